This is an optimization exercise on Yosys and OpenROAD, whose aim is small area and a short achievable clock period, not a production implementation. RTL that was checked went through simulation tests only; none was proved equivalent to the original. Order is by start time. A run may have started before the one above it ended, and the first run may already hold edits. Some runs may be left out. An edit can pass the tests and still lose a function that they never use. The RTL of runs 18, 24 to 27, 29, 31, 32 and 38 was laid out without a check of its function.

==> flow/constraint.sdc <==
create_clock -name core_clock -period 20.0 [get_ports {clk}]
set_input_delay 4.0000 -clock core_clock [delete_from_list [all_inputs] [get_ports {clk}]]
set_output_delay 4.0000 -clock core_clock [all_outputs]
set_load 0.01 [all_outputs]
==> flow/design.v <==
`timescale 1ns / 1ns
module reduce_instr#(
	parameter rank_z = 3'b0,
	parameter rank_y = 3'b0,
	parameter rank_x = 3'b0,
	parameter lg_numprocs = 3,
	parameter PayloadWidth = 32
)
(
	input [FlitWidth-1:0] packetIn,
	input [NewCommWidth-1:0] new_comm,
	input clk,
	input rst,
	output rd_en,
	output [FlitChildWidth-1:0] packetOut
);
localparam num_procs = 1 << lg_numprocs;
localparam opPos = PayloadWidth;
localparam opWidth = 4;
localparam AlgTypePos = opPos+opWidth;
localparam AlgTypeWidth = 2;
localparam TagPos=AlgTypePos+AlgTypeWidth;
localparam TagWidth = 8;
localparam ContextIdPos = TagPos+TagWidth;
localparam ContextIdWidth = 8;
localparam RankPos = ContextIdPos + ContextIdWidth;
localparam RankWidth = 9;
localparam Src_XPos = RankPos+RankWidth;
localparam Src_XWidth = 3;
localparam Src_YPos = Src_XPos+Src_XWidth;
localparam Src_YWidth = 3;
localparam Src_ZPos = Src_YPos+Src_YWidth;
localparam Src_ZWidth = 3;
localparam Dst_XPos = Src_ZPos+Src_ZWidth;
localparam Dst_XWidth = 3;
localparam Dst_YPos = Dst_XPos+Dst_XWidth;
localparam Dst_YWidth = 3;
localparam Dst_ZPos = Dst_YPos+Dst_YWidth;
localparam Dst_ZWidth = 3;
localparam SrcPos = Src_XPos;
localparam SrcWidth = Src_XWidth+Src_YWidth+Src_ZWidth;
localparam DstPos = Dst_XPos;
localparam DstWidth = Dst_XWidth+Dst_YWidth+Dst_ZWidth;
localparam ValidBitPos = Dst_ZPos+Dst_ZWidth;
localparam FlitWidth = ValidBitPos + 1;
localparam ChildrenPos=ValidBitPos+1;
localparam ChildrenWidth=lg_numprocs;
localparam FlitChildWidth = FlitWidth+ChildrenWidth;
localparam CommTableSize = 4;
localparam lgCommSizePos = lg_numprocs*DstWidth;
localparam CommChildrenPos = lgCommSizePos+lg_numprocs+1;
localparam LocalRankPos = CommChildrenPos + lg_numprocs;
localparam RootPos = LocalRankPos+DstWidth;
localparam CommTableWidth = RootPos + DstWidth + 1;
localparam NewCommWidth = CommTableWidth+ContextIdWidth;
localparam Scan = 4'b0011;
localparam AlltoAll = 4'b0100;
localparam LargeBcast = 4'b0101;
localparam MediumBcast = 4'b0110;
localparam ShortBcast = 4'b0111;
localparam Scatter = 4'b1000;
localparam LargeAllGather = 4'b1001;
localparam ShortAllGather = 4'b1010;
localparam Gather = 4'b1011;
localparam ShortReduce = 4'b1100;
localparam LargeReduce = 4'b1101;
localparam ShortAllReduce = 4'b1110;
localparam LargeAllReduce = 4'b1111;
assign rd_en = ((t_op==ShortAllReduce)||(t_op==ShortAllGather))?rd_en_doubling: (t_op == LargeAllGather)? rd_en_ring : (t_op == ShortBcast) ? rd_en_bcast : 1'b1;
function [SrcWidth-1:0] rank_lookup;
	input [DstWidth:0] idx;
	begin
		rank_lookup = 0;
		if (idx < num_procs*num_procs) begin
			case (idx[5:0])
			6'd0: rank_lookup = {3'b0, 3'b0, 3'b0};
			6'd1: rank_lookup = {3'b0, 3'b0, 3'b01};
			6'd2: rank_lookup = {3'b0, 3'b01, 3'b0};
			6'd3: rank_lookup = {3'b0, 3'b1, 3'b1};	 
			6'd4: rank_lookup = {3'b1, 3'b0, 3'b0};
			6'd5: rank_lookup = {3'b01, 3'b0, 3'b01};
			6'd6: rank_lookup = {3'b01, 3'b01, 3'b0};
			6'd7: rank_lookup = {3'b01, 3'b01, 3'b01};	 
			6'd8: rank_lookup = {3'b0, 3'b0, 3'b011};
			6'd9: rank_lookup = {3'b0, 3'b0, 3'b010};
			6'd10: rank_lookup = {3'b0, 3'b01, 3'b011};
			6'd11: rank_lookup = {3'b0, 3'b1, 3'b010};	 
			6'd12: rank_lookup = {3'b1, 3'b0, 3'b011};
			6'd13: rank_lookup = {3'b01, 3'b0, 3'b010};
			6'd14: rank_lookup = {3'b01, 3'b01, 3'b011};
			6'd15: rank_lookup = {3'b01, 3'b01, 3'b010};
			6'd16: rank_lookup = {3'b0, 3'b011, 3'b0};
			6'd17: rank_lookup = {3'b0, 3'b011, 3'b01};
			6'd18: rank_lookup = {3'b0, 3'b010, 3'b0};
			6'd19: rank_lookup = {3'b0, 3'b10, 3'b1};	 
			6'd20: rank_lookup = {3'b1, 3'b011, 3'b0};
			6'd21: rank_lookup = {3'b01, 3'b011, 3'b01};
			6'd22: rank_lookup = {3'b01, 3'b010, 3'b0};
			6'd23: rank_lookup = {3'b01, 3'b010, 3'b01};	 
			6'd24: rank_lookup = {3'b0, 3'b011, 3'b011};
			6'd25: rank_lookup = {3'b0, 3'b011, 3'b010};
			6'd26: rank_lookup = {3'b0, 3'b010, 3'b011};
			6'd27: rank_lookup = {3'b0, 3'b10, 3'b010};	 
			6'd28: rank_lookup = {3'b1, 3'b011, 3'b011};
			6'd29: rank_lookup = {3'b01, 3'b011, 3'b010};
			6'd30: rank_lookup = {3'b01, 3'b010, 3'b011};
			6'd31: rank_lookup = {3'b01, 3'b010, 3'b010};
			6'd32: rank_lookup = {3'b011, 3'b0, 3'b0};
			6'd33: rank_lookup = {3'b011, 3'b0, 3'b01};
			6'd34: rank_lookup = {3'b011, 3'b01, 3'b0};
			6'd35: rank_lookup = {3'b011, 3'b1, 3'b1};	 
			6'd36: rank_lookup = {3'b010, 3'b0, 3'b0};
			6'd37: rank_lookup = {3'b010, 3'b0, 3'b01};
			6'd38: rank_lookup = {3'b010, 3'b01, 3'b0};
			6'd39: rank_lookup = {3'b010, 3'b01, 3'b01};	 
			6'd40: rank_lookup = {3'b011, 3'b0, 3'b011};
			6'd41: rank_lookup = {3'b011, 3'b0, 3'b010};
			6'd42: rank_lookup = {3'b011, 3'b01, 3'b011};
			6'd43: rank_lookup = {3'b011, 3'b1, 3'b010};	 
			6'd44: rank_lookup = {3'b010, 3'b0, 3'b011};
			6'd45: rank_lookup = {3'b010, 3'b0, 3'b010};
			6'd46: rank_lookup = {3'b010, 3'b01, 3'b011};
			6'd47: rank_lookup = {3'b010, 3'b01, 3'b010};
			6'd48: rank_lookup = {3'b011, 3'b011, 3'b0};
			6'd49: rank_lookup = {3'b011, 3'b011, 3'b01};
			6'd50: rank_lookup = {3'b011, 3'b010, 3'b0};
			6'd51: rank_lookup = {3'b011, 3'b10, 3'b1};	 
			6'd52: rank_lookup = {3'b010, 3'b011, 3'b0};
			6'd53: rank_lookup = {3'b010, 3'b011, 3'b01};
			6'd54: rank_lookup = {3'b010, 3'b010, 3'b0};
			6'd55: rank_lookup = {3'b010, 3'b010, 3'b01};	 
			6'd56: rank_lookup = {3'b011, 3'b011, 3'b011};
			6'd57: rank_lookup = {3'b011, 3'b011, 3'b010};
			6'd58: rank_lookup = {3'b011, 3'b010, 3'b011};
			6'd59: rank_lookup = {3'b011, 3'b10, 3'b010};	 
			6'd60: rank_lookup = {3'b010, 3'b011, 3'b011};
			6'd61: rank_lookup = {3'b010, 3'b011, 3'b010};
			6'd62: rank_lookup = {3'b010, 3'b010, 3'b011};
			6'd63: rank_lookup = {3'b010, 3'b010, 3'b010};
			endcase
		end
	end
endfunction
function [DstWidth-1:0] row_field;
	input [CommTableWidth-1:0] row;
	input [DstWidth:0] off;
	reg [CommTableWidth+2*DstWidth+1:0] ext;
	begin
		ext = {{(2*DstWidth+2){1'b0}}, row};
		row_field = (off < CommTableWidth) ? ext[off[5:0] +: DstWidth] : {DstWidth{1'b0}};
	end
endfunction
reg[CommTableWidth-1:0] comm_table[CommTableSize-1:0];
reg [CommTableSize-1:0]i;
wire [ContextIdWidth-1:0]new_comm_context = new_comm[NewCommWidth-2:NewCommWidth-1-ContextIdWidth];
always @(posedge clk) begin
 if (rst) begin  
  for(i=0;i<CommTableSize;i=i+1)begin
	comm_table[i]<=0;
  end
 end
 else if((new_comm[NewCommWidth-1]==1'b1)&&(new_comm_context < CommTableSize))begin
		comm_table[new_comm_context[1:0]][CommTableWidth-2:0] <= new_comm[CommTableWidth-2:0];
		comm_table[new_comm_context[1:0]][CommTableWidth-1] <= 1'b1;
 end
end
wire [ContextIdWidth-1:0]pkt_context = packetIn[ContextIdPos+ContextIdWidth-1:ContextIdPos];
wire [CommTableWidth-1:0]comm_row = (pkt_context < CommTableSize) ? comm_table[pkt_context[1:0]] : {CommTableWidth{1'b0}};
wire [lg_numprocs-1:0]lg_commsize = comm_row[lgCommSizePos+lg_numprocs-1:lgCommSizePos];
wire [num_procs-1:0]commsize = 1 << lg_commsize;
wire [lg_numprocs-1:0]communicator_children = comm_row[CommChildrenPos+ChildrenWidth-1:CommChildrenPos];
wire [DstWidth-1:0]local_rank = comm_row[LocalRankPos+DstWidth-1:LocalRankPos];
wire [DstWidth-1:0]t_root = comm_row[RootPos+DstWidth-1:RootPos];
wire [TagWidth-1:0]t_tag = (packetIn[TagPos+TagWidth-1:TagPos])%commsize;
wire [DstWidth-1:0]t_rank = packetIn[RankPos+RankWidth-1:RankPos];
wire [opWidth-1:0]t_op = packetIn[opPos+opWidth-1:opPos];
wire [DstWidth-1:0]my_rank = {rank_z[Dst_ZWidth-1:0], rank_y[Dst_YWidth-1:0], rank_x[Dst_XWidth-1:0]};
wire from_guest = (my_rank!=packetIn[SrcPos+SrcWidth-1:SrcPos]);
reg [Dst_XWidth-1:0] dst_x_ring, dst_y_ring, dst_z_ring;
reg home_ring;
wire rd_en_ring = ((home_ring) || (!from_guest));
always @(posedge clk) begin
	if(rst) begin
		home_ring <= 0;
		{dst_z_ring, dst_y_ring, dst_x_ring} <= 0;
	end
	else if (packetIn[ValidBitPos])begin
		{dst_z_ring, dst_y_ring, dst_x_ring} <= (home_ring)? my_rank : (local_rank == (num_procs-1))? t_root : rank_lookup(local_rank+1);
		home_ring <= ((from_guest) && (!home_ring) && (t_op==LargeAllGather));
	end
	else begin
		{dst_z_ring, dst_y_ring, dst_x_ring} <= 0;
	end
end
wire [Dst_XWidth-1:0] dst_x_uptree, dst_y_uptree, dst_z_uptree;
wire [DstWidth:0]uptree_offset = (lg_commsize-communicator_children-1)*DstWidth;
assign {dst_z_uptree, dst_y_uptree, dst_x_uptree} = (local_rank == 0)? my_rank : rank_lookup(row_field(comm_row, uptree_offset));  
reg [Dst_XWidth-1:0] dst_x_bcast, dst_y_bcast, dst_z_bcast;
reg [lg_numprocs:0] send_again_bcast;
reg home_bcast, send_home_bcast, one_child;
wire valid_bcast = (t_op == ShortBcast);
wire [DstWidth:0]bcast_offset = ((lg_commsize - communicator_children)+send_again_bcast)*DstWidth;
wire [DstWidth:0]bcast_threshold = (lg_commsize-2)*DstWidth;
wire rd_en_bcast = (local_rank==0)? (bcast_offset == bcast_threshold) : (communicator_children == 1)? one_child : ((home_bcast)||(local_rank[0]));
always @(posedge clk) begin
	if(rst) begin
		{dst_x_bcast, dst_y_bcast, dst_z_bcast} <= 0;
		send_again_bcast <= 0;
		home_bcast <= 0;
		one_child <= 0;
	end
	else if (packetIn[ValidBitPos])begin
		if(send_again_bcast == communicator_children-1) begin
			send_again_bcast<=0;
			home_bcast <= (local_rank!=0);
		end
		else begin
			send_again_bcast <= ((!home_bcast)&&(valid_bcast))? send_again_bcast+1 : send_again_bcast;
			home_bcast <= 0;
		end
		case(communicator_children)
			3'b000: {dst_z_bcast, dst_y_bcast, dst_x_bcast} <= my_rank;
			3'b001: {dst_z_bcast, dst_y_bcast, dst_x_bcast} <= (one_child)? my_rank : rank_lookup(row_field(comm_row, DstWidth*(lg_numprocs-1)));
			default: {dst_z_bcast, dst_y_bcast, dst_x_bcast} <= (send_home_bcast)? my_rank : rank_lookup(row_field(comm_row, bcast_offset));
		endcase
		one_child <= ((communicator_children==1) && (!one_child) && (t_op==ShortBcast));
	end
end
always @(posedge clk)begin
	send_home_bcast <= (rst)? 0 : home_bcast;
end
reg [Dst_XWidth-1:0] dst_x_halving, dst_y_halving, dst_z_halving;
reg [lg_numprocs-1:0]bitmask;
reg higher_differs;
reg [DstWidth:0]halving_offset;
reg [lg_numprocs:0]p, f;
always @(*)begin
	higher_differs = 0;
	for(f=0; f<lg_numprocs; f=f+1)begin
		bitmask[f] = ((t_tag[lg_numprocs-1-f] != local_rank[lg_numprocs-1-f])&&(!higher_differs));
		higher_differs = higher_differs || (t_tag[lg_numprocs-1-f] != local_rank[lg_numprocs-1-f]);
	end
	halving_offset=0;
	for(p=0; p<lg_numprocs; p=p+1) begin
		if ((1<<p) <= bitmask)
			halving_offset = p*DstWidth;
	end
end
always @(posedge clk)begin	 
	if (rst) begin
		{dst_z_halving, dst_y_halving, dst_x_halving} <= 0;
	end
	else if (packetIn[ValidBitPos])begin
		{dst_z_halving, dst_y_halving, dst_x_halving} <= (t_tag == local_rank[TagWidth-1:0])? my_rank : rank_lookup(row_field(comm_row, halving_offset));
	end
end
reg [Dst_XWidth-1:0]dst_x_doubling, dst_y_doubling, dst_z_doubling;
reg [lg_numprocs:0]send_again_doubling;
reg [lg_numprocs:0]base2;
reg home_doubling, send_home_doubling;
integer a;
wire valid_doubling = ((t_op == ShortAllGather) || (t_op == ShortAllReduce));
wire [DstWidth - 1 : 0] diff  = (t_rank > local_rank)? t_rank - local_rank : local_rank - t_rank;
wire [DstWidth : 0] doubling_offset = (((lg_commsize - 1) - (send_again_doubling+base2)) * DstWidth);
wire rd_en_doubling = (from_guest)? ((home_doubling)||(diff==(commsize/2))) : (doubling_offset == DstWidth);
always @(*)begin
	base2 = 0;
	for(a=0; a<DstWidth; a=a+1) begin
		if (diff[a])
			base2 = a+1;
	end
end
always @(posedge clk)begin
	if(rst) begin
		{dst_z_doubling, dst_y_doubling, dst_x_doubling} <= 0;
		send_again_doubling <= 0;
		home_doubling <= 0;
	end
	else if(packetIn[ValidBitPos])begin
		if((send_again_doubling == (lg_commsize-base2-1))&&(!home_doubling))begin
			send_again_doubling <= 0;
			home_doubling <= from_guest;
		end
		else begin
			if(valid_doubling) begin
				send_again_doubling <= ((!home_doubling)&&(valid_doubling))? send_again_doubling+1 : send_again_doubling;
			end
			home_doubling <= 0;
		end
		{dst_z_doubling, dst_y_doubling, dst_x_doubling} <= ((send_home_doubling)||(diff==(commsize/2)))? my_rank : rank_lookup(row_field(comm_row, doubling_offset));
	end
end
always @(posedge clk) begin
	send_home_doubling <= (rst)? 0 : home_doubling;
end
wire meant_for_me = ((packetIn[DstPos+DstWidth-1:DstPos]==my_rank)&&(comm_row[CommTableWidth-1]));
reg [Dst_XWidth-1:0] dst1, dst2, dst3;
reg [ChildrenWidth-1:0]children;
reg [TagWidth-1:0]tag;
always @(posedge clk) begin
	if(rst) begin
		{dst1, dst2, dst3} <= 0;
		children <= 0;
		tag <= 0;
	end
	else if((meant_for_me)&&(t_op>4'b0)) begin
		tag <= packetIn[TagPos+TagWidth-1:TagPos];
		case(t_op)
			LargeBcast: 	begin
									children <= 0;
									{dst1, dst2, dst3} <= {dst_x_halving, dst_y_halving, dst_z_halving};
								end
			MediumBcast: 	begin
									children <= 0;
									{dst1, dst2, dst3} <= {dst_x_halving, dst_y_halving, dst_z_halving};
								end
			ShortBcast: 	begin
									children <= 0;
									{dst1, dst2, dst3} <= {dst_x_bcast, dst_y_bcast, dst_z_bcast};
								end
			Scatter: 		begin
									children <= 0;
									{dst1, dst2, dst3} <= {dst_x_halving, dst_y_halving, dst_z_halving};
								end
			LargeAllGather:begin
									children <= 0;
									{dst1, dst2, dst3} <= {dst_x_ring, dst_y_ring, dst_z_ring};
								end
			ShortAllGather:begin
									children <= 0;
									{dst1, dst2, dst3} <= {dst_x_doubling, dst_y_doubling, dst_z_doubling};
								end
			Gather: 			begin
									children <= 0;
									{dst1, dst2, dst3} <= {dst_x_uptree, dst_y_uptree, dst_z_uptree};
								end
			ShortReduce: 	begin
									children <= communicator_children;
									{dst1, dst2, dst3} <= {dst_x_uptree, dst_y_uptree, dst_z_uptree};
								end
			LargeReduce: 	begin
									children <= (t_tag == local_rank)? lg_commsize : (halving_offset/DstWidth);
									{dst1, dst2, dst3} <= {dst_x_halving, dst_y_halving, dst_z_halving};
								end
			ShortAllReduce:begin
									children <= ((send_home_doubling)||(diff==(commsize/2)))? lg_commsize : ((lg_commsize-1)-(doubling_offset/DstWidth));
									{dst1, dst2, dst3} <= {dst_x_doubling, dst_y_doubling, dst_z_doubling};
								end
			LargeAllReduce:begin
									children <= (t_tag == local_rank)? lg_commsize : (halving_offset/DstWidth);
									{dst1, dst2, dst3} <= {dst_x_halving, dst_y_halving, dst_z_halving};
								end
			default: 		begin
									children <= 0;
									{dst3, dst2, dst1} <= packetIn[DstPos+DstWidth-1:DstPos];
								end
		endcase
	end
	else begin
			tag <= packetIn[TagPos+TagWidth-1:TagPos];
			children <= 0;
		   {dst3, dst2, dst1} <= packetIn[DstPos+DstWidth-1:DstPos];
	end
end
reg [PayloadWidth-1:0]payload;
reg [ContextIdWidth-1:0]contextId;
reg [opWidth-1:0]op;
reg [AlgTypeWidth-1:0]algtype;
reg [RankWidth-1:0]rank;
reg [Src_XWidth-1:0] src_x, src_y, src_z;
reg valid;
reg ok_meant_for_me;
reg [RankWidth-1:0]loc_rank;
always @(posedge clk) begin
 if ((rst) || (!packetIn[ValidBitPos])) begin  
  payload<=0;
  contextId<=0;
  op <= 0;
  algtype <= 0;
  rank<=0;
  {src_z, src_y, src_x}<=0;
  valid<=0;
  ok_meant_for_me <= 0;
  loc_rank <= 0;
 end
 else begin
  payload<=packetIn[PayloadWidth-1:0];
  contextId <= pkt_context;
  op <= t_op;
  algtype <= packetIn[AlgTypePos+AlgTypeWidth-1:AlgTypePos];
  rank<= t_rank;
  {src_z, src_y, src_x}<= packetIn[SrcPos+SrcWidth-1:SrcPos];
  valid<=packetIn[ValidBitPos];
  ok_meant_for_me <= meant_for_me;
  loc_rank <= local_rank;
 end  
end  
assign packetOut[PayloadWidth-1:0] = payload;
assign packetOut[opPos+opWidth-1:opPos] = op;
assign packetOut[AlgTypePos+AlgTypeWidth-1:AlgTypePos] = algtype;
assign packetOut[TagPos+TagWidth-1:TagPos] = tag;
assign packetOut[ContextIdPos+ContextIdWidth-1:ContextIdPos] = contextId;
assign packetOut[DstPos+DstWidth-1:DstPos] = {dst3, dst2, dst1};
assign packetOut[RankPos+RankWidth-1:RankPos] = ((ok_meant_for_me)&&({dst3, dst2, dst1}!=my_rank))? loc_rank : rank;
assign packetOut[SrcPos+SrcWidth-1:SrcPos] = ((ok_meant_for_me)&&({dst3, dst2, dst1}!=my_rank))? my_rank : {src_z, src_y, src_x};
assign packetOut[ValidBitPos] = valid;
assign packetOut[ChildrenPos+ChildrenWidth-1:ChildrenPos] = children;
endmodule
==> flow/run.sh <==
#!/bin/bash
# synth_recipe.tcl (not shown) runs the flow's synth.tcl, then flattens the netlist and writes it again
# the make line also repeats each setting of config.mk as NAME=value (left out here)
make -C /OpenROAD-flow-scripts/flow DESIGN_CONFIG=/design/flow/config.mk WORK_HOME=/design/flow/orfs CLKGATE_MAP_FILE= SYNTH_SCRIPT=/design/flow/synth_recipe.tcl finish
==> flow/config.mk <==
export PLATFORM = sky130hd
export DESIGN_NAME = reduce_instr
export DESIGN_NICKNAME = reduce_instr
export VERILOG_FILES = /design/flow/design.v
export SDC_FILE = /design/flow/constraint.sdc
export NUM_CORES = 4
export LEC_CHECK = 0
export CAP_MARGIN = 20
export CORE_MARGIN = 2
export CORE_UTILIZATION = 40
export SLEW_MARGIN = 20
==> results of run 1 <==
what timing repair did:
item                       4_1_cts  5_1_grt
pin swaps                        0        1
buffers inserted                 0        2
setup endpoints to repair        3       10
gates resized for setup          1       16
registers in the layout, indices dropped and copies added, names as in the netlist, 3 cells and up:
register             flops
dst_z_ring               3
comm_table             212
loc_rank                 9
op                       4
payload                 32
tag                      8
send_again_doubling      4
dst3                     3
children                 3
src_y                    3
rank                     9
send_again_bcast         4
dst1                     3
dst2                     3
dst_y_ring               3
src_z                    3
contextId                8
src_x                    3
dst_x_ring               3
worst max-delay path, delay by kind of cell:
family          cells  cell delay [ns]
simple gates       11             3.26
compound gates     10             3.12
buf+inv             7             2.11
fa+ha+maj           5             1.50
mux                 2             0.67
xor+xnor            2             0.45
cell families after synthesis:
family	Yosys count	synth area share
multiplexers	332	0.164
buffers and inverters	307	0.0444
AND/OR/NAND/NOR	1049	0.197
flip-flops	348	0.342
XOR/XNOR	90	0.0302
adder cells (fa/ha/maj)	146	0.0727
AO/OA/AOI/OAI	607	0.149
through the flow:
| stage | instances | cell area (um2) |
|---|---|---|
| floorplan | 2879 | 26500 |
| global placement | 3834 | 29600 |
| detailed placement | 3834 | 29600 |
| CTS | 3909 | 31100 |
| global route | 3912 | 31100 |
| finish | 3912 | 31100 |
cells in the mapped netlist (all sizes together) (6+ instances only):
library cell	n	share of area
o21bai	9	0.0025
mux2	60	0.025
xor2	32	0.011
buf	44	0.0072
o22ai	13	0.0031
dfxtp	136	0.10
o31ai	7	0.0020
and2	274	0.065
clkbuf	153	0.022
a2111oi	6	0.0020
nand4	10	0.0024
fa	14	0.011
a21oi	143	0.027
nor2	285	0.040
o21ai	157	0.030
nor4	16	0.0038
a311oi	11	0.0036
a221oi	8	0.0026
a211oi	37	0.011
inv	105	0.015
and3	29	0.0068
xnor2	57	0.019
nor4b	7	0.0023
nand3b	9	0.0025
nand2	225	0.032
nor3	63	0.012
o211a	11	0.0041
ha	131	0.062
edfxtp	212	0.24
nand3	31	0.0060
mux2i	195	0.074
nor3b	7	0.0020
a21o	31	0.0088
a31oi	35	0.0083
a21boi	9	0.0025
or2	12	0.0028
a22oi	17	0.0048
mux4	77	0.065
nor2b	35	0.0083
o211ai	24	0.0068
nand2b	27	0.0064
o21a	36	0.010
or3	10	0.0024
how the worst max path moves through the flow:
stage | start | to | slack [ns] | cells past startpoint
CTS | packetIn[53] | children[1]$_SDFF_PP0_ | 0.06 | 68
global placement | packetIn[53] | children[1]$_SDFF_PP0_ | 0.16 | 68
global route | packetIn[53] | dst_x_halving[0]$_SDFFE_PP0P_ | -0.13 | 68
floorplan | packetIn[46] | dst_z_halving[1]$_SDFFE_PP0P_ | 0.95 | 72
detailed placement | packetIn[53] | children[1]$_SDFF_PP0_ | -0.71 | 68
finish | packetIn[53] | rd_en | 0.87 | 37
layer usage:
metal | global-route usage | wire (um)
met1 | 0.345 | 39100
met2 | 0.431 | 41900
met3 | 0.0407 | 5700
met4 | 0.104 | 3910
met5 | 0 | 0
cell type report:
class	instances	area [um2]
Clock buffer	47	1080
Clock inverter	28	342
Fill cell	6131	34600
Inverter	110	413
Multi-Input combinational cell	2224	16400
Sequential cell	348	9090
Tap cell	864	1080
Timing Repair Buffer	291	2750
==> metrics.md, run 1 <==
| Metric | Value |
|---|---|
| Hold EP | `dst1[2]$_SDFF_PP0_` |
| Crit path top cell by count | `ha_1` |
| Layout area overhead | `17.4%` |
| GRT overflow | `0` |
| Max Clock Skew | `roughly 0.016 ns` |
| Min-delay worst type | `flop to flop` |
| Initial antenna violation count | `1` |
| Ys async rst share | `0` |
| CP Capture Type | `output pin` |
| Max clock buf depth | `3` |
| Total core area | `roughly 66000 um2` |
| Startpoint Class | `input port` |
| Fin worst setup slack | `0.871 ns` |
| Endpoints failing setup | `0` |
| All-Layer GR Usage | `0.262` |
| Total Routed Length | `around 90000 um` |
| Share of cells above drive strength 1 | `0.104` |
| Port Buf Inserts | `230` |
| Post-Syn Area | `around 27000 um2` |
| Distinct cells, synth | `87` |
| DRT iter0 DRCs | `approximately 2000` |
| Relative max-transition margin | `0.305` |
| Vias | `between 20000 and 25000` |
| Actual slew at the worst max-slew pin | `1.03 ns` |
| CP required | `about 16 ns` |
| Tcrit/Tclk final | `0.956` |
| Max H-tree Level | `2` |
| Global-route wire length before repair | `137000 um` |
| Worst path slowest cell | `clkdlybuf4s50_1` |
| Root buffer cell | `clkbuf_16` |
| Pre-CTS setup slack | `-0.707 ns` |
| Fin. Hold Viols | `0` |
| Die H | `between 200 and 300 um` |
| DP HPWL | `between 60000 and 70000 um` |
| Ys Warns | `1` |
| Hold-fix buffers at CTS | `0` |
| Fmax | `roughly 0.052 GHz` |
| Clock tree from TritonCTS | `built` |
| Final setup TNS | `0 ns` |
| Worst-path fanout max | `18` |
| Reg-to-reg endpoint | `children[1]$_SDFF_PP0_` |
| Clock Sinks | `between 300 and 400` |
| Final ANT Viol Nets | `0` |
| Commonest non-fill, non-tap cells in the layout | `nor2_1 (282), and2_1 (273), clkdlybuf4s50_1 (227)` |
| Avg Cell Area, Syn | `around 9.2 um2` |
| Syn_nets | `~3200` |
| Inserted Diodes | `0` |
| Die Span X | `about 260 um` |
| Reg clk slew, reported paths | `0.06 ns` |
| Max cap viols | `0` |
| FP Rows | `94` |
| Yosys reg bits | `approximately 350` |
| Critical path arrival | `about 15 ns` |
| Starting density of the core | `0.404` |
| Final core utilization | `0.474` |
| Largest net degree at the start of global routing | `63` |
| Avg WL per Cell | `approximately 23 um` |
| Top_reg_cell synth | `edfxtp_1` |
| CTS Buf Count | `a little over 40` |
| Status | `finished clean` |
| Leading cell type in the layout, fill and taps excluded | `nor2_1` |
| Vias in the first global route | `approximately 22000` |
| Via-to-Cell Ratio | `roughly 5.8` |
| Max stage delay on crit path | `approximately 0.66 ns` |
| Insertion delay to the later sink of the worst-skew pair | `0.59 ns` |
| Slew Limit Fails | `0` |
| Crit Reg-Reg Startpoint | `comm_table[0][28]$_SDFFCE_PN0P_` |
| GPL Wtd Cong | `0.972` |
| Hold wc startpoint | `dst_x_ring[2]$_SDFF_PP0_` |
| Hold WS | `about 0.46 ns` |
| Worst R2R Path Depth | `67` |
| Ports | `approximately 230` |
| Final #Nets | `between 3000 and 4000` |
| R2R Setup Slk | `4.37 ns` |
| EDFF count, synth | `between 200 and 250` |
| Critical path type | `input port to output pin` |
| TritonRoute pass-1 iters | `8` |
| Min cycle time layout | `around 19 ns` |
| Die area | `around 68000 um2` |
| Register area share after synthesis | `0.342` |
| Post-synthesis instance total | `2879` |
| DRC Markers | `0` |
| WHS Path Cells | `2` |
Power of run 1 is not shown: the default activity estimate is doubtful for this run.
==> inputs of run 2 (changes only) <==
==> flow/design.v (replaced) <==
`timescale 1ns / 1ns
module reduce_instr (
	input  [81:0] packetIn,
	input  [60:0] new_comm,
	input         clk,
	input         rst,
	output        rd_en,
	output [84:0] packetOut
);
function [5:0] addr6;
	input [5:0] i;
	addr6 = {i[5], i[5]^i[2], i[4], i[4]^i[1], i[3], i[3]^i[0]};
endfunction
function [8:0] expand;
	input [5:0] a;
	expand = {1'b0, a[5:4], 1'b0, a[3:2], 1'b0, a[1:0]};
endfunction
function [5:0] rank_addr;
	input [8:0] r;
	rank_addr = (r[8:6] == 3'd0) ? addr6(r[5:0]) : 6'd0;
endfunction
reg        t_v    [0:3];
reg [8:0]  t_root [0:3];
reg [8:0]  t_lr   [0:3];
reg [2:0]  t_ch   [0:3];
reg [3:0]  t_lg   [0:3];
reg [5:0]  t_p1   [0:3];
reg [5:0]  t_p2   [0:3];
reg [5:0]  t_p3   [0:3];
wire wr = new_comm[60] && (new_comm[59:54] == 6'd0);
wire [1:0] wsel = new_comm[53:52];
integer n;
always @(posedge clk) begin
	for (n = 0; n < 4; n = n + 1) begin
		if (rst)
			t_v[n] <= 1'b0;
		else if (wr && wsel == n)
			t_v[n] <= 1'b1;
		if (wr && wsel == n) begin
			t_root[n] <= new_comm[51:43];
			t_lr[n]   <= new_comm[42:34];
			t_ch[n]   <= new_comm[33:31];
			t_lg[n]   <= new_comm[30:27];
			t_p3[n]   <= rank_addr(new_comm[26:18]);
			t_p2[n]   <= rank_addr(new_comm[17:9]);
			t_p1[n]   <= rank_addr(new_comm[8:0]);
		end
	end
end
wire [7:0] pkt_context = packetIn[53:46];
reg  [3:0] rs;
reg  [8:0] root, lr;
reg  [2:0] ch;
reg  [3:0] lg4;
reg  [5:0] p1, p2, p3;
always @(*) begin
	root = 0; lr = 0; ch = 0; lg4 = 0; p1 = 0; p2 = 0; p3 = 0;
	for (n = 0; n < 4; n = n + 1) begin
		rs[n] = (pkt_context == n) && t_v[n];
		root = root | ({9{rs[n]}} & t_root[n]);
		lr   = lr   | ({9{rs[n]}} & t_lr[n]);
		ch   = ch   | ({3{rs[n]}} & t_ch[n]);
		lg4  = lg4  | ({4{rs[n]}} & t_lg[n]);
		p1   = p1   | ({6{rs[n]}} & t_p1[n]);
		p2   = p2   | ({6{rs[n]}} & t_p2[n]);
		p3   = p3   | ({6{rs[n]}} & t_p3[n]);
	end
end
wire row_valid = |rs;
wire [2:0] lg = lg4[2:0];
wire [5:0] fa3 = (lr[1:0] == 2'd0 && ch[2] == 1'b0) ? addr6({ch[1:0], lg4}) : 6'd0;
wire [5:0] fa4 = (root[1:0] == 2'd0 && lr[8] == 1'b0) ? addr6(lr[7:2]) : 6'd0;
function [5:0] fsel;
	input [2:0] k;
	input en;
	input [5:0] a0, a1, a2, a3, a4;
	begin
		fsel = 6'd0;
		if (en) case (k)
			3'd0: fsel = a0;
			3'd1: fsel = a1;
			3'd2: fsel = a2;
			3'd3: fsel = a3;
			3'd4: fsel = a4;
			default: fsel = 6'd0;
		endcase
	end
endfunction
wire [7:0] tag_raw   = packetIn[45:38];
wire [7:0] lgmask    = ~(8'hFF << lg);
wire [7:0] t_tag     = tag_raw & lgmask;
wire [8:0] t_rank    = packetIn[62:54];
wire [3:0] t_op      = packetIn[35:32];
wire       from_guest = (packetIn[71:63] != 9'd0);
wire       vin       = packetIn[81];
wire op_bc   = (t_op == 4'b0111);
wire op_ring = (t_op == 4'b1001);
wire op_dbl  = (t_op == 4'b1110) || (t_op == 4'b1010);
reg [8:0] dst_ring;
reg       home_ring;
wire rd_en_ring = home_ring || !from_guest;
always @(posedge clk) begin
	if (rst) begin
		home_ring <= 1'b0;
		dst_ring  <= 9'd0;
	end else if (vin) begin
		dst_ring  <= home_ring ? 9'd0 : (lr == 9'd7) ? root : (lr < 9'd63) ? expand(addr6(lr[5:0] + 6'd1)) : 9'd0;
		home_ring <= from_guest && !home_ring && op_ring;
	end else
		dst_ring  <= 9'd0;
end
wire [4:0] ku = {2'b0, lg} - {2'b0, ch} - 5'd1;
wire [5:0] dst_uptree = (lr == 9'd0) ? 6'd0 : fsel(ku[2:0], !ku[4] && !ku[3], p1, p2, p3, fa3, fa4);
reg [5:0] dst_bcast;
reg [3:0] sa_b;
reg       home_b, send_home_b, one_child;
wire [5:0] kb = {3'b0, lg} - {3'b0, ch} + {2'b0, sa_b};
wire rd_en_bcast = (lr == 9'd0) ? ({2'b0, ch} == {1'b0, sa_b} + 5'd2) :
                   (ch == 3'd1) ? one_child : (home_b || lr[0]);
always @(posedge clk) begin
	if (rst) begin
		dst_bcast <= 6'd0;
		sa_b      <= 4'd0;
		home_b    <= 1'b0;
		one_child <= 1'b0;
	end else if (vin) begin
		if (ch != 3'd0 && sa_b == {1'b0, ch} - 4'd1) begin
			sa_b   <= 4'd0;
			home_b <= (lr != 9'd0);
		end else begin
			if (!home_b && op_bc) sa_b <= sa_b + 4'd1;
			home_b <= 1'b0;
		end
		case (ch)
			3'd0: dst_bcast <= 6'd0;
			3'd1: dst_bcast <= one_child ? 6'd0 : p3;
			default: dst_bcast <= send_home_b ? 6'd0 : fsel(kb[2:0], kb[5:3] == 3'd0, p1, p2, p3, fa3, fa4);
		endcase
		one_child <= (ch == 3'd1) && !one_child && op_bc;
	end
end
always @(posedge clk)
	send_home_b <= rst ? 1'b0 : home_b;
wire [2:0] tx = t_tag[2:0] ^ lr[2:0];
wire [1:0] hidx = tx[2] ? 2'd0 : tx[1] ? 2'd1 : tx[0] ? 2'd2 : 2'd0;
wire       tag_eq8 = (t_tag == lr[7:0]);
reg  [5:0] dst_halving;
always @(posedge clk) begin
	if (rst)
		dst_halving <= 6'd0;
	else if (vin)
		dst_halving <= tag_eq8 ? 6'd0 : (hidx == 2'd2) ? p3 : (hidx == 2'd1) ? p2 : p1;
end
reg [5:0] dst_doubling;
reg [3:0] sa_d;
reg       home_d, send_home_d;
wire [9:0] sub  = {1'b0, t_rank} - {1'b0, lr};
wire [8:0] diff = sub[9] ? (lr - t_rank) : sub[8:0];
reg  [3:0] base2;
integer a;
always @(*) begin
	base2 = 4'd0;
	for (a = 0; a < 9; a = a + 1)
		if (diff[a]) base2 = a + 1;
end
wire [7:0] half     = (lg == 3'd0) ? 8'd0 : (8'd1 << (lg - 3'd1));
wire       diff_half = (diff == {1'b0, half});
wire [4:0] sb       = {1'b0, sa_d} + {1'b0, base2};           
wire [5:0] xd       = {3'b0, lg} - 6'd1 - {1'b0, sb};         
wire rd_en_doubling = from_guest ? (home_d || diff_half) : ({2'b0, lg} == sb + 5'd2);
always @(posedge clk) begin
	if (rst) begin
		dst_doubling <= 6'd0;
		sa_d         <= 4'd0;
		home_d       <= 1'b0;
	end else if (vin) begin
		if (({2'b0, lg} == sb + 5'd1) && !home_d) begin
			sa_d   <= 4'd0;
			home_d <= from_guest;
		end else begin
			if (op_dbl && !home_d) sa_d <= sa_d + 4'd1;
			home_d <= 1'b0;
		end
		dst_doubling <= (send_home_d || diff_half) ? 6'd0 : fsel(xd[2:0], xd[5:3] == 3'd0, p1, p2, p3, fa3, fa4);
	end
end
always @(posedge clk)
	send_home_d <= rst ? 1'b0 : home_d;
assign rd_en = op_dbl ? rd_en_doubling : op_ring ? rd_en_ring : op_bc ? rd_en_bcast : 1'b1;
wire [8:0] pkt_dst = packetIn[80:72];
wire mfm = (pkt_dst == 9'd0) && row_valid;
reg [8:0] dsel;
reg [2:0] csel;
always @(*) begin
	dsel = 9'd0;
	csel = 3'd0;
	case (t_op)
		4'b0101, 4'b0110, 4'b1000: dsel = expand(dst_halving);
		4'b0111: dsel = expand(dst_bcast);
		4'b1001: dsel = dst_ring;
		4'b1010: dsel = expand(dst_doubling);
		4'b1011: dsel = expand(dst_uptree);
		4'b1100: begin dsel = expand(dst_uptree); csel = ch; end
		4'b1101, 4'b1111: begin
			dsel = expand(dst_halving);
			csel = (tag_eq8 && !lr[8]) ? lg : {1'b0, hidx};
		end
		4'b1110: begin
			dsel = expand(dst_doubling);
			csel = (send_home_d || diff_half) ? lg : (sb[2:0] - {2'b0, (sb >= {2'b0, lg})});
		end
		default: ;
	endcase
end
wire fwd = mfm && (dsel != 9'd0);
reg [8:0]  dst_o;
reg [2:0]  children;
reg [7:0]  tag;
reg [31:0] payload;
reg [7:0]  contextId;
reg [3:0]  op;
reg [1:0]  algtype;
reg [8:0]  rank_o, src_o;
reg        valid;
always @(posedge clk) begin
	if (rst) begin
		dst_o    <= 9'd0;
		children <= 3'd0;
		tag      <= 8'd0;
	end else begin
		dst_o    <= pkt_dst | (mfm ? dsel : 9'd0);
		children <= mfm ? csel : 3'd0;
		tag      <= tag_raw;
	end
	if (rst || !vin) begin
		payload   <= 32'd0;
		contextId <= 8'd0;
		op        <= 4'd0;
		algtype   <= 2'd0;
		rank_o    <= 9'd0;
		src_o     <= 9'd0;
		valid     <= 1'b0;
	end else begin
		payload   <= packetIn[31:0];
		contextId <= pkt_context;
		op        <= t_op;
		algtype   <= packetIn[37:36];
		rank_o    <= fwd ? lr : t_rank;
		src_o     <= fwd ? 9'd0 : packetIn[71:63];
		valid     <= 1'b1;
	end
end
assign packetOut = {children, valid, dst_o, src_o, rank_o, contextId, tag, algtype, op, payload};
endmodule
==> run 2 against run 1 <==
First-iteration DRC count is 53% lower. Synthesized cell count is 50% lower. Final cell count is 44% lower. Routed wire length is 50% lower.
==> metrics.md, run 2 <==
| Metric | Value |
|---|---|
| Final #Nets | `between 1500 and 2000` |
| Max clock buf depth | `3` |
| Worst R2R Path Depth | `24` |
| Reg clk slew, reported paths | `0.06 ns` |
| GRT overflow | `0` |
| CTS Buf Count | `34` |
| Avg Cell Area, Syn | `10.6 um2` |
| Share of cells above drive strength 1 | `0.0630` |
| Leading cell type in the layout, fill and taps excluded | `clkdlybuf4s50_1` |
| Inserted Diodes | `0` |
| Post-Syn Area | `between 15000 and 20000 um2` |
| Endpoints failing setup | `0` |
| WHS Path Cells | `2` |
| Commonest non-fill, non-tap cells in the layout | `clkdlybuf4s50_1 (228), edfxtp_1 (172), dfxtp_1 (130)` |
| Buf/Inv on CP | `3` |
| Yosys reg bits | `slightly above 300` |
| Actual slew at the worst max-slew pin | `1.11 ns` |
| Tcrit/Tclk final | `0.790` |
| Port Buf Inserts | `230` |
| Ports | `231` |
| Min cycle time layout | `between 15 and 20 ns` |
| Max cap viols | `0` |
| Status | `finished clean` |
| Pre-CTS setup slack | `4.19 ns` |
| Setup Buffers After CTS | `0` |
| GPL Wtd Cong | `~0.98` |
| Post-synthesis instance total | `1439` |
| Total core area | `37600 um2` |
| Worst-path fanout max | `43` |
| Total Routed Length | `roughly 46000 um` |
| Die area | `slightly below 40000 um2` |
| Top_reg_cell synth | `edfxtp_1` |
| TritonRoute pass-1 iters | `5` |
| Final ANT Viol Nets | `0` |
| Starting density of the core | `0.405` |
| CP required | `between 15 and 20 ns` |
| Register area share after synthesis | `0.510` |
| Synth area leader | `edfxtp_1` |
| All-Layer GR Usage | `0.227` |
| Worst path slowest cell | `nor3b_2` |
| Max stage delay on crit path | `roughly 0.84 ns` |
| Layout area overhead | `24.9%` |
| DRC Markers | `0` |
| Slew Limit Fails | `0` |
| Root buffer cell | `clkbuf_16` |
| Critical path arrival | `roughly 12 ns` |
| Most common library cells after synthesis | `edfxtp_1 (172), dfxtp_1 (130), nand2_1 (109), nor2_1 (109), and2_1 (71)` |
| WP depth | `25` |
| Top-count cell post-synth | `edfxtp_1` |
| Max H-tree Level | `2` |
| Largest registers | `t_lr (36), t_root (36), payload (32)` |
| Fin worst setup slack | `about 4.2 ns` |
| Avg WL per Cell | `roughly 21 um` |
| Delay-heaviest family, CP | `simple AND/OR/NAND/NOR gates` |
| Largest net degree at the start of global routing | `approximately 60` |
| Insertion delay to the later sink of the worst-skew pair | `approximately 0.55 ns` |
| Crit path top cell by count | `ha_1` |
| Synth area leaders | `edfxtp_1 (34%), dfxtp_1 (17%), ha_1 (4.5%)` |
| Max Clock Skew | `0.0298 ns` |
| Critical path type | `input port to output pin` |
| Syn_nets | `1645` |
| CP Capture Type | `output pin` |
| EDFF count, synth | `172` |
| RSZ-0062 raised after global routing | `no` |
| Clock tree from TritonCTS | `built` |
| Via-to-Cell Ratio | `roughly 5.6` |
| Fmax | `approximately 0.063 GHz` |
| Ys Warns | `9` |
| FP Rows | `71` |
| Hold-fix buffers at CTS | `0` |
| Vias | `around 12000` |
| Vias in the first global route | `about 12000` |
| Die H | `199 um` |
| Final setup TNS | `0 ns` |
| Relative max-transition margin | `0.254` |
| DP HPWL | `around 34000 um` |
| Resized cells post-CTS | `0` |
| Final core utilization | `0.506` |
| Initial antenna violation count | `0` |
| Startpoint Class | `input port` |
| Die Span X | `199 um` |
| Ys async rst share | `0` |
| Min-delay worst type | `flop to flop` |
| Post-synth top area share | `0.339` |
| DRT iter0 DRCs | `946` |
| Distinct cells, synth | `91` |
| Clock Sinks | `302` |
| Fin. Hold Viols | `0` |
| Global-route wire length before repair | `about 68000 um` |
| Filler Cells Inserted | `about 3500` |
-- run 2: changes by cell type after synthesis, sizes merged, moves of 55 or more --
cell | before | now
mux4 | 77 | 6
nor2 | 285 | 110
o21ai | 157 | 70
mux2i | 195 | 30
nand2 | 225 | 111
ha | 131 | 55
a21oi | 143 | 61
mux2 | 60 | 5
and2 | 274 | 71
clkbuf | 153 | 55
-- run 2: final cells by class --
cell class / count / area [um2] / share of cell area
clock buffer: 48 / 977 / 0.0514
clock inverter: 14 / 75.1 / 0.00395
inverter: 60 / 225 / 0.0118
timing repair buffer: 247 / 2420 / 0.127
sequential: 302 / 7770 / 0.408
tap: 511 / 639 / 0.0336
multi-input combinational: 996 / 6920 / 0.364
-- run 2: metal layers --
metal  routed length [um]  vias up  GRT usage
li1                     -     5736          -
met1                19700     5822      0.305
met2                21400      477      0.370
met3                 2860       78     0.0351
met4                 1560        0     0.0862
met5                    0        -          0
-- run 2: logic make-up after synthesis --
logic type	Yosys count	synth area share
xor+xnor	61	0.0360
mux	41	0.0323
buf+inv	141	0.0371
flops	302	0.510
simple gates	471	0.160
compound gates	362	0.172
fa+ha+maj	61	0.0531
-- run 2: path summary, 6_finish.rpt --
path	from	end	slack (ns)
setup / recovery	packetIn[46]	rd_en	4.19
setup reg to reg	t_v[0]$_SDFFE_PP0P_	dst_doubling[3]$_SDFFE_PP0P_	10.89
hold reg to reg	home_b$_SDFFE_PP0P_	home_b$_SDFFE_PP0P_	0.47
hold / removal	home_b$_SDFFE_PP0P_	home_b$_SDFFE_PP0P_	0.47
-- run 2: through the flow --
stage / hold WS, ns / area [um2] / instances
2_1_floorplan: 0.441 / 15200 / 1439
3_3_place_gp: 0.449 / 18000 / 2116
3_5_place_dp: 0.462 / 18000 / 2116
4_1_cts: 0.472 / 19000 / 2178
5_1_grt: 0.480 / 19000 / 2178
6_report: 0.472 / 19000 / 2178
-- run 2: worst reg2reg max path, cell delays in order (launching register included) --
cell	delay (ns)
dfxtp_1	0.65
nor3b_2	0.91
a2111oi_4	0.21
nor2_1	0.67
ha_1	0.45
and2_1	0.21
o21a_1	0.20
a221oi_4	0.35
a31oi_2	0.18
nor2_1	0.42
mux2i_1	0.38
xnor2_1	0.13
o21ai_0	0.17
nand2_1	0.07
a21bo_2	0.23
a21bo_2	0.22
ha_1	0.21
fa_1	0.41
xor2_1	0.51
inv_1	0.19
ha_1	0.38
xnor2_1	0.68
or4bb_1	0.65
o221ai_1	0.38
a22o_1	0.18
Power of run 2 is not shown: the default activity estimate is doubtful for this run.
==> inputs of run 3 (changes only) <==
--- a/flow/config.mk
+++ b/flow/config.mk
@@ -10,2 +10,3 @@
 export CORE_UTILIZATION = 40
+export SETUP_SLACK_MARGIN = 5
 export SLEW_MARGIN = 20
==> run 3 against run 2 <==
Core utilization rose by 0.42 points. Clock skew fell by 0.0018 ns. Critical path type unchanged. Die area did not move. Setup slack improved by 1.1 ns. Still clean on timing, DRC and antenna. Maximum frequency rose by 7.8%.
==> metrics.md, run 3 <==
| Metric | Value |
|---|---|
| Status | `finished clean` |
| Commonest non-fill, non-tap cells in the layout | `clkdlybuf4s50_1 (228), edfxtp_1 (172), dfxtp_1 (130)` |
| Post-Place Cells | `between 2000 and 2500` |
| R2R Setup Slk | `around 12 ns` |
| Reg clk slew, reported paths | `about 0.060 ns` |
| Fmax | `about 0.068 GHz` |
| Post-synth top area share | `0.339` |
| Max cap viols | `0` |
| Via-to-Cell Ratio | `around 5.5` |
| Critical path type | `input port to output pin` |
| Final ANT Viol Nets | `0` |
| Max H-tree Level | `2` |
| Ys async rst share | `0` |
| DP HPWL | `about 34000 um` |
| Die area | `between 30000 and 40000 um2` |
| Fin. Hold Viols | `0` |
| Final #Nets | `around 1900` |
| Mux cell area share after synthesis | `0.0323` |
| Share of cells above drive strength 1 | `0.0764` |
| Die H | `around 200 um` |
| Top_reg_cell synth | `edfxtp_1` |
| Worst-path fanout max | `26` |
| Relative max-transition margin | `0.242` |
| Synth Area in XOR/XNOR | `0.0360` |
| Clock Sinks | `approximately 300` |
| Largest net degree at the start of global routing | `just over 60` |
| GPL Wtd Cong | `slightly below 1` |
| Endpoints failing setup | `0` |
| Critical path arrival | `about 11 ns` |
| Ports | `around 230` |
| Starting density of the core | `0.405` |
| Min-delay worst type | `flop to flop` |
| Yosys reg bits | `slightly above 300` |
| Global-route wire length before repair | `68400 um` |
| Hold EP | `home_b$_SDFFE_PP0P_` |
| CP required | `16.00 ns` |
| DRT iter0 DRCs | `a little under 900` |
| WHS Path Cells | `2` |
| Vias | `approximately 12000` |
| Vias in the first global route | `11666` |
| Tcrit/Tclk final | `0.733` |
| Hold wc startpoint | `home_b$_SDFFE_PP0P_` |
| Finished Layout Cells | `roughly 2200` |
| DRC Markers | `0` |
| All-Layer GR Usage | `0.228` |
| Synth Area in Compound Gates | `0.172` |
| Die Span X | `199 um` |
| Crit Reg-Reg Startpoint | `t_v[0]$_SDFFE_PP0P_` |
| Ys Warns | `9` |
| Max clock buf depth | `3` |
| Synth Area in Adders | `0.0531` |
| Min cycle time layout | `about 15 ns` |
| RSZ-0062 raised after global routing | `no` |
| Slew Limit Fails | `0` |
| Post-Syn Area | `15200 um2` |
| Synth area leader | `edfxtp_1` |
| Total placed instance area | `~18000 um2` |
| Total Routed Length | `around 46000 um` |
| TritonRoute pass-1 iters | `5` |
| Startpoint Class | `input port` |
| EDFF count, synth | `172` |
| Avg WL per Cell | `about 21 um` |
| Root buffer cell | `clkbuf_16` |
| Synth Area in Simple Gates | `0.160` |
| Distinct cells, synth | `91` |
| Leading cell type in the layout, fill and taps excluded | `clkdlybuf4s50_1` |
| Layout area overhead | `26.0%` |
| Most common library cells after synthesis | `edfxtp_1 (172), dfxtp_1 (130), nand2_1 (109), nor2_1 (109), and2_1 (71)` |
| Max Clock Skew | `approximately 0.028 ns` |
| Register area share after synthesis | `0.510` |
| Largest registers | `t_lr (36), t_root (36), payload (32)` |
| Clock tree from TritonCTS | `built` |
| Port Buf Inserts | `230` |
| Reg-to-reg endpoint | `dst_doubling[3]$_SDFFE_PP0P_` |
| Worst R2R Path Depth | `25` |
| Top-count cell post-synth | `edfxtp_1` |
| FP Rows | `71` |
| Total core area | `around 38000 um2` |
| Hold WS | `0.473 ns` |
| Avg Cell Area, Syn | `about 11 um2` |
| Largest family of logic cells by synthesized area | `compound AO/OA/AOI/OAI gates` |
| Actual slew at the worst max-slew pin | `about 1.1 ns` |
| Final instance area | `~19000 um2` |
| GRT overflow | `0` |
| Inserted Diodes | `0` |
| Syn_nets | `about 1600` |
| Initial antenna violation count | `0` |
| CTS Buf Count | `34` |
| Final setup TNS | `0 ns` |
| Post-synthesis instance total | `~1400` |
| Insertion delay to the later sink of the worst-skew pair | `between 0.5 and 0.6 ns` |
| Synth area leaders | `edfxtp_1 (34%), dfxtp_1 (17%), ha_1 (4.5%)` |
| CP Capture Type | `output pin` |
[run 3: worst max-delay path, cell delays in order]
cell and delay (ns):
clkdlybuf4s50_1 0.46, nor4_4 0.27, buf_4 0.20, nand2_4 0.24, nor2_4 0.37, ha_1 0.38, and2_1 0.21, o21a_1 0.20
a221oi_4 0.36, a31oi_2 0.22, a2111o_1 0.45, a21o_1 0.23, and2_1 0.18, o21ai_0 0.07, nand2_1 0.07, a21bo_2 0.23
a21bo_2 0.22, ha_1 0.21, fa_1 0.48, a21o_1 0.21, a21oi_2 0.27, xnor2_1 0.15, nand3_1 0.08, o21ai_0 0.09
a31oi_1 0.11, o21ai_1 0.11, clkdlybuf4s50_1 0.56
[run 3: repair_timing]
item                                    4_1_cts  5_1_grt
gates resized for setup                      11       14
hold buffers                                  0        0
buffers inserted                              1        7
pin swaps                                     1        4
endpoints found under the setup margin        1        1
[run 3: layout make-up]
class	instances	area [um2]
clock buffers	48	977
fillers	3446	18400
repair buffers	255	2490
flip-flops and latches	302	7770
multi-input cells	996	7000
inverters	60	226
well taps	511	639
clock inverters	14	75.1
[run 3: worst max path at each step]
stage	slack, ns	startpoint	cells past startpoint	to
3_3_place_gp	4.40	packetIn[46]	25	rd_en
5_1_grt	5.01	packetIn[46]	28	rd_en
2_1_floorplan	6.39	packetIn[47]	27	rd_en
3_5_place_dp	4.19	packetIn[46]	25	rd_en
6_report	5.33	packetIn[49]	27	rd_en
4_1_cts	5.01	packetIn[49]	24	rd_en
[run 3: kinds of logic after synthesis]
group                    after synthesis
AO/OA/AOI/OAI                        362
XOR/XNOR                              61
adder cells (fa/ha/maj)               61
buffers and inverters                141
flip-flops                           302
multiplexers                          41
AND/OR/NAND/NOR                      471
[run 3: metrics by stage]
| stage | utilization | setup WS (ns) |
|---|---|---|
| 2_1_floorplan | - | 6.39 |
| 5_1_grt | 0.511 | 5.01 |
| 6_report | 0.511 | 5.33 |
| 3_5_place_dp | 0.478 | 4.19 |
| 3_3_place_gp | 0.478 | 4.40 |
| 4_1_cts | 0.508 | 5.01 |
[run 3: metal layers]
layer,global-route usage,up-vias,share of wire
met5,0,-,0
met4,0.0871,0,0.034
met3,0.0351,75,0.057
met2,0.370,466,0.47
met1,0.307,5828,0.44
li1,-,5749,-
Power of run 3 is not shown: the default activity estimate is doubtful for this run.
==> inputs of run 4 (changes only) <==
--- a/flow/design.v
+++ b/flow/design.v
@@ -156,6 +156,20 @@
 reg       home_d, send_home_d;
-wire [9:0] sub  = {1'b0, t_rank} - {1'b0, lr};
-wire [8:0] diff = sub[9] ? (lr - t_rank) : sub[8:0];
-reg  [3:0] base2;
+wire [9:0] s = {1'b0, t_rank} - {1'b0, lr};
+reg  [10:0] zh, oh;    
+reg  [10:0] zl;        
+reg  [9:0]  zm;        
 integer a;
+always @(*) begin
+	zh[10] = 1'b1; oh[10] = 1'b1;
+	for (a = 9; a >= 0; a = a - 1) begin
+		zh[a] = zh[a+1] & ~s[a];
+		oh[a] = oh[a+1] & s[a];
+	end
+	zl[0] = 1'b1;
+	for (a = 0; a < 10; a = a + 1)
+		zl[a+1] = zl[a] & ~s[a];
+	for (a = 0; a < 10; a = a + 1)
+		zm[a] = zh[a] | (oh[a] & ~zl[a]);
+end
+reg [3:0] base2;
 always @(*) begin
@@ -163,9 +177,21 @@
 	for (a = 0; a < 9; a = a + 1)
-		if (diff[a]) base2 = a + 1;
-end
-wire [7:0] half     = (lg == 3'd0) ? 8'd0 : (8'd1 << (lg - 3'd1));
-wire       diff_half = (diff == {1'b0, half});
+		if (!zm[a]) base2 = a + 1;
+end
+reg diff_half;
+always @(*) begin
+	diff_half = zh[0];
+	for (a = 0; a < 7; a = a + 1)
+		if (lg == a + 1) diff_half = zl[a] & s[a] & (zh[a+1] | oh[a+1]);
+end
+wire [4:0] tq = {2'b0, lg} - 5'd2 - {1'b0, sa_d};
+reg eq_t;
+always @(*) begin
+	eq_t = 1'b0;
+	if (tq == 5'd0) eq_t = zh[0];
+	for (a = 1; a < 6; a = a + 1)
+		if (tq == a) eq_t = zm[a] & ~zm[a-1];
+end
 wire [4:0] sb       = {1'b0, sa_d} + {1'b0, base2};           
 wire [5:0] xd       = {3'b0, lg} - 6'd1 - {1'b0, sb};         
-wire rd_en_doubling = from_guest ? (home_d || diff_half) : ({2'b0, lg} == sb + 5'd2);
+wire rd_en_doubling = from_guest ? (home_d || diff_half) : eq_t;
 always @(posedge clk) begin
--- a/flow/config.mk
+++ b/flow/config.mk
@@ -7,2 +7,3 @@
 export LEC_CHECK = 0
+export ABC_AREA = 1
 export CAP_MARGIN = 20
==> run 4 against run 3 <==
Sequential share of layout area is 0.59 points higher. Clock skew down 0.0012 ns. Hold slack got worse by 0.0074 ns. Register-to-register slack worse by 1.2 ns. Maximum frequency up 7.7%.
==> metrics.md, run 4 <==
| Metric | Value |
|---|---|
| CP Capture Type | `output pin` |
| Port Buf Inserts | `between 200 and 250` |
| Top_reg_cell synth | `edfxtp_1` |
| Setup Buffers After CTS | `0` |
| Max Clock Skew | `approximately 0.027 ns` |
| DP HPWL | `32900 um` |
| Resized cells post-CTS | `0` |
| Min-delay worst type | `flop to flop` |
| Syn_nets | `around 1800` |
| Die H | `about 200 um` |
| Hold-fix buffers at CTS | `0` |
| Total Routed Length | `roughly 45000 um` |
| Commonest non-fill, non-tap cells in the layout | `inv_1 (241), clkdlybuf4s50_1 (229), nor2_1 (201), nand2_1 (201), edfxtp_1 (172)` |
| Leading cell type in the layout, fill and taps excluded | `inv_1` |
| Total core area | `36700 um2` |
| Endpoints failing setup | `0` |
| Vias | `12318` |
| Avg WL per Cell | `about 19 um` |
| Fin. Hold Viols | `0` |
| Pre-CTS setup slack | `around 6.4 ns` |
| Synth area leader | `edfxtp_1` |
| Tcrit/Tclk final | `0.681` |
| GPL Wtd Cong | `slightly above 1` |
| Max clock buf depth | `3` |
| Largest net degree at the start of global routing | `47` |
| Avg Cell Area, Syn | `roughly 9.3 um2` |
| DRT iter0 DRCs | `about 990` |
| Max stage delay on crit path | `a little under 0.6 ns` |
| Insertion delay to the later sink of the worst-skew pair | `0.55 ns` |
| Post-synthesis instance total | `1608` |
| Synth area leaders | `edfxtp_1 (35%), dfxtp_1 (17%), inv_1 (6.1%)` |
| Global-route wire length before repair | `between 60000 and 70000 um` |
| GRT overflow | `0` |
| Yosys reg bits | `~300` |
| Relative max-transition margin | `0.237` |
| Min cycle time layout | `between 10 and 15 ns` |
| Fin worst setup slack | `roughly 6.4 ns` |
| CP required | `16.00 ns` |
| Post-Syn Area | `14900 um2` |
| RSZ-0062 raised after global routing | `no` |
| Max cap viols | `0` |
| Die Span X | `~200 um` |
| Crit path top cell by count | `nand2_1` |
| Root buffer cell | `clkbuf_16` |
| EDFF count, synth | `about 170` |
| Worst path slowest cell | `clkdlybuf4s50_1` |
| Share of cells above drive strength 1 | `0.0915` |
| Crit Reg-Reg Startpoint | `t_v[1]$_SDFFE_PP0P_` |
| Delay-heaviest family, CP | `simple AND/OR/NAND/NOR gates` |
| DRC Markers | `0` |
| Final setup TNS | `0 ns` |
| Hold EP | `one_child$_SDFFE_PP0P_` |
| All-Layer GR Usage | `0.231` |
| Clock Sinks | `around 300` |
| Startpoint Class | `input port` |
| FP Rows | `70` |
| Reg clk slew, reported paths | `~0.060 ns` |
| Top-count cell post-synth | `inv_1` |
| Critical path arrival | `roughly 9.6 ns` |
| Layout area overhead | `26.7%` |
| Register area share after synthesis | `0.521` |
| Via-to-Cell Ratio | `between 5 and 6` |
| CTS Buf Count | `35` |
| Slew Limit Fails | `0` |
| Inserted Diodes | `0` |
| Worst-path fanout max | `37` |
| Most common library cells after synthesis | `inv_1 (241), nor2_1 (202), nand2_1 (201), edfxtp_1 (172), dfxtp_1 (130)` |
| Final #Nets | `approximately 2000` |
| Die area | `roughly 39000 um2` |
| Post-synth top area share | `0.346` |
| Status | `finished clean` |
| Final ANT Viol Nets | `0` |
| Critical path type | `input port to output pin` |
| Worst R2R Path Depth | `roughly 40` |
| Distinct cells, synth | `65` |
| Initial antenna violation count | `0` |
| Actual slew at the worst max-slew pin | `about 1.1 ns` |
| Buf/Inv on CP | `6` |
| Ports | `about 230` |
| R2R Setup Slk | `10.94 ns` |
| Hold wc startpoint | `one_child$_SDFFE_PP0P_` |
| Ys Warns | `9` |
| Clock tree from TritonCTS | `built` |
| Ys async rst share | `0` |
| Largest registers | `t_lr (36), t_root (36), payload (32)` |
| Fmax | `~0.073 GHz` |
| Max H-tree Level | `2` |
| Reg-to-reg endpoint | `dst_doubling[3]$_SDFFE_PP0P_` |
| TritonRoute pass-1 iters | `5` |
| WHS Path Cells | `2` |
| Vias in the first global route | `~12000` |
| Starting density of the core | `0.407` |
[run 4: cell types whose count changed in the layout (fill, tap and decap cells not counted), moves of 17 or more]
cell     delta
inv_1     +184
nor2b_1    -17
mux2i_1    -30
and2_1     -67
a22oi_1    -25
a22o_1     +20
a21oi_1    +35
xnor2_1    -25
nand2_1    +92
nand2_2    +28
nor2_1     +98
[run 4: metrics by stage]
step	cells	area [um2]	hold WS, ns	utilization
6_report	2348	18900	0.465	0.515
5_1_grt	2348	18900	0.481	0.515
4_1_cts	2348	18900	0.464	0.515
3_5_place_dp	2287	17800	0.456	0.485
3_3_place_gp	2287	17800	0.451	0.485
2_1_floorplan	1608	14900	0.440	-
[run 4: area by class of cell]
| cell class | count | area, um2 |
|---|---|---|
| multi-input combinational | 1008 | 6040 |
| inverter | 262 | 991 |
| sequential | 302 | 7770 |
| clock buffer | 43 | 906 |
| fill | 3409 | 17800 |
| tap | 468 | 586 |
| clock inverter | 18 | 191 |
| timing repair buffer | 247 | 2420 |
[run 4: worst max path at each step]
stage                      start    end  slack, ns  depth (start not counted)
floorplan           packetIn[53]  rd_en       8.24                         37
global placement    packetIn[47]  rd_en       6.46                         35
detailed placement  packetIn[47]  rd_en       6.37                         35
CTS                 packetIn[47]  rd_en       6.37                         35
global route        packetIn[47]  rd_en       5.85                         35
finish              packetIn[47]  rd_en       6.38                         35
[run 4: tightest hold or removal path, stage by stage (launching register included)]
cell     delay, ns
dfxtp_1       0.31
nand2_1       0.06
a21oi_1       0.05
[run 4: cell families (layout without fill, tap and decap cells)]
logic type	Yosys count	after routing	synth area share
DFF	302	302	0.521
and+or+nand+nor	615	615	0.195
buffers and inverters	298	570	0.0769
AOI/OAI and AO/OA	296	296	0.131
xor gates and xnor gates	41	41	0.0263
adders and majority gates	56	56	0.0500
[run 4: layer usage]
layer | GRT usage | wire length (um) | part of all wire
met4 | 0.0852 | 1370 | 0.031
met2 | 0.378 | 20900 | 0.47
met5 | 0 | 0 | 0
met3 | 0.0350 | 2390 | 0.053
met1 | 0.309 | 20100 | 0.45
Power of run 4 is not shown: the default activity estimate is doubtful for this run.
==> inputs of run 5 (changes only) <==
==> flow/flow/run.sh (new file) <==
#!/bin/bash
# Standard layout, with plain buf_1 cells as the port buffers.
set -euo pipefail
export BUFFER_PORTS_ARGS="-buffer_cell sky130_fd_sc_hd__buf_1"
bash standard.sh finish > standard.log 2>&1
==> flow/standard.sh (new file) <==
#!/bin/bash
# synth_recipe.tcl (not shown) runs the flow's synth.tcl, then flattens the netlist and writes it again
# the make line also repeats each setting of config.mk as NAME=value (left out here)
make -C /OpenROAD-flow-scripts/flow DESIGN_CONFIG=/design/flow/config.mk WORK_HOME=/design/flow/orfs CLKGATE_MAP_FILE= SYNTH_SCRIPT=/design/flow/synth_recipe.tcl "${@:-finish}"
removed: flow/run.sh
==> run 5 against run 4 <==
Largest cell class unchanged. Via count is 0.39% lower. Global-route usage is 1.5 points lower. Area after synthesis stayed put. Still clean on timing, DRC and antenna. Flip-flop and latch count stayed put. Setup slack better by 0.75 ns. Clock-buffer cell count stayed put. Die area stayed put. Critical path type unchanged. Register-to-register slack better by 0.13 ns. Final cell count is 0.17% higher. Critical path depth stayed put. Maximum frequency is 5.8% higher.
==> metrics.md, run 5 <==
| Metric | Value |
|---|---|
| Distinct cells, synth | `65` |
| Top_reg_cell synth | `edfxtp_1` |
| Max Clock Skew | `approximately 0.027 ns` |
| Filler Cells Inserted | `approximately 3500` |
| Worst path slowest cell | `nor2_1` |
| Leading cell type in the layout, fill and taps excluded | `inv_1` |
| Critical path type | `input port to output pin` |
| Largest net degree at the start of global routing | `47` |
| RSZ-0062 raised after global routing | `no` |
| Final #Nets | `roughly 2000` |
| Syn_nets | `approximately 1800` |
| All-Layer GR Usage | `0.216` |
| FP Rows | `70` |
| Status | `finished clean` |
| Fmax | `approximately 0.078 GHz` |
| Starting density of the core | `0.407` |
| Die H | `197 um` |
| Hold WS | `approximately 0.47 ns` |
| Avg WL per Cell | `around 18 um` |
| Final ANT Viol Nets | `0` |
| Min-delay worst type | `flop to flop` |
| Min cycle time layout | `about 13 ns` |
| DRC Markers | `0` |
| Final instance area | `between 15000 and 20000 um2` |
| Die Span X | `approximately 200 um` |
| Commonest non-fill, non-tap cells in the layout | `inv_1 (241), buf_1 (229), nor2_1 (202)` |
| DP HPWL | `around 31000 um` |
| CP required | `16.00 ns` |
| Max H-tree Level | `2` |
| Vias | `roughly 12000` |
| Yosys reg bits | `approximately 300` |
| Ys async rst share | `0` |
| EDFF count, synth | `172` |
| Relative max-transition margin | `0.209` |
| Actual slew at the worst max-slew pin | `1.18 ns` |
| Initial antenna violation count | `0` |
| Max cap viols | `0` |
| Avg Cell Area, Syn | `just over 9 um2` |
| Max clock buf depth | `3` |
| Insertion delay to the later sink of the worst-skew pair | `approximately 0.54 ns` |
| Synth area leader | `edfxtp_1` |
| Share of cells above drive strength 1 | `0.0913` |
| Die area | `~40000 um2` |
| Fin. Hold Viols | `0` |
| Resized cells post-CTS | `0` |
| Setup Buffers After CTS | `0` |
| Slew Limit Fails | `0` |
| Port Buf Inserts | `between 200 and 250` |
| Largest registers | `t_lr (36), t_root (36), payload (32)` |
| Max stage delay on crit path | `~0.48 ns` |
| Crit path top cell by count | `nand2_1` |
| Total core area | `between 30000 and 40000 um2` |
| Clock Sinks | `roughly 300` |
| Final setup TNS | `0 ns` |
| Total Routed Length | `approximately 42000 um` |
| Post-synthesis instance total | `1608` |
| Vias in the first global route | `approximately 12000` |
| Synth area leaders | `edfxtp_1 (35%), dfxtp_1 (17%), inv_1 (6.1%)` |
| CP Capture Type | `output pin` |
| GRT overflow | `0` |
| Hold-fix buffers at CTS | `0` |
| Post-Syn Area | `about 15000 um2` |
| Inserted Diodes | `0` |
| Total placed instance area | `approximately 16000 um2` |
| Endpoints failing setup | `0` |
| CTS Buf Count | `35` |
| Ports | `around 230` |
| GPL Wtd Cong | `between 0.9 and 1` |
| Top-count cell post-synth | `inv_1` |
| TritonRoute pass-1 iters | `5` |
| Startpoint Class | `input port` |
| Global-route wire length before repair | `64300 um` |
| Worst-path fanout max | `37` |
| Reg clk slew, reported paths | `0.06 ns` |
| Clock tree from TritonCTS | `built` |
| Post-synth top area share | `0.346` |
| Layout area overhead | `17.3%` |
| Most common library cells after synthesis | `inv_1 (241), nor2_1 (202), nand2_1 (201), edfxtp_1 (172), dfxtp_1 (130)` |
| Multi-input gate area | `slightly above 6000 um2` |
| Ys Warns | `9` |
| Root buffer cell | `clkbuf_16` |
| Critical path arrival | `8.88 ns` |
| DRT iter0 DRCs | `roughly 1000` |
| Final core utilization | `0.477` |
| Register area share after synthesis | `0.521` |
| Tcrit/Tclk final | `0.644` |
| Reg area | `slightly below 8000 um2` |
| Via-to-Cell Ratio | `5.22` |
run 5: changes by cell type in the layout (fill, tap and decap cells not counted), sizes merged:
cell,change
inv,+2
buf,+231
clkinvlp,-1
clkdlybuf4s50,-229
clkbuf,+1
run 5: per-layer routing:
| layer | vias to the layer above | track usage | wire (um) |
|---|---|---|---|
| met5 | - | 0.0102 | 53 |
| met4 | 2 | 0.0877 | 1560 |
| met3 | 89 | 0.0338 | 2510 |
| met2 | 421 | 0.358 | 19600 |
| met1 | 5781 | 0.281 | 18700 |
| li1 | 5977 | - | - |
run 5: path summary, 6_finish.rpt:
| check | cells past startpoint | slack, ns | endpoint | from |
|---|---|---|---|---|
| setup / recovery | 35 | 7.12 | rd_en | packetIn[47] |
| hold reg to reg | 2 | 0.47 | dst_halving[4]$_SDFFE_PP0P_ | dst_halving[4]$_SDFFE_PP0P_ |
| hold / removal | 2 | 0.47 | dst_halving[4]$_SDFFE_PP0P_ | dst_halving[4]$_SDFFE_PP0P_ |
| setup reg to reg | 41 | 11.07 | dst_doubling[3]$_SDFFE_PP0P_ | t_v[1]$_SDFFE_PP0P_ |
run 5: kinds of logic (layout without fill, tap and decap cells):
logic type,after synthesis,after routing,synth area share
xor gates and xnor gates,41,41,0.0263
AOI/OAI and AO/OA,296,296,0.131
DFF,302,302,0.521
and+or+nand+nor,615,615,0.195
adders and majority gates,56,56,0.0500
buffers and inverters,298,574,0.0769
run 5: area by class of cell:
type,count,area share
clock inverters,19,0.0109
clock buffers,43,0.0529
inverters,262,0.0566
well taps,468,0.0334
repair buffers,250,0.0580
flip-flops and latches,302,0.444
multi-input cells,1008,0.345
run 5: worst max-delay path: cells and delay by family:
kind	cells	cell delay, ns
AND/OR/NAND/NOR	24	2.54
adder cells (fa/ha/maj)	2	0.63
buffers and inverters	6	1.10
AO/OA/AOI/OAI	3	0.59
run 5: through the flow:
| step | setup slack [ns] | cells |
|---|---|---|
| 2_1_floorplan | 8.24 | 1608 |
| 3_3_place_gp | 7.28 | 2290 |
| 3_5_place_dp | 7.09 | 2290 |
| 4_1_cts | 7.09 | 2352 |
| 5_1_grt | 6.58 | 2352 |
| 6_report | 7.12 | 2352 |
Power of run 5 is not shown: the default activity estimate is doubtful for this run.
==> inputs of run 6 (changes only) <==
==> flow/flow/run.sh (replaced) <==
#!/bin/bash
# Standard layout, with plain buf_1 cells as the port buffers and a larger
# setup target for the timing repair steps.
set -euo pipefail
export BUFFER_PORTS_ARGS="-buffer_cell sky130_fd_sc_hd__buf_1"
export SETUP_SLACK_MARGIN=8
bash standard.sh finish > standard.log 2>&1
--- a/flow/config.mk
+++ b/flow/config.mk
@@ -11,3 +11,2 @@
 export CORE_UTILIZATION = 40
-export SETUP_SLACK_MARGIN = 5
 export SLEW_MARGIN = 20
==> run 6 against run 5 <==
Area after synthesis is the same. Die area unchanged. Clock skew rose by 0.0023 ns. Critical path depth up 1. Final cell count grew 2.1%. Maximum frequency is 8.9% higher. Hold slack better by 0.00079 ns. Via count grew 3.5%.
==> metrics.md, run 6 <==
| Metric | Value |
|---|---|
| Status | `finished clean` |
| Busiest grt layer | `met2` |
| Worst-path fanout max | `6` |
| Die area | `slightly below 40000 um2` |
| Initial antenna violation count | `0` |
| WHS Path Cells | `2` |
| DP HPWL | `between 30000 and 40000 um` |
| Final ANT Viol Nets | `0` |
| Fmax | `approximately 0.085 GHz` |
| Vias in the first global route | `roughly 12000` |
| Worst R2R Path Depth | `40` |
| Reg clk slew, reported paths | `0.06 ns` |
| Total core area | `36700 um2` |
| DRC Markers | `0` |
| Tcrit/Tclk final | `0.591` |
| Avg WL per Cell | `roughly 19 um` |
| Total placed instance area | `~16000 um2` |
| Final setup TNS | `0 ns` |
| Post-synthesis instance total | `roughly 1600` |
| Ys Warns | `9` |
| Post-Syn Area | `between 10000 and 15000 um2` |
| Die H | `between 150 and 200 um` |
| GPL Wtd Cong | `just under 1` |
| Met1 Usage GRT | `0.294` |
| Max Clock Skew | `between 0.02 and 0.03 ns` |
| Worst path slowest cell | `fa_2` |
| Die Span X | `approximately 200 um` |
| Root buffer cell | `clkbuf_16` |
| Vias | `approximately 13000` |
| Layout area overhead | `23.5%` |
| Inserted Diodes | `0` |
| Max clock buf depth | `3` |
| Synth area leader | `edfxtp_1` |
| Min cycle time layout | `11.83 ns` |
| Fin. Hold Viols | `0` |
| All-Layer GR Usage | `0.226` |
| Clock tree from TritonCTS | `built` |
| Met3 usage | `0.0324` |
| Endpoints failing setup | `0` |
| Leading cell type in the layout, fill and taps excluded | `inv_1` |
| Slew Limit Fails | `0` |
| Hold-fix buffers at CTS | `0` |
| Critical path type | `input port to output pin` |
| Clock Sinks | `about 300` |
| Final instance area | `18400 um2` |
| Startpoint Class | `input port` |
| Largest registers | `t_lr (36), t_root (36), payload (32)` |
| Largest net degree at the start of global routing | `47` |
| Via-to-Cell Ratio | `~5.3` |
| CP Capture Type | `output pin` |
| Final #Nets | `2109` |
| Ys async rst share | `0` |
| Ports | `~230` |
| Register area share after synthesis | `0.521` |
| CP required | `~16 ns` |
| Hold WS | `approximately 0.47 ns` |
| Distinct cells, synth | `between 60 and 70` |
| Top_reg_cell synth | `edfxtp_1` |
| Avg Cell Area, Syn | `a little over 9 um2` |
| Syn_nets | `1809` |
| Top-count cell post-synth | `inv_1` |
| Total Routed Length | `45000 um` |
| Port Buf Inserts | `230` |
| Synth area leaders | `edfxtp_1 (35%), dfxtp_1 (17%), inv_1 (6.1%)` |
| CTS Buf Count | `35` |
| Relative max-transition margin | `0.217` |
| Share of cells above drive strength 1 | `0.138` |
| Actual slew at the worst max-slew pin | `1.17 ns` |
| Commonest non-fill, non-tap cells in the layout | `inv_1 (234), buf_1 (220), nor2_1 (197)` |
| Insertion delay to the later sink of the worst-skew pair | `between 0.5 and 0.6 ns` |
| Max H-tree Level | `2` |
| GRT overflow | `0` |
| Most common library cells after synthesis | `inv_1 (241), nor2_1 (202), nand2_1 (201), edfxtp_1 (172), dfxtp_1 (130)` |
| DRT iter0 DRCs | `between 900 and 1000` |
| Max stage delay on crit path | `between 0.3 and 0.4 ns` |
| Post-synth top area share | `0.346` |
| FP Rows | `70` |
| Crit path top cell by count | `nand2_1` |
| Max cap viols | `0` |
| Global-route wire length before repair | `around 67000 um` |
| EDFF count, synth | `~170` |
| Critical path arrival | `approximately 7.8 ns` |
| RSZ-0062 raised after global routing | `yes` |
| Min-delay worst type | `flop to flop` |
| Starting density of the core | `0.407` |
| TritonRoute pass-1 iters | `5` |
| Met2 Use GR | `0.381` |
| Yosys reg bits | `~300` |
run 6: path summary, 6_finish.rpt:
kind / startpoint / endpoint / slack, ns
hold reg to reg: dst_halving[4]$_SDFFE_PP0P_ / dst_halving[4]$_SDFFE_PP0P_ / 0.47
setup / recovery: packetIn[52] / rd_en / 8.17
hold / removal: dst_halving[4]$_SDFFE_PP0P_ / dst_halving[4]$_SDFFE_PP0P_ / 0.47
setup reg to reg: t_v[1]$_SDFFE_PP0P_ / dst_doubling[3]$_SDFFE_PP0P_ / 12.11
run 6: kinds of logic after synthesis:
group,after synthesis,synth area share
xor gates and xnor gates,41,0.0263
buffers and inverters,298,0.0769
DFF,302,0.521
adders and majority gates,56,0.0500
and+or+nand+nor,615,0.195
AOI/OAI and AO/OA,296,0.131
run 6: repair_timing:
item                       in CTS  in global routing
resized for setup              51                 59
buffers inserted               14                 28
setup endpoints to repair       7                  1
cloned                          6                  1
pin swaps                      13                 38
run 6: area by class of cell:
cell class	count	area, um2
clock inverters	19	191
well taps	468	586
repair buffers	297	1550
repair inverters	2	17.5
fillers	3419	18300
clock buffers	43	926
multi-input cells	1008	6330
inverters	262	1050
flip-flops and latches	302	7770
run 6: critical path: cells and delay by family:
kind	cells	cell delay, ns
compound gates	2	0.44
fa+ha+maj	2	0.49
buf+inv	6	0.57
simple gates	26	2.28
run 6: per-stage QoR:
stage               setup slack, ns  instances   util
floorplan                      8.24       1608      -
CTS                            8.00       2372  0.489
global route                   7.84       2401  0.502
finish                         8.17       2401  0.502
global placement               7.28       2290  0.447
detailed placement             7.09       2290  0.447
run 6: per-layer routing:
layer | up-vias | part of all wire
li1 | 6077 | -
met1 | 6106 | 0.43
met2 | 431 | 0.48
met3 | 84 | 0.057
met4 | 0 | 0.033
met5 | - | 0
Power of run 6 is not shown: the default activity estimate is doubtful for this run.
==> inputs of run 7 (changes only) <==
--- a/flow/flow/run.sh
+++ b/flow/flow/run.sh
@@ -5,3 +5,3 @@
 export BUFFER_PORTS_ARGS="-buffer_cell sky130_fd_sc_hd__buf_1"
-export SETUP_SLACK_MARGIN=8
+export SETUP_SLACK_MARGIN=10
 bash standard.sh finish > standard.log 2>&1
==> run 7 against run 6 <==
Flip-flop and latch count is the same. Clock-buffer cell count grew 3. Still clean on timing, DRC and antenna. Routed wire length grew 0.45%. Die area is the same. Hold slack is essentially flat. Clock skew shrank 0.00064 ns. Highest routed layer unchanged. Critical path type unchanged. Sequential share of layout area shrank 0.18 points. Maximum frequency grew 0.69%. Setup slack gained 0.081 ns. Final cell count grew 0.46%. First-iteration DRC count shrank 11%.
==> metrics.md, run 7 <==
| Metric | Value |
|---|---|
| Status | `finished clean` |
| Total placed instance area | `roughly 16000 um2` |
| Vias | `12608` |
| Layout area overhead | `24.0%` |
| All-Layer GR Usage | `0.231` |
| Fin. Hold Viols | `0` |
| Ys Warns | `9` |
| Min-delay worst type | `flop to flop` |
| CP Capture Type | `output pin` |
| Actual slew at the worst max-slew pin | `between 1 and 1.5 ns` |
| EDFF count, synth | `between 150 and 200` |
| Tcrit/Tclk final | `0.587` |
| Ys async rst share | `0` |
| Max H-tree Level | `2` |
| GRT overflow | `0` |
| Top-count cell post-synth | `inv_1` |
| Multi-input gate area | `about 6400 um2` |
| Max clock buf depth | `3` |
| Reg area | `~8000 um2` |
| Via-to-Cell Ratio | `approximately 5.2` |
| Top_reg_cell synth | `edfxtp_1` |
| Largest registers | `t_lr (36), t_root (36), payload (32)` |
| Hold-fix buffers at CTS | `0` |
| Max Clock Skew | `about 0.028 ns` |
| Share of cells above drive strength 1 | `0.147` |
| Filler Cells Inserted | `~3400` |
| DRC Markers | `0` |
| Worst-path fanout max | `11` |
| Critical path arrival | `7.75 ns` |
| Root buffer cell | `clkbuf_16` |
| GPL Wtd Cong | `between 0.9 and 1` |
| Avg Cell Area, Syn | `between 9 and 10 um2` |
| Final ANT Viol Nets | `0` |
| Startpoint Class | `input port` |
| Largest net degree at the start of global routing | `48` |
| Commonest non-fill, non-tap cells in the layout | `inv_1 (235), buf_1 (220), nor2_1 (194)` |
| Reg clk slew, reported paths | `roughly 0.060 ns` |
| Synth area leaders | `edfxtp_1 (35%), dfxtp_1 (17%), inv_1 (6.1%)` |
| RSZ-0062 raised after global routing | `yes` |
| Register area share after synthesis | `0.521` |
| Syn_nets | `about 1800` |
| TritonRoute pass-1 iters | `5` |
| Hold WS | `roughly 0.47 ns` |
| Vias in the first global route | `between 10000 and 15000` |
| Die H | `a little under 200 um` |
| Leading cell type in the layout, fill and taps excluded | `inv_1` |
| Max stage delay on crit path | `roughly 0.27 ns` |
| Crit path top cell by count | `nand2_1` |
| Ports | `approximately 230` |
| Global-route wire length before repair | `a little under 70000 um` |
| Slew Limit Fails | `0` |
| DP HPWL | `around 32000 um` |
| Port Buf Inserts | `230` |
| Endpoints failing setup | `0` |
| Post-synth top area share | `0.346` |
| Insertion delay to the later sink of the worst-skew pair | `around 0.55 ns` |
| Final #Nets | `approximately 2100` |
| Starting density of the core | `0.407` |
| Synth area leader | `edfxtp_1` |
| Clock tree from TritonCTS | `built` |
| Distinct cells, synth | `between 60 and 70` |
| Die area | `just under 40000 um2` |
| Fmax | `around 0.085 GHz` |
| Relative max-transition margin | `0.273` |
| Worst path slowest cell | `ha_1` |
| Post-synthesis instance total | `~1600` |
| Critical path type | `input port to output pin` |
| Die Span X | `~200 um` |
| Avg WL per Cell | `18.7 um` |
| CP required | `~16 ns` |
| Max cap viols | `0` |
| Most common library cells after synthesis | `inv_1 (241), nor2_1 (202), nand2_1 (201), edfxtp_1 (172), dfxtp_1 (130)` |
| Min cycle time layout | `11.75 ns` |
| CTS Buf Count | `35` |
| Yosys reg bits | `just over 300` |
| Total Routed Length | `~45000 um` |
| Total core area | `between 30000 and 40000 um2` |
| Final instance area | `18500 um2` |
| Initial antenna violation count | `1` |
| Fin worst setup slack | `just over 8 ns` |
| DRT iter0 DRCs | `between 800 and 900` |
| Final setup TNS | `0 ns` |
| Pre-CTS setup slack | `about 7.2 ns` |
| FP Rows | `70` |
| Post-Syn Area | `14900 um2` |
| Clock Sinks | `around 300` |
[run 7: cell count changes in the layout (fill, tap and decap cells not counted), sizes merged]
cell,before,now
bufbuf,4,2
inv,261,264
bufinv,3,2
diode,0,1
buf,290,300
clkbuf,46,48
clkinvlp,3,5
clkinv,16,12
[run 7: layout make-up]
cell class / instances / share of cell area
timing repair inverter: 4 / 0.00189
timing repair buffer: 304 / 0.0855
clock inverter: 17 / 0.00926
antenna: 1 / 0.000135
tap: 468 / 0.0316
inverter: 262 / 0.0565
clock buffer: 46 / 0.0507
sequential: 302 / 0.420
multi-input combinational: 1008 / 0.345
[run 7: per-layer routing]
metal,GRT usage,up-vias,part of all wire
met5,0,-,0
met4,0.0919,0,0.035
met3,0.0328,95,0.060
met2,0.380,430,0.46
met1,0.308,5979,0.44
li1,-,6104,-
[run 7: final timing paths]
path | startpoint | endpoint | slack [ns] | cells after the start
min reg2reg | t_v[0]$_SDFFE_PP0P_ | t_v[0]$_SDFFE_PP0P_ | 0.47 | 2
max | packetIn[52] | rd_en | 8.25 | 36
min | t_v[0]$_SDFFE_PP0P_ | t_v[0]$_SDFFE_PP0P_ | 0.47 | 2
max reg2reg | t_v[2]$_SDFFE_PP0P_ | dst_doubling[5]$_SDFFE_PP0P_ | 13.25 | 42
[run 7: metrics by stage]
| stage | utilization | std cells |
|---|---|---|
| 3_5_place_dp | 0.448 | 2287 |
| 4_1_cts | 0.497 | 2397 |
| 2_1_floorplan | - | 1608 |
| 3_3_place_gp | 0.448 | 2287 |
| 6_report | 0.504 | 2412 |
| 5_1_grt | 0.504 | 2412 |
[run 7: what timing repair did]
action	4_1_cts	5_1_grt
setup buffers	41	14
cloned	6	0
pin swaps	32	35
endpoints found under the setup margin	15	10
gates resized for setup	71	34
[run 7: critical path: cells and delay by family]
family,cells,cell delay [ns]
xor+xnor,1,0.18
compound gates,3,0.40
simple gates,24,2.09
buf+inv,7,0.77
fa+ha+maj,1,0.27
[run 7: kinds of logic after synthesis]
family	after synthesis	share of synthesized area
fa+ha+maj	56	0.0500
compound gates	296	0.131
xor+xnor	41	0.0263
buf+inv	298	0.0769
flops	302	0.521
simple gates	615	0.195
Power of run 7 is not shown: the default activity estimate is doubtful for this run.
==> inputs of run 8 (changes only) <==
==> flow/flow/run.sh (replaced) <==
#!/bin/bash
# Standard layout, with plain buf_1 cells as the port buffers, a larger setup
# target for the timing repair steps and a lighter clock tree.
set -euo pipefail
export BUFFER_PORTS_ARGS="-buffer_cell sky130_fd_sc_hd__buf_1"
export SETUP_SLACK_MARGIN=10
export CTS_ARGS="-sink_clustering_enable -repair_clock_nets -buf_list sky130_fd_sc_hd__clkbuf_8 -dont_use_dummy_load"
bash standard.sh finish > standard.log 2>&1
==> run 8 against run 7 <==
Still clean. Area after synthesis unchanged. Routed wire length increased by 0.13%. Non-clock buffer count decreased by 1. Critical path type unchanged. Maximum frequency increased by 0.14%. Register-to-register slack got worse by 0.11 ns.
==> metrics.md, run 8 <==
| Metric | Value |
|---|---|
| Status | `finished clean` |
| Critical path type | `input port to output pin` |
| CP required | `16.00 ns` |
| Worst-path fanout max | `6` |
| Synth Area in Compound Gates | `0.131` |
| Clock Sinks | `just over 300` |
| Insertion delay to the later sink of the worst-skew pair | `a little over 0.6 ns` |
| Actual slew at the worst max-slew pin | `1.07 ns` |
| Distinct cells, synth | `65` |
| Layout area overhead | `21.2%` |
| TritonRoute pass-1 iters | `5` |
| Synth area leader | `edfxtp_1` |
| Die Span X | `a little under 200 um` |
| Min cycle time layout | `11.73 ns` |
| Ys async rst share | `0` |
| Max Clock Skew | `slightly below 0.08 ns` |
| DP HPWL | `31800 um` |
| DR top layer | `met4` |
| Vias | `between 10000 and 15000` |
| Slew Limit Fails | `0` |
| Worst R2R Path Depth | `42` |
| Syn_nets | `roughly 1800` |
| Largest net degree at the start of global routing | `48` |
| WHS Path Cells | `2` |
| Relative max-transition margin | `0.284` |
| Total core area | `between 30000 and 40000 um2` |
| Tcrit/Tclk final | `0.587` |
| Worst Setup SP | `packetIn[50]` |
| CP Capture Type | `output pin` |
| Final ANT Viol Nets | `0` |
| All-Layer GR Usage | `0.230` |
| DRC Markers | `0` |
| Endpoints failing setup | `0` |
| Commonest non-fill, non-tap cells in the layout | `inv_1 (235), buf_1 (220), nor2_1 (195)` |
| Met2 routed WL | `21100 um` |
| Reg-to-reg endpoint | `dst_doubling[1]$_SDFFE_PP0P_` |
| Register area share after synthesis | `0.521` |
| Clock tree from TritonCTS | `built` |
| Largest family of logic cells by synthesized area | `simple AND/OR/NAND/NOR gates` |
| Critical path arrival | `between 7 and 8 ns` |
| Die area | `~39000 um2` |
| DRT iter0 DRCs | `around 890` |
| Mux cell area share after synthesis | `0` |
| Ports | `approximately 230` |
| Post-synthesis instance total | `approximately 1600` |
| Min-delay worst type | `flop to flop` |
| Pre-CTS setup slack | `between 7 and 8 ns` |
| Top_reg_cell synth | `edfxtp_1` |
| Crit Reg-Reg Startpoint | `t_v[1]$_SDFFE_PP0P_` |
| Most common library cells after synthesis | `inv_1 (241), nor2_1 (202), nand2_1 (201), edfxtp_1 (172), dfxtp_1 (130)` |
| Leading cell type in the layout, fill and taps excluded | `inv_1` |
| Top-count cell post-synth | `inv_1` |
| Met3 Wirelength | `between 2000 and 3000 um` |
| Initial antenna violation count | `1` |
| Total Routed Length | `45200 um` |
| Max H-tree Level | `2` |
| Die H | `slightly below 200 um` |
| Root buffer cell | `clkbuf_8` |
| Fmax | `between 0.08 and 0.09 GHz` |
| Synth Area in XOR/XNOR | `0.0263` |
| Max cap viols | `0` |
| Yosys reg bits | `302` |
| Hold wc startpoint | `home_d$_SDFFE_PP0P_` |
| RSZ-0062 raised after global routing | `yes` |
| EDFF count, synth | `about 170` |
| Post-Route M1 WL | `between 15000 and 20000 um` |
| Avg WL per Cell | `approximately 19 um` |
| Hold EP | `send_home_d$_SDFF_PP0_` |
| FP Rows | `70` |
| Avg Cell Area, Syn | `~9.3 um2` |
| Post-synth top area share | `0.346` |
| Crit path top cell by count | `nand2_1` |
| Largest registers | `t_lr (36), t_root (36), payload (32)` |
| Final #Nets | `roughly 2100` |
| Port Buf Inserts | `between 200 and 250` |
| GPL Wtd Cong | `about 0.98` |
| Starting density of the core | `0.407` |
| Via-to-Cell Ratio | `~5.2` |
| Synth Area in Adders | `0.0500` |
| CTS Buf Count | `49` |
| Startpoint Class | `input port` |
| Filler Cells Inserted | `3490` |
| Synth area leaders | `edfxtp_1 (35%), dfxtp_1 (17%), inv_1 (6.1%)` |
| Reg clk slew, reported paths | `about 0.06 ns` |
| Max clock buf depth | `3` |
| Vias in the first global route | `approximately 12000` |
| Final setup TNS | `0 ns` |
| Post-Syn Area | `~15000 um2` |
| Worst path slowest cell | `ha_1` |
| GRT overflow | `0` |
| Fin. Hold Viols | `0` |
| Ys Warns | `9` |
| Share of cells above drive strength 1 | `0.148` |
| Global-route wire length before repair | `slightly below 70000 um` |
| Max stage delay on crit path | `approximately 0.38 ns` |
| R2R Setup Slk | `13.14 ns` |
| Synth Area in Simple Gates | `0.195` |
| Fin worst setup slack | `roughly 8.3 ns` |
## run 8: cell count changes in the layout (fill, tap and decap cells not counted), moves of 2 or more
cell and change:
bufinv_16 -2, clkbuf_1 -8, clkbuf_16 -35, clkbuf_8 +47, clkinv_1 -4, clkinv_2 -2
clkinv_8 -2, clkinvlp_4 -4
## run 8: worst max path at each step
stage / end / slack (ns) / cells after the start
after global routing: rd_en / 7.95 / 37
after CTS: rd_en / 8.28 / 38
after global placement: rd_en / 7.39 / 22
after detailed placement: rd_en / 7.22 / 21
after floorplan: rd_en / 8.53 / 37
final: rd_en / 8.27 / 34
## run 8: layout make-up
class                           instances  area [um2]  area share
Timing Repair Buffer                  303        1570      0.0866
Clock buffer                           49         674      0.0373
Inverter                              262        1040      0.0578
Timing Repair inverter                  5        43.8     0.00242
Sequential cell                       302        7770       0.429
Tap cell                              468         586      0.0324
Antenna cell                            1        2.50    0.000138
Multi-Input combinational cell       1008        6400       0.354
## run 8: kinds of logic after synthesis
logic type,Yosys count
AO/OA/AOI/OAI,296
XOR/XNOR,41
adder cells (fa/ha/maj),56
buffers and inverters,298
flip-flops,302
AND/OR/NAND/NOR,615
## run 8: layer usage
metal	up-vias	global-route usage
met3	85	0.0340
li1	6089	-
met1	5932	0.304
met5	-	0
met2	459	0.379
met4	0	0.0936
## run 8: worst max-delay path: cells and delay by family
family | cells | cell delay, ns
AO/OA/AOI/OAI | 3 | 0.30
buffers and inverters | 6 | 0.76
AND/OR/NAND/NOR | 24 | 2.26
adder cells (fa/ha/maj) | 1 | 0.38
## run 8: per-stage QoR
| step | util | std cells | hold slack, ns | cell area (um2) |
|---|---|---|---|---|
| global route | 0.493 | 2398 | 0.467 | 18100 |
| finish | 0.493 | 2398 | 0.451 | 18100 |
| global placement | 0.448 | 2287 | 0.452 | 16400 |
| CTS | 0.485 | 2382 | 0.452 | 17800 |
| detailed placement | 0.448 | 2287 | 0.456 | 16400 |
| floorplan | - | 1608 | 0.440 | 15000 |
## run 8: repair_timing
item | in CTS | in global routing
pin swaps | 32 | 41
buffers inserted | 40 | 14
endpoints found under the setup margin | 15 | 9
hold buffers | 0 | 0
cloned | 6 | 1
gates resized for setup | 71 | 37
Power of run 8 is not shown: the default activity estimate is doubtful for this run.
==> inputs of run 9 (changes only) <==
--- a/flow/flow/run.sh
+++ b/flow/flow/run.sh
@@ -6,3 +6,3 @@
 export SETUP_SLACK_MARGIN=10
-export CTS_ARGS="-sink_clustering_enable -repair_clock_nets -buf_list sky130_fd_sc_hd__clkbuf_8 -dont_use_dummy_load"
+export CTS_ARGS="-sink_clustering_enable -repair_clock_nets -buf_list sky130_fd_sc_hd__clkbuf_4 -dont_use_dummy_load"
 bash standard.sh finish > standard.log 2>&1
==> run 9 against run 8 <==
Still clean on timing, DRC and antenna. Core utilization down 0.061 points. Clock-buffer cell count up 31. Routed wire length about the same. Maximum frequency down 0.17%. Clock skew up 0.0055 ns. Highest routed layer unchanged.
==> metrics.md, run 9 <==
| Metric | Value |
|---|---|
| Status | `finished clean` |
| Min cycle time layout | `around 12 ns` |
| Yosys reg bits | `302` |
| CP Capture Type | `output pin` |
| RSZ-0062 raised after global routing | `yes` |
| Most common library cells after synthesis | `inv_1 (241), nor2_1 (202), nand2_1 (201), edfxtp_1 (172), dfxtp_1 (130)` |
| Total core area | `around 37000 um2` |
| Max clock buf depth | `3` |
| Filler Cells Inserted | `around 3500` |
| Vias | `around 13000` |
| Slew Limit Fails | `0` |
| DRT iter0 DRCs | `744` |
| Avg WL per Cell | `approximately 19 um` |
| CTS Buf Count | `80` |
| Endpoints failing setup | `0` |
| Final setup TNS | `0 ns` |
| Critical path arrival | `between 7 and 8 ns` |
| Finished Layout Cells | `between 2000 and 2500` |
| Post-Place Cells | `approximately 2300` |
| Largest registers | `t_lr (36), t_root (36), payload (32)` |
| Post-synth top area share | `0.346` |
| Synth area leaders | `edfxtp_1 (35%), dfxtp_1 (17%), inv_1 (6.1%)` |
| DP HPWL | `31800 um` |
| Buf/Inv on CP | `6` |
| Top_reg_cell synth | `edfxtp_1` |
| Avg Cell Area, Syn | `9.28 um2` |
| Delay-heaviest family, CP | `simple AND/OR/NAND/NOR gates` |
| Total Routed Length | `around 45000 um` |
| Largest net degree at the start of global routing | `between 40 and 50` |
| Hold WS | `around 0.47 ns` |
| Worst path slowest cell | `ha_4` |
| Startpoint Class | `input port` |
| FP Rows | `70` |
| Reg clk slew, reported paths | `0.05 ns` |
| DRC Markers | `0` |
| Commonest non-fill, non-tap cells in the layout | `inv_1 (235), buf_1 (220), nor2_1 (195)` |
| Final #Nets | `~2200` |
| GRT overflow | `0` |
| Max cap viols | `0` |
| Ys async rst share | `0` |
| Synth area leader | `edfxtp_1` |
| Min-delay worst type | `flop to flop` |
| Max stage delay on crit path | `0.25 ns` |
| Crit path top cell by count | `nor2_4` |
| Port Buf Inserts | `230` |
| Register area share after synthesis | `0.521` |
| Reg area | `about 7800 um2` |
| Syn_nets | `around 1800` |
| Multi-input gate area | `6410 um2` |
| Critical path type | `input port to output pin` |
| CP required | `~16 ns` |
| Global-route wire length before repair | `~68000 um` |
| Via-to-Cell Ratio | `about 5.2` |
| Top-count cell post-synth | `inv_1` |
| Die H | `~200 um` |
| Distinct cells, synth | `65` |
| Max Clock Skew | `0.0837 ns` |
| Starting density of the core | `0.407` |
| Initial antenna violation count | `3` |
| Relative max-transition margin | `0.247` |
| EDFF count, synth | `~170` |
| Clock tree from TritonCTS | `built` |
| Fmax | `0.0851 GHz` |
| Ports | `between 200 and 250` |
| Ys Warns | `9` |
| Hold-fix buffers at CTS | `0` |
| TritonRoute pass-1 iters | `5` |
| Vias in the first global route | `around 12000` |
| Root buffer cell | `clkbuf_4` |
| Tcrit/Tclk final | `0.588` |
| Leading cell type in the layout, fill and taps excluded | `inv_1` |
| Share of cells above drive strength 1 | `0.163` |
| Actual slew at the worst max-slew pin | `between 1 and 1.5 ns` |
| Final ANT Viol Nets | `0` |
| Insertion delay to the later sink of the worst-skew pair | `roughly 0.74 ns` |
| GPL Wtd Cong | `approximately 0.98` |
| Fin. Hold Viols | `0` |
| Max H-tree Level | `3` |
| Layout area overhead | `21.1%` |
| Post-Syn Area | `about 15000 um2` |
| Clock Sinks | `302` |
| Die area | `~40000 um2` |
| Die Span X | `approximately 200 um` |
| All-Layer GR Usage | `0.230` |
| Worst-path fanout max | `5` |
| Post-synthesis instance total | `between 1500 and 2000` |
==> run 9: cell count changes in the layout (fill, tap and decap cells not counted), sizes merged <==
| cell | change |
|---|---|
| inv | -1 |
| clkbuf | +31 |
| buf | +5 |
| clkinv | +1 |
| diode | +5 |
==> run 9: area by class of cell <==
type / instances / area share
Timing Repair inverter: 5 / 0.00242
Timing Repair Buffer: 308 / 0.0886
Clock buffer: 80 / 0.0332
Inverter: 262 / 0.0578
Multi-Input combinational cell: 1008 / 0.355
Sequential cell: 302 / 0.430
Tap cell: 468 / 0.0324
Antenna cell: 6 / 0.000831
==> run 9: kinds of logic (layout without fill, tap and decap cells) <==
group | after synthesis | count (layout) | share of synthesized area
other | 0 | 6 | 0
AND/OR/NAND/NOR | 615 | 615 | 0.195
AO/OA/AOI/OAI | 296 | 296 | 0.131
flip-flops | 302 | 302 | 0.521
XOR/XNOR | 41 | 41 | 0.0263
adder cells (fa/ha/maj) | 56 | 56 | 0.0500
buffers and inverters | 298 | 655 | 0.0769
==> run 9: timing repair <==
| action | in CTS | in global routing |
|---|---|---|
| buffers inserted | 41 | 18 |
| gates resized for setup | 71 | 36 |
| gates cloned | 6 | 1 |
| endpoints found under the setup margin | 14 | 7 |
| pin swaps | 32 | 40 |
==> run 9: metal layers <==
layer	vias to the layer above	wire, um	global-route usage	share of wire
met5	-	0	0	0
met4	0	1260	0.0883	0.028
met3	81	2670	0.0400	0.059
met2	457	21300	0.380	0.47
met1	5976	20000	0.303	0.44
li1	6200	-	-	-
==> run 9: stage by stage <==
step	util	setup WS, ns	area (um2)
final	0.492	8.25	18100
after global routing	0.492	7.94	18100
after CTS	0.483	8.28	17700
after detailed placement	0.448	7.22	16400
after global placement	0.448	7.39	16400
after floorplan	-	8.53	15000
==> run 9: worst paths after layout <==
| kind | from | endpoint | slack (ns) | depth (start not counted) |
|---|---|---|---|---|
| setup / recovery | packetIn[52] | rd_en | 8.25 | 31 |
| setup reg to reg | t_v[1]$_SDFFE_PP0P_ | dst_doubling[5]$_SDFFE_PP0P_ | 13.18 | 42 |
| hold reg to reg | dst_doubling[3]$_SDFFE_PP0P_ | dst_doubling[3]$_SDFFE_PP0P_ | 0.47 | 2 |
| hold / removal | dst_doubling[3]$_SDFFE_PP0P_ | dst_doubling[3]$_SDFFE_PP0P_ | 0.47 | 2 |
==> run 9: tightest hold or removal path, stage by stage, from the launching register on <==
cell and delay, ns:
dfxtp_1 0.31, nand2_1 0.06, a21oi_1 0.05
Power of run 9 is not shown: the default activity estimate is doubtful for this run.
==> inputs of run 10 (changes only) <==
==> flow/flow/run.sh (replaced) <==
#!/bin/bash
# Standard synthesis; its combinational cells re-mapped by ABC for area
# (flip-flops untouched); then the standard layout steps, with buf_1 port
# buffers, a larger setup target for timing repair and a lighter clock tree.
set -euo pipefail
export BUFFER_PORTS_ARGS="-buffer_cell sky130_fd_sc_hd__buf_1"
export SETUP_SLACK_MARGIN=10
export CTS_ARGS="-sink_clustering_enable -repair_clock_nets -buf_list sky130_fd_sc_hd__clkbuf_16 -sink_clustering_size 30 -sink_clustering_max_diameter 120 -dont_use_dummy_load"
bash standard.sh synth > synth.log 2>&1
R=orfs/results/$FLOW_PLATFORM/reduce_instr/base
cp $R/1_2_yosys.v std_synth.v
export REMAP_LIB=$FLOW_HOME/platforms/$FLOW_PLATFORM/lib/sky130_fd_sc_hd__tt_025C_1v80.lib
export REMAP_IN=std_synth.v REMAP_OUT=remapped.v REMAP_TOP=$FLOW_TOP
export REMAP_DONT_USE="$(cat flow/dont_use.txt)"
$FLOW_HOME/../tools/install/yosys/bin/yosys -c flow/remap.tcl > remap.log 2>&1
cp remapped.v $R/1_2_yosys.v
rm -f $R/1_synth.odb $R/1_synth.sdc
bash standard.sh finish > finish.log 2>&1
==> flow/flow/dont_use.txt (new file) <==
sky130_fd_sc_hd__probe_p_8
sky130_fd_sc_hd__probec_p_8
sky130_fd_sc_hd__lpflow_bleeder_1
sky130_fd_sc_hd__lpflow_clkbufkapwr_1
sky130_fd_sc_hd__lpflow_clkbufkapwr_16
sky130_fd_sc_hd__lpflow_clkbufkapwr_2
sky130_fd_sc_hd__lpflow_clkbufkapwr_4
sky130_fd_sc_hd__lpflow_clkbufkapwr_8
sky130_fd_sc_hd__lpflow_clkinvkapwr_1
sky130_fd_sc_hd__lpflow_clkinvkapwr_16
sky130_fd_sc_hd__lpflow_clkinvkapwr_2
sky130_fd_sc_hd__lpflow_clkinvkapwr_4
sky130_fd_sc_hd__lpflow_clkinvkapwr_8
sky130_fd_sc_hd__lpflow_decapkapwr_12
sky130_fd_sc_hd__lpflow_decapkapwr_3
sky130_fd_sc_hd__lpflow_decapkapwr_4
sky130_fd_sc_hd__lpflow_decapkapwr_6
sky130_fd_sc_hd__lpflow_decapkapwr_8
sky130_fd_sc_hd__lpflow_inputiso0n_1
sky130_fd_sc_hd__lpflow_inputiso0p_1
sky130_fd_sc_hd__lpflow_inputiso1n_1
sky130_fd_sc_hd__lpflow_inputiso1p_1
sky130_fd_sc_hd__lpflow_inputisolatch_1
sky130_fd_sc_hd__lpflow_isobufsrc_1
sky130_fd_sc_hd__lpflow_isobufsrc_16
sky130_fd_sc_hd__lpflow_isobufsrc_2
sky130_fd_sc_hd__lpflow_isobufsrc_4
sky130_fd_sc_hd__lpflow_isobufsrc_8
sky130_fd_sc_hd__lpflow_isobufsrckapwr_16
sky130_fd_sc_hd__lpflow_lsbuf_lh_hl_isowell_tap_1
sky130_fd_sc_hd__lpflow_lsbuf_lh_hl_isowell_tap_2
sky130_fd_sc_hd__lpflow_lsbuf_lh_hl_isowell_tap_4
sky130_fd_sc_hd__lpflow_lsbuf_lh_isowell_4
sky130_fd_sc_hd__lpflow_lsbuf_lh_isowell_tap_1
sky130_fd_sc_hd__lpflow_lsbuf_lh_isowell_tap_2
sky130_fd_sc_hd__lpflow_lsbuf_lh_isowell_tap_4
==> flow/flow/remap.tcl (new file) <==
# Re-map the combinational cells of the standard synthesis netlist with ABC's
# default area-oriented script. The flip-flop instances (names, cell types)
# are kept as they are: they are black boxes here.
set lib $::env(REMAP_LIB)
yosys read_liberty -ignore_miss_func -overwrite -setattr liberty_cell $lib
yosys read_verilog $::env(REMAP_IN)
yosys hierarchy -top $::env(REMAP_TOP)
set seq {}
foreach c [split [string trim [exec grep -oE {sky130_fd_sc_hd__[a-z0-9_]+} $::env(REMAP_IN) | sort -u]] "\n"] {
  if { [regexp {__(e?dfxtp|dfrtp|dfstp|dfbbp|sdf|dl)} $c] } { lappend seq $c }
}
yosys blackbox {*}$seq
yosys flatten
yosys opt -purge
set du {}
foreach c $::env(REMAP_DONT_USE) { lappend du -dont_use $c }
yosys abc -liberty $lib {*}$du
yosys opt_clean -purge
yosys stat -liberty $lib
yosys write_verilog -noattr -nohex -nodec $::env(REMAP_OUT)
==> run 10 against run 9 <==
Still clean. Sequential share of layout area grew 5.3 points. Synthesized cell count shrank 23%. Die area shrank 11%. Hold slack lost 0.0091 ns. Final cell count shrank 18%. Highest routed layer unchanged. Cell area shrank 11%. Clock skew shrank 0.018 ns.
==> metrics.md, run 10 <==
| Metric | Value |
|---|---|
| Max clock buf depth | `3` |
| Finished Layout Cells | `approximately 2000` |
| Die Span X | `~190 um` |
| FP Rows | `66` |
| Vias in the first global route | `about 11000` |
| Min-delay worst type | `flop to flop` |
| Share of cells above drive strength 1 | `0.101` |
| CTS Buf Count | `14` |
| Max Clock Skew | `between 0.06 and 0.07 ns` |
| Final ANT Viol Nets | `0` |
| Vias | `between 10000 and 15000` |
| Relative max-transition margin | `0.344` |
| Clock tree from TritonCTS | `built` |
| Via-to-Cell Ratio | `around 5.8` |
| Max H-tree Level | `1` |
| Filler Cells Inserted | `just over 3000` |
| DR top layer | `met4` |
| Clock Sinks | `302` |
| Tcrit/Tclk final | `0.613` |
| Total Routed Length | `approximately 42000 um` |
| Critical path type | `input port to output pin` |
| DRC Markers | `0` |
| CP Capture Type | `output pin` |
| Pre-CTS setup slack | `6.78 ns` |
| Insertion delay to the later sink of the worst-skew pair | `around 0.52 ns` |
| Commonest non-fill, non-tap cells in the layout | `buf_1 (220), edfxtp_1 (172), nand2_1 (167)` |
| Reg clk slew, reported paths | `0.08 ns` |
| Fin. Hold Viols | `0` |
| Status | `finished clean` |
| Avg Cell Area, Syn | `about 11 um2` |
| Fin worst setup slack | `between 7 and 8 ns` |
| Die H | `between 150 and 200 um` |
| Critical path arrival | `around 8.3 ns` |
| Startpoint Class | `input port` |
| GRT overflow | `0` |
| Final setup TNS | `0 ns` |
| Die area | `approximately 35000 um2` |
| Total core area | `32600 um2` |
| Ports | `231` |
| Fmax | `slightly above 0.08 GHz` |
| Worst R2R Path Depth | `24` |
| Avg WL per Cell | `roughly 21 um` |
| DRT iter0 DRCs | `~1400` |
| Final #Nets | `approximately 1700` |
| Hold-fix buffers at CTS | `0` |
| Hold wc startpoint | `dst_doubling[2]$_SDFFE_PP0P_` |
| Global-route wire length before repair | `approximately 64000 um` |
| Worst-path fanout max | `8` |
| CP required | `16.00 ns` |
| Ys Warns | `9` |
| Slew Limit Fails | `0` |
| All-Layer GR Usage | `0.244` |
| Min cycle time layout | `~12 ns` |
| Endpoints failing setup | `0` |
| Leading cell type in the layout, fill and taps excluded | `buf_1` |
| Hold WS | `between 0.4 and 0.5 ns` |
| Syn_nets | `1382` |
| Largest registers | `t_lr (36), t_root (36), payload (32)` |
| WHS Path Cells | `2` |
| Worst Setup SP | `packetIn[52]` |
| Port Buf Inserts | `230` |
| Post-Syn Area | `approximately 13000 um2` |
| Largest net degree at the start of global routing | `50` |
| Actual slew at the worst max-slew pin | `roughly 0.97 ns` |
| Post-synthesis instance total | `about 1200` |
| DP HPWL | `about 28000 um` |
| Max cap viols | `0` |
| GPL Wtd Cong | `0.914` |
| TritonRoute pass-1 iters | `8` |
| Initial antenna violation count | `1` |
| Met2 routed WL | `between 15000 and 20000 um` |
| Post-Route M1 WL | `18200 um` |
| Starting density of the core | `0.407` |
| Crit Reg-Reg Startpoint | `t_v[3]$_SDFFE_PP0P_` |
| Post-Place Cells | `~1900` |
| Met3 Wirelength | `between 3000 and 4000 um` |
| Root buffer cell | `clkbuf_16` |
| Layout area overhead | `21.3%` |
| RSZ-0062 raised after global routing | `yes` |
run 10: path summary, 6_finish.rpt:
kind,end,slack (ns)
setup / recovery,rd_en,7.73
hold / removal,dst_doubling[2]$_SDFFE_PP0P_,0.46
setup reg to reg,dst_doubling[3]$_SDFFE_PP0P_,13.58
hold reg to reg,dst_doubling[2]$_SDFFE_PP0P_,0.46
run 10: cell type report:
cell class	instances	area, um2	share of cell area
Sequential cell	302	7770	0.483
Multi-Input combinational cell	912	5870	0.365
Timing Repair Buffer	298	1420	0.0883
Tap cell	442	553	0.0344
Clock buffer	14	350	0.0218
Inverter	32	121	0.00754
Antenna cell	1	2.50	0.000156
run 10: critical path: stages:
cell,delay (ns)
buf_4,0.13
nor4_4,0.05
buf_6,0.13
buf_4,0.14
nand4_1,0.08
nand4_1,0.23
or2_4,0.35
a221oi_4,0.35
o31ai_2,0.14
or3_1,0.33
o32a_1,0.41
nor4_4,0.31
nand4_1,0.25
nand2b_1,0.27
o21ai_0,0.13
a21oi_1,0.09
a21oi_1,0.14
o22ai_1,0.11
a31oi_2,0.20
nor4_2,0.07
o32ai_2,0.16
buf_2,0.19
run 10: what timing repair did:
item / 4_1_cts / 5_1_grt
setup endpoints to repair: 14 / 8
buffers inserted: 45 / 7
resized for setup: 49 / 21
cloned: 9 / 0
pin swaps: 29 / 10
run 10: per-layer routing:
metal,vias to the layer above,track usage
li1,5351,-
met1,5505,0.343
met2,555,0.390
met3,95,0.0276
met4,0,0.0913
met5,-,0
run 10: through the flow:
step | instance area, um2 | util
after CTS | 15900 | 0.488
final | 16100 | 0.493
after global placement | 15000 | 0.459
after floorplan | 13400 | -
after detailed placement | 15000 | 0.459
after global routing | 16100 | 0.493
Power of run 10 is not shown: the default activity estimate is doubtful for this run.
==> inputs of run 11 (changes only) <==
--- a/flow/flow/run.sh
+++ b/flow/flow/run.sh
@@ -7,3 +7,3 @@
 export SETUP_SLACK_MARGIN=10
-export CTS_ARGS="-sink_clustering_enable -repair_clock_nets -buf_list sky130_fd_sc_hd__clkbuf_16 -sink_clustering_size 30 -sink_clustering_max_diameter 120 -dont_use_dummy_load"
+export CTS_ARGS="-sink_clustering_enable -repair_clock_nets -buf_list sky130_fd_sc_hd__clkbuf_8 -sink_clustering_size 14 -sink_clustering_max_diameter 80 -dont_use_dummy_load"
 bash standard.sh synth > synth.log 2>&1
==> run 11 against run 10 <==
Still clean. Flip-flop and latch count unchanged. Setup slack improved by 0.0075 ns. Cell area is 0.19% lower. Maximum frequency about the same. Clock-buffer cell count increased by 13. Largest cell class unchanged. Highest routed layer unchanged.
==> metrics.md, run 11 <==
| Metric | Value |
|---|---|
| Status | `finished clean` |
| Worst path cell trace | `buf_4 -> nor4_4 -> buf_6 -> buf_4 -> nand4_1 -> a41oi_2 -> maj3_2 -> a221oi_4 -> o311ai_4 -> a21oi_2 -> o31ai_2 -> xor2_1 -> nand4_1 -> or4_4 -> o21a_1 -> nand4_1 -> o311ai_0 -> a21oi_1 -> o21ai_1 -> nand2_1 -> o32ai_2 -> buf_2` |
| CP Capture Type | `output pin` |
| Total Routed Length | `42500 um` |
| R2R Setup Slk | `about 14 ns` |
| Clock tree from TritonCTS | `built` |
| Min-delay worst type | `flop to flop` |
| Ys Warns | `9` |
| Critical path arrival | `between 8 and 9 ns` |
| Total core area | `32600 um2` |
| Root buffer cell | `clkbuf_8` |
| Largest registers | `t_lr (36), t_root (36), payload (32)` |
| Syn_nets | `~1400` |
| Final ANT Viol Nets | `0` |
| Avg Cell Area, Syn | `10.7 um2` |
| GRT overflow | `0` |
| Critical path type | `input port to output pin` |
| Delay-heaviest family, CP | `compound AO/OA/AOI/OAI gates` |
| Tcrit/Tclk final | `0.613` |
| Vias | `11550` |
| Worst path slowest cell | `or4_4` |
| Port Buf Inserts | `230` |
| Clock Sinks | `302` |
| Starting density of the core | `0.407` |
| Min cycle time layout | `12.26 ns` |
| Buf/Inv on CP | `4` |
| DP HPWL | `27800 um` |
| FP Rows | `66` |
| DRC Markers | `0` |
| Post-synthesis instance total | `1237` |
| Layout area overhead | `21.0%` |
| RSZ-0062 raised after global routing | `yes` |
| Die H | `around 190 um` |
| Final setup TNS | `0 ns` |
| All-Layer GR Usage | `0.246` |
| Reg clk slew, reported paths | `around 0.080 ns` |
| Via-to-Cell Ratio | `approximately 5.7` |
| Endpoints failing setup | `0` |
| Die Span X | `186 um` |
| Post-Syn Area | `13300 um2` |
| DRT iter0 DRCs | `1414` |
| Insertion delay to the later sink of the worst-skew pair | `about 0.60 ns` |
| Vias in the first global route | `11019` |
| Leading cell type in the layout, fill and taps excluded | `buf_1` |
| GPL Wtd Cong | `0.914` |
| Relative max-transition margin | `0.351` |
| Actual slew at the worst max-slew pin | `slightly below 1 ns` |
| Max stage delay on crit path | `about 0.6 ns` |
| Max cap viols | `0` |
| Ports | `about 230` |
| Worst-path fanout max | `8` |
| Fin. Hold Viols | `0` |
| Share of cells above drive strength 1 | `0.106` |
| Die area | `~35000 um2` |
| Max clock buf depth | `3` |
| Final #Nets | `between 1500 and 2000` |
| Crit path top cell by count | `nand4_1` |
| Fmax | `around 0.08 GHz` |
| Global-route wire length before repair | `64900 um` |
| Startpoint Class | `input port` |
| Slew Limit Fails | `0` |
| TritonRoute pass-1 iters | `7` |
| Largest net degree at the start of global routing | `50` |
| CP required | `around 16 ns` |
| Max H-tree Level | `1` |
| Initial antenna violation count | `1` |
| CTS Buf Count | `27` |
| Avg WL per Cell | `21.2 um` |
| Max Clock Skew | `between 0.05 and 0.06 ns` |
| Commonest non-fill, non-tap cells in the layout | `buf_1 (220), edfxtp_1 (172), nand2_1 (167)` |
## run 11: path summary, 6_finish.rpt
kind,cells past startpoint,endpoint,start
worst max-delay path,22,rd_en,packetIn[51]
worst min-delay path,2,dst_doubling[4]$_SDFFE_PP0P_,dst_doubling[4]$_SDFFE_PP0P_
worst max register to register,23,dst_doubling[4]$_SDFFE_PP0P_,t_v[1]$_SDFFE_PP0P_
worst min register to register,2,dst_doubling[4]$_SDFFE_PP0P_,dst_doubling[4]$_SDFFE_PP0P_
## run 11: area by class of cell
class                           count  area [um2]
Fill cell                        3061       16600
Inverter                           32         121
Sequential cell                   302        7770
Multi-Input combinational cell    912        5850
Antenna cell                        1        2.50
Tap cell                          442         553
Timing Repair Buffer              294        1390
Clock buffer                       27         372
## run 11: tightest hold or removal path: stages, from the launching register on
cell and delay [ns]:
dfxtp_1 0.33, nand2_1 0.05, o31ai_1 0.05
## run 11: per-stage QoR
step | hold WS [ns] | utilization | setup slack [ns] | cell area (um2) | instances
floorplan | 0.425 | - | 7.89 | 13400 | 1237
global placement | 0.438 | 0.459 | 6.86 | 15000 | 1925
detailed placement | 0.442 | 0.459 | 6.78 | 15000 | 1925
CTS | 0.462 | 0.489 | 7.85 | 16000 | 2006
global route | 0.481 | 0.492 | 7.45 | 16100 | 2010
finish | 0.460 | 0.492 | 7.74 | 16100 | 2010
## run 11: repair_timing
| action | CTS | global route |
|---|---|---|
| hold endpoints to repair | 0 | 0 |
| resized for setup | 49 | 18 |
| setup endpoints to repair | 14 | 7 |
| gates cloned | 9 | 0 |
| pin swaps | 29 | 6 |
| buffers inserted | 45 | 3 |
| hold buffers | 0 | 0 |
## run 11: per-layer routing
metal / vias up / routed length, um / global-route usage
met2: 555 / 19300 / 0.391
met5: - / 0 / 0
met3: 101 / 3120 / 0.0309
li1: 5371 / - / -
met4: 0 / 1670 / 0.0951
met1: 5523 / 18400 / 0.343
Power of run 11 is not shown: the default activity estimate is doubtful for this run.
==> inputs of run 12 (changes only) <==
--- a/flow/design.v
+++ b/flow/design.v
@@ -50,9 +50,13 @@
 wire [7:0] pkt_context = packetIn[53:46];
+wire [1:0] cs = pkt_context[1:0];
+wire       row_valid = (pkt_context[7:2] == 6'd0) && t_v[cs];
+wire [8:0] lr_u = t_lr[cs];
+wire [3:0] lg4_u = t_lg[cs];
+wire [2:0] ch_u = t_ch[cs];
+wire [2:0] lg_u = lg4_u[2:0];
 reg  [3:0] rs;
-reg  [8:0] root, lr;
-reg  [2:0] ch;
-reg  [3:0] lg4;
+reg  [8:0] root;
 reg  [5:0] p1, p2, p3;
 always @(*) begin
-	root = 0; lr = 0; ch = 0; lg4 = 0; p1 = 0; p2 = 0; p3 = 0;
+	root = 0; p1 = 0; p2 = 0; p3 = 0;
 	for (n = 0; n < 4; n = n + 1) begin
@@ -60,5 +64,2 @@
 		root = root | ({9{rs[n]}} & t_root[n]);
-		lr   = lr   | ({9{rs[n]}} & t_lr[n]);
-		ch   = ch   | ({3{rs[n]}} & t_ch[n]);
-		lg4  = lg4  | ({4{rs[n]}} & t_lg[n]);
 		p1   = p1   | ({6{rs[n]}} & t_p1[n]);
@@ -68,4 +69,6 @@
 end
-wire row_valid = |rs;
-wire [2:0] lg = lg4[2:0];
+wire [8:0] lr  = {9{row_valid}} & lr_u;
+wire [3:0] lg4 = {4{row_valid}} & lg4_u;
+wire [2:0] ch  = {3{row_valid}} & ch_u;
+wire [2:0] lg  = lg4[2:0];
 wire [5:0] fa3 = (lr[1:0] == 2'd0 && ch[2] == 1'b0) ? addr6({ch[1:0], lg4}) : 6'd0;
@@ -117,4 +120,5 @@
 wire [5:0] kb = {3'b0, lg} - {3'b0, ch} + {2'b0, sa_b};
-wire rd_en_bcast = (lr == 9'd0) ? ({2'b0, ch} == {1'b0, sa_b} + 5'd2) :
-                   (ch == 3'd1) ? one_child : (home_b || lr[0]);
+wire rd_en_bcast_u = (lr_u == 9'd0) ? ({2'b0, ch_u} == {1'b0, sa_b} + 5'd2) :
+                     (ch_u == 3'd1) ? one_child : (home_b || lr_u[0]);
+wire rd_en_bcast = row_valid && rd_en_bcast_u;
 always @(posedge clk) begin
@@ -156,6 +160,7 @@
 reg       home_d, send_home_d;
-wire [9:0] s = {1'b0, t_rank} - {1'b0, lr};
+wire [9:0] s = {1'b0, t_rank} - {1'b0, lr_u};
 reg  [10:0] zh, oh;    
 reg  [10:0] zl;        
-reg  [9:0]  zm;        
+reg  [9:0]  zm_u;      
+reg  [9:0]  zt;        
 integer a;
@@ -171,4 +176,25 @@
 	for (a = 0; a < 10; a = a + 1)
-		zm[a] = zh[a] | (oh[a] & ~zl[a]);
-end
+		zm_u[a] = zh[a] | (oh[a] & ~zl[a]);
+	zt[9] = 1'b1;
+	for (a = 8; a >= 0; a = a - 1)
+		zt[a] = zt[a+1] & ~t_rank[a];
+end
+reg dh_u;
+always @(*) begin
+	dh_u = zh[0];
+	for (a = 0; a < 7; a = a + 1)
+		if (lg_u == a + 1) dh_u = zl[a] & s[a] & (zh[a+1] | oh[a+1]);
+end
+wire [4:0] tq = {2'b0, lg_u} - 5'd2 - {1'b0, sa_d};
+reg eq_t;
+always @(*) begin
+	eq_t = 1'b0;
+	if (tq == 5'd0) eq_t = zh[0];
+	for (a = 1; a < 6; a = a + 1)
+		if (tq == a) eq_t = zm_u[a] & ~zm_u[a-1];
+end
+wire rd_en_doubling = row_valid ? (from_guest ? (home_d || dh_u) : eq_t)
+                                : (from_guest && (home_d || zt[0]));
+wire [9:0] zm = row_valid ? zm_u : zt;
+wire diff_half = row_valid ? dh_u : zt[0];
 reg [3:0] base2;
@@ -179,19 +205,4 @@
 end
-reg diff_half;
-always @(*) begin
-	diff_half = zh[0];
-	for (a = 0; a < 7; a = a + 1)
-		if (lg == a + 1) diff_half = zl[a] & s[a] & (zh[a+1] | oh[a+1]);
-end
-wire [4:0] tq = {2'b0, lg} - 5'd2 - {1'b0, sa_d};
-reg eq_t;
-always @(*) begin
-	eq_t = 1'b0;
-	if (tq == 5'd0) eq_t = zh[0];
-	for (a = 1; a < 6; a = a + 1)
-		if (tq == a) eq_t = zm[a] & ~zm[a-1];
-end
 wire [4:0] sb       = {1'b0, sa_d} + {1'b0, base2};           
 wire [5:0] xd       = {3'b0, lg} - 6'd1 - {1'b0, sb};         
-wire rd_en_doubling = from_guest ? (home_d || diff_half) : eq_t;
 always @(posedge clk) begin
@@ -202,3 +213,3 @@
 	end else if (vin) begin
-		if (({2'b0, lg} == sb + 5'd1) && !home_d) begin
+		if ((xd == 6'd0) && !home_d) begin
 			sa_d   <= 4'd0;
@@ -235,3 +246,3 @@
 			dsel = expand(dst_doubling);
-			csel = (send_home_d || diff_half) ? lg : (sb[2:0] - {2'b0, (sb >= {2'b0, lg})});
+			csel = (send_home_d || diff_half) ? lg : (sb[2:0] - {2'b0, xd[5]});
 		end
==> run 12 against run 11 <==
Synthesized cell count up 8.6%. First-iteration DRC count down 28%. Setup slack lost 0.21 ns. Sequential share of layout area is 1.7 points lower. Non-clock buffer count decreased by 2. Routed wire length rose by 8.0%. Flip-flop and latch count did not move. Final cell count grew 5.3%. Global-route usage is 0.081 points higher. Cell area rose by 3.6%. Highest routed layer unchanged.
==> metrics.md, run 12 <==
| Metric | Value |
|---|---|
| Status | `finished clean` |
| Post-Syn Area | `between 10000 and 15000 um2` |
| Reg-to-reg endpoint | `dst_doubling[5]$_SDFFE_PP0P_` |
| R2R Setup Slk | `about 14 ns` |
| Worst Setup SP | `packetIn[46]` |
| RSZ-0062 raised after global routing | `yes` |
| Leading cell type in the layout, fill and taps excluded | `buf_1` |
| Global-route wire length before repair | `around 69000 um` |
| Worst R2R Path Depth | `24` |
| DRC Markers | `0` |
| Critical path type | `input port to output pin` |
| Layout area overhead | `19.0%` |
| Crit Reg-Reg Startpoint | `t_lr[0][0]$_DFFE_PP_` |
| Fin. Hold Viols | `0` |
| Crit path top cell by count | `a2111o_1` |
| DRT iter0 DRCs | `just over 1000` |
| Reg clk slew, reported paths | `about 0.060 ns` |
| DP HPWL | `32600 um` |
| Busiest grt layer | `met2` |
| Worst path cell trace | `buf_6 -> buf_12 -> mux4_2 -> nand2b_4 -> o31ai_2 -> a21oi_2 -> o31ai_4 -> a2111o_1 -> a211oi_4 -> o21ai_2 -> a2111o_1 -> nor4_4 -> nand3_1 -> nor2b_4 -> o41ai_2 -> o21ai_1 -> a21oi_1 -> o22ai_2 -> a311oi_1 -> nor2_1 -> a211oi_2 -> buf_2` |
| Vias in the first global route | `between 10000 and 15000` |
| Commonest non-fill, non-tap cells in the layout | `buf_1 (226), edfxtp_1 (172), nand2_1 (152)` |
| Worst-path fanout max | `5` |
| Slew Limit Fails | `0` |
| Worst path slowest cell | `mux4_2` |
| Pre-CTS setup slack | `between 6 and 7 ns` |
| All-Layer GR Usage | `0.247` |
| Starting density of the core | `0.406` |
| Critical path arrival | `between 8 and 9 ns` |
| Avg WL per Cell | `21.7 um` |
| Vias | `about 12000` |
| Total core area | `approximately 34000 um2` |
| TritonRoute pass-1 iters | `5` |
| Clock tree from TritonCTS | `built` |
| Max H-tree Level | `1` |
| Avg Cell Area, Syn | `approximately 10 um2` |
| CP Capture Type | `output pin` |
| GRT overflow | `0` |
| Tcrit/Tclk final | `0.623` |
| Min cycle time layout | `between 10 and 15 ns` |
| Max Clock Skew | `just under 0.05 ns` |
| Relative max-transition margin | `0.307` |
| Die area | `about 36000 um2` |
| Total Routed Length | `roughly 46000 um` |
| Max cap viols | `0` |
| Initial antenna violation count | `0` |
| Final core utilization | `0.483` |
| Root buffer cell | `clkbuf_8` |
| Fmax | `about 0.080 GHz` |
| Met2 Use GR | `0.406` |
| Min-delay worst type | `flop to flop` |
| Largest net degree at the start of global routing | `62` |
| Met3 usage | `0.0299` |
| Share of cells above drive strength 1 | `0.0879` |
| CTS Buf Count | `26` |
| Max stage delay on crit path | `approximately 0.55 ns` |
| FP Rows | `68` |
| Via-to-Cell Ratio | `roughly 5.8` |
| Actual slew at the worst max-slew pin | `approximately 1.0 ns` |
| Die H | `about 190 um` |
| CP required | `~16 ns` |
| Ports | `231` |
| Syn_nets | `1488` |
| Clock Sinks | `between 300 and 400` |
| Post-synthesis instance total | `1343` |
| Final #Nets | `~1800` |
| Hold-fix buffers at CTS | `0` |
| Final ANT Viol Nets | `0` |
| Insertion delay to the later sink of the worst-skew pair | `~0.6 ns` |
| Ys Warns | `9` |
| Die Span X | `191 um` |
| GPL Wtd Cong | `approximately 1` |
| Met1 Usage GRT | `0.343` |
| Max clock buf depth | `3` |
| Endpoints failing setup | `0` |
| Crit path to | `rd_en` |
| Filler Cells Inserted | `between 3000 and 4000` |
| Largest registers | `t_lr (36), t_root (36), payload (32)` |
| Final setup TNS | `0 ns` |
| Fin worst setup slack | `7.53 ns` |
| Startpoint Class | `input port` |
| Port Buf Inserts | `between 200 and 250` |
## run 12: worst min path at each step
stage | startpoint | to | slack (ns) | cells past startpoint
2_1_floorplan | dst_doubling[2]$_SDFFE_PP0P_ | dst_doubling[2]$_SDFFE_PP0P_ | 0.42 | 2
5_1_grt | dst_doubling[2]$_SDFFE_PP0P_ | dst_doubling[2]$_SDFFE_PP0P_ | 0.50 | 2
3_3_place_gp | dst_doubling[0]$_SDFFE_PP0P_ | dst_doubling[0]$_SDFFE_PP0P_ | 0.44 | 2
4_1_cts | dst_doubling[0]$_SDFFE_PP0P_ | dst_doubling[0]$_SDFFE_PP0P_ | 0.46 | 2
3_5_place_dp | dst_doubling[0]$_SDFFE_PP0P_ | dst_doubling[0]$_SDFFE_PP0P_ | 0.44 | 2
6_report | dst_doubling[0]$_SDFFE_PP0P_ | dst_doubling[0]$_SDFFE_PP0P_ | 0.46 | 2
## run 12: routing by layer
metal	vias to the layer above	part of all wire
met5	-	0
met4	0	0.026
met3	73	0.070
met2	515	0.46
met1	5965	0.44
li1	5800	-
## run 12: layout make-up
| type | instances | area [um2] | area share |
|---|---|---|---|
| inverter | 27 | 108 | 0.00647 |
| timing repair buffer | 292 | 1460 | 0.0875 |
| antenna | 1 | 2.50 | 0.000150 |
| clock buffer | 26 | 358 | 0.0215 |
| multi-input combinational | 1014 | 6380 | 0.383 |
| sequential | 302 | 7770 | 0.467 |
| tap | 455 | 569 | 0.0342 |
## run 12: through the flow
step,area (um2),instances,hold slack (ns)
global placement,15700,2058,0.441
CTS,16400,2101,0.457
floorplan,14000,1343,0.424
detailed placement,15700,2058,0.443
finish,16600,2117,0.459
global route,16600,2116,0.496
## run 12: what timing repair did
action | 4_1_cts | 5_1_grt
setup endpoints to repair | 13 | 30
buffers inserted | 14 | 15
cloned | 3 | 0
gates resized for setup | 41 | 27
pin swaps | 21 | 17
## run 12: worst max-delay path: cells and delay by family
family / cells / cell delay (ns)
compound gates: 13 / 2.73
simple gates: 5 / 0.78
mux: 1 / 0.55
buf+inv: 3 / 0.39
Power of run 12 is not shown: the default activity estimate is doubtful for this run.
==> inputs of run 13 (changes only) <==
==> flow/design.v: back to that of run 4 <==
--- a/flow/flow/run.sh
+++ b/flow/flow/run.sh
@@ -14,2 +14,3 @@
 export REMAP_DONT_USE="$(cat flow/dont_use.txt)"
+export REMAP_FAST=flow/fast.abc
 $FLOW_HOME/../tools/install/yosys/bin/yosys -c flow/remap.tcl > remap.log 2>&1
==> flow/flow/fast.abc (new file) <==
strash
dc2
dch
map -B 0.9
--- a/flow/flow/remap.tcl
+++ b/flow/flow/remap.tcl
@@ -16,3 +16,3 @@
 foreach c $::env(REMAP_DONT_USE) { lappend du -dont_use $c }
-yosys abc -liberty $lib {*}$du
+yosys abc -script $::env(REMAP_FAST) -liberty $lib {*}$du
 yosys opt_clean -purge
==> run 13 against run 12 <==
Register-to-register slack improved by 0.64 ns. Sequential share of layout area fell by 1.1 points. Critical path type unchanged. Maximum frequency rose by 7.7%. Non-clock buffer count fell by 6. Critical path depth rose by 7. Core utilization rose by 1.5 points. Die area fell by 1.2%. Via count rose by 0.24%. Area after synthesis fell by 1.3%. Still clean on timing, DRC and antenna. Cell area rose by 2.5%. Routed wire length fell by 5.0%.
==> metrics.md, run 13 <==
| Metric | Value |
|---|---|
| Root buffer cell | `clkbuf_8` |
| Clock Sinks | `302` |
| Worst-path fanout max | `8` |
| CP Capture Type | `output pin` |
| Reg clk slew, reported paths | `around 0.09 ns` |
| Ys Warns | `9` |
| Largest registers | `t_lr (36), t_root (36), payload (32)` |
| Die Span X | `approximately 190 um` |
| Worst path slowest cell | `or2_4` |
| Post-synthesis instance total | `1588` |
| FP Rows | `68` |
| Die H | `between 150 and 200 um` |
| Die area | `36000 um2` |
| Post-Syn Area | `between 10000 and 15000 um2` |
| Starting density of the core | `0.403` |
| Insertion delay to the later sink of the worst-skew pair | `0.61 ns` |
| DRC Markers | `0` |
| Final #Nets | `about 2100` |
| Vias in the first global route | `around 11000` |
| Fmax | `0.0864 GHz` |
| Inserted Diodes | `0` |
| Avg Cell Area, Syn | `between 8 and 9 um2` |
| Min cycle time layout | `11.58 ns` |
| Final ANT Viol Nets | `0` |
| Critical path arrival | `7.58 ns` |
| Pre-CTS setup slack | `~7.7 ns` |
| Vias | `between 10000 and 15000` |
| Max H-tree Level | `1` |
| DP HPWL | `between 20000 and 30000 um` |
| Tcrit/Tclk final | `0.579` |
| Final setup TNS | `0 ns` |
| Share of cells above drive strength 1 | `0.148` |
| Hold wc startpoint | `dst_doubling[2]$_SDFFE_PP0P_` |
| TritonRoute pass-1 iters | `5` |
| Hold WS | `~0.47 ns` |
| CTS Buf Count | `26` |
| Total core area | `between 30000 and 40000 um2` |
| Startpoint Class | `input port` |
| GRT overflow | `0` |
| Max cap viols | `0` |
| Clock tree from TritonCTS | `built` |
| Port Buf Inserts | `230` |
| All-Layer GR Usage | `0.234` |
| Max stage delay on crit path | `approximately 0.29 ns` |
| CP required | `16.00 ns` |
| Fin. Hold Viols | `0` |
| Min-delay worst type | `flop to flop` |
| DRT iter0 DRCs | `1125` |
| Critical path type | `input port to output pin` |
| Layout area overhead | `23.5%` |
| Via-to-Cell Ratio | `between 5 and 6` |
| Endpoints failing setup | `0` |
| Fin worst setup slack | `~8.4 ns` |
| Slew Limit Fails | `0` |
| Commonest non-fill, non-tap cells in the layout | `nand2_1 (340), buf_1 (222), clkinv_1 (214)` |
| Avg WL per Cell | `18.4 um` |
| Worst Setup SP | `packetIn[50]` |
| Leading cell type in the layout, fill and taps excluded | `nand2_1` |
| Syn_nets | `1733` |
| GPL Wtd Cong | `roughly 1` |
| Relative max-transition margin | `0.341` |
| Status | `finished clean` |
| Hold-fix buffers at CTS | `0` |
| Actual slew at the worst max-slew pin | `roughly 0.98 ns` |
| RSZ-0062 raised after global routing | `yes` |
| Max clock buf depth | `3` |
| Crit Reg-Reg Startpoint | `t_v[0]$_SDFFE_PP0P_` |
| Max Clock Skew | `between 0.07 and 0.08 ns` |
| Global-route wire length before repair | `around 64000 um` |
| Largest net degree at the start of global routing | `45` |
| Initial antenna violation count | `0` |
| Total Routed Length | `roughly 44000 um` |
| Ports | `231` |
## run 13: changes by cell type in the layout (fill, tap and decap cells not counted), moves of 24 or more
cell,before,now
a21oi_1,73,46
a22o_2,0,39
and2_0,32,0
and3_1,59,0
clkinv_1,24,214
nand2_1,152,340
nand3_1,42,84
nand4_1,16,61
nor2_1,127,188
nor2_4,2,26
xnor2_1,39,12
## run 13: cell type report
cell class / count / area (um2)
clock buffer: 26 / 358
fill: 3277 / 17200
inverter: 241 / 1020
multi-input combinational: 1045 / 5820
sequential: 302 / 7770
tap: 455 / 569
timing repair buffer: 286 / 1380
timing repair inverter: 10 / 143
## run 13: timing repair
item	4_1_cts	5_1_grt
gates resized for setup	73	96
pin swaps	36	45
buffers inserted	35	10
gates cloned	9	1
setup endpoints to repair	1	1
## run 13: metrics by stage
step / std cells / util / area [um2]
after global placement: 2284 / 0.453 / 15500
after CTS: 2354 / 0.484 / 16600
after floorplan: 1588 / - / 14000
after global routing: 2365 / 0.497 / 17100
final: 2365 / 0.497 / 17100
after detailed placement: 2284 / 0.453 / 15500
## run 13: path summary, 6_finish.rpt
kind | endpoint | slack (ns) | cells after the start
max | rd_en | 8.42 | 29
min | dst_doubling[2]$_SDFFE_PP0P_ | 0.47 | 2
max reg2reg | dst_doubling[0]$_SDFFE_PP0P_ | 14.16 | 33
min reg2reg | dst_doubling[2]$_SDFFE_PP0P_ | 0.47 | 2
## run 13: metal layers
| metal | routed length, um | vias up | global-route usage |
|---|---|---|---|
| met5 | 0 | - | 0 |
| met4 | 1930 | 0 | 0.0993 |
| met3 | 2810 | 113 | 0.0470 |
| met2 | 20000 | 444 | 0.381 |
| met1 | 18900 | 5809 | 0.303 |
| li1 | - | 6017 | - |
## run 13: critical path, delay by kind of cell
family,cells,cell delay (ns)
buf+inv,8,0.97
simple gates,15,1.65
compound gates,6,0.97
Power of run 13 is not shown: the default activity estimate is doubtful for this run.
==> inputs of run 14 (changes only) <==
==> flow/design.v: back to that of run 12 <==
--- a/flow/flow/remap.tcl
+++ b/flow/flow/remap.tcl
@@ -16,3 +16,5 @@
 foreach c $::env(REMAP_DONT_USE) { lappend du -dont_use $c }
-yosys abc -script $::env(REMAP_FAST) -liberty $lib {*}$du
+yosys select -set cone w:rd_en %cie*
+yosys abc -script $::env(REMAP_FAST) -liberty $lib {*}$du @cone
+yosys abc -liberty $lib {*}$du
 yosys opt_clean -purge
==> run 14 against run 13 <==
Synthesized cell count decreased by 11%. Still clean on timing, DRC and antenna. Critical path depth fell by 1. First-iteration DRC count is 18% lower. Final cell count decreased by 8.1%. Die area is 0.80% lower. Register-to-register slack got worse by 0.68 ns. Sequential share of layout area rose by 2.0 points. Cell area decreased by 4.2%. Non-clock buffer count shrank 6. Critical path type unchanged.
==> metrics.md, run 14 <==
| Metric | Value |
|---|---|
| Status | `finished clean` |
| Max Clock Skew | `0.119 ns` |
| GPL Wtd Cong | `between 0.9 and 1` |
| Inserted Diodes | `0` |
| Filler Cells Inserted | `3224` |
| Slew Limit Fails | `0` |
| Commonest non-fill, non-tap cells in the layout | `buf_1 (226), nand2_1 (214), edfxtp_1 (172)` |
| Total core area | `around 34000 um2` |
| Critical path arrival | `slightly above 7 ns` |
| Min-delay worst type | `flop to flop` |
| Ys Warns | `9` |
| Post-Syn Area | `~14000 um2` |
| All-Layer GR Usage | `0.222` |
| CP Capture Type | `output pin` |
| Die area | `around 36000 um2` |
| Final ANT Viol Nets | `0` |
| Total placed instance area | `approximately 15000 um2` |
| Final instance area | `roughly 16000 um2` |
| FP Rows | `67` |
| Endpoints failing setup | `0` |
| Finished Layout Cells | `2174` |
| Global-route wire length before repair | `just over 60000 um` |
| Worst-path fanout max | `9` |
| Critical path type | `input port to output pin` |
| TritonRoute pass-1 iters | `7` |
| Initial antenna violation count | `1` |
| Avg WL per Cell | `about 19 um` |
| Final setup TNS | `0 ns` |
| Via-to-Cell Ratio | `roughly 5.5` |
| Startpoint Class | `input port` |
| Total Routed Length | `between 40000 and 50000 um` |
| DRC Markers | `0` |
| Layout area overhead | `19.3%` |
| Vias in the first global route | `about 11000` |
| Clock Sinks | `approximately 300` |
| CP required | `roughly 16 ns` |
| Max clock buf depth | `3` |
| Insertion delay to the later sink of the worst-skew pair | `0.63 ns` |
| DRT iter0 DRCs | `approximately 900` |
| Die H | `between 150 and 200 um` |
| Fmax | `~0.089 GHz` |
| CTS Buf Count | `28` |
| Vias | `11966` |
| Hold WS | `approximately 0.47 ns` |
| Avg Cell Area, Syn | `roughly 9.7 um2` |
| Max cap viols | `0` |
| Port Buf Inserts | `230` |
| Fin. Hold Viols | `0` |
| Hold wc startpoint | `dst_doubling[5]$_SDFFE_PP0P_` |
| RSZ-0062 raised after global routing | `yes` |
| Actual slew at the worst max-slew pin | `0.942 ns` |
| Post-Place Cells | `roughly 2100` |
| Reg clk slew, reported paths | `about 0.080 ns` |
| Worst Setup SP | `packetIn[46]` |
| Post-synthesis instance total | `between 1000 and 1500` |
| DP HPWL | `about 30000 um` |
| GRT overflow | `0` |
| Leading cell type in the layout, fill and taps excluded | `buf_1` |
| Min cycle time layout | `11.18 ns` |
| Largest net degree at the start of global routing | `between 50 and 60` |
| Clock tree from TritonCTS | `built` |
| Starting density of the core | `0.407` |
| Relative max-transition margin | `0.367` |
| Final #Nets | `about 1900` |
| Share of cells above drive strength 1 | `0.0991` |
| Ports | `231` |
| Crit Reg-Reg Startpoint | `t_lr[2][1]$_DFFE_PP_` |
| Largest registers | `t_lr (36), t_root (36), payload (32)` |
| Root buffer cell | `clkbuf_8` |
| Max H-tree Level | `1` |
| Syn_nets | `around 1600` |
| Die Span X | `~190 um` |
| Tcrit/Tclk final | `0.559` |
-- run 14: per-layer routing --
metal	track usage	wire (um)	vias up	share of wire
li1	-	-	5728	-
met1	0.304	18100	5709	0.44
met2	0.362	19000	460	0.46
met3	0.0302	2650	67	0.065
met4	0.0760	1200	2	0.029
met5	0	11	-	0.00027
-- run 14: layout make-up --
type                       count  area (um2)  area share
sequential                   302        7770       0.475
multi-input combinational   1005        5890       0.360
timing repair buffer         280        1280      0.0784
tap                          448         561      0.0343
inverter                     108         439      0.0269
clock buffer                  28         385      0.0236
timing repair inverter         3        18.8     0.00115
-- run 14: metrics by stage --
step                       util  setup WS (ns)
after detailed placement  0.458           8.00
after floorplan               -           9.38
after global placement    0.458           8.08
after CTS                 0.478           8.81
after global routing      0.486           8.54
final                     0.486           8.82
-- run 14: what timing repair did --
action / in CTS / in global routing
setup buffers: 16 / 14
resized for setup: 39 / 44
cloned: 2 / 1
hold buffers: 0 / 0
pin swaps: 24 / 21
endpoints found under the setup margin: 13 / 27
-- run 14: worst paths after layout --
check | end | slack (ns) | depth (start not counted)
setup / recovery | rd_en | 8.82 | 28
hold / removal | dst_doubling[5]$_SDFFE_PP0P_ | 0.47 | 2
setup reg to reg | dst_doubling[2]$_SDFFE_PP0P_ | 13.48 | 33
hold reg to reg | dst_doubling[5]$_SDFFE_PP0P_ | 0.47 | 2
-- run 14: worst max-delay path, cell delays in order --
cell,delay (ns)
buf_8,0.13
nor2_4,0.20
clkinv_8,0.10
or2_4,0.26
nand3_4,0.11
nand2_4,0.07
nand3_4,0.09
nand3_4,0.08
nand3_4,0.08
nand3b_1,0.12
nand2_2,0.10
nand2_1,0.05
nand2_1,0.07
nand2_2,0.09
inv_2,0.07
nand4_1,0.17
nor3_4,0.33
nand2_2,0.12
o21ai_4,0.22
nand3_2,0.08
nand2_1,0.06
nand2_1,0.05
nand3_1,0.08
nand2_1,0.06
clkinv_2,0.06
nand2_2,0.05
a21oi_2,0.11
buf_2,0.14
Power of run 14 is not shown: the default activity estimate is doubtful for this run.
==> inputs of run 15 (changes only) <==
--- a/flow/flow/run.sh
+++ b/flow/flow/run.sh
@@ -6,3 +6,3 @@
 export BUFFER_PORTS_ARGS="-buffer_cell sky130_fd_sc_hd__buf_1"
-export SETUP_SLACK_MARGIN=10
+export SETUP_SLACK_MARGIN=12
 export CTS_ARGS="-sink_clustering_enable -repair_clock_nets -buf_list sky130_fd_sc_hd__clkbuf_8 -sink_clustering_size 14 -sink_clustering_max_diameter 80 -dont_use_dummy_load"
==> run 15 against run 14 <==
Die area stayed put. First-iteration DRC count is 11% higher. Synthesized cell count stayed put. Largest cell class unchanged. Core utilization is 2.1 points higher. Global-route usage is 0.36 points higher. Cell area is 4.3% higher. Critical endpoint unchanged. Clock-buffer cell count stayed put. Non-clock buffer count is 29 higher. Area after synthesis stayed put. Clock skew is 0.034 ns lower.
==> metrics.md, run 15 <==
| Metric | Value |
|---|---|
| Insertion delay to the later sink of the worst-skew pair | `0.61 ns` |
| Initial antenna violation count | `0` |
| Ports | `roughly 230` |
| CTS Buf Count | `28` |
| Relative max-transition margin | `0.381` |
| FP Rows | `67` |
| Die Span X | `around 190 um` |
| Reg clk slew, reported paths | `~0.090 ns` |
| Fin worst setup slack | `between 8 and 9 ns` |
| Total Routed Length | `~42000 um` |
| Syn_nets | `between 1500 and 2000` |
| GPL Wtd Cong | `between 0.9 and 1` |
| Commonest non-fill, non-tap cells in the layout | `buf_1 (226), nand2_1 (210), edfxtp_1 (172)` |
| Fmax | `approximately 0.09 GHz` |
| Root buffer cell | `clkbuf_8` |
| Final core utilization | `0.507` |
| Global-route wire length before repair | `between 60000 and 70000 um` |
| Endpoints failing setup | `0` |
| CP Capture Type | `output pin` |
| TritonRoute pass-1 iters | `6` |
| Hold EP | `dst_doubling[4]$_SDFFE_PP0P_` |
| R2R Setup Slk | `between 10 and 15 ns` |
| All-Layer GR Usage | `0.226` |
| WHS Path Cells | `2` |
| Vias | `around 12000` |
| Max cap viols | `0` |
| Critical path type | `input port to output pin` |
| DRC Markers | `0` |
| Filler Cells Inserted | `3126` |
| Post-synthesis instance total | `~1400` |
| Avg WL per Cell | `between 15 and 20 um` |
| Vias in the first global route | `around 11000` |
| Post-Syn Area | `13700 um2` |
| Inserted Diodes | `0` |
| GRT overflow | `0` |
| RSZ-0062 raised after global routing | `yes` |
| Ys Warns | `9` |
| Largest registers | `t_lr (36), t_root (36), payload (32)` |
| Clock Sinks | `approximately 300` |
| Layout area overhead | `24.5%` |
| Min cycle time layout | `approximately 11 ns` |
| Die area | `approximately 36000 um2` |
| Hold-fix buffers at CTS | `0` |
| Starting density of the core | `0.407` |
| Die H | `approximately 190 um` |
| Tcrit/Tclk final | `0.559` |
| Slew Limit Fails | `0` |
| DP HPWL | `roughly 29000 um` |
| Final setup TNS | `0 ns` |
| Worst R2R Path Depth | `30` |
| DRT iter0 DRCs | `1019` |
| Via-to-Cell Ratio | `between 5 and 6` |
| Reg-to-reg endpoint | `dst_doubling[0]$_SDFFE_PP0P_` |
| Hold wc startpoint | `dst_doubling[4]$_SDFFE_PP0P_` |
| CP required | `~16 ns` |
| Clock tree from TritonCTS | `built` |
| Max Clock Skew | `approximately 0.085 ns` |
| Critical path arrival | `roughly 7 ns` |
| Share of cells above drive strength 1 | `0.150` |
| Largest net degree at the start of global routing | `57` |
| Status | `finished clean` |
| Actual slew at the worst max-slew pin | `0.921 ns` |
| Worst-path fanout max | `8` |
| Max H-tree Level | `1` |
| Pre-CTS setup slack | `~8.0 ns` |
| Max clock buf depth | `3` |
| Port Buf Inserts | `230` |
| Crit Reg-Reg Startpoint | `t_lr[2][3]$_DFFE_PP_` |
| Startpoint Class | `input port` |
| Final #Nets | `about 1900` |
| Hold WS | `between 0.4 and 0.5 ns` |
| Avg Cell Area, Syn | `between 9 and 10 um2` |
| Leading cell type in the layout, fill and taps excluded | `buf_1` |
| Final ANT Viol Nets | `0` |
| Min-delay worst type | `flop to flop` |
| Fin. Hold Viols | `0` |
| Total core area | `between 30000 and 40000 um2` |
-- run 15: worst max-delay path: stages --
cell and delay (ns):
buf_12 0.12, nor2_4 0.20, clkinv_8 0.11, buf_6 0.13, o21ai_4 0.21, or2_4 0.17
nand3_2 0.09, nand3_2 0.09, nand3_2 0.09, nand2_2 0.09, nand2_2 0.06, nand2_2 0.08
nand3_2 0.07, nand2_2 0.07, nand4_1 0.20, nor3_4 0.34, buf_4 0.16, nand4_1 0.08
nand2_2 0.13, nand3_2 0.06, nand2_1 0.07, nand2_1 0.04, nand2_1 0.08, nand2_1 0.07
nand3_2 0.06, nand2_2 0.06, a21oi_2 0.10, buf_2 0.14
-- run 15: layer usage --
layer	GRT usage	routed length, um	share of wire
met5	0	0	0
met4	0.0679	1220	0.029
met3	0.0258	2420	0.058
met2	0.375	19800	0.47
met1	0.310	18400	0.44
-- run 15: stage by stage --
| stage | instance area (um2) | instances |
|---|---|---|
| finish | 17000 | 2203 |
| detailed placement | 15400 | 2110 |
| floorplan | 13800 | 1415 |
| CTS | 16400 | 2173 |
| global placement | 15400 | 2110 |
| global route | 17000 | 2203 |
-- run 15: cell type report --
type	count	area, um2	share of cell area
Timing Repair Buffer	309	1550	0.0911
Multi-Input combinational cell	1005	6300	0.370
Inverter	108	457	0.0268
Timing Repair inverter	3	22.5	0.00132
Sequential cell	302	7770	0.456
Tap cell	448	561	0.0329
Clock buffer	28	385	0.0226
-- run 15: worst max path at each step --
stage,start,to,slack (ns),cells after the start
2_1_floorplan,packetIn[46],rd_en,9.39,26
3_5_place_dp,packetIn[46],rd_en,8.02,24
3_3_place_gp,packetIn[47],rd_en,8.03,26
4_1_cts,packetIn[47],rd_en,8.90,25
6_report,packetIn[46],rd_en,8.83,28
5_1_grt,packetIn[46],rd_en,8.62,28
-- run 15: what timing repair did --
action / 4_1_cts / 5_1_grt
endpoints found under the hold margin: 0 / 0
buffers inserted: 33 / 28
pin swaps: 30 / 63
gates cloned: 2 / 2
endpoints found under the setup margin: 49 / 39
gates resized for setup: 71 / 105
Power of run 15 is not shown: the default activity estimate is doubtful for this run.
==> inputs of run 16 (changes only) <==
--- a/flow/flow/run.sh
+++ b/flow/flow/run.sh
@@ -6,3 +6,3 @@
 export BUFFER_PORTS_ARGS="-buffer_cell sky130_fd_sc_hd__buf_1"
-export SETUP_SLACK_MARGIN=12
+export SETUP_SLACK_MARGIN=10
 export CTS_ARGS="-sink_clustering_enable -repair_clock_nets -buf_list sky130_fd_sc_hd__clkbuf_8 -sink_clustering_size 14 -sink_clustering_max_diameter 80 -dont_use_dummy_load"
--- a/flow/config.mk
+++ b/flow/config.mk
@@ -10,3 +10,3 @@
 export CORE_MARGIN = 2
-export CORE_UTILIZATION = 40
+export CORE_UTILIZATION = 55
 export SLEW_MARGIN = 20
==> run 16 against run 15 <==
Still clean on timing, DRC and antenna. Cell area decreased by 5.9%. Register-to-register slack worse by 0.46 ns. Hold slack gained 0.011 ns. Routed wire length shrank 8.7%.
==> metrics.md, run 16 <==
| Metric | Value |
|---|---|
| Fin. Hold Viols | `0` |
| Post-synthesis instance total | `between 1000 and 1500` |
| FP Rows | `57` |
| Post-Route M1 WL | `16000 um` |
| Largest registers | `t_lr (36), t_root (36), payload (32)` |
| DRT iter0 DRCs | `~1100` |
| Share of cells above drive strength 1 | `0.0903` |
| Worst Setup SP | `packetIn[46]` |
| Delay-heaviest family, CP | `simple AND/OR/NAND/NOR gates` |
| Clock Sinks | `302` |
| Die Span X | `162 um` |
| Endpoints failing setup | `0` |
| Die area | `between 20000 and 30000 um2` |
| Avg Cell Area, Syn | `between 9 and 10 um2` |
| Total core area | `about 24000 um2` |
| Syn_nets | `around 1600` |
| Vias in the first global route | `10973` |
| Max H-tree Level | `1` |
| DRC Markers | `0` |
| Reg-to-reg endpoint | `dst_doubling[1]$_SDFFE_PP0P_` |
| DR top layer | `met4` |
| CP required | `16.00 ns` |
| Total Routed Length | `between 30000 and 40000 um` |
| Final setup TNS | `0 ns` |
| Filler Cells Inserted | `~2100` |
| Post-Syn Area | `13700 um2` |
| Max clock buf depth | `3` |
| Layout area overhead | `17.2%` |
| DP HPWL | `27400 um` |
| Insertion delay to the later sink of the worst-skew pair | `0.57 ns` |
| RSZ-0062 raised after global routing | `yes` |
| R2R Setup Slk | `13.93 ns` |
| Starting density of the core | `0.561` |
| Relative max-transition margin | `0.368` |
| Global-route wire length before repair | `about 59000 um` |
| Clock tree from TritonCTS | `built` |
| Tcrit/Tclk final | `0.561` |
| Crit Reg-Reg Startpoint | `t_lr[2][5]$_DFFE_PP_` |
| Max cap viols | `0` |
| Inserted Diodes | `0` |
| Avg WL per Cell | `between 15 and 20 um` |
| Worst-path fanout max | `9` |
| Final #Nets | `1863` |
| Die H | `around 160 um` |
| Initial antenna violation count | `0` |
| Via-to-Cell Ratio | `slightly below 6` |
| Port Buf Inserts | `230` |
| Crit path to | `rd_en` |
| Worst R2R Path Depth | `31` |
| CP Capture Type | `output pin` |
| Reg clk slew, reported paths | `around 0.090 ns` |
| GPL Wtd Cong | `~0.96` |
| Worst path slowest cell | `or2_4` |
| Startpoint Class | `input port` |
| TritonRoute pass-1 iters | `7` |
| Min cycle time layout | `roughly 11 ns` |
| CTS Buf Count | `25` |
| Max Clock Skew | `between 0.02 and 0.025 ns` |
| GRT overflow | `0` |
| Met2 routed WL | `around 17000 um` |
| Vias | `around 12000` |
| Critical path type | `input port to output pin` |
| Ports | `~230` |
| Min-delay worst type | `flop to flop` |
| Actual slew at the worst max-slew pin | `0.940 ns` |
| Slew Limit Fails | `0` |
| Ys Warns | `9` |
| Root buffer cell | `clkbuf_8` |
| Final ANT Viol Nets | `0` |
| Max stage delay on crit path | `0.27 ns` |
| Buf/Inv on CP | `4` |
| Met3 Wirelength | `between 3000 and 4000 um` |
| Fmax | `between 0.08 and 0.09 GHz` |
| Status | `finished clean` |
| Commonest non-fill, non-tap cells in the layout | `buf_1 (226), nand2_1 (222), edfxtp_1 (172)` |
| Largest net degree at the start of global routing | `between 50 and 60` |
| WP depth | `27` |
| Leading cell type in the layout, fill and taps excluded | `buf_1` |
| All-Layer GR Usage | `0.285` |
| Critical path arrival | `7.22 ns` |
==> run 16: cell count changes in the layout (fill, tap and decap cells not counted), moves of 6 or more <==
| cell | before | now |
|---|---|---|
| o21ai_0 | 61 | 69 |
| nand3_2 | 14 | 8 |
| nand2_2 | 23 | 12 |
| buf_4 | 71 | 43 |
| nand2_1 | 210 | 222 |
| xnor2_1 | 21 | 28 |
==> run 16: how the worst min path moves through the flow <==
stage / from / to / cells after the start
after floorplan: dst_doubling[2]$_SDFFE_PP0P_ / dst_doubling[2]$_SDFFE_PP0P_ / 2
after global placement: dst_halving[2]$_SDFFE_PP0P_ / dst_halving[2]$_SDFFE_PP0P_ / 1
after detailed placement: dst_doubling[2]$_SDFFE_PP0P_ / dst_doubling[2]$_SDFFE_PP0P_ / 2
after CTS: dst_doubling[2]$_SDFFE_PP0P_ / dst_doubling[2]$_SDFFE_PP0P_ / 2
after global routing: dst_halving[2]$_SDFFE_PP0P_ / dst_halving[2]$_SDFFE_PP0P_ / 1
final: dst_doubling[2]$_SDFFE_PP0P_ / dst_doubling[2]$_SDFFE_PP0P_ / 2
==> run 16: worst register-to-register path, delay by kind of cell, from the launching register on <==
kind / cells / cell delay, ns
DFF: 1 / 0.40
and+or+nand+nor: 15 / 2.59
AOI/OAI and AO/OA: 9 / 1.69
buffers and inverters: 5 / 0.48
muxes: 1 / 0.41
adders and majority gates: 1 / 0.45
==> run 16: metrics by stage <==
stage	hold WS (ns)	instances	worst slack, ns	utilization	area [um2]
floorplan	0.425	1415	9.38	-	13800
global placement	0.440	1988	8.18	0.625	15200
detailed placement	0.443	1988	8.06	0.625	15200
CTS	0.467	2032	8.87	0.650	15800
global route	0.495	2040	8.52	0.658	16000
finish	0.465	2040	8.78	0.658	16000
==> run 16: final cells by class <==
cell class              count  area (um2)  area share
clock buffers              25         344      0.0215
repair buffers            274        1220      0.0763
repair inverters            2        13.8    0.000858
well taps                 324         405      0.0253
flip-flops and latches    302        7770       0.484
inverters                 108         444      0.0277
multi-input cells        1005        5840       0.364
==> run 16: routing by layer <==
metal  global-route usage  vias up
li1                     -     5708
met1                0.392     5548
met2                0.453      534
met3               0.0544       87
met4                0.106        0
met5                    0        -
==> run 16: timing repair <==
action,in CTS,in global routing
pin swaps,22,20
hold buffers,0,0
gates cloned,2,0
setup buffers,17,8
setup endpoints to repair,11,28
gates resized for setup,37,34
endpoints found under the hold margin,0,0
Power of run 16 is not shown: the default activity estimate is doubtful for this run.
==> inputs of run 17 (changes only) <==
--- a/flow/flow/run.sh
+++ b/flow/flow/run.sh
@@ -6,3 +6,3 @@
 export BUFFER_PORTS_ARGS="-buffer_cell sky130_fd_sc_hd__buf_1"
-export SETUP_SLACK_MARGIN=10
+export SETUP_SLACK_MARGIN=8
 export CTS_ARGS="-sink_clustering_enable -repair_clock_nets -buf_list sky130_fd_sc_hd__clkbuf_8 -sink_clustering_size 14 -sink_clustering_max_diameter 80 -dont_use_dummy_load"
==> run 17 against run 16 <==
Still clean on timing, DRC and antenna. Routed wire length fell by 1.2%. Clock-buffer cell count is the same. Non-clock buffer count is 15 lower. Final cell count shrank 0.83%. Via count down 0.72%. Hold slack barely moved. Register-to-register slack got worse by 0.43 ns. Area after synthesis unchanged. Critical path type unchanged. Highest routed layer unchanged.
==> metrics.md, run 17 <==
| Metric | Value |
|---|---|
| Status | `finished clean` |
| Vias | `11791` |
| DP HPWL | `between 20000 and 30000 um` |
| Inserted Diodes | `0` |
| R2R Setup Slk | `roughly 14 ns` |
| Vias in the first global route | `around 11000` |
| Root buffer cell | `clkbuf_8` |
| Layout area overhead | `14.1%` |
| Max Clock Skew | `roughly 0.028 ns` |
| Post-synthesis instance total | `~1400` |
| RSZ-0062 raised after global routing | `no` |
| Final ANT Viol Nets | `0` |
| Ys Warns | `9` |
| Largest net degree at the start of global routing | `57` |
| All-Layer GR Usage | `0.282` |
| Relative max-transition margin | `0.271` |
| Total core area | `between 20000 and 25000 um2` |
| CTS Buf Count | `25` |
| TritonRoute pass-1 iters | `6` |
| Tcrit/Tclk final | `0.578` |
| Initial antenna violation count | `0` |
| Starting density of the core | `0.561` |
| Syn_nets | `1560` |
| Fin. Hold Viols | `0` |
| Clock Sinks | `between 300 and 400` |
| Slew Limit Fails | `0` |
| Avg WL per Cell | `about 19 um` |
| Largest registers | `t_lr (36), t_root (36), payload (32)` |
| Total Routed Length | `approximately 38000 um` |
| FP Rows | `57` |
| Reg clk slew, reported paths | `0.09 ns` |
| Max clock buf depth | `3` |
| Global-route wire length before repair | `58100 um` |
| Ports | `around 230` |
| Die Span X | `approximately 160 um` |
| Critical path type | `input port to output pin` |
| Share of cells above drive strength 1 | `0.0524` |
| DRT iter0 DRCs | `1112` |
| Worst-path fanout max | `9` |
| Fmax | `roughly 0.086 GHz` |
| Critical path arrival | `between 7 and 8 ns` |
| GPL Wtd Cong | `0.976` |
| CP required | `16.00 ns` |
| Port Buf Inserts | `230` |
| Startpoint Class | `input port` |
| Max H-tree Level | `1` |
| GRT overflow | `0` |
| Final setup TNS | `0 ns` |
| Final #Nets | `1846` |
| Leading cell type in the layout, fill and taps excluded | `nand2_1` |
| Commonest non-fill, non-tap cells in the layout | `nand2_1 (234), buf_1 (227), edfxtp_1 (172)` |
| Insertion delay to the later sink of the worst-skew pair | `0.59 ns` |
| Endpoints failing setup | `0` |
| Max cap viols | `0` |
| Avg Cell Area, Syn | `roughly 9.7 um2` |
| Actual slew at the worst max-slew pin | `1.08 ns` |
| Die H | `162 um` |
| Post-Syn Area | `13700 um2` |
| Die area | `around 26000 um2` |
| Min-delay worst type | `flop to flop` |
| CP Capture Type | `output pin` |
| Min cycle time layout | `approximately 12 ns` |
| DRC Markers | `0` |
| Via-to-Cell Ratio | `around 5.8` |
| Clock tree from TritonCTS | `built` |
[run 17: layout make-up]
type,instances,area [um2]
Tap cell,324,405
Multi-Input combinational cell,1005,5600
Timing Repair Buffer,259,1080
Fill cell,2103,8770
Sequential cell,302,7770
Inverter,108,420
Clock buffer,25,344
[run 17: per-layer routing]
| layer | global-route usage | routed length (um) |
|---|---|---|
| met5 | 0 | 0 |
| met4 | 0.0897 | 1210 |
| met1 | 0.405 | 16600 |
| met3 | 0.0414 | 2790 |
| met2 | 0.444 | 17100 |
[run 17: metrics by stage]
step / std cells / util / area (um2) / setup WS (ns) / hold WS [ns]
finish: 2023 / 0.641 / 15600 / 8.43 / 0.465
global route: 2023 / 0.641 / 15600 / 8.01 / 0.486
CTS: 2014 / 0.635 / 15500 / 8.07 / 0.464
detailed placement: 1989 / 0.621 / 15100 / 7.35 / 0.442
global placement: 1989 / 0.621 / 15100 / 7.59 / 0.436
floorplan: 1415 / - / 13700 / 8.78 / 0.425
[run 17: worst max-delay path: stages]
cell	delay [ns]
clkbuf_2	0.17
nor2_4	0.18
clkinv_4	0.10
buf_4	0.16
buf_4	0.14
o21ai_0	0.60
nor2_1	0.14
clkinv_1	0.09
nand2_1	0.09
clkinv_1	0.07
nand2_1	0.05
nand2_1	0.11
nand4_1	0.21
nor3_4	0.31
nand3_1	0.13
nand2_1	0.15
nand3_1	0.08
nor2_1	0.10
nor2_1	0.05
nand3_1	0.09
nand2_1	0.06
clkinv_1	0.05
nand2_1	0.06
a21oi_1	0.16
buf_1	0.17
[run 17: what timing repair did]
item / 4_1_cts / 5_1_grt
hold buffers: 0 / 0
gates cloned: 0 / 0
endpoints found under the hold margin: 0 / 0
pin swaps: 0 / 3
setup buffers: 0 / 9
gates resized for setup: 11 / 23
endpoints found under the setup margin: 1 / 1
[run 17: path summary, 6_finish.rpt]
kind              cells after the start                      endpoint                    startpoint
setup / recovery                     25                         rd_en                  packetIn[47]
hold / removal                        2  dst_doubling[0]$_SDFFE_PP0P_  dst_doubling[0]$_SDFFE_PP0P_
setup reg to reg                     30  dst_doubling[2]$_SDFFE_PP0P_          t_lr[0][0]$_DFFE_PP_
hold reg to reg                       2  dst_doubling[0]$_SDFFE_PP0P_  dst_doubling[0]$_SDFFE_PP0P_
Power of run 17 is not shown: the default activity estimate is doubtful for this run.
==> inputs of run 18 (changes only) <==
--- a/flow/design.v
+++ b/flow/design.v
@@ -183,5 +183,5 @@
 always @(*) begin
-	dh_u = zh[0];
+	dh_u = (lg_u == 3'd0) & zh[0];
 	for (a = 0; a < 7; a = a + 1)
-		if (lg_u == a + 1) dh_u = zl[a] & s[a] & (zh[a+1] | oh[a+1]);
+		dh_u = dh_u | ((lg_u == a + 1) & zl[a] & s[a] & (zh[a+1] | oh[a+1]));
 end
@@ -190,6 +190,5 @@
 always @(*) begin
-	eq_t = 1'b0;
-	if (tq == 5'd0) eq_t = zh[0];
+	eq_t = (tq == 5'd0) & zh[0];
 	for (a = 1; a < 6; a = a + 1)
-		if (tq == a) eq_t = zm_u[a] & ~zm_u[a-1];
+		eq_t = eq_t | ((tq == a) & zm_u[a] & ~zm_u[a-1]);
 end
@@ -202,4 +201,4 @@
 	base2 = 4'd0;
-	for (a = 0; a < 9; a = a + 1)
-		if (!zm[a]) base2 = a + 1;
+	for (a = 1; a < 10; a = a + 1)
+		base2 = base2 | ({4{zm[a] & ~zm[a-1]}} & a);
 end
--- a/flow/flow/run.sh
+++ b/flow/flow/run.sh
@@ -6,3 +6,3 @@
 export BUFFER_PORTS_ARGS="-buffer_cell sky130_fd_sc_hd__buf_1"
-export SETUP_SLACK_MARGIN=8
+export SETUP_SLACK_MARGIN=10
 export CTS_ARGS="-sink_clustering_enable -repair_clock_nets -buf_list sky130_fd_sc_hd__clkbuf_8 -sink_clustering_size 14 -sink_clustering_max_diameter 80 -dont_use_dummy_load"
@@ -14,3 +14,3 @@
 export REMAP_DONT_USE="$(cat flow/dont_use.txt)"
-export REMAP_FAST=flow/fast.abc
+export REMAP_FAST=flow/fast.abc REMAP_AREA=flow/area.abc
 $FLOW_HOME/../tools/install/yosys/bin/yosys -c flow/remap.tcl > remap.log 2>&1
==> flow/flow/area.abc (new file) <==
strash
dc2
dch -f
amap
--- a/flow/flow/remap.tcl
+++ b/flow/flow/remap.tcl
@@ -18,3 +18,3 @@
 yosys abc -script $::env(REMAP_FAST) -liberty $lib {*}$du @cone
-yosys abc -liberty $lib {*}$du
+yosys abc -script $::env(REMAP_AREA) -liberty $lib {*}$du
 yosys opt_clean -purge
==> run 18 against run 17 <==
Die area about the same. Hold slack got worse by 0.023 ns. Still clean on timing, DRC and antenna. Via count grew 4.2%. Highest routed layer unchanged. Global-route usage is 0.84 points higher. Area after synthesis is essentially flat. Setup slack improved by 0.27 ns. Cell area rose by 3.6%. Non-clock buffer count rose by 20.
==> metrics.md, run 18 <==
| Metric | Value |
|---|---|
| Status | `finished clean` |
| Post-Syn Area | `~14000 um2` |
| Post-synthesis instance total | `around 1500` |
| Worst Setup SP | `packetIn[47]` |
| Leading cell type in the layout, fill and taps excluded | `buf_1` |
| WP depth | `27` |
| Final ANT Viol Nets | `0` |
| Total core area | `roughly 24000 um2` |
| Port Buf Inserts | `230` |
| Multi-input gate area | `5640 um2` |
| Avg WL per Cell | `about 19 um` |
| RSZ-0062 raised after global routing | `yes` |
| Delay-heaviest family, CP | `simple AND/OR/NAND/NOR gates` |
| Root buffer cell | `clkbuf_8` |
| Fmax | `0.0885 GHz` |
| Tcrit/Tclk final | `0.565` |
| Clock Sinks | `302` |
| Fin. Hold Viols | `0` |
| CP required | `roughly 16 ns` |
| Filler Cells Inserted | `between 2000 and 2500` |
| Buf/Inv on CP | `5` |
| Max cap viols | `0` |
| Worst R2R Path Depth | `38` |
| Max H-tree Level | `1` |
| Inserted Diodes | `0` |
| Initial antenna violation count | `0` |
| Critical path arrival | `7.30 ns` |
| Total Routed Length | `~40000 um` |
| Die area | `about 26000 um2` |
| Hold-fix buffers at CTS | `0` |
| Crit path to | `rd_en` |
| Endpoints failing setup | `0` |
| Min cycle time layout | `11.30 ns` |
| Crit Reg-Reg Startpoint | `t_lr[2][0]$_DFFE_PP_` |
| TritonRoute pass-1 iters | `6` |
| Final setup TNS | `0 ns` |
| DP HPWL | `~28000 um` |
| Insertion delay to the later sink of the worst-skew pair | `around 0.59 ns` |
| Max clock buf depth | `3` |
| Worst path slowest cell | `buf_4` |
| Min-delay worst type | `flop to flop` |
| Layout area overhead | `18.1%` |
| Actual slew at the worst max-slew pin | `about 0.97 ns` |
| Largest registers | `t_lr (36), t_root (36), payload (32)` |
| Critical path type | `input port to output pin` |
| Die H | `about 160 um` |
| Vias in the first global route | `11113` |
| Relative max-transition margin | `0.350` |
| Die Span X | `162 um` |
| Largest net degree at the start of global routing | `45` |
| Startpoint Class | `input port` |
| CP Capture Type | `output pin` |
| Via-to-Cell Ratio | `roughly 5.9` |
| Ports | `~230` |
| CTS Buf Count | `25` |
| Reg area | `just under 8000 um2` |
| DRT iter0 DRCs | `1222` |
| Max stage delay on crit path | `0.21 ns` |
| DRC Markers | `0` |
| Max Clock Skew | `0.0503 ns` |
| GPL Wtd Cong | `between 1 and 1.5` |
| Global-route wire length before repair | `roughly 60000 um` |
| Commonest non-fill, non-tap cells in the layout | `buf_1 (226), nor2_1 (182), clkinv_1 (175)` |
| All-Layer GR Usage | `0.290` |
| Slew Limit Fails | `0` |
| GRT overflow | `0` |
| Starting density of the core | `0.562` |
| Vias | `12289` |
| Reg clk slew, reported paths | `0.09 ns` |
| Avg Cell Area, Syn | `9.42 um2` |
| Ys Warns | `9` |
| Crit path top cell by count | `nand2_2` |
| Worst-path fanout max | `6` |
| R2R Setup Slk | `approximately 14 ns` |
| Reg-to-reg endpoint | `dst_doubling[1]$_SDFFE_PP0P_` |
| Syn_nets | `1600` |
| Final #Nets | `~1900` |
| Clock tree from TritonCTS | `built` |
| FP Rows | `57` |
| Share of cells above drive strength 1 | `0.0961` |
-- run 18: how the worst min path moves through the flow --
stage | start | end | slack (ns) | cells past startpoint
floorplan | t_v[1]$_SDFFE_PP0P_ | t_v[1]$_SDFFE_PP0P_ | 0.41 | 2
global placement | t_v[1]$_SDFFE_PP0P_ | t_v[1]$_SDFFE_PP0P_ | 0.43 | 2
detailed placement | home_d$_SDFFE_PP0P_ | send_home_d$_SDFF_PP0_ | 0.43 | 2
CTS | home_d$_SDFFE_PP0P_ | send_home_d$_SDFF_PP0_ | 0.44 | 2
global route | t_v[3]$_SDFFE_PP0P_ | t_v[3]$_SDFFE_PP0P_ | 0.47 | 2
finish | home_d$_SDFFE_PP0P_ | send_home_d$_SDFF_PP0_ | 0.44 | 2
-- run 18: final cells by class --
| class | count | area share |
|---|---|---|
| repair buffers | 279 | 0.0799 |
| inverters | 186 | 0.0455 |
| well taps | 324 | 0.0250 |
| multi-input cells | 967 | 0.348 |
| clock buffers | 25 | 0.0213 |
| flip-flops and latches | 302 | 0.480 |
-- run 18: worst register-to-register path, delay by kind of cell (launching register included) --
kind / cells / cell delay (ns)
and+or+nand+nor: 25 / 3.41
AOI/OAI and AO/OA: 7 / 1.69
buffers and inverters: 6 / 0.81
DFF: 1 / 0.38
-- run 18: timing repair --
item                       CTS  global route
pin swaps                   23            25
setup endpoints to repair   33            39
setup buffers               12            16
gates cloned                 0             1
gates resized for setup     55            50
-- run 18: per-stage QoR --
| step | instance area [um2] | instances | util | hold WS (ns) | setup WS [ns] |
|---|---|---|---|---|---|
| after floorplan | 13800 | 1455 | - | 0.415 | 9.40 |
| after global placement | 15200 | 2029 | 0.624 | 0.430 | 8.15 |
| after detailed placement | 15200 | 2029 | 0.624 | 0.425 | 7.95 |
| after CTS | 15800 | 2066 | 0.649 | 0.440 | 8.92 |
| after global routing | 16200 | 2083 | 0.664 | 0.474 | 8.48 |
| final | 16200 | 2083 | 0.664 | 0.442 | 8.70 |
-- run 18: per-layer routing --
metal | global-route usage | vias up | share of wire
met1 | 0.405 | 5704 | 0.42
met2 | 0.456 | 623 | 0.45
li1 | - | 5845 | -
met4 | 0.103 | 0 | 0.037
met3 | 0.0554 | 117 | 0.088
met5 | 0 | - | 0
Power of run 18 is not shown: the default activity estimate is doubtful for this run.
==> inputs of run 19 (changes only) <==
--- a/flow/design.v
+++ b/flow/design.v
@@ -160,19 +160,70 @@
 reg       home_d, send_home_d;
-wire [9:0] s = {1'b0, t_rank} - {1'b0, lr_u};
-reg  [10:0] zh, oh;    
-reg  [10:0] zl;        
+wire [9:0] tt = {1'b0, t_rank};
+wire [9:0] ll = {1'b0, lr_u};
+wire [9:0] e = ~(tt ^ ll);
+wire [9:0] u = tt & ~ll;
+wire [9:0] d = ~tt & ll;
+function [10:0] pfx_down;
+	input [9:0] g, p;
+	reg [9:0] G, P, G2, P2;
+	integer i, st;
+	begin
+		G = g; P = p;
+		for (st = 1; st < 10; st = st * 2) begin
+			for (i = 0; i < 10; i = i + 1) begin
+				if (i + st < 10) begin
+					G2[i] = G[i] | (P[i] & G[i+st]);
+					P2[i] = P[i] & P[i+st];
+				end else begin
+					G2[i] = G[i];
+					P2[i] = P[i];
+				end
+			end
+			G = G2; P = P2;
+		end
+		pfx_down = {1'b0, G};
+	end
+endfunction
+function [10:0] pfx_up;
+	input [9:0] g, p;
+	reg [9:0] G, P, G2, P2;
+	integer i, st;
+	begin
+		G = g; P = p;
+		for (st = 1; st < 10; st = st * 2) begin
+			for (i = 0; i < 10; i = i + 1) begin
+				if (i >= st) begin
+					G2[i] = G[i] | (P[i] & G[i-st]);
+					P2[i] = P[i] & P[i-st];
+				end else begin
+					G2[i] = G[i];
+					P2[i] = P[i];
+				end
+			end
+			G = G2; P = P2;
+		end
+		pfx_up = {G, 1'b0};
+	end
+endfunction
+reg  [10:0] eqh, eql;   
+integer a;
+always @(*) begin
+	eqh[10] = 1'b1;
+	for (a = 9; a >= 0; a = a - 1) eqh[a] = eqh[a+1] & e[a];
+	eql[0] = 1'b1;
+	for (a = 0; a < 10; a = a + 1) eql[a+1] = eql[a] & e[a];
+end
+wire [10:0] b  = pfx_up(d, e);
+wire [10:0] pp1 = pfx_down(u & {eqh[10:1]}, d) ;
+wire [10:0] mm1 = pfx_down(d & {eqh[10:1]}, u) ;
 reg  [9:0]  zm_u;      
 reg  [9:0]  zt;        
-integer a;
+reg  [10:0] zh, oh;    
 always @(*) begin
-	zh[10] = 1'b1; oh[10] = 1'b1;
-	for (a = 9; a >= 0; a = a - 1) begin
-		zh[a] = zh[a+1] & ~s[a];
-		oh[a] = oh[a+1] & s[a];
+	for (a = 0; a < 10; a = a + 1) begin
+		zh[a] = b[a] ? pp1[a] : eqh[a];
+		oh[a] = b[a] ? eqh[a] : mm1[a];
+		zm_u[a] = zh[a] | (oh[a] & ~eql[a]);
 	end
-	zl[0] = 1'b1;
-	for (a = 0; a < 10; a = a + 1)
-		zl[a+1] = zl[a] & ~s[a];
-	for (a = 0; a < 10; a = a + 1)
-		zm_u[a] = zh[a] | (oh[a] & ~zl[a]);
+	zh[10] = 1'b1; oh[10] = 1'b1;
 	zt[9] = 1'b1;
@@ -183,5 +234,5 @@
 always @(*) begin
-	dh_u = (lg_u == 3'd0) & zh[0];
+	dh_u = (lg_u == 3'd0) & eqh[0];
 	for (a = 0; a < 7; a = a + 1)
-		dh_u = dh_u | ((lg_u == a + 1) & zl[a] & s[a] & (zh[a+1] | oh[a+1]));
+		dh_u = dh_u | ((lg_u == a + 1) & eql[a] & (pp1[a] | mm1[a]));
 end
@@ -190,3 +241,3 @@
 always @(*) begin
-	eq_t = (tq == 5'd0) & zh[0];
+	eq_t = (tq == 5'd0) & eqh[0];
 	for (a = 1; a < 6; a = a + 1)
==> run 19 against run 18 <==
Global-route usage rose by 2.4 points. Final cell count rose by 5.7%. Sequential share of layout area fell by 2.6 points. Flip-flop and latch count did not move.
==> metrics.md, run 19 <==
| Metric | Value |
|---|---|
| Status | `finished clean` |
| Endpoints failing setup | `0` |
| CP Capture Type | `output pin` |
| Post-Syn Area | `approximately 14000 um2` |
| Tcrit/Tclk final | `0.527` |
| Post-synthesis instance total | `1556` |
| WHS Path Cells | `2` |
| R2R Setup Slk | `13.60 ns` |
| Relative max-transition margin | `0.286` |
| Hold-fix buffers at CTS | `0` |
| DP HPWL | `approximately 32000 um` |
| Layout area overhead | `20.8%` |
| Leading cell type in the layout, fill and taps excluded | `buf_1` |
| Ports | `around 230` |
| RSZ-0062 raised after global routing | `yes` |
| Vias | `roughly 13000` |
| Fin. Hold Viols | `0` |
| Via-to-Cell Ratio | `~6` |
| Actual slew at the worst max-slew pin | `1.05 ns` |
| Avg Cell Area, Syn | `9.10 um2` |
| Root buffer cell | `clkbuf_8` |
| Pre-CTS setup slack | `slightly above 8 ns` |
| DRT iter0 DRCs | `approximately 1400` |
| Final setup TNS | `0 ns` |
| Die area | `27100 um2` |
| Total Routed Length | `43800 um` |
| Final #Nets | `just over 2000` |
| CTS Buf Count | `26` |
| Insertion delay to the later sink of the worst-skew pair | `a little over 0.6 ns` |
| Max clock buf depth | `3` |
| Hold WS | `between 0.4 and 0.5 ns` |
| TritonRoute pass-1 iters | `6` |
| Initial antenna violation count | `0` |
| Avg WL per Cell | `between 15 and 20 um` |
| Slew Limit Fails | `0` |
| Final core utilization | `0.677` |
| Hold wc startpoint | `t_v[2]$_SDFFE_PP0P_` |
| Min cycle time layout | `10.54 ns` |
| Total core area | `between 20000 and 30000 um2` |
| Share of cells above drive strength 1 | `0.123` |
| Inserted Diodes | `0` |
| Die H | `roughly 160 um` |
| Max H-tree Level | `1` |
| Worst R2R Path Depth | `20` |
| Final ANT Viol Nets | `0` |
| Global-route wire length before repair | `approximately 66000 um` |
| Startpoint Class | `input port` |
| Clock Sinks | `roughly 300` |
| Max cap viols | `0` |
| Fin worst setup slack | `~9.5 ns` |
| Worst-path fanout max | `8` |
| Ys Warns | `9` |
| Reg-to-reg endpoint | `rank_o[0]$_SDFF_PN0_` |
| Min-delay worst type | `flop to flop` |
| Critical path type | `input port to output pin` |
| Reg clk slew, reported paths | `0.09 ns` |
| DRC Markers | `0` |
| Max Clock Skew | `0.0777 ns` |
| FP Rows | `58` |
| All-Layer GR Usage | `0.314` |
| Critical path arrival | `~6.5 ns` |
| Crit Reg-Reg Startpoint | `t_v[0]$_SDFFE_PP0P_` |
| Largest registers | `t_lr (36), t_root (36), payload (32)` |
| GRT overflow | `0` |
| GPL Wtd Cong | `1.03` |
| Hold EP | `t_v[2]$_SDFFE_PP0P_` |
| Commonest non-fill, non-tap cells in the layout | `buf_1 (227), nor2_1 (181), clkinv_1 (177)` |
| Filler Cells Inserted | `about 2100` |
| Largest net degree at the start of global routing | `between 40 and 50` |
| Starting density of the core | `0.561` |
| Die Span X | `164 um` |
| Fmax | `around 0.095 GHz` |
| Clock tree from TritonCTS | `built` |
| Vias in the first global route | `~12000` |
| CP required | `around 16 ns` |
| Syn_nets | `~1700` |
| Port Buf Inserts | `230` |
-- run 19: layout make-up --
class | count | area [um2] | share of cell area
clock buffers | 26 | 358 | 0.0209
inverters | 205 | 886 | 0.0518
multi-input cells | 1050 | 6250 | 0.365
flip-flops and latches | 302 | 7770 | 0.454
well taps | 330 | 413 | 0.0241
repair buffers | 285 | 1380 | 0.0805
repair inverters | 4 | 55.1 | 0.00322
-- run 19: routing by layer --
metal,share of wire,GRT usage,up-vias
met5,0,0,-
met4,0.041,0.123,0
met3,0.077,0.0357,118
met2,0.47,0.514,663
met1,0.41,0.432,6223
li1,-,-,6211
-- run 19: worst max-delay path by stage --
stage / to / start / slack, ns
after floorplan: rd_en / packetIn[47] / 9.94
after global placement: rd_en / packetIn[46] / 8.44
after detailed placement: rd_en / packetIn[46] / 8.25
after CTS: rd_en / packetIn[47] / 9.50
after global routing: rd_en / packetIn[46] / 9.27
final: rd_en / packetIn[47] / 9.46
-- run 19: critical path: stages --
cell	delay (ns)
buf_16	0.14
clkinv_16	0.07
nand2_8	0.07
or2_4	0.30
nand3_4	0.11
nand2_4	0.08
clkinv_4	0.05
nand2_4	0.05
nor2_4	0.15
nand2_4	0.11
nor2_4	0.16
inv_4	0.05
nor2_4	0.15
nand2_1	0.09
a21boi_2	0.17
nand2_1	0.06
a21boi_1	0.07
nand2_2	0.09
nand2_1	0.06
nand2_1	0.05
nand2_1	0.05
nand2_1	0.05
nand2_1	0.05
nand2_1	0.07
nand2_2	0.06
nand2_2	0.06
buf_6	0.09
-- run 19: metrics by stage --
stage          instance area (um2)  cells
2_1_floorplan                14400   1556
3_3_place_gp                 15800   2131
3_5_place_dp                 15800   2131
4_1_cts                      16800   2187
5_1_grt                      17100   2202
6_report                     17100   2202
-- run 19: what timing repair did --
action / in CTS / in global routing
gates cloned: 4 / 3
pin swaps: 28 / 28
setup buffers: 26 / 12
endpoints found under the setup margin: 16 / 21
resized for setup: 96 / 55
Power of run 19 is not shown: the default activity estimate is doubtful for this run.
==> inputs of run 20 (changes only) <==
--- a/flow/flow/run.sh
+++ b/flow/flow/run.sh
@@ -6,3 +6,3 @@
 export BUFFER_PORTS_ARGS="-buffer_cell sky130_fd_sc_hd__buf_1"
-export SETUP_SLACK_MARGIN=10
+export SETUP_SLACK_MARGIN=8
 export CTS_ARGS="-sink_clustering_enable -repair_clock_nets -buf_list sky130_fd_sc_hd__clkbuf_8 -sink_clustering_size 14 -sink_clustering_max_diameter 80 -dont_use_dummy_load"
==> run 20 against run 19 <==
Via count down 3.2%. Critical path depth increased by 1. Synthesized cell count stayed put. Core utilization down 4.4 points. Critical path type unchanged. Highest routed layer unchanged.
==> metrics.md, run 20 <==
| Metric | Value |
|---|---|
| Crit Reg-Reg Startpoint | `t_lr[2][2]$_DFFE_PP_` |
| Starting density of the core | `0.561` |
| Status | `finished clean` |
| Root buffer cell | `clkbuf_8` |
| Avg WL per Cell | `19.3 um` |
| Commonest non-fill, non-tap cells in the layout | `buf_1 (228), nand2_1 (215), clkinv_1 (201)` |
| Worst Setup SP | `packetIn[47]` |
| Fmax | `approximately 0.086 GHz` |
| Max cap viols | `0` |
| Max stage delay on crit path | `approximately 0.3 ns` |
| Min-delay worst type | `flop to flop` |
| Largest net degree at the start of global routing | `59` |
| GPL Wtd Cong | `about 1` |
| Global-route wire length before repair | `63900 um` |
| Critical path arrival | `approximately 7.6 ns` |
| RSZ-0062 raised after global routing | `no` |
| Vias | `approximately 13000` |
| Ys Warns | `9` |
| Min cycle time layout | `11.59 ns` |
| Fin. Hold Viols | `0` |
| Post-Syn Area | `approximately 14000 um2` |
| Crit path top cell by count | `nand2_1` |
| Post-synthesis instance total | `roughly 1600` |
| Max clock buf depth | `3` |
| Final setup TNS | `0 ns` |
| TritonRoute pass-1 iters | `8` |
| Final #Nets | `just under 2000` |
| Total Routed Length | `41700 um` |
| DP HPWL | `about 31000 um` |
| Inserted Diodes | `0` |
| Ports | `about 230` |
| Largest registers | `t_lr (36), t_root (36), payload (32)` |
| Max H-tree Level | `1` |
| Total core area | `around 25000 um2` |
| Initial antenna violation count | `0` |
| Worst path slowest cell | `or2_2` |
| Startpoint Class | `input port` |
| Clock tree from TritonCTS | `built` |
| DRT iter0 DRCs | `around 1500` |
| Leading cell type in the layout, fill and taps excluded | `buf_1` |
| Die Span X | `between 150 and 200 um` |
| Reg clk slew, reported paths | `0.10 ns` |
| Syn_nets | `roughly 1700` |
| Critical path type | `input port to output pin` |
| Layout area overhead | `13.0%` |
| Clock Sinks | `about 300` |
| All-Layer GR Usage | `0.305` |
| GRT overflow | `0` |
| CP Capture Type | `output pin` |
| Hold wc startpoint | `t_v[1]$_SDFFE_PP0P_` |
| Insertion delay to the later sink of the worst-skew pair | `0.61 ns` |
| Worst-path fanout max | `22` |
| Via-to-Cell Ratio | `about 5.9` |
| Endpoints failing setup | `0` |
| CTS Buf Count | `26` |
| FP Rows | `between 50 and 60` |
| Actual slew at the worst max-slew pin | `about 1.1 ns` |
| Slew Limit Fails | `0` |
| Max Clock Skew | `around 0.10 ns` |
| Die H | `between 150 and 200 um` |
| Share of cells above drive strength 1 | `0.0366` |
| Tcrit/Tclk final | `0.580` |
| Final ANT Viol Nets | `0` |
| Port Buf Inserts | `230` |
| CP required | `16.00 ns` |
| Die area | `roughly 27000 um2` |
| Relative max-transition margin | `0.292` |
| Avg Cell Area, Syn | `~9.1 um2` |
| Vias in the first global route | `about 12000` |
| DRC Markers | `0` |
| R2R Setup Slk | `~13 ns` |
| Setup Buffers After CTS | `0` |
-- run 20: worst paths after layout --
| kind | endpoint | cells past startpoint |
|---|---|---|
| min | t_v[1]$_SDFFE_PP0P_ | 2 |
| max | rd_en | 28 |
| max reg2reg | sa_d[3]$_SDFFE_PP0P_ | 33 |
| min reg2reg | t_v[1]$_SDFFE_PP0P_ | 2 |
-- run 20: layer usage --
metal | GRT usage | share of wire | up-vias
li1 | - | - | 6114
met1 | 0.417 | 0.42 | 5971
met2 | 0.500 | 0.47 | 593
met3 | 0.0389 | 0.076 | 109
met4 | 0.111 | 0.042 | 0
met5 | 0 | 0 | -
-- run 20: critical path, delay by kind of cell --
family                 cells  cell delay [ns]
AOI/OAI and AO/OA          1             0.17
buffers and inverters      6             1.01
and+or+nand+nor           21             2.41
-- run 20: through the flow --
step,setup WS (ns),area (um2),instances,hold WS [ns],utilization
2_1_floorplan,8.51,14200,1556,0.415,-
3_3_place_gp,7.55,15600,2133,0.429,0.618
3_5_place_dp,7.28,15600,2133,0.441,0.618
4_1_cts,8.02,16000,2159,0.455,0.633
5_1_grt,8.04,16000,2159,0.465,0.634
6_report,8.41,16000,2159,0.454,0.634
-- run 20: cell type report --
cell class | count | area, um2
clock buffers | 26 | 358
multi-input cells | 1049 | 5700
fillers | 2222 | 9240
flip-flops and latches | 302 | 7770
inverters | 205 | 778
repair buffers | 247 | 993
well taps | 330 | 413
-- run 20: what timing repair did --
| item | in CTS | in global routing |
|---|---|---|
| cloned | 0 | 0 |
| endpoints found under the setup margin | 1 | 10 |
| gates resized for setup | 6 | 13 |
| hold buffers | 0 | 0 |
| pin swaps | 0 | 0 |
Power of run 20 is not shown: the default activity estimate is doubtful for this run.
==> inputs of run 21 (changes only) <==
--- a/flow/flow/run.sh
+++ b/flow/flow/run.sh
@@ -6,3 +6,3 @@
 export BUFFER_PORTS_ARGS="-buffer_cell sky130_fd_sc_hd__buf_1"
-export SETUP_SLACK_MARGIN=8
+export SETUP_SLACK_MARGIN=9
 export CTS_ARGS="-sink_clustering_enable -repair_clock_nets -buf_list sky130_fd_sc_hd__clkbuf_8 -sink_clustering_size 14 -sink_clustering_max_diameter 80 -dont_use_dummy_load"
==> run 21 against run 20 <==
Critical endpoint unchanged. Die area unchanged. Area after synthesis unchanged. Setup slack better by 0.81 ns. Cell area up 3.2%. Still clean on timing, DRC and antenna. Sequential share of layout area down 1.5 points. Hold slack worse by 0.0031 ns. Critical path depth down 14. Clock skew down 0.0086 ns. Critical path type unchanged. Largest cell class unchanged. Core utilization up 2.1 points. First-iteration DRC count down 22%.
==> metrics.md, run 21 <==
| Metric | Value |
|---|---|
| CP Capture Type | `output pin` |
| Clock tree from TritonCTS | `built` |
| Largest registers | `t_lr (36), t_root (36), payload (32)` |
| Relative max-transition margin | `0.285` |
| Endpoints failing setup | `0` |
| Ports | `231` |
| FP Rows | `58` |
| Layout area overhead | `16.7%` |
| Worst-path fanout max | `37` |
| Insertion delay to the later sink of the worst-skew pair | `~0.6 ns` |
| Inserted Diodes | `0` |
| Tcrit/Tclk final | `0.539` |
| Initial antenna violation count | `1` |
| Die H | `about 160 um` |
| All-Layer GR Usage | `0.307` |
| TritonRoute pass-1 iters | `7` |
| Worst Setup SP | `packetIn[50]` |
| Filler Cells Inserted | `around 2100` |
| Startpoint Class | `input port` |
| Max cap viols | `0` |
| Leading cell type in the layout, fill and taps excluded | `buf_1` |
| DP HPWL | `31300 um` |
| Ys Warns | `9` |
| CTS Buf Count | `26` |
| Avg WL per Cell | `between 15 and 20 um` |
| Clock Sinks | `roughly 300` |
| Fmax | `around 0.093 GHz` |
| Vias in the first global route | `about 12000` |
| Max clock buf depth | `3` |
| Critical path arrival | `approximately 6.8 ns` |
| DRT iter0 DRCs | `1213` |
| CP required | `roughly 16 ns` |
| Reg clk slew, reported paths | `0.09 ns` |
| Largest net degree at the start of global routing | `59` |
| Port Buf Inserts | `230` |
| Min-delay worst type | `flop to flop` |
| Final setup TNS | `0 ns` |
| Root buffer cell | `clkbuf_8` |
| Status | `finished clean` |
| Total Routed Length | `between 40000 and 50000 um` |
| GRT overflow | `0` |
| Avg Cell Area, Syn | `~9.1 um2` |
| Final ANT Viol Nets | `0` |
| Min cycle time layout | `10.78 ns` |
| Commonest non-fill, non-tap cells in the layout | `buf_1 (227), nand2_1 (191), clkinv_1 (188)` |
| Critical path type | `input port to output pin` |
| Fin. Hold Viols | `0` |
| Total core area | `between 20000 and 30000 um2` |
| GPL Wtd Cong | `around 0.97` |
| Crit Reg-Reg Startpoint | `t_lr[2][2]$_DFFE_PP_` |
| DRC Markers | `0` |
| Reg-to-reg endpoint | `sa_d[3]$_SDFFE_PP0P_` |
| Global-route wire length before repair | `63900 um` |
| Starting density of the core | `0.561` |
| Syn_nets | `~1700` |
| Final #Nets | `~2000` |
| Max Clock Skew | `0.0955 ns` |
| Die area | `about 27000 um2` |
| Slew Limit Fails | `0` |
| RSZ-0062 raised after global routing | `no` |
| Post-Syn Area | `approximately 14000 um2` |
| Via-to-Cell Ratio | `5.87` |
| Crit path to | `rd_en` |
| Share of cells above drive strength 1 | `0.0872` |
| Post-synthesis instance total | `1556` |
| Max H-tree Level | `1` |
| Die Span X | `~160 um` |
| Vias | `12838` |
| Actual slew at the worst max-slew pin | `around 1.1 ns` |
| R2R Setup Slk | `13.24 ns` |
| Worst R2R Path Depth | `34` |
[run 21: how the worst min path moves through the flow]
stage	startpoint	endpoint	slack, ns	cells after the start
2_1_floorplan	t_v[1]$_SDFFE_PP0P_	t_v[1]$_SDFFE_PP0P_	0.41	2
3_5_place_dp	t_v[1]$_SDFFE_PP0P_	t_v[1]$_SDFFE_PP0P_	0.44	2
4_1_cts	t_v[1]$_SDFFE_PP0P_	t_v[1]$_SDFFE_PP0P_	0.46	2
6_report	t_v[1]$_SDFFE_PP0P_	t_v[1]$_SDFFE_PP0P_	0.45	2
3_3_place_gp	t_v[3]$_SDFFE_PP0P_	t_v[3]$_SDFFE_PP0P_	0.43	2
5_1_grt	t_v[2]$_SDFFE_PP0P_	t_v[2]$_SDFFE_PP0P_	0.48	2
[run 21: metrics by stage]
stage          hold slack (ns)  utilization  cells  setup WS [ns]  area [um2]
6_report                 0.450        0.654   2187           9.22       16500
2_1_floorplan            0.415            -   1556           9.06       14200
3_3_place_gp             0.427        0.619   2135           7.74       15600
5_1_grt                  0.478        0.654   2187           8.99       16500
3_5_place_dp             0.442        0.619   2135           7.48       15600
4_1_cts                  0.455        0.639   2164           9.01       16100
[run 21: repair_timing]
| item | 4_1_cts | 5_1_grt |
|---|---|---|
| setup buffers | 3 | 21 |
| endpoints found under the setup margin | 15 | 1 |
| gates cloned | 0 | 1 |
| resized for setup | 52 | 67 |
| pin swaps | 0 | 10 |
| hold buffers | 0 | 0 |
[run 21: cell type report]
type,count,area (um2),share of cell area
clock buffers,26,358,0.0217
inverters,205,821,0.0497
multi-input cells,1049,5950,0.360
flip-flops and latches,302,7770,0.470
well taps,330,413,0.0250
repair buffers,274,1210,0.0732
repair inverters,1,8.76,0.000530
[run 21: worst max-delay path: stages]
cell	delay [ns]
buf_1	0.08
or4_2	0.68
nor3_1	0.22
buf_4	0.23
clkinv_1	0.21
nor2_4	0.19
a31oi_2	0.05
buf_4	0.27
clkinvlp_4	0.23
o211ai_1	0.14
a21oi_1	0.14
nand2_1	0.11
nand2_1	0.09
buf_2	0.13
[run 21: per-layer routing]
metal | vias up | wire length (um) | track usage
li1 | 6190 | - | -
met1 | 5950 | 17300 | 0.422
met2 | 597 | 19900 | 0.499
met3 | 101 | 3430 | 0.0397
met4 | 0 | 1700 | 0.115
met5 | - | 0 | 0
Power of run 21 is not shown: the default activity estimate is doubtful for this run.
==> inputs of run 22 (changes only) <==
--- a/flow/config.mk
+++ b/flow/config.mk
@@ -10,3 +10,3 @@
 export CORE_MARGIN = 2
-export CORE_UTILIZATION = 55
+export CORE_UTILIZATION = 65
 export SLEW_MARGIN = 20
==> run 22 against run 21 <==
Non-clock buffer count fell by 5. Area after synthesis unchanged. Routed wire length fell by 1.5%. Clock-buffer cell count unchanged. Global-route usage grew 4.1 points. Largest cell class unchanged. Highest routed layer unchanged.
==> metrics.md, run 22 <==
| Metric | Value |
|---|---|
| Fmax | `a little over 0.09 GHz` |
| Endpoints failing setup | `0` |
| DP HPWL | `about 30000 um` |
| Syn_nets | `~1700` |
| CP required | `about 16 ns` |
| DRT iter0 DRCs | `~1500` |
| Status | `finished clean` |
| Largest net degree at the start of global routing | `59` |
| Share of cells above drive strength 1 | `0.0794` |
| Actual slew at the worst max-slew pin | `between 1 and 1.5 ns` |
| Slew Limit Fails | `0` |
| Relative max-transition margin | `0.295` |
| Reg clk slew, reported paths | `about 0.09 ns` |
| Starting density of the core | `0.655` |
| Startpoint Class | `input port` |
| GPL Wtd Cong | `about 1.0` |
| Post-Place Cells | `roughly 2100` |
| Die Span X | `approximately 150 um` |
| Tcrit/Tclk final | `0.544` |
| Root buffer cell | `clkbuf_8` |
| Max Clock Skew | `0.0732 ns` |
| Max cap viols | `0` |
| Max clock buf depth | `3` |
| CP Capture Type | `output pin` |
| Ports | `231` |
| Filler Cells Inserted | `~1500` |
| Die area | `23000 um2` |
| Die H | `about 150 um` |
| Total Routed Length | `around 42000 um` |
| Total core area | `around 22000 um2` |
| Min cycle time layout | `between 10 and 15 ns` |
| Port Buf Inserts | `between 200 and 250` |
| Layout area overhead | `15.8%` |
| Leading cell type in the layout, fill and taps excluded | `buf_1` |
| Initial antenna violation count | `0` |
| Final setup TNS | `0 ns` |
| All-Layer GR Usage | `0.348` |
| TritonRoute pass-1 iters | `6` |
| FP Rows | `54` |
| Min-delay worst type | `flop to flop` |
| Avg WL per Cell | `between 15 and 20 um` |
| R2R Setup Slk | `roughly 13 ns` |
| Max H-tree Level | `1` |
| Insertion delay to the later sink of the worst-skew pair | `0.59 ns` |
| Fin. Hold Viols | `0` |
| Commonest non-fill, non-tap cells in the layout | `buf_1 (227), nand2_1 (199), clkinv_1 (190)` |
| RSZ-0062 raised after global routing | `no` |
| Post-Syn Area | `about 14000 um2` |
| Finished Layout Cells | `2133` |
| Via-to-Cell Ratio | `~6.2` |
| Post-synthesis instance total | `around 1600` |
| Vias in the first global route | `roughly 12000` |
| CTS Buf Count | `26` |
| Final ANT Viol Nets | `0` |
| Clock Sinks | `between 300 and 400` |
| Largest registers | `t_lr (36), t_root (36), payload (32)` |
| Critical path type | `input port to output pin` |
| DRC Markers | `0` |
| Global-route wire length before repair | `61900 um` |
| Avg Cell Area, Syn | `9.10 um2` |
| Clock tree from TritonCTS | `built` |
| Vias | `13243` |
| Final #Nets | `roughly 2000` |
| GRT overflow | `0` |
| Ys Warns | `9` |
| Critical path arrival | `6.87 ns` |
| Worst-path fanout max | `12` |
==> run 22: final timing paths <==
kind / startpoint / end / cells past startpoint
worst min-delay path: t_v[2]$_SDFFE_PP0P_ / t_v[2]$_SDFFE_PP0P_ / 2
worst max register to register: t_lr[1][3]$_DFFE_PP_ / sa_d[3]$_SDFFE_PP0P_ / 35
worst max-delay path: packetIn[46] / rd_en / 23
worst min register to register: t_v[2]$_SDFFE_PP0P_ / t_v[2]$_SDFFE_PP0P_ / 2
==> run 22: critical path, stage by stage <==
cell,delay [ns]
buf_8,0.13
inv_8,0.10
buf_4,0.12
nand2_1,0.12
o221ai_1,0.21
o21ai_0,0.23
buf_4,0.25
nor2_2,0.14
clkinv_1,0.14
nand2_1,0.08
nand2_1,0.10
nand3_1,0.11
nand2_1,0.09
nand2_1,0.09
nand4_1,0.13
nor3_1,0.22
a21oi_1,0.09
a21oi_1,0.14
nand2_1,0.08
nand2_1,0.06
nand2_1,0.06
nand2_1,0.05
clkbuf_2,0.13
==> run 22: layout make-up <==
type                            instances  area (um2)  area share
Tap cell                              280         350      0.0214
Inverter                              205         810      0.0494
Antenna cell                            1        2.50    0.000153
Multi-Input combinational cell       1050        5940       0.362
Clock buffer                           26         358      0.0218
Sequential cell                       302        7770       0.474
Timing Repair Buffer                  269        1180      0.0717
==> run 22: what timing repair did <==
item | 4_1_cts | 5_1_grt
setup endpoints to repair | 15 | 4
hold buffers | 0 | 0
pin swaps | 0 | 11
resized for setup | 42 | 67
buffers inserted | 6 | 18
cloned | 0 | 1
==> run 22: layer usage <==
metal / global-route usage / wire [um] / share of wire
met1: 0.465 / 16000 / 0.38
met2: 0.562 / 19600 / 0.47
met3: 0.0527 / 4050 / 0.097
met4: 0.169 / 2150 / 0.051
met5: 0 / 0 / 0
==> run 22: per-stage QoR <==
| stage | instance area, um2 | hold slack, ns | util | worst slack, ns |
|---|---|---|---|---|
| after floorplan | 14200 | 0.415 | - | 9.06 |
| after CTS | 16000 | 0.447 | 0.742 | 9.02 |
| after detailed placement | 15500 | 0.433 | 0.718 | 7.62 |
| after global routing | 16400 | 0.471 | 0.759 | 8.86 |
| after global placement | 15500 | 0.427 | 0.718 | 7.75 |
| final | 16400 | 0.450 | 0.759 | 9.13 |
Power of run 22 is not shown: the default activity estimate is doubtful for this run.
==> inputs of run 23 (changes only) <==
--- a/flow/flow/run.sh
+++ b/flow/flow/run.sh
@@ -7,3 +7,3 @@
 export SETUP_SLACK_MARGIN=9
-export CTS_ARGS="-sink_clustering_enable -repair_clock_nets -buf_list sky130_fd_sc_hd__clkbuf_8 -sink_clustering_size 14 -sink_clustering_max_diameter 80 -dont_use_dummy_load"
+export CTS_ARGS="-sink_clustering_enable -repair_clock_nets -buf_list sky130_fd_sc_hd__clkbuf_8 -sink_clustering_size 20 -sink_clustering_max_diameter 60 -dont_use_dummy_load"
 bash standard.sh synth > synth.log 2>&1
--- a/flow/config.mk
+++ b/flow/config.mk
@@ -10,3 +10,3 @@
 export CORE_MARGIN = 2
-export CORE_UTILIZATION = 65
+export CORE_UTILIZATION = 55
 export SLEW_MARGIN = 20
==> run 23 against run 22 <==
Core utilization shrank 11 points. Via count shrank 3.0%. Area after synthesis is the same. Hold slack gained 0.0018 ns. Highest routed layer unchanged. Clock skew grew 0.025 ns. Non-clock buffer count grew 5. Critical endpoint unchanged. Still clean.
==> metrics.md, run 23 <==
| Metric | Value |
|---|---|
| Met3 Wirelength | `approximately 3500 um` |
| Min cycle time layout | `~11 ns` |
| Ports | `231` |
| DR top layer | `met4` |
| Vias in the first global route | `11798` |
| Endpoints failing setup | `0` |
| Final ANT Viol Nets | `0` |
| R2R Setup Slk | `approximately 13 ns` |
| Layout area overhead | `16.5%` |
| Met2 routed WL | `roughly 20000 um` |
| Fin. Hold Viols | `0` |
| Relative max-transition margin | `0.287` |
| TritonRoute pass-1 iters | `7` |
| DRT iter0 DRCs | `1315` |
| Clock tree from TritonCTS | `built` |
| Total core area | `about 25000 um2` |
| Global-route wire length before repair | `63700 um` |
| Total Routed Length | `between 40000 and 50000 um` |
| Root buffer cell | `clkbuf_8` |
| Final setup TNS | `0 ns` |
| Critical path type | `input port to output pin` |
| CP Capture Type | `output pin` |
| RSZ-0062 raised after global routing | `no` |
| CP required | `16.00 ns` |
| Ys Warns | `9` |
| Die Span X | `~160 um` |
| Startpoint Class | `input port` |
| Initial antenna violation count | `1` |
| Max H-tree Level | `1` |
| Worst-path fanout max | `37` |
| Post-Place Cells | `around 2100` |
| Min-delay worst type | `flop to flop` |
| Reg clk slew, reported paths | `around 0.10 ns` |
| Die H | `approximately 160 um` |
| Vias | `12849` |
| Leading cell type in the layout, fill and taps excluded | `buf_1` |
| Avg WL per Cell | `slightly below 20 um` |
| Tcrit/Tclk final | `0.539` |
| Filler Cells Inserted | `around 2100` |
| DP HPWL | `approximately 31000 um` |
| Max cap viols | `0` |
| Final core utilization | `0.653` |
| Final #Nets | `2002` |
| Post-synthesis instance total | `about 1600` |
| Syn_nets | `roughly 1700` |
| Max clock buf depth | `3` |
| CTS Buf Count | `24` |
| Fmax | `~0.093 GHz` |
| All-Layer GR Usage | `0.305` |
| Die area | `around 27000 um2` |
| Slew Limit Fails | `0` |
| DRC Markers | `0` |
| Insertion delay to the later sink of the worst-skew pair | `about 0.59 ns` |
| Max Clock Skew | `just under 0.1 ns` |
| Max stage delay on crit path | `0.68 ns` |
| Clock Sinks | `302` |
| Post-Syn Area | `roughly 14000 um2` |
| Worst path slowest cell | `or4_2` |
| Actual slew at the worst max-slew pin | `around 1.1 ns` |
| Starting density of the core | `0.561` |
| GRT overflow | `0` |
| Largest net degree at the start of global routing | `59` |
| Via-to-Cell Ratio | `5.88` |
| Status | `finished clean` |
| FP Rows | `58` |
| Commonest non-fill, non-tap cells in the layout | `buf_1 (227), nand2_1 (192), clkinv_1 (188)` |
| Share of cells above drive strength 1 | `0.0857` |
| Worst path cell trace | `buf_1 -> or4_2 -> nor3_1 -> buf_4 -> clkinv_1 -> nor2_4 -> a31oi_2 -> buf_4 -> clkinvlp_4 -> o211ai_1 -> a21oi_1 -> nand2_1 -> nand2_1 -> buf_2` |
| Avg Cell Area, Syn | `slightly above 9 um2` |
| Critical path arrival | `6.78 ns` |
| Inserted Diodes | `0` |
| GPL Wtd Cong | `roughly 0.97` |
| Port Buf Inserts | `between 200 and 250` |
| Post-Route M1 WL | `around 17000 um` |
| Largest registers | `t_lr (36), t_root (36), payload (32)` |
| Finished Layout Cells | `around 2200` |
[run 23: area by class of cell]
cell class	instances	area [um2]	share of cell area
tap	330	413	0.0250
timing repair buffer	274	1210	0.0733
sequential	302	7770	0.471
timing repair inverter	1	8.76	0.000531
clock buffer	24	330	0.0200
multi-input combinational	1049	5950	0.361
inverter	205	821	0.0497
[run 23: routing by layer]
metal | vias up | GRT usage
li1 | 6177 | -
met1 | 5942 | 0.424
met2 | 635 | 0.500
met3 | 95 | 0.0347
met4 | 0 | 0.105
met5 | - | 0
[run 23: through the flow]
stage / hold slack (ns) / instance area, um2 / setup WS [ns]
floorplan: 0.415 / 14200 / 9.06
global placement: 0.427 / 15600 / 7.74
detailed placement: 0.442 / 15600 / 7.48
CTS: 0.457 / 16100 / 9.01
global route: 0.480 / 16500 / 8.99
finish: 0.452 / 16500 / 9.22
[run 23: final timing paths]
kind | from | to | cells after the start
setup / recovery | packetIn[50] | rd_en | 14
hold / removal | t_v[1]$_SDFFE_PP0P_ | t_v[1]$_SDFFE_PP0P_ | 2
setup reg to reg | t_lr[2][2]$_DFFE_PP_ | sa_d[3]$_SDFFE_PP0P_ | 34
hold reg to reg | t_v[1]$_SDFFE_PP0P_ | t_v[1]$_SDFFE_PP0P_ | 2
[run 23: repair_timing]
item,CTS,global route
hold buffers,0,0
setup endpoints to repair,15,2
gates resized for setup,52,66
cloned,0,1
buffers inserted,3,21
pin swaps,0,10
[run 23: critical path: cells and delay by family]
family                 cells  cell delay [ns]
buffers and inverters      6             1.15
AOI/OAI and AO/OA          3             0.33
and+or+nand+nor            5             1.27
Power of run 23 is not shown: the default activity estimate is doubtful for this run.
==> inputs of run 24 (changes only) <==
--- a/flow/design.v
+++ b/flow/design.v
@@ -162,68 +162,39 @@
 wire [9:0] ll = {1'b0, lr_u};
-wire [9:0] e = ~(tt ^ ll);
-wire [9:0] u = tt & ~ll;
-wire [9:0] d = ~tt & ll;
-function [10:0] pfx_down;
-	input [9:0] g, p;
-	reg [9:0] G, P, G2, P2;
-	integer i, st;
-	begin
-		G = g; P = p;
-		for (st = 1; st < 10; st = st * 2) begin
-			for (i = 0; i < 10; i = i + 1) begin
-				if (i + st < 10) begin
-					G2[i] = G[i] | (P[i] & G[i+st]);
-					P2[i] = P[i] & P[i+st];
-				end else begin
-					G2[i] = G[i];
-					P2[i] = P[i];
-				end
-			end
-			G = G2; P = P2;
-		end
-		pfx_down = {1'b0, G};
-	end
-endfunction
-function [10:0] pfx_up;
-	input [9:0] g, p;
-	reg [9:0] G, P, G2, P2;
-	integer i, st;
-	begin
-		G = g; P = p;
-		for (st = 1; st < 10; st = st * 2) begin
-			for (i = 0; i < 10; i = i + 1) begin
-				if (i >= st) begin
-					G2[i] = G[i] | (P[i] & G[i-st]);
-					P2[i] = P[i] & P[i-st];
-				end else begin
-					G2[i] = G[i];
-					P2[i] = P[i];
-				end
+reg  [9:0] bw;    
+reg  [9:0] G, P, G2, P2;
+integer st, q;
+always @(*) begin
+	G = ~tt & ll;           
+	P = ~(tt ^ ll);         
+	for (st = 1; st < 10; st = st * 2) begin
+		for (q = 0; q < 10; q = q + 1) begin
+			if (q >= st) begin
+				G2[q] = G[q] | (P[q] & G[q-st]);
+				P2[q] = P[q] & P[q-st];
+			end else begin
+				G2[q] = G[q];
+				P2[q] = P[q];
 			end
-			G = G2; P = P2;
 		end
-		pfx_up = {G, 1'b0};
+		G = G2; P = P2;
 	end
-endfunction
-reg  [10:0] eqh, eql;   
-integer a;
-always @(*) begin
-	eqh[10] = 1'b1;
-	for (a = 9; a >= 0; a = a - 1) eqh[a] = eqh[a+1] & e[a];
-	eql[0] = 1'b1;
-	for (a = 0; a < 10; a = a + 1) eql[a+1] = eql[a] & e[a];
+	bw = {G[8:0], 1'b0};
 end
-wire [10:0] b  = pfx_up(d, e);
-wire [10:0] pp1 = pfx_down(u & {eqh[10:1]}, d) ;
-wire [10:0] mm1 = pfx_down(d & {eqh[10:1]}, u) ;
+wire [9:0] s = tt ^ ll ^ bw;
+reg  [10:0] zh, oh;    
+reg  [10:0] zl;        
 reg  [9:0]  zm_u;      
 reg  [9:0]  zt;        
-reg  [10:0] zh, oh;    
+integer a;
 always @(*) begin
-	for (a = 0; a < 10; a = a + 1) begin
-		zh[a] = b[a] ? pp1[a] : eqh[a];
-		oh[a] = b[a] ? eqh[a] : mm1[a];
-		zm_u[a] = zh[a] | (oh[a] & ~eql[a]);
-	end
 	zh[10] = 1'b1; oh[10] = 1'b1;
+	for (a = 9; a >= 0; a = a - 1) begin
+		zh[a] = zh[a+1] & ~s[a];
+		oh[a] = oh[a+1] & s[a];
+	end
+	zl[0] = 1'b1;
+	for (a = 0; a < 10; a = a + 1)
+		zl[a+1] = zl[a] & ~s[a];
+	for (a = 0; a < 10; a = a + 1)
+		zm_u[a] = zh[a] | (oh[a] & ~zl[a]);
 	zt[9] = 1'b1;
@@ -234,5 +205,5 @@
 always @(*) begin
-	dh_u = (lg_u == 3'd0) & eqh[0];
+	dh_u = (lg_u == 3'd0) & zh[0];
 	for (a = 0; a < 7; a = a + 1)
-		dh_u = dh_u | ((lg_u == a + 1) & eql[a] & (pp1[a] | mm1[a]));
+		dh_u = dh_u | ((lg_u == a + 1) & zl[a] & s[a] & (zh[a+1] | oh[a+1]));
 end
@@ -241,3 +212,3 @@
 always @(*) begin
-	eq_t = (tq == 5'd0) & eqh[0];
+	eq_t = (tq == 5'd0) & zh[0];
 	for (a = 1; a < 6; a = a + 1)
--- a/flow/flow/run.sh
+++ b/flow/flow/run.sh
@@ -7,3 +7,3 @@
 export SETUP_SLACK_MARGIN=9
-export CTS_ARGS="-sink_clustering_enable -repair_clock_nets -buf_list sky130_fd_sc_hd__clkbuf_8 -sink_clustering_size 20 -sink_clustering_max_diameter 60 -dont_use_dummy_load"
+export CTS_ARGS="-sink_clustering_enable -repair_clock_nets -buf_list sky130_fd_sc_hd__clkbuf_8 -sink_clustering_size 14 -sink_clustering_max_diameter 80 -dont_use_dummy_load"
 bash standard.sh synth > synth.log 2>&1
==> run 24 against run 23 <==
Flip-flop and latch count unchanged. Global-route usage down 1.6 points. Still clean on timing, DRC and antenna. Area after synthesis down 3.2%. Via count down 5.1%.
==> metrics.md, run 24 <==
| Metric | Value |
|---|---|
| Clock Sinks | `a little over 300` |
| Final ANT Viol Nets | `0` |
| Starting density of the core | `0.562` |
| Die Span X | `approximately 160 um` |
| CP Capture Type | `output pin` |
| Fin worst setup slack | `slightly below 9 ns` |
| Final #Nets | `around 1900` |
| Vias | `roughly 12000` |
| TritonRoute pass-1 iters | `6` |
| DP HPWL | `27600 um` |
| RSZ-0062 raised after global routing | `yes` |
| Min-delay worst type | `flop to flop` |
| Actual slew at the worst max-slew pin | `around 1.1 ns` |
| Fmax | `around 0.09 GHz` |
| Final core utilization | `0.664` |
| Leading cell type in the layout, fill and taps excluded | `buf_1` |
| Avg Cell Area, Syn | `9.45 um2` |
| Largest registers | `t_lr (36), t_root (36), payload (32)` |
| Clock tree from TritonCTS | `built` |
| Max cap viols | `0` |
| DRT iter0 DRCs | `~1200` |
| GPL Wtd Cong | `a little over 1` |
| Root buffer cell | `clkbuf_8` |
| Final setup TNS | `0 ns` |
| Post-Syn Area | `~14000 um2` |
| Fin. Hold Viols | `0` |
| Slew Limit Fails | `0` |
| Share of cells above drive strength 1 | `0.0942` |
| Tcrit/Tclk final | `0.556` |
| Ys Warns | `9` |
| Commonest non-fill, non-tap cells in the layout | `buf_1 (227), nor2_1 (198), edfxtp_1 (172)` |
| Total Routed Length | `slightly below 40000 um` |
| All-Layer GR Usage | `0.289` |
| Via-to-Cell Ratio | `5.88` |
| Finished Layout Cells | `approximately 2100` |
| Reg clk slew, reported paths | `0.10 ns` |
| Syn_nets | `about 1600` |
| Vias in the first global route | `11308` |
| Initial antenna violation count | `0` |
| Insertion delay to the later sink of the worst-skew pair | `a little under 0.6 ns` |
| GRT overflow | `0` |
| Pre-CTS setup slack | `7.82 ns` |
| Relative max-transition margin | `0.271` |
| Total core area | `24400 um2` |
| Min cycle time layout | `approximately 11 ns` |
| Die area | `approximately 26000 um2` |
| Endpoints failing setup | `0` |
| Die H | `~160 um` |
| Max Clock Skew | `0.0240 ns` |
| Global-route wire length before repair | `about 60000 um` |
| Inserted Diodes | `0` |
| Max clock buf depth | `3` |
| Layout area overhead | `18.0%` |
| Post-Place Cells | `2027` |
| Post-synthesis instance total | `around 1500` |
| Largest net degree at the start of global routing | `53` |
| CTS Buf Count | `25` |
| Avg WL per Cell | `around 19 um` |
| Critical path type | `input port to output pin` |
| Critical path arrival | `7.13 ns` |
| Ports | `about 230` |
| Status | `finished clean` |
| Worst-path fanout max | `10` |
| Port Buf Inserts | `between 200 and 250` |
| DRC Markers | `0` |
| Max H-tree Level | `1` |
| CP required | `around 16 ns` |
| FP Rows | `between 50 and 60` |
| Startpoint Class | `input port` |
## run 24: changes by cell type in the layout (fill, tap and decap cells not counted), sizes merged, moves of 7 or more
cell and delta:
nand2 -31, a21oi -13, a22o +11, nor4 +11, a21boi -7, a221oi +10
clkinv -35, o21ai -15, a222oi -11
## run 24: layout make-up
cell class                      instances  area (um2)
Fill cell                            2004        8200
Sequential cell                       302        7770
Multi-Input combinational cell        981        5750
Timing Repair Buffer                  274        1240
Inverter                              169         674
Tap cell                              324         405
Clock buffer                           25         344
Timing Repair inverter                  1        5.00
## run 24: layer usage
layer / vias to the layer above / part of all wire / global-route usage
met2: 593 / 0.46 / 0.468
met1: 5648 / 0.42 / 0.400
met4: 0 / 0.033 / 0.0949
met5: - / 0 / 0
met3: 94 / 0.086 / 0.0480
li1: 5863 / - / -
## run 24: timing repair
item,in CTS,in global routing
pin swaps,12,26
endpoints found under the hold margin,0,0
buffers inserted,12,11
setup endpoints to repair,12,2
gates resized for setup,65,59
hold buffers,0,0
gates cloned,1,0
## run 24: per-stage QoR
stage / hold WS [ns] / cell area, um2
after detailed placement: 0.446 / 15200
after floorplan: 0.416 / 13700
after global placement: 0.443 / 15200
after CTS: 0.459 / 15800
after global routing: 0.466 / 16200
final: 0.458 / 16200
## run 24: path summary, 6_finish.rpt
path                                           start                     end  slack (ns)  depth (start not counted)
worst max-delay path                    packetIn[46]                   rd_en        8.87                         28
worst max register to register  t_lr[2][1]$_DFFE_PP_    sa_d[3]$_SDFFE_PP0P_       13.08                         34
worst min-delay path             home_b$_SDFFE_PP0P_  send_home_b$_SDFF_PP0_        0.46                          2
worst min register to register   home_b$_SDFFE_PP0P_  send_home_b$_SDFF_PP0_        0.46                          2
## run 24: critical path, cell delays in order
cell and delay (ns):
buf_8 0.13, nor2_4 0.14, clkinv_4 0.11, or2_4 0.28, nand3_4 0.11, nand2_4 0.07, nand3_4 0.07, nand3_4 0.08
nand3_4 0.09, nand3_2 0.07, nand2_2 0.10, nand2_4 0.07, nand3_4 0.12, nand3_2 0.13, nand2_4 0.10, nand4_1 0.23
nor2_2 0.20, nand4_1 0.19, nand2_1 0.14, nand3_1 0.07, nor2_1 0.11, nor2_1 0.05, nand3_1 0.08, nand2_1 0.06
nand2_1 0.07, nand2_1 0.05, nand2_1 0.08, buf_2 0.13
Power of run 24 is not shown: the default activity estimate is doubtful for this run.
==> inputs of run 25 (changes only) <==
--- a/flow/design.v
+++ b/flow/design.v
@@ -162,39 +162,65 @@
 wire [9:0] ll = {1'b0, lr_u};
-reg  [9:0] bw;    
-reg  [9:0] G, P, G2, P2;
-integer st, q;
-always @(*) begin
-	G = ~tt & ll;           
-	P = ~(tt ^ ll);         
-	for (st = 1; st < 10; st = st * 2) begin
-		for (q = 0; q < 10; q = q + 1) begin
-			if (q >= st) begin
-				G2[q] = G[q] | (P[q] & G[q-st]);
-				P2[q] = P[q] & P[q-st];
-			end else begin
-				G2[q] = G[q];
-				P2[q] = P[q];
+wire [9:0] e = ~(tt ^ ll);
+wire [9:0] u = tt & ~ll;
+wire [9:0] d = ~tt & ll;
+function [10:0] pfx_down;
+	input [9:0] g, p;
+	reg [9:0] G, P, G2, P2;
+	integer i, st;
+	begin
+		G = g; P = p;
+		for (st = 1; st < 10; st = st * 2) begin
+			for (i = 0; i < 10; i = i + 1) begin
+				if (i + st < 10) begin
+					G2[i] = G[i] | (P[i] & G[i+st]);
+					P2[i] = P[i] & P[i+st];
+				end else begin
+					G2[i] = G[i];
+					P2[i] = P[i];
+				end
 			end
+			G = G2; P = P2;
 		end
-		G = G2; P = P2;
+		pfx_down = {1'b0, G};
 	end
-	bw = {G[8:0], 1'b0};
-end
-wire [9:0] s = tt ^ ll ^ bw;
-reg  [10:0] zh, oh;    
-reg  [10:0] zl;        
+endfunction
+function [10:0] pfx_up;
+	input [9:0] g, p;
+	reg [9:0] G, P, G2, P2;
+	integer i, st;
+	begin
+		G = g; P = p;
+		for (st = 1; st < 10; st = st * 2) begin
+			for (i = 0; i < 10; i = i + 1) begin
+				if (i >= st) begin
+					G2[i] = G[i] | (P[i] & G[i-st]);
+					P2[i] = P[i] & P[i-st];
+				end else begin
+					G2[i] = G[i];
+					P2[i] = P[i];
+				end
+			end
+			G = G2; P = P2;
+		end
+		pfx_up = {G, 1'b0};
+	end
+endfunction
+wire [10:0] eqh_x = pfx_down({e[9], 9'd0}, {1'b0, e[8:0]});
+wire [10:0] eql_x = pfx_up({9'd0, e[0]}, {e[9:1], 1'b0});
+wire [10:0] eqh = {1'b1, eqh_x[9:0]};
+wire [10:0] eql = {eql_x[10:1], 1'b1};
+integer a;
+wire [10:0] b  = pfx_up(d, e);
+wire [10:0] pp1 = pfx_down(u & {eqh[10:1]}, d) ;
+wire [10:0] mm1 = pfx_down(d & {eqh[10:1]}, u) ;
 reg  [9:0]  zm_u;      
 reg  [9:0]  zt;        
-integer a;
+reg  [10:0] zh, oh;    
 always @(*) begin
-	zh[10] = 1'b1; oh[10] = 1'b1;
-	for (a = 9; a >= 0; a = a - 1) begin
-		zh[a] = zh[a+1] & ~s[a];
-		oh[a] = oh[a+1] & s[a];
+	for (a = 0; a < 10; a = a + 1) begin
+		zh[a] = b[a] ? pp1[a] : eqh[a];
+		oh[a] = b[a] ? eqh[a] : mm1[a];
+		zm_u[a] = zh[a] | (oh[a] & ~eql[a]);
 	end
-	zl[0] = 1'b1;
-	for (a = 0; a < 10; a = a + 1)
-		zl[a+1] = zl[a] & ~s[a];
-	for (a = 0; a < 10; a = a + 1)
-		zm_u[a] = zh[a] | (oh[a] & ~zl[a]);
+	zh[10] = 1'b1; oh[10] = 1'b1;
 	zt[9] = 1'b1;
@@ -205,5 +231,5 @@
 always @(*) begin
-	dh_u = (lg_u == 3'd0) & zh[0];
+	dh_u = (lg_u == 3'd0) & eqh[0];
 	for (a = 0; a < 7; a = a + 1)
-		dh_u = dh_u | ((lg_u == a + 1) & zl[a] & s[a] & (zh[a+1] | oh[a+1]));
+		dh_u = dh_u | ((lg_u == a + 1) & eql[a] & (pp1[a] | mm1[a]));
 end
@@ -212,3 +238,3 @@
 always @(*) begin
-	eq_t = (tq == 5'd0) & zh[0];
+	eq_t = (tq == 5'd0) & eqh[0];
 	for (a = 1; a < 6; a = a + 1)
--- a/flow/flow/run.sh
+++ b/flow/flow/run.sh
@@ -1,5 +1,8 @@
 #!/bin/bash
-# Standard synthesis; its combinational cells re-mapped by ABC for area
-# (flip-flops untouched); then the standard layout steps, with buf_1 port
-# buffers, a larger setup target for timing repair and a lighter clock tree.
+# Standard synthesis (ORFS synth.tcl through synth_recipe.tcl), with only its ABC
+# script changed to one that keeps the design's logic structure; then the
+# combinational cells re-mapped by ABC (flip-flops untouched): the input cone
+# of rd_en for delay, the rest for area. Then the standard layout steps, with
+# buf_1 port buffers, a larger setup target for timing repair and a lighter
+# clock tree.
 set -euo pipefail
@@ -8,3 +11,6 @@
 export CTS_ARGS="-sink_clustering_enable -repair_clock_nets -buf_list sky130_fd_sc_hd__clkbuf_8 -sink_clustering_size 14 -sink_clustering_max_diameter 80 -dont_use_dummy_load"
-bash standard.sh synth > synth.log 2>&1
+rm -rf scripts_local
+cp -r $FLOW_HOME/scripts scripts_local
+cp flow/synth.abc scripts_local/abc_area.script
+SCRIPTS_DIR=$PWD/scripts_local bash standard.sh synth > synth.log 2>&1
 R=orfs/results/$FLOW_PLATFORM/reduce_instr/base
==> flow/flow/synth.abc (new file) <==
strash
map
==> run 25 against run 24 <==
Still clean. Synthesized cell count increased by 7.4%. Setup slack improved by 0.27 ns. Cell area increased by 1.6%. Final cell count increased by 5.8%. Sequential share of layout area decreased by 0.77 points. Area after synthesis increased by 2.1%. Clock skew increased by 0.052 ns. Critical path type unchanged. Largest cell class unchanged. Highest routed layer is now met5.
==> metrics.md, run 25 <==
| Metric | Value |
|---|---|
| CP required | `16.00 ns` |
| Insertion delay to the later sink of the worst-skew pair | `~0.61 ns` |
| Via-to-Cell Ratio | `5.87` |
| Status | `finished clean` |
| Min cycle time layout | `10.86 ns` |
| Syn_nets | `1705` |
| Crit Reg-Reg Startpoint | `t_lr[0][1]$_DFFE_PP_` |
| CP Capture Type | `output pin` |
| Buf/Inv on CP | `6` |
| Startpoint Class | `input port` |
| GRT overflow | `0` |
| Port Buf Inserts | `between 200 and 250` |
| Total Routed Length | `around 42000 um` |
| Relative max-transition margin | `0.316` |
| Avg Cell Area, Syn | `around 9 um2` |
| Final ANT Viol Nets | `0` |
| Delay-heaviest family, CP | `simple AND/OR/NAND/NOR gates` |
| Largest net degree at the start of global routing | `47` |
| RSZ-0062 raised after global routing | `no` |
| Reg clk slew, reported paths | `around 0.1 ns` |
| DRT iter0 DRCs | `~1300` |
| Final setup TNS | `0 ns` |
| Global-route wire length before repair | `between 60000 and 70000 um` |
| Max clock buf depth | `3` |
| Die area | `roughly 27000 um2` |
| Fin worst setup slack | `between 9 and 10 ns` |
| FP Rows | `58` |
| Total core area | `about 25000 um2` |
| Max Clock Skew | `0.0759 ns` |
| Clock tree from TritonCTS | `built` |
| Worst-path fanout max | `9` |
| Min-delay worst type | `flop to flop` |
| DP HPWL | `between 30000 and 40000 um` |
| Share of cells above drive strength 1 | `0.100` |
| Clock Sinks | `302` |
| Final core utilization | `0.655` |
| Critical path arrival | `between 6 and 7 ns` |
| Max cap viols | `0` |
| Tcrit/Tclk final | `0.543` |
| Hold-fix buffers at CTS | `0` |
| Root buffer cell | `clkbuf_8` |
| Ports | `around 230` |
| Post-synthesis instance total | `1560` |
| Hold wc startpoint | `home_d$_SDFFE_PP0P_` |
| Commonest non-fill, non-tap cells in the layout | `nor2_1 (227), buf_1 (226), nand2_1 (196)` |
| Final #Nets | `around 2000` |
| Largest registers | `t_lr (36), t_root (36), payload (32)` |
| Vias | `around 13000` |
| Endpoints failing setup | `0` |
| All-Layer GR Usage | `0.305` |
| Inserted Diodes | `0` |
| Crit path top cell by count | `nand2_2` |
| Die Span X | `roughly 160 um` |
| GPL Wtd Cong | `between 1 and 1.5` |
| TritonRoute pass-1 iters | `8` |
| Pre-CTS setup slack | `7.73 ns` |
| Layout area overhead | `17.5%` |
| Ys Warns | `9` |
| Initial antenna violation count | `2` |
| Starting density of the core | `0.558` |
| Actual slew at the worst max-slew pin | `around 1 ns` |
| Max stage delay on crit path | `~0.21 ns` |
| DRC Markers | `0` |
| Worst path slowest cell | `nor2_4` |
| Slew Limit Fails | `0` |
| Vias in the first global route | `11752` |
| Post-Syn Area | `~14000 um2` |
| CTS Buf Count | `26` |
| Avg WL per Cell | `19.0 um` |
| Fin. Hold Viols | `0` |
| Critical path type | `input port to output pin` |
| Die H | `roughly 160 um` |
| Worst Setup SP | `packetIn[47]` |
| Fmax | `roughly 0.092 GHz` |
| Leading cell type in the layout, fill and taps excluded | `nor2_1` |
| Max H-tree Level | `1` |
==> run 25: cell type report <==
cell class	instances	area, um2
Sequential cell	302	7770
Tap cell	330	413
Clock buffer	26	358
Inverter	200	788
Multi-Input combinational cell	1058	5850
Timing Repair Buffer	280	1280
Fill cell	2127	8660
==> run 25: worst register-to-register path: cells and delay by family, from the launching register on <==
family	cells	cell delay, ns
flip-flops	1	0.43
AO/OA/AOI/OAI	15	3.61
buffers and inverters	4	0.57
AND/OR/NAND/NOR	13	2.02
==> run 25: worst paths after layout <==
path | endpoint | slack (ns) | depth (start not counted)
max | rd_en | 9.14 | 29
min | send_home_d$_SDFF_PP0_ | 0.45 | 2
max reg2reg | sa_d[3]$_SDFFE_PP0P_ | 13.25 | 32
min reg2reg | send_home_d$_SDFF_PP0_ | 0.45 | 2
==> run 25: per-stage QoR <==
stage | cells | area, um2 | hold slack, ns
after global routing | 2196 | 16500 | 0.481
final | 2196 | 16500 | 0.452
after global placement | 2131 | 15400 | 0.445
after detailed placement | 2131 | 15400 | 0.442
after floorplan | 1560 | 14000 | 0.425
after CTS | 2165 | 16000 | 0.454
==> run 25: timing repair <==
item,in CTS,in global routing
resized for setup,47,92
buffers inserted,8,31
endpoints found under the setup margin,5,3
hold endpoints to repair,0,0
pin swaps,2,34
==> run 25: routing by layer <==
| layer | part of all wire | wire length, um | track usage | vias up |
|---|---|---|---|---|
| met2 | 0.44 | 18300 | 0.465 | 672 |
| met1 | 0.41 | 17200 | 0.419 | 5933 |
| met4 | 0.050 | 2090 | 0.138 | 2 |
| met5 | 0.00038 | 16 | 0 | - |
| li1 | - | - | - | 6148 |
| met3 | 0.10 | 4190 | 0.0653 | 133 |
Power of run 25 is not shown: the default activity estimate is doubtful for this run.
==> inputs of run 26 (changes only) <==
==> flow/flow/fast.abc (replaced) <==
strash
map
==> run 26 against run 25 <==
Still clean on timing, DRC and antenna. Non-clock buffer count rose by 7. Global-route usage increased by 3.1 points. Via count increased by 17%. Flip-flop and latch count unchanged. Cell area increased by 9.4%. Synthesized cell count increased by 9.9%. Area after synthesis up 8.4%. Critical path type unchanged.
==> metrics.md, run 26 <==
| Metric | Value |
|---|---|
| Die Span X | `roughly 170 um` |
| Syn_nets | `about 1900` |
| Worst path slowest cell | `a41oi_4` |
| Max clock buf depth | `3` |
| Post-Syn Area | `around 15000 um2` |
| Reg clk slew, reported paths | `around 0.10 ns` |
| Die H | `approximately 170 um` |
| Inserted Diodes | `0` |
| Fmax | `approximately 0.09 GHz` |
| Fin. Hold Viols | `0` |
| Multi-input gate area | `between 7000 and 8000 um2` |
| CTS Buf Count | `26` |
| GPL Wtd Cong | `~1.0` |
| GRT overflow | `0` |
| Min-delay worst type | `flop to flop` |
| Share of cells above drive strength 1 | `0.0981` |
| Die area | `a little under 30000 um2` |
| Worst-path fanout max | `19` |
| Worst path cell trace | `buf_2 -> bufbuf_16 -> nand3b_1 -> a41oi_4 -> nand2_2 -> nand2_4 -> nand4_1 -> buf_4 -> nor2_1 -> a311oi_2 -> o21ai_0 -> o2bb2ai_2 -> nand4_1 -> o21ai_0 -> o211ai_1 -> nand3_1 -> nand2_1 -> nand2_1 -> buf_2` |
| Final instance area | `around 18000 um2` |
| Filler Cells Inserted | `2300` |
| Vias | `roughly 15000` |
| Pre-CTS setup slack | `a little over 7 ns` |
| All-Layer GR Usage | `0.336` |
| Ys Warns | `9` |
| TritonRoute pass-1 iters | `6` |
| Clock Sinks | `302` |
| Final ANT Viol Nets | `0` |
| Via-to-Cell Ratio | `~6.4` |
| Min cycle time layout | `around 11 ns` |
| Starting density of the core | `0.562` |
| Max H-tree Level | `1` |
| FP Rows | `60` |
| Max cap viols | `0` |
| Status | `finished clean` |
| Root buffer cell | `clkbuf_8` |
| CP Capture Type | `output pin` |
| Startpoint Class | `input port` |
| Actual slew at the worst max-slew pin | `around 1.2 ns` |
| Avg WL per Cell | `between 20 and 25 um` |
| Ports | `231` |
| Critical path arrival | `between 7 and 8 ns` |
| Final setup TNS | `0 ns` |
| Largest registers | `t_lr (36), t_root (36), payload (32)` |
| CP required | `16.00 ns` |
| Relative max-transition margin | `0.179` |
| DRC Markers | `0` |
| Delay-heaviest family, CP | `simple AND/OR/NAND/NOR gates` |
| Fin worst setup slack | `8.92 ns` |
| Max stage delay on crit path | `about 0.35 ns` |
| Global-route wire length before repair | `75300 um` |
| Tcrit/Tclk final | `0.554` |
| Total core area | `27000 um2` |
| Max Clock Skew | `0.0948 ns` |
| Slew Limit Fails | `0` |
| Endpoints failing setup | `0` |
| Final #Nets | `around 2200` |
| RSZ-0062 raised after global routing | `yes` |
| Total Routed Length | `around 50000 um` |
| Reg area | `between 7000 and 8000 um2` |
| Critical path type | `input port to output pin` |
| Hold WS | `between 0.4 and 0.5 ns` |
| Post-synthesis instance total | `roughly 1700` |
| Initial antenna violation count | `1` |
| Buf/Inv on CP | `4` |
| Total placed instance area | `16700 um2` |
| Vias in the first global route | `about 14000` |
| Layout area overhead | `18.5%` |
| Commonest non-fill, non-tap cells in the layout | `nor2_1 (226), buf_1 (226), clkinv_1 (211)` |
| DRT iter0 DRCs | `1953` |
| Insertion delay to the later sink of the worst-skew pair | `~0.62 ns` |
| Largest net degree at the start of global routing | `57` |
| Port Buf Inserts | `230` |
| DP HPWL | `roughly 36000 um` |
| Avg Cell Area, Syn | `8.86 um2` |
| Hold-fix buffers at CTS | `0` |
| Clock tree from TritonCTS | `built` |
run 26: cell types whose count changed in the layout (fill, tap and decap cells not counted), moves of 7 or more:
cell      change
nand4_1      +42
nor3_1        +9
nand3b_1     +13
nand2_1      -30
clkinv_1     +29
inv_2         -7
nand3_1      +43
nor2_4       -13
nand2_2      -15
nor2_2        -8
run 26: final cells by class:
cell class,count,share of cell area
multi-input combinational,1196,0.399
timing repair buffer,287,0.0785
tap,341,0.0237
inverter,218,0.0471
clock buffer,26,0.0199
sequential,302,0.431
run 26: path summary, 6_finish.rpt:
| kind | endpoint | startpoint | slack (ns) | depth (start not counted) |
|---|---|---|---|---|
| setup / recovery | rd_en | packetIn[47] | 8.92 | 19 |
| hold / removal | dst_bcast[5]$_SDFFE_PP0P_ | dst_bcast[5]$_SDFFE_PP0P_ | 0.47 | 2 |
| setup reg to reg | sa_d[3]$_SDFFE_PP0P_ | t_lr[0][5]$_DFFE_PP_ | 13.11 | 33 |
| hold reg to reg | dst_bcast[5]$_SDFFE_PP0P_ | dst_bcast[5]$_SDFFE_PP0P_ | 0.47 | 2 |
run 26: per-layer routing:
metal  share of wire  track usage
met5               0            0
met4           0.047        0.133
met3            0.11       0.0802
met2            0.43        0.505
met1            0.42        0.470
run 26: worst min-delay path: stages, from the launching register on:
cell,delay (ns)
dfxtp_1,0.31
clkinv_1,0.05
o22ai_1,0.07
run 26: what timing repair did:
action | CTS | global route
setup endpoints to repair | 14 | 7
gates cloned | 4 | 0
pin swaps | 16 | 19
buffers inserted | 14 | 18
gates resized for setup | 99 | 44
run 26: metrics by stage:
stage | util | cells
2_1_floorplan | - | 1715
3_3_place_gp | 0.618 | 2308
3_5_place_dp | 0.618 | 2308
4_1_cts | 0.654 | 2352
5_1_grt | 0.666 | 2370
6_report | 0.666 | 2370
Power of run 26 is not shown: the default activity estimate is doubtful for this run.
==> inputs of run 27 (changes only) <==
==> flow/design.v: back to that of run 24 <==
==> flow/flow/run.sh (replaced) <==
#!/bin/bash
# Standard synthesis; its combinational cells re-mapped by ABC for area
# (flip-flops untouched); then the standard layout steps, with buf_1 port
# buffers, a larger setup target for timing repair and a lighter clock tree.
set -euo pipefail
export BUFFER_PORTS_ARGS="-buffer_cell sky130_fd_sc_hd__buf_1"
export SETUP_SLACK_MARGIN=9.5
export CTS_ARGS="-sink_clustering_enable -repair_clock_nets -buf_list sky130_fd_sc_hd__clkbuf_8 -sink_clustering_size 14 -sink_clustering_max_diameter 80 -dont_use_dummy_load"
bash standard.sh synth > synth.log 2>&1
R=orfs/results/$FLOW_PLATFORM/reduce_instr/base
cp $R/1_2_yosys.v std_synth.v
export REMAP_LIB=$FLOW_HOME/platforms/$FLOW_PLATFORM/lib/sky130_fd_sc_hd__tt_025C_1v80.lib
export REMAP_IN=std_synth.v REMAP_OUT=remapped.v REMAP_TOP=$FLOW_TOP
export REMAP_DONT_USE="$(cat flow/dont_use.txt)"
export REMAP_FAST=flow/fast.abc REMAP_AREA=flow/area.abc
$FLOW_HOME/../tools/install/yosys/bin/yosys -c flow/remap.tcl > remap.log 2>&1
cp remapped.v $R/1_2_yosys.v
rm -f $R/1_synth.odb $R/1_synth.sdc
bash standard.sh finish > finish.log 2>&1
==> flow/flow/fast.abc (replaced) <==
strash
dc2
dch
map -B 0.9
removed: flow/flow/synth.abc
==> run 27 against run 26 <==
Maximum frequency down 0.30%. Largest cell class unchanged. Global-route usage shrank 4.4 points. Routed wire length is 21% lower. Final cell count down 12%. Cell area down 9.6%. Die area decreased by 9.5%. First-iteration DRC count fell by 39%. Setup slack got worse by 0.033 ns. Clock-buffer cell count down 1. Clock skew shrank 0.047 ns. Highest routed layer unchanged. Area after synthesis is 9.7% lower. Critical path depth up 10.
==> metrics.md, run 27 <==
| Metric | Value |
|---|---|
| Status | `finished clean` |
| DRC Markers | `0` |
| Leading cell type in the layout, fill and taps excluded | `buf_1` |
| Clock Sinks | `between 300 and 400` |
| Pre-CTS setup slack | `a little over 8 ns` |
| Root buffer cell | `clkbuf_8` |
| Avg WL per Cell | `19.0 um` |
| Max H-tree Level | `1` |
| CP required | `between 15 and 20 ns` |
| DRT iter0 DRCs | `~1200` |
| GPL Wtd Cong | `0.992` |
| Syn_nets | `between 1500 and 2000` |
| Post-synthesis instance total | `1452` |
| Vias in the first global route | `between 10000 and 15000` |
| Critical path arrival | `approximately 7.1 ns` |
| Fmax | `approximately 0.09 GHz` |
| Die H | `around 160 um` |
| Clock tree from TritonCTS | `built` |
| Insertion delay to the later sink of the worst-skew pair | `approximately 0.59 ns` |
| Layout area overhead | `18.7%` |
| Initial antenna violation count | `0` |
| Busiest grt layer | `met2` |
| Share of cells above drive strength 1 | `0.0964` |
| Vias | `12346` |
| Post-Syn Area | `approximately 14000 um2` |
| Max clock buf depth | `3` |
| Worst R2R Path Depth | `36` |
| GRT overflow | `0` |
| Worst path slowest cell | `or2_4` |
| Max cap viols | `0` |
| Crit Reg-Reg Startpoint | `t_lr[2][1]$_DFFE_PP_` |
| Final ANT Viol Nets | `0` |
| Slew Limit Fails | `0` |
| Max Clock Skew | `~0.048 ns` |
| Buf/Inv on CP | `3` |
| Die area | `26200 um2` |
| Crit path top cell by count | `nand2_2` |
| Largest registers | `t_lr (36), t_root (36), payload (32)` |
| Tcrit/Tclk final | `0.556` |
| Startpoint Class | `input port` |
| Starting density of the core | `0.562` |
| Met1 Usage GRT | `0.413` |
| Final setup TNS | `0 ns` |
| Die Span X | `between 150 and 200 um` |
| Reg-to-reg endpoint | `sa_d[3]$_SDFFE_PP0P_` |
| CP Capture Type | `output pin` |
| CTS Buf Count | `25` |
| Critical path type | `input port to output pin` |
| TritonRoute pass-1 iters | `5` |
| DP HPWL | `about 28000 um` |
| Port Buf Inserts | `230` |
| Min-delay worst type | `flop to flop` |
| Worst Setup SP | `packetIn[46]` |
| Crit path to | `rd_en` |
| Ports | `between 200 and 250` |
| Met2 Use GR | `0.471` |
| Inserted Diodes | `0` |
| WP depth | `29` |
| Min cycle time layout | `roughly 11 ns` |
| All-Layer GR Usage | `0.292` |
| Worst-path fanout max | `5` |
| Ys Warns | `9` |
| Fin. Hold Viols | `0` |
| Delay-heaviest family, CP | `simple AND/OR/NAND/NOR gates` |
| RSZ-0062 raised after global routing | `yes` |
| Reg clk slew, reported paths | `~0.1 ns` |
| Relative max-transition margin | `0.287` |
| Via-to-Cell Ratio | `5.91` |
| Hold-fix buffers at CTS | `0` |
| Total core area | `around 24000 um2` |
| Commonest non-fill, non-tap cells in the layout | `buf_1 (227), nor2_1 (199), edfxtp_1 (172)` |
| Actual slew at the worst max-slew pin | `around 1.1 ns` |
| R2R Setup Slk | `approximately 13 ns` |
| Total Routed Length | `~40000 um` |
| Fin worst setup slack | `~8.9 ns` |
| Endpoints failing setup | `0` |
| Met3 usage | `0.0432` |
| Largest net degree at the start of global routing | `46` |
| Global-route wire length before repair | `60400 um` |
| Max stage delay on crit path | `0.30 ns` |
| Final #Nets | `~1900` |
| FP Rows | `57` |
| Avg Cell Area, Syn | `~9.4 um2` |
## run 27: area by class of cell
type,count,area (um2)
repair inverters,2,15.0
fillers,2005,8110
clock buffers,25,344
flip-flops and latches,302,7770
inverters,169,683
repair buffers,285,1340
multi-input cells,981,5730
well taps,324,405
## run 27: worst min-delay path by stage
stage | from | end | cells past startpoint
after floorplan | home_b$_SDFFE_PP0P_ | send_home_b$_SDFF_PP0_ | 2
after global routing | home_b$_SDFFE_PP0P_ | send_home_b$_SDFF_PP0_ | 2
after CTS | home_b$_SDFFE_PP0P_ | send_home_b$_SDFF_PP0_ | 2
final | home_b$_SDFFE_PP0P_ | send_home_b$_SDFF_PP0_ | 2
after detailed placement | home_b$_SDFFE_PP0P_ | send_home_b$_SDFF_PP0_ | 2
after global placement | home_b$_SDFFE_PP0P_ | send_home_b$_SDFF_PP0_ | 2
## run 27: timing repair
item / in CTS / in global routing
gates resized for setup: 43 / 47
cloned: 1 / 2
setup buffers: 17 / 13
pin swaps: 14 / 19
setup endpoints to repair: 6 / 13
## run 27: worst reg2reg max path, delay by kind of cell, from the launching register on
kind            cells  cell delay, ns
compound gates      7            1.84
simple gates       21            3.42
buf+inv             7            0.76
xor+xnor            1            0.23
flops               1            0.37
## run 27: through the flow
stage                     area [um2]  utilization  instances  hold slack, ns
after floorplan                13800            -       1452           0.416
after global placement         15300        0.629       2030           0.427
after detailed placement       15300        0.629       2030           0.433
after CTS                      16000        0.655       2073           0.448
after global routing           16300        0.668       2088           0.461
final                          16300        0.668       2088           0.459
## run 27: metal layers
| layer | vias to the layer above | routed length [um] |
|---|---|---|
| li1 | 5889 | - |
| met1 | 5779 | 16900 |
| met2 | 588 | 18400 |
| met3 | 90 | 3400 |
| met4 | 0 | 1070 |
| met5 | - | 0 |
Power of run 27 is not shown: the default activity estimate is doubtful for this run.
==> inputs of run 28 (changes only) <==
--- a/flow/design.v
+++ b/flow/design.v
@@ -22,4 +22,5 @@
 reg        t_v    [0:3];
-reg [8:0]  t_root [0:3];
-reg [8:0]  t_lr   [0:3];
+reg [8:0]  t_x    [0:3];
+reg        t_is7  [0:3];
+reg        t_rz   [0:3];
 reg [2:0]  t_ch   [0:3];
@@ -31,2 +32,4 @@
 wire [1:0] wsel = new_comm[53:52];
+wire       w_is7 = (new_comm[42:34] == 9'd7);
+wire [8:0] w_x = w_is7 ? new_comm[51:43] : new_comm[42:34];
 integer n;
@@ -39,4 +42,5 @@
 		if (wr && wsel == n) begin
-			t_root[n] <= new_comm[51:43];
-			t_lr[n]   <= new_comm[42:34];
+			t_x[n]    <= w_x;
+			t_is7[n]  <= w_is7;
+			t_rz[n]   <= (new_comm[44:43] == 2'd0);
 			t_ch[n]   <= new_comm[33:31];
@@ -52,3 +56,5 @@
 wire       row_valid = (pkt_context[7:2] == 6'd0) && t_v[cs];
-wire [8:0] lr_u = t_lr[cs];
+wire [8:0] x_u = t_x[cs];
+wire       is7_u = t_is7[cs];
+wire [8:0] lr_u = is7_u ? 9'd7 : x_u;
 wire [3:0] lg4_u = t_lg[cs];
@@ -57,9 +63,9 @@
 reg  [3:0] rs;
-reg  [8:0] root;
+reg        rz;
 reg  [5:0] p1, p2, p3;
 always @(*) begin
-	root = 0; p1 = 0; p2 = 0; p3 = 0;
+	rz = 0; p1 = 0; p2 = 0; p3 = 0;
 	for (n = 0; n < 4; n = n + 1) begin
 		rs[n] = (pkt_context == n) && t_v[n];
-		root = root | ({9{rs[n]}} & t_root[n]);
+		rz   = rz   | (rs[n] & t_rz[n]);
 		p1   = p1   | ({6{rs[n]}} & t_p1[n]);
@@ -70,2 +76,4 @@
 wire [8:0] lr  = {9{row_valid}} & lr_u;
+wire       is7 = row_valid & is7_u;
+wire [8:0] root_if7 = {9{row_valid}} & x_u;    
 wire [3:0] lg4 = {4{row_valid}} & lg4_u;
@@ -74,3 +82,3 @@
 wire [5:0] fa3 = (lr[1:0] == 2'd0 && ch[2] == 1'b0) ? addr6({ch[1:0], lg4}) : 6'd0;
-wire [5:0] fa4 = (root[1:0] == 2'd0 && lr[8] == 1'b0) ? addr6(lr[7:2]) : 6'd0;
+wire [5:0] fa4 = (rz && lr[8] == 1'b0) ? addr6(lr[7:2]) : 6'd0;
 function [5:0] fsel;
@@ -109,3 +117,3 @@
 	end else if (vin) begin
-		dst_ring  <= home_ring ? 9'd0 : (lr == 9'd7) ? root : (lr < 9'd63) ? expand(addr6(lr[5:0] + 6'd1)) : 9'd0;
+		dst_ring  <= home_ring ? 9'd0 : is7 ? root_if7 : (lr < 9'd63) ? expand(addr6(lr[5:0] + 6'd1)) : 9'd0;
 		home_ring <= from_guest && !home_ring && op_ring;
@@ -162,39 +170,68 @@
 wire [9:0] ll = {1'b0, lr_u};
-reg  [9:0] bw;    
-reg  [9:0] G, P, G2, P2;
-integer st, q;
-always @(*) begin
-	G = ~tt & ll;           
-	P = ~(tt ^ ll);         
-	for (st = 1; st < 10; st = st * 2) begin
-		for (q = 0; q < 10; q = q + 1) begin
-			if (q >= st) begin
-				G2[q] = G[q] | (P[q] & G[q-st]);
-				P2[q] = P[q] & P[q-st];
-			end else begin
-				G2[q] = G[q];
-				P2[q] = P[q];
+wire [9:0] e = ~(tt ^ ll);
+wire [9:0] u = tt & ~ll;
+wire [9:0] d = ~tt & ll;
+function [10:0] pfx_down;
+	input [9:0] g, p;
+	reg [9:0] G, P, G2, P2;
+	integer i, st;
+	begin
+		G = g; P = p;
+		for (st = 1; st < 10; st = st * 2) begin
+			for (i = 0; i < 10; i = i + 1) begin
+				if (i + st < 10) begin
+					G2[i] = G[i] | (P[i] & G[i+st]);
+					P2[i] = P[i] & P[i+st];
+				end else begin
+					G2[i] = G[i];
+					P2[i] = P[i];
+				end
 			end
+			G = G2; P = P2;
 		end
-		G = G2; P = P2;
+		pfx_down = {1'b0, G};
 	end
-	bw = {G[8:0], 1'b0};
-end
-wire [9:0] s = tt ^ ll ^ bw;
-reg  [10:0] zh, oh;    
-reg  [10:0] zl;        
+endfunction
+function [10:0] pfx_up;
+	input [9:0] g, p;
+	reg [9:0] G, P, G2, P2;
+	integer i, st;
+	begin
+		G = g; P = p;
+		for (st = 1; st < 10; st = st * 2) begin
+			for (i = 0; i < 10; i = i + 1) begin
+				if (i >= st) begin
+					G2[i] = G[i] | (P[i] & G[i-st]);
+					P2[i] = P[i] & P[i-st];
+				end else begin
+					G2[i] = G[i];
+					P2[i] = P[i];
+				end
+			end
+			G = G2; P = P2;
+		end
+		pfx_up = {G, 1'b0};
+	end
+endfunction
+reg  [10:0] eqh, eql;   
+integer a;
+always @(*) begin
+	eqh[10] = 1'b1;
+	for (a = 9; a >= 0; a = a - 1) eqh[a] = eqh[a+1] & e[a];
+	eql[0] = 1'b1;
+	for (a = 0; a < 10; a = a + 1) eql[a+1] = eql[a] & e[a];
+end
+wire [10:0] b  = pfx_up(d, e);
+wire [10:0] pp1 = pfx_down(u & {eqh[10:1]}, d) ;
+wire [10:0] mm1 = pfx_down(d & {eqh[10:1]}, u) ;
 reg  [9:0]  zm_u;      
 reg  [9:0]  zt;        
-integer a;
+reg  [10:0] zh, oh;    
 always @(*) begin
+	for (a = 0; a < 10; a = a + 1) begin
+		zh[a] = b[a] ? pp1[a] : eqh[a];
+		oh[a] = b[a] ? eqh[a] : mm1[a];
+		zm_u[a] = zh[a] | (oh[a] & ~eql[a]);
+	end
 	zh[10] = 1'b1; oh[10] = 1'b1;
-	for (a = 9; a >= 0; a = a - 1) begin
-		zh[a] = zh[a+1] & ~s[a];
-		oh[a] = oh[a+1] & s[a];
-	end
-	zl[0] = 1'b1;
-	for (a = 0; a < 10; a = a + 1)
-		zl[a+1] = zl[a] & ~s[a];
-	for (a = 0; a < 10; a = a + 1)
-		zm_u[a] = zh[a] | (oh[a] & ~zl[a]);
 	zt[9] = 1'b1;
@@ -205,5 +242,5 @@
 always @(*) begin
-	dh_u = (lg_u == 3'd0) & zh[0];
+	dh_u = (lg_u == 3'd0) & eqh[0];
 	for (a = 0; a < 7; a = a + 1)
-		dh_u = dh_u | ((lg_u == a + 1) & zl[a] & s[a] & (zh[a+1] | oh[a+1]));
+		dh_u = dh_u | ((lg_u == a + 1) & eql[a] & (pp1[a] | mm1[a]));
 end
@@ -212,3 +249,3 @@
 always @(*) begin
-	eq_t = (tq == 5'd0) & zh[0];
+	eq_t = (tq == 5'd0) & eqh[0];
 	for (a = 1; a < 6; a = a + 1)
--- a/flow/flow/run.sh
+++ b/flow/flow/run.sh
@@ -6,3 +6,3 @@
 export BUFFER_PORTS_ARGS="-buffer_cell sky130_fd_sc_hd__buf_1"
-export SETUP_SLACK_MARGIN=9.5
+export SETUP_SLACK_MARGIN=9
 export CTS_ARGS="-sink_clustering_enable -repair_clock_nets -buf_list sky130_fd_sc_hd__clkbuf_8 -sink_clustering_size 14 -sink_clustering_max_diameter 80 -dont_use_dummy_load"
==> run 28 against run 27 <==
Maximum frequency up 0.97%. Still clean on timing, DRC and antenna. Synthesized cell count up 10%. Setup slack better by 0.11 ns. Clock-buffer cell count down 1. Die area down 1.5%. Sequential share of layout area down 4.7 points. First-iteration DRC count down 1.8%.
==> metrics.md, run 28 <==
| Metric | Value |
|---|---|
| Status | `finished clean` |
| Post-Syn Area | `between 10000 and 15000 um2` |
| Actual slew at the worst max-slew pin | `between 1 and 1.5 ns` |
| Avg Cell Area, Syn | `8.43 um2` |
| Reg clk slew, reported paths | `~0.1 ns` |
| Insertion delay to the later sink of the worst-skew pair | `roughly 0.58 ns` |
| Vias in the first global route | `~12000` |
| TritonRoute pass-1 iters | `8` |
| CTS Buf Count | `24` |
| Max H-tree Level | `1` |
| Post-synthesis instance total | `approximately 1600` |
| Worst-path fanout max | `11` |
| Fin. Hold Viols | `0` |
| Root buffer cell | `clkbuf_8` |
| DRT iter0 DRCs | `roughly 1200` |
| FP Rows | `between 50 and 60` |
| Port Buf Inserts | `230` |
| Via-to-Cell Ratio | `between 5 and 6` |
| CP Capture Type | `output pin` |
| Finished Layout Cells | `2239` |
| R2R Setup Slk | `roughly 13 ns` |
| Share of cells above drive strength 1 | `0.114` |
| Fmax | `just over 0.09 GHz` |
| Max reg flops | `36` |
| DRC Markers | `0` |
| DP HPWL | `between 30000 and 40000 um` |
| Slew Limit Fails | `0` |
| Initial antenna violation count | `0` |
| Critical path type | `input port to output pin` |
| Commonest non-fill, non-tap cells in the layout | `buf_1 (228), nor2_1 (219), clkinv_1 (212)` |
| Max Clock Skew | `approximately 0.054 ns` |
| Clock Sinks | `274` |
| Clock tree from TritonCTS | `built` |
| Tcrit/Tclk final | `0.550` |
| GPL Wtd Cong | `about 1.0` |
| Max clock buf depth | `3` |
| Critical path arrival | `roughly 7.0 ns` |
| Total core area | `about 24000 um2` |
| Ys Warns | `10` |
| RSZ-0062 raised after global routing | `yes` |
| Total Routed Length | `between 40000 and 50000 um` |
| Final setup TNS | `0 ns` |
| CP required | `approximately 16 ns` |
| Layout area overhead | `19.2%` |
| Ports | `231` |
| Min-delay worst type | `flop to flop` |
| Avg WL per Cell | `~19 um` |
| Die H | `161 um` |
| Max cap viols | `0` |
| Global-route wire length before repair | `approximately 64000 um` |
| Filler Cells Inserted | `around 2100` |
| Endpoints failing setup | `0` |
| Post-Place Cells | `~2200` |
| Largest net degree at the start of global routing | `between 50 and 60` |
| Die Span X | `161 um` |
| Min cycle time layout | `between 10 and 15 ns` |
| Relative max-transition margin | `0.204` |
| Largest registers | `t_x (36), payload (32)` |
| GRT overflow | `0` |
| Final ANT Viol Nets | `0` |
| All-Layer GR Usage | `0.312` |
| Final #Nets | `roughly 2100` |
| Starting density of the core | `0.557` |
| Die area | `25800 um2` |
| Leading cell type in the layout, fill and taps excluded | `buf_1` |
| Syn_nets | `around 1700` |
| Vias | `13104` |
| Startpoint Class | `input port` |
| Reg with most FFs | `t_x` |
| Inserted Diodes | `0` |
run 28: metrics by stage:
stage	area [um2]	hold slack, ns	utilization	worst slack [ns]
after global placement	15000	0.435	0.617	7.63
after global routing	16100	0.484	0.664	8.89
after detailed placement	15000	0.439	0.617	7.53
final	16100	0.449	0.664	9.00
after CTS	15600	0.450	0.644	9.02
after floorplan	13500	0.415	-	9.01
run 28: critical path: stages:
cell,delay [ns]
buf_12,0.13
nor2_4,0.24
clkinv_4,0.10
or2_4,0.28
nand4_1,0.16
nand2_2,0.13
nor2_4,0.21
nand2_4,0.09
inv_8,0.09
nand2_2,0.05
nand2_2,0.09
nand2_2,0.06
nand2_2,0.09
buf_4,0.12
o21ai_0,0.09
nor3_1,0.21
nor3_1,0.09
a21oi_1,0.23
nand2_2,0.12
nand2_2,0.10
nand2_2,0.05
a21oi_2,0.13
buf_2,0.14
run 28: final cells by class:
type	count	area, um2	share of cell area
Inverter	236	936	0.0581
Sequential cell	274	6930	0.430
Multi-Input combinational cell	1092	6150	0.382
Timing Repair Buffer	287	1340	0.0832
Tap cell	324	405	0.0252
Clock buffer	24	330	0.0205
Timing Repair inverter	2	13.8	0.000855
run 28: final timing paths:
path,from,to,cells past startpoint
worst min-delay path,t_v[3]$_SDFFE_PP0P_,t_v[3]$_SDFFE_PP0P_,2
worst max-delay path,packetIn[46],rd_en,23
worst max register to register,t_is7[3]$_DFFE_PP_,sa_d[3]$_SDFFE_PP0P_,31
worst min register to register,t_v[3]$_SDFFE_PP0P_,t_v[3]$_SDFFE_PP0P_,2
run 28: what timing repair did:
item                                   4_1_cts  5_1_grt
endpoints found under the hold margin        0        0
setup endpoints to repair                   11        5
buffers inserted                            11       26
cloned                                       2        0
hold buffers                                 0        0
gates resized for setup                     81       97
pin swaps                                   10       42
run 28: layer usage:
| layer | vias to the layer above | routed length [um] | GRT usage |
|---|---|---|---|
| li1 | 6240 | - | - |
| met3 | 115 | 3680 | 0.0555 |
| met5 | - | 0 | 0 |
| met4 | 0 | 1780 | 0.120 |
| met1 | 6060 | 17300 | 0.421 |
| met2 | 689 | 19000 | 0.504 |
Power of run 28 is not shown: the default activity estimate is doubtful for this run.
==> inputs of run 29 (changes only) <==
--- a/flow/design.v
+++ b/flow/design.v
@@ -56,5 +56,9 @@
 wire       row_valid = (pkt_context[7:2] == 6'd0) && t_v[cs];
+reg  [8:0] t_lr [0:3];
+always @(*)
+	for (n = 0; n < 4; n = n + 1)
+		t_lr[n] = t_is7[n] ? 9'd7 : t_x[n];
 wire [8:0] x_u = t_x[cs];
 wire       is7_u = t_is7[cs];
-wire [8:0] lr_u = is7_u ? 9'd7 : x_u;
+wire [8:0] lr_u = t_lr[cs];
 wire [3:0] lg4_u = t_lg[cs];
==> run 29 against run 28 <==
Flip-flop and latch count is the same. Register-to-register slack lost 0.10 ns. Global-route usage grew 0.39 points. Cell area shrank 0.47%. Critical path depth grew 3. Area after synthesis grew 1.5%. Final cell count shrank 0.22%. Clock-buffer cell count is the same. Largest cell class unchanged. Core utilization shrank 0.70 points. Die area grew 1.4%.
==> metrics.md, run 29 <==
| Metric | Value |
|---|---|
| Global-route wire length before repair | `around 65000 um` |
| Starting density of the core | `0.562` |
| Critical path arrival | `6.81 ns` |
| All-Layer GR Usage | `0.316` |
| Via-to-Cell Ratio | `roughly 5.9` |
| Vias in the first global route | `~12000` |
| Clock Sinks | `274` |
| Leading cell type in the layout, fill and taps excluded | `buf_1` |
| Commonest non-fill, non-tap cells in the layout | `buf_1 (227), clkinv_1 (212), nand2_1 (210)` |
| Max Clock Skew | `between 0.08 and 0.09 ns` |
| DRT iter0 DRCs | `approximately 1400` |
| FP Rows | `57` |
| Critical path type | `input port to output pin` |
| Fmax | `0.0925 GHz` |
| Worst Setup SP | `packetIn[46]` |
| Layout area overhead | `17.0%` |
| Final setup TNS | `0 ns` |
| Largest registers | `t_x (36), payload (32)` |
| Reg with most FFs | `t_x` |
| Reg clk slew, reported paths | `approximately 0.09 ns` |
| GRT overflow | `0` |
| Max clock buf depth | `3` |
| Avg WL per Cell | `between 15 and 20 um` |
| DP HPWL | `31700 um` |
| Die H | `162 um` |
| Hold wc startpoint | `t_v[2]$_SDFFE_PP0P_` |
| Filler Cells Inserted | `roughly 2200` |
| Total Routed Length | `42300 um` |
| Ys Warns | `11` |
| Die area | `about 26000 um2` |
| Final #Nets | `slightly above 2000` |
| Ports | `231` |
| Startpoint Class | `input port` |
| Die Span X | `162 um` |
| Slew Limit Fails | `0` |
| Fin. Hold Viols | `0` |
| CP required | `between 15 and 20 ns` |
| Finished Layout Cells | `between 2000 and 2500` |
| Multi-input gate area | `roughly 6300 um2` |
| Post-Syn Area | `~14000 um2` |
| Port Buf Inserts | `230` |
| DRC Markers | `0` |
| Status | `finished clean` |
| Relative max-transition margin | `0.258` |
| Max cap viols | `0` |
| Post-synthesis instance total | `about 1600` |
| Hold-fix buffers at CTS | `0` |
| Largest net degree at the start of global routing | `55` |
| TritonRoute pass-1 iters | `9` |
| Share of cells above drive strength 1 | `0.0869` |
| Inserted Diodes | `0` |
| Actual slew at the worst max-slew pin | `roughly 1.1 ns` |
| Min-delay worst type | `flop to flop` |
| Worst-path fanout max | `13` |
| Clock tree from TritonCTS | `built` |
| CP Capture Type | `output pin` |
| Min cycle time layout | `about 11 ns` |
| Root buffer cell | `clkbuf_8` |
| CTS Buf Count | `24` |
| Vias | `roughly 13000` |
| Total core area | `24400 um2` |
| Crit Reg-Reg Startpoint | `t_is7[1]$_DFFE_PP_` |
| Endpoints failing setup | `0` |
| Tcrit/Tclk final | `0.540` |
| Post-Place Cells | `around 2200` |
| RSZ-0062 raised after global routing | `no` |
| Syn_nets | `1770` |
| Reg area | `between 6000 and 7000 um2` |
| Initial antenna violation count | `0` |
| Insertion delay to the later sink of the worst-skew pair | `approximately 0.59 ns` |
| Avg Cell Area, Syn | `between 8 and 9 um2` |
| GPL Wtd Cong | `between 1 and 1.5` |
| Max reg flops | `36` |
| Final ANT Viol Nets | `0` |
| Max H-tree Level | `1` |
[run 29: area by class of cell]
| cell class | instances | share of cell area |
|---|---|---|
| Multi-Input combinational cell | 1125 | 0.396 |
| Sequential cell | 274 | 0.432 |
| Inverter | 226 | 0.0553 |
| Clock buffer | 24 | 0.0206 |
| Tap cell | 324 | 0.0253 |
| Timing Repair Buffer | 261 | 0.0709 |
[run 29: worst paths after layout]
| kind | end | slack [ns] | cells past startpoint |
|---|---|---|---|
| setup / recovery | rd_en | 9.19 | 26 |
| hold / removal | t_v[2]$_SDFFE_PP0P_ | 0.45 | 2 |
| hold reg to reg | t_v[2]$_SDFFE_PP0P_ | 0.45 | 2 |
| setup reg to reg | sa_d[3]$_SDFFE_PP0P_ | 13.07 | 31 |
[run 29: critical path, stage by stage]
cell and delay [ns]:
buf_12 0.14, nor2_4 0.21, buf_6 0.14, nand3_1 0.06, nand2_1 0.12, clkinv_1 0.07
nand2_1 0.14, nand2_1 0.13, clkinv_1 0.13, nand3_1 0.10, nand2_1 0.10, nand2_1 0.07
nand4_1 0.21, nand2_1 0.09, nand2_1 0.12, nand2_1 0.09, nand2_1 0.08, nand2_1 0.06
nand3_1 0.13, nand2_1 0.07, nand2_1 0.06, nand3_1 0.08, nand3_1 0.07, nand2_1 0.07
a21oi_2 0.13, buf_2 0.14
[run 29: through the flow]
stage	hold slack (ns)	util	cell area [um2]	setup WS, ns
detailed placement	0.437	0.621	15100	7.54
CTS	0.450	0.641	15600	8.83
global placement	0.430	0.621	15100	7.70
floorplan	0.414	-	13700	9.06
finish	0.450	0.657	16000	9.19
global route	0.474	0.657	16000	8.98
[run 29: what timing repair did]
item / 4_1_cts / 5_1_grt
buffers inserted: 6 / 8
endpoints found under the setup margin: 8 / 24
pin swaps: 2 / 17
resized for setup: 39 / 111
gates cloned: 0 / 0
[run 29: layer usage]
layer / vias up / share of wire / track usage
li1: 6327 / - / -
met1: 6066 / 0.42 / 0.444
met2: 721 / 0.44 / 0.491
met3: 114 / 0.10 / 0.0536
met4: 0 / 0.039 / 0.121
met5: - / 0 / 0
Power of run 29 is not shown: the default activity estimate is doubtful for this run.
==> inputs of run 30 (changes only) <==
--- a/flow/design.v
+++ b/flow/design.v
@@ -56,9 +56,5 @@
 wire       row_valid = (pkt_context[7:2] == 6'd0) && t_v[cs];
-reg  [8:0] t_lr [0:3];
-always @(*)
-	for (n = 0; n < 4; n = n + 1)
-		t_lr[n] = t_is7[n] ? 9'd7 : t_x[n];
 wire [8:0] x_u = t_x[cs];
 wire       is7_u = t_is7[cs];
-wire [8:0] lr_u = t_lr[cs];
+wire [8:0] lr_u = is7_u ? 9'd7 : x_u;
 wire [3:0] lg4_u = t_lg[cs];
--- a/flow/config.mk
+++ b/flow/config.mk
@@ -10,3 +10,3 @@
 export CORE_MARGIN = 2
-export CORE_UTILIZATION = 55
+export CORE_UTILIZATION = 60
 export SLEW_MARGIN = 20
==> run 30 against run 29 <==
First-iteration DRC count fell by 3.2%. Flip-flop and latch count did not move. Setup slack got worse by 0.13 ns. Critical path type unchanged. Critical endpoint unchanged.
==> metrics.md, run 30 <==
| Metric | Value |
|---|---|
| Starting density of the core | `0.615` |
| Post-Syn Area | `roughly 14000 um2` |
| Max stage delay on crit path | `about 0.21 ns` |
| WHS Path Cells | `2` |
| GRT overflow | `0` |
| Max H-tree Level | `1` |
| Relative max-transition margin | `0.304` |
| Layout area overhead | `16.6%` |
| Filler Cells Inserted | `1815` |
| Worst R2R Path Depth | `31` |
| Clock tree from TritonCTS | `built` |
| Fin. Hold Viols | `0` |
| Final ANT Viol Nets | `0` |
| Vias | `between 10000 and 15000` |
| Max reg flops | `36` |
| Max clock buf depth | `3` |
| Die H | `~150 um` |
| TritonRoute pass-1 iters | `6` |
| Root buffer cell | `clkbuf_8` |
| Hold-fix buffers at CTS | `0` |
| Max Clock Skew | `approximately 0.045 ns` |
| GPL Wtd Cong | `roughly 1` |
| Startpoint Class | `input port` |
| Actual slew at the worst max-slew pin | `1.04 ns` |
| Avg WL per Cell | `around 19 um` |
| Fmax | `roughly 0.091 GHz` |
| CP required | `16.00 ns` |
| Vias in the first global route | `12293` |
| Syn_nets | `around 1700` |
| Total Routed Length | `~42000 um` |
| Hold EP | `dst_bcast[2]$_SDFFE_PP0P_` |
| Crit Reg-Reg Startpoint | `t_is7[2]$_DFFE_PP_` |
| Critical path type | `input port to output pin` |
| Share of cells above drive strength 1 | `0.0855` |
| Tcrit/Tclk final | `0.547` |
| Final setup TNS | `0 ns` |
| Clock Sinks | `approximately 270` |
| Reg with most FFs | `t_x` |
| Worst path slowest cell | `nand4_1` |
| Critical path arrival | `6.94 ns` |
| Reg clk slew, reported paths | `0.09 ns` |
| Crit path top cell by count | `nand2_1` |
| Port Buf Inserts | `230` |
| Ports | `231` |
| Slew Limit Fails | `0` |
| DP HPWL | `~31000 um` |
| Endpoints failing setup | `0` |
| Worst-path fanout max | `14` |
| R2R Setup Slk | `~13 ns` |
| Largest registers | `t_x (36), payload (32)` |
| FP Rows | `54` |
| Total core area | `22000 um2` |
| Hold wc startpoint | `dst_bcast[2]$_SDFFE_PP0P_` |
| Via-to-Cell Ratio | `~6.0` |
| Leading cell type in the layout, fill and taps excluded | `buf_1` |
| CP Capture Type | `output pin` |
| CTS Buf Count | `23` |
| Largest net degree at the start of global routing | `58` |
| Global-route wire length before repair | `approximately 65000 um` |
| Min-delay worst type | `flop to flop` |
| Post-synthesis instance total | `1602` |
| Min cycle time layout | `10.94 ns` |
| All-Layer GR Usage | `0.343` |
| Initial antenna violation count | `1` |
| RSZ-0062 raised after global routing | `yes` |
| Die area | `23700 um2` |
| Max cap viols | `0` |
| Ys Warns | `10` |
| DRT iter0 DRCs | `1391` |
| Avg Cell Area, Syn | `8.43 um2` |
| Insertion delay to the later sink of the worst-skew pair | `about 0.56 ns` |
| Final #Nets | `approximately 2000` |
| Status | `finished clean` |
| Commonest non-fill, non-tap cells in the layout | `buf_1 (227), nor2_1 (222), clkinv_1 (218)` |
| DRC Markers | `0` |
| Reg-to-reg endpoint | `dst_doubling[4]$_SDFFE_PP0P_` |
| Die Span X | `between 150 and 200 um` |
run 30: worst max-delay path by stage:
stage / start / endpoint / slack [ns] / cells after the start
after floorplan: packetIn[46] / rd_en / 9.01 / 24
after global placement: packetIn[46] / rd_en / 7.80 / 26
after detailed placement: packetIn[46] / rd_en / 7.65 / 26
after CTS: packetIn[47] / rd_en / 9.01 / 29
after global routing: packetIn[46] / rd_en / 8.84 / 28
final: packetIn[47] / rd_en / 9.06 / 29
run 30: per-stage QoR:
stage / setup slack [ns] / hold slack (ns) / utilization / instance area (um2) / cells
after floorplan: 9.01 / 0.415 / - / 13500 / 1602
after global placement: 7.80 / 0.432 / 0.678 / 14900 / 2129
after detailed placement: 7.65 / 0.458 / 0.679 / 14900 / 2130
after CTS: 9.01 / 0.475 / 0.704 / 15500 / 2159
after global routing: 8.84 / 0.496 / 0.717 / 15800 / 2174
final: 9.06 / 0.469 / 0.717 / 15800 / 2175
run 30: repair_timing:
action | CTS | global route
resized for setup | 65 | 57
endpoints found under the setup margin | 9 | 17
buffers inserted | 6 | 15
pin swaps | 6 | 16
run 30: final cells by class:
class | count | area (um2) | share of cell area
clock buffer | 23 | 317 | 0.0201
multi-input combinational | 1092 | 6020 | 0.382
inverter | 236 | 927 | 0.0589
sequential | 274 | 6930 | 0.440
antenna | 1 | 2.50 | 0.000159
tap | 280 | 350 | 0.0222
timing repair buffer | 269 | 1210 | 0.0767
run 30: routing by layer:
layer / share of wire / vias to the layer above / global-route usage
met2: 0.46 / 810 / 0.555
met5: 0 / - / 0
met3: 0.11 / 125 / 0.0671
met1: 0.39 / 5987 / 0.461
met4: 0.042 / 0 / 0.130
li1: - / 6199 / -
run 30: critical path, delay by kind of cell:
kind / cells / cell delay, ns
compound gates: 3 / 0.33
simple gates: 22 / 1.89
buf+inv: 4 / 0.70
Power of run 30 is not shown: the default activity estimate is doubtful for this run.
==> inputs of run 31 (changes only) <==
--- a/flow/design.v
+++ b/flow/design.v
@@ -56,5 +56,9 @@
 wire       row_valid = (pkt_context[7:2] == 6'd0) && t_v[cs];
+reg  [8:0] t_lr [0:3];
+always @(*)
+	for (n = 0; n < 4; n = n + 1)
+		t_lr[n] = t_is7[n] ? 9'd7 : t_x[n];
 wire [8:0] x_u = t_x[cs];
 wire       is7_u = t_is7[cs];
-wire [8:0] lr_u = is7_u ? 9'd7 : x_u;
+wire [8:0] lr_u = t_lr[cs];
 wire [3:0] lg4_u = t_lg[cs];
==> run 31 against run 30 <==
Clock-buffer cell count grew 1. Area after synthesis grew 1.5%. Final cell count grew 0.74%. Routed wire length shrank 1.3%. Global-route usage shrank 1.1 points. Register-to-register slack lost 0.19 ns. First-iteration DRC count grew 14%. Non-clock buffer count shrank 12.
==> metrics.md, run 31 <==
| Metric | Value |
|---|---|
| Status | `finished clean` |
| Fin worst setup slack | `9.03 ns` |
| Relative max-transition margin | `0.287` |
| Die area | `between 20000 and 25000 um2` |
| Vias | `13363` |
| Filler Cells Inserted | `1828` |
| Max H-tree Level | `1` |
| Final ANT Viol Nets | `0` |
| CP required | `around 16 ns` |
| Ports | `around 230` |
| Commonest non-fill, non-tap cells in the layout | `buf_1 (227), nand2_1 (221), clkinv_1 (217)` |
| Pre-CTS setup slack | `between 7 and 8 ns` |
| Die Span X | `155 um` |
| Crit Reg-Reg Startpoint | `t_is7[1]$_DFFE_PP_` |
| Vias in the first global route | `between 10000 and 15000` |
| Worst Setup SP | `packetIn[47]` |
| GRT overflow | `0` |
| Leading cell type in the layout, fill and taps excluded | `buf_1` |
| Largest net degree at the start of global routing | `55` |
| Total placed instance area | `approximately 15000 um2` |
| Min-delay worst type | `flop to flop` |
| Reg area | `6930 um2` |
| Tcrit/Tclk final | `0.549` |
| Ys Warns | `11` |
| Global-route wire length before repair | `between 60000 and 70000 um` |
| Hold wc startpoint | `t_v[3]$_SDFFE_PP0P_` |
| Layout area overhead | `14.9%` |
| Post-synthesis instance total | `around 1600` |
| Max Clock Skew | `approximately 0.076 ns` |
| Insertion delay to the later sink of the worst-skew pair | `about 0.60 ns` |
| Max reg flops | `36` |
| Total core area | `22500 um2` |
| Min cycle time layout | `between 10 and 15 ns` |
| Reg clk slew, reported paths | `~0.080 ns` |
| Critical path arrival | `between 6 and 7 ns` |
| Avg WL per Cell | `approximately 19 um` |
| FP Rows | `55` |
| Endpoints failing setup | `0` |
| Initial antenna violation count | `0` |
| Final instance area | `15700 um2` |
| Reg with most FFs | `t_x` |
| Critical path type | `input port to output pin` |
| Starting density of the core | `0.609` |
| Final #Nets | `around 2000` |
| Max clock buf depth | `3` |
| Avg Cell Area, Syn | `about 8.4 um2` |
| WHS Path Cells | `2` |
| RSZ-0062 raised after global routing | `yes` |
| DP HPWL | `about 31000 um` |
| CTS Buf Count | `24` |
| Post-Syn Area | `13700 um2` |
| Startpoint Class | `input port` |
| Final core utilization | `0.700` |
| Via-to-Cell Ratio | `6.10` |
| Fin. Hold Viols | `0` |
| Syn_nets | `approximately 1800` |
| Share of cells above drive strength 1 | `0.0645` |
| DRC Markers | `0` |
| Largest registers | `t_x (36), payload (32)` |
| TritonRoute pass-1 iters | `6` |
| Multi-input gate area | `between 6000 and 7000 um2` |
| Total Routed Length | `around 40000 um` |
| Worst R2R Path Depth | `34` |
| CP Capture Type | `output pin` |
| Root buffer cell | `clkbuf_8` |
| Clock tree from TritonCTS | `built` |
| Clock Sinks | `274` |
| GPL Wtd Cong | `roughly 0.98` |
| DRT iter0 DRCs | `about 1600` |
| Max cap viols | `0` |
| Fmax | `0.0912 GHz` |
| Worst-path fanout max | `14` |
| Final setup TNS | `0 ns` |
| Slew Limit Fails | `0` |
| All-Layer GR Usage | `0.332` |
| Die H | `around 160 um` |
| Port Buf Inserts | `230` |
| Inserted Diodes | `0` |
| Actual slew at the worst max-slew pin | `1.07 ns` |
run 31: stage by stage:
| stage | hold slack (ns) | std cells |
|---|---|---|
| floorplan | 0.414 | 1625 |
| detailed placement | 0.451 | 2154 |
| global placement | 0.434 | 2154 |
| finish | 0.459 | 2191 |
| CTS | 0.465 | 2186 |
| global route | 0.495 | 2191 |
run 31: what timing repair did:
item / CTS / global route
hold buffers: 0 / 0
pin swaps: 5 / 4
resized for setup: 59 / 24
buffers inserted: 8 / 3
cloned: 0 / 0
endpoints found under the setup margin: 3 / 17
run 31: path summary, 6_finish.rpt:
kind,end,slack [ns]
worst min-delay path,t_v[3]$_SDFFE_PP0P_,0.46
worst min register to register,t_v[3]$_SDFFE_PP0P_,0.46
worst max-delay path,rd_en,9.03
worst max register to register,sa_d[3]$_SDFFE_PP0P_,13.08
run 31: per-layer routing:
layer	GRT usage	share of wire
met5	0	0
met2	0.516	0.44
met3	0.0582	0.10
met4	0.129	0.041
met1	0.467	0.41
run 31: critical path, stage by stage:
cell	delay, ns
buf_6	0.15
inv_8	0.11
nor2_4	0.05
buf_4	0.14
nand3_1	0.09
nand2_1	0.14
nor2_1	0.46
nor2_2	0.10
nand4_1	0.14
nand2_1	0.07
nand2_1	0.05
nand2_1	0.05
nand2_1	0.05
nand2_1	0.12
nand2_1	0.09
nand2_1	0.13
nand2_1	0.10
nand2_1	0.08
a21oi_2	0.17
nand3_1	0.10
nand2_1	0.07
nand2_1	0.04
nand3_1	0.08
nand2_1	0.07
a21oi_2	0.15
buf_2	0.15
run 31: layout make-up:
cell class / instances / share of cell area
Clock buffer: 24 / 0.0210
Sequential cell: 274 / 0.440
Tap cell: 285 / 0.0226
Timing Repair Buffer: 257 / 0.0697
Inverter: 226 / 0.0559
Multi-Input combinational cell: 1125 / 0.391
Power of run 31 is not shown: the default activity estimate is doubtful for this run.
==> inputs of run 32 (changes only) <==
--- a/flow/design.v
+++ b/flow/design.v
@@ -56,9 +56,5 @@
 wire       row_valid = (pkt_context[7:2] == 6'd0) && t_v[cs];
-reg  [8:0] t_lr [0:3];
-always @(*)
-	for (n = 0; n < 4; n = n + 1)
-		t_lr[n] = t_is7[n] ? 9'd7 : t_x[n];
 wire [8:0] x_u = t_x[cs];
 wire       is7_u = t_is7[cs];
-wire [8:0] lr_u = t_lr[cs];
+wire [8:0] lr_u = is7_u ? 9'd7 : x_u;
 wire [3:0] lg4_u = t_lg[cs];
@@ -174,68 +170,39 @@
 wire [9:0] ll = {1'b0, lr_u};
-wire [9:0] e = ~(tt ^ ll);
-wire [9:0] u = tt & ~ll;
-wire [9:0] d = ~tt & ll;
-function [10:0] pfx_down;
-	input [9:0] g, p;
-	reg [9:0] G, P, G2, P2;
-	integer i, st;
-	begin
-		G = g; P = p;
-		for (st = 1; st < 10; st = st * 2) begin
-			for (i = 0; i < 10; i = i + 1) begin
-				if (i + st < 10) begin
-					G2[i] = G[i] | (P[i] & G[i+st]);
-					P2[i] = P[i] & P[i+st];
-				end else begin
-					G2[i] = G[i];
-					P2[i] = P[i];
-				end
-			end
-			G = G2; P = P2;
-		end
-		pfx_down = {1'b0, G};
-	end
-endfunction
-function [10:0] pfx_up;
-	input [9:0] g, p;
-	reg [9:0] G, P, G2, P2;
-	integer i, st;
-	begin
-		G = g; P = p;
-		for (st = 1; st < 10; st = st * 2) begin
-			for (i = 0; i < 10; i = i + 1) begin
-				if (i >= st) begin
-					G2[i] = G[i] | (P[i] & G[i-st]);
-					P2[i] = P[i] & P[i-st];
-				end else begin
-					G2[i] = G[i];
-					P2[i] = P[i];
-				end
+reg  [9:0] bw;    
+reg  [9:0] G, P, G2, P2;
+integer st, q;
+always @(*) begin
+	G = ~tt & ll;           
+	P = ~(tt ^ ll);         
+	for (st = 1; st < 10; st = st * 2) begin
+		for (q = 0; q < 10; q = q + 1) begin
+			if (q >= st) begin
+				G2[q] = G[q] | (P[q] & G[q-st]);
+				P2[q] = P[q] & P[q-st];
+			end else begin
+				G2[q] = G[q];
+				P2[q] = P[q];
 			end
-			G = G2; P = P2;
 		end
-		pfx_up = {G, 1'b0};
+		G = G2; P = P2;
 	end
-endfunction
-reg  [10:0] eqh, eql;   
-integer a;
-always @(*) begin
-	eqh[10] = 1'b1;
-	for (a = 9; a >= 0; a = a - 1) eqh[a] = eqh[a+1] & e[a];
-	eql[0] = 1'b1;
-	for (a = 0; a < 10; a = a + 1) eql[a+1] = eql[a] & e[a];
-end
-wire [10:0] b  = pfx_up(d, e);
-wire [10:0] pp1 = pfx_down(u & {eqh[10:1]}, d) ;
-wire [10:0] mm1 = pfx_down(d & {eqh[10:1]}, u) ;
+	bw = {G[8:0], 1'b0};
+end
+wire [9:0] s = tt ^ ll ^ bw;
+reg  [10:0] zh, oh;    
+reg  [10:0] zl;        
 reg  [9:0]  zm_u;      
 reg  [9:0]  zt;        
-reg  [10:0] zh, oh;    
+integer a;
 always @(*) begin
-	for (a = 0; a < 10; a = a + 1) begin
-		zh[a] = b[a] ? pp1[a] : eqh[a];
-		oh[a] = b[a] ? eqh[a] : mm1[a];
-		zm_u[a] = zh[a] | (oh[a] & ~eql[a]);
-	end
 	zh[10] = 1'b1; oh[10] = 1'b1;
+	for (a = 9; a >= 0; a = a - 1) begin
+		zh[a] = zh[a+1] & ~s[a];
+		oh[a] = oh[a+1] & s[a];
+	end
+	zl[0] = 1'b1;
+	for (a = 0; a < 10; a = a + 1)
+		zl[a+1] = zl[a] & ~s[a];
+	for (a = 0; a < 10; a = a + 1)
+		zm_u[a] = zh[a] | (oh[a] & ~zl[a]);
 	zt[9] = 1'b1;
@@ -246,5 +213,5 @@
 always @(*) begin
-	dh_u = (lg_u == 3'd0) & eqh[0];
+	dh_u = (lg_u == 3'd0) & zh[0];
 	for (a = 0; a < 7; a = a + 1)
-		dh_u = dh_u | ((lg_u == a + 1) & eql[a] & (pp1[a] | mm1[a]));
+		dh_u = dh_u | ((lg_u == a + 1) & zl[a] & s[a] & (zh[a+1] | oh[a+1]));
 end
@@ -253,3 +220,3 @@
 always @(*) begin
-	eq_t = (tq == 5'd0) & eqh[0];
+	eq_t = (tq == 5'd0) & zh[0];
 	for (a = 1; a < 6; a = a + 1)
==> run 32 against run 31 <==
Via count is 6.7% lower. Register-to-register slack improved by 0.19 ns. Maximum frequency shrank 0.64%. Clock skew shrank 0.033 ns. Setup slack worse by 0.070 ns. Clock-buffer cell count down 1. Global-route usage is 0.53 points lower. Synthesized cell count fell by 7.5%. Sequential share of layout area grew 0.094 points. Critical path depth is 7 higher. First-iteration DRC count down 24%. Critical path type unchanged. Highest routed layer unchanged.
==> metrics.md, run 32 <==
| Metric | Value |
|---|---|
| Final setup TNS | `0 ns` |
| Hold-fix buffers at CTS | `0` |
| Slew Limit Fails | `0` |
| DRC Markers | `0` |
| Fin. Hold Viols | `0` |
| Share of cells above drive strength 1 | `0.103` |
| Total Routed Length | `39400 um` |
| Die Span X | `~150 um` |
| Critical path type | `input port to output pin` |
| Final #Nets | `just under 2000` |
| Max cap viols | `0` |
| CP Capture Type | `output pin` |
| Max clock buf depth | `3` |
| Met1 Usage GRT | `0.443` |
| Ys Warns | `10` |
| Pre-CTS setup slack | `roughly 7.5 ns` |
| CP required | `approximately 16 ns` |
| Post-Place Cells | `~2000` |
| Leading cell type in the layout, fill and taps excluded | `buf_1` |
| Min-delay worst type | `flop to flop` |
| Total placed instance area | `approximately 14000 um2` |
| Port Buf Inserts | `230` |
| Starting density of the core | `0.606` |
| Total core area | `between 20000 and 25000 um2` |
| Actual slew at the worst max-slew pin | `1.09 ns` |
| Initial antenna violation count | `0` |
| Avg Cell Area, Syn | `about 8.7 um2` |
| Global-route wire length before repair | `just over 60000 um` |
| Commonest non-fill, non-tap cells in the layout | `buf_1 (227), clkinv_1 (188), nor2_1 (186)` |
| RSZ-0062 raised after global routing | `yes` |
| Min cycle time layout | `~11 ns` |
| Met3 usage | `0.0585` |
| Post-synthesis instance total | `between 1500 and 2000` |
| Critical path arrival | `7.04 ns` |
| Max Clock Skew | `between 0.04 and 0.05 ns` |
| Post-Syn Area | `about 13000 um2` |
| Finished Layout Cells | `roughly 2100` |
| Via-to-Cell Ratio | `slightly below 6` |
| DP HPWL | `~29000 um` |
| Clock tree from TritonCTS | `built` |
| Largest registers | `t_x (36), payload (32)` |
| Syn_nets | `1648` |
| Fin worst setup slack | `around 9 ns` |
| CTS Buf Count | `23` |
| Worst-path fanout max | `8` |
| GRT overflow | `0` |
| Startpoint Class | `input port` |
| Vias | `roughly 12000` |
| Worst path slowest cell | `nor2_4` |
| Final ANT Viol Nets | `0` |
| Tcrit/Tclk final | `0.552` |
| Max stage delay on crit path | `roughly 0.2 ns` |
| Final instance area | `15700 um2` |
| Insertion delay to the later sink of the worst-skew pair | `slightly below 0.6 ns` |
| Max H-tree Level | `1` |
| Die area | `about 23000 um2` |
| Status | `finished clean` |
| Vias in the first global route | `between 10000 and 15000` |
| Largest net degree at the start of global routing | `49` |
| Die H | `around 150 um` |
| Avg WL per Cell | `18.8 um` |
| DRT iter0 DRCs | `1210` |
| Reg clk slew, reported paths | `0.09 ns` |
| GPL Wtd Cong | `1.04` |
| Fmax | `~0.09 GHz` |
| Endpoints failing setup | `0` |
| Layout area overhead | `19.9%` |
| Ports | `between 200 and 250` |
| Max reg flops | `36` |
| Clock Sinks | `274` |
| Reg with most FFs | `t_x` |
| All-Layer GR Usage | `0.326` |
| Met2 Use GR | `0.525` |
| Inserted Diodes | `0` |
| TritonRoute pass-1 iters | `6` |
| Busiest grt layer | `met2` |
| FP Rows | `54` |
| Root buffer cell | `clkbuf_8` |
| Relative max-transition margin | `0.272` |
==> run 32: metal layers <==
layer  wire length, um  up-vias  part of all wire
li1                  -     5936                 -
met3              3740      115             0.095
met5                 0        -                 0
met4              1670        0             0.043
met1             15500     5727              0.39
met2             18400      685              0.47
==> run 32: final timing paths <==
check	start	end	slack (ns)	cells past startpoint
setup / recovery	packetIn[46]	rd_en	8.96	33
hold / removal	dst_halving[5]$_SDFFE_PP0P_	dst_halving[5]$_SDFFE_PP0P_	0.47	2
setup reg to reg	t_is7[3]$_DFFE_PP_	sa_d[3]$_SDFFE_PP0P_	13.27	38
hold reg to reg	dst_halving[5]$_SDFFE_PP0P_	dst_halving[5]$_SDFFE_PP0P_	0.47	2
==> run 32: critical path: cells and delay by family <==
kind                   cells  cell delay [ns]
AND/OR/NAND/NOR           28             2.47
buffers and inverters      5             0.55
==> run 32: what timing repair did <==
action,in CTS,in global routing
endpoints found under the setup margin,6,9
gates resized for setup,92,58
gates cloned,4,0
setup buffers,22,14
pin swaps,20,35
==> run 32: cell type report <==
type	count	area (um2)
fillers	1656	5910
repair inverters	2	17.5
clock buffers	23	317
well taps	280	350
inverters	204	842
repair buffers	281	1410
flip-flops and latches	274	6930
multi-input cells	1025	5850
==> run 32: metrics by stage <==
stage | hold WS (ns) | utilization
after floorplan | 0.425 | -
after global placement | 0.449 | 0.668
after detailed placement | 0.460 | 0.670
after CTS | 0.471 | 0.711
after global routing | 0.484 | 0.727
final | 0.473 | 0.727
Power of run 32 is not shown: the default activity estimate is doubtful for this run.
==> inputs of run 33 (changes only) <==
==> flow/design.v: back to that of run 28 <==
--- a/flow/config.mk
+++ b/flow/config.mk
@@ -10,3 +10,3 @@
 export CORE_MARGIN = 2
-export CORE_UTILIZATION = 60
+export CORE_UTILIZATION = 70
 export SLEW_MARGIN = 20
==> run 33 against run 32 <==
Highest routed layer unchanged. Global-route usage up 12 points. Via count up 21%. Clock skew up 0.033 ns. Core utilization up 13 points. Critical path type unchanged. Final cell count up 4.0%. Cell area up 2.6%.
==> metrics.md, run 33 <==
| Metric | Value |
|---|---|
| Status | `finished clean` |
| RSZ-0062 raised after global routing | `no` |
| Final ANT Viol Nets | `0` |
| Slew Limit Fails | `0` |
| Largest net degree at the start of global routing | `54` |
| DRT iter0 DRCs | `3117` |
| Avg WL per Cell | `24.2 um` |
| Max stage delay on crit path | `roughly 0.24 ns` |
| Worst path slowest cell | `nand2_1` |
| Vias | `15090` |
| Total Routed Length | `about 53000 um` |
| Commonest non-fill, non-tap cells in the layout | `buf_1 (227), nor2_1 (220), clkinv_1 (213)` |
| Min-delay worst type | `flop to flop` |
| GPL Wtd Cong | `roughly 1.1` |
| Starting density of the core | `0.717` |
| Post-synthesis instance total | `between 1500 and 2000` |
| Largest registers | `t_x (36), payload (32)` |
| Clock Sinks | `between 200 and 300` |
| Reg with most FFs | `t_x` |
| Root buffer cell | `clkbuf_8` |
| Total core area | `18800 um2` |
| Startpoint Class | `input port` |
| CP required | `~16 ns` |
| Max Clock Skew | `~0.075 ns` |
| Min cycle time layout | `11.10 ns` |
| Endpoints failing setup | `0` |
| Die area | `20400 um2` |
| Max cap viols | `0` |
| Ports | `approximately 230` |
| CTS Buf Count | `23` |
| Ys Warns | `10` |
| Post-Syn Area | `around 14000 um2` |
| Via-to-Cell Ratio | `between 6 and 7` |
| GRT overflow | `0` |
| Relative max-transition margin | `0.211` |
| Syn_nets | `~1700` |
| CP Capture Type | `output pin` |
| Crit path top cell by count | `nand2_1` |
| Max reg flops | `36` |
| Delay-heaviest family, CP | `simple AND/OR/NAND/NOR gates` |
| Tcrit/Tclk final | `0.555` |
| Die H | `roughly 140 um` |
| Post-Place Cells | `~2100` |
| Hold-fix buffers at CTS | `0` |
| Insertion delay to the later sink of the worst-skew pair | `~0.62 ns` |
| All-Layer GR Usage | `0.449` |
| Leading cell type in the layout, fill and taps excluded | `buf_1` |
| FP Rows | `50` |
| Critical path type | `input port to output pin` |
| Layout area overhead | `19.3%` |
| Finished Layout Cells | `roughly 2200` |
| DP HPWL | `about 32000 um` |
| Max clock buf depth | `3` |
| Die Span X | `approximately 140 um` |
| Vias in the first global route | `about 13000` |
| Final #Nets | `between 2000 and 2500` |
| Worst-path fanout max | `15` |
| Filler Cells Inserted | `just under 1000` |
| Final setup TNS | `0 ns` |
| Avg Cell Area, Syn | `between 8 and 9 um2` |
| Share of cells above drive strength 1 | `0.118` |
| Fin. Hold Viols | `0` |
| Initial antenna violation count | `1` |
| Max H-tree Level | `1` |
| Actual slew at the worst max-slew pin | `1.15 ns` |
| Global-route wire length before repair | `about 71000 um` |
| Critical path arrival | `about 7 ns` |
| Port Buf Inserts | `230` |
| DRC Markers | `0` |
| Fmax | `around 0.090 GHz` |
| TritonRoute pass-1 iters | `20` |
| Reg clk slew, reported paths | `about 0.10 ns` |
| Buf/Inv on CP | `6` |
| Clock tree from TritonCTS | `built` |
run 33: worst register-to-register path: cells and delay by family, from the launching register on:
kind                   cells  cell delay (ns)
buffers and inverters      3             0.42
AOI/OAI and AO/OA         10             3.10
DFF                        1             0.49
and+or+nand+nor           17             2.98
run 33: area by class of cell:
| cell class | count | area (um2) | share of cell area |
|---|---|---|---|
| Antenna cell | 1 | 2.50 | 0.000155 |
| Clock buffer | 23 | 317 | 0.0196 |
| Inverter | 236 | 935 | 0.0580 |
| Multi-Input combinational cell | 1092 | 6220 | 0.386 |
| Sequential cell | 274 | 6930 | 0.430 |
| Tap cell | 260 | 325 | 0.0202 |
| Timing Repair Buffer | 285 | 1380 | 0.0853 |
| Timing Repair inverter | 2 | 15.0 | 0.000932 |
run 33: metrics by stage:
stage                      util  setup slack [ns]  instance area, um2  hold slack [ns]
final                     0.856              8.90               16100            0.465
after global routing      0.856              8.68               16100            0.478
after CTS                 0.822              9.00               15500            0.460
after detailed placement  0.790              7.62               14900            0.447
after global placement    0.787              7.83               14800            0.429
after floorplan               -              9.01               13500            0.415
run 33: path summary, 6_finish.rpt:
check	startpoint	cells after the start	slack, ns	endpoint
setup reg to reg	t_is7[0]$_DFFE_PP_	30	12.87	sa_d[3]$_SDFFE_PP0P_
hold / removal	dst_bcast[1]$_SDFFE_PP0P_	2	0.47	dst_bcast[1]$_SDFFE_PP0P_
setup / recovery	packetIn[47]	25	8.90	rd_en
hold reg to reg	dst_bcast[1]$_SDFFE_PP0P_	2	0.47	dst_bcast[1]$_SDFFE_PP0P_
run 33: what timing repair did:
item,4_1_cts,5_1_grt
pin swaps,9,42
gates cloned,0,2
buffers inserted,8,32
setup endpoints to repair,9,20
gates resized for setup,74,118
run 33: metal layers:
layer / wire length, um / track usage / up-vias / share of wire
met5: 0 / 0 / - / 0
met4: 5410 / 0.241 / 0 / 0.10
met3: 8400 / 0.111 / 556 / 0.16
met2: 22300 / 0.728 / 1720 / 0.42
met1: 16500 / 0.554 / 6600 / 0.31
li1: - / - / 6214 / -
Power of run 33 is not shown: the default activity estimate is doubtful for this run.
==> inputs of run 34 (changes only) <==
--- a/flow/flow/run.sh
+++ b/flow/flow/run.sh
@@ -1,5 +1,8 @@
 #!/bin/bash
-# Standard synthesis; its combinational cells re-mapped by ABC for area
-# (flip-flops untouched); then the standard layout steps, with buf_1 port
-# buffers, a larger setup target for timing repair and a lighter clock tree.
+# Standard synthesis (ORFS synth.tcl through synth_recipe.tcl), with only its ABC
+# script changed to one that keeps the design's logic structure; then the
+# combinational cells re-mapped by ABC (flip-flops untouched): the input cone
+# of rd_en for delay, the rest for area. Then the standard layout steps, with
+# buf_1 port buffers, a larger setup target for timing repair and a lighter
+# clock tree.
 set -euo pipefail
@@ -8,3 +11,6 @@
 export CTS_ARGS="-sink_clustering_enable -repair_clock_nets -buf_list sky130_fd_sc_hd__clkbuf_8 -sink_clustering_size 14 -sink_clustering_max_diameter 80 -dont_use_dummy_load"
-bash standard.sh synth > synth.log 2>&1
+rm -rf scripts_local
+cp -r $FLOW_HOME/scripts scripts_local
+cp flow/synth.abc scripts_local/abc_area.script
+SCRIPTS_DIR=$PWD/scripts_local bash standard.sh synth > synth.log 2>&1
 R=orfs/results/$FLOW_PLATFORM/reduce_instr/base
==> flow/flow/synth.abc (new file) <==
strash
map
--- a/flow/config.mk
+++ b/flow/config.mk
@@ -10,3 +10,3 @@
 export CORE_MARGIN = 2
-export CORE_UTILIZATION = 70
+export CORE_UTILIZATION = 60
 export SLEW_MARGIN = 20
==> run 34 against run 33 <==
Synthesized cell count is 3.1% higher. Area after synthesis is 1.1% higher. Die area is 17% higher. Register-to-register slack better by 0.19 ns. Critical path type unchanged. Setup slack better by 0.19 ns. Routed wire length is 20% lower.
==> metrics.md, run 34 <==
| Metric | Value |
|---|---|
| Total Routed Length | `~42000 um` |
| WHS Path Cells | `2` |
| Share of cells above drive strength 1 | `0.118` |
| Leading cell type in the layout, fill and taps excluded | `clkinv_1` |
| Post-synthesis instance total | `1652` |
| GRT overflow | `0` |
| Max reg flops | `36` |
| DRT iter0 DRCs | `between 1000 and 1500` |
| Vias in the first global route | `12321` |
| Clock tree from TritonCTS | `built` |
| Global-route wire length before repair | `~64000 um` |
| Max stage delay on crit path | `0.20 ns` |
| Ports | `around 230` |
| Layout area overhead | `20.2%` |
| TritonRoute pass-1 iters | `6` |
| Fmax | `around 0.092 GHz` |
| Clock Sinks | `274` |
| Final setup TNS | `0 ns` |
| Worst-path fanout max | `7` |
| Final #Nets | `roughly 2100` |
| Worst R2R Path Depth | `29` |
| Post-Syn Area | `~14000 um2` |
| Insertion delay to the later sink of the worst-skew pair | `roughly 0.6 ns` |
| Hold-fix buffers at CTS | `0` |
| Filler Cells Inserted | `between 1500 and 2000` |
| All-Layer GR Usage | `0.334` |
| RSZ-0062 raised after global routing | `no` |
| Max clock buf depth | `3` |
| CTS Buf Count | `24` |
| Crit path top cell by count | `nand2_1` |
| Worst path slowest cell | `nor2_4` |
| Die H | `about 150 um` |
| Critical path arrival | `just under 7 ns` |
| Largest registers | `t_x (36), payload (32)` |
| Worst Setup SP | `packetIn[47]` |
| Die Span X | `approximately 150 um` |
| CP required | `16.00 ns` |
| Via-to-Cell Ratio | `5.98` |
| Ys Warns | `10` |
| Commonest non-fill, non-tap cells in the layout | `clkinv_1 (262), buf_1 (227), nor2_1 (212)` |
| Min cycle time layout | `between 10 and 15 ns` |
| Reg with most FFs | `t_x` |
| Status | `finished clean` |
| Max H-tree Level | `1` |
| Actual slew at the worst max-slew pin | `1.02 ns` |
| Port Buf Inserts | `230` |
| Critical path type | `input port to output pin` |
| Endpoints failing setup | `0` |
| Root buffer cell | `clkbuf_8` |
| Syn_nets | `around 1800` |
| Initial antenna violation count | `0` |
| Max cap viols | `0` |
| Vias | `13507` |
| Startpoint Class | `input port` |
| Crit Reg-Reg Startpoint | `t_is7[0]$_DFFE_PP_` |
| GPL Wtd Cong | `roughly 1.0` |
| Reg clk slew, reported paths | `0.08 ns` |
| FP Rows | `55` |
| Tcrit/Tclk final | `0.545` |
| Fin. Hold Viols | `0` |
| Starting density of the core | `0.607` |
| Inserted Diodes | `0` |
| Min-delay worst type | `flop to flop` |
| Slew Limit Fails | `0` |
| CP Capture Type | `output pin` |
| DP HPWL | `30000 um` |
| Relative max-transition margin | `0.312` |
| Largest net degree at the start of global routing | `a little over 60` |
| Avg WL per Cell | `~19 um` |
| Hold wc startpoint | `dst_bcast[2]$_SDFFE_PP0P_` |
| Avg Cell Area, Syn | `8.26 um2` |
| Max Clock Skew | `slightly below 0.08 ns` |
| DRC Markers | `0` |
| Total core area | `roughly 23000 um2` |
| Final ANT Viol Nets | `0` |
| Die area | `24000 um2` |
run 34: worst paths after layout:
check / to / slack [ns]
max: rd_en / 9.09
min: dst_bcast[2]$_SDFFE_PP0P_ / 0.46
max reg2reg: sa_d[1]$_SDFFE_PP0P_ / 13.06
min reg2reg: dst_bcast[2]$_SDFFE_PP0P_ / 0.46
run 34: critical path, delay by kind of cell:
family,cells,cell delay (ns)
simple gates,23,2.02
buf+inv,7,0.73
compound gates,1,0.16
run 34: layout make-up:
type                    count  area [um2]  share of cell area
clock buffers              24         330              0.0201
repair buffers            295        1400              0.0853
repair inverters            1        6.26            0.000381
multi-input cells        1096        6260               0.382
flip-flops and latches    274        6930               0.422
well taps                 285         357              0.0217
inverters                 283        1120              0.0684
run 34: layer usage:
layer  global-route usage  share of wire  up-vias
met5                    0              0        -
met4                0.151          0.051        0
met3               0.0597          0.087      176
met2                0.534           0.46      794
met1                0.448           0.40     6155
li1                     -              -     6382
run 34: what timing repair did:
item,CTS,global route
gates cloned,2,0
setup endpoints to repair,13,5
setup buffers,21,22
pin swaps,10,44
gates resized for setup,72,125
run 34: metrics by stage:
stage | util | worst slack, ns | instances | hold WS (ns) | cell area [um2]
final | 0.729 | 9.09 | 2258 | 0.462 | 16400
after CTS | 0.703 | 9.00 | 2236 | 0.465 | 15800
after floorplan | - | 9.02 | 1652 | 0.430 | 13700
after global placement | 0.671 | 7.80 | 2189 | 0.445 | 15100
after detailed placement | 0.671 | 7.56 | 2189 | 0.451 | 15100
after global routing | 0.729 | 8.85 | 2258 | 0.492 | 16400
Power of run 34 is not shown: the default activity estimate is doubtful for this run.
==> inputs of run 35 (changes only) <==
==> flow/flow/run.sh (replaced) <==
#!/bin/bash
# Standard synthesis; its combinational cells re-mapped by ABC for area
# (flip-flops untouched); then the standard layout steps, with buf_1 port
# buffers, a larger setup target for timing repair and a lighter clock tree.
set -euo pipefail
export BUFFER_PORTS_ARGS="-buffer_cell sky130_fd_sc_hd__buf_1"
export SETUP_SLACK_MARGIN=9
export CTS_ARGS="-sink_clustering_enable -repair_clock_nets -buf_list sky130_fd_sc_hd__clkbuf_8 -sink_clustering_size 14 -sink_clustering_max_diameter 80 -dont_use_dummy_load"
bash standard.sh synth > synth.log 2>&1
R=orfs/results/$FLOW_PLATFORM/reduce_instr/base
cp $R/1_2_yosys.v std_synth.v
export REMAP_LIB=$FLOW_HOME/platforms/$FLOW_PLATFORM/lib/sky130_fd_sc_hd__tt_025C_1v80.lib
export REMAP_IN=std_synth.v REMAP_OUT=remapped.v REMAP_TOP=$FLOW_TOP
export REMAP_DONT_USE="$(cat flow/dont_use.txt)"
export REMAP_FAST=flow/fast.abc REMAP_AREA=flow/area.abc
$FLOW_HOME/../tools/install/yosys/bin/yosys -c flow/remap.tcl > remap.log 2>&1
cp remapped.v $R/1_2_yosys.v
rm -f $R/1_synth.odb $R/1_synth.sdc
bash standard.sh finish > finish.log 2>&1
==> flow/flow/fast.abc (replaced) <==
strash
&get -n
&st
&syn2
&if -g -K 6
&synch2
&nf
&put
removed: flow/flow/synth.abc
==> run 35 against run 34 <==
Clock-buffer cell count is the same. Cell area grew 0.89%. Still clean. Critical endpoint unchanged. Setup slack lost 0.47 ns. Register-to-register slack lost 0.48 ns. Hold slack gained 0.00092 ns. Critical path depth shrank 15. Die area grew 1.3%. Sequential share of layout area shrank 0.37 points.
==> metrics.md, run 35 <==
| Metric | Value |
|---|---|
| Status | `finished clean` |
| Avg Cell Area, Syn | `between 9 and 10 um2` |
| FP Rows | `55` |
| Clock Sinks | `about 270` |
| Startpoint Class | `input port` |
| Multi-input gate area | `just under 7000 um2` |
| Port Buf Inserts | `230` |
| Largest registers | `t_x (36), payload (32)` |
| Filler Cells Inserted | `about 1700` |
| Global-route wire length before repair | `between 70000 and 80000 um` |
| Starting density of the core | `0.611` |
| Worst path slowest cell | `mux4_2` |
| Post-Syn Area | `approximately 14000 um2` |
| Total core area | `between 20000 and 25000 um2` |
| Worst-path fanout max | `8` |
| Total Routed Length | `~48000 um` |
| Ports | `roughly 230` |
| Hold-fix buffers at CTS | `0` |
| Syn_nets | `between 1500 and 2000` |
| Via-to-Cell Ratio | `6.56` |
| TritonRoute pass-1 iters | `7` |
| Actual slew at the worst max-slew pin | `1.06 ns` |
| GRT overflow | `0` |
| Final #Nets | `between 1500 and 2000` |
| Initial antenna violation count | `3` |
| CTS Buf Count | `24` |
| Reg area | `roughly 6900 um2` |
| Share of cells above drive strength 1 | `0.101` |
| Critical path type | `input port to output pin` |
| CP Capture Type | `output pin` |
| Max clock buf depth | `3` |
| Buf/Inv on CP | `5` |
| Delay-heaviest family, CP | `compound AO/OA/AOI/OAI gates` |
| Relative max-transition margin | `0.292` |
| Final setup TNS | `0 ns` |
| Commonest non-fill, non-tap cells in the layout | `nor2_1 (227), buf_1 (225), clkinv_1 (169)` |
| Insertion delay to the later sink of the worst-skew pair | `0.58 ns` |
| Root buffer cell | `clkbuf_8` |
| RSZ-0062 raised after global routing | `yes` |
| Worst path cell trace | `buf_8 -> buf_12 -> mux4_2 -> clkinvlp_4 -> nand2_2 -> clkinv_2 -> a211o_1 -> and3b_2 -> nor3_4 -> nor2_1 -> a211oi_2 -> nor4_1 -> a2111o_1 -> o22ai_2 -> a21oi_2 -> buf_2` |
| Avg WL per Cell | `around 23 um` |
| Reg with most FFs | `t_x` |
| DRC Markers | `0` |
| Fmax | `approximately 0.088 GHz` |
| Layout area overhead | `19.7%` |
| Final ANT Viol Nets | `0` |
| Critical path arrival | `between 7 and 8 ns` |
| Max cap viols | `0` |
| GPL Wtd Cong | `about 1.1` |
| Die area | `~24000 um2` |
| Max H-tree Level | `1` |
| CP required | `16.00 ns` |
| Vias | `between 10000 and 15000` |
| Max Clock Skew | `0.0551 ns` |
| Min-delay worst type | `flop to flop` |
| DRT iter0 DRCs | `roughly 1800` |
| Endpoints failing setup | `0` |
| Fin. Hold Viols | `0` |
| Max stage delay on crit path | `0.49 ns` |
| Die Span X | `156 um` |
| Total placed instance area | `15200 um2` |
| Die H | `between 150 and 200 um` |
| Slew Limit Fails | `0` |
| Final instance area | `16600 um2` |
| Tcrit/Tclk final | `0.569` |
| Reg clk slew, reported paths | `0.08 ns` |
| Clock tree from TritonCTS | `built` |
| Min cycle time layout | `11.38 ns` |
| All-Layer GR Usage | `0.384` |
| Leading cell type in the layout, fill and taps excluded | `nor2_1` |
| Vias in the first global route | `approximately 13000` |
| Post-synthesis instance total | `1500` |
| Largest net degree at the start of global routing | `between 50 and 60` |
| Ys Warns | `10` |
| Max reg flops | `36` |
| DP HPWL | `about 34000 um` |
-- run 35: area by class of cell --
type	count	share of cell area
multi-input combinational	1050	0.406
inverter	178	0.0412
timing repair buffer	296	0.0926
sequential	274	0.419
clock buffer	24	0.0200
tap	285	0.0215
antenna	1	0.000151
-- run 35: worst paths after layout --
kind | from | endpoint | slack, ns | cells past startpoint
worst max register to register | t_is7[1]$_DFFE_PP_ | sa_d[3]$_SDFFE_PP0P_ | 12.58 | 25
worst min register to register | dst_bcast[2]$_SDFFE_PP0P_ | dst_bcast[2]$_SDFFE_PP0P_ | 0.46 | 2
worst min-delay path | dst_bcast[2]$_SDFFE_PP0P_ | dst_bcast[2]$_SDFFE_PP0P_ | 0.46 | 2
worst max-delay path | packetIn[47] | rd_en | 8.62 | 16
-- run 35: repair_timing --
| action | 4_1_cts | 5_1_grt |
|---|---|---|
| resized for setup | 86 | 31 |
| pin swaps | 20 | 18 |
| gates cloned | 5 | 0 |
| setup buffers | 37 | 12 |
| setup endpoints to repair | 1 | 13 |
-- run 35: tightest hold or removal path: cells and delay by family (launching register included) --
kind            cells  cell delay [ns]
compound gates      1             0.06
buf+inv             1             0.05
flops               1             0.31
-- run 35: routing by layer --
metal	track usage	vias up	part of all wire	wire length, um
met5	0	-	0.00027	13
met2	0.606	1081	0.45	21400
met4	0.171	2	0.050	2400
li1	-	6202	-	-
met3	0.0903	205	0.13	6140
met1	0.509	6337	0.37	18000
-- run 35: stage by stage --
stage / worst slack [ns] / utilization / hold slack (ns) / instances
after detailed placement: 7.74 / 0.672 / 0.444 / 2028
after CTS: 8.68 / 0.720 / 0.462 / 2094
after global placement: 7.78 / 0.671 / 0.430 / 2027
after floorplan: 9.02 / - / 0.415 / 1500
final: 8.62 / 0.731 / 0.463 / 2108
after global routing: 8.54 / 0.731 / 0.480 / 2107
Power of run 35 is not shown: the default activity estimate is doubtful for this run.
==> inputs of run 36 (changes only) <==
--- a/flow/flow/run.sh
+++ b/flow/flow/run.sh
@@ -6,3 +6,3 @@
 export BUFFER_PORTS_ARGS="-buffer_cell sky130_fd_sc_hd__buf_1"
-export SETUP_SLACK_MARGIN=9
+export SETUP_SLACK_MARGIN=8.5
 export CTS_ARGS="-sink_clustering_enable -repair_clock_nets -buf_list sky130_fd_sc_hd__clkbuf_8 -sink_clustering_size 14 -sink_clustering_max_diameter 80 -dont_use_dummy_load"
==> flow/flow/fast.abc (replaced) <==
strash
dc2
dch
map -B 0.9
==> run 36 against run 35 <==
Setup slack better by 0.15 ns. Hold slack worse by 0.013 ns. Die area shrank 2.3%. Sequential share of layout area up 2.9 points. Core utilization fell by 2.7 points. Critical endpoint unchanged. First-iteration DRC count is 24% lower. Critical path depth rose by 12. Final cell count up 2.8%.
==> metrics.md, run 36 <==
| Metric | Value |
|---|---|
| Status | `finished clean` |
| Insertion delay to the later sink of the worst-skew pair | `0.58 ns` |
| Clock tree from TritonCTS | `built` |
| All-Layer GR Usage | `0.336` |
| Post-Syn Area | `13500 um2` |
| Max Clock Skew | `approximately 0.057 ns` |
| Global-route wire length before repair | `around 63000 um` |
| Total core area | `22000 um2` |
| Final #Nets | `about 2000` |
| Critical path type | `input port to output pin` |
| Min cycle time layout | `~11 ns` |
| Slew Limit Fails | `0` |
| Largest net degree at the start of global routing | `between 50 and 60` |
| Crit path to | `rd_en` |
| Actual slew at the worst max-slew pin | `~1.1 ns` |
| WP depth | `28` |
| CP required | `between 15 and 20 ns` |
| DRT iter0 DRCs | `around 1400` |
| Endpoints failing setup | `0` |
| WHS Path Cells | `2` |
| Fin. Hold Viols | `0` |
| Final instance area | `15500 um2` |
| CTS Buf Count | `23` |
| Die area | `23700 um2` |
| Commonest non-fill, non-tap cells in the layout | `nand2_1 (229), nor2_1 (227), buf_1 (227)` |
| DP HPWL | `between 30000 and 40000 um` |
| Filler Cells Inserted | `roughly 1800` |
| Max cap viols | `0` |
| Port Buf Inserts | `230` |
| Leading cell type in the layout, fill and taps excluded | `nand2_1` |
| Via-to-Cell Ratio | `approximately 6` |
| CP Capture Type | `output pin` |
| Avg WL per Cell | `roughly 19 um` |
| Worst-path fanout max | `11` |
| Ys Warns | `10` |
| Reg clk slew, reported paths | `~0.090 ns` |
| Avg Cell Area, Syn | `~8.4 um2` |
| TritonRoute pass-1 iters | `7` |
| Die H | `~150 um` |
| Hold-fix buffers at CTS | `0` |
| Tcrit/Tclk final | `0.562` |
| R2R Setup Slk | `13.16 ns` |
| Max clock buf depth | `3` |
| Buf/Inv on CP | `8` |
| Worst Setup SP | `packetIn[46]` |
| Final ANT Viol Nets | `0` |
| Critical path arrival | `roughly 7.2 ns` |
| Final setup TNS | `0 ns` |
| Worst R2R Path Depth | `31` |
| Largest registers | `t_x (36), payload (32)` |
| Die Span X | `around 150 um` |
| Vias in the first global route | `11761` |
| Max stage delay on crit path | `0.29 ns` |
| Total Routed Length | `~40000 um` |
| Reg-to-reg endpoint | `sa_d[3]$_SDFFE_PP0P_` |
| Ports | `approximately 230` |
| Crit Reg-Reg Startpoint | `t_is7[3]$_DFFE_PP_` |
| Max H-tree Level | `1` |
| Delay-heaviest family, CP | `simple AND/OR/NAND/NOR gates` |
| Total placed instance area | `about 15000 um2` |
| Fmax | `a little under 0.09 GHz` |
| Final core utilization | `0.704` |
| RSZ-0062 raised after global routing | `no` |
| Crit path top cell by count | `nand2_1` |
| Hold WS | `0.450 ns` |
| FP Rows | `54` |
| GPL Wtd Cong | `between 0.9 and 1` |
| Relative max-transition margin | `0.230` |
| Initial antenna violation count | `1` |
| Reg with most FFs | `t_x` |
| Min-delay worst type | `flop to flop` |
| Share of cells above drive strength 1 | `0.0573` |
| DRC Markers | `0` |
| Starting density of the core | `0.615` |
| Syn_nets | `around 1700` |
| Clock Sinks | `~270` |
| Layout area overhead | `14.5%` |
| Max reg flops | `36` |
| Post-synthesis instance total | `between 1500 and 2000` |
| Vias | `12943` |
| Startpoint Class | `input port` |
| Root buffer cell | `clkbuf_8` |
| GRT overflow | `0` |
| Worst path slowest cell | `or2_2` |
## run 36: routing by layer
| metal | wire [um] | GRT usage |
|---|---|---|
| met1 | 16500 | 0.459 |
| met2 | 18200 | 0.538 |
| met3 | 4130 | 0.0592 |
| met4 | 1660 | 0.131 |
| met5 | 13 | 0 |
## run 36: layout make-up
class / instances / area (um2) / share of cell area
Timing Repair Buffer: 259 / 1090 / 0.0705
Timing Repair inverter: 1 / 5.00 / 0.000324
Clock buffer: 23 / 317 / 0.0205
Tap cell: 280 / 350 / 0.0227
Sequential cell: 274 / 6930 / 0.448
Antenna cell: 1 / 2.50 / 0.000162
Multi-Input combinational cell: 1092 / 5860 / 0.379
Inverter: 236 / 910 / 0.0588
## run 36: worst min path at each step
stage	to	slack, ns	start
floorplan	t_v[2]$_SDFFE_PP0P_	0.41	t_v[2]$_SDFFE_PP0P_
global placement	t_v[2]$_SDFFE_PP0P_	0.43	t_v[2]$_SDFFE_PP0P_
detailed placement	t_v[2]$_SDFFE_PP0P_	0.44	t_v[2]$_SDFFE_PP0P_
CTS	t_v[2]$_SDFFE_PP0P_	0.45	t_v[2]$_SDFFE_PP0P_
global route	t_v[2]$_SDFFE_PP0P_	0.48	t_v[2]$_SDFFE_PP0P_
finish	t_v[2]$_SDFFE_PP0P_	0.45	t_v[2]$_SDFFE_PP0P_
## run 36: worst reg2reg max path, delay by kind of cell, from the launching register on
kind	cells	cell delay, ns
and+or+nand+nor	17	2.94
DFF	1	0.33
buffers and inverters	3	0.37
AOI/OAI and AO/OA	11	3.05
## run 36: through the flow
step | worst slack, ns | cells
finish | 8.77 | 2166
global route | 8.47 | 2165
CTS | 8.53 | 2153
detailed placement | 7.13 | 2126
global placement | 7.30 | 2126
floorplan | 8.82 | 1602
## run 36: what timing repair did
| action | 4_1_cts | 5_1_grt |
|---|---|---|
| pin swaps | 2 | 4 |
| setup buffers | 3 | 12 |
| endpoints found under the setup margin | 6 | 1 |
| gates cloned | 1 | 0 |
| gates resized for setup | 23 | 34 |
Power of run 36 is not shown: the default activity estimate is doubtful for this run.
==> inputs of run 37 (changes only) <==
--- a/flow/flow/run.sh
+++ b/flow/flow/run.sh
@@ -6,3 +6,3 @@
 export BUFFER_PORTS_ARGS="-buffer_cell sky130_fd_sc_hd__buf_1"
-export SETUP_SLACK_MARGIN=8.5
+export SETUP_SLACK_MARGIN=9.5
 export CTS_ARGS="-sink_clustering_enable -repair_clock_nets -buf_list sky130_fd_sc_hd__clkbuf_8 -sink_clustering_size 14 -sink_clustering_max_diameter 80 -dont_use_dummy_load"
==> run 37 against run 36 <==
Clock skew decreased by 0.016 ns. Hold slack better by 0.0084 ns. Register-to-register slack better by 0.52 ns. Core utilization rose by 2.6 points. Global-route usage increased by 1.5 points. Area after synthesis unchanged. Die area is the same. Non-clock buffer count grew 24. Highest routed layer unchanged.
==> metrics.md, run 37 <==
| Metric | Value |
|---|---|
| Final ANT Viol Nets | `0` |
| Fin worst setup slack | `~9 ns` |
| Starting density of the core | `0.615` |
| Busiest grt layer | `met2` |
| Global-route wire length before repair | `66200 um` |
| Ys Warns | `10` |
| Post-Syn Area | `around 14000 um2` |
| Root buffer cell | `clkbuf_8` |
| Multi-input gate area | `about 6100 um2` |
| Crit path to | `rd_en` |
| Max H-tree Level | `1` |
| FP Rows | `between 50 and 60` |
| Share of cells above drive strength 1 | `0.103` |
| Inserted Diodes | `0` |
| Buf/Inv on CP | `6` |
| Max stage delay on crit path | `roughly 0.25 ns` |
| Crit path top cell by count | `nand2_2` |
| Max cap viols | `0` |
| Endpoints failing setup | `0` |
| Actual slew at the worst max-slew pin | `between 1 and 1.5 ns` |
| Vias | `between 10000 and 15000` |
| Avg Cell Area, Syn | `8.43 um2` |
| WHS Path Cells | `2` |
| Via-to-Cell Ratio | `just over 6` |
| Critical path type | `input port to output pin` |
| Filler Cells Inserted | `between 1500 and 2000` |
| Fin. Hold Viols | `0` |
| Fmax | `approximately 0.091 GHz` |
| Die Span X | `roughly 150 um` |
| Hold WS | `0.458 ns` |
| Port Buf Inserts | `230` |
| CTS Buf Count | `23` |
| Reg area | `approximately 7000 um2` |
| Crit Reg-Reg Startpoint | `t_x[2][4]$_DFFE_PP_` |
| Met2 Use GR | `0.585` |
| Tcrit/Tclk final | `0.548` |
| DRT iter0 DRCs | `between 1000 and 1500` |
| TritonRoute pass-1 iters | `8` |
| Worst R2R Path Depth | `32` |
| Final instance area | `16000 um2` |
| Clock Sinks | `~270` |
| RSZ-0062 raised after global routing | `yes` |
| Delay-heaviest family, CP | `simple AND/OR/NAND/NOR gates` |
| Insertion delay to the later sink of the worst-skew pair | `about 0.56 ns` |
| Vias in the first global route | `~12000` |
| Total Routed Length | `42400 um` |
| Post-synthesis instance total | `~1600` |
| Initial antenna violation count | `1` |
| Slew Limit Fails | `0` |
| Worst-path fanout max | `14` |
| Max reg flops | `36` |
| Reg clk slew, reported paths | `~0.090 ns` |
| Reg-to-reg endpoint | `sa_d[3]$_SDFFE_PP0P_` |
| Largest net degree at the start of global routing | `58` |
| Die H | `roughly 150 um` |
| Max Clock Skew | `around 0.041 ns` |
| GPL Wtd Cong | `0.993` |
| Pre-CTS setup slack | `about 8.0 ns` |
| Leading cell type in the layout, fill and taps excluded | `buf_1` |
| Largest registers | `t_x (36), payload (32)` |
| Max clock buf depth | `3` |
| Final #Nets | `2055` |
| WP depth | `29` |
| Relative max-transition margin | `0.154` |
| Total core area | `between 20000 and 25000 um2` |
| Met3 usage | `0.0538` |
| Die area | `approximately 24000 um2` |
| Commonest non-fill, non-tap cells in the layout | `buf_1 (227), nor2_1 (217), clkinv_1 (215)` |
| Critical path arrival | `6.96 ns` |
| Met1 Usage GRT | `0.464` |
| R2R Setup Slk | `roughly 14 ns` |
| Syn_nets | `between 1500 and 2000` |
| All-Layer GR Usage | `0.351` |
| Status | `finished clean` |
| Startpoint Class | `input port` |
| Ports | `231` |
| Min cycle time layout | `approximately 11 ns` |
| Total placed instance area | `approximately 15000 um2` |
| Worst Setup SP | `packetIn[47]` |
| Hold wc startpoint | `t_v[2]$_SDFFE_PP0P_` |
| Hold-fix buffers at CTS | `0` |
| Final setup TNS | `0 ns` |
| Layout area overhead | `18.7%` |
| Min-delay worst type | `flop to flop` |
| CP Capture Type | `output pin` |
| GRT overflow | `0` |
| Clock tree from TritonCTS | `built` |
| DP HPWL | `approximately 31000 um` |
| Avg WL per Cell | `~19 um` |
| Reg with most FFs | `t_x` |
| Worst path slowest cell | `or2_4` |
| DRC Markers | `0` |
| CP required | `16.00 ns` |
==> run 37: final cells by class <==
type,instances,share of cell area
multi-input combinational,1092,0.383
tap,280,0.0218
sequential,274,0.432
timing repair buffer,283,0.0842
inverter,236,0.0591
clock buffer,23,0.0197
==> run 37: how the worst min path moves through the flow <==
stage	to	slack, ns
after detailed placement	t_v[2]$_SDFFE_PP0P_	0.45
after global routing	t_v[2]$_SDFFE_PP0P_	0.47
after global placement	t_v[3]$_SDFFE_PP0P_	0.43
final	t_v[2]$_SDFFE_PP0P_	0.46
after CTS	t_v[2]$_SDFFE_PP0P_	0.46
after floorplan	t_v[2]$_SDFFE_PP0P_	0.41
==> run 37: repair_timing <==
action	CTS	global route
endpoints found under the hold margin	0	0
pin swaps	29	17
setup endpoints to repair	28	31
resized for setup	109	40
setup buffers	27	12
==> run 37: worst register-to-register path: cells and delay by family, from the launching register on <==
kind,cells,cell delay (ns)
buffers and inverters,5,0.52
flip-flops,1,0.38
AO/OA/AOI/OAI,11,2.82
AND/OR/NAND/NOR,16,2.51
==> run 37: per-layer routing <==
layer | wire [um] | vias up
met2 | 19600 | 858
met4 | 1950 | 2
li1 | - | 6225
met3 | 4400 | 140
met1 | 16400 | 6149
met5 | 12 | -
==> run 37: metrics by stage <==
step | util | instances
2_1_floorplan | - | 1602
3_3_place_gp | 0.679 | 2124
3_5_place_dp | 0.681 | 2126
4_1_cts | 0.721 | 2176
5_1_grt | 0.730 | 2188
6_report | 0.730 | 2188
Power of run 37 is not shown: the default activity estimate is doubtful for this run.
==> inputs of run 38 (changes only) <==
--- a/flow/design.v
+++ b/flow/design.v
@@ -309,3 +309,2 @@
 end
-wire fwd = mfm && (dsel != 9'd0);
 reg [8:0]  dst_o;
@@ -317,3 +316,4 @@
 reg [1:0]  algtype;
-reg [8:0]  rank_o, src_o;
+reg [8:0]  rank, src, loc_rank;
+reg        ok_mfm;
 reg        valid;
@@ -334,4 +334,6 @@
 		algtype   <= 2'd0;
-		rank_o    <= 9'd0;
-		src_o     <= 9'd0;
+		rank      <= 9'd0;
+		src       <= 9'd0;
+		loc_rank  <= 9'd0;
+		ok_mfm    <= 1'b0;
 		valid     <= 1'b0;
@@ -342,4 +344,6 @@
 		algtype   <= packetIn[37:36];
-		rank_o    <= fwd ? lr : t_rank;
-		src_o     <= fwd ? 9'd0 : packetIn[71:63];
+		rank      <= t_rank;
+		src       <= packetIn[71:63];
+		loc_rank  <= lr;
+		ok_mfm    <= mfm;
 		valid     <= 1'b1;
@@ -347,2 +351,5 @@
 end
+wire fwd = ok_mfm && (dst_o != 9'd0);
+wire [8:0] rank_o = fwd ? loc_rank : rank;
+wire [8:0] src_o  = fwd ? 9'd0 : src;
 assign packetOut = {children, valid, dst_o, src_o, rank_o, contextId, tag, algtype, op, payload};
--- a/flow/flow/run.sh
+++ b/flow/flow/run.sh
@@ -6,3 +6,3 @@
 export BUFFER_PORTS_ARGS="-buffer_cell sky130_fd_sc_hd__buf_1"
-export SETUP_SLACK_MARGIN=9.5
+export SETUP_SLACK_MARGIN=9
 export CTS_ARGS="-sink_clustering_enable -repair_clock_nets -buf_list sky130_fd_sc_hd__clkbuf_8 -sink_clustering_size 14 -sink_clustering_max_diameter 80 -dont_use_dummy_load"
==> run 38 against run 37 <==
Via count down 3.0%. Register-to-register slack lost 0.71 ns. Routed wire length is 3.4% lower. Non-clock buffer count grew 2. Clock-buffer cell count rose by 1. First-iteration DRC count decreased by 10%. Maximum frequency is 0.43% higher. Critical path type unchanged. Critical endpoint unchanged. Largest cell class unchanged.
==> metrics.md, run 38 <==
| Metric | Value |
|---|---|
| CP required | `16.00 ns` |
| Starting density of the core | `0.606` |
| Tcrit/Tclk final | `0.546` |
| Hold WS | `0.449 ns` |
| GRT overflow | `0` |
| Delay-heaviest family, CP | `simple AND/OR/NAND/NOR gates` |
| DRT iter0 DRCs | `1315` |
| Worst-path fanout max | `5` |
| Vias | `12968` |
| Syn_nets | `1703` |
| Met2 routed WL | `approximately 19000 um` |
| CP Capture Type | `output pin` |
| Largest registers | `t_x (36), payload (32)` |
| Global-route wire length before repair | `61600 um` |
| RSZ-0062 raised after global routing | `yes` |
| R2R Setup Slk | `approximately 13 ns` |
| Ys Warns | `10` |
| Startpoint Class | `input port` |
| Critical path type | `input port to output pin` |
| Final #Nets | `roughly 2000` |
| Slew Limit Fails | `0` |
| Min-delay worst type | `flop to flop` |
| GPL Wtd Cong | `approximately 1.1` |
| Die Span X | `about 150 um` |
| Initial antenna violation count | `0` |
| Filler Cells Inserted | `between 1500 and 2000` |
| Via-to-Cell Ratio | `around 6.0` |
| Total Routed Length | `about 41000 um` |
| Reg clk slew, reported paths | `approximately 0.090 ns` |
| CTS Buf Count | `24` |
| Share of cells above drive strength 1 | `0.108` |
| Met3 Wirelength | `between 4000 and 5000 um` |
| DRC Markers | `0` |
| DR top layer | `met4` |
| Total core area | `between 20000 and 25000 um2` |
| Max reg flops | `36` |
| Worst path slowest cell | `or2_4` |
| Die area | `between 20000 and 25000 um2` |
| Hold-fix buffers at CTS | `0` |
| Final ANT Viol Nets | `0` |
| All-Layer GR Usage | `0.327` |
| Endpoints failing setup | `0` |
| Commonest non-fill, non-tap cells in the layout | `buf_1 (227), nor2_1 (204), nand2_1 (197)` |
| Avg Cell Area, Syn | `8.72 um2` |
| Avg WL per Cell | `~19 um` |
| Reg with most FFs | `t_x` |
| Min cycle time layout | `10.91 ns` |
| Clock Sinks | `~280` |
| Fmax | `between 0.09 and 0.1 GHz` |
| Relative max-transition margin | `0.254` |
| Vias in the first global route | `11747` |
| Crit path top cell by count | `nand2_2` |
| Max Clock Skew | `0.0507 ns` |
| Ports | `231` |
| Clock tree from TritonCTS | `built` |
| Multi-input gate area | `a little over 6000 um2` |
| Post-Syn Area | `about 14000 um2` |
| Inserted Diodes | `0` |
| Max stage delay on crit path | `between 0.2 and 0.3 ns` |
| Max clock buf depth | `3` |
| Post-Route M1 WL | `16000 um` |
| Layout area overhead | `18.4%` |
| DP HPWL | `between 20000 and 30000 um` |
| Root buffer cell | `clkbuf_8` |
| Port Buf Inserts | `230` |
| Die H | `between 150 and 200 um` |
| Insertion delay to the later sink of the worst-skew pair | `around 0.59 ns` |
| Max H-tree Level | `1` |
| Final setup TNS | `0 ns` |
| Buf/Inv on CP | `6` |
| Post-synthesis instance total | `around 1600` |
| Fin. Hold Viols | `0` |
| Max cap viols | `0` |
| TritonRoute pass-1 iters | `6` |
| Critical path arrival | `6.91 ns` |
| Leading cell type in the layout, fill and taps excluded | `buf_1` |
| FP Rows | `55` |
| Reg area | `~7100 um2` |
| Status | `finished clean` |
| Actual slew at the worst max-slew pin | `approximately 1.1 ns` |
| Largest net degree at the start of global routing | `78` |
run 38: through the flow:
stage	area [um2]	util	setup WS, ns	std cells
after global routing	16100	0.717	8.89	2153
after floorplan	13600	-	9.04	1558
after global placement	15000	0.667	7.84	2087
final	16100	0.717	9.09	2153
after CTS	15600	0.695	9.03	2128
after detailed placement	15000	0.667	7.67	2087
run 38: timing repair:
item	4_1_cts	5_1_grt
setup endpoints to repair	12	2
pin swaps	9	37
gates resized for setup	63	93
endpoints found under the hold margin	0	0
gates cloned	1	1
buffers inserted	16	24
run 38: per-layer routing:
layer	vias to the layer above	GRT usage
met3	153	0.0594
met1	5911	0.437
met2	790	0.534
met5	-	0
li1	6114	-
met4	0	0.126
run 38: cell type report:
| class | count | area share |
|---|---|---|
| Clock buffer | 24 | 0.0205 |
| Inverter | 216 | 0.0529 |
| Multi-Input combinational cell | 1058 | 0.377 |
| Sequential cell | 284 | 0.443 |
| Tap cell | 285 | 0.0222 |
| Timing Repair Buffer | 285 | 0.0839 |
| Timing Repair inverter | 1 | 0.000311 |
run 38: worst register-to-register path: cells and delay by family (launching register included):
family	cells	cell delay (ns)
compound gates	12	3.61
buf+inv	4	0.58
flops	1	0.39
simple gates	18	2.35
run 38: path summary, 6_finish.rpt:
check                                    startpoint                           end  cells past startpoint
worst max-delay path                   packetIn[46]                         rd_en                     32
worst min-delay path            t_v[3]$_SDFFE_PP0P_           t_v[3]$_SDFFE_PP0P_                      2
worst max register to register   t_is7[1]$_DFFE_PP_  dst_doubling[3]$_SDFFE_PP0P_                     34
worst min register to register  t_v[3]$_SDFFE_PP0P_           t_v[3]$_SDFFE_PP0P_                      2
Power of run 38 is not shown: the default activity estimate is doubtful for this run.

[separate check: timing with driven ports]
Ports are ideal in the flow. The routed layouts listed here were re-timed in OpenROAD. Step 1 sets driving cells, clkbuf_16 on the clock port and buf_2 on the other inputs (assumed; they add their load-dependent delay and slew). Step 2 also shifts input and output timing later by t, the mid clock arrival at the registers, as if the neighbouring blocks saw the same clock. Three values: ideal, step 1, step 2; two values: the first two.
run	t, ns	slack for setup (ns)	worst setup path after step 2	clock arrival spread, ns
run 1	0.643	0.871 / 0.845 / 0.369	input to register	0.017 / 0.017
run 2	0.593	4.190 / 4.169 / 4.169	input to output	0.031 / 0.031
run 3	0.587	5.333 / 5.310 / 5.310	input to output	0.030 / 0.030
run 4	0.587	6.378 / 6.341 / 6.341	input to output	0.027 / 0.028
run 5	0.579	7.124 / 7.088 / 7.088	input to output	0.027 / 0.027
run 6	0.583	8.171 / 8.118 / 8.118	input to output	0.030 / 0.030
run 7	0.589	8.252 / 8.199 / 8.199	input to output	0.028 / 0.028
run 8	0.629	8.268 / 8.201 / 8.201	input to output	0.078 / 0.078
run 9	0.745	8.248 / 8.205 / 8.205	input to output	0.084 / 0.084
run 10	0.543	7.732 / 7.690 / 7.690	input to output	0.066 / 0.066
run 11	0.615	7.740 / 7.716 / 7.716	input to output	0.060 / 0.060
run 12	0.618	7.531 / 7.494 / 7.494	input to output	0.048 / 0.048
run 13	0.624	8.424 / 8.363 / 8.363	input to output	0.076 / 0.076
run 14	0.618	8.824 / 8.784 / 8.784	input to output	0.119 / 0.119
run 15	0.613	8.827 / 8.764 / 8.764	input to output	0.086 / 0.085
run 16	0.602	8.777 / 8.745 / 8.745	input to output	0.022 / 0.022
run 17	0.621	8.435 / 8.414 / 8.414	input to output	0.029 / 0.029
run 18	0.607	8.705 / 8.627 / 8.627	input to output	0.051 / 0.051
run 19	0.619	9.459 / 9.338 / 9.338	input to output	0.077 / 0.077
run 20	0.609	8.405 / 8.385 / 8.385	input to output	0.105 / 0.104
run 21	0.605	9.216 / 9.195 / 9.176	input to register	0.096 / 0.096
run 22	0.604	9.130 / 9.084 / 9.084	input to output	0.074 / 0.074
run 23	0.589	9.222 / 9.201 / 9.191	input to register	0.099 / 0.099
run 24	0.618	8.870 / 8.829 / 8.829	input to output	0.025 / 0.024
run 25	0.617	9.141 / 9.092 / 9.092	input to output	0.076 / 0.076
run 26	0.621	8.922 / 8.898 / 8.898	input to output	0.095 / 0.095
run 27	0.609	8.889 / 8.813 / 8.813	input to output	0.049 / 0.049
run 28	0.606	8.996 / 8.944 / 8.944	input to output	0.058 / 0.058
run 29	0.597	9.194 / 9.146 / 8.717	input to register	0.085 / 0.085
run 30	0.583	9.060 / 9.023 / 8.873	input to register	0.047 / 0.047
run 31	0.609	9.029 / 8.997 / 8.951	input to register	0.076 / 0.076
run 32	0.602	8.959 / 8.843 / 8.843	input to output	0.042 / 0.042
run 33	0.629	8.897 / 8.828 / 8.544	input to register	0.076 / 0.075
run 34	0.607	9.092 / 9.043 / 9.043	input to output	0.076 / 0.077
run 35	0.597	8.622 / 8.580 / 8.580	input to output	0.055 / 0.055
run 36	0.597	8.770 / 8.750 / 8.455	input to register	0.056 / 0.057
run 37	0.587	9.043 / 8.982 / 8.982	input to output	0.041 / 0.041
run 38	0.611	9.090 / 9.002 / 9.002	input to output	0.051 / 0.051
After both steps every run listed still meets setup and hold. The setup slack of run 1, which loses most, moves by -0.026 ns with the drivers and by -0.502 ns with both steps.
